Background: an optimization exercise with open tools, aiming at small area. Do not read the settings as production practice. Where RTL was checked, it was by simulation tests only, not by an equivalence proof against the original. Runs are listed by start time; runs that overlapped did not see each other's results, and the first one shown may already differ from the original design. The series may have gaps, and a smaller design here may also do less where the tests do not look. No functional check of the RTL was part of runs 7, 10, 11 and 13. No activity file was given, so power comes from the tool's default toggle rates.

==> design/flow/design.v <==
module ALU_top (
    input  wire        clk,
    input  wire [31:0] operand1,
    input  wire [31:0] operand2,
    input  wire [2:0]  opcode,
    input  wire        is_signed,
    output reg  [31:0] alu_res
);
    reg [31:0] op1_q, op2_q;
    reg [2:0]  opc_q;
    reg        sgn_q;
    wire [31:0] res;
    always @(posedge clk) begin
        op1_q   <= operand1;
        op2_q   <= operand2;
        opc_q   <= opcode;
        sgn_q   <= is_signed;
        alu_res <= res;
    end
    ALU u_alu (
        .operand1(op1_q),
        .operand2(op2_q),
        .alu_res(res),
        .opcode(opc_q),
        .is_signed(sgn_q)
    );
endmodule

`timescale 1ns / 1ps
module ALU (
    input wire [31:0] operand1,
    input wire [31:0] operand2,
    output reg [31:0] alu_res,
    input wire [2:0] opcode,
    input wire is_signed
);
always@(*) begin
    case(opcode)
        3'b000: begin 
            if(is_signed==1)  alu_res = operand1 + operand2;  
            else alu_res = operand1 - operand2;  
            end
        3'b010: alu_res = $signed(operand1) < $signed(operand2) ? 1:0;  
        3'b011: alu_res = operand1 < operand2 ? 1:0;  
        3'b100: alu_res = operand1 ^ operand2;  
        3'b110: alu_res = operand1 | operand2;  
        3'b111: alu_res = operand1 & operand2;  
        3'b001: alu_res = operand1 << operand2;  
        3'b101: begin  
            if (is_signed == 1) begin
                alu_res = $signed(operand1) >> operand2;  
            end
            else alu_res = operand1 >> operand2;
            end
    endcase
end
endmodule
==> design/flow/run.sh <==
#!/bin/bash
# synth_recipe.tcl (not shown) runs the flow's synth.tcl, then flattens the netlist and writes it again
# the make line also repeats each setting of config.mk as NAME=value (left out here)
make -C /OpenROAD-flow-scripts/flow DESIGN_CONFIG=/design/flow/config.mk WORK_HOME=/design/flow/orfs CLKGATE_MAP_FILE= SYNTH_SCRIPT=/design/flow/synth_recipe.tcl finish
==> design/flow/config.mk <==
export PLATFORM = sky130hd
export DESIGN_NAME = ALU_top
export DESIGN_NICKNAME = ALU_top
export VERILOG_FILES = /design/flow/design.v
export SDC_FILE = /design/flow/constraint.sdc
export NUM_CORES = 4
export LEC_CHECK = 0
export CAP_MARGIN = 20
export CORE_MARGIN = 2
export CORE_UTILIZATION = 45
export SLEW_MARGIN = 20
==> design/flow/constraint.sdc <==
create_clock -name core_clock -period 4.5 [get_ports {clk}]
set_input_delay 0.9000 -clock core_clock [delete_from_list [all_inputs] [get_ports {clk}]]
set_output_delay 0.9000 -clock core_clock [all_outputs]
set_load 0.01 [all_outputs]
==> results.toml, run 1 <==
[synthesis]
yosys-top-cells-area = "dfxtp_1 19%, ha_1 12%, o21ai_0 7.2%"
synth_top_area_share_pct = 19.2
syn-instance-count = 1424
avgSynthCellArea_um2 = 7.33
synth_top_area_cell = "dfxtp_1"
synth_area_um2 = 10400
synth_warnings = 2
ys_ff_latch = 100
synth_nets = 1591
synth_edf_count = 0
synth_ff_type = "dfxtp_1"
synth_cell_types = 73
ys_seq_area_share_pct = 19.2
synth_async_sr_flop_share_pct = 0

[die]
die_h_um = 156
die_x_um = 156
core_um2 = 22700
die_area_um2 = 24400
placementRows = 55
io-pin-count = 101
start_util_pct = 45.9

[timing]
skew_ns = 0.0117
maxSlewHeadroom_pct = 38.2
tightest_slew_ns = 0.924
grt_setup_unrepaired = "no"
fin_crit_sh_pct = 77.9
layout_setup_ws_ns = 0.994
final.setup.tns_ns = 0
hold_viol = 0
finalCriticalPeriod_ns = 3.51
slew_viol_final = 0
fmax_mhz = 285
setup_viol = 0

[clock_tree]
clk_latency_ns = 0.36
cts_hold_buf = 0
ctsLongestPathBuffers = 2
cts_setup_buffers = 0
cts-root-buf = "clkbuf_16"
cts_sinks = 100
cts_inserted_buffers = 9
clk_pin_slew_ns = 0.08
postCtsResizedCells = 0
h-tree-depth = 3
tritoncts = "built"

[worst_setup_path]
end_kind = "register"
crit_type = "reg -> reg"
r2r_slack_ns = 0.99
r2r_cells = 10
r2r-end = "alu_res[16]"
r2r_start = "op2_q[14]"
start_kind = "register"
critPathRequiredTime_ns = 4.81
crit_arrival_ns = 3.81
crit_fanout = 23

[detailed_routing]
drt_pass1_iterations = 6
vias = 11039
routed_wl_um = 41600
drtIter0Drc = 1365
avgViaCountPerCell = 6.28
ant_nets = 0
wire_per_inst_um = 23.7
post-route-drc-count = 0

[layout]
final_cell_mix = "150 x nor2_1, 150 x o21ai_0, 140 x nand2_1"
finish.instance_area_um2 = 12000
post_route_cells_drive_above_1_share_pct = 8.01
nets = 1636
syn_to_final_growth_pct = 14.6
stdcell_count = 1759
diodes = 0

[placed_design]
place.gp.congestion = 0.973
dpl.hpwl_um = 32200
post-place-ws_ns = 1.06
io_buffer_count = 100
dpl_cell_area_um2 = 11700
dp_cells = 1743

[worst_hold_path]
hold_end = "alu_res[28]"
min-delay-start = "op2_q[5]"
hold_class = "reg -> reg"
whs_path_depth = 3

[global_routing]
grt_overflow_total = 0
busiest_layer = "met2"
grt_max_degree = 83
grt_pass1_vias = 10283
use_met3_pct = 5.87
gr-usage-met1_pct = 45.1
grt_pass1_wl_um = 63000
met2_usage_pct = 53.1
antenna_found_initial = 2
grtUsageTotal_pct = 34.0

[outcome]
status = "complete, no violations"

[power_and_ir_drop]
peakVddDrop_mv = 0.198
p_leak_nw = 4.94
p_per_area_nw_per_um2 = 243

[run]
maxCapViolations = 0
[sequential cells by signal (all words and copies together), names as in the netlist]
name     flops
op2_q       32
sgn_q        1
opc_q        3
alu_res     32
op1_q       32
[through the flow]
stage / hold WS (ns) / util (%) / power, mW
after floorplan: 0.722 / - / 1.70
after global placement: 0.696 / 51.3 / 2.08
after detailed placement: 0.711 / 51.3 / 2.08
after CTS: 0.730 / 52.6 / 2.91
after global routing: 0.775 / 52.6 / 3.07
final: 0.751 / 52.6 / 2.91
[where the power goes]
group          switching, mW  total [mW]  internal, mW
registers             0.0730        1.02         0.950
clock network          0.394       0.819         0.425
logic                  0.626        1.06         0.439
total                   1.09        2.91          1.81
[routing by layer]
layer	up-vias	share of wire [%]
met5	-	0
met4	0	5.5
met3	97	7.8
met2	536	44
met1	5183	43
li1	5223	-
[synthesized netlist by cell type (13+ instances only)]
cell type,count
a211oi_1,27
a21o_1,14
a21oi_1,114
a221o_1,14
a221oi_1,24
a31oi_1,15
buf_1,14
buf_2,21
clkbuf_1,66
dfxtp_1,100
ha_1,96
inv_1,89
mux2_2,18
mux2i_1,50
mux4_2,20
nand2_1,140
nand2b_1,13
nand3_1,32
nor2_1,150
nor3_1,43
nor4_1,15
o21ai_0,150
xnor2_1,20
[worst max path at each step]
stage	startpoint	to	cells past startpoint
5_1_grt	op2_q[5]	alu_res[22]	11
3_5_place_dp	op1_q[0]	alu_res[0]	12
2_1_floorplan	op2_q[2]	alu_res[22]	15
6_report	op2_q[14]	alu_res[16]	10
4_1_cts	op1_q[0]	alu_res[0]	12
3_3_place_gp	op1_q[9]	alu_res[26]	11
[worst max-delay path: stages (launching register included)]
cell and delay [ns]:
dfxtp_1 0.36, nor4_1 0.62, nand3_1 0.17, buf_4 0.21
or2_1 0.31, buf_4 0.26, a211oi_1 0.41, mux2i_1 0.16
nand2b_1 0.20, a221oi_1 0.54, a221o_1 0.19
[layout make-up]
type	instances	area, um^2
fill	2244	10800
multi-input combinational	1120	7590
sequential	100	2010
timing repair buffer	145	1350
tap	285	357
inverter	93	349
clock buffer	12	267
clock inverter	4	31.3
[cells by family after synthesis]
group	count (synthesis)	share of synthesized area, %
fa+ha+maj	98	11.9
flops	100	19.2
xor+xnor	26	2.18
compound gates	465	28.6
mux	88	11.1
buf+inv	204	8.13
simple gates	443	19.0
==> inputs of run 2 (changes only) <==
==> design/flow/design.v (replaced) <==
module ALU_top (
    input  wire        clk,
    input  wire [31:0] operand1,
    input  wire [31:0] operand2,
    input  wire [2:0]  opcode,
    input  wire        is_signed,
    output reg  [31:0] alu_res
);
    reg [31:0] op1_q, op2_q;
    reg [2:0]  opc_q;
    reg        sgn_q;
    wire [31:0] res;
    always @(posedge clk) begin
        op1_q   <= operand1;
        op2_q   <= operand2;
        opc_q   <= opcode;
        sgn_q   <= is_signed;
        alu_res <= res;
    end
    ALU u_alu (
        .operand1(op1_q),
        .operand2(op2_q),
        .alu_res(res),
        .opcode(opc_q),
        .is_signed(sgn_q)
    );
endmodule

module ALU (
    input wire [31:0] operand1,
    input wire [31:0] operand2,
    output reg [31:0] alu_res,
    input wire [2:0] opcode,
    input wire is_signed
);
    wire [31:0] a = operand1;
    wire [31:0] b = operand2;
    wire        sub = ~opcode[2] & (opcode[1] | ~is_signed);
    wire [31:0] bx  = b ^ {32{sub}};
    wire [31:0] p   = a ^ bx;
    wire [31:0] g   = a & bx;
    reg  [31:0] G1, P1;
    reg  [32:0] c;
    integer i, l, s;
    reg [31:0] Gt, Pt;
    always @(*) begin
        Gt = g; Pt = p;
        Gt[0] = g[0] | (p[0] & sub);
        for (l = 1; l < 32; l = l * 2)
            for (i = 2*l - 1; i < 32; i = i + 2*l) begin
                Gt[i] = Gt[i] | (Pt[i] & Gt[i-l]);
                Pt[i] = Pt[i] & Pt[i-l];
            end
        for (l = 8; l >= 1; l = l / 2)
            for (i = 3*l - 1; i < 32; i = i + 2*l) begin
                Gt[i] = Gt[i] | (Pt[i] & Gt[i-l]);
                Pt[i] = Pt[i] & Pt[i-l];
            end
        c[0] = sub;
        for (i = 0; i < 32; i = i + 1) c[i+1] = Gt[i];
    end
    wire [31:0] sum = p ^ c[31:0];
    wire        ltu = ~c[32];
    wire        lt  = ltu ^ (~opcode[0] & (a[31] ^ b[31]));
    wire        big = |b[31:5];
    reg  [31:0] r0, r1, r2, r3, r4, r5;
    always @(*) begin
        for (i = 0; i < 32; i = i + 1) r0[i] = opcode[2] ? a[i] : a[31-i];
        r1 = b[0] ? {1'b0,  r0[31:1]}  : r0;
        r2 = b[1] ? {2'b0,  r1[31:2]}  : r1;
        r3 = b[2] ? {4'b0,  r2[31:4]}  : r2;
        r4 = b[3] ? {8'b0,  r3[31:8]}  : r3;
        r5 = b[4] ? {16'b0, r4[31:16]} : r4;
    end
    always @(*) begin
        for (i = 0; i < 32; i = i + 1) begin
            case (opcode)
                3'b000: alu_res[i] = sum[i];
                3'b001: alu_res[i] = ~big & r5[31-i];
                3'b010, 3'b011: alu_res[i] = (i == 0) ? lt : 1'b0;
                3'b100: alu_res[i] = p[i];
                3'b101: alu_res[i] = ~big & r5[i];
                3'b110: alu_res[i] = p[i] | g[i];
                default: alu_res[i] = g[i];
            endcase
        end
    end
endmodule
--- a/design/flow/config.mk
+++ b/design/flow/config.mk
@@ -6,4 +6,5 @@
 export NUM_CORES = 4
 export LEC_CHECK = 0
+export ABC_AREA = 1
 export CAP_MARGIN = 20
 export CORE_MARGIN = 2
==> run 2 against run 1 <==
Compared with the run above:
- count of clock-buffer cells in the layout down 3
- combinational power down 16%
- highest routed layer is now met5
- die area down 23%
- via count down 26%
- largest power group is now registers
- non-clock buffer count down 29
==> results.toml, run 2 <==
[clock_tree]
ctsLongestPathBuffers = 2
cts_inserted_buffers = 9
cts_sinks = 100
cts-root-buf = "clkbuf_16"
tritoncts = "built"
cts_setup_buffers = 0
h-tree-depth = 3
cts_hold_buf = 0
clk_latency_ns = 0.36
postCtsResizedCells = 0
clk_pin_slew_ns = 0.07

[synthesis]
synth_edf_count = 0
synth_async_sr_flop_share_pct = 0
synth_common_cells = "278 x nand2_1, 233 x nand3_1, 119 x inv_1"
synth_area_um2 = 8020
avgSynthCellArea_um2 = 6.78
yosysMostFrequentCell = "nand2_1"
synth_nets = 1331
synth_top_area_share_pct = 25.0
synth_top_area_cell = "dfxtp_1"
syn-instance-count = 1182
ys_ff_latch = 100
synth_ff_type = "dfxtp_1"
synth_warnings = 2
synth_cell_types = 49
ys_seq_area_share_pct = 25.0
yosys-top-cells-area = "dfxtp_1 25%, nand3_1 15%, nand2_1 13%"

[layout]
reg_top3 = "alu_res (32), op1_q (32), op2_q (32)"
nets = 1400
final_common_cell = "nand2_1"
post_route_cells_drive_above_1_share_pct = 7.17
final_cell_mix = "278 x nand2_1, 233 x nand3_1, 119 x inv_1"
diodes = 0
stdcell_count = 1480
final_util_pct = 54.0
fillers = 1744
finish.instance_area_um2 = 9370
syn_to_final_growth_pct = 16.9

[worst_setup_path]
crit_slowest_cell = "fa_1"
crit_type = "reg -> reg"
start_kind = "register"
cp_top_family = "simple AND/OR/NAND/NOR gates"
cp.buffers_inverters = 4
end_kind = "register"
crit_arrival_ns = 4.23
crit_chain = "inv_1 > a21oi_4 > buf_12 > xor2_1 > inv_1 > ha_1 > nand2_1 > nor2_1 > nand3_1 > nand3_1 > nand2_1 > nand2_1 > nand2_1 > nand3_1 > inv_1 > o21bai_1 > a21oi_1 > fa_1 > nor2_1 > a21oi_1 > o21ai_0 > o211ai_1 > a31oi_1 > a22oi_2"
critPathRequiredTime_ns = 4.74
max_stage_delay_ns = 0.36
cp_common_cell = "nand2_1"
crit_fanout = 24

[die]
start_util_pct = 46.2
die_x_um = 137
placementRows = 48
core_um2 = 17400
die_area_um2 = 18900
io-pin-count = 101
die_h_um = 137

[run]
maxCapViolations = 0

[timing]
hold_viol = 0
final.setup.tns_ns = 0
skew_ns = 0.00738
slew_viol_final = 0
fmax_mhz = 250
maxSlewHeadroom_pct = 32.8
fin_crit_sh_pct = 88.8
setup_viol = 0
finalCriticalPeriod_ns = 4.00
tightest_slew_ns = 1.01
grt_setup_unrepaired = "no"

[detailed_routing]
avgViaCountPerCell = 5.50
post-route-drc-count = 0
wire_per_inst_um = 18.5
vias = 8145
drtIter0Drc = 833
drt_pass1_iterations = 6
routed_wl_um = 27300
ant_nets = 0

[global_routing]
grt_pass1_vias = 7505
grt_overflow_total = 0
antenna_found_initial = 2
grtUsageTotal_pct = 29.9
grt_max_degree = 50
grt_pass1_wl_um = 41800

[power_and_ir_drop]
combPwrFrac_pct = 32.8
p_sw_share_pct = 35.2
power_frac_clock_pct = 29.9
p_seq_share_pct = 37.3
p_sw_mw = 0.962
power.internal_mw = 1.77
p_leak_nw = 4.54
peakVddDrop_mv = 0.192
p_per_area_nw_per_um2 = 291
p_total_mw = 2.73

[placed_design]
dpl.hpwl_um = 20800
place.gp.congestion = 1.00
io_buffer_count = 100
dpl_cell_area_um2 = 9060
dp_cells = 1465

[outcome]
status = "complete, no violations"

[worst_hold_path]
hold_class = "reg -> reg"
-- run 2: cell types whose count changed after synthesis, moves of 20 or more --
| cell | before | now |
|---|---|---|
| a21oi_1 | 114 | 46 |
| mux4_2 | 20 | 0 |
| clkbuf_1 | 66 | 9 |
| ha_1 | 96 | 64 |
| xor2_1 | 6 | 31 |
| mux2i_1 | 50 | 0 |
| inv_1 | 89 | 119 |
| nor3_1 | 43 | 9 |
| nor2_1 | 150 | 91 |
| a211oi_1 | 27 | 5 |
| nand2_1 | 140 | 278 |
| o21ai_0 | 150 | 17 |
| a221oi_1 | 24 | 0 |
| nand3_1 | 32 | 233 |
-- run 2: final cells by class --
type	instances	area [um^2]	area share, %
clock buffer	9	225	2.40
clock inverter	6	83.8	0.895
inverter	127	487	5.19
multi-input combinational	897	5160	55.0
sequential	100	2000	21.4
tap	225	282	3.00
timing repair buffer	116	1130	12.1
-- run 2: metrics by stage --
step	hold WS [ns]	setup WS, ns
floorplan	0.648	0.783
CTS	0.765	0.537
global route	0.781	0.174
global placement	0.760	0.640
finish	0.775	0.503
detailed placement	0.746	0.556
-- run 2: worst min-delay path: cells and delay by family (launching register included) --
family / cells / cell delay (ns)
flops: 1 / 0.35
simple gates: 2 / 0.16
fa+ha+maj: 1 / 0.23
-- run 2: cells by family after synthesis --
logic type | after synthesis | synth area share (%)
buf+inv | 185 | 10.8
fa+ha+maj | 80 | 14.0
simple gates | 672 | 38.1
xor+xnor | 32 | 3.50
flops | 100 | 25.0
compound gates | 113 | 8.62
-- run 2: final timing paths --
path	startpoint	end	slack (ns)	cells after the start
max reg2reg	opc_q[1]	alu_res[31]	0.50	24
min reg2reg	op1_q[13]	alu_res[13]	0.78	3
max	opc_q[1]	alu_res[31]	0.50	24
min	op1_q[13]	alu_res[13]	0.78	3
-- run 2: power groups by stage --
| stage | Sequential (mW) | Combinational (mW) | Clock, mW |
|---|---|---|---|
| floorplan | 1.04 | 0.569 | 0 |
| global placement | 1.04 | 0.874 | 0 |
| detailed placement | 1.04 | 0.878 | 0 |
| CTS | 1.02 | 0.883 | 0.830 |
| global route | 1.03 | 1.01 | 0.871 |
| finish | 1.02 | 0.894 | 0.816 |
-- run 2: metal layers --
layer / up-vias / share of wire (%) / track usage [%]
li1: 3989 / - / -
met5: - / 0.099 / 0
met1: 3692 / 43 / 40.0
met3: 88 / 8.0 / 5.59
met4: 4 / 5.2 / 15.5
met2: 372 / 43 / 45.9
==> inputs of run 3 (changes only) <==
==> design/flow/design.v (replaced) <==
module ALU_top (
    input  wire        clk,
    input  wire [31:0] operand1,
    input  wire [31:0] operand2,
    input  wire [2:0]  opcode,
    input  wire        is_signed,
    output reg  [31:0] alu_res
);
    reg [31:0] op1_q, op2_q;
    reg [2:0]  opc_q;
    reg        sgn_q;
    wire [31:0] res;
    always @(posedge clk) begin
        op1_q   <= operand1;
        op2_q   <= operand2;
        opc_q   <= opcode;
        sgn_q   <= is_signed;
        alu_res <= res;
    end
    ALU u_alu (
        .operand1(op1_q),
        .operand2(op2_q),
        .alu_res(res),
        .opcode(opc_q),
        .is_signed(sgn_q)
    );
endmodule

module ALU (
    input wire [31:0] operand1,
    input wire [31:0] operand2,
    output wire [31:0] alu_res,
    input wire [2:0] opcode,
    input wire is_signed
);
    wire n0;
    wire n1;
    wire n2;
    wire n3;
    wire n4;
    wire n5;
    wire n6;
    wire n7;
    wire n8;
    wire n9;
    wire n10;
    wire n11;
    wire n12;
    wire n13;
    wire n14;
    wire n15;
    wire n16;
    wire n17;
    wire n18;
    wire n19;
    wire n20;
    wire n21;
    wire n22;
    wire n23;
    wire n24;
    wire n25;
    wire n26;
    wire n27;
    wire n28;
    wire n29;
    wire n30;
    wire n31;
    wire n32;
    wire n33;
    wire n34;
    wire n35;
    wire n36;
    wire n37;
    wire n38;
    wire n39;
    wire n40;
    wire n41;
    wire n42;
    wire n43;
    wire n44;
    wire n45;
    wire n46;
    wire n47;
    wire n48;
    wire n49;
    wire n50;
    wire n51;
    wire n52;
    wire n53;
    wire n54;
    wire n55;
    wire n56;
    wire n57;
    wire n58;
    wire n59;
    wire n60;
    wire n61;
    wire n62;
    wire n63;
    wire n64;
    wire n65;
    wire n66;
    wire n67;
    wire n68;
    wire n69;
    wire n70;
    wire n71;
    wire n72;
    wire n73;
    wire n74;
    wire n75;
    wire n76;
    wire n77;
    wire n78;
    wire n79;
    wire n80;
    wire n81;
    wire n82;
    wire n83;
    wire n84;
    wire n85;
    wire n86;
    wire n87;
    wire n88;
    wire n89;
    wire n90;
    wire n91;
    wire n92;
    wire n93;
    wire n94;
    wire n95;
    wire n96;
    wire n97;
    wire n98;
    wire n99;
    wire n100;
    wire n101;
    wire n102;
    wire n103;
    wire n104;
    wire n105;
    wire n106;
    wire n107;
    wire n108;
    wire n109;
    wire n110;
    wire n111;
    wire n112;
    wire n113;
    wire n114;
    wire n115;
    wire n116;
    wire n117;
    wire n118;
    wire n119;
    wire n120;
    wire n121;
    wire n122;
    wire n123;
    wire n124;
    wire n125;
    wire n126;
    wire n127;
    wire n128;
    wire n129;
    wire n130;
    wire n131;
    wire n132;
    wire n133;
    wire n134;
    wire n135;
    wire n136;
    wire n137;
    wire n138;
    wire n139;
    wire n140;
    wire n141;
    wire n142;
    wire n143;
    wire n144;
    wire n145;
    wire n146;
    wire n147;
    wire n148;
    wire n149;
    wire n150;
    wire n151;
    wire n152;
    wire n153;
    wire n154;
    wire n155;
    wire n156;
    wire n157;
    wire n158;
    wire n159;
    wire n160;
    wire n161;
    wire n162;
    wire n163;
    wire n164;
    wire n165;
    wire n166;
    wire n167;
    wire n168;
    wire n169;
    wire n170;
    wire n171;
    wire n172;
    wire n173;
    wire n174;
    wire n175;
    wire n176;
    wire n177;
    wire n178;
    wire n179;
    wire n180;
    wire n181;
    wire n182;
    wire n183;
    wire n184;
    wire n185;
    wire n186;
    wire n187;
    wire n188;
    wire n189;
    wire n190;
    wire n191;
    wire n192;
    wire n193;
    wire n194;
    wire n195;
    wire n196;
    wire n197;
    wire n198;
    wire n199;
    wire n200;
    wire n201;
    wire n202;
    wire n203;
    wire n204;
    wire n205;
    wire n206;
    wire n207;
    wire n208;
    wire n209;
    wire n210;
    wire n211;
    wire n212;
    wire n213;
    wire n214;
    wire n215;
    wire n216;
    wire n217;
    wire n218;
    wire n219;
    wire n220;
    wire n221;
    wire n222;
    wire n223;
    wire n224;
    wire n225;
    wire n226;
    wire n227;
    wire n228;
    wire n229;
    wire n230;
    wire n231;
    wire n232;
    wire n233;
    wire n234;
    wire n235;
    wire n236;
    wire n237;
    wire n238;
    wire n239;
    wire n240;
    wire n241;
    wire n242;
    wire n243;
    wire n244;
    wire n245;
    wire n246;
    wire n247;
    wire n248;
    wire n249;
    wire n250;
    wire n251;
    wire n252;
    wire n253;
    wire n254;
    wire n255;
    wire n256;
    wire n257;
    wire n258;
    wire n259;
    wire n260;
    wire n261;
    wire n262;
    wire n263;
    wire n264;
    wire n265;
    wire n266;
    wire n267;
    wire n268;
    wire n269;
    wire n270;
    wire n271;
    wire n272;
    wire n273;
    wire n274;
    wire n275;
    wire n276;
    wire n277;
    wire n278;
    wire n279;
    wire n280;
    wire n281;
    wire n282;
    wire n283;
    wire n284;
    wire n285;
    wire n286;
    wire n287;
    wire n288;
    wire n289;
    wire n290;
    wire n291;
    wire n292;
    wire n293;
    wire n294;
    wire n295;
    wire n296;
    wire n297;
    wire n298;
    wire n299;
    wire n300;
    wire n301;
    wire n302;
    wire n303;
    wire n304;
    wire n305;
    wire n306;
    wire n307;
    wire n308;
    wire n309;
    wire n310;
    wire n311;
    wire n312;
    wire n313;
    wire n314;
    wire n315;
    wire n316;
    wire n317;
    wire n318;
    wire n319;
    wire n320;
    wire n321;
    wire n322;
    wire n323;
    wire n324;
    wire n325;
    wire n326;
    wire n327;
    wire n328;
    wire n329;
    wire n330;
    wire n331;
    wire n332;
    wire n333;
    wire n334;
    wire n335;
    wire n336;
    wire n337;
    wire n338;
    wire n339;
    wire n340;
    wire n341;
    wire n342;
    wire n343;
    wire n344;
    wire n345;
    wire n346;
    wire n347;
    wire n348;
    wire n349;
    wire n350;
    wire n351;
    wire n352;
    wire n353;
    wire n354;
    wire n355;
    wire n356;
    wire n357;
    wire n358;
    wire n359;
    wire n360;
    wire n361;
    wire n362;
    wire n363;
    wire n364;
    wire n365;
    wire n366;
    wire n367;
    wire n368;
    wire n369;
    wire n370;
    wire n371;
    wire n372;
    wire n373;
    wire n374;
    wire n375;
    wire n376;
    wire n377;
    wire n378;
    wire n379;
    wire n380;
    wire n381;
    wire n382;
    wire n383;
    wire n384;
    wire n385;
    wire n386;
    wire n387;
    wire n388;
    wire n389;
    wire n390;
    wire n391;
    wire n392;
    wire n393;
    wire n394;
    wire n395;
    wire n396;
    wire n397;
    wire n398;
    wire n399;
    wire n400;
    wire n401;
    wire n402;
    wire n403;
    wire n404;
    wire n405;
    wire n406;
    wire n407;
    wire n408;
    wire n409;
    wire n410;
    wire n411;
    wire n412;
    wire n413;
    wire n414;
    wire n415;
    wire n416;
    wire n417;
    wire n418;
    wire n419;
    wire n420;
    wire n421;
    wire n422;
    wire n423;
    wire n424;
    wire n425;
    wire n426;
    wire n427;
    wire n428;
    wire n429;
    wire n430;
    wire n431;
    wire n432;
    wire n433;
    wire n434;
    wire n435;
    wire n436;
    wire n437;
    wire n438;
    wire n439;
    wire n440;
    wire n441;
    wire n442;
    wire n443;
    wire n444;
    wire n445;
    wire n446;
    wire n447;
    wire n448;
    wire n449;
    wire n450;
    wire n451;
    wire n452;
    wire n453;
    wire n454;
    wire n455;
    wire n456;
    wire n457;
    wire n458;
    wire n459;
    wire n460;
    wire n461;
    wire n462;
    wire n463;
    wire n464;
    wire n465;
    wire n466;
    wire n467;
    wire n468;
    wire n469;
    wire n470;
    wire n471;
    wire n472;
    wire n473;
    wire n474;
    wire n475;
    wire n476;
    wire n477;
    wire n478;
    wire n479;
    wire n480;
    wire n481;
    wire n482;
    wire n483;
    wire n484;
    wire n485;
    wire n486;
    wire n487;
    wire n488;
    wire n489;
    wire n490;
    wire n491;
    wire n492;
    wire n493;
    wire n494;
    wire n495;
    wire n496;
    wire n497;
    wire n498;
    wire n499;
    wire n500;
    wire n501;
    wire n502;
    wire n503;
    wire n504;
    wire n505;
    wire n506;
    wire n507;
    wire n508;
    wire n509;
    wire n510;
    wire n511;
    wire n512;
    wire n513;
    wire n514;
    wire n515;
    wire n516;
    wire n517;
    wire n518;
    wire n519;
    wire n520;
    wire n521;
    wire n522;
    wire n523;
    wire n524;
    wire n525;
    wire n526;
    wire n527;
    wire n528;
    wire n529;
    wire n530;
    wire n531;
    wire n532;
    wire n533;
    wire n534;
    wire n535;
    wire n536;
    wire n537;
    ALU_inv c0 (.A(opcode[0]), .Y(n0));
    ALU_nor2b c1 (.A(opcode[1]), .B_N(is_signed), .Y(n1));
    ALU_nor2 c2 (.A(opcode[2]), .B(n1), .Y(n2));
    ALU_nor3 c3 (.A(opcode[2]), .B(opcode[1]), .C(opcode[0]), .Y(n3));
    ALU_nor2b c4 (.A(opcode[0]), .B_N(opcode[2]), .Y(n4));
    ALU_and2 c5 (.A(opcode[2]), .B(opcode[1]), .X(n5));
    ALU_nor2b c6 (.A(opcode[2]), .B_N(opcode[1]), .Y(n6));
    ALU_nor4 c7 (.A(operand2[5]), .B(operand2[6]), .C(operand2[7]), .D(operand2[8]), .Y(n7));
    ALU_nor4 c8 (.A(operand2[9]), .B(operand2[10]), .C(operand2[11]), .D(operand2[12]), .Y(n8));
    ALU_nor4 c9 (.A(operand2[13]), .B(operand2[14]), .C(operand2[15]), .D(operand2[16]), .Y(n9));
    ALU_nor4 c10 (.A(operand2[17]), .B(operand2[18]), .C(operand2[19]), .D(operand2[20]), .Y(n10));
    ALU_nor4 c11 (.A(operand2[21]), .B(operand2[22]), .C(operand2[23]), .D(operand2[24]), .Y(n11));
    ALU_nor4 c12 (.A(operand2[25]), .B(operand2[26]), .C(operand2[27]), .D(operand2[28]), .Y(n12));
    ALU_nor3 c13 (.A(operand2[29]), .B(operand2[30]), .C(operand2[31]), .Y(n13));
    ALU_nand4 c14 (.A(n7), .B(n8), .C(n9), .D(n10), .Y(n14));
    ALU_nand3 c15 (.A(n11), .B(n12), .C(n13), .Y(n15));
    ALU_nor4 c16 (.A(n0), .B(opcode[1]), .C(n14), .D(n15), .Y(n16));
    ALU_and2 c17 (.A(n16), .B(opcode[2]), .X(n17));
    ALU_nor2b c18 (.A(opcode[2]), .B_N(n16), .Y(n18));
    ALU_xor2 c19 (.A(operand2[0]), .B(n2), .X(n19));
    ALU_ha c20 (.A(operand1[0]), .B(n19), .COUT(n20), .SUM(n21));
    ALU_xor2 c21 (.A(operand2[1]), .B(n2), .X(n22));
    ALU_ha c22 (.A(operand1[1]), .B(n22), .COUT(n23), .SUM(n24));
    ALU_xor2 c23 (.A(operand2[2]), .B(n2), .X(n25));
    ALU_ha c24 (.A(operand1[2]), .B(n25), .COUT(n26), .SUM(n27));
    ALU_xor2 c25 (.A(operand2[3]), .B(n2), .X(n28));
    ALU_ha c26 (.A(operand1[3]), .B(n28), .COUT(n29), .SUM(n30));
    ALU_xor2 c27 (.A(operand2[4]), .B(n2), .X(n31));
    ALU_ha c28 (.A(operand1[4]), .B(n31), .COUT(n32), .SUM(n33));
    ALU_xor2 c29 (.A(operand2[5]), .B(n2), .X(n34));
    ALU_ha c30 (.A(operand1[5]), .B(n34), .COUT(n35), .SUM(n36));
    ALU_xor2 c31 (.A(operand2[6]), .B(n2), .X(n37));
    ALU_ha c32 (.A(operand1[6]), .B(n37), .COUT(n38), .SUM(n39));
    ALU_xor2 c33 (.A(operand2[7]), .B(n2), .X(n40));
    ALU_ha c34 (.A(operand1[7]), .B(n40), .COUT(n41), .SUM(n42));
    ALU_xor2 c35 (.A(operand2[8]), .B(n2), .X(n43));
    ALU_ha c36 (.A(operand1[8]), .B(n43), .COUT(n44), .SUM(n45));
    ALU_xor2 c37 (.A(operand2[9]), .B(n2), .X(n46));
    ALU_ha c38 (.A(operand1[9]), .B(n46), .COUT(n47), .SUM(n48));
    ALU_xor2 c39 (.A(operand2[10]), .B(n2), .X(n49));
    ALU_ha c40 (.A(operand1[10]), .B(n49), .COUT(n50), .SUM(n51));
    ALU_xor2 c41 (.A(operand2[11]), .B(n2), .X(n52));
    ALU_ha c42 (.A(operand1[11]), .B(n52), .COUT(n53), .SUM(n54));
    ALU_xor2 c43 (.A(operand2[12]), .B(n2), .X(n55));
    ALU_ha c44 (.A(operand1[12]), .B(n55), .COUT(n56), .SUM(n57));
    ALU_xor2 c45 (.A(operand2[13]), .B(n2), .X(n58));
    ALU_ha c46 (.A(operand1[13]), .B(n58), .COUT(n59), .SUM(n60));
    ALU_xor2 c47 (.A(operand2[14]), .B(n2), .X(n61));
    ALU_ha c48 (.A(operand1[14]), .B(n61), .COUT(n62), .SUM(n63));
    ALU_xor2 c49 (.A(operand2[15]), .B(n2), .X(n64));
    ALU_ha c50 (.A(operand1[15]), .B(n64), .COUT(n65), .SUM(n66));
    ALU_xor2 c51 (.A(operand2[16]), .B(n2), .X(n67));
    ALU_ha c52 (.A(operand1[16]), .B(n67), .COUT(n68), .SUM(n69));
    ALU_xor2 c53 (.A(operand2[17]), .B(n2), .X(n70));
    ALU_ha c54 (.A(operand1[17]), .B(n70), .COUT(n71), .SUM(n72));
    ALU_xor2 c55 (.A(operand2[18]), .B(n2), .X(n73));
    ALU_ha c56 (.A(operand1[18]), .B(n73), .COUT(n74), .SUM(n75));
    ALU_xor2 c57 (.A(operand2[19]), .B(n2), .X(n76));
    ALU_ha c58 (.A(operand1[19]), .B(n76), .COUT(n77), .SUM(n78));
    ALU_xor2 c59 (.A(operand2[20]), .B(n2), .X(n79));
    ALU_ha c60 (.A(operand1[20]), .B(n79), .COUT(n80), .SUM(n81));
    ALU_xor2 c61 (.A(operand2[21]), .B(n2), .X(n82));
    ALU_ha c62 (.A(operand1[21]), .B(n82), .COUT(n83), .SUM(n84));
    ALU_xor2 c63 (.A(operand2[22]), .B(n2), .X(n85));
    ALU_ha c64 (.A(operand1[22]), .B(n85), .COUT(n86), .SUM(n87));
    ALU_xor2 c65 (.A(operand2[23]), .B(n2), .X(n88));
    ALU_ha c66 (.A(operand1[23]), .B(n88), .COUT(n89), .SUM(n90));
    ALU_xor2 c67 (.A(operand2[24]), .B(n2), .X(n91));
    ALU_ha c68 (.A(operand1[24]), .B(n91), .COUT(n92), .SUM(n93));
    ALU_xor2 c69 (.A(operand2[25]), .B(n2), .X(n94));
    ALU_ha c70 (.A(operand1[25]), .B(n94), .COUT(n95), .SUM(n96));
    ALU_xor2 c71 (.A(operand2[26]), .B(n2), .X(n97));
    ALU_ha c72 (.A(operand1[26]), .B(n97), .COUT(n98), .SUM(n99));
    ALU_xor2 c73 (.A(operand2[27]), .B(n2), .X(n100));
    ALU_ha c74 (.A(operand1[27]), .B(n100), .COUT(n101), .SUM(n102));
    ALU_xor2 c75 (.A(operand2[28]), .B(n2), .X(n103));
    ALU_ha c76 (.A(operand1[28]), .B(n103), .COUT(n104), .SUM(n105));
    ALU_xor2 c77 (.A(operand2[29]), .B(n2), .X(n106));
    ALU_ha c78 (.A(operand1[29]), .B(n106), .COUT(n107), .SUM(n108));
    ALU_xor2 c79 (.A(operand2[30]), .B(n2), .X(n109));
    ALU_ha c80 (.A(operand1[30]), .B(n109), .COUT(n110), .SUM(n111));
    ALU_xor2 c81 (.A(operand2[31]), .B(n2), .X(n112));
    ALU_ha c82 (.A(operand1[31]), .B(n112), .COUT(n113), .SUM(n114));
    ALU_a21oi c83 (.A1(n21), .A2(n2), .B1(n20), .Y(n115));
    ALU_inv c84 (.A(n115), .Y(n116));
    ALU_a21oi c85 (.A1(n24), .A2(n116), .B1(n23), .Y(n117));
    ALU_a21oi c86 (.A1(n30), .A2(n26), .B1(n29), .Y(n118));
    ALU_nand2 c87 (.A(n30), .B(n27), .Y(n119));
    ALU_a21oi c88 (.A1(n36), .A2(n32), .B1(n35), .Y(n120));
    ALU_nand2 c89 (.A(n36), .B(n33), .Y(n121));
    ALU_a21oi c90 (.A1(n42), .A2(n38), .B1(n41), .Y(n122));
    ALU_nand2 c91 (.A(n42), .B(n39), .Y(n123));
    ALU_a21oi c92 (.A1(n48), .A2(n44), .B1(n47), .Y(n124));
    ALU_nand2 c93 (.A(n48), .B(n45), .Y(n125));
    ALU_a21oi c94 (.A1(n54), .A2(n50), .B1(n53), .Y(n126));
    ALU_nand2 c95 (.A(n54), .B(n51), .Y(n127));
    ALU_a21oi c96 (.A1(n60), .A2(n56), .B1(n59), .Y(n128));
    ALU_nand2 c97 (.A(n60), .B(n57), .Y(n129));
    ALU_a21oi c98 (.A1(n66), .A2(n62), .B1(n65), .Y(n130));
    ALU_nand2 c99 (.A(n66), .B(n63), .Y(n131));
    ALU_a21oi c100 (.A1(n72), .A2(n68), .B1(n71), .Y(n132));
    ALU_nand2 c101 (.A(n72), .B(n69), .Y(n133));
    ALU_a21oi c102 (.A1(n78), .A2(n74), .B1(n77), .Y(n134));
    ALU_nand2 c103 (.A(n78), .B(n75), .Y(n135));
    ALU_a21oi c104 (.A1(n84), .A2(n80), .B1(n83), .Y(n136));
    ALU_nand2 c105 (.A(n84), .B(n81), .Y(n137));
    ALU_a21oi c106 (.A1(n90), .A2(n86), .B1(n89), .Y(n138));
    ALU_nand2 c107 (.A(n90), .B(n87), .Y(n139));
    ALU_a21oi c108 (.A1(n96), .A2(n92), .B1(n95), .Y(n140));
    ALU_nand2 c109 (.A(n96), .B(n93), .Y(n141));
    ALU_a21oi c110 (.A1(n102), .A2(n98), .B1(n101), .Y(n142));
    ALU_nand2 c111 (.A(n102), .B(n99), .Y(n143));
    ALU_a21oi c112 (.A1(n108), .A2(n104), .B1(n107), .Y(n144));
    ALU_nand2 c113 (.A(n108), .B(n105), .Y(n145));
    ALU_a21oi c114 (.A1(n114), .A2(n110), .B1(n113), .Y(n146));
    ALU_nand2 c115 (.A(n114), .B(n111), .Y(n147));
    ALU_o21ai c116 (.A1(n119), .A2(n117), .B1(n118), .Y(n148));
    ALU_o21ai c117 (.A1(n123), .A2(n120), .B1(n122), .Y(n149));
    ALU_nor2 c118 (.A(n123), .B(n121), .Y(n150));
    ALU_o21ai c119 (.A1(n127), .A2(n124), .B1(n126), .Y(n151));
    ALU_nor2 c120 (.A(n127), .B(n125), .Y(n152));
    ALU_o21ai c121 (.A1(n131), .A2(n128), .B1(n130), .Y(n153));
    ALU_nor2 c122 (.A(n131), .B(n129), .Y(n154));
    ALU_o21ai c123 (.A1(n135), .A2(n132), .B1(n134), .Y(n155));
    ALU_nor2 c124 (.A(n135), .B(n133), .Y(n156));
    ALU_o21ai c125 (.A1(n139), .A2(n136), .B1(n138), .Y(n157));
    ALU_nor2 c126 (.A(n139), .B(n137), .Y(n158));
    ALU_o21ai c127 (.A1(n143), .A2(n140), .B1(n142), .Y(n159));
    ALU_nor2 c128 (.A(n143), .B(n141), .Y(n160));
    ALU_o21ai c129 (.A1(n147), .A2(n144), .B1(n146), .Y(n161));
    ALU_nor2 c130 (.A(n147), .B(n145), .Y(n162));
    ALU_a21oi c131 (.A1(n150), .A2(n148), .B1(n149), .Y(n163));
    ALU_a21oi c132 (.A1(n154), .A2(n151), .B1(n153), .Y(n164));
    ALU_nand2 c133 (.A(n154), .B(n152), .Y(n165));
    ALU_a21oi c134 (.A1(n158), .A2(n155), .B1(n157), .Y(n166));
    ALU_nand2 c135 (.A(n158), .B(n156), .Y(n167));
    ALU_a21oi c136 (.A1(n162), .A2(n159), .B1(n161), .Y(n168));
    ALU_nand2 c137 (.A(n162), .B(n160), .Y(n169));
    ALU_o21ai c138 (.A1(n165), .A2(n163), .B1(n164), .Y(n170));
    ALU_o21ai c139 (.A1(n169), .A2(n166), .B1(n168), .Y(n171));
    ALU_nor2 c140 (.A(n169), .B(n167), .Y(n172));
    ALU_a21oi c141 (.A1(n172), .A2(n170), .B1(n171), .Y(n173));
    ALU_inv c142 (.A(n170), .Y(n174));
    ALU_o21ai c143 (.A1(n167), .A2(n174), .B1(n166), .Y(n175));
    ALU_inv c144 (.A(n163), .Y(n176));
    ALU_a21oi c145 (.A1(n152), .A2(n176), .B1(n151), .Y(n177));
    ALU_a21oi c146 (.A1(n156), .A2(n170), .B1(n155), .Y(n178));
    ALU_a21oi c147 (.A1(n160), .A2(n175), .B1(n159), .Y(n179));
    ALU_inv c148 (.A(n148), .Y(n180));
    ALU_o21ai c149 (.A1(n121), .A2(n180), .B1(n120), .Y(n181));
    ALU_o21ai c150 (.A1(n125), .A2(n163), .B1(n124), .Y(n182));
    ALU_o21ai c151 (.A1(n129), .A2(n177), .B1(n128), .Y(n183));
    ALU_inv c152 (.A(n170), .Y(n184));
    ALU_o21ai c153 (.A1(n133), .A2(n184), .B1(n132), .Y(n185));
    ALU_o21ai c154 (.A1(n137), .A2(n178), .B1(n136), .Y(n186));
    ALU_inv c155 (.A(n175), .Y(n187));
    ALU_o21ai c156 (.A1(n141), .A2(n187), .B1(n140), .Y(n188));
    ALU_o21ai c157 (.A1(n145), .A2(n179), .B1(n144), .Y(n189));
    ALU_inv c158 (.A(n117), .Y(n190));
    ALU_a21oi c159 (.A1(n27), .A2(n190), .B1(n26), .Y(n191));
    ALU_a21oi c160 (.A1(n33), .A2(n148), .B1(n32), .Y(n192));
    ALU_a21oi c161 (.A1(n39), .A2(n181), .B1(n38), .Y(n193));
    ALU_inv c162 (.A(n163), .Y(n194));
    ALU_a21oi c163 (.A1(n45), .A2(n194), .B1(n44), .Y(n195));
    ALU_a21oi c164 (.A1(n51), .A2(n182), .B1(n50), .Y(n196));
    ALU_inv c165 (.A(n177), .Y(n197));
    ALU_a21oi c166 (.A1(n57), .A2(n197), .B1(n56), .Y(n198));
    ALU_a21oi c167 (.A1(n63), .A2(n183), .B1(n62), .Y(n199));
    ALU_a21oi c168 (.A1(n69), .A2(n170), .B1(n68), .Y(n200));
    ALU_a21oi c169 (.A1(n75), .A2(n185), .B1(n74), .Y(n201));
    ALU_inv c170 (.A(n178), .Y(n202));
    ALU_a21oi c171 (.A1(n81), .A2(n202), .B1(n80), .Y(n203));
    ALU_a21oi c172 (.A1(n87), .A2(n186), .B1(n86), .Y(n204));
    ALU_a21oi c173 (.A1(n93), .A2(n175), .B1(n92), .Y(n205));
    ALU_a21oi c174 (.A1(n99), .A2(n188), .B1(n98), .Y(n206));
    ALU_inv c175 (.A(n179), .Y(n207));
    ALU_a21oi c176 (.A1(n105), .A2(n207), .B1(n104), .Y(n208));
    ALU_a21oi c177 (.A1(n111), .A2(n189), .B1(n110), .Y(n209));
    ALU_xor2 c178 (.A(n21), .B(n2), .X(n210));
    ALU_xnor2 c179 (.A(n24), .B(n115), .Y(n211));
    ALU_xnor2 c180 (.A(n27), .B(n117), .Y(n212));
    ALU_xnor2 c181 (.A(n30), .B(n191), .Y(n213));
    ALU_xor2 c182 (.A(n33), .B(n148), .X(n214));
    ALU_xnor2 c183 (.A(n36), .B(n192), .Y(n215));
    ALU_xor2 c184 (.A(n39), .B(n181), .X(n216));
    ALU_xnor2 c185 (.A(n42), .B(n193), .Y(n217));
    ALU_xnor2 c186 (.A(n45), .B(n163), .Y(n218));
    ALU_xnor2 c187 (.A(n48), .B(n195), .Y(n219));
    ALU_xor2 c188 (.A(n51), .B(n182), .X(n220));
    ALU_xnor2 c189 (.A(n54), .B(n196), .Y(n221));
    ALU_xnor2 c190 (.A(n57), .B(n177), .Y(n222));
    ALU_xnor2 c191 (.A(n60), .B(n198), .Y(n223));
    ALU_xor2 c192 (.A(n63), .B(n183), .X(n224));
    ALU_xnor2 c193 (.A(n66), .B(n199), .Y(n225));
    ALU_xor2 c194 (.A(n69), .B(n170), .X(n226));
    ALU_xnor2 c195 (.A(n72), .B(n200), .Y(n227));
    ALU_xor2 c196 (.A(n75), .B(n185), .X(n228));
    ALU_xnor2 c197 (.A(n78), .B(n201), .Y(n229));
    ALU_xnor2 c198 (.A(n81), .B(n178), .Y(n230));
    ALU_xnor2 c199 (.A(n84), .B(n203), .Y(n231));
    ALU_xor2 c200 (.A(n87), .B(n186), .X(n232));
    ALU_xnor2 c201 (.A(n90), .B(n204), .Y(n233));
    ALU_xor2 c202 (.A(n93), .B(n175), .X(n234));
    ALU_xnor2 c203 (.A(n96), .B(n205), .Y(n235));
    ALU_xor2 c204 (.A(n99), .B(n188), .X(n236));
    ALU_xnor2 c205 (.A(n102), .B(n206), .Y(n237));
    ALU_xnor2 c206 (.A(n105), .B(n179), .Y(n238));
    ALU_xnor2 c207 (.A(n108), .B(n208), .Y(n239));
    ALU_xor2 c208 (.A(n111), .B(n189), .X(n240));
    ALU_xnor2 c209 (.A(n114), .B(n209), .Y(n241));
    ALU_nor2 c210 (.A(opcode[0]), .B(n114), .Y(n242));
    ALU_xor2 c211 (.A(n173), .B(n242), .X(n243));
    ALU_inv c212 (.A(opcode[2]), .Y(n244));
    ALU_o22ai c213 (.A1(operand1[0]), .A2(n244), .B1(operand1[31]), .B2(opcode[2]), .Y(n245));
    ALU_o22ai c214 (.A1(operand1[1]), .A2(n244), .B1(operand1[30]), .B2(opcode[2]), .Y(n246));
    ALU_o22ai c215 (.A1(operand1[2]), .A2(n244), .B1(operand1[29]), .B2(opcode[2]), .Y(n247));
    ALU_o22ai c216 (.A1(operand1[3]), .A2(n244), .B1(operand1[28]), .B2(opcode[2]), .Y(n248));
    ALU_o22ai c217 (.A1(operand1[4]), .A2(n244), .B1(operand1[27]), .B2(opcode[2]), .Y(n249));
    ALU_o22ai c218 (.A1(operand1[5]), .A2(n244), .B1(operand1[26]), .B2(opcode[2]), .Y(n250));
    ALU_o22ai c219 (.A1(operand1[6]), .A2(n244), .B1(operand1[25]), .B2(opcode[2]), .Y(n251));
    ALU_o22ai c220 (.A1(operand1[7]), .A2(n244), .B1(operand1[24]), .B2(opcode[2]), .Y(n252));
    ALU_o22ai c221 (.A1(operand1[8]), .A2(n244), .B1(operand1[23]), .B2(opcode[2]), .Y(n253));
    ALU_o22ai c222 (.A1(operand1[9]), .A2(n244), .B1(operand1[22]), .B2(opcode[2]), .Y(n254));
    ALU_o22ai c223 (.A1(operand1[10]), .A2(n244), .B1(operand1[21]), .B2(opcode[2]), .Y(n255));
    ALU_o22ai c224 (.A1(operand1[11]), .A2(n244), .B1(operand1[20]), .B2(opcode[2]), .Y(n256));
    ALU_o22ai c225 (.A1(operand1[12]), .A2(n244), .B1(operand1[19]), .B2(opcode[2]), .Y(n257));
    ALU_o22ai c226 (.A1(operand1[13]), .A2(n244), .B1(operand1[18]), .B2(opcode[2]), .Y(n258));
    ALU_o22ai c227 (.A1(operand1[14]), .A2(n244), .B1(operand1[17]), .B2(opcode[2]), .Y(n259));
    ALU_o22ai c228 (.A1(operand1[15]), .A2(n244), .B1(operand1[16]), .B2(opcode[2]), .Y(n260));
    ALU_o22ai c229 (.A1(operand1[16]), .A2(n244), .B1(operand1[15]), .B2(opcode[2]), .Y(n261));
    ALU_o22ai c230 (.A1(operand1[17]), .A2(n244), .B1(operand1[14]), .B2(opcode[2]), .Y(n262));
    ALU_o22ai c231 (.A1(operand1[18]), .A2(n244), .B1(operand1[13]), .B2(opcode[2]), .Y(n263));
    ALU_o22ai c232 (.A1(operand1[19]), .A2(n244), .B1(operand1[12]), .B2(opcode[2]), .Y(n264));
    ALU_o22ai c233 (.A1(operand1[20]), .A2(n244), .B1(operand1[11]), .B2(opcode[2]), .Y(n265));
    ALU_o22ai c234 (.A1(operand1[21]), .A2(n244), .B1(operand1[10]), .B2(opcode[2]), .Y(n266));
    ALU_o22ai c235 (.A1(operand1[22]), .A2(n244), .B1(operand1[9]), .B2(opcode[2]), .Y(n267));
    ALU_o22ai c236 (.A1(operand1[23]), .A2(n244), .B1(operand1[8]), .B2(opcode[2]), .Y(n268));
    ALU_o22ai c237 (.A1(operand1[24]), .A2(n244), .B1(operand1[7]), .B2(opcode[2]), .Y(n269));
    ALU_o22ai c238 (.A1(operand1[25]), .A2(n244), .B1(operand1[6]), .B2(opcode[2]), .Y(n270));
    ALU_o22ai c239 (.A1(operand1[26]), .A2(n244), .B1(operand1[5]), .B2(opcode[2]), .Y(n271));
    ALU_o22ai c240 (.A1(operand1[27]), .A2(n244), .B1(operand1[4]), .B2(opcode[2]), .Y(n272));
    ALU_o22ai c241 (.A1(operand1[28]), .A2(n244), .B1(operand1[3]), .B2(opcode[2]), .Y(n273));
    ALU_o22ai c242 (.A1(operand1[29]), .A2(n244), .B1(operand1[2]), .B2(opcode[2]), .Y(n274));
    ALU_o22ai c243 (.A1(operand1[30]), .A2(n244), .B1(operand1[1]), .B2(opcode[2]), .Y(n275));
    ALU_o22ai c244 (.A1(operand1[31]), .A2(n244), .B1(operand1[0]), .B2(opcode[2]), .Y(n276));
    ALU_inv c245 (.A(operand2[0]), .Y(n277));
    ALU_o22ai c246 (.A1(n246), .A2(n277), .B1(n245), .B2(operand2[0]), .Y(n278));
    ALU_o22ai c247 (.A1(n247), .A2(n277), .B1(n246), .B2(operand2[0]), .Y(n279));
    ALU_o22ai c248 (.A1(n248), .A2(n277), .B1(n247), .B2(operand2[0]), .Y(n280));
    ALU_o22ai c249 (.A1(n249), .A2(n277), .B1(n248), .B2(operand2[0]), .Y(n281));
    ALU_o22ai c250 (.A1(n250), .A2(n277), .B1(n249), .B2(operand2[0]), .Y(n282));
    ALU_o22ai c251 (.A1(n251), .A2(n277), .B1(n250), .B2(operand2[0]), .Y(n283));
    ALU_o22ai c252 (.A1(n252), .A2(n277), .B1(n251), .B2(operand2[0]), .Y(n284));
    ALU_o22ai c253 (.A1(n253), .A2(n277), .B1(n252), .B2(operand2[0]), .Y(n285));
    ALU_o22ai c254 (.A1(n254), .A2(n277), .B1(n253), .B2(operand2[0]), .Y(n286));
    ALU_o22ai c255 (.A1(n255), .A2(n277), .B1(n254), .B2(operand2[0]), .Y(n287));
    ALU_o22ai c256 (.A1(n256), .A2(n277), .B1(n255), .B2(operand2[0]), .Y(n288));
    ALU_o22ai c257 (.A1(n257), .A2(n277), .B1(n256), .B2(operand2[0]), .Y(n289));
    ALU_o22ai c258 (.A1(n258), .A2(n277), .B1(n257), .B2(operand2[0]), .Y(n290));
    ALU_o22ai c259 (.A1(n259), .A2(n277), .B1(n258), .B2(operand2[0]), .Y(n291));
    ALU_o22ai c260 (.A1(n260), .A2(n277), .B1(n259), .B2(operand2[0]), .Y(n292));
    ALU_o22ai c261 (.A1(n261), .A2(n277), .B1(n260), .B2(operand2[0]), .Y(n293));
    ALU_o22ai c262 (.A1(n262), .A2(n277), .B1(n261), .B2(operand2[0]), .Y(n294));
    ALU_o22ai c263 (.A1(n263), .A2(n277), .B1(n262), .B2(operand2[0]), .Y(n295));
    ALU_o22ai c264 (.A1(n264), .A2(n277), .B1(n263), .B2(operand2[0]), .Y(n296));
    ALU_o22ai c265 (.A1(n265), .A2(n277), .B1(n264), .B2(operand2[0]), .Y(n297));
    ALU_o22ai c266 (.A1(n266), .A2(n277), .B1(n265), .B2(operand2[0]), .Y(n298));
    ALU_o22ai c267 (.A1(n267), .A2(n277), .B1(n266), .B2(operand2[0]), .Y(n299));
    ALU_o22ai c268 (.A1(n268), .A2(n277), .B1(n267), .B2(operand2[0]), .Y(n300));
    ALU_o22ai c269 (.A1(n269), .A2(n277), .B1(n268), .B2(operand2[0]), .Y(n301));
    ALU_o22ai c270 (.A1(n270), .A2(n277), .B1(n269), .B2(operand2[0]), .Y(n302));
    ALU_o22ai c271 (.A1(n271), .A2(n277), .B1(n270), .B2(operand2[0]), .Y(n303));
    ALU_o22ai c272 (.A1(n272), .A2(n277), .B1(n271), .B2(operand2[0]), .Y(n304));
    ALU_o22ai c273 (.A1(n273), .A2(n277), .B1(n272), .B2(operand2[0]), .Y(n305));
    ALU_o22ai c274 (.A1(n274), .A2(n277), .B1(n273), .B2(operand2[0]), .Y(n306));
    ALU_o22ai c275 (.A1(n275), .A2(n277), .B1(n274), .B2(operand2[0]), .Y(n307));
    ALU_o22ai c276 (.A1(n276), .A2(n277), .B1(n275), .B2(operand2[0]), .Y(n308));
    ALU_nor2 c277 (.A(operand2[0]), .B(n276), .Y(n309));
    ALU_inv c278 (.A(operand2[1]), .Y(n310));
    ALU_o22ai c279 (.A1(n280), .A2(n310), .B1(n278), .B2(operand2[1]), .Y(n311));
    ALU_o22ai c280 (.A1(n281), .A2(n310), .B1(n279), .B2(operand2[1]), .Y(n312));
    ALU_o22ai c281 (.A1(n282), .A2(n310), .B1(n280), .B2(operand2[1]), .Y(n313));
    ALU_o22ai c282 (.A1(n283), .A2(n310), .B1(n281), .B2(operand2[1]), .Y(n314));
    ALU_o22ai c283 (.A1(n284), .A2(n310), .B1(n282), .B2(operand2[1]), .Y(n315));
    ALU_o22ai c284 (.A1(n285), .A2(n310), .B1(n283), .B2(operand2[1]), .Y(n316));
    ALU_o22ai c285 (.A1(n286), .A2(n310), .B1(n284), .B2(operand2[1]), .Y(n317));
    ALU_o22ai c286 (.A1(n287), .A2(n310), .B1(n285), .B2(operand2[1]), .Y(n318));
    ALU_o22ai c287 (.A1(n288), .A2(n310), .B1(n286), .B2(operand2[1]), .Y(n319));
    ALU_o22ai c288 (.A1(n289), .A2(n310), .B1(n287), .B2(operand2[1]), .Y(n320));
    ALU_o22ai c289 (.A1(n290), .A2(n310), .B1(n288), .B2(operand2[1]), .Y(n321));
    ALU_o22ai c290 (.A1(n291), .A2(n310), .B1(n289), .B2(operand2[1]), .Y(n322));
    ALU_o22ai c291 (.A1(n292), .A2(n310), .B1(n290), .B2(operand2[1]), .Y(n323));
    ALU_o22ai c292 (.A1(n293), .A2(n310), .B1(n291), .B2(operand2[1]), .Y(n324));
    ALU_o22ai c293 (.A1(n294), .A2(n310), .B1(n292), .B2(operand2[1]), .Y(n325));
    ALU_o22ai c294 (.A1(n295), .A2(n310), .B1(n293), .B2(operand2[1]), .Y(n326));
    ALU_o22ai c295 (.A1(n296), .A2(n310), .B1(n294), .B2(operand2[1]), .Y(n327));
    ALU_o22ai c296 (.A1(n297), .A2(n310), .B1(n295), .B2(operand2[1]), .Y(n328));
    ALU_o22ai c297 (.A1(n298), .A2(n310), .B1(n296), .B2(operand2[1]), .Y(n329));
    ALU_o22ai c298 (.A1(n299), .A2(n310), .B1(n297), .B2(operand2[1]), .Y(n330));
    ALU_o22ai c299 (.A1(n300), .A2(n310), .B1(n298), .B2(operand2[1]), .Y(n331));
    ALU_o22ai c300 (.A1(n301), .A2(n310), .B1(n299), .B2(operand2[1]), .Y(n332));
    ALU_o22ai c301 (.A1(n302), .A2(n310), .B1(n300), .B2(operand2[1]), .Y(n333));
    ALU_o22ai c302 (.A1(n303), .A2(n310), .B1(n301), .B2(operand2[1]), .Y(n334));
    ALU_o22ai c303 (.A1(n304), .A2(n310), .B1(n302), .B2(operand2[1]), .Y(n335));
    ALU_o22ai c304 (.A1(n305), .A2(n310), .B1(n303), .B2(operand2[1]), .Y(n336));
    ALU_o22ai c305 (.A1(n306), .A2(n310), .B1(n304), .B2(operand2[1]), .Y(n337));
    ALU_o22ai c306 (.A1(n307), .A2(n310), .B1(n305), .B2(operand2[1]), .Y(n338));
    ALU_o22ai c307 (.A1(n308), .A2(n310), .B1(n306), .B2(operand2[1]), .Y(n339));
    ALU_o22ai c308 (.A1(n309), .A2(n310), .B1(n307), .B2(operand2[1]), .Y(n340));
    ALU_nand2 c309 (.A(n310), .B(n308), .Y(n341));
    ALU_nand2 c310 (.A(n310), .B(n309), .Y(n342));
    ALU_inv c311 (.A(operand2[2]), .Y(n343));
    ALU_o22ai c312 (.A1(n315), .A2(n343), .B1(n311), .B2(operand2[2]), .Y(n344));
    ALU_o22ai c313 (.A1(n316), .A2(n343), .B1(n312), .B2(operand2[2]), .Y(n345));
    ALU_o22ai c314 (.A1(n317), .A2(n343), .B1(n313), .B2(operand2[2]), .Y(n346));
    ALU_o22ai c315 (.A1(n318), .A2(n343), .B1(n314), .B2(operand2[2]), .Y(n347));
    ALU_o22ai c316 (.A1(n319), .A2(n343), .B1(n315), .B2(operand2[2]), .Y(n348));
    ALU_o22ai c317 (.A1(n320), .A2(n343), .B1(n316), .B2(operand2[2]), .Y(n349));
    ALU_o22ai c318 (.A1(n321), .A2(n343), .B1(n317), .B2(operand2[2]), .Y(n350));
    ALU_o22ai c319 (.A1(n322), .A2(n343), .B1(n318), .B2(operand2[2]), .Y(n351));
    ALU_o22ai c320 (.A1(n323), .A2(n343), .B1(n319), .B2(operand2[2]), .Y(n352));
    ALU_o22ai c321 (.A1(n324), .A2(n343), .B1(n320), .B2(operand2[2]), .Y(n353));
    ALU_o22ai c322 (.A1(n325), .A2(n343), .B1(n321), .B2(operand2[2]), .Y(n354));
    ALU_o22ai c323 (.A1(n326), .A2(n343), .B1(n322), .B2(operand2[2]), .Y(n355));
    ALU_o22ai c324 (.A1(n327), .A2(n343), .B1(n323), .B2(operand2[2]), .Y(n356));
    ALU_o22ai c325 (.A1(n328), .A2(n343), .B1(n324), .B2(operand2[2]), .Y(n357));
    ALU_o22ai c326 (.A1(n329), .A2(n343), .B1(n325), .B2(operand2[2]), .Y(n358));
    ALU_o22ai c327 (.A1(n330), .A2(n343), .B1(n326), .B2(operand2[2]), .Y(n359));
    ALU_o22ai c328 (.A1(n331), .A2(n343), .B1(n327), .B2(operand2[2]), .Y(n360));
    ALU_o22ai c329 (.A1(n332), .A2(n343), .B1(n328), .B2(operand2[2]), .Y(n361));
    ALU_o22ai c330 (.A1(n333), .A2(n343), .B1(n329), .B2(operand2[2]), .Y(n362));
    ALU_o22ai c331 (.A1(n334), .A2(n343), .B1(n330), .B2(operand2[2]), .Y(n363));
    ALU_o22ai c332 (.A1(n335), .A2(n343), .B1(n331), .B2(operand2[2]), .Y(n364));
    ALU_o22ai c333 (.A1(n336), .A2(n343), .B1(n332), .B2(operand2[2]), .Y(n365));
    ALU_o22ai c334 (.A1(n337), .A2(n343), .B1(n333), .B2(operand2[2]), .Y(n366));
    ALU_o22ai c335 (.A1(n338), .A2(n343), .B1(n334), .B2(operand2[2]), .Y(n367));
    ALU_o22ai c336 (.A1(n339), .A2(n343), .B1(n335), .B2(operand2[2]), .Y(n368));
    ALU_o22ai c337 (.A1(n340), .A2(n343), .B1(n336), .B2(operand2[2]), .Y(n369));
    ALU_o22ai c338 (.A1(n341), .A2(n343), .B1(n337), .B2(operand2[2]), .Y(n370));
    ALU_o22ai c339 (.A1(n342), .A2(n343), .B1(n338), .B2(operand2[2]), .Y(n371));
    ALU_nor2 c340 (.A(operand2[2]), .B(n339), .Y(n372));
    ALU_nor2 c341 (.A(operand2[2]), .B(n340), .Y(n373));
    ALU_nor2 c342 (.A(operand2[2]), .B(n341), .Y(n374));
    ALU_nor2 c343 (.A(operand2[2]), .B(n342), .Y(n375));
    ALU_inv c344 (.A(operand2[3]), .Y(n376));
    ALU_o22ai c345 (.A1(n352), .A2(n376), .B1(n344), .B2(operand2[3]), .Y(n377));
    ALU_o22ai c346 (.A1(n353), .A2(n376), .B1(n345), .B2(operand2[3]), .Y(n378));
    ALU_o22ai c347 (.A1(n354), .A2(n376), .B1(n346), .B2(operand2[3]), .Y(n379));
    ALU_o22ai c348 (.A1(n355), .A2(n376), .B1(n347), .B2(operand2[3]), .Y(n380));
    ALU_o22ai c349 (.A1(n356), .A2(n376), .B1(n348), .B2(operand2[3]), .Y(n381));
    ALU_o22ai c350 (.A1(n357), .A2(n376), .B1(n349), .B2(operand2[3]), .Y(n382));
    ALU_o22ai c351 (.A1(n358), .A2(n376), .B1(n350), .B2(operand2[3]), .Y(n383));
    ALU_o22ai c352 (.A1(n359), .A2(n376), .B1(n351), .B2(operand2[3]), .Y(n384));
    ALU_o22ai c353 (.A1(n360), .A2(n376), .B1(n352), .B2(operand2[3]), .Y(n385));
    ALU_o22ai c354 (.A1(n361), .A2(n376), .B1(n353), .B2(operand2[3]), .Y(n386));
    ALU_o22ai c355 (.A1(n362), .A2(n376), .B1(n354), .B2(operand2[3]), .Y(n387));
    ALU_o22ai c356 (.A1(n363), .A2(n376), .B1(n355), .B2(operand2[3]), .Y(n388));
    ALU_o22ai c357 (.A1(n364), .A2(n376), .B1(n356), .B2(operand2[3]), .Y(n389));
    ALU_o22ai c358 (.A1(n365), .A2(n376), .B1(n357), .B2(operand2[3]), .Y(n390));
    ALU_o22ai c359 (.A1(n366), .A2(n376), .B1(n358), .B2(operand2[3]), .Y(n391));
    ALU_o22ai c360 (.A1(n367), .A2(n376), .B1(n359), .B2(operand2[3]), .Y(n392));
    ALU_o22ai c361 (.A1(n368), .A2(n376), .B1(n360), .B2(operand2[3]), .Y(n393));
    ALU_o22ai c362 (.A1(n369), .A2(n376), .B1(n361), .B2(operand2[3]), .Y(n394));
    ALU_o22ai c363 (.A1(n370), .A2(n376), .B1(n362), .B2(operand2[3]), .Y(n395));
    ALU_o22ai c364 (.A1(n371), .A2(n376), .B1(n363), .B2(operand2[3]), .Y(n396));
    ALU_o22ai c365 (.A1(n372), .A2(n376), .B1(n364), .B2(operand2[3]), .Y(n397));
    ALU_o22ai c366 (.A1(n373), .A2(n376), .B1(n365), .B2(operand2[3]), .Y(n398));
    ALU_o22ai c367 (.A1(n374), .A2(n376), .B1(n366), .B2(operand2[3]), .Y(n399));
    ALU_o22ai c368 (.A1(n375), .A2(n376), .B1(n367), .B2(operand2[3]), .Y(n400));
    ALU_nand2 c369 (.A(n376), .B(n368), .Y(n401));
    ALU_nand2 c370 (.A(n376), .B(n369), .Y(n402));
    ALU_nand2 c371 (.A(n376), .B(n370), .Y(n403));
    ALU_nand2 c372 (.A(n376), .B(n371), .Y(n404));
    ALU_nand2 c373 (.A(n376), .B(n372), .Y(n405));
    ALU_nand2 c374 (.A(n376), .B(n373), .Y(n406));
    ALU_nand2 c375 (.A(n376), .B(n374), .Y(n407));
    ALU_nand2 c376 (.A(n376), .B(n375), .Y(n408));
    ALU_inv c377 (.A(operand2[4]), .Y(n409));
    ALU_o22ai c378 (.A1(n393), .A2(n409), .B1(n377), .B2(operand2[4]), .Y(n410));
    ALU_o22ai c379 (.A1(n394), .A2(n409), .B1(n378), .B2(operand2[4]), .Y(n411));
    ALU_o22ai c380 (.A1(n395), .A2(n409), .B1(n379), .B2(operand2[4]), .Y(n412));
    ALU_o22ai c381 (.A1(n396), .A2(n409), .B1(n380), .B2(operand2[4]), .Y(n413));
    ALU_o22ai c382 (.A1(n397), .A2(n409), .B1(n381), .B2(operand2[4]), .Y(n414));
    ALU_o22ai c383 (.A1(n398), .A2(n409), .B1(n382), .B2(operand2[4]), .Y(n415));
    ALU_o22ai c384 (.A1(n399), .A2(n409), .B1(n383), .B2(operand2[4]), .Y(n416));
    ALU_o22ai c385 (.A1(n400), .A2(n409), .B1(n384), .B2(operand2[4]), .Y(n417));
    ALU_o22ai c386 (.A1(n401), .A2(n409), .B1(n385), .B2(operand2[4]), .Y(n418));
    ALU_o22ai c387 (.A1(n402), .A2(n409), .B1(n386), .B2(operand2[4]), .Y(n419));
    ALU_o22ai c388 (.A1(n403), .A2(n409), .B1(n387), .B2(operand2[4]), .Y(n420));
    ALU_o22ai c389 (.A1(n404), .A2(n409), .B1(n388), .B2(operand2[4]), .Y(n421));
    ALU_o22ai c390 (.A1(n405), .A2(n409), .B1(n389), .B2(operand2[4]), .Y(n422));
    ALU_o22ai c391 (.A1(n406), .A2(n409), .B1(n390), .B2(operand2[4]), .Y(n423));
    ALU_o22ai c392 (.A1(n407), .A2(n409), .B1(n391), .B2(operand2[4]), .Y(n424));
    ALU_o22ai c393 (.A1(n408), .A2(n409), .B1(n392), .B2(operand2[4]), .Y(n425));
    ALU_nor2 c394 (.A(operand2[4]), .B(n393), .Y(n426));
    ALU_nor2 c395 (.A(operand2[4]), .B(n394), .Y(n427));
    ALU_nor2 c396 (.A(operand2[4]), .B(n395), .Y(n428));
    ALU_nor2 c397 (.A(operand2[4]), .B(n396), .Y(n429));
    ALU_nor2 c398 (.A(operand2[4]), .B(n397), .Y(n430));
    ALU_nor2 c399 (.A(operand2[4]), .B(n398), .Y(n431));
    ALU_nor2 c400 (.A(operand2[4]), .B(n399), .Y(n432));
    ALU_nor2 c401 (.A(operand2[4]), .B(n400), .Y(n433));
    ALU_nor2 c402 (.A(operand2[4]), .B(n401), .Y(n434));
    ALU_nor2 c403 (.A(operand2[4]), .B(n402), .Y(n435));
    ALU_nor2 c404 (.A(operand2[4]), .B(n403), .Y(n436));
    ALU_nor2 c405 (.A(operand2[4]), .B(n404), .Y(n437));
    ALU_nor2 c406 (.A(operand2[4]), .B(n405), .Y(n438));
    ALU_nor2 c407 (.A(operand2[4]), .B(n406), .Y(n439));
    ALU_nor2 c408 (.A(operand2[4]), .B(n407), .Y(n440));
    ALU_nor2 c409 (.A(operand2[4]), .B(n408), .Y(n441));
    ALU_a222oi c410 (.A1(n210), .A2(n3), .B1(n21), .B2(n4), .C1(n20), .C2(n5), .Y(n442));
    ALU_a222oi c411 (.A1(n410), .A2(n17), .B1(n441), .B2(n18), .C1(n243), .C2(n6), .Y(n443));
    ALU_nand2 c412 (.A(n442), .B(n443), .Y(n444));
    ALU_a222oi c413 (.A1(n211), .A2(n3), .B1(n24), .B2(n4), .C1(n23), .C2(n5), .Y(n445));
    ALU_a22oi c414 (.A1(n411), .A2(n17), .B1(n440), .B2(n18), .Y(n446));
    ALU_nand2 c415 (.A(n445), .B(n446), .Y(n447));
    ALU_a222oi c416 (.A1(n212), .A2(n3), .B1(n27), .B2(n4), .C1(n26), .C2(n5), .Y(n448));
    ALU_a22oi c417 (.A1(n412), .A2(n17), .B1(n439), .B2(n18), .Y(n449));
    ALU_nand2 c418 (.A(n448), .B(n449), .Y(n450));
    ALU_a222oi c419 (.A1(n213), .A2(n3), .B1(n30), .B2(n4), .C1(n29), .C2(n5), .Y(n451));
    ALU_a22oi c420 (.A1(n413), .A2(n17), .B1(n438), .B2(n18), .Y(n452));
    ALU_nand2 c421 (.A(n451), .B(n452), .Y(n453));
    ALU_a222oi c422 (.A1(n214), .A2(n3), .B1(n33), .B2(n4), .C1(n32), .C2(n5), .Y(n454));
    ALU_a22oi c423 (.A1(n414), .A2(n17), .B1(n437), .B2(n18), .Y(n455));
    ALU_nand2 c424 (.A(n454), .B(n455), .Y(n456));
    ALU_a222oi c425 (.A1(n215), .A2(n3), .B1(n36), .B2(n4), .C1(n35), .C2(n5), .Y(n457));
    ALU_a22oi c426 (.A1(n415), .A2(n17), .B1(n436), .B2(n18), .Y(n458));
    ALU_nand2 c427 (.A(n457), .B(n458), .Y(n459));
    ALU_a222oi c428 (.A1(n216), .A2(n3), .B1(n39), .B2(n4), .C1(n38), .C2(n5), .Y(n460));
    ALU_a22oi c429 (.A1(n416), .A2(n17), .B1(n435), .B2(n18), .Y(n461));
    ALU_nand2 c430 (.A(n460), .B(n461), .Y(n462));
    ALU_a222oi c431 (.A1(n217), .A2(n3), .B1(n42), .B2(n4), .C1(n41), .C2(n5), .Y(n463));
    ALU_a22oi c432 (.A1(n417), .A2(n17), .B1(n434), .B2(n18), .Y(n464));
    ALU_nand2 c433 (.A(n463), .B(n464), .Y(n465));
    ALU_a222oi c434 (.A1(n218), .A2(n3), .B1(n45), .B2(n4), .C1(n44), .C2(n5), .Y(n466));
    ALU_a22oi c435 (.A1(n418), .A2(n17), .B1(n433), .B2(n18), .Y(n467));
    ALU_nand2 c436 (.A(n466), .B(n467), .Y(n468));
    ALU_a222oi c437 (.A1(n219), .A2(n3), .B1(n48), .B2(n4), .C1(n47), .C2(n5), .Y(n469));
    ALU_a22oi c438 (.A1(n419), .A2(n17), .B1(n432), .B2(n18), .Y(n470));
    ALU_nand2 c439 (.A(n469), .B(n470), .Y(n471));
    ALU_a222oi c440 (.A1(n220), .A2(n3), .B1(n51), .B2(n4), .C1(n50), .C2(n5), .Y(n472));
    ALU_a22oi c441 (.A1(n420), .A2(n17), .B1(n431), .B2(n18), .Y(n473));
    ALU_nand2 c442 (.A(n472), .B(n473), .Y(n474));
    ALU_a222oi c443 (.A1(n221), .A2(n3), .B1(n54), .B2(n4), .C1(n53), .C2(n5), .Y(n475));
    ALU_a22oi c444 (.A1(n421), .A2(n17), .B1(n430), .B2(n18), .Y(n476));
    ALU_nand2 c445 (.A(n475), .B(n476), .Y(n477));
    ALU_a222oi c446 (.A1(n222), .A2(n3), .B1(n57), .B2(n4), .C1(n56), .C2(n5), .Y(n478));
    ALU_a22oi c447 (.A1(n422), .A2(n17), .B1(n429), .B2(n18), .Y(n479));
    ALU_nand2 c448 (.A(n478), .B(n479), .Y(n480));
    ALU_a222oi c449 (.A1(n223), .A2(n3), .B1(n60), .B2(n4), .C1(n59), .C2(n5), .Y(n481));
    ALU_a22oi c450 (.A1(n423), .A2(n17), .B1(n428), .B2(n18), .Y(n482));
    ALU_nand2 c451 (.A(n481), .B(n482), .Y(n483));
    ALU_a222oi c452 (.A1(n224), .A2(n3), .B1(n63), .B2(n4), .C1(n62), .C2(n5), .Y(n484));
    ALU_a22oi c453 (.A1(n424), .A2(n17), .B1(n427), .B2(n18), .Y(n485));
    ALU_nand2 c454 (.A(n484), .B(n485), .Y(n486));
    ALU_a222oi c455 (.A1(n225), .A2(n3), .B1(n66), .B2(n4), .C1(n65), .C2(n5), .Y(n487));
    ALU_a22oi c456 (.A1(n425), .A2(n17), .B1(n426), .B2(n18), .Y(n488));
    ALU_nand2 c457 (.A(n487), .B(n488), .Y(n489));
    ALU_a222oi c458 (.A1(n226), .A2(n3), .B1(n69), .B2(n4), .C1(n68), .C2(n5), .Y(n490));
    ALU_a22oi c459 (.A1(n426), .A2(n17), .B1(n425), .B2(n18), .Y(n491));
    ALU_nand2 c460 (.A(n490), .B(n491), .Y(n492));
    ALU_a222oi c461 (.A1(n227), .A2(n3), .B1(n72), .B2(n4), .C1(n71), .C2(n5), .Y(n493));
    ALU_a22oi c462 (.A1(n427), .A2(n17), .B1(n424), .B2(n18), .Y(n494));
    ALU_nand2 c463 (.A(n493), .B(n494), .Y(n495));
    ALU_a222oi c464 (.A1(n228), .A2(n3), .B1(n75), .B2(n4), .C1(n74), .C2(n5), .Y(n496));
    ALU_a22oi c465 (.A1(n428), .A2(n17), .B1(n423), .B2(n18), .Y(n497));
    ALU_nand2 c466 (.A(n496), .B(n497), .Y(n498));
    ALU_a222oi c467 (.A1(n229), .A2(n3), .B1(n78), .B2(n4), .C1(n77), .C2(n5), .Y(n499));
    ALU_a22oi c468 (.A1(n429), .A2(n17), .B1(n422), .B2(n18), .Y(n500));
    ALU_nand2 c469 (.A(n499), .B(n500), .Y(n501));
    ALU_a222oi c470 (.A1(n230), .A2(n3), .B1(n81), .B2(n4), .C1(n80), .C2(n5), .Y(n502));
    ALU_a22oi c471 (.A1(n430), .A2(n17), .B1(n421), .B2(n18), .Y(n503));
    ALU_nand2 c472 (.A(n502), .B(n503), .Y(n504));
    ALU_a222oi c473 (.A1(n231), .A2(n3), .B1(n84), .B2(n4), .C1(n83), .C2(n5), .Y(n505));
    ALU_a22oi c474 (.A1(n431), .A2(n17), .B1(n420), .B2(n18), .Y(n506));
    ALU_nand2 c475 (.A(n505), .B(n506), .Y(n507));
    ALU_a222oi c476 (.A1(n232), .A2(n3), .B1(n87), .B2(n4), .C1(n86), .C2(n5), .Y(n508));
    ALU_a22oi c477 (.A1(n432), .A2(n17), .B1(n419), .B2(n18), .Y(n509));
    ALU_nand2 c478 (.A(n508), .B(n509), .Y(n510));
    ALU_a222oi c479 (.A1(n233), .A2(n3), .B1(n90), .B2(n4), .C1(n89), .C2(n5), .Y(n511));
    ALU_a22oi c480 (.A1(n433), .A2(n17), .B1(n418), .B2(n18), .Y(n512));
    ALU_nand2 c481 (.A(n511), .B(n512), .Y(n513));
    ALU_a222oi c482 (.A1(n234), .A2(n3), .B1(n93), .B2(n4), .C1(n92), .C2(n5), .Y(n514));
    ALU_a22oi c483 (.A1(n434), .A2(n17), .B1(n417), .B2(n18), .Y(n515));
    ALU_nand2 c484 (.A(n514), .B(n515), .Y(n516));
    ALU_a222oi c485 (.A1(n235), .A2(n3), .B1(n96), .B2(n4), .C1(n95), .C2(n5), .Y(n517));
    ALU_a22oi c486 (.A1(n435), .A2(n17), .B1(n416), .B2(n18), .Y(n518));
    ALU_nand2 c487 (.A(n517), .B(n518), .Y(n519));
    ALU_a222oi c488 (.A1(n236), .A2(n3), .B1(n99), .B2(n4), .C1(n98), .C2(n5), .Y(n520));
    ALU_a22oi c489 (.A1(n436), .A2(n17), .B1(n415), .B2(n18), .Y(n521));
    ALU_nand2 c490 (.A(n520), .B(n521), .Y(n522));
    ALU_a222oi c491 (.A1(n237), .A2(n3), .B1(n102), .B2(n4), .C1(n101), .C2(n5), .Y(n523));
    ALU_a22oi c492 (.A1(n437), .A2(n17), .B1(n414), .B2(n18), .Y(n524));
    ALU_nand2 c493 (.A(n523), .B(n524), .Y(n525));
    ALU_a222oi c494 (.A1(n238), .A2(n3), .B1(n105), .B2(n4), .C1(n104), .C2(n5), .Y(n526));
    ALU_a22oi c495 (.A1(n438), .A2(n17), .B1(n413), .B2(n18), .Y(n527));
    ALU_nand2 c496 (.A(n526), .B(n527), .Y(n528));
    ALU_a222oi c497 (.A1(n239), .A2(n3), .B1(n108), .B2(n4), .C1(n107), .C2(n5), .Y(n529));
    ALU_a22oi c498 (.A1(n439), .A2(n17), .B1(n412), .B2(n18), .Y(n530));
    ALU_nand2 c499 (.A(n529), .B(n530), .Y(n531));
    ALU_a222oi c500 (.A1(n240), .A2(n3), .B1(n111), .B2(n4), .C1(n110), .C2(n5), .Y(n532));
    ALU_a22oi c501 (.A1(n440), .A2(n17), .B1(n411), .B2(n18), .Y(n533));
    ALU_nand2 c502 (.A(n532), .B(n533), .Y(n534));
    ALU_a222oi c503 (.A1(n241), .A2(n3), .B1(n114), .B2(n4), .C1(n113), .C2(n5), .Y(n535));
    ALU_a22oi c504 (.A1(n441), .A2(n17), .B1(n410), .B2(n18), .Y(n536));
    ALU_nand2 c505 (.A(n535), .B(n536), .Y(n537));
    assign alu_res[0] = n444;
    assign alu_res[1] = n447;
    assign alu_res[2] = n450;
    assign alu_res[3] = n453;
    assign alu_res[4] = n456;
    assign alu_res[5] = n459;
    assign alu_res[6] = n462;
    assign alu_res[7] = n465;
    assign alu_res[8] = n468;
    assign alu_res[9] = n471;
    assign alu_res[10] = n474;
    assign alu_res[11] = n477;
    assign alu_res[12] = n480;
    assign alu_res[13] = n483;
    assign alu_res[14] = n486;
    assign alu_res[15] = n489;
    assign alu_res[16] = n492;
    assign alu_res[17] = n495;
    assign alu_res[18] = n498;
    assign alu_res[19] = n501;
    assign alu_res[20] = n504;
    assign alu_res[21] = n507;
    assign alu_res[22] = n510;
    assign alu_res[23] = n513;
    assign alu_res[24] = n516;
    assign alu_res[25] = n519;
    assign alu_res[26] = n522;
    assign alu_res[27] = n525;
    assign alu_res[28] = n528;
    assign alu_res[29] = n531;
    assign alu_res[30] = n534;
    assign alu_res[31] = n537;
endmodule
module ALU_a21oi (input wire A1, input wire A2, input wire B1, output wire Y);
    assign Y = ~((A1 & A2) | B1);
endmodule
module ALU_a222oi (input wire A1, input wire A2, input wire B1, input wire B2, input wire C1, input wire C2, output wire Y);
    assign Y = ~((A1 & A2) | (B1 & B2) | (C1 & C2));
endmodule
module ALU_a22oi (input wire A1, input wire A2, input wire B1, input wire B2, output wire Y);
    assign Y = ~((A1 & A2) | (B1 & B2));
endmodule
module ALU_and2 (input wire A, input wire B, output wire X);
    assign X = A & B;
endmodule
module ALU_ha (input wire A, input wire B, output wire COUT, output wire SUM);
    assign COUT = A & B;
    assign SUM = A ^ B;
endmodule
module ALU_inv (input wire A, output wire Y);
    assign Y = ~A;
endmodule
module ALU_nand2 (input wire A, input wire B, output wire Y);
    assign Y = ~(A & B);
endmodule
module ALU_nand3 (input wire A, input wire B, input wire C, output wire Y);
    assign Y = ~(A & B & C);
endmodule
module ALU_nand4 (input wire A, input wire B, input wire C, input wire D, output wire Y);
    assign Y = ~(A & B & C & D);
endmodule
module ALU_nor2 (input wire A, input wire B, output wire Y);
    assign Y = ~(A | B);
endmodule
module ALU_nor2b (input wire A, input wire B_N, output wire Y);
    assign Y = ~A & B_N;
endmodule
module ALU_nor3 (input wire A, input wire B, input wire C, output wire Y);
    assign Y = ~(A | B | C);
endmodule
module ALU_nor4 (input wire A, input wire B, input wire C, input wire D, output wire Y);
    assign Y = ~(A | B | C | D);
endmodule
module ALU_o21ai (input wire A1, input wire A2, input wire B1, output wire Y);
    assign Y = ~((A1 | A2) & B1);
endmodule
module ALU_o22ai (input wire A1, input wire A2, input wire B1, input wire B2, output wire Y);
    assign Y = ~((A1 | A2) & (B1 | B2));
endmodule
module ALU_xnor2 (input wire A, input wire B, output wire Y);
    assign Y = ~(A ^ B);
endmodule
module ALU_xor2 (input wire A, input wire B, output wire X);
    assign X = A ^ B;
endmodule
==> design/flow/flow/run.sh (new file) <==
#!/bin/bash
# Own flow: the ALU is written as a netlist of cell models (ALU_<cell>, see gen/).
# Swap each model for the sky130 cell of the same function and pins, then run the
# standard ORFS flow on that design. Everything else is the standard layout.
set -euo pipefail
cd "$(dirname "$0")/.."
DESIGN=${FLOW_DESIGN:-$PWD/design.v}
sed -e '/CELL MODELS BEGIN/,/CELL MODELS END/d' \
    -e 's/^\(\s*\)ALU_\([a-z0-9]*\) /\1sky130_fd_sc_hd__\2_1 /' "$DESIGN" > "$PWD/mapped.v"
grep -c 'sky130_fd_sc_hd__' "$PWD/mapped.v" > map.log
bash standard.sh VERILOG_FILES="$PWD/mapped.v" finish > standard.log 2>&1
==> design/flow/standard.sh (new file) <==
#!/bin/bash
# synth_recipe.tcl (not shown) runs the flow's synth.tcl, then flattens the netlist and writes it again
# the make line also repeats each setting of config.mk as NAME=value (left out here)
make -C /OpenROAD-flow-scripts/flow DESIGN_CONFIG=/design/flow/config.mk WORK_HOME=/design/flow/orfs CLKGATE_MAP_FILE= SYNTH_SCRIPT=/design/flow/synth_recipe.tcl "${@:-finish}"
--- a/design/flow/config.mk
+++ b/design/flow/config.mk
@@ -6,5 +6,4 @@
 export NUM_CORES = 4
 export LEC_CHECK = 0
-export ABC_AREA = 1
 export CAP_MARGIN = 20
 export CORE_MARGIN = 2
removed: design/flow/run.sh
==> run 3 against run 2 <==
Compared with the run above:
- synthesized cell count shrank 49%
- setup slack lost 0.12 ns
- maximum frequency shrank 2.9%
- register-to-register slack lost 0.12 ns
- die area shrank 32%
- global-route usage grew 0.24 points
- critical path type unchanged
==> results.toml, run 3 <==
[detailed_routing]
routed_wl_um = 19600
post-route-drc-count = 0
avgViaCountPerCell = 6.60
drtIter0Drc = 643
ant_nets = 0
vias = 5819
drt_pass1_iterations = 18
wire_per_inst_um = 22.2

[worst_setup_path]
cp_common_cell = "a21oi_1"
critPathRequiredTime_ns = 4.73
crit_start = "opc_q[1]"
max_stage_delay_ns = 0.49
start_kind = "register"
crit_arrival_ns = 4.35
crit_type = "reg -> reg"
cp_top_family = "compound AO/OA/AOI/OAI gates"
crit_fanout = 7
crit_slowest_cell = "a21oi_1"
cp.buffers_inverters = 3
crit_chain = "nor2b_1 > nor2_4 > xor2_1 > ha_1 > a21oi_1 > inv_1 > a21oi_1 > o21ai_1 > a21oi_1 > buf_4 > o21ai_1 > inv_1 > o21ai_1 > a21oi_1 > o21ai_1 > a21oi_1 > xnor2_1 > a222oi_1 > nand2_1"
end_kind = "register"
r2r_start = "opc_q[1]"

[clock_tree]
postCtsResizedCells = 0
h-tree-depth = 3
cts-root-buf = "clkbuf_16"
cts_sinks = 100
cts_inserted_buffers = 9
cts_hold_buf = 0
clk_latency_ns = 0.35
ctsLongestPathBuffers = 2
clk_pin_slew_ns = 0.07
tritoncts = "built"
cts_setup_buffers = 0

[timing]
grt_setup_unrepaired = "no"
whs_ns = 0.704
layout_setup_ws_ns = 0.385
finalCriticalPeriod_ns = 4.12
final.setup.tns_ns = 0
tightest_slew_ns = 1.02
maxSlewHeadroom_pct = 31.6
fin_crit_sh_pct = 91.5
skew_ns = 0.00596
hold_viol = 0
setup_viol = 0
fmax_mhz = 243
slew_viol_final = 0

[layout]
stdcell_count = 881
syn_to_final_growth_pct = 30.4
final_cell_mix = "161 x o22ai_1, 100 x dfxtp_1, 100 x clkdlybuf4s50_1"
nets = 834
post_route_cells_drive_above_1_share_pct = 4.74
final_common_cell = "o22ai_1"
fillers = 1032
diodes = 0
reg_top3 = "alu_res (32), op1_q (32), op2_q (32)"

[power_and_ir_drop]
p_leak_nw = 2.71
peakVddDrop_mv = 0.240
p_per_area_nw_per_um2 = 377

[synthesis]
synth_top_area_share_pct = 37.5
synth_area_um2 = 5340
synth_edf_count = 0
yosys-top-cells-area = "dfxtp_1 37%, o22ai_1 19%, ha_1 7.5%"
synth_nets = 707
synth_top_area_cell = "dfxtp_1"
synth_cell_types = 18
synth_ff_type = "dfxtp_1"
synth_common_cells = "161 x o22ai_1, 100 x dfxtp_1, 60 x nand2_1"
ys_ff_latch = 100
yosysMostFrequentCell = "o22ai_1"
synth_async_sr_flop_share_pct = 0
synth_warnings = 1
ys_seq_area_share_pct = 37.5
syn-instance-count = 606
avgSynthCellArea_um2 = 8.82

[die]
io-pin-count = 101
die_x_um = 113
placementRows = 39
start_util_pct = 46.4
core_um2 = 11500
die_h_um = 113
die_area_um2 = 12800

[global_routing]
grt_pass1_vias = 5454
grtUsageTotal_pct = 30.2
grt_max_degree = 40
antenna_found_initial = 0
grt_pass1_wl_um = 29500
grt_overflow_total = 0

[worst_hold_path]
hold_class = "reg -> reg"
min-delay-start = "op1_q[11]"

[run]
maxCapViolations = 0

[placed_design]
post-place-ws_ns = 0.492
dp_cells = 865
io_buffer_count = 100
dpl.hpwl_um = 14800
place.gp.congestion = 1.01

[outcome]
status = "complete, no violations"
-- run 3: cell count changes after synthesis, moves of 18 or more --
cell / before / now
inv_1: 119 / 18
o22ai_1: 4 / 161
buf_2: 30 / 0
nor2_1: 91 / 31
xnor2_1: 1 / 21
a22oi_1: 0 / 31
nand2_1: 278 / 60
a222oi_1: 0 / 33
ha_1: 64 / 32
nand2_2: 18 / 0
nand3_1: 233 / 1
-- run 3: final cells by class --
class	count	area, um^2	area share [%]
multi-input combinational	488	3290	47.3
timing repair buffer	116	1130	16.3
clock buffer	10	229	3.29
inverter	18	67.6	0.970
tap	143	179	2.57
clock inverter	6	63.8	0.916
sequential	100	2000	28.7
-- run 3: metal layers --
| metal | share of wire (%) | vias up | track usage [%] |
|---|---|---|---|
| li1 | - | 2715 | - |
| met1 | 44 | 2774 | 41.4 |
| met2 | 46 | 295 | 47.8 |
| met3 | 7.8 | 35 | 5.62 |
| met4 | 2.2 | 0 | 10.6 |
| met5 | 0 | - | 0 |
-- run 3: kinds of logic (layout without fill, tap and decap cells) --
logic type	Yosys count	count (layout)	share of synthesized area [%]
AND/OR/NAND/NOR	108	108	8.31
XOR/XNOR	65	65	10.7
buffers and inverters	18	150	1.26
adder cells (fa/ha/maj)	32	32	7.49
flip-flops	100	100	37.5
AO/OA/AOI/OAI	283	283	34.8
-- run 3: final timing paths --
kind | to | slack (ns) | cells past startpoint
setup / recovery | alu_res[31] | 0.38 | 19
hold / removal | alu_res[11] | 0.70 | 3
setup reg to reg | alu_res[31] | 0.38 | 19
hold reg to reg | alu_res[11] | 0.70 | 3
-- run 3: worst reg2reg max path, cell delays in order (launching register included) --
cell	delay, ns
dfxtp_1	0.41
nor2b_1	0.10
nor2_4	0.24
xor2_1	0.21
ha_1	0.29
a21oi_1	0.21
inv_1	0.06
a21oi_1	0.29
o21ai_1	0.21
a21oi_1	0.19
buf_4	0.16
o21ai_1	0.08
inv_1	0.07
o21ai_1	0.11
a21oi_1	0.49
o21ai_1	0.18
a21oi_1	0.20
xnor2_1	0.08
a222oi_1	0.33
nand2_1	0.08
-- run 3: where the power goes --
group / internal [mW] / leakage [nW] / switching, mW
registers: 0.960 / 0.840 / 0.0444
clock network: 0.431 / 0.139 / 0.333
logic: 0.388 / 1.73 / 0.473
total: 1.78 / 2.71 / 0.850
-- run 3: through the flow --
stage               area [um^2]  utilization, %  power [mW]
CTS                        6970            60.5        2.63
global placement           6670            58.0        1.83
finish                     6970            60.5        2.63
floorplan                  5350               -        1.54
global route               6970            60.5        2.75
detailed placement         6670            58.0        1.85
==> inputs of run 4 (changes only) <==
==> design/flow/flow/run.sh (replaced) <==
#!/bin/bash
# Own flow: the ALU is written as a netlist of cell models (ALU_<cell>, see gen/).
# Swap each model for the sky130 cell of the same function and pins, then run the
# standard ORFS flow on that design, with plain buf_1 cells as the port buffers.
set -euo pipefail
cd "$(dirname "$0")/.."
DESIGN=${FLOW_DESIGN:-$PWD/design.v}
sed -e '/CELL MODELS BEGIN/,/CELL MODELS END/d' \
    -e 's/^\(\s*\)ALU_\([a-z0-9]*\) /\1sky130_fd_sc_hd__\2_1 /' "$DESIGN" > "$PWD/mapped.v"
grep -c 'sky130_fd_sc_hd__' "$PWD/mapped.v" > map.log
bash standard.sh VERILOG_FILES="$PWD/mapped.v" \
    BUFFER_PORTS_ARGS="-buffer_cell sky130_fd_sc_hd__buf_1" \
    finish > standard.log 2>&1
--- a/design/flow/config.mk
+++ b/design/flow/config.mk
@@ -9,3 +9,4 @@
 export CORE_MARGIN = 2
 export CORE_UTILIZATION = 45
+export CTS_BUF_LIST = sky130_fd_sc_hd__clkbuf_8
 export SLEW_MARGIN = 20
==> run 4 against run 3 <==
Compared with the run above:
- die area unchanged
- final cell count unchanged
- synthesized cell count unchanged
- core utilization is 6.2 points lower
- total power is 10% lower
- largest cell class unchanged
- critical path depth unchanged
- synthesized area unchanged
- highest routed layer unchanged
==> results.toml, run 4 <==
[synthesis]
synth_edf_count = 0
synth_nets = 707
synth_async_sr_flop_share_pct = 0
synth_top_area_cell = "dfxtp_1"
ys_ff_latch = 100
yosysMostFrequentCell = "o22ai_1"
syn-instance-count = 606
synth_ff_type = "dfxtp_1"
ys_seq_area_share_pct = 37.5
yosys-top-cells-area = "dfxtp_1 37%, o22ai_1 19%, ha_1 7.5%"
synth_area_um2 = 5340
synth_common_cells = "161 x o22ai_1, 100 x dfxtp_1, 60 x nand2_1"
avgSynthCellArea_um2 = 8.82
synth_top_area_share_pct = 37.5
synth_cell_types = 18
synth_warnings = 1

[clock_tree]
clk_pin_slew_ns = 0.09
clk_latency_ns = 0.38
cts_hold_buf = 0
tritoncts = "built"
cts-root-buf = "clkbuf_8"
cts_inserted_buffers = 9
cts_sinks = 100
h-tree-depth = 3
ctsLongestPathBuffers = 2
postCtsResizedCells = 0
cts_setup_buffers = 0

[layout]
final_common_cell = "o22ai_1"
final_util_pct = 54.3
finish.instance_area_um2 = 6250
final_cell_mix = "161 x o22ai_1, 100 x dfxtp_1, 100 x buf_1"
diodes = 0
multi_input_area_um2 = 3300
seq_area_um2 = 2000
fillers = 1089
nets = 835
reg_top3 = "alu_res (32), op1_q (32), op2_q (32)"
syn_to_final_growth_pct = 17.0
post_route_cells_drive_above_1_share_pct = 4.74

[die]
start_util_pct = 46.4
die_area_um2 = 12800
io-pin-count = 101
placementRows = 39
core_um2 = 11500
die_h_um = 113
die_x_um = 113

[power_and_ir_drop]
p_leak_nw = 2.41
combPwrFrac_pct = 32.2
p_sw_share_pct = 33.9
p_per_area_nw_per_um2 = 378
p_seq_share_pct = 42.4
power_frac_clock_pct = 25.4
power.internal_mw = 1.56
p_total_mw = 2.36
peakVddDrop_mv = 0.286
p_sw_mw = 0.800

[worst_setup_path]
crit_start = "opc_q[1]"
end_kind = "register"
crit_type = "reg -> reg"
crit_arrival_ns = 4.51
crit_fanout = 8
start_kind = "register"
critPathRequiredTime_ns = 4.77
r2r_start = "opc_q[1]"

[placed_design]
dpl_cell_area_um2 = 6050
dpl.hpwl_um = 14300
post-place-ws_ns = 0.426
place.gp.congestion = 0.994
io_buffer_count = 100

[detailed_routing]
avgViaCountPerCell = 6.49
vias = 5718
post-route-drc-count = 0
drt_pass1_iterations = 25
ant_nets = 0
routed_wl_um = 18600
drtIter0Drc = 778
wire_per_inst_um = 21.2

[global_routing]
grtUsageTotal_pct = 28.3
grt_pass1_wl_um = 27600
grt_pass1_vias = 5014
grt_max_degree = 40
antenna_found_initial = 0
grt_overflow_total = 0

[timing]
tightest_slew_ns = 0.965
grt_setup_unrepaired = "no"
fin_crit_sh_pct = 94.3
setup_viol = 0
maxSlewHeadroom_pct = 35.6
finalCriticalPeriod_ns = 4.24
fmax_mhz = 236
skew_ns = 0.00711
final.setup.tns_ns = 0
layout_setup_ws_ns = 0.258
hold_viol = 0
slew_viol_final = 0

[worst_hold_path]
min-delay-start = "operand1[31]"
hold_class = "in -> reg"

[outcome]
status = "complete, no violations"

[run]
maxCapViolations = 0
==> run 4: cell counts after synthesis <==
No cell type changed its count.
==> run 4: worst paths after layout <==
| check | endpoint | slack (ns) | cells past startpoint |
|---|---|---|---|
| setup / recovery | alu_res[31] | 0.26 | 19 |
| hold / removal | op1_q[31] | 0.60 | 1 |
| setup reg to reg | alu_res[31] | 0.26 | 19 |
| hold reg to reg | alu_res[0] | 0.72 | 3 |
==> run 4: power by group through the flow <==
| stage | clock network (mW) | registers, mW | logic, mW |
|---|---|---|---|
| after global placement | 0 | 1.02 | 0.725 |
| after floorplan | 0 | 1.05 | 0.490 |
| after detailed placement | 0 | 1.02 | 0.735 |
| after global routing | 0.650 | 1.01 | 0.820 |
| final | 0.601 | 1.00 | 0.760 |
| after CTS | 0.618 | 1.00 | 0.741 |
==> run 4: per-layer routing <==
metal / global-route usage, % / part of all wire, % / vias up
li1: - / - / 2703
met1: 39.4 / 45 / 2711
met2: 43.9 / 45 / 267
met3: 5.62 / 7.1 / 37
met4: 10.0 / 2.6 / 0
met5: 0 / 0 / -
==> run 4: final cells by class <==
cell class | instances | share of cell area [%]
timing repair buffer | 117 | 8.04
sequential | 100 | 32.0
clock buffer | 9 | 1.98
clock inverter | 6 | 1.30
multi-input combinational | 488 | 52.7
inverter | 18 | 1.08
tap | 143 | 2.86
==> run 4: kinds of logic after synthesis <==
group	after synthesis	synth area share [%]
buffers and inverters	18	1.26
flip-flops	100	37.5
XOR/XNOR	65	10.7
AND/OR/NAND/NOR	108	8.31
adder cells (fa/ha/maj)	32	7.49
AO/OA/AOI/OAI	283	34.8
==> run 4: worst max-delay path: stages (launching register included) <==
cell and delay (ns):
dfxtp_1 0.44, nor2b_1 0.11, nor2_4 0.24, xor2_1 0.19, ha_1 0.29, a21oi_1 0.24
inv_1 0.06, a21oi_1 0.28, o21ai_1 0.25, a21oi_1 0.20, buf_4 0.16, o21ai_1 0.08
inv_1 0.07, o21ai_1 0.12, a21oi_1 0.50, o21ai_1 0.19, a21oi_1 0.20, xnor2_1 0.08
a222oi_1 0.33, nand2_1 0.08
==> run 4: stage by stage <==
stage                     instances  hold slack [ns]
after floorplan                 606            0.625
final                           881            0.601
after detailed placement        866            0.679
after global routing            881            0.581
after global placement          866            0.692
after CTS                       881            0.582
==> inputs of run 5 (changes only) <==
--- a/design/flow/flow/run.sh
+++ b/design/flow/flow/run.sh
@@ -2,5 +2,6 @@
 # Own flow: the ALU is written as a netlist of cell models (ALU_<cell>, see gen/).
 # Swap each model for the sky130 cell of the same function and pins, then run the
-# standard ORFS flow on that design, with plain buf_1 cells as the port buffers.
+# standard ORFS flow on that design, with plain buf_1 cells as the port buffers and
+# a clock tree of clkbuf_8 without dummy loads.
 set -euo pipefail
 cd "$(dirname "$0")/.."
@@ -11,3 +12,4 @@
 bash standard.sh VERILOG_FILES="$PWD/mapped.v" \
     BUFFER_PORTS_ARGS="-buffer_cell sky130_fd_sc_hd__buf_1" \
+    CTS_ARGS="-sink_clustering_enable -repair_clock_nets -dont_use_dummy_load -buf_list sky130_fd_sc_hd__clkbuf_8" \
     finish > standard.log 2>&1
--- a/design/flow/config.mk
+++ b/design/flow/config.mk
@@ -9,4 +9,3 @@
 export CORE_MARGIN = 2
 export CORE_UTILIZATION = 45
-export CTS_BUF_LIST = sky130_fd_sc_hd__clkbuf_8
 export SLEW_MARGIN = 20
==> run 5 against run 4 <==
Compared with the run above:
- still clean on timing, DRC and antenna
- final area is 1.3% lower
- register-to-register slack hardly changed
- final cell count is 0.68% lower
- critical path type unchanged
- largest power group unchanged
==> results.toml, run 5 <==
[layout]
post_route_cells_drive_above_1_share_pct = 4.10
syn_to_final_growth_pct = 15.5
final_common_cell = "o22ai_1"
diodes = 0
nets = 835
reg_top3 = "alu_res (32), op1_q (32), op2_q (32)"
stdcell_count = 875
final_util_pct = 53.6
final_cell_mix = "161 x o22ai_1, 100 x dfxtp_1, 100 x buf_1"

[placed_design]
post-place-ws_ns = 0.426
dpl.hpwl_um = 14300
io_buffer_count = 100
dp_cells = 866
place.gp.congestion = 0.994

[worst_setup_path]
cp_common_cell = "a21oi_1"
start_kind = "register"
r2r_cells = 19
crit_chain = "nor2b_1 > nor2_4 > xor2_1 > ha_1 > a21oi_1 > inv_1 > a21oi_1 > o21ai_1 > a21oi_1 > buf_4 > o21ai_1 > inv_1 > o21ai_1 > a21oi_1 > o21ai_1 > a21oi_1 > xnor2_1 > a222oi_1 > nand2_1"
cp.buffers_inverters = 3
critPathRequiredTime_ns = 4.76
crit_type = "reg -> reg"
end_kind = "register"
r2r_slack_ns = 0.25
r2r-end = "alu_res[31]"
cp_top_family = "compound AO/OA/AOI/OAI gates"
max_stage_delay_ns = 0.51
crit_arrival_ns = 4.51
cp_num_cells = 19
crit_fanout = 8
crit_slowest_cell = "a21oi_1"
r2r_start = "opc_q[1]"

[detailed_routing]
drtIter0Drc = 794
wire_per_inst_um = 21.1
ant_nets = 0
drt_pass1_iterations = 26
avgViaCountPerCell = 6.52
vias = 5702
routed_wl_um = 18500
post-route-drc-count = 0

[global_routing]
grt_pass1_vias = 4987
grt_overflow_total = 0
grt_pass1_wl_um = 27400
grtUsageTotal_pct = 28.1
grt_max_degree = 40
antenna_found_initial = 0

[synthesis]
synth_edf_count = 0
avgSynthCellArea_um2 = 8.82
synth_area_um2 = 5340
ys_seq_area_share_pct = 37.5
synth_async_sr_flop_share_pct = 0
synth_cell_types = 18
synth_top_area_share_pct = 37.5
yosysMostFrequentCell = "o22ai_1"
synth_common_cells = "161 x o22ai_1, 100 x dfxtp_1, 60 x nand2_1"
synth_nets = 707
synth_ff_type = "dfxtp_1"
syn-instance-count = 606
yosys-top-cells-area = "dfxtp_1 37%, o22ai_1 19%, ha_1 7.5%"
ys_ff_latch = 100
synth_warnings = 1
synth_top_area_cell = "dfxtp_1"

[timing]
maxSlewHeadroom_pct = 36.0
layout_setup_ws_ns = 0.245
hold_viol = 0
slew_viol_final = 0
setup_viol = 0
fin_crit_sh_pct = 94.6
grt_setup_unrepaired = "no"
final.setup.tns_ns = 0
finalCriticalPeriod_ns = 4.25
fmax_mhz = 235
skew_ns = 0.0135
tightest_slew_ns = 0.959

[die]
die_x_um = 113
die_h_um = 113
start_util_pct = 46.4
placementRows = 39
core_um2 = 11500
io-pin-count = 101
die_area_um2 = 12800

[clock_tree]
cts_hold_buf = 0
cts_setup_buffers = 0
cts_inserted_buffers = 9
ctsLongestPathBuffers = 2
cts-root-buf = "clkbuf_8"
clk_latency_ns = 0.37
clk_pin_slew_ns = 0.08
h-tree-depth = 3
cts_sinks = 100
tritoncts = "built"
postCtsResizedCells = 0

[run]
maxCapViolations = 0

[worst_hold_path]
hold_class = "in -> reg"
whs_path_depth = 1
hold_end = "op2_q[22]"
min-delay-start = "operand2[22]"

[power_and_ir_drop]
p_leak_nw = 2.37
p_per_area_nw_per_um2 = 357
p_total_mw = 2.20
peakVddDrop_mv = 0.281

[outcome]
status = "complete, no violations"
## run 5: worst max-delay path by stage
stage / from / to
floorplan: opc_q[2] / alu_res[31]
global placement: opc_q[1] / alu_res[31]
detailed placement: opc_q[1] / alu_res[31]
CTS: opc_q[1] / alu_res[31]
global route: opc_q[1] / alu_res[31]
finish: opc_q[1] / alu_res[31]
## run 5: metal layers
layer  track usage [%]  vias up  part of all wire, %
met4              9.35        0                  2.7
met5                 0        -                    0
met2              43.4      285                   45
met3              5.73       32                  7.6
met1              39.3     2678                   45
li1                  -     2707                    -
## run 5: area by class of cell
| class | instances | area (um^2) |
|---|---|---|
| timing repair buffer | 117 | 503 |
| multi-input combinational | 488 | 3300 |
| sequential | 100 | 2000 |
| clock buffer | 9 | 124 |
| inverter | 18 | 67.6 |
| tap | 143 | 179 |
| fill | 1092 | 5340 |
## run 5: metrics by stage
step | cell area, um^2 | hold WS [ns]
final | 6170 | 0.612
after global routing | 6170 | 0.587
after CTS | 6170 | 0.586
after detailed placement | 6050 | 0.679
after global placement | 6040 | 0.692
after floorplan | 5350 | 0.625
## run 5: worst register-to-register path, cell delays in order (launching register included)
cell	delay (ns)
dfxtp_1	0.44
nor2b_1	0.11
nor2_4	0.24
xor2_1	0.19
ha_1	0.29
a21oi_1	0.24
inv_1	0.06
a21oi_1	0.28
o21ai_1	0.26
a21oi_1	0.21
buf_4	0.16
o21ai_1	0.08
inv_1	0.07
o21ai_1	0.12
a21oi_1	0.51
o21ai_1	0.18
a21oi_1	0.21
xnor2_1	0.08
a222oi_1	0.34
nand2_1	0.08
## run 5: cell families after synthesis
group           synth area share [%]
simple gates                    8.31
flops                           37.5
buf+inv                         1.26
fa+ha+maj                       7.49
xor+xnor                        10.7
compound gates                  34.8
## run 5: power breakdown
part / leakage (nW) / switching [mW] / total (mW) / internal (mW)
registers: 0.840 / 0.0417 / 1.00 / 0.960
clock network: 0.0647 / 0.263 / 0.442 / 0.179
logic: 1.47 / 0.461 / 0.759 / 0.297
==> inputs of run 6 (changes only) <==
--- a/design/flow/config.mk
+++ b/design/flow/config.mk
@@ -8,4 +8,5 @@
 export CAP_MARGIN = 20
 export CORE_MARGIN = 2
-export CORE_UTILIZATION = 45
+export CORE_UTILIZATION = 65
+export GPL_TIMING_DRIVEN = 0
 export SLEW_MARGIN = 20
==> run 6 against run 5 <==
Compared with the run above:
- highest routed layer unchanged
- critical endpoint unchanged
- sequential share of layout area is 0.39 points higher
- sequential power hardly changed
- via count is 5.2% higher
- final cell count is 5.4% lower
==> results.toml, run 6 <==
[layout]
finish.instance_area_um2 = 6130
final_cell_mix = "161 x o22ai_1, 100 x buf_1, 95 x dfxtp_1"
diodes = 0
fillers = 587
post_route_cells_drive_above_1_share_pct = 4.56
syn_to_final_growth_pct = 14.6
reg_top3 = "alu_res (32), op1_q (32), op2_q (32)"
nets = 826
final_common_cell = "o22ai_1"

[worst_setup_path]
r2r_cells = 17
crit_chain = "nor2b_2 > nor2_4 > buf_4 > xor2_1 > ha_1 > a21oi_1 > o21ai_1 > a21oi_4 > o21ai_2 > inv_1 > o21ai_1 > a21oi_2 > o21ai_1 > a21oi_1 > xnor2_1 > a222oi_1 > nand2_1"
start_kind = "register"
end_kind = "register"
max_stage_delay_ns = 0.42
crit_fanout = 9
r2r_slack_ns = 0.15
critPathRequiredTime_ns = 4.72
crit_arrival_ns = 4.57
cp_common_cell = "o21ai_1"
crit_type = "reg -> reg"
crit_slowest_cell = "o21ai_1"

[timing]
tightest_slew_ns = 1.06
final.setup.tns_ns = 0
grt_setup_unrepaired = "no"
skew_ns = 0.0380
finalCriticalPeriod_ns = 4.35
layout_setup_ws_ns = 0.147
fmax_mhz = 230
slew_viol_final = 0
maxSlewHeadroom_pct = 29.4
setup_viol = 0
hold_viol = 0
fin_crit_sh_pct = 96.7

[clock_tree]
clk_latency_ns = 0.37
ctsLongestPathBuffers = 2
h-tree-depth = 3
cts-root-buf = "clkbuf_8"
clk_pin_slew_ns = 0.11
cts_sinks = 100
tritoncts = "built"
cts_hold_buf = 0
cts_inserted_buffers = 9

[die]
core_um2 = 8090
io-pin-count = 101
placementRows = 33
start_util_pct = 66.0
die_h_um = 94.7
die_area_um2 = 8960
die_x_um = 94.7

[placed_design]
post-place-ws_ns = -1.10
place.gp.congestion = 0.976
dpl_cell_area_um2 = 5910
io_buffer_count = 100
dpl.hpwl_um = 12900

[synthesis]
ys_seq_area_share_pct = 37.5
synth_warnings = 1
synth_ff_type = "dfxtp_1"
synth_area_um2 = 5340
yosysMostFrequentCell = "o22ai_1"
yosys-top-cells-area = "dfxtp_1 37%, o22ai_1 19%, ha_1 7.5%"
synth_async_sr_flop_share_pct = 0
syn-instance-count = 606
ys_ff_latch = 100
synth_nets = 707
synth_top_area_cell = "dfxtp_1"
synth_cell_types = 18
synth_common_cells = "161 x o22ai_1, 100 x dfxtp_1, 60 x nand2_1"
synth_top_area_share_pct = 37.5
avgSynthCellArea_um2 = 8.82
synth_edf_count = 0

[global_routing]
antenna_found_initial = 0
grt_max_degree = 42
grt_overflow_total = 0
grt_pass1_wl_um = 27400
grtUsageTotal_pct = 39.9
grt_pass1_vias = 5460

[worst_hold_path]
hold_class = "in -> reg"
whs_path_depth = 1

[power_and_ir_drop]
power.internal_mw = 1.44
combPwrFrac_pct = 33.8
p_seq_share_pct = 45.9
p_total_mw = 2.23
peakVddDrop_mv = 0.214
p_sw_share_pct = 35.8
power_frac_clock_pct = 20.3
p_leak_nw = 2.34
p_sw_mw = 0.800
p_per_area_nw_per_um2 = 365

[detailed_routing]
avgViaCountPerCell = 7.24
post-route-drc-count = 0
drtIter0Drc = 968
ant_nets = 0
vias = 5996
wire_per_inst_um = 22.1
drt_pass1_iterations = 8
routed_wl_um = 18300

[run]
maxCapViolations = 0

[outcome]
status = "complete, no violations"
## run 6: area by class of cell
type	instances	area, um^2	share of cell area (%)
well taps	105	131	2.14
multi-input cells	489	3350	54.6
clock buffers	9	124	2.02
repair buffers	107	447	7.29
flip-flops and latches	100	2010	32.8
inverters	18	67.6	1.10
## run 6: path summary, 6_finish.rpt
| path | start | to |
|---|---|---|
| worst max-delay path | opc_q[1] | alu_res[31] |
| worst min-delay path | operand2[5] | op2_q[5] |
| worst max register to register | opc_q[1] | alu_res[31] |
| worst min register to register | op1_q[21] | alu_res[21] |
## run 6: kinds of logic after synthesis
group,after synthesis,synth area share [%]
buffers and inverters,18,1.26
and+or+nand+nor,108,8.31
AOI/OAI and AO/OA,283,34.8
adders and majority gates,32,7.49
xor gates and xnor gates,65,10.7
DFF,100,37.5
## run 6: timing repair
item	4_1_cts	5_1_grt
resized for setup	5	6
buffers inserted	3	0
gates cloned	1	0
endpoints found under the setup margin	24	8
pin swaps	1	0
hold endpoints to repair	0	0
## run 6: stage by stage
stage                     util (%)  std cells  hold WS (ns)
after floorplan                  -        606         0.625
after global placement        72.4        811         0.667
after detailed placement      73.0        814         0.678
after CTS                     75.1        827         0.603
after global routing          75.7        828         0.596
final                         75.7        828         0.606
## run 6: routing by layer
metal / part of all wire (%) / global-route usage (%)
met1: 38 / 50.6
met2: 46 / 62.7
met3: 12 / 9.98
met4: 4.7 / 20.9
met5: 0 / 0
## run 6: worst max-delay path, delay by kind of cell, from the launching register on
kind / cells / cell delay (ns)
adders and majority gates: 1 / 0.39
DFF: 1 / 0.40
xor gates and xnor gates: 2 / 0.32
AOI/OAI and AO/OA: 9 / 2.23
and+or+nand+nor: 3 / 0.56
buffers and inverters: 2 / 0.30
## run 6: power groups by stage
stage          sequential [mW]  clock, mW  combinational [mW]
2_1_floorplan             1.05          0               0.490
3_3_place_gp              1.04          0               0.660
3_5_place_dp              1.04          0               0.700
4_1_cts                   1.02      0.457               0.714
5_1_grt                   1.03      0.489               0.804
6_report                  1.03      0.455               0.754
## Run 7: large edit since run 6, in outline
design/flow/design.v: 1164 -> 1180 lines; modules unchanged: 1
  ALU: edited, 1084 -> 1100 lines, shown in part
  ALU_a21oi_1: new, 3 lines
  ALU_a222oi_1: new, 3 lines
  ALU_a22oi_1: new, 3 lines
  ALU_and2_1: new, 3 lines
  ALU_ha_1: new, 4 lines
  ALU_inv_2: new, 3 lines
  ALU_nand2_1: new, 3 lines
  ALU_nand3_1: new, 3 lines
  ALU_nand4_1: new, 3 lines
  ALU_nor2_1: new, 3 lines
  ALU_nor2b_1: new, 3 lines
  ALU_nor3_1: new, 3 lines
  ALU_nor4_1: new, 3 lines
  ALU_o21ai_1: new, 3 lines
  ALU_o22ai_1: new, 3 lines
  ALU_xnor2_1: new, 3 lines
  ALU_xor2_1: new, 3 lines
  removed: ALU_a21oi, ALU_a222oi, ALU_a22oi, ALU_and2, ALU_ha, ALU_inv, ALU_nand2, ALU_nand3, ALU_nand4, ALU_nor2, ALU_nor2b, ALU_nor3, ALU_nor4, ALU_o21ai, ALU_o22ai, ALU_xnor2, ALU_xor2
==> module ALU as of run 7, first 123 of 1100 lines <==
module ALU (
    input wire [31:0] operand1,
    input wire [31:0] operand2,
    output wire [31:0] alu_res,
    input wire [2:0] opcode,
    input wire is_signed
);
    wire n0;
    wire n1;
    wire n2;
    wire n3;
    wire n4;
    wire n5;
    wire n6;
    wire n7;
    wire n8;
    wire n9;
    wire n10;
    wire n11;
    wire n12;
    wire n13;
    wire n14;
    wire n15;
    wire n16;
    wire n17;
    wire n18;
    wire n19;
    wire n20;
    wire n21;
    wire n22;
    wire n23;
    wire n24;
    wire n25;
    wire n26;
    wire n27;
    wire n28;
    wire n29;
    wire n30;
    wire n31;
    wire n32;
    wire n33;
    wire n34;
    wire n35;
    wire n36;
    wire n37;
    wire n38;
    wire n39;
    wire n40;
    wire n41;
    wire n42;
    wire n43;
    wire n44;
    wire n45;
    wire n46;
    wire n47;
    wire n48;
    wire n49;
    wire n50;
    wire n51;
    wire n52;
    wire n53;
    wire n54;
    wire n55;
    wire n56;
    wire n57;
    wire n58;
    wire n59;
    wire n60;
    wire n61;
    wire n62;
    wire n63;
    wire n64;
    wire n65;
    wire n66;
    wire n67;
    wire n68;
    wire n69;
    wire n70;
    wire n71;
    wire n72;
    wire n73;
    wire n74;
    wire n75;
    wire n76;
    wire n77;
    wire n78;
    wire n79;
    wire n80;
    wire n81;
    wire n82;
    wire n83;
    wire n84;
    wire n85;
    wire n86;
    wire n87;
    wire n88;
    wire n89;
    wire n90;
    wire n91;
    wire n92;
    wire n93;
    wire n94;
    wire n95;
    wire n96;
    wire n97;
    wire n98;
    wire n99;
    wire n100;
    wire n101;
    wire n102;
    wire n103;
    wire n104;
    wire n105;
    wire n106;
    wire n107;
    wire n108;
    wire n109;
    wire n110;
    wire n111;
    wire n112;
    wire n113;
    wire n114;
    wire n115;
==> module ALU_a21oi_1 as of run 7 <==
module ALU_a21oi_1 (input wire A1, input wire A2, input wire B1, output wire Y);
    assign Y = ~((A1 & A2) | B1);
endmodule
==> module ALU_a222oi_1 as of run 7 <==
module ALU_a222oi_1 (input wire A1, input wire A2, input wire B1, input wire B2, input wire C1, input wire C2, output wire Y);
    assign Y = ~((A1 & A2) | (B1 & B2) | (C1 & C2));
endmodule
==> module ALU_a22oi_1 as of run 7 <==
module ALU_a22oi_1 (input wire A1, input wire A2, input wire B1, input wire B2, output wire Y);
    assign Y = ~((A1 & A2) | (B1 & B2));
endmodule
==> module ALU_and2_1 as of run 7 <==
module ALU_and2_1 (input wire A, input wire B, output wire X);
    assign X = A & B;
endmodule
==> module ALU_ha_1 as of run 7 <==
module ALU_ha_1 (input wire A, input wire B, output wire COUT, output wire SUM);
    assign COUT = A & B;
    assign SUM = A ^ B;
endmodule
==> module ALU_inv_2 as of run 7 <==
module ALU_inv_2 (input wire A, output wire Y);
    assign Y = ~A;
endmodule
==> module ALU_nand2_1 as of run 7 <==
module ALU_nand2_1 (input wire A, input wire B, output wire Y);
    assign Y = ~(A & B);
endmodule
==> module ALU_nand3_1 as of run 7 <==
module ALU_nand3_1 (input wire A, input wire B, input wire C, output wire Y);
    assign Y = ~(A & B & C);
endmodule
==> module ALU_nand4_1 as of run 7 <==
module ALU_nand4_1 (input wire A, input wire B, input wire C, input wire D, output wire Y);
    assign Y = ~(A & B & C & D);
endmodule
==> module ALU_nor2_1 as of run 7 <==
module ALU_nor2_1 (input wire A, input wire B, output wire Y);
    assign Y = ~(A | B);
endmodule
==> module ALU_nor2b_1 as of run 7 <==
module ALU_nor2b_1 (input wire A, input wire B_N, output wire Y);
    assign Y = ~A & B_N;
endmodule
==> module ALU_nor3_1 as of run 7 <==
module ALU_nor3_1 (input wire A, input wire B, input wire C, output wire Y);
    assign Y = ~(A | B | C);
endmodule
==> module ALU_nor4_1 as of run 7 <==
module ALU_nor4_1 (input wire A, input wire B, input wire C, input wire D, output wire Y);
    assign Y = ~(A | B | C | D);
endmodule
==> module ALU_o21ai_1 as of run 7 <==
module ALU_o21ai_1 (input wire A1, input wire A2, input wire B1, output wire Y);
    assign Y = ~((A1 | A2) & B1);
endmodule
==> module ALU_o22ai_1 as of run 7 <==
module ALU_o22ai_1 (input wire A1, input wire A2, input wire B1, input wire B2, output wire Y);
    assign Y = ~((A1 | A2) & (B1 | B2));
endmodule
==> module ALU_xnor2_1 as of run 7 <==
module ALU_xnor2_1 (input wire A, input wire B, output wire Y);
    assign Y = ~(A ^ B);
endmodule
==> module ALU_xor2_1 as of run 7 <==
module ALU_xor2_1 (input wire A, input wire B, output wire X);
    assign X = A ^ B;
endmodule
--- a/design/flow/flow/run.sh
+++ b/design/flow/flow/run.sh
@@ -8,5 +8,5 @@
 DESIGN=${FLOW_DESIGN:-$PWD/design.v}
 sed -e '/CELL MODELS BEGIN/,/CELL MODELS END/d' \
-    -e 's/^\(\s*\)ALU_\([a-z0-9]*\) /\1sky130_fd_sc_hd__\2_1 /' "$DESIGN" > "$PWD/mapped.v"
+    -e 's/^\(\s*\)ALU_\([a-z0-9_]*\) /\1sky130_fd_sc_hd__\2 /' "$DESIGN" > "$PWD/mapped.v"
 grep -c 'sky130_fd_sc_hd__' "$PWD/mapped.v" > map.log
 bash standard.sh VERILOG_FILES="$PWD/mapped.v" \
--- a/design/flow/config.mk
+++ b/design/flow/config.mk
@@ -8,5 +8,4 @@
 export CAP_MARGIN = 20
 export CORE_MARGIN = 2
-export CORE_UTILIZATION = 65
-export GPL_TIMING_DRIVEN = 0
+export CORE_UTILIZATION = 45
 export SLEW_MARGIN = 20
==> run 7 against run 6 <==
Compared with the run above:
- still clean
- sequential share of layout area fell by 0.45 points
- sequential power barely moved
- non-clock buffer count increased by 9
- via count shrank 5.9%
- synthesized cell count rose by 1.2%
- die area grew 43%
- global-route usage fell by 12 points
- setup slack gained 0.24 ns
- synthesized area is 0.49% higher
- critical path depth did not move
- routed wire length decreased by 1.2%
- sequential cell count stayed put
- critical endpoint unchanged
- largest power group unchanged
- highest routed layer unchanged
==> results.toml, run 7 <==
[global_routing]
grt_overflow_total = 0
grt_pass1_vias = 5222
grt_max_degree = 43
grt_pass1_wl_um = 27800
grtUsageTotal_pct = 28.3
antenna_found_initial = 0

[worst_hold_path]
hold_class = "in -> reg"
min-delay-start = "operand2[17]"
hold_end = "op2_q[17]"
whs_path_depth = 1

[synthesis]
synth_area_um2 = 5370
synth_ff_type = "dfxtp_1"
syn-instance-count = 613
ys_ff_latch = 100
synth_async_sr_flop_share_pct = 0
synth_top_area_share_pct = 37.3
avgSynthCellArea_um2 = 8.76
synth_edf_count = 0
synth_nets = 714
synth_top_area_cell = "dfxtp_1"
yosys-top-cells-area = "dfxtp_1 37%, o22ai_1 19%, ha_1 7.5%"
synth_cell_types = 18
synth_warnings = 1
ys_seq_area_share_pct = 37.3
yosysMostFrequentCell = "o22ai_1"
synth_common_cells = "161 x o22ai_1, 100 x dfxtp_1, 60 x nand2_1"

[layout]
post_route_cells_drive_above_1_share_pct = 7.05
stdcell_count = 881
diodes = 0
final_util_pct = 53.7
nets = 841
reg_top3 = "alu_res (32), op1_q (32), op2_q (32)"
syn_to_final_growth_pct = 15.2
final_cell_mix = "161 x o22ai_1, 100 x buf_1, 99 x dfxtp_1"
final_common_cell = "o22ai_1"
finish.instance_area_um2 = 6190
fillers = 1129

[placed_design]
io_buffer_count = 100
dpl.hpwl_um = 14300
dp_cells = 872
dpl_cell_area_um2 = 6060
place.gp.congestion = 0.926
post-place-ws_ns = 0.469

[worst_setup_path]
crit_chain = "nor2b_1 > nor2_1 > buf_4 > xor2_1 > ha_1 > a21oi_1 > o21ai_1 > a21oi_1 > o21ai_1 > inv_2 > o21ai_1 > a21oi_1 > o21ai_1 > a21oi_1 > xnor2_1 > a222oi_1 > nand2_1"
critPathRequiredTime_ns = 4.76
crit_arrival_ns = 4.37
r2r-end = "alu_res[31]"
r2r_slack_ns = 0.39
r2r_start = "opc_q[1]"
end_kind = "register"
cp_top_family = "compound AO/OA/AOI/OAI gates"
cp.buffers_inverters = 2
crit_type = "reg -> reg"
max_stage_delay_ns = 0.53
crit_slowest_cell = "o21ai_1"
r2r_cells = 17
start_kind = "register"
crit_fanout = 9

[timing]
slew_viol_final = 0
hold_viol = 0
maxSlewHeadroom_pct = 49.3
fin_crit_sh_pct = 91.4
skew_ns = 0.0270
layout_setup_ws_ns = 0.385
whs_ns = 0.599
setup_viol = 0
finalCriticalPeriod_ns = 4.11
grt_setup_unrepaired = "no"
tightest_slew_ns = 0.758
fmax_mhz = 243
final.setup.tns_ns = 0

[run]
maxCapViolations = 0

[die]
die_h_um = 113
io-pin-count = 101
core_um2 = 11500
start_util_pct = 46.6
die_x_um = 113
placementRows = 39
die_area_um2 = 12800

[clock_tree]
clk_pin_slew_ns = 0.10
cts_sinks = 100
h-tree-depth = 3
clk_latency_ns = 0.38
postCtsResizedCells = 0
tritoncts = "built"
cts-root-buf = "clkbuf_8"
cts_hold_buf = 0
ctsLongestPathBuffers = 2
cts_inserted_buffers = 9
cts_setup_buffers = 0

[power_and_ir_drop]
p_leak_nw = 2.37
p_total_mw = 2.22
p_per_area_nw_per_um2 = 359
peakVddDrop_mv = 0.332

[detailed_routing]
avgViaCountPerCell = 6.40
vias = 5641
routed_wl_um = 18100
ant_nets = 0
post-route-drc-count = 0
wire_per_inst_um = 20.5
drtIter0Drc = 738
drt_pass1_iterations = 18

[outcome]
status = "complete, no violations"
[run 7: worst register-to-register path, delay by kind of cell, from the launching register on]
family	cells	cell delay, ns
compound gates	9	2.35
flops	1	0.43
simple gates	3	0.38
fa+ha+maj	1	0.33
buf+inv	2	0.30
xor+xnor	2	0.22
[run 7: layer usage]
| layer | vias up | share of wire, % | global-route usage, % | wire [um] |
|---|---|---|---|---|
| met2 | 292 | 45 | 43.8 | 8070 |
| met4 | 0 | 2.7 | 11.3 | 488 |
| met1 | 2606 | 43 | 38.6 | 7770 |
| met3 | 25 | 9.7 | 6.27 | 1750 |
| met5 | - | 0 | 0 | 0 |
| li1 | 2718 | - | - | - |
[run 7: how the worst max path moves through the flow]
stage / start / to / cells after the start
final: opc_q[1] / alu_res[31] / 17
after floorplan: opc_q[2] / alu_res[31] / 17
after global routing: opc_q[1] / alu_res[27] / 17
after detailed placement: opc_q[1] / alu_res[27] / 17
after CTS: opc_q[1] / alu_res[31] / 17
after global placement: opc_q[1] / alu_res[27] / 17
[run 7: logic make-up after synthesis]
kind of cell / after synthesis / share of synthesized area [%]
compound gates: 283 / 34.6
xor+xnor: 65 / 10.6
fa+ha+maj: 32 / 7.46
buf+inv: 22 / 1.54
flops: 100 / 37.3
simple gates: 111 / 8.48
[run 7: layout make-up]
class | count | area, um^2 | area share, %
multi-input cells | 491 | 3300 | 53.4
flip-flops and latches | 100 | 2000 | 32.4
repair buffers | 116 | 495 | 8.01
well taps | 143 | 179 | 2.89
clock buffers | 9 | 124 | 2.00
inverters | 22 | 82.6 | 1.33
[run 7: where the power goes]
part           internal, mW  switching, mW  total (mW)  leakage (nW)
clock                 0.180          0.280       0.460        0.0647
sequential            0.960         0.0487        1.01         0.840
combinational         0.298          0.455       0.753          1.46
total                  1.44          0.783        2.22          2.37
==> inputs of run 8 (changes only) <==
==> design/flow/design.v: back to that of run 3 <==
--- a/design/flow/flow/run.sh
+++ b/design/flow/flow/run.sh
@@ -8,5 +8,5 @@
 DESIGN=${FLOW_DESIGN:-$PWD/design.v}
 sed -e '/CELL MODELS BEGIN/,/CELL MODELS END/d' \
-    -e 's/^\(\s*\)ALU_\([a-z0-9_]*\) /\1sky130_fd_sc_hd__\2 /' "$DESIGN" > "$PWD/mapped.v"
+    -e 's/^\(\s*\)ALU_\([a-z0-9]*\) /\1sky130_fd_sc_hd__\2_1 /' "$DESIGN" > "$PWD/mapped.v"
 grep -c 'sky130_fd_sc_hd__' "$PWD/mapped.v" > map.log
 bash standard.sh VERILOG_FILES="$PWD/mapped.v" \
--- a/design/flow/config.mk
+++ b/design/flow/config.mk
@@ -6,6 +6,7 @@
 export NUM_CORES = 4
 export LEC_CHECK = 0
-export CAP_MARGIN = 20
+export CAP_MARGIN = 0
 export CORE_MARGIN = 2
 export CORE_UTILIZATION = 45
-export SLEW_MARGIN = 20
+export GPL_TIMING_DRIVEN = 0
+export SLEW_MARGIN = 0
==> run 8 against run 7 <==
Compared with the run above:
- still clean
- critical endpoint unchanged
- global-route usage up 0.58 points
- core utilization decreased by 0.29 points
- worst hold slack lost 0.00057 ns
- sequential cell count did not move
- largest power group unchanged
- sequential power barely moved
- synthesized area down 0.49%
- die area shrank 0.47%
- critical path depth decreased by 3
==> results.toml, run 8 <==
[layout]
final_common_cell = "o22ai_1"
diodes = 0
post_route_cells_drive_above_1_share_pct = 4.29
final_cell_mix = "161 x o22ai_1, 100 x buf_1, 95 x dfxtp_1"
syn_to_final_growth_pct = 15.1
reg_top3 = "alu_res (32), op1_q (32), op2_q (32)"
final_util_pct = 53.4
fillers = 1131
nets = 825

[synthesis]
avgSynthCellArea_um2 = 8.82
synth_area_um2 = 5340
yosys-top-cells-area = "dfxtp_1 37%, o22ai_1 19%, ha_1 7.5%"
synth_top_area_cell = "dfxtp_1"
ys_seq_area_share_pct = 37.5
synth_cell_types = 18
yosysMostFrequentCell = "o22ai_1"
synth_ff_type = "dfxtp_1"
synth_common_cells = "161 x o22ai_1, 100 x dfxtp_1, 60 x nand2_1"
synth_top_area_share_pct = 37.5
ys_ff_latch = 100
synth_nets = 707
syn-instance-count = 606
synth_async_sr_flop_share_pct = 0
synth_warnings = 1
synth_edf_count = 0

[detailed_routing]
drtIter0Drc = 853
avgViaCountPerCell = 6.51
post-route-drc-count = 0
routed_wl_um = 18700
vias = 5634
wire_per_inst_um = 21.6
drt_pass1_iterations = 17
ant_nets = 0

[worst_setup_path]
crit_fanout = 26
end_kind = "register"
crit_type = "reg -> reg"
critPathRequiredTime_ns = 4.75
r2r-end = "alu_res[31]"
r2r_slack_ns = 0.25
r2r_cells = 14
start_kind = "register"
crit_arrival_ns = 4.50
r2r_start = "op2_q[3]"

[timing]
skew_ns = 0.0230
layout_setup_ws_ns = 0.247
fmax_mhz = 235
hold_viol = 0
setup_viol = 0
tightest_slew_ns = 1.14
maxSlewHeadroom_pct = 23.8
grt_setup_unrepaired = "no"
slew_viol_final = 0
finalCriticalPeriod_ns = 4.25
whs_ns = 0.599
fin_crit_sh_pct = 94.5

[clock_tree]
tritoncts = "built"
clk_pin_slew_ns = 0.10
cts_hold_buf = 0
clk_latency_ns = 0.38
cts-root-buf = "clkbuf_8"
cts_inserted_buffers = 9
ctsLongestPathBuffers = 2
h-tree-depth = 3
cts_sinks = 100

[placed_design]
post-place-ws_ns = -1.56
io_buffer_count = 100
place.gp.congestion = 0.917
dpl.hpwl_um = 13700

[worst_hold_path]
whs_path_depth = 1
min-delay-start = "operand2[12]"
hold_class = "in -> reg"
hold_end = "op2_q[12]"

[global_routing]
grt_max_degree = 42
grtUsageTotal_pct = 28.9
grt_pass1_wl_um = 28100
antenna_found_initial = 0
grt_pass1_vias = 5073
grt_overflow_total = 0

[run]
maxCapViolations = 0

[die]
die_area_um2 = 12800
placementRows = 39
die_x_um = 113
core_um2 = 11500
die_h_um = 113
start_util_pct = 46.4
io-pin-count = 101

[power_and_ir_drop]
p_leak_nw = 2.33
peakVddDrop_mv = 0.292
p_per_area_nw_per_um2 = 359
p_total_mw = 2.21

[outcome]
status = "complete, no violations"
-- run 8: cells by family (layout without fill, tap and decap cells) --
| group | count (synthesis) | after routing | synth area share [%] |
|---|---|---|---|
| flip-flops | 100 | 100 | 37.5 |
| XOR/XNOR | 65 | 65 | 10.7 |
| AND/OR/NAND/NOR | 108 | 109 | 8.31 |
| buffers and inverters | 18 | 133 | 1.26 |
| adder cells (fa/ha/maj) | 32 | 32 | 7.49 |
| AO/OA/AOI/OAI | 283 | 283 | 34.8 |
-- run 8: timing repair --
item                                    CTS  global route
hold endpoints to repair                  0             0
gates resized for setup                   9             4
gates cloned                              1             0
pin swaps                                 1             0
endpoints found under the setup margin   26             5
setup buffers                             2             0
-- run 8: final cells by class --
class                           count  area [um^2]  area share, %
Clock buffer                        9          124           2.01
Inverter                           18         67.6           1.10
Multi-Input combinational cell    489         3330           54.1
Sequential cell                   100         2010           32.7
Tap cell                          143          179           2.91
Timing Repair Buffer              106          443           7.20
-- run 8: through the flow --
stage | TNS (ns) | cells | instance area (um^2)
2_1_floorplan | 0 | 606 | 5350
4_1_cts | 0 | 865 | 6140
3_5_place_dp | -24.31 | 853 | 5970
3_3_place_gp | -22.30 | 849 | 5910
5_1_grt | 0 | 865 | 6150
6_report | 0 | 865 | 6150
-- run 8: how the worst max path moves through the flow --
stage                     startpoint           to
after global placement      opc_q[2]  alu_res[31]
final                       op2_q[3]  alu_res[31]
after global routing        opc_q[2]  alu_res[31]
after CTS                   opc_q[1]  alu_res[31]
after detailed placement    opc_q[2]  alu_res[31]
after floorplan             opc_q[2]  alu_res[31]
-- run 8: power by group --
part / internal, mW / switching, mW
Sequential: 0.960 / 0.0662
Combinational: 0.292 / 0.442
Clock: 0.180 / 0.269
-- run 8: per-layer routing --
metal,vias to the layer above,routed length [um],global-route usage [%]
met5,-,0,0
met4,0,382,9.27
met3,21,1370,4.98
met2,302,8630,45.7
met1,2631,8320,40.5
li1,2680,-,-
-- run 8: worst max-delay path: stages, from the launching register on --
cell and delay, ns:
dfxtp_1 0.99, xor2_1 0.15, ha_1 0.39, nand2_1 0.08
o21ai_2 0.39, a21oi_4 0.18, o21ai_2 0.39, inv_1 0.08
o21ai_1 0.43, a21oi_2 0.18, o21ai_1 0.22, a21oi_1 0.11
xnor2_1 0.13, a222oi_1 0.32, nand2_1 0.08
==> inputs of run 9 (changes only) <==
--- a/design/flow/config.mk
+++ b/design/flow/config.mk
@@ -6,7 +6,7 @@
 export NUM_CORES = 4
 export LEC_CHECK = 0
-export CAP_MARGIN = 0
+export CAP_MARGIN = 20
 export CORE_MARGIN = 2
 export CORE_UTILIZATION = 45
 export GPL_TIMING_DRIVEN = 0
-export SLEW_MARGIN = 0
+export SLEW_MARGIN = 20
==> run 9 against run 8 <==
Compared with the run above:
- still clean on timing, DRC and antenna
- core utilization increased by 0.14 points
- clock skew decreased by 0.0028 ns
- clock power about the same
- die area unchanged
==> results.toml, run 9 <==
[synthesis]
ys_ff_latch = 100
synth.mux.area_fraction_pct = 0
synth_nets = 707
synth_area_um2 = 5340
synth_edf_count = 0
yosys-top-cells-area = "dfxtp_1 37%, o22ai_1 19%, ha_1 7.5%"
synth-compound-area-share_pct = 34.8
synth_top_family_by_area = "compound AO/OA/AOI/OAI gates"
synth_warnings = 1
synth_xor_area_share_pct = 10.7
synth_ff_type = "dfxtp_1"
synth_top_area_cell = "dfxtp_1"
synth_adder_area_share_pct = 7.49
synth_cell_types = 18
synth_async_sr_flop_share_pct = 0
syn-instance-count = 606
synth_common_cells = "161 x o22ai_1, 100 x dfxtp_1, 60 x nand2_1"
synth_top_area_share_pct = 37.5
ys_seq_area_share_pct = 37.5
yosysMostFrequentCell = "o22ai_1"
avgSynthCellArea_um2 = 8.82
synth-simple-area-share_pct = 8.31

[die]
io-pin-count = 101
die_x_um = 113
die_area_um2 = 12800
placementRows = 39
start_util_pct = 46.4
core_um2 = 11500
die_h_um = 113

[global_routing]
grtUsageTotal_pct = 28.7
grt_pass1_vias = 5186
grt_pass1_wl_um = 28100
grt_overflow_total = 0
antenna_found_initial = 0
grt_max_degree = 41

[worst_setup_path]
crit_fanout = 20
start_kind = "register"
crit_start = "opc_q[1]"
cp_top_family = "compound AO/OA/AOI/OAI gates"
crit_type = "reg -> reg"
crit_chain = "nor2b_1 > nor2_4 > buf_12 > xor2_1 > ha_1 > a21oi_1 > inv_1 > a21oi_1 > o21ai_2 > a21oi_4 > o21ai_2 > inv_1 > o21ai_2 > a21oi_2 > o21ai_1 > a21oi_1 > xnor2_1 > a222oi_1 > nand2_1"
cp.buffers_inverters = 3
crit_arrival_ns = 4.38
max_stage_delay_ns = 0.36
r2r_start = "opc_q[1]"
critPathRequiredTime_ns = 4.76
r2r_slack_ns = 0.37
crit_slowest_cell = "dfxtp_1"
end_kind = "register"

[detailed_routing]
avgViaCountPerCell = 6.51
routed_wl_um = 18700
drt_pass1_iterations = 17
drtIter0Drc = 810
vias = 5624
wire_per_inst_um = 21.6
post-route-drc-count = 0
ant_nets = 0

[timing]
whs_ns = 0.601
skew_ns = 0.0203
grt_setup_unrepaired = "no"
fmax_mhz = 242
finalCriticalPeriod_ns = 4.13
tightest_slew_ns = 0.995
final.setup.tns_ns = 0
setup_viol = 0
slew_viol_final = 0
fin_crit_sh_pct = 91.7
hold_viol = 0
maxSlewHeadroom_pct = 33.6

[placed_design]
io_buffer_count = 100
dpl.hpwl_um = 13800
place.gp.congestion = 0.917

[clock_tree]
cts_inserted_buffers = 9
cts-root-buf = "clkbuf_8"
h-tree-depth = 3
cts_sinks = 100
ctsLongestPathBuffers = 2
clk_pin_slew_ns = 0.09
clk_latency_ns = 0.38
tritoncts = "built"
cts_hold_buf = 0

[layout]
syn_to_final_growth_pct = 15.5
final_common_cell = "o22ai_1"
nets = 824
reg_top3 = "alu_res (32), op1_q (32), op2_q (32)"
diodes = 0
final_cell_mix = "161 x o22ai_1, 100 x buf_1, 95 x dfxtp_1"
post_route_cells_drive_above_1_share_pct = 4.30

[run]
maxCapViolations = 0

[power_and_ir_drop]
p_per_area_nw_per_um2 = 358
p_leak_nw = 2.34
peakVddDrop_mv = 0.239

[outcome]
status = "complete, no violations"

[worst_hold_path]
min-delay-start = "operand2[12]"
hold_class = "in -> reg"
==> run 9: per-stage QoR <==
step	total power, mW	util [%]	cell area [um^2]	setup WS, ns	std cells
2_1_floorplan	1.54	-	5350	0.144	606
3_3_place_gp	1.72	51.3	5910	-1.49	849
3_5_place_dp	1.75	51.9	5980	-0.937	853
4_1_cts	2.20	53.2	6130	0.0220	863
5_1_grt	2.33	53.6	6170	0.0886	864
6_report	2.21	53.6	6170	0.373	864
==> run 9: where the power goes <==
part	switching, mW	internal (mW)	leakage (nW)
Combinational	0.445	0.296	1.44
Clock	0.267	0.179	0.0647
Sequential	0.0637	0.960	0.841
Total	0.775	1.44	2.34
==> run 9: final timing paths <==
path / endpoint / depth (start not counted)
setup / recovery: alu_res[31] / 19
hold reg to reg: alu_res[31] / 3
setup reg to reg: alu_res[31] / 19
hold / removal: op2_q[12] / 1
==> run 9: worst register-to-register path: stages (launching register included) <==
cell and delay, ns:
dfxtp_1 0.36, nor2b_1 0.21, nor2_4 0.07, buf_12 0.18
xor2_1 0.15, ha_1 0.35, a21oi_1 0.23, inv_1 0.06
a21oi_1 0.33, o21ai_2 0.21, a21oi_4 0.34, o21ai_2 0.20
inv_1 0.11, o21ai_2 0.12, a21oi_2 0.29, o21ai_1 0.13
a21oi_1 0.19, xnor2_1 0.08, a222oi_1 0.31, nand2_1 0.08
==> run 9: layer usage <==
layer	up-vias	wire length [um]	GRT usage (%)
met4	0	395	10.0
li1	2685	-	-
met2	303	8590	45.5
met5	-	0	0
met1	2613	8300	39.9
met3	23	1400	4.71
==> run 9: cell type report <==
class                      instances  area, um^2
sequential                       100        2010
fill                            1098        5350
tap                              143         179
timing repair buffer             106         458
clock buffer                       9         124
inverter                          18        67.6
multi-input combinational        488        3330
==> run 9: cell families (layout without fill, tap and decap cells) <==
group           count (synthesis)  in the layout
buf+inv                        18            133
flops                         100            100
compound gates                283            283
fa+ha+maj                      32             32
simple gates                  108            108
xor+xnor                       65             65
==> run 9: timing repair <==
action,CTS,global route
pin swaps,1,0
endpoints found under the hold margin,0,0
resized for setup,5,3
buffers inserted,1,1
cloned,0,0
endpoints found under the setup margin,20,6
==> inputs of run 10 (changes only) <==
==> design/flow/design.v (replaced) <==
module ALU_top (
    input  wire        clk,
    input  wire [31:0] operand1,
    input  wire [31:0] operand2,
    input  wire [2:0]  opcode,
    input  wire        is_signed,
    output reg  [31:0] alu_res
);
    reg [31:0] op1_q, op2_q;
    reg [2:0]  opc_q;
    reg        sgn_q;
    wire [31:0] res;
    always @(posedge clk) begin
        op1_q   <= operand1;
        op2_q   <= operand2;
        opc_q   <= opcode;
        sgn_q   <= is_signed;
        alu_res <= res;
    end
    ALU u_alu (
        .operand1(op1_q),
        .operand2(op2_q),
        .alu_res(res),
        .opcode(opc_q),
        .is_signed(sgn_q)
    );
endmodule

module ALU (
    input wire [31:0] operand1,
    input wire [31:0] operand2,
    output wire [31:0] alu_res,
    input wire [2:0] opcode,
    input wire is_signed
);
    wire n0;
    wire n1;
    wire n2;
    wire n3;
    wire n4;
    wire n5;
    wire n6;
    wire n7;
    wire n8;
    wire n9;
    wire n10;
    wire n11;
    wire n12;
    wire n13;
    wire n14;
    wire n15;
    wire n16;
    wire n17;
    wire n18;
    wire n19;
    wire n20;
    wire n21;
    wire n22;
    wire n23;
    wire n24;
    wire n25;
    wire n26;
    wire n27;
    wire n28;
    wire n29;
    wire n30;
    wire n31;
    wire n32;
    wire n33;
    wire n34;
    wire n35;
    wire n36;
    wire n37;
    wire n38;
    wire n39;
    wire n40;
    wire n41;
    wire n42;
    wire n43;
    wire n44;
    wire n45;
    wire n46;
    wire n47;
    wire n48;
    wire n49;
    wire n50;
    wire n51;
    wire n52;
    wire n53;
    wire n54;
    wire n55;
    wire n56;
    wire n57;
    wire n58;
    wire n59;
    wire n60;
    wire n61;
    wire n62;
    wire n63;
    wire n64;
    wire n65;
    wire n66;
    wire n67;
    wire n68;
    wire n69;
    wire n70;
    wire n71;
    wire n72;
    wire n73;
    wire n74;
    wire n75;
    wire n76;
    wire n77;
    wire n78;
    wire n79;
    wire n80;
    wire n81;
    wire n82;
    wire n83;
    wire n84;
    wire n85;
    wire n86;
    wire n87;
    wire n88;
    wire n89;
    wire n90;
    wire n91;
    wire n92;
    wire n93;
    wire n94;
    wire n95;
    wire n96;
    wire n97;
    wire n98;
    wire n99;
    wire n100;
    wire n101;
    wire n102;
    wire n103;
    wire n104;
    wire n105;
    wire n106;
    wire n107;
    wire n108;
    wire n109;
    wire n110;
    wire n111;
    wire n112;
    wire n113;
    wire n114;
    wire n115;
    wire n116;
    wire n117;
    wire n118;
    wire n119;
    wire n120;
    wire n121;
    wire n122;
    wire n123;
    wire n124;
    wire n125;
    wire n126;
    wire n127;
    wire n128;
    wire n129;
    wire n130;
    wire n131;
    wire n132;
    wire n133;
    wire n134;
    wire n135;
    wire n136;
    wire n137;
    wire n138;
    wire n139;
    wire n140;
    wire n141;
    wire n142;
    wire n143;
    wire n144;
    wire n145;
    wire n146;
    wire n147;
    wire n148;
    wire n149;
    wire n150;
    wire n151;
    wire n152;
    wire n153;
    wire n154;
    wire n155;
    wire n156;
    wire n157;
    wire n158;
    wire n159;
    wire n160;
    wire n161;
    wire n162;
    wire n163;
    wire n164;
    wire n165;
    wire n166;
    wire n167;
    wire n168;
    wire n169;
    wire n170;
    wire n171;
    wire n172;
    wire n173;
    wire n174;
    wire n175;
    wire n176;
    wire n177;
    wire n178;
    wire n179;
    wire n180;
    wire n181;
    wire n182;
    wire n183;
    wire n184;
    wire n185;
    wire n186;
    wire n187;
    wire n188;
    wire n189;
    wire n190;
    wire n191;
    wire n192;
    wire n193;
    wire n194;
    wire n195;
    wire n196;
    wire n197;
    wire n198;
    wire n199;
    wire n200;
    wire n201;
    wire n202;
    wire n203;
    wire n204;
    wire n205;
    wire n206;
    wire n207;
    wire n208;
    wire n209;
    wire n210;
    wire n211;
    wire n212;
    wire n213;
    wire n214;
    wire n215;
    wire n216;
    wire n217;
    wire n218;
    wire n219;
    wire n220;
    wire n221;
    wire n222;
    wire n223;
    wire n224;
    wire n225;
    wire n226;
    wire n227;
    wire n228;
    wire n229;
    wire n230;
    wire n231;
    wire n232;
    wire n233;
    wire n234;
    wire n235;
    wire n236;
    wire n237;
    wire n238;
    wire n239;
    wire n240;
    wire n241;
    wire n242;
    wire n243;
    wire n244;
    wire n245;
    wire n246;
    wire n247;
    wire n248;
    wire n249;
    wire n250;
    wire n251;
    wire n252;
    wire n253;
    wire n254;
    wire n255;
    wire n256;
    wire n257;
    wire n258;
    wire n259;
    wire n260;
    wire n261;
    wire n262;
    wire n263;
    wire n264;
    wire n265;
    wire n266;
    wire n267;
    wire n268;
    wire n269;
    wire n270;
    wire n271;
    wire n272;
    wire n273;
    wire n274;
    wire n275;
    wire n276;
    wire n277;
    wire n278;
    wire n279;
    wire n280;
    wire n281;
    wire n282;
    wire n283;
    wire n284;
    wire n285;
    wire n286;
    wire n287;
    wire n288;
    wire n289;
    wire n290;
    wire n291;
    wire n292;
    wire n293;
    wire n294;
    wire n295;
    wire n296;
    wire n297;
    wire n298;
    wire n299;
    wire n300;
    wire n301;
    wire n302;
    wire n303;
    wire n304;
    wire n305;
    wire n306;
    wire n307;
    wire n308;
    wire n309;
    wire n310;
    wire n311;
    wire n312;
    wire n313;
    wire n314;
    wire n315;
    wire n316;
    wire n317;
    wire n318;
    wire n319;
    wire n320;
    wire n321;
    wire n322;
    wire n323;
    wire n324;
    wire n325;
    wire n326;
    wire n327;
    wire n328;
    wire n329;
    wire n330;
    wire n331;
    wire n332;
    wire n333;
    wire n334;
    wire n335;
    wire n336;
    wire n337;
    wire n338;
    wire n339;
    wire n340;
    wire n341;
    wire n342;
    wire n343;
    wire n344;
    wire n345;
    wire n346;
    wire n347;
    wire n348;
    wire n349;
    wire n350;
    wire n351;
    wire n352;
    wire n353;
    wire n354;
    wire n355;
    wire n356;
    wire n357;
    wire n358;
    wire n359;
    wire n360;
    wire n361;
    wire n362;
    wire n363;
    wire n364;
    wire n365;
    wire n366;
    wire n367;
    wire n368;
    wire n369;
    wire n370;
    wire n371;
    wire n372;
    wire n373;
    wire n374;
    wire n375;
    wire n376;
    wire n377;
    wire n378;
    wire n379;
    wire n380;
    wire n381;
    wire n382;
    wire n383;
    wire n384;
    wire n385;
    wire n386;
    wire n387;
    wire n388;
    wire n389;
    wire n390;
    wire n391;
    wire n392;
    wire n393;
    wire n394;
    wire n395;
    wire n396;
    wire n397;
    wire n398;
    wire n399;
    wire n400;
    wire n401;
    wire n402;
    wire n403;
    wire n404;
    wire n405;
    wire n406;
    wire n407;
    wire n408;
    wire n409;
    wire n410;
    wire n411;
    wire n412;
    wire n413;
    wire n414;
    wire n415;
    wire n416;
    wire n417;
    wire n418;
    wire n419;
    wire n420;
    wire n421;
    wire n422;
    wire n423;
    wire n424;
    wire n425;
    wire n426;
    wire n427;
    wire n428;
    wire n429;
    wire n430;
    wire n431;
    wire n432;
    wire n433;
    wire n434;
    wire n435;
    wire n436;
    wire n437;
    wire n438;
    wire n439;
    wire n440;
    wire n441;
    wire n442;
    wire n443;
    wire n444;
    wire n445;
    wire n446;
    wire n447;
    wire n448;
    wire n449;
    wire n450;
    wire n451;
    wire n452;
    wire n453;
    wire n454;
    wire n455;
    wire n456;
    wire n457;
    wire n458;
    wire n459;
    wire n460;
    wire n461;
    wire n462;
    wire n463;
    wire n464;
    wire n465;
    wire n466;
    wire n467;
    wire n468;
    wire n469;
    wire n470;
    wire n471;
    wire n472;
    wire n473;
    wire n474;
    wire n475;
    wire n476;
    wire n477;
    wire n478;
    wire n479;
    wire n480;
    wire n481;
    wire n482;
    wire n483;
    wire n484;
    wire n485;
    wire n486;
    wire n487;
    wire n488;
    wire n489;
    wire n490;
    wire n491;
    wire n492;
    wire n493;
    wire n494;
    wire n495;
    wire n496;
    wire n497;
    wire n498;
    wire n499;
    wire n500;
    wire n501;
    wire n502;
    wire n503;
    wire n504;
    wire n505;
    wire n506;
    wire n507;
    wire n508;
    wire n509;
    wire n510;
    wire n511;
    wire n512;
    wire n513;
    wire n514;
    wire n515;
    wire n516;
    wire n517;
    wire n518;
    wire n519;
    wire n520;
    wire n521;
    wire n522;
    wire n523;
    wire n524;
    wire n525;
    wire n526;
    wire n527;
    wire n528;
    wire n529;
    wire n530;
    wire n531;
    wire n532;
    wire n533;
    wire n534;
    wire n535;
    wire n536;
    wire n537;
    wire n538;
    wire n539;
    wire n540;
    wire n541;
    wire n542;
    wire n543;
    wire n544;
    wire n545;
    wire n546;
    wire n547;
    wire n548;
    wire n549;
    wire n550;
    wire n551;
    wire n552;
    wire n553;
    wire n554;
    wire n555;
    wire n556;
    wire n557;
    wire n558;
    wire n559;
    wire n560;
    wire n561;
    wire n562;
    wire n563;
    wire n564;
    wire n565;
    wire n566;
    wire n567;
    wire n568;
    wire n569;
    wire n570;
    ALU_inv c0 (.A(opcode[0]), .Y(n0));
    ALU_inv c1 (.A(opcode[1]), .Y(n1));
    ALU_a21oi c2 (.A1(n1), .A2(is_signed), .B1(opcode[2]), .Y(n2));
    ALU_nor3 c3 (.A(opcode[2]), .B(opcode[1]), .C(opcode[0]), .Y(n3));
    ALU_nand2b c4 (.A_N(opcode[0]), .B(opcode[2]), .Y(n4));
    ALU_nand2 c5 (.A(opcode[2]), .B(opcode[1]), .Y(n5));
    ALU_nor2b c6 (.A(opcode[2]), .B_N(opcode[1]), .Y(n6));
    ALU_nor4 c7 (.A(operand2[5]), .B(operand2[6]), .C(operand2[7]), .D(operand2[8]), .Y(n7));
    ALU_nor4 c8 (.A(operand2[9]), .B(operand2[10]), .C(operand2[11]), .D(operand2[12]), .Y(n8));
    ALU_nor4 c9 (.A(operand2[13]), .B(operand2[14]), .C(operand2[15]), .D(operand2[16]), .Y(n9));
    ALU_nor4 c10 (.A(operand2[17]), .B(operand2[18]), .C(operand2[19]), .D(operand2[20]), .Y(n10));
    ALU_nor4 c11 (.A(operand2[21]), .B(operand2[22]), .C(operand2[23]), .D(operand2[24]), .Y(n11));
    ALU_nor4 c12 (.A(operand2[25]), .B(operand2[26]), .C(operand2[27]), .D(operand2[28]), .Y(n12));
    ALU_nor3 c13 (.A(operand2[29]), .B(operand2[30]), .C(operand2[31]), .Y(n13));
    ALU_nand4 c14 (.A(n7), .B(n8), .C(n9), .D(n10), .Y(n14));
    ALU_nand3 c15 (.A(n11), .B(n12), .C(n13), .Y(n15));
    ALU_nor4 c16 (.A(n0), .B(opcode[1]), .C(n14), .D(n15), .Y(n16));
    ALU_and2 c17 (.A(n16), .B(opcode[2]), .X(n17));
    ALU_nor2b c18 (.A(opcode[2]), .B_N(n16), .Y(n18));
    ALU_xor2 c19 (.A(operand1[0]), .B(operand2[0]), .X(n19));
    ALU_xnor2 c20 (.A(n19), .B(n2), .Y(n20));
    ALU_nand2 c21 (.A(operand1[0]), .B(n20), .Y(n21));
    ALU_xor2 c22 (.A(operand1[1]), .B(operand2[1]), .X(n22));
    ALU_xnor2 c23 (.A(n22), .B(n2), .Y(n23));
    ALU_nand2 c24 (.A(operand1[1]), .B(n23), .Y(n24));
    ALU_xor2 c25 (.A(operand1[2]), .B(operand2[2]), .X(n25));
    ALU_xnor2 c26 (.A(n25), .B(n2), .Y(n26));
    ALU_nand2 c27 (.A(operand1[2]), .B(n26), .Y(n27));
    ALU_xor2 c28 (.A(operand1[3]), .B(operand2[3]), .X(n28));
    ALU_xnor2 c29 (.A(n28), .B(n2), .Y(n29));
    ALU_nand2 c30 (.A(operand1[3]), .B(n29), .Y(n30));
    ALU_xor2 c31 (.A(operand1[4]), .B(operand2[4]), .X(n31));
    ALU_xnor2 c32 (.A(n31), .B(n2), .Y(n32));
    ALU_nand2 c33 (.A(operand1[4]), .B(n32), .Y(n33));
    ALU_xor2 c34 (.A(operand1[5]), .B(operand2[5]), .X(n34));
    ALU_xnor2 c35 (.A(n34), .B(n2), .Y(n35));
    ALU_nand2 c36 (.A(operand1[5]), .B(n35), .Y(n36));
    ALU_xor2 c37 (.A(operand1[6]), .B(operand2[6]), .X(n37));
    ALU_xnor2 c38 (.A(n37), .B(n2), .Y(n38));
    ALU_nand2 c39 (.A(operand1[6]), .B(n38), .Y(n39));
    ALU_xor2 c40 (.A(operand1[7]), .B(operand2[7]), .X(n40));
    ALU_xnor2 c41 (.A(n40), .B(n2), .Y(n41));
    ALU_nand2 c42 (.A(operand1[7]), .B(n41), .Y(n42));
    ALU_xor2 c43 (.A(operand1[8]), .B(operand2[8]), .X(n43));
    ALU_xnor2 c44 (.A(n43), .B(n2), .Y(n44));
    ALU_nand2 c45 (.A(operand1[8]), .B(n44), .Y(n45));
    ALU_xor2 c46 (.A(operand1[9]), .B(operand2[9]), .X(n46));
    ALU_xnor2 c47 (.A(n46), .B(n2), .Y(n47));
    ALU_nand2 c48 (.A(operand1[9]), .B(n47), .Y(n48));
    ALU_xor2 c49 (.A(operand1[10]), .B(operand2[10]), .X(n49));
    ALU_xnor2 c50 (.A(n49), .B(n2), .Y(n50));
    ALU_nand2 c51 (.A(operand1[10]), .B(n50), .Y(n51));
    ALU_xor2 c52 (.A(operand1[11]), .B(operand2[11]), .X(n52));
    ALU_xnor2 c53 (.A(n52), .B(n2), .Y(n53));
    ALU_nand2 c54 (.A(operand1[11]), .B(n53), .Y(n54));
    ALU_xor2 c55 (.A(operand1[12]), .B(operand2[12]), .X(n55));
    ALU_xnor2 c56 (.A(n55), .B(n2), .Y(n56));
    ALU_nand2 c57 (.A(operand1[12]), .B(n56), .Y(n57));
    ALU_xor2 c58 (.A(operand1[13]), .B(operand2[13]), .X(n58));
    ALU_xnor2 c59 (.A(n58), .B(n2), .Y(n59));
    ALU_nand2 c60 (.A(operand1[13]), .B(n59), .Y(n60));
    ALU_xor2 c61 (.A(operand1[14]), .B(operand2[14]), .X(n61));
    ALU_xnor2 c62 (.A(n61), .B(n2), .Y(n62));
    ALU_nand2 c63 (.A(operand1[14]), .B(n62), .Y(n63));
    ALU_xor2 c64 (.A(operand1[15]), .B(operand2[15]), .X(n64));
    ALU_xnor2 c65 (.A(n64), .B(n2), .Y(n65));
    ALU_nand2 c66 (.A(operand1[15]), .B(n65), .Y(n66));
    ALU_xor2 c67 (.A(operand1[16]), .B(operand2[16]), .X(n67));
    ALU_xnor2 c68 (.A(n67), .B(n2), .Y(n68));
    ALU_nand2 c69 (.A(operand1[16]), .B(n68), .Y(n69));
    ALU_xor2 c70 (.A(operand1[17]), .B(operand2[17]), .X(n70));
    ALU_xnor2 c71 (.A(n70), .B(n2), .Y(n71));
    ALU_nand2 c72 (.A(operand1[17]), .B(n71), .Y(n72));
    ALU_xor2 c73 (.A(operand1[18]), .B(operand2[18]), .X(n73));
    ALU_xnor2 c74 (.A(n73), .B(n2), .Y(n74));
    ALU_nand2 c75 (.A(operand1[18]), .B(n74), .Y(n75));
    ALU_xor2 c76 (.A(operand1[19]), .B(operand2[19]), .X(n76));
    ALU_xnor2 c77 (.A(n76), .B(n2), .Y(n77));
    ALU_nand2 c78 (.A(operand1[19]), .B(n77), .Y(n78));
    ALU_xor2 c79 (.A(operand1[20]), .B(operand2[20]), .X(n79));
    ALU_xnor2 c80 (.A(n79), .B(n2), .Y(n80));
    ALU_nand2 c81 (.A(operand1[20]), .B(n80), .Y(n81));
    ALU_xor2 c82 (.A(operand1[21]), .B(operand2[21]), .X(n82));
    ALU_xnor2 c83 (.A(n82), .B(n2), .Y(n83));
    ALU_nand2 c84 (.A(operand1[21]), .B(n83), .Y(n84));
    ALU_xor2 c85 (.A(operand1[22]), .B(operand2[22]), .X(n85));
    ALU_xnor2 c86 (.A(n85), .B(n2), .Y(n86));
    ALU_nand2 c87 (.A(operand1[22]), .B(n86), .Y(n87));
    ALU_xor2 c88 (.A(operand1[23]), .B(operand2[23]), .X(n88));
    ALU_xnor2 c89 (.A(n88), .B(n2), .Y(n89));
    ALU_nand2 c90 (.A(operand1[23]), .B(n89), .Y(n90));
    ALU_xor2 c91 (.A(operand1[24]), .B(operand2[24]), .X(n91));
    ALU_xnor2 c92 (.A(n91), .B(n2), .Y(n92));
    ALU_nand2 c93 (.A(operand1[24]), .B(n92), .Y(n93));
    ALU_xor2 c94 (.A(operand1[25]), .B(operand2[25]), .X(n94));
    ALU_xnor2 c95 (.A(n94), .B(n2), .Y(n95));
    ALU_nand2 c96 (.A(operand1[25]), .B(n95), .Y(n96));
    ALU_xor2 c97 (.A(operand1[26]), .B(operand2[26]), .X(n97));
    ALU_xnor2 c98 (.A(n97), .B(n2), .Y(n98));
    ALU_nand2 c99 (.A(operand1[26]), .B(n98), .Y(n99));
    ALU_xor2 c100 (.A(operand1[27]), .B(operand2[27]), .X(n100));
    ALU_xnor2 c101 (.A(n100), .B(n2), .Y(n101));
    ALU_nand2 c102 (.A(operand1[27]), .B(n101), .Y(n102));
    ALU_xor2 c103 (.A(operand1[28]), .B(operand2[28]), .X(n103));
    ALU_xnor2 c104 (.A(n103), .B(n2), .Y(n104));
    ALU_nand2 c105 (.A(operand1[28]), .B(n104), .Y(n105));
    ALU_xor2 c106 (.A(operand1[29]), .B(operand2[29]), .X(n106));
    ALU_xnor2 c107 (.A(n106), .B(n2), .Y(n107));
    ALU_nand2 c108 (.A(operand1[29]), .B(n107), .Y(n108));
    ALU_xor2 c109 (.A(operand1[30]), .B(operand2[30]), .X(n109));
    ALU_xnor2 c110 (.A(n109), .B(n2), .Y(n110));
    ALU_nand2 c111 (.A(operand1[30]), .B(n110), .Y(n111));
    ALU_xor2 c112 (.A(operand1[31]), .B(operand2[31]), .X(n112));
    ALU_xnor2 c113 (.A(n112), .B(n2), .Y(n113));
    ALU_nand2 c114 (.A(operand1[31]), .B(n113), .Y(n114));
    ALU_inv c115 (.A(n2), .Y(n115));
    ALU_o21ai c116 (.A1(n20), .A2(n115), .B1(n21), .Y(n116));
    ALU_inv c117 (.A(n116), .Y(n117));
    ALU_o21ai c118 (.A1(n23), .A2(n117), .B1(n24), .Y(n118));
    ALU_o21ai c119 (.A1(n29), .A2(n27), .B1(n30), .Y(n119));
    ALU_nor2 c120 (.A(n29), .B(n26), .Y(n120));
    ALU_o21ai c121 (.A1(n35), .A2(n33), .B1(n36), .Y(n121));
    ALU_nor2 c122 (.A(n35), .B(n32), .Y(n122));
    ALU_o21ai c123 (.A1(n41), .A2(n39), .B1(n42), .Y(n123));
    ALU_nor2 c124 (.A(n41), .B(n38), .Y(n124));
    ALU_o21ai c125 (.A1(n47), .A2(n45), .B1(n48), .Y(n125));
    ALU_nor2 c126 (.A(n47), .B(n44), .Y(n126));
    ALU_o21ai c127 (.A1(n53), .A2(n51), .B1(n54), .Y(n127));
    ALU_nor2 c128 (.A(n53), .B(n50), .Y(n128));
    ALU_o21ai c129 (.A1(n59), .A2(n57), .B1(n60), .Y(n129));
    ALU_nor2 c130 (.A(n59), .B(n56), .Y(n130));
    ALU_o21ai c131 (.A1(n65), .A2(n63), .B1(n66), .Y(n131));
    ALU_nor2 c132 (.A(n65), .B(n62), .Y(n132));
    ALU_o21ai c133 (.A1(n71), .A2(n69), .B1(n72), .Y(n133));
    ALU_nor2 c134 (.A(n71), .B(n68), .Y(n134));
    ALU_o21ai c135 (.A1(n77), .A2(n75), .B1(n78), .Y(n135));
    ALU_nor2 c136 (.A(n77), .B(n74), .Y(n136));
    ALU_o21ai c137 (.A1(n83), .A2(n81), .B1(n84), .Y(n137));
    ALU_nor2 c138 (.A(n83), .B(n80), .Y(n138));
    ALU_o21ai c139 (.A1(n89), .A2(n87), .B1(n90), .Y(n139));
    ALU_nor2 c140 (.A(n89), .B(n86), .Y(n140));
    ALU_o21ai c141 (.A1(n95), .A2(n93), .B1(n96), .Y(n141));
    ALU_nor2 c142 (.A(n95), .B(n92), .Y(n142));
    ALU_o21ai c143 (.A1(n101), .A2(n99), .B1(n102), .Y(n143));
    ALU_nor2 c144 (.A(n101), .B(n98), .Y(n144));
    ALU_o21ai c145 (.A1(n107), .A2(n105), .B1(n108), .Y(n145));
    ALU_nor2 c146 (.A(n107), .B(n104), .Y(n146));
    ALU_o21ai c147 (.A1(n113), .A2(n111), .B1(n114), .Y(n147));
    ALU_nor2 c148 (.A(n113), .B(n110), .Y(n148));
    ALU_a21oi c149 (.A1(n120), .A2(n118), .B1(n119), .Y(n149));
    ALU_a21oi c150 (.A1(n124), .A2(n121), .B1(n123), .Y(n150));
    ALU_nand2 c151 (.A(n124), .B(n122), .Y(n151));
    ALU_a21oi c152 (.A1(n128), .A2(n125), .B1(n127), .Y(n152));
    ALU_nand2 c153 (.A(n128), .B(n126), .Y(n153));
    ALU_a21oi c154 (.A1(n132), .A2(n129), .B1(n131), .Y(n154));
    ALU_nand2 c155 (.A(n132), .B(n130), .Y(n155));
    ALU_a21oi c156 (.A1(n136), .A2(n133), .B1(n135), .Y(n156));
    ALU_nand2 c157 (.A(n136), .B(n134), .Y(n157));
    ALU_a21oi c158 (.A1(n140), .A2(n137), .B1(n139), .Y(n158));
    ALU_nand2 c159 (.A(n140), .B(n138), .Y(n159));
    ALU_a21oi c160 (.A1(n144), .A2(n141), .B1(n143), .Y(n160));
    ALU_nand2 c161 (.A(n144), .B(n142), .Y(n161));
    ALU_a21oi c162 (.A1(n148), .A2(n145), .B1(n147), .Y(n162));
    ALU_nand2 c163 (.A(n148), .B(n146), .Y(n163));
    ALU_o21ai c164 (.A1(n151), .A2(n149), .B1(n150), .Y(n164));
    ALU_o21ai c165 (.A1(n155), .A2(n152), .B1(n154), .Y(n165));
    ALU_nor2 c166 (.A(n155), .B(n153), .Y(n166));
    ALU_o21ai c167 (.A1(n159), .A2(n156), .B1(n158), .Y(n167));
    ALU_nor2 c168 (.A(n159), .B(n157), .Y(n168));
    ALU_o21ai c169 (.A1(n163), .A2(n160), .B1(n162), .Y(n169));
    ALU_nor2 c170 (.A(n163), .B(n161), .Y(n170));
    ALU_a21oi c171 (.A1(n166), .A2(n164), .B1(n165), .Y(n171));
    ALU_a21oi c172 (.A1(n170), .A2(n167), .B1(n169), .Y(n172));
    ALU_nand2 c173 (.A(n170), .B(n168), .Y(n173));
    ALU_o21ai c174 (.A1(n173), .A2(n171), .B1(n172), .Y(n174));
    ALU_inv c175 (.A(n171), .Y(n175));
    ALU_a21oi c176 (.A1(n168), .A2(n175), .B1(n167), .Y(n176));
    ALU_inv c177 (.A(n164), .Y(n177));
    ALU_o21ai c178 (.A1(n153), .A2(n177), .B1(n152), .Y(n178));
    ALU_o21ai c179 (.A1(n157), .A2(n171), .B1(n156), .Y(n179));
    ALU_o21ai c180 (.A1(n161), .A2(n176), .B1(n160), .Y(n180));
    ALU_inv c181 (.A(n149), .Y(n181));
    ALU_a21oi c182 (.A1(n122), .A2(n181), .B1(n121), .Y(n182));
    ALU_a21oi c183 (.A1(n126), .A2(n164), .B1(n125), .Y(n183));
    ALU_a21oi c184 (.A1(n130), .A2(n178), .B1(n129), .Y(n184));
    ALU_inv c185 (.A(n171), .Y(n185));
    ALU_a21oi c186 (.A1(n134), .A2(n185), .B1(n133), .Y(n186));
    ALU_a21oi c187 (.A1(n138), .A2(n179), .B1(n137), .Y(n187));
    ALU_inv c188 (.A(n176), .Y(n188));
    ALU_a21oi c189 (.A1(n142), .A2(n188), .B1(n141), .Y(n189));
    ALU_a21oi c190 (.A1(n146), .A2(n180), .B1(n145), .Y(n190));
    ALU_inv c191 (.A(n118), .Y(n191));
    ALU_o21ai c192 (.A1(n26), .A2(n191), .B1(n27), .Y(n192));
    ALU_o21ai c193 (.A1(n32), .A2(n149), .B1(n33), .Y(n193));
    ALU_o21ai c194 (.A1(n38), .A2(n182), .B1(n39), .Y(n194));
    ALU_inv c195 (.A(n164), .Y(n195));
    ALU_o21ai c196 (.A1(n44), .A2(n195), .B1(n45), .Y(n196));
    ALU_o21ai c197 (.A1(n50), .A2(n183), .B1(n51), .Y(n197));
    ALU_inv c198 (.A(n178), .Y(n198));
    ALU_o21ai c199 (.A1(n56), .A2(n198), .B1(n57), .Y(n199));
    ALU_o21ai c200 (.A1(n62), .A2(n184), .B1(n63), .Y(n200));
    ALU_o21ai c201 (.A1(n68), .A2(n171), .B1(n69), .Y(n201));
    ALU_o21ai c202 (.A1(n74), .A2(n186), .B1(n75), .Y(n202));
    ALU_inv c203 (.A(n179), .Y(n203));
    ALU_o21ai c204 (.A1(n80), .A2(n203), .B1(n81), .Y(n204));
    ALU_o21ai c205 (.A1(n86), .A2(n187), .B1(n87), .Y(n205));
    ALU_o21ai c206 (.A1(n92), .A2(n176), .B1(n93), .Y(n206));
    ALU_o21ai c207 (.A1(n98), .A2(n189), .B1(n99), .Y(n207));
    ALU_inv c208 (.A(n180), .Y(n208));
    ALU_o21ai c209 (.A1(n104), .A2(n208), .B1(n105), .Y(n209));
    ALU_o21ai c210 (.A1(n110), .A2(n190), .B1(n111), .Y(n210));
    ALU_xnor2 c211 (.A(n20), .B(n2), .Y(n211));
    ALU_xnor2 c212 (.A(n23), .B(n116), .Y(n212));
    ALU_xnor2 c213 (.A(n26), .B(n118), .Y(n213));
    ALU_xnor2 c214 (.A(n29), .B(n192), .Y(n214));
    ALU_xor2 c215 (.A(n32), .B(n149), .X(n215));
    ALU_xnor2 c216 (.A(n35), .B(n193), .Y(n216));
    ALU_xor2 c217 (.A(n38), .B(n182), .X(n217));
    ALU_xnor2 c218 (.A(n41), .B(n194), .Y(n218));
    ALU_xnor2 c219 (.A(n44), .B(n164), .Y(n219));
    ALU_xnor2 c220 (.A(n47), .B(n196), .Y(n220));
    ALU_xor2 c221 (.A(n50), .B(n183), .X(n221));
    ALU_xnor2 c222 (.A(n53), .B(n197), .Y(n222));
    ALU_xnor2 c223 (.A(n56), .B(n178), .Y(n223));
    ALU_xnor2 c224 (.A(n59), .B(n199), .Y(n224));
    ALU_xor2 c225 (.A(n62), .B(n184), .X(n225));
    ALU_xnor2 c226 (.A(n65), .B(n200), .Y(n226));
    ALU_xor2 c227 (.A(n68), .B(n171), .X(n227));
    ALU_xnor2 c228 (.A(n71), .B(n201), .Y(n228));
    ALU_xor2 c229 (.A(n74), .B(n186), .X(n229));
    ALU_xnor2 c230 (.A(n77), .B(n202), .Y(n230));
    ALU_xnor2 c231 (.A(n80), .B(n179), .Y(n231));
    ALU_xnor2 c232 (.A(n83), .B(n204), .Y(n232));
    ALU_xor2 c233 (.A(n86), .B(n187), .X(n233));
    ALU_xnor2 c234 (.A(n89), .B(n205), .Y(n234));
    ALU_xor2 c235 (.A(n92), .B(n176), .X(n235));
    ALU_xnor2 c236 (.A(n95), .B(n206), .Y(n236));
    ALU_xor2 c237 (.A(n98), .B(n189), .X(n237));
    ALU_xnor2 c238 (.A(n101), .B(n207), .Y(n238));
    ALU_xnor2 c239 (.A(n104), .B(n180), .Y(n239));
    ALU_xnor2 c240 (.A(n107), .B(n209), .Y(n240));
    ALU_xor2 c241 (.A(n110), .B(n190), .X(n241));
    ALU_xnor2 c242 (.A(n113), .B(n210), .Y(n242));
    ALU_nor2b c243 (.A(opcode[0]), .B_N(n112), .Y(n243));
    ALU_xnor2 c244 (.A(n174), .B(n243), .Y(n244));
    ALU_inv c245 (.A(opcode[2]), .Y(n245));
    ALU_o22ai c246 (.A1(operand1[0]), .A2(n245), .B1(operand1[31]), .B2(opcode[2]), .Y(n246));
    ALU_o22ai c247 (.A1(operand1[1]), .A2(n245), .B1(operand1[30]), .B2(opcode[2]), .Y(n247));
    ALU_o22ai c248 (.A1(operand1[2]), .A2(n245), .B1(operand1[29]), .B2(opcode[2]), .Y(n248));
    ALU_o22ai c249 (.A1(operand1[3]), .A2(n245), .B1(operand1[28]), .B2(opcode[2]), .Y(n249));
    ALU_o22ai c250 (.A1(operand1[4]), .A2(n245), .B1(operand1[27]), .B2(opcode[2]), .Y(n250));
    ALU_o22ai c251 (.A1(operand1[5]), .A2(n245), .B1(operand1[26]), .B2(opcode[2]), .Y(n251));
    ALU_o22ai c252 (.A1(operand1[6]), .A2(n245), .B1(operand1[25]), .B2(opcode[2]), .Y(n252));
    ALU_o22ai c253 (.A1(operand1[7]), .A2(n245), .B1(operand1[24]), .B2(opcode[2]), .Y(n253));
    ALU_o22ai c254 (.A1(operand1[8]), .A2(n245), .B1(operand1[23]), .B2(opcode[2]), .Y(n254));
    ALU_o22ai c255 (.A1(operand1[9]), .A2(n245), .B1(operand1[22]), .B2(opcode[2]), .Y(n255));
    ALU_o22ai c256 (.A1(operand1[10]), .A2(n245), .B1(operand1[21]), .B2(opcode[2]), .Y(n256));
    ALU_o22ai c257 (.A1(operand1[11]), .A2(n245), .B1(operand1[20]), .B2(opcode[2]), .Y(n257));
    ALU_o22ai c258 (.A1(operand1[12]), .A2(n245), .B1(operand1[19]), .B2(opcode[2]), .Y(n258));
    ALU_o22ai c259 (.A1(operand1[13]), .A2(n245), .B1(operand1[18]), .B2(opcode[2]), .Y(n259));
    ALU_o22ai c260 (.A1(operand1[14]), .A2(n245), .B1(operand1[17]), .B2(opcode[2]), .Y(n260));
    ALU_o22ai c261 (.A1(operand1[15]), .A2(n245), .B1(operand1[16]), .B2(opcode[2]), .Y(n261));
    ALU_o22ai c262 (.A1(operand1[16]), .A2(n245), .B1(operand1[15]), .B2(opcode[2]), .Y(n262));
    ALU_o22ai c263 (.A1(operand1[17]), .A2(n245), .B1(operand1[14]), .B2(opcode[2]), .Y(n263));
    ALU_o22ai c264 (.A1(operand1[18]), .A2(n245), .B1(operand1[13]), .B2(opcode[2]), .Y(n264));
    ALU_o22ai c265 (.A1(operand1[19]), .A2(n245), .B1(operand1[12]), .B2(opcode[2]), .Y(n265));
    ALU_o22ai c266 (.A1(operand1[20]), .A2(n245), .B1(operand1[11]), .B2(opcode[2]), .Y(n266));
    ALU_o22ai c267 (.A1(operand1[21]), .A2(n245), .B1(operand1[10]), .B2(opcode[2]), .Y(n267));
    ALU_o22ai c268 (.A1(operand1[22]), .A2(n245), .B1(operand1[9]), .B2(opcode[2]), .Y(n268));
    ALU_o22ai c269 (.A1(operand1[23]), .A2(n245), .B1(operand1[8]), .B2(opcode[2]), .Y(n269));
    ALU_o22ai c270 (.A1(operand1[24]), .A2(n245), .B1(operand1[7]), .B2(opcode[2]), .Y(n270));
    ALU_o22ai c271 (.A1(operand1[25]), .A2(n245), .B1(operand1[6]), .B2(opcode[2]), .Y(n271));
    ALU_o22ai c272 (.A1(operand1[26]), .A2(n245), .B1(operand1[5]), .B2(opcode[2]), .Y(n272));
    ALU_o22ai c273 (.A1(operand1[27]), .A2(n245), .B1(operand1[4]), .B2(opcode[2]), .Y(n273));
    ALU_o22ai c274 (.A1(operand1[28]), .A2(n245), .B1(operand1[3]), .B2(opcode[2]), .Y(n274));
    ALU_o22ai c275 (.A1(operand1[29]), .A2(n245), .B1(operand1[2]), .B2(opcode[2]), .Y(n275));
    ALU_o22ai c276 (.A1(operand1[30]), .A2(n245), .B1(operand1[1]), .B2(opcode[2]), .Y(n276));
    ALU_o22ai c277 (.A1(operand1[31]), .A2(n245), .B1(operand1[0]), .B2(opcode[2]), .Y(n277));
    ALU_inv c278 (.A(operand2[0]), .Y(n278));
    ALU_o22ai c279 (.A1(n247), .A2(n278), .B1(n246), .B2(operand2[0]), .Y(n279));
    ALU_o22ai c280 (.A1(n248), .A2(n278), .B1(n247), .B2(operand2[0]), .Y(n280));
    ALU_o22ai c281 (.A1(n249), .A2(n278), .B1(n248), .B2(operand2[0]), .Y(n281));
    ALU_o22ai c282 (.A1(n250), .A2(n278), .B1(n249), .B2(operand2[0]), .Y(n282));
    ALU_o22ai c283 (.A1(n251), .A2(n278), .B1(n250), .B2(operand2[0]), .Y(n283));
    ALU_o22ai c284 (.A1(n252), .A2(n278), .B1(n251), .B2(operand2[0]), .Y(n284));
    ALU_o22ai c285 (.A1(n253), .A2(n278), .B1(n252), .B2(operand2[0]), .Y(n285));
    ALU_o22ai c286 (.A1(n254), .A2(n278), .B1(n253), .B2(operand2[0]), .Y(n286));
    ALU_o22ai c287 (.A1(n255), .A2(n278), .B1(n254), .B2(operand2[0]), .Y(n287));
    ALU_o22ai c288 (.A1(n256), .A2(n278), .B1(n255), .B2(operand2[0]), .Y(n288));
    ALU_o22ai c289 (.A1(n257), .A2(n278), .B1(n256), .B2(operand2[0]), .Y(n289));
    ALU_o22ai c290 (.A1(n258), .A2(n278), .B1(n257), .B2(operand2[0]), .Y(n290));
    ALU_o22ai c291 (.A1(n259), .A2(n278), .B1(n258), .B2(operand2[0]), .Y(n291));
    ALU_o22ai c292 (.A1(n260), .A2(n278), .B1(n259), .B2(operand2[0]), .Y(n292));
    ALU_o22ai c293 (.A1(n261), .A2(n278), .B1(n260), .B2(operand2[0]), .Y(n293));
    ALU_o22ai c294 (.A1(n262), .A2(n278), .B1(n261), .B2(operand2[0]), .Y(n294));
    ALU_o22ai c295 (.A1(n263), .A2(n278), .B1(n262), .B2(operand2[0]), .Y(n295));
    ALU_o22ai c296 (.A1(n264), .A2(n278), .B1(n263), .B2(operand2[0]), .Y(n296));
    ALU_o22ai c297 (.A1(n265), .A2(n278), .B1(n264), .B2(operand2[0]), .Y(n297));
    ALU_o22ai c298 (.A1(n266), .A2(n278), .B1(n265), .B2(operand2[0]), .Y(n298));
    ALU_o22ai c299 (.A1(n267), .A2(n278), .B1(n266), .B2(operand2[0]), .Y(n299));
    ALU_o22ai c300 (.A1(n268), .A2(n278), .B1(n267), .B2(operand2[0]), .Y(n300));
    ALU_o22ai c301 (.A1(n269), .A2(n278), .B1(n268), .B2(operand2[0]), .Y(n301));
    ALU_o22ai c302 (.A1(n270), .A2(n278), .B1(n269), .B2(operand2[0]), .Y(n302));
    ALU_o22ai c303 (.A1(n271), .A2(n278), .B1(n270), .B2(operand2[0]), .Y(n303));
    ALU_o22ai c304 (.A1(n272), .A2(n278), .B1(n271), .B2(operand2[0]), .Y(n304));
    ALU_o22ai c305 (.A1(n273), .A2(n278), .B1(n272), .B2(operand2[0]), .Y(n305));
    ALU_o22ai c306 (.A1(n274), .A2(n278), .B1(n273), .B2(operand2[0]), .Y(n306));
    ALU_o22ai c307 (.A1(n275), .A2(n278), .B1(n274), .B2(operand2[0]), .Y(n307));
    ALU_o22ai c308 (.A1(n276), .A2(n278), .B1(n275), .B2(operand2[0]), .Y(n308));
    ALU_o22ai c309 (.A1(n277), .A2(n278), .B1(n276), .B2(operand2[0]), .Y(n309));
    ALU_nor2 c310 (.A(operand2[0]), .B(n277), .Y(n310));
    ALU_inv c311 (.A(operand2[1]), .Y(n311));
    ALU_o22ai c312 (.A1(n281), .A2(n311), .B1(n279), .B2(operand2[1]), .Y(n312));
    ALU_o22ai c313 (.A1(n282), .A2(n311), .B1(n280), .B2(operand2[1]), .Y(n313));
    ALU_o22ai c314 (.A1(n283), .A2(n311), .B1(n281), .B2(operand2[1]), .Y(n314));
    ALU_o22ai c315 (.A1(n284), .A2(n311), .B1(n282), .B2(operand2[1]), .Y(n315));
    ALU_o22ai c316 (.A1(n285), .A2(n311), .B1(n283), .B2(operand2[1]), .Y(n316));
    ALU_o22ai c317 (.A1(n286), .A2(n311), .B1(n284), .B2(operand2[1]), .Y(n317));
    ALU_o22ai c318 (.A1(n287), .A2(n311), .B1(n285), .B2(operand2[1]), .Y(n318));
    ALU_o22ai c319 (.A1(n288), .A2(n311), .B1(n286), .B2(operand2[1]), .Y(n319));
    ALU_o22ai c320 (.A1(n289), .A2(n311), .B1(n287), .B2(operand2[1]), .Y(n320));
    ALU_o22ai c321 (.A1(n290), .A2(n311), .B1(n288), .B2(operand2[1]), .Y(n321));
    ALU_o22ai c322 (.A1(n291), .A2(n311), .B1(n289), .B2(operand2[1]), .Y(n322));
    ALU_o22ai c323 (.A1(n292), .A2(n311), .B1(n290), .B2(operand2[1]), .Y(n323));
    ALU_o22ai c324 (.A1(n293), .A2(n311), .B1(n291), .B2(operand2[1]), .Y(n324));
    ALU_o22ai c325 (.A1(n294), .A2(n311), .B1(n292), .B2(operand2[1]), .Y(n325));
    ALU_o22ai c326 (.A1(n295), .A2(n311), .B1(n293), .B2(operand2[1]), .Y(n326));
    ALU_o22ai c327 (.A1(n296), .A2(n311), .B1(n294), .B2(operand2[1]), .Y(n327));
    ALU_o22ai c328 (.A1(n297), .A2(n311), .B1(n295), .B2(operand2[1]), .Y(n328));
    ALU_o22ai c329 (.A1(n298), .A2(n311), .B1(n296), .B2(operand2[1]), .Y(n329));
    ALU_o22ai c330 (.A1(n299), .A2(n311), .B1(n297), .B2(operand2[1]), .Y(n330));
    ALU_o22ai c331 (.A1(n300), .A2(n311), .B1(n298), .B2(operand2[1]), .Y(n331));
    ALU_o22ai c332 (.A1(n301), .A2(n311), .B1(n299), .B2(operand2[1]), .Y(n332));
    ALU_o22ai c333 (.A1(n302), .A2(n311), .B1(n300), .B2(operand2[1]), .Y(n333));
    ALU_o22ai c334 (.A1(n303), .A2(n311), .B1(n301), .B2(operand2[1]), .Y(n334));
    ALU_o22ai c335 (.A1(n304), .A2(n311), .B1(n302), .B2(operand2[1]), .Y(n335));
    ALU_o22ai c336 (.A1(n305), .A2(n311), .B1(n303), .B2(operand2[1]), .Y(n336));
    ALU_o22ai c337 (.A1(n306), .A2(n311), .B1(n304), .B2(operand2[1]), .Y(n337));
    ALU_o22ai c338 (.A1(n307), .A2(n311), .B1(n305), .B2(operand2[1]), .Y(n338));
    ALU_o22ai c339 (.A1(n308), .A2(n311), .B1(n306), .B2(operand2[1]), .Y(n339));
    ALU_o22ai c340 (.A1(n309), .A2(n311), .B1(n307), .B2(operand2[1]), .Y(n340));
    ALU_o22ai c341 (.A1(n310), .A2(n311), .B1(n308), .B2(operand2[1]), .Y(n341));
    ALU_nand2 c342 (.A(n311), .B(n309), .Y(n342));
    ALU_nand2 c343 (.A(n311), .B(n310), .Y(n343));
    ALU_inv c344 (.A(operand2[2]), .Y(n344));
    ALU_o22ai c345 (.A1(n316), .A2(n344), .B1(n312), .B2(operand2[2]), .Y(n345));
    ALU_o22ai c346 (.A1(n317), .A2(n344), .B1(n313), .B2(operand2[2]), .Y(n346));
    ALU_o22ai c347 (.A1(n318), .A2(n344), .B1(n314), .B2(operand2[2]), .Y(n347));
    ALU_o22ai c348 (.A1(n319), .A2(n344), .B1(n315), .B2(operand2[2]), .Y(n348));
    ALU_o22ai c349 (.A1(n320), .A2(n344), .B1(n316), .B2(operand2[2]), .Y(n349));
    ALU_o22ai c350 (.A1(n321), .A2(n344), .B1(n317), .B2(operand2[2]), .Y(n350));
    ALU_o22ai c351 (.A1(n322), .A2(n344), .B1(n318), .B2(operand2[2]), .Y(n351));
    ALU_o22ai c352 (.A1(n323), .A2(n344), .B1(n319), .B2(operand2[2]), .Y(n352));
    ALU_o22ai c353 (.A1(n324), .A2(n344), .B1(n320), .B2(operand2[2]), .Y(n353));
    ALU_o22ai c354 (.A1(n325), .A2(n344), .B1(n321), .B2(operand2[2]), .Y(n354));
    ALU_o22ai c355 (.A1(n326), .A2(n344), .B1(n322), .B2(operand2[2]), .Y(n355));
    ALU_o22ai c356 (.A1(n327), .A2(n344), .B1(n323), .B2(operand2[2]), .Y(n356));
    ALU_o22ai c357 (.A1(n328), .A2(n344), .B1(n324), .B2(operand2[2]), .Y(n357));
    ALU_o22ai c358 (.A1(n329), .A2(n344), .B1(n325), .B2(operand2[2]), .Y(n358));
    ALU_o22ai c359 (.A1(n330), .A2(n344), .B1(n326), .B2(operand2[2]), .Y(n359));
    ALU_o22ai c360 (.A1(n331), .A2(n344), .B1(n327), .B2(operand2[2]), .Y(n360));
    ALU_o22ai c361 (.A1(n332), .A2(n344), .B1(n328), .B2(operand2[2]), .Y(n361));
    ALU_o22ai c362 (.A1(n333), .A2(n344), .B1(n329), .B2(operand2[2]), .Y(n362));
    ALU_o22ai c363 (.A1(n334), .A2(n344), .B1(n330), .B2(operand2[2]), .Y(n363));
    ALU_o22ai c364 (.A1(n335), .A2(n344), .B1(n331), .B2(operand2[2]), .Y(n364));
    ALU_o22ai c365 (.A1(n336), .A2(n344), .B1(n332), .B2(operand2[2]), .Y(n365));
    ALU_o22ai c366 (.A1(n337), .A2(n344), .B1(n333), .B2(operand2[2]), .Y(n366));
    ALU_o22ai c367 (.A1(n338), .A2(n344), .B1(n334), .B2(operand2[2]), .Y(n367));
    ALU_o22ai c368 (.A1(n339), .A2(n344), .B1(n335), .B2(operand2[2]), .Y(n368));
    ALU_o22ai c369 (.A1(n340), .A2(n344), .B1(n336), .B2(operand2[2]), .Y(n369));
    ALU_o22ai c370 (.A1(n341), .A2(n344), .B1(n337), .B2(operand2[2]), .Y(n370));
    ALU_o22ai c371 (.A1(n342), .A2(n344), .B1(n338), .B2(operand2[2]), .Y(n371));
    ALU_o22ai c372 (.A1(n343), .A2(n344), .B1(n339), .B2(operand2[2]), .Y(n372));
    ALU_nor2 c373 (.A(operand2[2]), .B(n340), .Y(n373));
    ALU_nor2 c374 (.A(operand2[2]), .B(n341), .Y(n374));
    ALU_nor2 c375 (.A(operand2[2]), .B(n342), .Y(n375));
    ALU_nor2 c376 (.A(operand2[2]), .B(n343), .Y(n376));
    ALU_inv c377 (.A(operand2[3]), .Y(n377));
    ALU_o22ai c378 (.A1(n353), .A2(n377), .B1(n345), .B2(operand2[3]), .Y(n378));
    ALU_o22ai c379 (.A1(n354), .A2(n377), .B1(n346), .B2(operand2[3]), .Y(n379));
    ALU_o22ai c380 (.A1(n355), .A2(n377), .B1(n347), .B2(operand2[3]), .Y(n380));
    ALU_o22ai c381 (.A1(n356), .A2(n377), .B1(n348), .B2(operand2[3]), .Y(n381));
    ALU_o22ai c382 (.A1(n357), .A2(n377), .B1(n349), .B2(operand2[3]), .Y(n382));
    ALU_o22ai c383 (.A1(n358), .A2(n377), .B1(n350), .B2(operand2[3]), .Y(n383));
    ALU_o22ai c384 (.A1(n359), .A2(n377), .B1(n351), .B2(operand2[3]), .Y(n384));
    ALU_o22ai c385 (.A1(n360), .A2(n377), .B1(n352), .B2(operand2[3]), .Y(n385));
    ALU_o22ai c386 (.A1(n361), .A2(n377), .B1(n353), .B2(operand2[3]), .Y(n386));
    ALU_o22ai c387 (.A1(n362), .A2(n377), .B1(n354), .B2(operand2[3]), .Y(n387));
    ALU_o22ai c388 (.A1(n363), .A2(n377), .B1(n355), .B2(operand2[3]), .Y(n388));
    ALU_o22ai c389 (.A1(n364), .A2(n377), .B1(n356), .B2(operand2[3]), .Y(n389));
    ALU_o22ai c390 (.A1(n365), .A2(n377), .B1(n357), .B2(operand2[3]), .Y(n390));
    ALU_o22ai c391 (.A1(n366), .A2(n377), .B1(n358), .B2(operand2[3]), .Y(n391));
    ALU_o22ai c392 (.A1(n367), .A2(n377), .B1(n359), .B2(operand2[3]), .Y(n392));
    ALU_o22ai c393 (.A1(n368), .A2(n377), .B1(n360), .B2(operand2[3]), .Y(n393));
    ALU_o22ai c394 (.A1(n369), .A2(n377), .B1(n361), .B2(operand2[3]), .Y(n394));
    ALU_o22ai c395 (.A1(n370), .A2(n377), .B1(n362), .B2(operand2[3]), .Y(n395));
    ALU_o22ai c396 (.A1(n371), .A2(n377), .B1(n363), .B2(operand2[3]), .Y(n396));
    ALU_o22ai c397 (.A1(n372), .A2(n377), .B1(n364), .B2(operand2[3]), .Y(n397));
    ALU_o22ai c398 (.A1(n373), .A2(n377), .B1(n365), .B2(operand2[3]), .Y(n398));
    ALU_o22ai c399 (.A1(n374), .A2(n377), .B1(n366), .B2(operand2[3]), .Y(n399));
    ALU_o22ai c400 (.A1(n375), .A2(n377), .B1(n367), .B2(operand2[3]), .Y(n400));
    ALU_o22ai c401 (.A1(n376), .A2(n377), .B1(n368), .B2(operand2[3]), .Y(n401));
    ALU_nand2 c402 (.A(n377), .B(n369), .Y(n402));
    ALU_nand2 c403 (.A(n377), .B(n370), .Y(n403));
    ALU_nand2 c404 (.A(n377), .B(n371), .Y(n404));
    ALU_nand2 c405 (.A(n377), .B(n372), .Y(n405));
    ALU_nand2 c406 (.A(n377), .B(n373), .Y(n406));
    ALU_nand2 c407 (.A(n377), .B(n374), .Y(n407));
    ALU_nand2 c408 (.A(n377), .B(n375), .Y(n408));
    ALU_nand2 c409 (.A(n377), .B(n376), .Y(n409));
    ALU_inv c410 (.A(operand2[4]), .Y(n410));
    ALU_o22ai c411 (.A1(n394), .A2(n410), .B1(n378), .B2(operand2[4]), .Y(n411));
    ALU_o22ai c412 (.A1(n395), .A2(n410), .B1(n379), .B2(operand2[4]), .Y(n412));
    ALU_o22ai c413 (.A1(n396), .A2(n410), .B1(n380), .B2(operand2[4]), .Y(n413));
    ALU_o22ai c414 (.A1(n397), .A2(n410), .B1(n381), .B2(operand2[4]), .Y(n414));
    ALU_o22ai c415 (.A1(n398), .A2(n410), .B1(n382), .B2(operand2[4]), .Y(n415));
    ALU_o22ai c416 (.A1(n399), .A2(n410), .B1(n383), .B2(operand2[4]), .Y(n416));
    ALU_o22ai c417 (.A1(n400), .A2(n410), .B1(n384), .B2(operand2[4]), .Y(n417));
    ALU_o22ai c418 (.A1(n401), .A2(n410), .B1(n385), .B2(operand2[4]), .Y(n418));
    ALU_o22ai c419 (.A1(n402), .A2(n410), .B1(n386), .B2(operand2[4]), .Y(n419));
    ALU_o22ai c420 (.A1(n403), .A2(n410), .B1(n387), .B2(operand2[4]), .Y(n420));
    ALU_o22ai c421 (.A1(n404), .A2(n410), .B1(n388), .B2(operand2[4]), .Y(n421));
    ALU_o22ai c422 (.A1(n405), .A2(n410), .B1(n389), .B2(operand2[4]), .Y(n422));
    ALU_o22ai c423 (.A1(n406), .A2(n410), .B1(n390), .B2(operand2[4]), .Y(n423));
    ALU_o22ai c424 (.A1(n407), .A2(n410), .B1(n391), .B2(operand2[4]), .Y(n424));
    ALU_o22ai c425 (.A1(n408), .A2(n410), .B1(n392), .B2(operand2[4]), .Y(n425));
    ALU_o22ai c426 (.A1(n409), .A2(n410), .B1(n393), .B2(operand2[4]), .Y(n426));
    ALU_nor2 c427 (.A(operand2[4]), .B(n394), .Y(n427));
    ALU_nor2 c428 (.A(operand2[4]), .B(n395), .Y(n428));
    ALU_nor2 c429 (.A(operand2[4]), .B(n396), .Y(n429));
    ALU_nor2 c430 (.A(operand2[4]), .B(n397), .Y(n430));
    ALU_nor2 c431 (.A(operand2[4]), .B(n398), .Y(n431));
    ALU_nor2 c432 (.A(operand2[4]), .B(n399), .Y(n432));
    ALU_nor2 c433 (.A(operand2[4]), .B(n400), .Y(n433));
    ALU_nor2 c434 (.A(operand2[4]), .B(n401), .Y(n434));
    ALU_nor2 c435 (.A(operand2[4]), .B(n402), .Y(n435));
    ALU_nor2 c436 (.A(operand2[4]), .B(n403), .Y(n436));
    ALU_nor2 c437 (.A(operand2[4]), .B(n404), .Y(n437));
    ALU_nor2 c438 (.A(operand2[4]), .B(n405), .Y(n438));
    ALU_nor2 c439 (.A(operand2[4]), .B(n406), .Y(n439));
    ALU_nor2 c440 (.A(operand2[4]), .B(n407), .Y(n440));
    ALU_nor2 c441 (.A(operand2[4]), .B(n408), .Y(n441));
    ALU_nor2 c442 (.A(operand2[4]), .B(n409), .Y(n442));
    ALU_o22ai c443 (.A1(n20), .A2(n4), .B1(n21), .B2(n5), .Y(n443));
    ALU_a21oi c444 (.A1(n211), .A2(n3), .B1(n443), .Y(n444));
    ALU_a222oi c445 (.A1(n411), .A2(n17), .B1(n442), .B2(n18), .C1(n244), .C2(n6), .Y(n445));
    ALU_nand2 c446 (.A(n444), .B(n445), .Y(n446));
    ALU_o22ai c447 (.A1(n23), .A2(n4), .B1(n24), .B2(n5), .Y(n447));
    ALU_a21oi c448 (.A1(n212), .A2(n3), .B1(n447), .Y(n448));
    ALU_a22oi c449 (.A1(n412), .A2(n17), .B1(n441), .B2(n18), .Y(n449));
    ALU_nand2 c450 (.A(n448), .B(n449), .Y(n450));
    ALU_o22ai c451 (.A1(n26), .A2(n4), .B1(n27), .B2(n5), .Y(n451));
    ALU_a21oi c452 (.A1(n213), .A2(n3), .B1(n451), .Y(n452));
    ALU_a22oi c453 (.A1(n413), .A2(n17), .B1(n440), .B2(n18), .Y(n453));
    ALU_nand2 c454 (.A(n452), .B(n453), .Y(n454));
    ALU_o22ai c455 (.A1(n29), .A2(n4), .B1(n30), .B2(n5), .Y(n455));
    ALU_a21oi c456 (.A1(n214), .A2(n3), .B1(n455), .Y(n456));
    ALU_a22oi c457 (.A1(n414), .A2(n17), .B1(n439), .B2(n18), .Y(n457));
    ALU_nand2 c458 (.A(n456), .B(n457), .Y(n458));
    ALU_o22ai c459 (.A1(n32), .A2(n4), .B1(n33), .B2(n5), .Y(n459));
    ALU_a21oi c460 (.A1(n215), .A2(n3), .B1(n459), .Y(n460));
    ALU_a22oi c461 (.A1(n415), .A2(n17), .B1(n438), .B2(n18), .Y(n461));
    ALU_nand2 c462 (.A(n460), .B(n461), .Y(n462));
    ALU_o22ai c463 (.A1(n35), .A2(n4), .B1(n36), .B2(n5), .Y(n463));
    ALU_a21oi c464 (.A1(n216), .A2(n3), .B1(n463), .Y(n464));
    ALU_a22oi c465 (.A1(n416), .A2(n17), .B1(n437), .B2(n18), .Y(n465));
    ALU_nand2 c466 (.A(n464), .B(n465), .Y(n466));
    ALU_o22ai c467 (.A1(n38), .A2(n4), .B1(n39), .B2(n5), .Y(n467));
    ALU_a21oi c468 (.A1(n217), .A2(n3), .B1(n467), .Y(n468));
    ALU_a22oi c469 (.A1(n417), .A2(n17), .B1(n436), .B2(n18), .Y(n469));
    ALU_nand2 c470 (.A(n468), .B(n469), .Y(n470));
    ALU_o22ai c471 (.A1(n41), .A2(n4), .B1(n42), .B2(n5), .Y(n471));
    ALU_a21oi c472 (.A1(n218), .A2(n3), .B1(n471), .Y(n472));
    ALU_a22oi c473 (.A1(n418), .A2(n17), .B1(n435), .B2(n18), .Y(n473));
    ALU_nand2 c474 (.A(n472), .B(n473), .Y(n474));
    ALU_o22ai c475 (.A1(n44), .A2(n4), .B1(n45), .B2(n5), .Y(n475));
    ALU_a21oi c476 (.A1(n219), .A2(n3), .B1(n475), .Y(n476));
    ALU_a22oi c477 (.A1(n419), .A2(n17), .B1(n434), .B2(n18), .Y(n477));
    ALU_nand2 c478 (.A(n476), .B(n477), .Y(n478));
    ALU_o22ai c479 (.A1(n47), .A2(n4), .B1(n48), .B2(n5), .Y(n479));
    ALU_a21oi c480 (.A1(n220), .A2(n3), .B1(n479), .Y(n480));
    ALU_a22oi c481 (.A1(n420), .A2(n17), .B1(n433), .B2(n18), .Y(n481));
    ALU_nand2 c482 (.A(n480), .B(n481), .Y(n482));
    ALU_o22ai c483 (.A1(n50), .A2(n4), .B1(n51), .B2(n5), .Y(n483));
    ALU_a21oi c484 (.A1(n221), .A2(n3), .B1(n483), .Y(n484));
    ALU_a22oi c485 (.A1(n421), .A2(n17), .B1(n432), .B2(n18), .Y(n485));
    ALU_nand2 c486 (.A(n484), .B(n485), .Y(n486));
    ALU_o22ai c487 (.A1(n53), .A2(n4), .B1(n54), .B2(n5), .Y(n487));
    ALU_a21oi c488 (.A1(n222), .A2(n3), .B1(n487), .Y(n488));
    ALU_a22oi c489 (.A1(n422), .A2(n17), .B1(n431), .B2(n18), .Y(n489));
    ALU_nand2 c490 (.A(n488), .B(n489), .Y(n490));
    ALU_o22ai c491 (.A1(n56), .A2(n4), .B1(n57), .B2(n5), .Y(n491));
    ALU_a21oi c492 (.A1(n223), .A2(n3), .B1(n491), .Y(n492));
    ALU_a22oi c493 (.A1(n423), .A2(n17), .B1(n430), .B2(n18), .Y(n493));
    ALU_nand2 c494 (.A(n492), .B(n493), .Y(n494));
    ALU_o22ai c495 (.A1(n59), .A2(n4), .B1(n60), .B2(n5), .Y(n495));
    ALU_a21oi c496 (.A1(n224), .A2(n3), .B1(n495), .Y(n496));
    ALU_a22oi c497 (.A1(n424), .A2(n17), .B1(n429), .B2(n18), .Y(n497));
    ALU_nand2 c498 (.A(n496), .B(n497), .Y(n498));
    ALU_o22ai c499 (.A1(n62), .A2(n4), .B1(n63), .B2(n5), .Y(n499));
    ALU_a21oi c500 (.A1(n225), .A2(n3), .B1(n499), .Y(n500));
    ALU_a22oi c501 (.A1(n425), .A2(n17), .B1(n428), .B2(n18), .Y(n501));
    ALU_nand2 c502 (.A(n500), .B(n501), .Y(n502));
    ALU_o22ai c503 (.A1(n65), .A2(n4), .B1(n66), .B2(n5), .Y(n503));
    ALU_a21oi c504 (.A1(n226), .A2(n3), .B1(n503), .Y(n504));
    ALU_a22oi c505 (.A1(n426), .A2(n17), .B1(n427), .B2(n18), .Y(n505));
    ALU_nand2 c506 (.A(n504), .B(n505), .Y(n506));
    ALU_o22ai c507 (.A1(n68), .A2(n4), .B1(n69), .B2(n5), .Y(n507));
    ALU_a21oi c508 (.A1(n227), .A2(n3), .B1(n507), .Y(n508));
    ALU_a22oi c509 (.A1(n427), .A2(n17), .B1(n426), .B2(n18), .Y(n509));
    ALU_nand2 c510 (.A(n508), .B(n509), .Y(n510));
    ALU_o22ai c511 (.A1(n71), .A2(n4), .B1(n72), .B2(n5), .Y(n511));
    ALU_a21oi c512 (.A1(n228), .A2(n3), .B1(n511), .Y(n512));
    ALU_a22oi c513 (.A1(n428), .A2(n17), .B1(n425), .B2(n18), .Y(n513));
    ALU_nand2 c514 (.A(n512), .B(n513), .Y(n514));
    ALU_o22ai c515 (.A1(n74), .A2(n4), .B1(n75), .B2(n5), .Y(n515));
    ALU_a21oi c516 (.A1(n229), .A2(n3), .B1(n515), .Y(n516));
    ALU_a22oi c517 (.A1(n429), .A2(n17), .B1(n424), .B2(n18), .Y(n517));
    ALU_nand2 c518 (.A(n516), .B(n517), .Y(n518));
    ALU_o22ai c519 (.A1(n77), .A2(n4), .B1(n78), .B2(n5), .Y(n519));
    ALU_a21oi c520 (.A1(n230), .A2(n3), .B1(n519), .Y(n520));
    ALU_a22oi c521 (.A1(n430), .A2(n17), .B1(n423), .B2(n18), .Y(n521));
    ALU_nand2 c522 (.A(n520), .B(n521), .Y(n522));
    ALU_o22ai c523 (.A1(n80), .A2(n4), .B1(n81), .B2(n5), .Y(n523));
    ALU_a21oi c524 (.A1(n231), .A2(n3), .B1(n523), .Y(n524));
    ALU_a22oi c525 (.A1(n431), .A2(n17), .B1(n422), .B2(n18), .Y(n525));
    ALU_nand2 c526 (.A(n524), .B(n525), .Y(n526));
    ALU_o22ai c527 (.A1(n83), .A2(n4), .B1(n84), .B2(n5), .Y(n527));
    ALU_a21oi c528 (.A1(n232), .A2(n3), .B1(n527), .Y(n528));
    ALU_a22oi c529 (.A1(n432), .A2(n17), .B1(n421), .B2(n18), .Y(n529));
    ALU_nand2 c530 (.A(n528), .B(n529), .Y(n530));
    ALU_o22ai c531 (.A1(n86), .A2(n4), .B1(n87), .B2(n5), .Y(n531));
    ALU_a21oi c532 (.A1(n233), .A2(n3), .B1(n531), .Y(n532));
    ALU_a22oi c533 (.A1(n433), .A2(n17), .B1(n420), .B2(n18), .Y(n533));
    ALU_nand2 c534 (.A(n532), .B(n533), .Y(n534));
    ALU_o22ai c535 (.A1(n89), .A2(n4), .B1(n90), .B2(n5), .Y(n535));
    ALU_a21oi c536 (.A1(n234), .A2(n3), .B1(n535), .Y(n536));
    ALU_a22oi c537 (.A1(n434), .A2(n17), .B1(n419), .B2(n18), .Y(n537));
    ALU_nand2 c538 (.A(n536), .B(n537), .Y(n538));
    ALU_o22ai c539 (.A1(n92), .A2(n4), .B1(n93), .B2(n5), .Y(n539));
    ALU_a21oi c540 (.A1(n235), .A2(n3), .B1(n539), .Y(n540));
    ALU_a22oi c541 (.A1(n435), .A2(n17), .B1(n418), .B2(n18), .Y(n541));
    ALU_nand2 c542 (.A(n540), .B(n541), .Y(n542));
    ALU_o22ai c543 (.A1(n95), .A2(n4), .B1(n96), .B2(n5), .Y(n543));
    ALU_a21oi c544 (.A1(n236), .A2(n3), .B1(n543), .Y(n544));
    ALU_a22oi c545 (.A1(n436), .A2(n17), .B1(n417), .B2(n18), .Y(n545));
    ALU_nand2 c546 (.A(n544), .B(n545), .Y(n546));
    ALU_o22ai c547 (.A1(n98), .A2(n4), .B1(n99), .B2(n5), .Y(n547));
    ALU_a21oi c548 (.A1(n237), .A2(n3), .B1(n547), .Y(n548));
    ALU_a22oi c549 (.A1(n437), .A2(n17), .B1(n416), .B2(n18), .Y(n549));
    ALU_nand2 c550 (.A(n548), .B(n549), .Y(n550));
    ALU_o22ai c551 (.A1(n101), .A2(n4), .B1(n102), .B2(n5), .Y(n551));
    ALU_a21oi c552 (.A1(n238), .A2(n3), .B1(n551), .Y(n552));
    ALU_a22oi c553 (.A1(n438), .A2(n17), .B1(n415), .B2(n18), .Y(n553));
    ALU_nand2 c554 (.A(n552), .B(n553), .Y(n554));
    ALU_o22ai c555 (.A1(n104), .A2(n4), .B1(n105), .B2(n5), .Y(n555));
    ALU_a21oi c556 (.A1(n239), .A2(n3), .B1(n555), .Y(n556));
    ALU_a22oi c557 (.A1(n439), .A2(n17), .B1(n414), .B2(n18), .Y(n557));
    ALU_nand2 c558 (.A(n556), .B(n557), .Y(n558));
    ALU_o22ai c559 (.A1(n107), .A2(n4), .B1(n108), .B2(n5), .Y(n559));
    ALU_a21oi c560 (.A1(n240), .A2(n3), .B1(n559), .Y(n560));
    ALU_a22oi c561 (.A1(n440), .A2(n17), .B1(n413), .B2(n18), .Y(n561));
    ALU_nand2 c562 (.A(n560), .B(n561), .Y(n562));
    ALU_o22ai c563 (.A1(n110), .A2(n4), .B1(n111), .B2(n5), .Y(n563));
    ALU_a21oi c564 (.A1(n241), .A2(n3), .B1(n563), .Y(n564));
    ALU_a22oi c565 (.A1(n441), .A2(n17), .B1(n412), .B2(n18), .Y(n565));
    ALU_nand2 c566 (.A(n564), .B(n565), .Y(n566));
    ALU_o22ai c567 (.A1(n113), .A2(n4), .B1(n114), .B2(n5), .Y(n567));
    ALU_a21oi c568 (.A1(n242), .A2(n3), .B1(n567), .Y(n568));
    ALU_a22oi c569 (.A1(n442), .A2(n17), .B1(n411), .B2(n18), .Y(n569));
    ALU_nand2 c570 (.A(n568), .B(n569), .Y(n570));
    assign alu_res[0] = n446;
    assign alu_res[1] = n450;
    assign alu_res[2] = n454;
    assign alu_res[3] = n458;
    assign alu_res[4] = n462;
    assign alu_res[5] = n466;
    assign alu_res[6] = n470;
    assign alu_res[7] = n474;
    assign alu_res[8] = n478;
    assign alu_res[9] = n482;
    assign alu_res[10] = n486;
    assign alu_res[11] = n490;
    assign alu_res[12] = n494;
    assign alu_res[13] = n498;
    assign alu_res[14] = n502;
    assign alu_res[15] = n506;
    assign alu_res[16] = n510;
    assign alu_res[17] = n514;
    assign alu_res[18] = n518;
    assign alu_res[19] = n522;
    assign alu_res[20] = n526;
    assign alu_res[21] = n530;
    assign alu_res[22] = n534;
    assign alu_res[23] = n538;
    assign alu_res[24] = n542;
    assign alu_res[25] = n546;
    assign alu_res[26] = n550;
    assign alu_res[27] = n554;
    assign alu_res[28] = n558;
    assign alu_res[29] = n562;
    assign alu_res[30] = n566;
    assign alu_res[31] = n570;
endmodule
module ALU_a21oi (input wire A1, input wire A2, input wire B1, output wire Y);
    assign Y = ~((A1 & A2) | B1);
endmodule
module ALU_a222oi (input wire A1, input wire A2, input wire B1, input wire B2, input wire C1, input wire C2, output wire Y);
    assign Y = ~((A1 & A2) | (B1 & B2) | (C1 & C2));
endmodule
module ALU_a22oi (input wire A1, input wire A2, input wire B1, input wire B2, output wire Y);
    assign Y = ~((A1 & A2) | (B1 & B2));
endmodule
module ALU_and2 (input wire A, input wire B, output wire X);
    assign X = A & B;
endmodule
module ALU_inv (input wire A, output wire Y);
    assign Y = ~A;
endmodule
module ALU_nand2 (input wire A, input wire B, output wire Y);
    assign Y = ~(A & B);
endmodule
module ALU_nand2b (input wire A_N, input wire B, output wire Y);
    assign Y = ~(~A_N & B);
endmodule
module ALU_nand3 (input wire A, input wire B, input wire C, output wire Y);
    assign Y = ~(A & B & C);
endmodule
module ALU_nand4 (input wire A, input wire B, input wire C, input wire D, output wire Y);
    assign Y = ~(A & B & C & D);
endmodule
module ALU_nor2 (input wire A, input wire B, output wire Y);
    assign Y = ~(A | B);
endmodule
module ALU_nor2b (input wire A, input wire B_N, output wire Y);
    assign Y = ~A & B_N;
endmodule
module ALU_nor3 (input wire A, input wire B, input wire C, output wire Y);
    assign Y = ~(A | B | C);
endmodule
module ALU_nor4 (input wire A, input wire B, input wire C, input wire D, output wire Y);
    assign Y = ~(A | B | C | D);
endmodule
module ALU_o21ai (input wire A1, input wire A2, input wire B1, output wire Y);
    assign Y = ~((A1 | A2) & B1);
endmodule
module ALU_o22ai (input wire A1, input wire A2, input wire B1, input wire B2, output wire Y);
    assign Y = ~((A1 | A2) & (B1 | B2));
endmodule
module ALU_xnor2 (input wire A, input wire B, output wire Y);
    assign Y = ~(A ^ B);
endmodule
module ALU_xor2 (input wire A, input wire B, output wire X);
    assign X = A ^ B;
endmodule
==> run 10 against run 9 <==
Compared with the run above:
- register-to-register slack better by 0.05 ns
- highest routed layer unchanged
- final area up 0.10%
- critical endpoint is now alu_res[27]
- maximum frequency up 1.3%
- sequential share of layout area about the same
- synthesized cell count up 11%
- via count up 4.0%
- setup slack better by 0.053 ns
- largest cell class unchanged
==> results.toml, run 10 <==
[power_and_ir_drop]
peakVddDrop_mv = 0.301
p_per_area_nw_per_um2 = 363
p_leak_nw = 2.19

[worst_setup_path]
start_kind = "register"
end_kind = "register"
max_stage_delay_ns = 0.65
crit_chain = "a21oi_4 > buf_4 > buf_16 > xnor2_1 > o21ai_1 > a21oi_1 > o21ai_1 > a21oi_2 > inv_1 > a21oi_1 > inv_1 > a21oi_1 > o21ai_1 > xnor2_1 > a21oi_1 > nand2_1"
cp_common_cell = "a21oi_1"
cp_top_family = "compound AO/OA/AOI/OAI gates"
crit_slowest_cell = "dfxtp_4"
crit_fanout = 40
cp.buffers_inverters = 4
crit_type = "reg -> reg"
critPathRequiredTime_ns = 4.73
crit_arrival_ns = 4.31

[synthesis]
syn-instance-count = 671
synth_async_sr_flop_share_pct = 0
synth_common_cells = "193 x o22ai_1, 100 x dfxtp_1, 83 x nand2_1"
yosysMostFrequentCell = "o22ai_1"
avgSynthCellArea_um2 = 8.03
ys_ff_latch = 100
synth_edf_count = 0
synth_ff_type = "dfxtp_1"
synth_warnings = 1
synth_cell_types = 18
synth_top_area_share_pct = 37.2
synth_nets = 740
yosys-top-cells-area = "dfxtp_1 37%, o22ai_1 22%, xnor2_1 8.9%"
synth_area_um2 = 5390
ys_seq_area_share_pct = 37.2
synth_top_area_cell = "dfxtp_1"

[placed_design]
dp_cells = 917
io_buffer_count = 100
dpl_cell_area_um2 = 6020
dpl.hpwl_um = 13000
place.gp.congestion = 0.888

[clock_tree]
clk_pin_slew_ns = 0.10
cts_inserted_buffers = 9
cts-root-buf = "clkbuf_8"
cts_sinks = 100
cts_hold_buf = 0
tritoncts = "built"
clk_latency_ns = 0.38
h-tree-depth = 3
ctsLongestPathBuffers = 2

[detailed_routing]
wl_met2_um = 7410
drt_pass1_iterations = 6
ant_nets = 0
vias = 5848
maxUsedRoutingLayer = "met4"
wire_per_inst_um = 18.6
wl_met3_um = 1710
avgViaCountPerCell = 6.30
routed_wl_um = 17200
drtIter0Drc = 651
post-route-drc-count = 0
wl_met1_um = 7750

[layout]
reg_top3 = "alu_res (32), op1_q (32), op2_q (32)"
syn_to_final_growth_pct = 14.7
final_common_cell = "o22ai_1"
nets = 856
finish.instance_area_um2 = 6180
diodes = 0
stdcell_count = 928
post_route_cells_drive_above_1_share_pct = 3.57
final_cell_mix = "193 x o22ai_1, 100 x buf_1, 94 x dfxtp_1"
final_util_pct = 53.4

[outcome]
status = "complete, no violations"

[global_routing]
grt_overflow_total = 0
grt_max_degree = 41
antenna_found_initial = 0
grtUsageTotal_pct = 26.5
grt_pass1_wl_um = 26700
grt_pass1_vias = 5151

[timing]
finalCriticalPeriod_ns = 4.07
skew_ns = 0.0287
setup_viol = 0
tightest_slew_ns = 0.956
fmax_mhz = 245
grt_setup_unrepaired = "no"
hold_viol = 0
maxSlewHeadroom_pct = 36.2
slew_viol_final = 0
whs_ns = 0.596
fin_crit_sh_pct = 90.5

[die]
die_h_um = 113
die_x_um = 113
start_util_pct = 46.6
io-pin-count = 101
die_area_um2 = 12900
placementRows = 39
core_um2 = 11600

[worst_hold_path]
hold_class = "in -> reg"

[run]
maxCapViolations = 0
-- run 10: final cells by class --
type                       instances  area, um^2
sequential                       100        2010
tap                              143         179
clock buffer                       9         124
inverter                          20        75.1
timing repair buffer             105         437
fill                            1172        5390
multi-input combinational        551        3350
-- run 10: worst paths after layout --
kind	from	endpoint	slack, ns	cells past startpoint
worst min-delay path	operand2[26]	op2_q[26]	0.60	1
worst max register to register	opc_q[2]	alu_res[27]	0.43	16
worst min register to register	op1_q[15]	alu_res[15]	0.72	4
worst max-delay path	opc_q[2]	alu_res[27]	0.43	16
-- run 10: metrics by stage --
stage | worst slack [ns] | setup TNS (ns) | total power, mW
CTS | 0.162 | 0 | 2.25
detailed placement | -0.432 | -2.02 | 1.80
global route | 0.0668 | 0 | 2.38
global placement | -1.14 | -13.60 | 1.78
finish | 0.426 | 0 | 2.24
floorplan | 0.246 | 0 | 1.59
-- run 10: report_power, final --
part	switching, mW	leakage (nW)	internal [mW]	total (mW)
clock	0.264	0.0647	0.179	0.443
combinational	0.470	1.29	0.297	0.766
sequential	0.0722	0.841	0.962	1.03
total	0.806	2.19	1.44	2.24
-- run 10: logic make-up after synthesis --
kind of cell	synth area share (%)
compound gates	35.4
simple gates	10.3
flops	37.2
xor+xnor	15.8
buf+inv	1.39
-- run 10: layer usage --
layer / up-vias / global-route usage [%]
met5: - / 0
met4: 0 / 8.70
met3: 27 / 5.37
met2: 296 / 40.2
met1: 2710 / 37.9
li1: 2815 / -
-- run 10: repair_timing --
action | in CTS | in global routing
gates resized for setup | 6 | 2
endpoints found under the setup margin | 10 | 6
endpoints found under the hold margin | 0 | 0
setup buffers | 2 | 0
==> inputs of run 11 (changes only) <==
==> design/flow/design.v: back to that of run 7 <==
--- a/design/flow/flow/run.sh
+++ b/design/flow/flow/run.sh
@@ -8,5 +8,5 @@
 DESIGN=${FLOW_DESIGN:-$PWD/design.v}
 sed -e '/CELL MODELS BEGIN/,/CELL MODELS END/d' \
-    -e 's/^\(\s*\)ALU_\([a-z0-9]*\) /\1sky130_fd_sc_hd__\2_1 /' "$DESIGN" > "$PWD/mapped.v"
+    -e 's/^\(\s*\)ALU_\([a-z0-9_]*\) /\1sky130_fd_sc_hd__\2 /' "$DESIGN" > "$PWD/mapped.v"
 grep -c 'sky130_fd_sc_hd__' "$PWD/mapped.v" > map.log
 bash standard.sh VERILOG_FILES="$PWD/mapped.v" \
==> run 11 against run 10 <==
Compared with the run above:
- worst hold slack worse by 0.0026 ns
- count of clock-buffer cells in the layout stayed put
- non-clock buffer count is 1 higher
- sequential power hardly changed
- final area hardly changed
- clock skew is 0.0083 ns lower
- maximum frequency is 3.9% lower
- largest cell class unchanged
==> results.toml, run 11 <==
[power_and_ir_drop]
p_seq_share_pct = 46.0
p_leak_nw = 2.33
power_frac_clock_pct = 20.5
p_total_mw = 2.23
peakVddDrop_mv = 0.297
power.internal_mw = 1.44
p_per_area_nw_per_um2 = 360
p_sw_share_pct = 35.5
p_sw_mw = 0.791
combPwrFrac_pct = 33.5

[synthesis]
syn-instance-count = 613
synth-simple-area-share_pct = 8.48
synth_common_cells = "161 x o22ai_1, 100 x dfxtp_1, 60 x nand2_1"
synth.mux.area_fraction_pct = 0
yosysMostFrequentCell = "o22ai_1"
avgSynthCellArea_um2 = 8.76
yosys-top-cells-area = "dfxtp_1 37%, o22ai_1 19%, ha_1 7.5%"
synth_top_area_cell = "dfxtp_1"
synth_xor_area_share_pct = 10.6
synth_cell_types = 18
synth_area_um2 = 5370
synth_ff_type = "dfxtp_1"
synth_top_family_by_area = "compound AO/OA/AOI/OAI gates"
ys_ff_latch = 100
synth_warnings = 1
synth-compound-area-share_pct = 34.6
synth_nets = 714
ys_seq_area_share_pct = 37.3
synth_edf_count = 0
synth_adder_area_share_pct = 7.46
synth_top_area_share_pct = 37.3
synth_async_sr_flop_share_pct = 0

[clock_tree]
clk_pin_slew_ns = 0.10
cts_sinks = 100
cts-root-buf = "clkbuf_8"
tritoncts = "built"
ctsLongestPathBuffers = 2
cts_hold_buf = 0
h-tree-depth = 3
clk_latency_ns = 0.39
cts_inserted_buffers = 9

[timing]
tightest_slew_ns = 0.863
fin_crit_sh_pct = 94.1
setup_viol = 0
finalCriticalPeriod_ns = 4.24
skew_ns = 0.0204
fmax_mhz = 236
grt_setup_unrepaired = "no"
final.setup.tns_ns = 0
slew_viol_final = 0
whs_ns = 0.593
maxSlewHeadroom_pct = 42.3
hold_viol = 0
layout_setup_ws_ns = 0.263

[layout]
reg_top3 = "alu_res (32), op1_q (32), op2_q (32)"
final_util_pct = 53.7
final_cell_mix = "161 x o22ai_1, 100 x buf_1, 94 x dfxtp_1"
nets = 831
diodes = 0
finish.instance_area_um2 = 6180
stdcell_count = 871
final_common_cell = "o22ai_1"
syn_to_final_growth_pct = 15.1
post_route_cells_drive_above_1_share_pct = 7.83

[worst_setup_path]
end_kind = "register"
start_kind = "register"
crit_type = "reg -> reg"
crit_arrival_ns = 4.47
r2r_cells = 17
r2r_slack_ns = 0.26
critPathRequiredTime_ns = 4.73
r2r-end = "alu_res[27]"
r2r_start = "opc_q[1]"
crit_fanout = 7

[detailed_routing]
vias = 5697
drt_pass1_iterations = 19
wire_per_inst_um = 20.6
post-route-drc-count = 0
routed_wl_um = 17900
ant_nets = 0
drtIter0Drc = 675
avgViaCountPerCell = 6.54

[placed_design]
dpl_cell_area_um2 = 5970
dpl.hpwl_um = 13600
dp_cells = 859
post-place-ws_ns = -1.08
io_buffer_count = 100
place.gp.congestion = 0.955

[global_routing]
grtUsageTotal_pct = 27.6
grt_max_degree = 44
grt_pass1_vias = 5119
antenna_found_initial = 1
grt_overflow_total = 0
grt_pass1_wl_um = 27000

[die]
die_area_um2 = 12800
io-pin-count = 101
die_x_um = 113
placementRows = 39
core_um2 = 11500
die_h_um = 113
start_util_pct = 46.6

[worst_hold_path]
hold_end = "op1_q[25]"
whs_path_depth = 1
hold_class = "in -> reg"
min-delay-start = "operand1[25]"

[outcome]
status = "complete, no violations"

[run]
maxCapViolations = 0
## run 11: changes by cell type in the layout (fill, tap and decap cells not counted), sizes merged, moves of 11 or more
cell    previous run  this run
o22ai            193       161
a222oi             1        33
nand2             83        60
ha                 0        32
a21oi             51        40
xnor2             55        21
o21ai             40        18
## run 11: kinds of logic after synthesis
group | count (synthesis)
and+or+nand+nor | 111
xor gates and xnor gates | 65
buffers and inverters | 22
adders and majority gates | 32
DFF | 100
AOI/OAI and AO/OA | 283
## run 11: final cells by class
cell class | instances | area [um^2]
Clock buffer | 9 | 124
Sequential cell | 100 | 2010
Timing Repair Buffer | 106 | 428
Tap cell | 143 | 179
Fill cell | 1149 | 5340
Inverter | 22 | 82.6
Multi-Input combinational cell | 491 | 3350
## run 11: worst max path at each step
stage                        start          end  slack [ns]  depth (start not counted)
after floorplan           opc_q[2]  alu_res[31]        0.25                         17
after global placement    opc_q[2]  alu_res[29]       -0.90                         17
after detailed placement  opc_q[2]  alu_res[29]       -1.08                         17
after CTS                 opc_q[1]  alu_res[30]         0.1                         17
after global routing      opc_q[1]  alu_res[30]        0.01                         16
final                     opc_q[1]  alu_res[27]        0.26                         17
## run 11: critical path, stage by stage, from the launching register on
cell and delay (ns):
dfxtp_1 0.36, nor2b_2 0.29, nor2_4 0.08, buf_4 0.19, xor2_1 0.15, ha_1 0.38, nand2_1 0.09, o21ai_2 0.35
a21oi_4 0.16, o21ai_2 0.38, inv_2 0.04, o21ai_1 0.38, inv_2 0.06, o21ai_1 0.20, a21oi_1 0.11, xnor2_1 0.14
a222oi_1 0.57, nand2_1 0.14
## run 11: layer usage
layer / share of wire (%) / up-vias / track usage (%)
met3: 10 / 20 / 5.52
li1: - / 2704 / -
met1: 43 / 2650 / 37.9
met4: 2.1 / 0 / 9.67
met5: 0 / - / 0
met2: 45 / 323 / 43.3
## run 11: power by group through the flow
stage / Combinational [mW] / Clock [mW] / Sequential (mW)
6_report: 0.746 / 0.456 / 1.02
5_1_grt: 0.810 / 0.512 / 1.03
4_1_cts: 0.719 / 0.474 / 1.03
3_5_place_dp: 0.709 / 0 / 1.05
3_3_place_gp: 0.692 / 0 / 1.04
2_1_floorplan: 0.495 / 0 / 1.05
## run 11: repair_timing
item | 4_1_cts | 5_1_grt
endpoints found under the setup margin | 24 | 10
buffers inserted | 0 | 3
pin swaps | 2 | 2
gates resized for setup | 10 | 6
==> inputs of run 12 (changes only) <==
==> design/flow/design.v (replaced) <==
module ALU_top (
    input  wire        clk,
    input  wire [31:0] operand1,
    input  wire [31:0] operand2,
    input  wire [2:0]  opcode,
    input  wire        is_signed,
    output reg  [31:0] alu_res
);
    reg [31:0] op1_q, op2_q;
    reg [2:0]  opc_q;
    reg        sgn_q;
    wire [31:0] res;
    always @(posedge clk) begin
        op1_q   <= operand1;
        op2_q   <= operand2;
        opc_q   <= opcode;
        sgn_q   <= is_signed;
        alu_res <= res;
    end
    ALU u_alu (
        .operand1(op1_q),
        .operand2(op2_q),
        .alu_res(res),
        .opcode(opc_q),
        .is_signed(sgn_q)
    );
endmodule

module ALU (
    input wire [31:0] operand1,
    input wire [31:0] operand2,
    output wire [31:0] alu_res,
    input wire [2:0] opcode,
    input wire is_signed
);
    wire n0;
    wire n1;
    wire n2;
    wire n3;
    wire n4;
    wire n5;
    wire n6;
    wire n7;
    wire n8;
    wire n9;
    wire n10;
    wire n11;
    wire n12;
    wire n13;
    wire n14;
    wire n15;
    wire n16;
    wire n17;
    wire n18;
    wire n19;
    wire n20;
    wire n21;
    wire n22;
    wire n23;
    wire n24;
    wire n25;
    wire n26;
    wire n27;
    wire n28;
    wire n29;
    wire n30;
    wire n31;
    wire n32;
    wire n33;
    wire n34;
    wire n35;
    wire n36;
    wire n37;
    wire n38;
    wire n39;
    wire n40;
    wire n41;
    wire n42;
    wire n43;
    wire n44;
    wire n45;
    wire n46;
    wire n47;
    wire n48;
    wire n49;
    wire n50;
    wire n51;
    wire n52;
    wire n53;
    wire n54;
    wire n55;
    wire n56;
    wire n57;
    wire n58;
    wire n59;
    wire n60;
    wire n61;
    wire n62;
    wire n63;
    wire n64;
    wire n65;
    wire n66;
    wire n67;
    wire n68;
    wire n69;
    wire n70;
    wire n71;
    wire n72;
    wire n73;
    wire n74;
    wire n75;
    wire n76;
    wire n77;
    wire n78;
    wire n79;
    wire n80;
    wire n81;
    wire n82;
    wire n83;
    wire n84;
    wire n85;
    wire n86;
    wire n87;
    wire n88;
    wire n89;
    wire n90;
    wire n91;
    wire n92;
    wire n93;
    wire n94;
    wire n95;
    wire n96;
    wire n97;
    wire n98;
    wire n99;
    wire n100;
    wire n101;
    wire n102;
    wire n103;
    wire n104;
    wire n105;
    wire n106;
    wire n107;
    wire n108;
    wire n109;
    wire n110;
    wire n111;
    wire n112;
    wire n113;
    wire n114;
    wire n115;
    wire n116;
    wire n117;
    wire n118;
    wire n119;
    wire n120;
    wire n121;
    wire n122;
    wire n123;
    wire n124;
    wire n125;
    wire n126;
    wire n127;
    wire n128;
    wire n129;
    wire n130;
    wire n131;
    wire n132;
    wire n133;
    wire n134;
    wire n135;
    wire n136;
    wire n137;
    wire n138;
    wire n139;
    wire n140;
    wire n141;
    wire n142;
    wire n143;
    wire n144;
    wire n145;
    wire n146;
    wire n147;
    wire n148;
    wire n149;
    wire n150;
    wire n151;
    wire n152;
    wire n153;
    wire n154;
    wire n155;
    wire n156;
    wire n157;
    wire n158;
    wire n159;
    wire n160;
    wire n161;
    wire n162;
    wire n163;
    wire n164;
    wire n165;
    wire n166;
    wire n167;
    wire n168;
    wire n169;
    wire n170;
    wire n171;
    wire n172;
    wire n173;
    wire n174;
    wire n175;
    wire n176;
    wire n177;
    wire n178;
    wire n179;
    wire n180;
    wire n181;
    wire n182;
    wire n183;
    wire n184;
    wire n185;
    wire n186;
    wire n187;
    wire n188;
    wire n189;
    wire n190;
    wire n191;
    wire n192;
    wire n193;
    wire n194;
    wire n195;
    wire n196;
    wire n197;
    wire n198;
    wire n199;
    wire n200;
    wire n201;
    wire n202;
    wire n203;
    wire n204;
    wire n205;
    wire n206;
    wire n207;
    wire n208;
    wire n209;
    wire n210;
    wire n211;
    wire n212;
    wire n213;
    wire n214;
    wire n215;
    wire n216;
    wire n217;
    wire n218;
    wire n219;
    wire n220;
    wire n221;
    wire n222;
    wire n223;
    wire n224;
    wire n225;
    wire n226;
    wire n227;
    wire n228;
    wire n229;
    wire n230;
    wire n231;
    wire n232;
    wire n233;
    wire n234;
    wire n235;
    wire n236;
    wire n237;
    wire n238;
    wire n239;
    wire n240;
    wire n241;
    wire n242;
    wire n243;
    wire n244;
    wire n245;
    wire n246;
    wire n247;
    wire n248;
    wire n249;
    wire n250;
    wire n251;
    wire n252;
    wire n253;
    wire n254;
    wire n255;
    wire n256;
    wire n257;
    wire n258;
    wire n259;
    wire n260;
    wire n261;
    wire n262;
    wire n263;
    wire n264;
    wire n265;
    wire n266;
    wire n267;
    wire n268;
    wire n269;
    wire n270;
    wire n271;
    wire n272;
    wire n273;
    wire n274;
    wire n275;
    wire n276;
    wire n277;
    wire n278;
    wire n279;
    wire n280;
    wire n281;
    wire n282;
    wire n283;
    wire n284;
    wire n285;
    wire n286;
    wire n287;
    wire n288;
    wire n289;
    wire n290;
    wire n291;
    wire n292;
    wire n293;
    wire n294;
    wire n295;
    wire n296;
    wire n297;
    wire n298;
    wire n299;
    wire n300;
    wire n301;
    wire n302;
    wire n303;
    wire n304;
    wire n305;
    wire n306;
    wire n307;
    wire n308;
    wire n309;
    wire n310;
    wire n311;
    wire n312;
    wire n313;
    wire n314;
    wire n315;
    wire n316;
    wire n317;
    wire n318;
    wire n319;
    wire n320;
    wire n321;
    wire n322;
    wire n323;
    wire n324;
    wire n325;
    wire n326;
    wire n327;
    wire n328;
    wire n329;
    wire n330;
    wire n331;
    wire n332;
    wire n333;
    wire n334;
    wire n335;
    wire n336;
    wire n337;
    wire n338;
    wire n339;
    wire n340;
    wire n341;
    wire n342;
    wire n343;
    wire n344;
    wire n345;
    wire n346;
    wire n347;
    wire n348;
    wire n349;
    wire n350;
    wire n351;
    wire n352;
    wire n353;
    wire n354;
    wire n355;
    wire n356;
    wire n357;
    wire n358;
    wire n359;
    wire n360;
    wire n361;
    wire n362;
    wire n363;
    wire n364;
    wire n365;
    wire n366;
    wire n367;
    wire n368;
    wire n369;
    wire n370;
    wire n371;
    wire n372;
    wire n373;
    wire n374;
    wire n375;
    wire n376;
    wire n377;
    wire n378;
    wire n379;
    wire n380;
    wire n381;
    wire n382;
    wire n383;
    wire n384;
    wire n385;
    wire n386;
    wire n387;
    wire n388;
    wire n389;
    wire n390;
    wire n391;
    wire n392;
    wire n393;
    wire n394;
    wire n395;
    wire n396;
    wire n397;
    wire n398;
    wire n399;
    wire n400;
    wire n401;
    wire n402;
    wire n403;
    wire n404;
    wire n405;
    wire n406;
    wire n407;
    wire n408;
    wire n409;
    wire n410;
    wire n411;
    wire n412;
    wire n413;
    wire n414;
    wire n415;
    wire n416;
    wire n417;
    wire n418;
    wire n419;
    wire n420;
    wire n421;
    wire n422;
    wire n423;
    wire n424;
    wire n425;
    wire n426;
    wire n427;
    wire n428;
    wire n429;
    wire n430;
    wire n431;
    wire n432;
    wire n433;
    wire n434;
    wire n435;
    wire n436;
    wire n437;
    wire n438;
    wire n439;
    wire n440;
    wire n441;
    wire n442;
    wire n443;
    wire n444;
    wire n445;
    wire n446;
    wire n447;
    wire n448;
    wire n449;
    wire n450;
    wire n451;
    wire n452;
    wire n453;
    wire n454;
    wire n455;
    wire n456;
    wire n457;
    wire n458;
    wire n459;
    wire n460;
    wire n461;
    wire n462;
    wire n463;
    wire n464;
    wire n465;
    wire n466;
    wire n467;
    wire n468;
    wire n469;
    wire n470;
    wire n471;
    wire n472;
    wire n473;
    wire n474;
    wire n475;
    wire n476;
    wire n477;
    wire n478;
    wire n479;
    wire n480;
    wire n481;
    wire n482;
    wire n483;
    wire n484;
    wire n485;
    wire n486;
    wire n487;
    wire n488;
    wire n489;
    wire n490;
    wire n491;
    wire n492;
    wire n493;
    wire n494;
    wire n495;
    wire n496;
    wire n497;
    wire n498;
    wire n499;
    wire n500;
    wire n501;
    wire n502;
    wire n503;
    wire n504;
    wire n505;
    wire n506;
    wire n507;
    wire n508;
    wire n509;
    wire n510;
    wire n511;
    wire n512;
    wire n513;
    wire n514;
    wire n515;
    wire n516;
    wire n517;
    wire n518;
    wire n519;
    wire n520;
    wire n521;
    wire n522;
    wire n523;
    wire n524;
    wire n525;
    wire n526;
    wire n527;
    wire n528;
    wire n529;
    wire n530;
    wire n531;
    wire n532;
    wire n533;
    wire n534;
    wire n535;
    ALU_inv c0 (.A(opcode[0]), .Y(n0));
    ALU_nor2b c1 (.A(opcode[1]), .B_N(is_signed), .Y(n1));
    ALU_nor2 c2 (.A(opcode[2]), .B(n1), .Y(n2));
    ALU_nor3 c3 (.A(opcode[2]), .B(opcode[1]), .C(opcode[0]), .Y(n3));
    ALU_nor2b c4 (.A(opcode[0]), .B_N(opcode[2]), .Y(n4));
    ALU_and2 c5 (.A(opcode[2]), .B(opcode[1]), .X(n5));
    ALU_nor2b c6 (.A(opcode[2]), .B_N(opcode[1]), .Y(n6));
    ALU_nor4 c7 (.A(operand2[5]), .B(operand2[6]), .C(operand2[7]), .D(operand2[8]), .Y(n7));
    ALU_nor4 c8 (.A(operand2[9]), .B(operand2[10]), .C(operand2[11]), .D(operand2[12]), .Y(n8));
    ALU_nor4 c9 (.A(operand2[13]), .B(operand2[14]), .C(operand2[15]), .D(operand2[16]), .Y(n9));
    ALU_nor4 c10 (.A(operand2[17]), .B(operand2[18]), .C(operand2[19]), .D(operand2[20]), .Y(n10));
    ALU_nor4 c11 (.A(operand2[21]), .B(operand2[22]), .C(operand2[23]), .D(operand2[24]), .Y(n11));
    ALU_nor4 c12 (.A(operand2[25]), .B(operand2[26]), .C(operand2[27]), .D(operand2[28]), .Y(n12));
    ALU_nor3 c13 (.A(operand2[29]), .B(operand2[30]), .C(operand2[31]), .Y(n13));
    ALU_nand4 c14 (.A(n7), .B(n8), .C(n9), .D(n10), .Y(n14));
    ALU_nand3 c15 (.A(n11), .B(n12), .C(n13), .Y(n15));
    ALU_nor4 c16 (.A(n0), .B(opcode[1]), .C(n14), .D(n15), .Y(n16));
    ALU_and2 c17 (.A(n16), .B(opcode[2]), .X(n17));
    ALU_nor2b c18 (.A(opcode[2]), .B_N(n16), .Y(n18));
    ALU_xor2 c19 (.A(operand2[0]), .B(n2), .X(n19));
    ALU_ha c20 (.A(operand1[0]), .B(n19), .COUT(n20), .SUM(n21));
    ALU_xor2 c21 (.A(operand2[1]), .B(n2), .X(n22));
    ALU_ha c22 (.A(operand1[1]), .B(n22), .COUT(n23), .SUM(n24));
    ALU_xor2 c23 (.A(operand2[2]), .B(n2), .X(n25));
    ALU_ha c24 (.A(operand1[2]), .B(n25), .COUT(n26), .SUM(n27));
    ALU_xor2 c25 (.A(operand2[3]), .B(n2), .X(n28));
    ALU_ha c26 (.A(operand1[3]), .B(n28), .COUT(n29), .SUM(n30));
    ALU_xor2 c27 (.A(operand2[4]), .B(n2), .X(n31));
    ALU_ha c28 (.A(operand1[4]), .B(n31), .COUT(n32), .SUM(n33));
    ALU_xor2 c29 (.A(operand2[5]), .B(n2), .X(n34));
    ALU_ha c30 (.A(operand1[5]), .B(n34), .COUT(n35), .SUM(n36));
    ALU_xor2 c31 (.A(operand2[6]), .B(n2), .X(n37));
    ALU_ha c32 (.A(operand1[6]), .B(n37), .COUT(n38), .SUM(n39));
    ALU_xor2 c33 (.A(operand2[7]), .B(n2), .X(n40));
    ALU_ha c34 (.A(operand1[7]), .B(n40), .COUT(n41), .SUM(n42));
    ALU_xor2 c35 (.A(operand2[8]), .B(n2), .X(n43));
    ALU_ha c36 (.A(operand1[8]), .B(n43), .COUT(n44), .SUM(n45));
    ALU_xor2 c37 (.A(operand2[9]), .B(n2), .X(n46));
    ALU_ha c38 (.A(operand1[9]), .B(n46), .COUT(n47), .SUM(n48));
    ALU_xor2 c39 (.A(operand2[10]), .B(n2), .X(n49));
    ALU_ha c40 (.A(operand1[10]), .B(n49), .COUT(n50), .SUM(n51));
    ALU_xor2 c41 (.A(operand2[11]), .B(n2), .X(n52));
    ALU_ha c42 (.A(operand1[11]), .B(n52), .COUT(n53), .SUM(n54));
    ALU_xor2 c43 (.A(operand2[12]), .B(n2), .X(n55));
    ALU_ha c44 (.A(operand1[12]), .B(n55), .COUT(n56), .SUM(n57));
    ALU_xor2 c45 (.A(operand2[13]), .B(n2), .X(n58));
    ALU_ha c46 (.A(operand1[13]), .B(n58), .COUT(n59), .SUM(n60));
    ALU_xor2 c47 (.A(operand2[14]), .B(n2), .X(n61));
    ALU_ha c48 (.A(operand1[14]), .B(n61), .COUT(n62), .SUM(n63));
    ALU_xor2 c49 (.A(operand2[15]), .B(n2), .X(n64));
    ALU_ha c50 (.A(operand1[15]), .B(n64), .COUT(n65), .SUM(n66));
    ALU_xor2 c51 (.A(operand2[16]), .B(n2), .X(n67));
    ALU_ha c52 (.A(operand1[16]), .B(n67), .COUT(n68), .SUM(n69));
    ALU_xor2 c53 (.A(operand2[17]), .B(n2), .X(n70));
    ALU_ha c54 (.A(operand1[17]), .B(n70), .COUT(n71), .SUM(n72));
    ALU_xor2 c55 (.A(operand2[18]), .B(n2), .X(n73));
    ALU_ha c56 (.A(operand1[18]), .B(n73), .COUT(n74), .SUM(n75));
    ALU_xor2 c57 (.A(operand2[19]), .B(n2), .X(n76));
    ALU_ha c58 (.A(operand1[19]), .B(n76), .COUT(n77), .SUM(n78));
    ALU_xor2 c59 (.A(operand2[20]), .B(n2), .X(n79));
    ALU_ha c60 (.A(operand1[20]), .B(n79), .COUT(n80), .SUM(n81));
    ALU_xor2 c61 (.A(operand2[21]), .B(n2), .X(n82));
    ALU_ha c62 (.A(operand1[21]), .B(n82), .COUT(n83), .SUM(n84));
    ALU_xor2 c63 (.A(operand2[22]), .B(n2), .X(n85));
    ALU_ha c64 (.A(operand1[22]), .B(n85), .COUT(n86), .SUM(n87));
    ALU_xor2 c65 (.A(operand2[23]), .B(n2), .X(n88));
    ALU_ha c66 (.A(operand1[23]), .B(n88), .COUT(n89), .SUM(n90));
    ALU_xor2 c67 (.A(operand2[24]), .B(n2), .X(n91));
    ALU_ha c68 (.A(operand1[24]), .B(n91), .COUT(n92), .SUM(n93));
    ALU_xor2 c69 (.A(operand2[25]), .B(n2), .X(n94));
    ALU_ha c70 (.A(operand1[25]), .B(n94), .COUT(n95), .SUM(n96));
    ALU_xor2 c71 (.A(operand2[26]), .B(n2), .X(n97));
    ALU_ha c72 (.A(operand1[26]), .B(n97), .COUT(n98), .SUM(n99));
    ALU_xor2 c73 (.A(operand2[27]), .B(n2), .X(n100));
    ALU_ha c74 (.A(operand1[27]), .B(n100), .COUT(n101), .SUM(n102));
    ALU_xor2 c75 (.A(operand2[28]), .B(n2), .X(n103));
    ALU_ha c76 (.A(operand1[28]), .B(n103), .COUT(n104), .SUM(n105));
    ALU_xor2 c77 (.A(operand2[29]), .B(n2), .X(n106));
    ALU_ha c78 (.A(operand1[29]), .B(n106), .COUT(n107), .SUM(n108));
    ALU_xor2 c79 (.A(operand2[30]), .B(n2), .X(n109));
    ALU_ha c80 (.A(operand1[30]), .B(n109), .COUT(n110), .SUM(n111));
    ALU_xor2 c81 (.A(operand2[31]), .B(n2), .X(n112));
    ALU_ha c82 (.A(operand1[31]), .B(n112), .COUT(n113), .SUM(n114));
    ALU_a21oi c83 (.A1(n21), .A2(n2), .B1(n20), .Y(n115));
    ALU_inv c84 (.A(n115), .Y(n116));
    ALU_a21oi c85 (.A1(n24), .A2(n116), .B1(n23), .Y(n117));
    ALU_a21oi c86 (.A1(n30), .A2(n26), .B1(n29), .Y(n118));
    ALU_nand2 c87 (.A(n30), .B(n27), .Y(n119));
    ALU_a21oi c88 (.A1(n36), .A2(n32), .B1(n35), .Y(n120));
    ALU_nand2 c89 (.A(n36), .B(n33), .Y(n121));
    ALU_a21oi c90 (.A1(n42), .A2(n38), .B1(n41), .Y(n122));
    ALU_nand2 c91 (.A(n42), .B(n39), .Y(n123));
    ALU_a21oi c92 (.A1(n48), .A2(n44), .B1(n47), .Y(n124));
    ALU_nand2 c93 (.A(n48), .B(n45), .Y(n125));
    ALU_a21oi c94 (.A1(n54), .A2(n50), .B1(n53), .Y(n126));
    ALU_nand2 c95 (.A(n54), .B(n51), .Y(n127));
    ALU_a21oi c96 (.A1(n60), .A2(n56), .B1(n59), .Y(n128));
    ALU_nand2 c97 (.A(n60), .B(n57), .Y(n129));
    ALU_a21oi c98 (.A1(n66), .A2(n62), .B1(n65), .Y(n130));
    ALU_nand2 c99 (.A(n66), .B(n63), .Y(n131));
    ALU_a21oi c100 (.A1(n72), .A2(n68), .B1(n71), .Y(n132));
    ALU_nand2 c101 (.A(n72), .B(n69), .Y(n133));
    ALU_a21oi c102 (.A1(n78), .A2(n74), .B1(n77), .Y(n134));
    ALU_nand2 c103 (.A(n78), .B(n75), .Y(n135));
    ALU_a21oi c104 (.A1(n84), .A2(n80), .B1(n83), .Y(n136));
    ALU_nand2 c105 (.A(n84), .B(n81), .Y(n137));
    ALU_a21oi c106 (.A1(n90), .A2(n86), .B1(n89), .Y(n138));
    ALU_nand2 c107 (.A(n90), .B(n87), .Y(n139));
    ALU_a21oi c108 (.A1(n96), .A2(n92), .B1(n95), .Y(n140));
    ALU_nand2 c109 (.A(n96), .B(n93), .Y(n141));
    ALU_a21oi c110 (.A1(n102), .A2(n98), .B1(n101), .Y(n142));
    ALU_nand2 c111 (.A(n102), .B(n99), .Y(n143));
    ALU_a21oi c112 (.A1(n108), .A2(n104), .B1(n107), .Y(n144));
    ALU_nand2 c113 (.A(n108), .B(n105), .Y(n145));
    ALU_a21oi c114 (.A1(n114), .A2(n110), .B1(n113), .Y(n146));
    ALU_nand2 c115 (.A(n114), .B(n111), .Y(n147));
    ALU_o21ai c116 (.A1(n119), .A2(n117), .B1(n118), .Y(n148));
    ALU_o21ai c117 (.A1(n123), .A2(n120), .B1(n122), .Y(n149));
    ALU_nor2 c118 (.A(n123), .B(n121), .Y(n150));
    ALU_o21ai c119 (.A1(n127), .A2(n124), .B1(n126), .Y(n151));
    ALU_nor2 c120 (.A(n127), .B(n125), .Y(n152));
    ALU_o21ai c121 (.A1(n131), .A2(n128), .B1(n130), .Y(n153));
    ALU_nor2 c122 (.A(n131), .B(n129), .Y(n154));
    ALU_o21ai c123 (.A1(n135), .A2(n132), .B1(n134), .Y(n155));
    ALU_nor2 c124 (.A(n135), .B(n133), .Y(n156));
    ALU_o21ai c125 (.A1(n139), .A2(n136), .B1(n138), .Y(n157));
    ALU_nor2 c126 (.A(n139), .B(n137), .Y(n158));
    ALU_o21ai c127 (.A1(n143), .A2(n140), .B1(n142), .Y(n159));
    ALU_nor2 c128 (.A(n143), .B(n141), .Y(n160));
    ALU_o21ai c129 (.A1(n147), .A2(n144), .B1(n146), .Y(n161));
    ALU_nor2 c130 (.A(n147), .B(n145), .Y(n162));
    ALU_a21oi c131 (.A1(n150), .A2(n148), .B1(n149), .Y(n163));
    ALU_a21oi c132 (.A1(n154), .A2(n151), .B1(n153), .Y(n164));
    ALU_nand2 c133 (.A(n154), .B(n152), .Y(n165));
    ALU_a21oi c134 (.A1(n158), .A2(n155), .B1(n157), .Y(n166));
    ALU_nand2 c135 (.A(n158), .B(n156), .Y(n167));
    ALU_a21oi c136 (.A1(n162), .A2(n159), .B1(n161), .Y(n168));
    ALU_nand2 c137 (.A(n162), .B(n160), .Y(n169));
    ALU_o21ai c138 (.A1(n165), .A2(n163), .B1(n164), .Y(n170));
    ALU_o21ai c139 (.A1(n169), .A2(n166), .B1(n168), .Y(n171));
    ALU_nor2 c140 (.A(n169), .B(n167), .Y(n172));
    ALU_a21oi c141 (.A1(n172), .A2(n170), .B1(n171), .Y(n173));
    ALU_inv c142 (.A(n170), .Y(n174));
    ALU_o21ai c143 (.A1(n167), .A2(n174), .B1(n166), .Y(n175));
    ALU_inv c144 (.A(n163), .Y(n176));
    ALU_a21oi c145 (.A1(n152), .A2(n176), .B1(n151), .Y(n177));
    ALU_a21oi c146 (.A1(n156), .A2(n170), .B1(n155), .Y(n178));
    ALU_a21oi c147 (.A1(n160), .A2(n175), .B1(n159), .Y(n179));
    ALU_inv c148 (.A(n148), .Y(n180));
    ALU_o21ai c149 (.A1(n121), .A2(n180), .B1(n120), .Y(n181));
    ALU_o21ai c150 (.A1(n125), .A2(n163), .B1(n124), .Y(n182));
    ALU_o21ai c151 (.A1(n129), .A2(n177), .B1(n128), .Y(n183));
    ALU_o21ai c152 (.A1(n133), .A2(n174), .B1(n132), .Y(n184));
    ALU_o21ai c153 (.A1(n137), .A2(n178), .B1(n136), .Y(n185));
    ALU_inv c154 (.A(n175), .Y(n186));
    ALU_o21ai c155 (.A1(n141), .A2(n186), .B1(n140), .Y(n187));
    ALU_o21ai c156 (.A1(n145), .A2(n179), .B1(n144), .Y(n188));
    ALU_inv c157 (.A(n117), .Y(n189));
    ALU_a21oi c158 (.A1(n27), .A2(n189), .B1(n26), .Y(n190));
    ALU_a21oi c159 (.A1(n33), .A2(n148), .B1(n32), .Y(n191));
    ALU_a21oi c160 (.A1(n39), .A2(n181), .B1(n38), .Y(n192));
    ALU_a21oi c161 (.A1(n45), .A2(n176), .B1(n44), .Y(n193));
    ALU_a21oi c162 (.A1(n51), .A2(n182), .B1(n50), .Y(n194));
    ALU_inv c163 (.A(n177), .Y(n195));
    ALU_a21oi c164 (.A1(n57), .A2(n195), .B1(n56), .Y(n196));
    ALU_a21oi c165 (.A1(n63), .A2(n183), .B1(n62), .Y(n197));
    ALU_a21oi c166 (.A1(n69), .A2(n170), .B1(n68), .Y(n198));
    ALU_a21oi c167 (.A1(n75), .A2(n184), .B1(n74), .Y(n199));
    ALU_inv c168 (.A(n178), .Y(n200));
    ALU_a21oi c169 (.A1(n81), .A2(n200), .B1(n80), .Y(n201));
    ALU_a21oi c170 (.A1(n87), .A2(n185), .B1(n86), .Y(n202));
    ALU_a21oi c171 (.A1(n93), .A2(n175), .B1(n92), .Y(n203));
    ALU_a21oi c172 (.A1(n99), .A2(n187), .B1(n98), .Y(n204));
    ALU_inv c173 (.A(n179), .Y(n205));
    ALU_a21oi c174 (.A1(n105), .A2(n205), .B1(n104), .Y(n206));
    ALU_a21oi c175 (.A1(n111), .A2(n188), .B1(n110), .Y(n207));
    ALU_xor2 c176 (.A(n21), .B(n2), .X(n208));
    ALU_xnor2 c177 (.A(n24), .B(n115), .Y(n209));
    ALU_xnor2 c178 (.A(n27), .B(n117), .Y(n210));
    ALU_xnor2 c179 (.A(n30), .B(n190), .Y(n211));
    ALU_xor2 c180 (.A(n33), .B(n148), .X(n212));
    ALU_xnor2 c181 (.A(n36), .B(n191), .Y(n213));
    ALU_xor2 c182 (.A(n39), .B(n181), .X(n214));
    ALU_xnor2 c183 (.A(n42), .B(n192), .Y(n215));
    ALU_xnor2 c184 (.A(n45), .B(n163), .Y(n216));
    ALU_xnor2 c185 (.A(n48), .B(n193), .Y(n217));
    ALU_xor2 c186 (.A(n51), .B(n182), .X(n218));
    ALU_xnor2 c187 (.A(n54), .B(n194), .Y(n219));
    ALU_xnor2 c188 (.A(n57), .B(n177), .Y(n220));
    ALU_xnor2 c189 (.A(n60), .B(n196), .Y(n221));
    ALU_xor2 c190 (.A(n63), .B(n183), .X(n222));
    ALU_xnor2 c191 (.A(n66), .B(n197), .Y(n223));
    ALU_xor2 c192 (.A(n69), .B(n170), .X(n224));
    ALU_xnor2 c193 (.A(n72), .B(n198), .Y(n225));
    ALU_xor2 c194 (.A(n75), .B(n184), .X(n226));
    ALU_xnor2 c195 (.A(n78), .B(n199), .Y(n227));
    ALU_xnor2 c196 (.A(n81), .B(n178), .Y(n228));
    ALU_xnor2 c197 (.A(n84), .B(n201), .Y(n229));
    ALU_xor2 c198 (.A(n87), .B(n185), .X(n230));
    ALU_xnor2 c199 (.A(n90), .B(n202), .Y(n231));
    ALU_xor2 c200 (.A(n93), .B(n175), .X(n232));
    ALU_xnor2 c201 (.A(n96), .B(n203), .Y(n233));
    ALU_xor2 c202 (.A(n99), .B(n187), .X(n234));
    ALU_xnor2 c203 (.A(n102), .B(n204), .Y(n235));
    ALU_xnor2 c204 (.A(n105), .B(n179), .Y(n236));
    ALU_xnor2 c205 (.A(n108), .B(n206), .Y(n237));
    ALU_xor2 c206 (.A(n111), .B(n188), .X(n238));
    ALU_xnor2 c207 (.A(n114), .B(n207), .Y(n239));
    ALU_nor2 c208 (.A(opcode[0]), .B(n114), .Y(n240));
    ALU_xor2 c209 (.A(n173), .B(n240), .X(n241));
    ALU_inv c210 (.A(opcode[2]), .Y(n242));
    ALU_o22ai c211 (.A1(operand1[0]), .A2(n242), .B1(operand1[31]), .B2(opcode[2]), .Y(n243));
    ALU_o22ai c212 (.A1(operand1[1]), .A2(n242), .B1(operand1[30]), .B2(opcode[2]), .Y(n244));
    ALU_o22ai c213 (.A1(operand1[2]), .A2(n242), .B1(operand1[29]), .B2(opcode[2]), .Y(n245));
    ALU_o22ai c214 (.A1(operand1[3]), .A2(n242), .B1(operand1[28]), .B2(opcode[2]), .Y(n246));
    ALU_o22ai c215 (.A1(operand1[4]), .A2(n242), .B1(operand1[27]), .B2(opcode[2]), .Y(n247));
    ALU_o22ai c216 (.A1(operand1[5]), .A2(n242), .B1(operand1[26]), .B2(opcode[2]), .Y(n248));
    ALU_o22ai c217 (.A1(operand1[6]), .A2(n242), .B1(operand1[25]), .B2(opcode[2]), .Y(n249));
    ALU_o22ai c218 (.A1(operand1[7]), .A2(n242), .B1(operand1[24]), .B2(opcode[2]), .Y(n250));
    ALU_o22ai c219 (.A1(operand1[8]), .A2(n242), .B1(operand1[23]), .B2(opcode[2]), .Y(n251));
    ALU_o22ai c220 (.A1(operand1[9]), .A2(n242), .B1(operand1[22]), .B2(opcode[2]), .Y(n252));
    ALU_o22ai c221 (.A1(operand1[10]), .A2(n242), .B1(operand1[21]), .B2(opcode[2]), .Y(n253));
    ALU_o22ai c222 (.A1(operand1[11]), .A2(n242), .B1(operand1[20]), .B2(opcode[2]), .Y(n254));
    ALU_o22ai c223 (.A1(operand1[12]), .A2(n242), .B1(operand1[19]), .B2(opcode[2]), .Y(n255));
    ALU_o22ai c224 (.A1(operand1[13]), .A2(n242), .B1(operand1[18]), .B2(opcode[2]), .Y(n256));
    ALU_o22ai c225 (.A1(operand1[14]), .A2(n242), .B1(operand1[17]), .B2(opcode[2]), .Y(n257));
    ALU_o22ai c226 (.A1(operand1[15]), .A2(n242), .B1(operand1[16]), .B2(opcode[2]), .Y(n258));
    ALU_o22ai c227 (.A1(operand1[16]), .A2(n242), .B1(operand1[15]), .B2(opcode[2]), .Y(n259));
    ALU_o22ai c228 (.A1(operand1[17]), .A2(n242), .B1(operand1[14]), .B2(opcode[2]), .Y(n260));
    ALU_o22ai c229 (.A1(operand1[18]), .A2(n242), .B1(operand1[13]), .B2(opcode[2]), .Y(n261));
    ALU_o22ai c230 (.A1(operand1[19]), .A2(n242), .B1(operand1[12]), .B2(opcode[2]), .Y(n262));
    ALU_o22ai c231 (.A1(operand1[20]), .A2(n242), .B1(operand1[11]), .B2(opcode[2]), .Y(n263));
    ALU_o22ai c232 (.A1(operand1[21]), .A2(n242), .B1(operand1[10]), .B2(opcode[2]), .Y(n264));
    ALU_o22ai c233 (.A1(operand1[22]), .A2(n242), .B1(operand1[9]), .B2(opcode[2]), .Y(n265));
    ALU_o22ai c234 (.A1(operand1[23]), .A2(n242), .B1(operand1[8]), .B2(opcode[2]), .Y(n266));
    ALU_o22ai c235 (.A1(operand1[24]), .A2(n242), .B1(operand1[7]), .B2(opcode[2]), .Y(n267));
    ALU_o22ai c236 (.A1(operand1[25]), .A2(n242), .B1(operand1[6]), .B2(opcode[2]), .Y(n268));
    ALU_o22ai c237 (.A1(operand1[26]), .A2(n242), .B1(operand1[5]), .B2(opcode[2]), .Y(n269));
    ALU_o22ai c238 (.A1(operand1[27]), .A2(n242), .B1(operand1[4]), .B2(opcode[2]), .Y(n270));
    ALU_o22ai c239 (.A1(operand1[28]), .A2(n242), .B1(operand1[3]), .B2(opcode[2]), .Y(n271));
    ALU_o22ai c240 (.A1(operand1[29]), .A2(n242), .B1(operand1[2]), .B2(opcode[2]), .Y(n272));
    ALU_o22ai c241 (.A1(operand1[30]), .A2(n242), .B1(operand1[1]), .B2(opcode[2]), .Y(n273));
    ALU_o22ai c242 (.A1(operand1[31]), .A2(n242), .B1(operand1[0]), .B2(opcode[2]), .Y(n274));
    ALU_inv c243 (.A(operand2[0]), .Y(n275));
    ALU_o22ai c244 (.A1(n244), .A2(n275), .B1(n243), .B2(operand2[0]), .Y(n276));
    ALU_o22ai c245 (.A1(n245), .A2(n275), .B1(n244), .B2(operand2[0]), .Y(n277));
    ALU_o22ai c246 (.A1(n246), .A2(n275), .B1(n245), .B2(operand2[0]), .Y(n278));
    ALU_o22ai c247 (.A1(n247), .A2(n275), .B1(n246), .B2(operand2[0]), .Y(n279));
    ALU_o22ai c248 (.A1(n248), .A2(n275), .B1(n247), .B2(operand2[0]), .Y(n280));
    ALU_o22ai c249 (.A1(n249), .A2(n275), .B1(n248), .B2(operand2[0]), .Y(n281));
    ALU_o22ai c250 (.A1(n250), .A2(n275), .B1(n249), .B2(operand2[0]), .Y(n282));
    ALU_o22ai c251 (.A1(n251), .A2(n275), .B1(n250), .B2(operand2[0]), .Y(n283));
    ALU_o22ai c252 (.A1(n252), .A2(n275), .B1(n251), .B2(operand2[0]), .Y(n284));
    ALU_o22ai c253 (.A1(n253), .A2(n275), .B1(n252), .B2(operand2[0]), .Y(n285));
    ALU_o22ai c254 (.A1(n254), .A2(n275), .B1(n253), .B2(operand2[0]), .Y(n286));
    ALU_o22ai c255 (.A1(n255), .A2(n275), .B1(n254), .B2(operand2[0]), .Y(n287));
    ALU_o22ai c256 (.A1(n256), .A2(n275), .B1(n255), .B2(operand2[0]), .Y(n288));
    ALU_o22ai c257 (.A1(n257), .A2(n275), .B1(n256), .B2(operand2[0]), .Y(n289));
    ALU_o22ai c258 (.A1(n258), .A2(n275), .B1(n257), .B2(operand2[0]), .Y(n290));
    ALU_o22ai c259 (.A1(n259), .A2(n275), .B1(n258), .B2(operand2[0]), .Y(n291));
    ALU_o22ai c260 (.A1(n260), .A2(n275), .B1(n259), .B2(operand2[0]), .Y(n292));
    ALU_o22ai c261 (.A1(n261), .A2(n275), .B1(n260), .B2(operand2[0]), .Y(n293));
    ALU_o22ai c262 (.A1(n262), .A2(n275), .B1(n261), .B2(operand2[0]), .Y(n294));
    ALU_o22ai c263 (.A1(n263), .A2(n275), .B1(n262), .B2(operand2[0]), .Y(n295));
    ALU_o22ai c264 (.A1(n264), .A2(n275), .B1(n263), .B2(operand2[0]), .Y(n296));
    ALU_o22ai c265 (.A1(n265), .A2(n275), .B1(n264), .B2(operand2[0]), .Y(n297));
    ALU_o22ai c266 (.A1(n266), .A2(n275), .B1(n265), .B2(operand2[0]), .Y(n298));
    ALU_o22ai c267 (.A1(n267), .A2(n275), .B1(n266), .B2(operand2[0]), .Y(n299));
    ALU_o22ai c268 (.A1(n268), .A2(n275), .B1(n267), .B2(operand2[0]), .Y(n300));
    ALU_o22ai c269 (.A1(n269), .A2(n275), .B1(n268), .B2(operand2[0]), .Y(n301));
    ALU_o22ai c270 (.A1(n270), .A2(n275), .B1(n269), .B2(operand2[0]), .Y(n302));
    ALU_o22ai c271 (.A1(n271), .A2(n275), .B1(n270), .B2(operand2[0]), .Y(n303));
    ALU_o22ai c272 (.A1(n272), .A2(n275), .B1(n271), .B2(operand2[0]), .Y(n304));
    ALU_o22ai c273 (.A1(n273), .A2(n275), .B1(n272), .B2(operand2[0]), .Y(n305));
    ALU_o22ai c274 (.A1(n274), .A2(n275), .B1(n273), .B2(operand2[0]), .Y(n306));
    ALU_nor2 c275 (.A(operand2[0]), .B(n274), .Y(n307));
    ALU_inv c276 (.A(operand2[1]), .Y(n308));
    ALU_o22ai c277 (.A1(n278), .A2(n308), .B1(n276), .B2(operand2[1]), .Y(n309));
    ALU_o22ai c278 (.A1(n279), .A2(n308), .B1(n277), .B2(operand2[1]), .Y(n310));
    ALU_o22ai c279 (.A1(n280), .A2(n308), .B1(n278), .B2(operand2[1]), .Y(n311));
    ALU_o22ai c280 (.A1(n281), .A2(n308), .B1(n279), .B2(operand2[1]), .Y(n312));
    ALU_o22ai c281 (.A1(n282), .A2(n308), .B1(n280), .B2(operand2[1]), .Y(n313));
    ALU_o22ai c282 (.A1(n283), .A2(n308), .B1(n281), .B2(operand2[1]), .Y(n314));
    ALU_o22ai c283 (.A1(n284), .A2(n308), .B1(n282), .B2(operand2[1]), .Y(n315));
    ALU_o22ai c284 (.A1(n285), .A2(n308), .B1(n283), .B2(operand2[1]), .Y(n316));
    ALU_o22ai c285 (.A1(n286), .A2(n308), .B1(n284), .B2(operand2[1]), .Y(n317));
    ALU_o22ai c286 (.A1(n287), .A2(n308), .B1(n285), .B2(operand2[1]), .Y(n318));
    ALU_o22ai c287 (.A1(n288), .A2(n308), .B1(n286), .B2(operand2[1]), .Y(n319));
    ALU_o22ai c288 (.A1(n289), .A2(n308), .B1(n287), .B2(operand2[1]), .Y(n320));
    ALU_o22ai c289 (.A1(n290), .A2(n308), .B1(n288), .B2(operand2[1]), .Y(n321));
    ALU_o22ai c290 (.A1(n291), .A2(n308), .B1(n289), .B2(operand2[1]), .Y(n322));
    ALU_o22ai c291 (.A1(n292), .A2(n308), .B1(n290), .B2(operand2[1]), .Y(n323));
    ALU_o22ai c292 (.A1(n293), .A2(n308), .B1(n291), .B2(operand2[1]), .Y(n324));
    ALU_o22ai c293 (.A1(n294), .A2(n308), .B1(n292), .B2(operand2[1]), .Y(n325));
    ALU_o22ai c294 (.A1(n295), .A2(n308), .B1(n293), .B2(operand2[1]), .Y(n326));
    ALU_o22ai c295 (.A1(n296), .A2(n308), .B1(n294), .B2(operand2[1]), .Y(n327));
    ALU_o22ai c296 (.A1(n297), .A2(n308), .B1(n295), .B2(operand2[1]), .Y(n328));
    ALU_o22ai c297 (.A1(n298), .A2(n308), .B1(n296), .B2(operand2[1]), .Y(n329));
    ALU_o22ai c298 (.A1(n299), .A2(n308), .B1(n297), .B2(operand2[1]), .Y(n330));
    ALU_o22ai c299 (.A1(n300), .A2(n308), .B1(n298), .B2(operand2[1]), .Y(n331));
    ALU_o22ai c300 (.A1(n301), .A2(n308), .B1(n299), .B2(operand2[1]), .Y(n332));
    ALU_o22ai c301 (.A1(n302), .A2(n308), .B1(n300), .B2(operand2[1]), .Y(n333));
    ALU_o22ai c302 (.A1(n303), .A2(n308), .B1(n301), .B2(operand2[1]), .Y(n334));
    ALU_o22ai c303 (.A1(n304), .A2(n308), .B1(n302), .B2(operand2[1]), .Y(n335));
    ALU_o22ai c304 (.A1(n305), .A2(n308), .B1(n303), .B2(operand2[1]), .Y(n336));
    ALU_o22ai c305 (.A1(n306), .A2(n308), .B1(n304), .B2(operand2[1]), .Y(n337));
    ALU_o22ai c306 (.A1(n307), .A2(n308), .B1(n305), .B2(operand2[1]), .Y(n338));
    ALU_nand2 c307 (.A(n308), .B(n306), .Y(n339));
    ALU_nand2 c308 (.A(n308), .B(n307), .Y(n340));
    ALU_inv c309 (.A(operand2[2]), .Y(n341));
    ALU_o22ai c310 (.A1(n313), .A2(n341), .B1(n309), .B2(operand2[2]), .Y(n342));
    ALU_o22ai c311 (.A1(n314), .A2(n341), .B1(n310), .B2(operand2[2]), .Y(n343));
    ALU_o22ai c312 (.A1(n315), .A2(n341), .B1(n311), .B2(operand2[2]), .Y(n344));
    ALU_o22ai c313 (.A1(n316), .A2(n341), .B1(n312), .B2(operand2[2]), .Y(n345));
    ALU_o22ai c314 (.A1(n317), .A2(n341), .B1(n313), .B2(operand2[2]), .Y(n346));
    ALU_o22ai c315 (.A1(n318), .A2(n341), .B1(n314), .B2(operand2[2]), .Y(n347));
    ALU_o22ai c316 (.A1(n319), .A2(n341), .B1(n315), .B2(operand2[2]), .Y(n348));
    ALU_o22ai c317 (.A1(n320), .A2(n341), .B1(n316), .B2(operand2[2]), .Y(n349));
    ALU_o22ai c318 (.A1(n321), .A2(n341), .B1(n317), .B2(operand2[2]), .Y(n350));
    ALU_o22ai c319 (.A1(n322), .A2(n341), .B1(n318), .B2(operand2[2]), .Y(n351));
    ALU_o22ai c320 (.A1(n323), .A2(n341), .B1(n319), .B2(operand2[2]), .Y(n352));
    ALU_o22ai c321 (.A1(n324), .A2(n341), .B1(n320), .B2(operand2[2]), .Y(n353));
    ALU_o22ai c322 (.A1(n325), .A2(n341), .B1(n321), .B2(operand2[2]), .Y(n354));
    ALU_o22ai c323 (.A1(n326), .A2(n341), .B1(n322), .B2(operand2[2]), .Y(n355));
    ALU_o22ai c324 (.A1(n327), .A2(n341), .B1(n323), .B2(operand2[2]), .Y(n356));
    ALU_o22ai c325 (.A1(n328), .A2(n341), .B1(n324), .B2(operand2[2]), .Y(n357));
    ALU_o22ai c326 (.A1(n329), .A2(n341), .B1(n325), .B2(operand2[2]), .Y(n358));
    ALU_o22ai c327 (.A1(n330), .A2(n341), .B1(n326), .B2(operand2[2]), .Y(n359));
    ALU_o22ai c328 (.A1(n331), .A2(n341), .B1(n327), .B2(operand2[2]), .Y(n360));
    ALU_o22ai c329 (.A1(n332), .A2(n341), .B1(n328), .B2(operand2[2]), .Y(n361));
    ALU_o22ai c330 (.A1(n333), .A2(n341), .B1(n329), .B2(operand2[2]), .Y(n362));
    ALU_o22ai c331 (.A1(n334), .A2(n341), .B1(n330), .B2(operand2[2]), .Y(n363));
    ALU_o22ai c332 (.A1(n335), .A2(n341), .B1(n331), .B2(operand2[2]), .Y(n364));
    ALU_o22ai c333 (.A1(n336), .A2(n341), .B1(n332), .B2(operand2[2]), .Y(n365));
    ALU_o22ai c334 (.A1(n337), .A2(n341), .B1(n333), .B2(operand2[2]), .Y(n366));
    ALU_o22ai c335 (.A1(n338), .A2(n341), .B1(n334), .B2(operand2[2]), .Y(n367));
    ALU_o22ai c336 (.A1(n339), .A2(n341), .B1(n335), .B2(operand2[2]), .Y(n368));
    ALU_o22ai c337 (.A1(n340), .A2(n341), .B1(n336), .B2(operand2[2]), .Y(n369));
    ALU_nor2 c338 (.A(operand2[2]), .B(n337), .Y(n370));
    ALU_nor2 c339 (.A(operand2[2]), .B(n338), .Y(n371));
    ALU_nor2 c340 (.A(operand2[2]), .B(n339), .Y(n372));
    ALU_nor2 c341 (.A(operand2[2]), .B(n340), .Y(n373));
    ALU_inv c342 (.A(operand2[3]), .Y(n374));
    ALU_o22ai c343 (.A1(n350), .A2(n374), .B1(n342), .B2(operand2[3]), .Y(n375));
    ALU_o22ai c344 (.A1(n351), .A2(n374), .B1(n343), .B2(operand2[3]), .Y(n376));
    ALU_o22ai c345 (.A1(n352), .A2(n374), .B1(n344), .B2(operand2[3]), .Y(n377));
    ALU_o22ai c346 (.A1(n353), .A2(n374), .B1(n345), .B2(operand2[3]), .Y(n378));
    ALU_o22ai c347 (.A1(n354), .A2(n374), .B1(n346), .B2(operand2[3]), .Y(n379));
    ALU_o22ai c348 (.A1(n355), .A2(n374), .B1(n347), .B2(operand2[3]), .Y(n380));
    ALU_o22ai c349 (.A1(n356), .A2(n374), .B1(n348), .B2(operand2[3]), .Y(n381));
    ALU_o22ai c350 (.A1(n357), .A2(n374), .B1(n349), .B2(operand2[3]), .Y(n382));
    ALU_o22ai c351 (.A1(n358), .A2(n374), .B1(n350), .B2(operand2[3]), .Y(n383));
    ALU_o22ai c352 (.A1(n359), .A2(n374), .B1(n351), .B2(operand2[3]), .Y(n384));
    ALU_o22ai c353 (.A1(n360), .A2(n374), .B1(n352), .B2(operand2[3]), .Y(n385));
    ALU_o22ai c354 (.A1(n361), .A2(n374), .B1(n353), .B2(operand2[3]), .Y(n386));
    ALU_o22ai c355 (.A1(n362), .A2(n374), .B1(n354), .B2(operand2[3]), .Y(n387));
    ALU_o22ai c356 (.A1(n363), .A2(n374), .B1(n355), .B2(operand2[3]), .Y(n388));
    ALU_o22ai c357 (.A1(n364), .A2(n374), .B1(n356), .B2(operand2[3]), .Y(n389));
    ALU_o22ai c358 (.A1(n365), .A2(n374), .B1(n357), .B2(operand2[3]), .Y(n390));
    ALU_o22ai c359 (.A1(n366), .A2(n374), .B1(n358), .B2(operand2[3]), .Y(n391));
    ALU_o22ai c360 (.A1(n367), .A2(n374), .B1(n359), .B2(operand2[3]), .Y(n392));
    ALU_o22ai c361 (.A1(n368), .A2(n374), .B1(n360), .B2(operand2[3]), .Y(n393));
    ALU_o22ai c362 (.A1(n369), .A2(n374), .B1(n361), .B2(operand2[3]), .Y(n394));
    ALU_o22ai c363 (.A1(n370), .A2(n374), .B1(n362), .B2(operand2[3]), .Y(n395));
    ALU_o22ai c364 (.A1(n371), .A2(n374), .B1(n363), .B2(operand2[3]), .Y(n396));
    ALU_o22ai c365 (.A1(n372), .A2(n374), .B1(n364), .B2(operand2[3]), .Y(n397));
    ALU_o22ai c366 (.A1(n373), .A2(n374), .B1(n365), .B2(operand2[3]), .Y(n398));
    ALU_nand2 c367 (.A(n374), .B(n366), .Y(n399));
    ALU_nand2 c368 (.A(n374), .B(n367), .Y(n400));
    ALU_nand2 c369 (.A(n374), .B(n368), .Y(n401));
    ALU_nand2 c370 (.A(n374), .B(n369), .Y(n402));
    ALU_nand2 c371 (.A(n374), .B(n370), .Y(n403));
    ALU_nand2 c372 (.A(n374), .B(n371), .Y(n404));
    ALU_nand2 c373 (.A(n374), .B(n372), .Y(n405));
    ALU_nand2 c374 (.A(n374), .B(n373), .Y(n406));
    ALU_inv c375 (.A(operand2[4]), .Y(n407));
    ALU_o22ai c376 (.A1(n391), .A2(n407), .B1(n375), .B2(operand2[4]), .Y(n408));
    ALU_o22ai c377 (.A1(n392), .A2(n407), .B1(n376), .B2(operand2[4]), .Y(n409));
    ALU_o22ai c378 (.A1(n393), .A2(n407), .B1(n377), .B2(operand2[4]), .Y(n410));
    ALU_o22ai c379 (.A1(n394), .A2(n407), .B1(n378), .B2(operand2[4]), .Y(n411));
    ALU_o22ai c380 (.A1(n395), .A2(n407), .B1(n379), .B2(operand2[4]), .Y(n412));
    ALU_o22ai c381 (.A1(n396), .A2(n407), .B1(n380), .B2(operand2[4]), .Y(n413));
    ALU_o22ai c382 (.A1(n397), .A2(n407), .B1(n381), .B2(operand2[4]), .Y(n414));
    ALU_o22ai c383 (.A1(n398), .A2(n407), .B1(n382), .B2(operand2[4]), .Y(n415));
    ALU_o22ai c384 (.A1(n399), .A2(n407), .B1(n383), .B2(operand2[4]), .Y(n416));
    ALU_o22ai c385 (.A1(n400), .A2(n407), .B1(n384), .B2(operand2[4]), .Y(n417));
    ALU_o22ai c386 (.A1(n401), .A2(n407), .B1(n385), .B2(operand2[4]), .Y(n418));
    ALU_o22ai c387 (.A1(n402), .A2(n407), .B1(n386), .B2(operand2[4]), .Y(n419));
    ALU_o22ai c388 (.A1(n403), .A2(n407), .B1(n387), .B2(operand2[4]), .Y(n420));
    ALU_o22ai c389 (.A1(n404), .A2(n407), .B1(n388), .B2(operand2[4]), .Y(n421));
    ALU_o22ai c390 (.A1(n405), .A2(n407), .B1(n389), .B2(operand2[4]), .Y(n422));
    ALU_o22ai c391 (.A1(n406), .A2(n407), .B1(n390), .B2(operand2[4]), .Y(n423));
    ALU_nor2 c392 (.A(operand2[4]), .B(n391), .Y(n424));
    ALU_nor2 c393 (.A(operand2[4]), .B(n392), .Y(n425));
    ALU_nor2 c394 (.A(operand2[4]), .B(n393), .Y(n426));
    ALU_nor2 c395 (.A(operand2[4]), .B(n394), .Y(n427));
    ALU_nor2 c396 (.A(operand2[4]), .B(n395), .Y(n428));
    ALU_nor2 c397 (.A(operand2[4]), .B(n396), .Y(n429));
    ALU_nor2 c398 (.A(operand2[4]), .B(n397), .Y(n430));
    ALU_nor2 c399 (.A(operand2[4]), .B(n398), .Y(n431));
    ALU_nor2 c400 (.A(operand2[4]), .B(n399), .Y(n432));
    ALU_nor2 c401 (.A(operand2[4]), .B(n400), .Y(n433));
    ALU_nor2 c402 (.A(operand2[4]), .B(n401), .Y(n434));
    ALU_nor2 c403 (.A(operand2[4]), .B(n402), .Y(n435));
    ALU_nor2 c404 (.A(operand2[4]), .B(n403), .Y(n436));
    ALU_nor2 c405 (.A(operand2[4]), .B(n404), .Y(n437));
    ALU_nor2 c406 (.A(operand2[4]), .B(n405), .Y(n438));
    ALU_nor2 c407 (.A(operand2[4]), .B(n406), .Y(n439));
    ALU_a222oi c408 (.A1(n208), .A2(n3), .B1(n21), .B2(n4), .C1(n20), .C2(n5), .Y(n440));
    ALU_a222oi c409 (.A1(n408), .A2(n17), .B1(n439), .B2(n18), .C1(n241), .C2(n6), .Y(n441));
    ALU_nand2 c410 (.A(n440), .B(n441), .Y(n442));
    ALU_a222oi c411 (.A1(n209), .A2(n3), .B1(n24), .B2(n4), .C1(n23), .C2(n5), .Y(n443));
    ALU_a22oi c412 (.A1(n409), .A2(n17), .B1(n438), .B2(n18), .Y(n444));
    ALU_nand2 c413 (.A(n443), .B(n444), .Y(n445));
    ALU_a222oi c414 (.A1(n210), .A2(n3), .B1(n27), .B2(n4), .C1(n26), .C2(n5), .Y(n446));
    ALU_a22oi c415 (.A1(n410), .A2(n17), .B1(n437), .B2(n18), .Y(n447));
    ALU_nand2 c416 (.A(n446), .B(n447), .Y(n448));
    ALU_a222oi c417 (.A1(n211), .A2(n3), .B1(n30), .B2(n4), .C1(n29), .C2(n5), .Y(n449));
    ALU_a22oi c418 (.A1(n411), .A2(n17), .B1(n436), .B2(n18), .Y(n450));
    ALU_nand2 c419 (.A(n449), .B(n450), .Y(n451));
    ALU_a222oi c420 (.A1(n212), .A2(n3), .B1(n33), .B2(n4), .C1(n32), .C2(n5), .Y(n452));
    ALU_a22oi c421 (.A1(n412), .A2(n17), .B1(n435), .B2(n18), .Y(n453));
    ALU_nand2 c422 (.A(n452), .B(n453), .Y(n454));
    ALU_a222oi c423 (.A1(n213), .A2(n3), .B1(n36), .B2(n4), .C1(n35), .C2(n5), .Y(n455));
    ALU_a22oi c424 (.A1(n413), .A2(n17), .B1(n434), .B2(n18), .Y(n456));
    ALU_nand2 c425 (.A(n455), .B(n456), .Y(n457));
    ALU_a222oi c426 (.A1(n214), .A2(n3), .B1(n39), .B2(n4), .C1(n38), .C2(n5), .Y(n458));
    ALU_a22oi c427 (.A1(n414), .A2(n17), .B1(n433), .B2(n18), .Y(n459));
    ALU_nand2 c428 (.A(n458), .B(n459), .Y(n460));
    ALU_a222oi c429 (.A1(n215), .A2(n3), .B1(n42), .B2(n4), .C1(n41), .C2(n5), .Y(n461));
    ALU_a22oi c430 (.A1(n415), .A2(n17), .B1(n432), .B2(n18), .Y(n462));
    ALU_nand2 c431 (.A(n461), .B(n462), .Y(n463));
    ALU_a222oi c432 (.A1(n216), .A2(n3), .B1(n45), .B2(n4), .C1(n44), .C2(n5), .Y(n464));
    ALU_a22oi c433 (.A1(n416), .A2(n17), .B1(n431), .B2(n18), .Y(n465));
    ALU_nand2 c434 (.A(n464), .B(n465), .Y(n466));
    ALU_a222oi c435 (.A1(n217), .A2(n3), .B1(n48), .B2(n4), .C1(n47), .C2(n5), .Y(n467));
    ALU_a22oi c436 (.A1(n417), .A2(n17), .B1(n430), .B2(n18), .Y(n468));
    ALU_nand2 c437 (.A(n467), .B(n468), .Y(n469));
    ALU_a222oi c438 (.A1(n218), .A2(n3), .B1(n51), .B2(n4), .C1(n50), .C2(n5), .Y(n470));
    ALU_a22oi c439 (.A1(n418), .A2(n17), .B1(n429), .B2(n18), .Y(n471));
    ALU_nand2 c440 (.A(n470), .B(n471), .Y(n472));
    ALU_a222oi c441 (.A1(n219), .A2(n3), .B1(n54), .B2(n4), .C1(n53), .C2(n5), .Y(n473));
    ALU_a22oi c442 (.A1(n419), .A2(n17), .B1(n428), .B2(n18), .Y(n474));
    ALU_nand2 c443 (.A(n473), .B(n474), .Y(n475));
    ALU_a222oi c444 (.A1(n220), .A2(n3), .B1(n57), .B2(n4), .C1(n56), .C2(n5), .Y(n476));
    ALU_a22oi c445 (.A1(n420), .A2(n17), .B1(n427), .B2(n18), .Y(n477));
    ALU_nand2 c446 (.A(n476), .B(n477), .Y(n478));
    ALU_a222oi c447 (.A1(n221), .A2(n3), .B1(n60), .B2(n4), .C1(n59), .C2(n5), .Y(n479));
    ALU_a22oi c448 (.A1(n421), .A2(n17), .B1(n426), .B2(n18), .Y(n480));
    ALU_nand2 c449 (.A(n479), .B(n480), .Y(n481));
    ALU_a222oi c450 (.A1(n222), .A2(n3), .B1(n63), .B2(n4), .C1(n62), .C2(n5), .Y(n482));
    ALU_a22oi c451 (.A1(n422), .A2(n17), .B1(n425), .B2(n18), .Y(n483));
    ALU_nand2 c452 (.A(n482), .B(n483), .Y(n484));
    ALU_a222oi c453 (.A1(n223), .A2(n3), .B1(n66), .B2(n4), .C1(n65), .C2(n5), .Y(n485));
    ALU_a22oi c454 (.A1(n423), .A2(n17), .B1(n424), .B2(n18), .Y(n486));
    ALU_nand2 c455 (.A(n485), .B(n486), .Y(n487));
    ALU_a222oi c456 (.A1(n224), .A2(n3), .B1(n69), .B2(n4), .C1(n68), .C2(n5), .Y(n488));
    ALU_a22oi c457 (.A1(n424), .A2(n17), .B1(n423), .B2(n18), .Y(n489));
    ALU_nand2 c458 (.A(n488), .B(n489), .Y(n490));
    ALU_a222oi c459 (.A1(n225), .A2(n3), .B1(n72), .B2(n4), .C1(n71), .C2(n5), .Y(n491));
    ALU_a22oi c460 (.A1(n425), .A2(n17), .B1(n422), .B2(n18), .Y(n492));
    ALU_nand2 c461 (.A(n491), .B(n492), .Y(n493));
    ALU_a222oi c462 (.A1(n226), .A2(n3), .B1(n75), .B2(n4), .C1(n74), .C2(n5), .Y(n494));
    ALU_a22oi c463 (.A1(n426), .A2(n17), .B1(n421), .B2(n18), .Y(n495));
    ALU_nand2 c464 (.A(n494), .B(n495), .Y(n496));
    ALU_a222oi c465 (.A1(n227), .A2(n3), .B1(n78), .B2(n4), .C1(n77), .C2(n5), .Y(n497));
    ALU_a22oi c466 (.A1(n427), .A2(n17), .B1(n420), .B2(n18), .Y(n498));
    ALU_nand2 c467 (.A(n497), .B(n498), .Y(n499));
    ALU_a222oi c468 (.A1(n228), .A2(n3), .B1(n81), .B2(n4), .C1(n80), .C2(n5), .Y(n500));
    ALU_a22oi c469 (.A1(n428), .A2(n17), .B1(n419), .B2(n18), .Y(n501));
    ALU_nand2 c470 (.A(n500), .B(n501), .Y(n502));
    ALU_a222oi c471 (.A1(n229), .A2(n3), .B1(n84), .B2(n4), .C1(n83), .C2(n5), .Y(n503));
    ALU_a22oi c472 (.A1(n429), .A2(n17), .B1(n418), .B2(n18), .Y(n504));
    ALU_nand2 c473 (.A(n503), .B(n504), .Y(n505));
    ALU_a222oi c474 (.A1(n230), .A2(n3), .B1(n87), .B2(n4), .C1(n86), .C2(n5), .Y(n506));
    ALU_a22oi c475 (.A1(n430), .A2(n17), .B1(n417), .B2(n18), .Y(n507));
    ALU_nand2 c476 (.A(n506), .B(n507), .Y(n508));
    ALU_a222oi c477 (.A1(n231), .A2(n3), .B1(n90), .B2(n4), .C1(n89), .C2(n5), .Y(n509));
    ALU_a22oi c478 (.A1(n431), .A2(n17), .B1(n416), .B2(n18), .Y(n510));
    ALU_nand2 c479 (.A(n509), .B(n510), .Y(n511));
    ALU_a222oi c480 (.A1(n232), .A2(n3), .B1(n93), .B2(n4), .C1(n92), .C2(n5), .Y(n512));
    ALU_a22oi c481 (.A1(n432), .A2(n17), .B1(n415), .B2(n18), .Y(n513));
    ALU_nand2 c482 (.A(n512), .B(n513), .Y(n514));
    ALU_a222oi c483 (.A1(n233), .A2(n3), .B1(n96), .B2(n4), .C1(n95), .C2(n5), .Y(n515));
    ALU_a22oi c484 (.A1(n433), .A2(n17), .B1(n414), .B2(n18), .Y(n516));
    ALU_nand2 c485 (.A(n515), .B(n516), .Y(n517));
    ALU_a222oi c486 (.A1(n234), .A2(n3), .B1(n99), .B2(n4), .C1(n98), .C2(n5), .Y(n518));
    ALU_a22oi c487 (.A1(n434), .A2(n17), .B1(n413), .B2(n18), .Y(n519));
    ALU_nand2 c488 (.A(n518), .B(n519), .Y(n520));
    ALU_a222oi c489 (.A1(n235), .A2(n3), .B1(n102), .B2(n4), .C1(n101), .C2(n5), .Y(n521));
    ALU_a22oi c490 (.A1(n435), .A2(n17), .B1(n412), .B2(n18), .Y(n522));
    ALU_nand2 c491 (.A(n521), .B(n522), .Y(n523));
    ALU_a222oi c492 (.A1(n236), .A2(n3), .B1(n105), .B2(n4), .C1(n104), .C2(n5), .Y(n524));
    ALU_a22oi c493 (.A1(n436), .A2(n17), .B1(n411), .B2(n18), .Y(n525));
    ALU_nand2 c494 (.A(n524), .B(n525), .Y(n526));
    ALU_a222oi c495 (.A1(n237), .A2(n3), .B1(n108), .B2(n4), .C1(n107), .C2(n5), .Y(n527));
    ALU_a22oi c496 (.A1(n437), .A2(n17), .B1(n410), .B2(n18), .Y(n528));
    ALU_nand2 c497 (.A(n527), .B(n528), .Y(n529));
    ALU_a222oi c498 (.A1(n238), .A2(n3), .B1(n111), .B2(n4), .C1(n110), .C2(n5), .Y(n530));
    ALU_a22oi c499 (.A1(n438), .A2(n17), .B1(n409), .B2(n18), .Y(n531));
    ALU_nand2 c500 (.A(n530), .B(n531), .Y(n532));
    ALU_a222oi c501 (.A1(n239), .A2(n3), .B1(n114), .B2(n4), .C1(n113), .C2(n5), .Y(n533));
    ALU_a22oi c502 (.A1(n439), .A2(n17), .B1(n408), .B2(n18), .Y(n534));
    ALU_nand2 c503 (.A(n533), .B(n534), .Y(n535));
    assign alu_res[0] = n442;
    assign alu_res[1] = n445;
    assign alu_res[2] = n448;
    assign alu_res[3] = n451;
    assign alu_res[4] = n454;
    assign alu_res[5] = n457;
    assign alu_res[6] = n460;
    assign alu_res[7] = n463;
    assign alu_res[8] = n466;
    assign alu_res[9] = n469;
    assign alu_res[10] = n472;
    assign alu_res[11] = n475;
    assign alu_res[12] = n478;
    assign alu_res[13] = n481;
    assign alu_res[14] = n484;
    assign alu_res[15] = n487;
    assign alu_res[16] = n490;
    assign alu_res[17] = n493;
    assign alu_res[18] = n496;
    assign alu_res[19] = n499;
    assign alu_res[20] = n502;
    assign alu_res[21] = n505;
    assign alu_res[22] = n508;
    assign alu_res[23] = n511;
    assign alu_res[24] = n514;
    assign alu_res[25] = n517;
    assign alu_res[26] = n520;
    assign alu_res[27] = n523;
    assign alu_res[28] = n526;
    assign alu_res[29] = n529;
    assign alu_res[30] = n532;
    assign alu_res[31] = n535;
endmodule
module ALU_a21oi (input wire A1, input wire A2, input wire B1, output wire Y);
    assign Y = ~((A1 & A2) | B1);
endmodule
module ALU_a222oi (input wire A1, input wire A2, input wire B1, input wire B2, input wire C1, input wire C2, output wire Y);
    assign Y = ~((A1 & A2) | (B1 & B2) | (C1 & C2));
endmodule
module ALU_a22oi (input wire A1, input wire A2, input wire B1, input wire B2, output wire Y);
    assign Y = ~((A1 & A2) | (B1 & B2));
endmodule
module ALU_and2 (input wire A, input wire B, output wire X);
    assign X = A & B;
endmodule
module ALU_ha (input wire A, input wire B, output wire COUT, output wire SUM);
    assign COUT = A & B;
    assign SUM = A ^ B;
endmodule
module ALU_inv (input wire A, output wire Y);
    assign Y = ~A;
endmodule
module ALU_nand2 (input wire A, input wire B, output wire Y);
    assign Y = ~(A & B);
endmodule
module ALU_nand3 (input wire A, input wire B, input wire C, output wire Y);
    assign Y = ~(A & B & C);
endmodule
module ALU_nand4 (input wire A, input wire B, input wire C, input wire D, output wire Y);
    assign Y = ~(A & B & C & D);
endmodule
module ALU_nor2 (input wire A, input wire B, output wire Y);
    assign Y = ~(A | B);
endmodule
module ALU_nor2b (input wire A, input wire B_N, output wire Y);
    assign Y = ~A & B_N;
endmodule
module ALU_nor3 (input wire A, input wire B, input wire C, output wire Y);
    assign Y = ~(A | B | C);
endmodule
module ALU_nor4 (input wire A, input wire B, input wire C, input wire D, output wire Y);
    assign Y = ~(A | B | C | D);
endmodule
module ALU_o21ai (input wire A1, input wire A2, input wire B1, output wire Y);
    assign Y = ~((A1 | A2) & B1);
endmodule
module ALU_o22ai (input wire A1, input wire A2, input wire B1, input wire B2, output wire Y);
    assign Y = ~((A1 | A2) & (B1 | B2));
endmodule
module ALU_xnor2 (input wire A, input wire B, output wire Y);
    assign Y = ~(A ^ B);
endmodule
module ALU_xor2 (input wire A, input wire B, output wire X);
    assign X = A ^ B;
endmodule
--- a/design/flow/flow/run.sh
+++ b/design/flow/flow/run.sh
@@ -8,5 +8,5 @@
 DESIGN=${FLOW_DESIGN:-$PWD/design.v}
 sed -e '/CELL MODELS BEGIN/,/CELL MODELS END/d' \
-    -e 's/^\(\s*\)ALU_\([a-z0-9_]*\) /\1sky130_fd_sc_hd__\2 /' "$DESIGN" > "$PWD/mapped.v"
+    -e 's/^\(\s*\)ALU_\([a-z0-9]*\) /\1sky130_fd_sc_hd__\2_1 /' "$DESIGN" > "$PWD/mapped.v"
 grep -c 'sky130_fd_sc_hd__' "$PWD/mapped.v" > map.log
 bash standard.sh VERILOG_FILES="$PWD/mapped.v" \
==> run 12 against run 11 <==
Compared with the run above:
- largest cell class unchanged
- count of clock-buffer cells in the layout did not move
- still clean on timing, DRC and antenna
- sequential share of layout area grew 0.15 points
- via count fell by 1.4%
- core utilization fell by 0.24 points
==> results.toml, run 12 <==
[outcome]
status = "complete, no violations"

[die]
io-pin-count = 101
core_um2 = 11500
die_area_um2 = 12700
die_x_um = 113
start_util_pct = 46.3
placementRows = 39
die_h_um = 113

[timing]
tightest_slew_ns = 0.985
setup_viol = 0
fmax_mhz = 237
finalCriticalPeriod_ns = 4.23
slew_viol_final = 0
fin_crit_sh_pct = 93.9
maxSlewHeadroom_pct = 34.3
hold_viol = 0
grt_setup_unrepaired = "no"
skew_ns = 0.0222

[detailed_routing]
ant_nets = 0
vias = 5617
drt_pass1_iterations = 18
post-route-drc-count = 0
routed_wl_um = 18300
avgViaCountPerCell = 6.51
wire_per_inst_um = 21.2
drtIter0Drc = 735

[layout]
nets = 823
fillers = 1117
stdcell_count = 863
syn_to_final_growth_pct = 15.3
reg_top3 = "alu_res (32), op1_q (32), op2_q (32)"
multi_input_area_um2 = 3320
final_common_cell = "o22ai_1"
seq_area_um2 = 2010
final_cell_mix = "161 x o22ai_1, 100 x buf_1, 94 x dfxtp_1"
diodes = 0
finish.instance_area_um2 = 6150
post_route_cells_drive_above_1_share_pct = 4.58

[worst_setup_path]
crit_type = "reg -> reg"
start_kind = "register"
r2r_start = "opc_q[2]"
crit_fanout = 40
end_kind = "register"
crit_chain = "nor2_4 > xor2_1 > ha_1 > a21oi_1 > inv_1 > a21oi_1 > o21ai_2 > a21oi_2 > o21ai_2 > inv_1 > o21ai_2 > a21oi_2 > o21ai_1 > a21oi_1 > xnor2_1 > a222oi_1 > nand2_1"
crit_arrival_ns = 4.47
r2r-end = "alu_res[31]"
max_stage_delay_ns = 0.64
critPathRequiredTime_ns = 4.75
crit_slowest_cell = "dfxtp_4"
r2r_cells = 17
r2r_slack_ns = 0.27

[clock_tree]
cts-root-buf = "clkbuf_8"
clk_latency_ns = 0.38
cts_sinks = 100
clk_pin_slew_ns = 0.09
cts_hold_buf = 0
h-tree-depth = 3
tritoncts = "built"
ctsLongestPathBuffers = 2
cts_inserted_buffers = 9

[placed_design]
io_buffer_count = 100
place.gp.congestion = 0.929
dpl_cell_area_um2 = 5980
dpl.hpwl_um = 14000
dp_cells = 852

[worst_hold_path]
hold_class = "in -> reg"
min-delay-start = "opcode[2]"
hold_end = "opc_q[2]"
whs_path_depth = 1

[synthesis]
synth_warnings = 1
synth_edf_count = 0
synth_top_area_cell = "dfxtp_1"
synth_async_sr_flop_share_pct = 0
avgSynthCellArea_um2 = 8.84
synth_cell_types = 18
synth_top_area_share_pct = 37.5
yosys-top-cells-area = "dfxtp_1 38%, o22ai_1 19%, ha_1 7.5%"
ys_ff_latch = 100
synth_nets = 705
synth_common_cells = "161 x o22ai_1, 100 x dfxtp_1, 60 x nand2_1"
syn-instance-count = 604
yosysMostFrequentCell = "o22ai_1"
synth_ff_type = "dfxtp_1"
synth_area_um2 = 5340
ys_seq_area_share_pct = 37.5

[global_routing]
antenna_found_initial = 0
grt_max_degree = 41
grt_overflow_total = 0
grt_pass1_wl_um = 27700
grtUsageTotal_pct = 28.4
grt_pass1_vias = 5009

[run]
maxCapViolations = 0

[power_and_ir_drop]
p_leak_nw = 2.33
peakVddDrop_mv = 0.266
p_per_area_nw_per_um2 = 358
[run 12: changes by cell type in the layout (fill, tap and decap cells not counted), sizes merged]
cell	change
inv	-6
buf	+1
nor2	-3
[run 12: repair_timing]
item / CTS / global route
endpoints found under the hold margin: 0 / 0
pin swaps: 1 / 0
resized for setup: 8 / 2
endpoints found under the setup margin: 17 / 4
buffers inserted: 2 / 0
[run 12: routing by layer]
| layer | track usage, % | wire [um] |
|---|---|---|
| met5 | 0 | 0 |
| met4 | 7.15 | 244 |
| met3 | 5.84 | 1320 |
| met2 | 46.1 | 8530 |
| met1 | 38.9 | 8230 |
[run 12: how the worst max path moves through the flow]
stage	startpoint	to	cells after the start
2_1_floorplan	opc_q[2]	alu_res[31]	17
3_3_place_gp	opc_q[2]	alu_res[31]	17
3_5_place_dp	opc_q[2]	alu_res[31]	17
4_1_cts	opc_q[2]	alu_res[31]	16
5_1_grt	opc_q[2]	alu_res[31]	17
6_report	opc_q[2]	alu_res[31]	17
[run 12: layout make-up]
cell class | instances | share of cell area [%]
well taps | 143 | 2.91
flip-flops and latches | 100 | 32.8
multi-input cells | 488 | 53.9
repair buffers | 107 | 7.40
clock buffers | 9 | 2.01
inverters | 16 | 0.976
[run 12: per-stage QoR]
stage | power (mW) | TNS (ns) | utilization (%) | hold WS (ns) | worst slack [ns]
finish | 2.20 | 0 | 53.4 | 0.598 | 0.274
global route | 2.33 | 0 | 53.4 | 0.577 | 0.00550
CTS | 2.20 | 0 | 53.3 | 0.575 | 0.0708
detailed placement | 1.75 | -6.32 | 51.9 | 0.682 | -0.932
global placement | 1.72 | -20.18 | 51.2 | 0.680 | -1.55
floorplan | 1.54 | 0 | - | 0.625 | 0.183
[run 12: power by group]
group	switching, mW	leakage, nW	total (mW)	internal [mW]
Sequential	0.0654	0.841	1.03	0.960
Clock	0.264	0.0647	0.443	0.179
Combinational	0.438	1.42	0.731	0.293
Total	0.767	2.33	2.20	1.43
[run 12: worst max-delay path: cells and delay by family (launching register included)]
family                     cells  cell delay, ns
xor gates and xnor gates       2            0.24
buffers and inverters          2            0.22
DFF                            1            0.64
and+or+nand+nor                2            0.16
adders and majority gates      1            0.33
AOI/OAI and AO/OA             10            2.49
[run 12: cells by family (layout without fill, tap and decap cells)]
kind of cell / count (synthesis) / in the layout / share of synthesized area (%)
simple gates: 108 / 108 / 8.32
fa+ha+maj: 32 / 32 / 7.50
xor+xnor: 65 / 65 / 10.7
flops: 100 / 100 / 37.5
compound gates: 283 / 283 / 34.9
buf+inv: 16 / 132 / 1.13
==> inputs of run 13 (changes only) <==
==> design/flow/design.v (replaced) <==
module ALU_top (
    input  wire        clk,
    input  wire [31:0] operand1,
    input  wire [31:0] operand2,
    input  wire [2:0]  opcode,
    input  wire        is_signed,
    output reg  [31:0] alu_res
);
    reg [31:0] op1_q, op2_q;
    reg [2:0]  opc_q;
    reg        sgn_q;
    wire [31:0] res;
    always @(posedge clk) begin
        op1_q   <= operand1;
        op2_q   <= operand2;
        opc_q   <= opcode;
        sgn_q   <= is_signed;
        alu_res <= res;
    end
    ALU u_alu (
        .operand1(op1_q),
        .operand2(op2_q),
        .alu_res(res),
        .opcode(opc_q),
        .is_signed(sgn_q)
    );
endmodule

module ALU (
    input wire [31:0] operand1,
    input wire [31:0] operand2,
    output wire [31:0] alu_res,
    input wire [2:0] opcode,
    input wire is_signed
);
    wire n0;
    wire n1;
    wire n2;
    wire n3;
    wire n4;
    wire n5;
    wire n6;
    wire n7;
    wire n8;
    wire n9;
    wire n10;
    wire n11;
    wire n12;
    wire n13;
    wire n14;
    wire n15;
    wire n16;
    wire n17;
    wire n18;
    wire n19;
    wire n20;
    wire n21;
    wire n22;
    wire n23;
    wire n24;
    wire n25;
    wire n26;
    wire n27;
    wire n28;
    wire n29;
    wire n30;
    wire n31;
    wire n32;
    wire n33;
    wire n34;
    wire n35;
    wire n36;
    wire n37;
    wire n38;
    wire n39;
    wire n40;
    wire n41;
    wire n42;
    wire n43;
    wire n44;
    wire n45;
    wire n46;
    wire n47;
    wire n48;
    wire n49;
    wire n50;
    wire n51;
    wire n52;
    wire n53;
    wire n54;
    wire n55;
    wire n56;
    wire n57;
    wire n58;
    wire n59;
    wire n60;
    wire n61;
    wire n62;
    wire n63;
    wire n64;
    wire n65;
    wire n66;
    wire n67;
    wire n68;
    wire n69;
    wire n70;
    wire n71;
    wire n72;
    wire n73;
    wire n74;
    wire n75;
    wire n76;
    wire n77;
    wire n78;
    wire n79;
    wire n80;
    wire n81;
    wire n82;
    wire n83;
    wire n84;
    wire n85;
    wire n86;
    wire n87;
    wire n88;
    wire n89;
    wire n90;
    wire n91;
    wire n92;
    wire n93;
    wire n94;
    wire n95;
    wire n96;
    wire n97;
    wire n98;
    wire n99;
    wire n100;
    wire n101;
    wire n102;
    wire n103;
    wire n104;
    wire n105;
    wire n106;
    wire n107;
    wire n108;
    wire n109;
    wire n110;
    wire n111;
    wire n112;
    wire n113;
    wire n114;
    wire n115;
    wire n116;
    wire n117;
    wire n118;
    wire n119;
    wire n120;
    wire n121;
    wire n122;
    wire n123;
    wire n124;
    wire n125;
    wire n126;
    wire n127;
    wire n128;
    wire n129;
    wire n130;
    wire n131;
    wire n132;
    wire n133;
    wire n134;
    wire n135;
    wire n136;
    wire n137;
    wire n138;
    wire n139;
    wire n140;
    wire n141;
    wire n142;
    wire n143;
    wire n144;
    wire n145;
    wire n146;
    wire n147;
    wire n148;
    wire n149;
    wire n150;
    wire n151;
    wire n152;
    wire n153;
    wire n154;
    wire n155;
    wire n156;
    wire n157;
    wire n158;
    wire n159;
    wire n160;
    wire n161;
    wire n162;
    wire n163;
    wire n164;
    wire n165;
    wire n166;
    wire n167;
    wire n168;
    wire n169;
    wire n170;
    wire n171;
    wire n172;
    wire n173;
    wire n174;
    wire n175;
    wire n176;
    wire n177;
    wire n178;
    wire n179;
    wire n180;
    wire n181;
    wire n182;
    wire n183;
    wire n184;
    wire n185;
    wire n186;
    wire n187;
    wire n188;
    wire n189;
    wire n190;
    wire n191;
    wire n192;
    wire n193;
    wire n194;
    wire n195;
    wire n196;
    wire n197;
    wire n198;
    wire n199;
    wire n200;
    wire n201;
    wire n202;
    wire n203;
    wire n204;
    wire n205;
    wire n206;
    wire n207;
    wire n208;
    wire n209;
    wire n210;
    wire n211;
    wire n212;
    wire n213;
    wire n214;
    wire n215;
    wire n216;
    wire n217;
    wire n218;
    wire n219;
    wire n220;
    wire n221;
    wire n222;
    wire n223;
    wire n224;
    wire n225;
    wire n226;
    wire n227;
    wire n228;
    wire n229;
    wire n230;
    wire n231;
    wire n232;
    wire n233;
    wire n234;
    wire n235;
    wire n236;
    wire n237;
    wire n238;
    wire n239;
    wire n240;
    wire n241;
    wire n242;
    wire n243;
    wire n244;
    wire n245;
    wire n246;
    wire n247;
    wire n248;
    wire n249;
    wire n250;
    wire n251;
    wire n252;
    wire n253;
    wire n254;
    wire n255;
    wire n256;
    wire n257;
    wire n258;
    wire n259;
    wire n260;
    wire n261;
    wire n262;
    wire n263;
    wire n264;
    wire n265;
    wire n266;
    wire n267;
    wire n268;
    wire n269;
    wire n270;
    wire n271;
    wire n272;
    wire n273;
    wire n274;
    wire n275;
    wire n276;
    wire n277;
    wire n278;
    wire n279;
    wire n280;
    wire n281;
    wire n282;
    wire n283;
    wire n284;
    wire n285;
    wire n286;
    wire n287;
    wire n288;
    wire n289;
    wire n290;
    wire n291;
    wire n292;
    wire n293;
    wire n294;
    wire n295;
    wire n296;
    wire n297;
    wire n298;
    wire n299;
    wire n300;
    wire n301;
    wire n302;
    wire n303;
    wire n304;
    wire n305;
    wire n306;
    wire n307;
    wire n308;
    wire n309;
    wire n310;
    wire n311;
    wire n312;
    wire n313;
    wire n314;
    wire n315;
    wire n316;
    wire n317;
    wire n318;
    wire n319;
    wire n320;
    wire n321;
    wire n322;
    wire n323;
    wire n324;
    wire n325;
    wire n326;
    wire n327;
    wire n328;
    wire n329;
    wire n330;
    wire n331;
    wire n332;
    wire n333;
    wire n334;
    wire n335;
    wire n336;
    wire n337;
    wire n338;
    wire n339;
    wire n340;
    wire n341;
    wire n342;
    wire n343;
    wire n344;
    wire n345;
    wire n346;
    wire n347;
    wire n348;
    wire n349;
    wire n350;
    wire n351;
    wire n352;
    wire n353;
    wire n354;
    wire n355;
    wire n356;
    wire n357;
    wire n358;
    wire n359;
    wire n360;
    wire n361;
    wire n362;
    wire n363;
    wire n364;
    wire n365;
    wire n366;
    wire n367;
    wire n368;
    wire n369;
    wire n370;
    wire n371;
    wire n372;
    wire n373;
    wire n374;
    wire n375;
    wire n376;
    wire n377;
    wire n378;
    wire n379;
    wire n380;
    wire n381;
    wire n382;
    wire n383;
    wire n384;
    wire n385;
    wire n386;
    wire n387;
    wire n388;
    wire n389;
    wire n390;
    wire n391;
    wire n392;
    wire n393;
    wire n394;
    wire n395;
    wire n396;
    wire n397;
    wire n398;
    wire n399;
    wire n400;
    wire n401;
    wire n402;
    wire n403;
    wire n404;
    wire n405;
    wire n406;
    wire n407;
    wire n408;
    wire n409;
    wire n410;
    wire n411;
    wire n412;
    wire n413;
    wire n414;
    wire n415;
    wire n416;
    wire n417;
    wire n418;
    wire n419;
    wire n420;
    wire n421;
    wire n422;
    wire n423;
    wire n424;
    wire n425;
    wire n426;
    wire n427;
    wire n428;
    wire n429;
    wire n430;
    wire n431;
    wire n432;
    wire n433;
    wire n434;
    wire n435;
    wire n436;
    wire n437;
    wire n438;
    wire n439;
    wire n440;
    wire n441;
    wire n442;
    wire n443;
    wire n444;
    wire n445;
    wire n446;
    wire n447;
    wire n448;
    wire n449;
    wire n450;
    wire n451;
    wire n452;
    wire n453;
    wire n454;
    wire n455;
    wire n456;
    wire n457;
    wire n458;
    wire n459;
    wire n460;
    wire n461;
    wire n462;
    wire n463;
    wire n464;
    wire n465;
    wire n466;
    wire n467;
    wire n468;
    wire n469;
    wire n470;
    wire n471;
    wire n472;
    wire n473;
    wire n474;
    wire n475;
    wire n476;
    wire n477;
    wire n478;
    wire n479;
    wire n480;
    wire n481;
    wire n482;
    wire n483;
    wire n484;
    wire n485;
    wire n486;
    wire n487;
    wire n488;
    wire n489;
    wire n490;
    wire n491;
    wire n492;
    wire n493;
    wire n494;
    wire n495;
    wire n496;
    wire n497;
    wire n498;
    wire n499;
    wire n500;
    wire n501;
    wire n502;
    wire n503;
    wire n504;
    wire n505;
    wire n506;
    wire n507;
    wire n508;
    wire n509;
    wire n510;
    wire n511;
    wire n512;
    wire n513;
    wire n514;
    wire n515;
    wire n516;
    wire n517;
    wire n518;
    wire n519;
    wire n520;
    wire n521;
    wire n522;
    wire n523;
    wire n524;
    wire n525;
    wire n526;
    wire n527;
    wire n528;
    wire n529;
    wire n530;
    wire n531;
    wire n532;
    wire n533;
    wire n534;
    wire n535;
    wire n536;
    wire n537;
    wire n538;
    wire n539;
    wire n540;
    wire n541;
    wire n542;
    wire n543;
    wire n544;
    wire n545;
    wire n546;
    wire n547;
    wire n548;
    ALU_inv c0 (.A(opcode[0]), .Y(n0));
    ALU_nor2b c1 (.A(opcode[1]), .B_N(is_signed), .Y(n1));
    ALU_nor2 c2 (.A(opcode[2]), .B(n1), .Y(n2));
    ALU_nor2 c3 (.A(opcode[2]), .B(n1), .Y(n3));
    ALU_nor2 c4 (.A(opcode[2]), .B(n1), .Y(n4));
    ALU_nor2 c5 (.A(opcode[2]), .B(n1), .Y(n5));
    ALU_nor3 c6 (.A(opcode[2]), .B(opcode[1]), .C(opcode[0]), .Y(n6));
    ALU_nor3 c7 (.A(opcode[2]), .B(opcode[1]), .C(opcode[0]), .Y(n7));
    ALU_nor2b c8 (.A(opcode[0]), .B_N(opcode[2]), .Y(n8));
    ALU_nor2b c9 (.A(opcode[0]), .B_N(opcode[2]), .Y(n9));
    ALU_and2 c10 (.A(opcode[2]), .B(opcode[1]), .X(n10));
    ALU_and2 c11 (.A(opcode[2]), .B(opcode[1]), .X(n11));
    ALU_nor2b c12 (.A(opcode[2]), .B_N(opcode[1]), .Y(n12));
    ALU_nor4 c13 (.A(operand2[5]), .B(operand2[6]), .C(operand2[7]), .D(operand2[8]), .Y(n13));
    ALU_nor4 c14 (.A(operand2[9]), .B(operand2[10]), .C(operand2[11]), .D(operand2[12]), .Y(n14));
    ALU_nor4 c15 (.A(operand2[13]), .B(operand2[14]), .C(operand2[15]), .D(operand2[16]), .Y(n15));
    ALU_nor4 c16 (.A(operand2[17]), .B(operand2[18]), .C(operand2[19]), .D(operand2[20]), .Y(n16));
    ALU_nor4 c17 (.A(operand2[21]), .B(operand2[22]), .C(operand2[23]), .D(operand2[24]), .Y(n17));
    ALU_nor4 c18 (.A(operand2[25]), .B(operand2[26]), .C(operand2[27]), .D(operand2[28]), .Y(n18));
    ALU_nor3 c19 (.A(operand2[29]), .B(operand2[30]), .C(operand2[31]), .Y(n19));
    ALU_nand4 c20 (.A(n13), .B(n14), .C(n15), .D(n16), .Y(n20));
    ALU_nand3 c21 (.A(n17), .B(n18), .C(n19), .Y(n21));
    ALU_nor4 c22 (.A(n0), .B(opcode[1]), .C(n20), .D(n21), .Y(n22));
    ALU_and2 c23 (.A(n22), .B(opcode[2]), .X(n23));
    ALU_and2 c24 (.A(n22), .B(opcode[2]), .X(n24));
    ALU_nor2b c25 (.A(opcode[2]), .B_N(n22), .Y(n25));
    ALU_nor2b c26 (.A(opcode[2]), .B_N(n22), .Y(n26));
    ALU_xor2 c27 (.A(operand2[0]), .B(n2), .X(n27));
    ALU_ha c28 (.A(operand1[0]), .B(n27), .COUT(n28), .SUM(n29));
    ALU_xor2 c29 (.A(operand2[1]), .B(n2), .X(n30));
    ALU_ha c30 (.A(operand1[1]), .B(n30), .COUT(n31), .SUM(n32));
    ALU_xor2 c31 (.A(operand2[2]), .B(n2), .X(n33));
    ALU_ha c32 (.A(operand1[2]), .B(n33), .COUT(n34), .SUM(n35));
    ALU_xor2 c33 (.A(operand2[3]), .B(n2), .X(n36));
    ALU_ha c34 (.A(operand1[3]), .B(n36), .COUT(n37), .SUM(n38));
    ALU_xor2 c35 (.A(operand2[4]), .B(n2), .X(n39));
    ALU_ha c36 (.A(operand1[4]), .B(n39), .COUT(n40), .SUM(n41));
    ALU_xor2 c37 (.A(operand2[5]), .B(n2), .X(n42));
    ALU_ha c38 (.A(operand1[5]), .B(n42), .COUT(n43), .SUM(n44));
    ALU_xor2 c39 (.A(operand2[6]), .B(n2), .X(n45));
    ALU_ha c40 (.A(operand1[6]), .B(n45), .COUT(n46), .SUM(n47));
    ALU_xor2 c41 (.A(operand2[7]), .B(n2), .X(n48));
    ALU_ha c42 (.A(operand1[7]), .B(n48), .COUT(n49), .SUM(n50));
    ALU_xor2 c43 (.A(operand2[8]), .B(n3), .X(n51));
    ALU_ha c44 (.A(operand1[8]), .B(n51), .COUT(n52), .SUM(n53));
    ALU_xor2 c45 (.A(operand2[9]), .B(n3), .X(n54));
    ALU_ha c46 (.A(operand1[9]), .B(n54), .COUT(n55), .SUM(n56));
    ALU_xor2 c47 (.A(operand2[10]), .B(n3), .X(n57));
    ALU_ha c48 (.A(operand1[10]), .B(n57), .COUT(n58), .SUM(n59));
    ALU_xor2 c49 (.A(operand2[11]), .B(n3), .X(n60));
    ALU_ha c50 (.A(operand1[11]), .B(n60), .COUT(n61), .SUM(n62));
    ALU_xor2 c51 (.A(operand2[12]), .B(n3), .X(n63));
    ALU_ha c52 (.A(operand1[12]), .B(n63), .COUT(n64), .SUM(n65));
    ALU_xor2 c53 (.A(operand2[13]), .B(n3), .X(n66));
    ALU_ha c54 (.A(operand1[13]), .B(n66), .COUT(n67), .SUM(n68));
    ALU_xor2 c55 (.A(operand2[14]), .B(n3), .X(n69));
    ALU_ha c56 (.A(operand1[14]), .B(n69), .COUT(n70), .SUM(n71));
    ALU_xor2 c57 (.A(operand2[15]), .B(n3), .X(n72));
    ALU_ha c58 (.A(operand1[15]), .B(n72), .COUT(n73), .SUM(n74));
    ALU_xor2 c59 (.A(operand2[16]), .B(n4), .X(n75));
    ALU_ha c60 (.A(operand1[16]), .B(n75), .COUT(n76), .SUM(n77));
    ALU_xor2 c61 (.A(operand2[17]), .B(n4), .X(n78));
    ALU_ha c62 (.A(operand1[17]), .B(n78), .COUT(n79), .SUM(n80));
    ALU_xor2 c63 (.A(operand2[18]), .B(n4), .X(n81));
    ALU_ha c64 (.A(operand1[18]), .B(n81), .COUT(n82), .SUM(n83));
    ALU_xor2 c65 (.A(operand2[19]), .B(n4), .X(n84));
    ALU_ha c66 (.A(operand1[19]), .B(n84), .COUT(n85), .SUM(n86));
    ALU_xor2 c67 (.A(operand2[20]), .B(n4), .X(n87));
    ALU_ha c68 (.A(operand1[20]), .B(n87), .COUT(n88), .SUM(n89));
    ALU_xor2 c69 (.A(operand2[21]), .B(n4), .X(n90));
    ALU_ha c70 (.A(operand1[21]), .B(n90), .COUT(n91), .SUM(n92));
    ALU_xor2 c71 (.A(operand2[22]), .B(n4), .X(n93));
    ALU_ha c72 (.A(operand1[22]), .B(n93), .COUT(n94), .SUM(n95));
    ALU_xor2 c73 (.A(operand2[23]), .B(n4), .X(n96));
    ALU_ha c74 (.A(operand1[23]), .B(n96), .COUT(n97), .SUM(n98));
    ALU_xor2 c75 (.A(operand2[24]), .B(n5), .X(n99));
    ALU_ha c76 (.A(operand1[24]), .B(n99), .COUT(n100), .SUM(n101));
    ALU_xor2 c77 (.A(operand2[25]), .B(n5), .X(n102));
    ALU_ha c78 (.A(operand1[25]), .B(n102), .COUT(n103), .SUM(n104));
    ALU_xor2 c79 (.A(operand2[26]), .B(n5), .X(n105));
    ALU_ha c80 (.A(operand1[26]), .B(n105), .COUT(n106), .SUM(n107));
    ALU_xor2 c81 (.A(operand2[27]), .B(n5), .X(n108));
    ALU_ha c82 (.A(operand1[27]), .B(n108), .COUT(n109), .SUM(n110));
    ALU_xor2 c83 (.A(operand2[28]), .B(n5), .X(n111));
    ALU_ha c84 (.A(operand1[28]), .B(n111), .COUT(n112), .SUM(n113));
    ALU_xor2 c85 (.A(operand2[29]), .B(n5), .X(n114));
    ALU_ha c86 (.A(operand1[29]), .B(n114), .COUT(n115), .SUM(n116));
    ALU_xor2 c87 (.A(operand2[30]), .B(n5), .X(n117));
    ALU_ha c88 (.A(operand1[30]), .B(n117), .COUT(n118), .SUM(n119));
    ALU_xor2 c89 (.A(operand2[31]), .B(n5), .X(n120));
    ALU_ha c90 (.A(operand1[31]), .B(n120), .COUT(n121), .SUM(n122));
    ALU_a21oi c91 (.A1(n29), .A2(n2), .B1(n28), .Y(n123));
    ALU_inv c92 (.A(n123), .Y(n124));
    ALU_a21oi c93 (.A1(n32), .A2(n124), .B1(n31), .Y(n125));
    ALU_a21oi c94 (.A1(n38), .A2(n34), .B1(n37), .Y(n126));
    ALU_nand2 c95 (.A(n38), .B(n35), .Y(n127));
    ALU_a21oi c96 (.A1(n44), .A2(n40), .B1(n43), .Y(n128));
    ALU_nand2 c97 (.A(n44), .B(n41), .Y(n129));
    ALU_a21oi c98 (.A1(n50), .A2(n46), .B1(n49), .Y(n130));
    ALU_nand2 c99 (.A(n50), .B(n47), .Y(n131));
    ALU_a21oi c100 (.A1(n56), .A2(n52), .B1(n55), .Y(n132));
    ALU_nand2 c101 (.A(n56), .B(n53), .Y(n133));
    ALU_a21oi c102 (.A1(n62), .A2(n58), .B1(n61), .Y(n134));
    ALU_nand2 c103 (.A(n62), .B(n59), .Y(n135));
    ALU_a21oi c104 (.A1(n68), .A2(n64), .B1(n67), .Y(n136));
    ALU_nand2 c105 (.A(n68), .B(n65), .Y(n137));
    ALU_a21oi c106 (.A1(n74), .A2(n70), .B1(n73), .Y(n138));
    ALU_nand2 c107 (.A(n74), .B(n71), .Y(n139));
    ALU_a21oi c108 (.A1(n80), .A2(n76), .B1(n79), .Y(n140));
    ALU_nand2 c109 (.A(n80), .B(n77), .Y(n141));
    ALU_a21oi c110 (.A1(n86), .A2(n82), .B1(n85), .Y(n142));
    ALU_nand2 c111 (.A(n86), .B(n83), .Y(n143));
    ALU_a21oi c112 (.A1(n92), .A2(n88), .B1(n91), .Y(n144));
    ALU_nand2 c113 (.A(n92), .B(n89), .Y(n145));
    ALU_a21oi c114 (.A1(n98), .A2(n94), .B1(n97), .Y(n146));
    ALU_nand2 c115 (.A(n98), .B(n95), .Y(n147));
    ALU_a21oi c116 (.A1(n104), .A2(n100), .B1(n103), .Y(n148));
    ALU_nand2 c117 (.A(n104), .B(n101), .Y(n149));
    ALU_a21oi c118 (.A1(n110), .A2(n106), .B1(n109), .Y(n150));
    ALU_nand2 c119 (.A(n110), .B(n107), .Y(n151));
    ALU_a21oi c120 (.A1(n116), .A2(n112), .B1(n115), .Y(n152));
    ALU_nand2 c121 (.A(n116), .B(n113), .Y(n153));
    ALU_a21oi c122 (.A1(n122), .A2(n118), .B1(n121), .Y(n154));
    ALU_nand2 c123 (.A(n122), .B(n119), .Y(n155));
    ALU_o21ai c124 (.A1(n127), .A2(n125), .B1(n126), .Y(n156));
    ALU_o21ai c125 (.A1(n131), .A2(n128), .B1(n130), .Y(n157));
    ALU_nor2 c126 (.A(n131), .B(n129), .Y(n158));
    ALU_o21ai c127 (.A1(n135), .A2(n132), .B1(n134), .Y(n159));
    ALU_nor2 c128 (.A(n135), .B(n133), .Y(n160));
    ALU_o21ai c129 (.A1(n139), .A2(n136), .B1(n138), .Y(n161));
    ALU_nor2 c130 (.A(n139), .B(n137), .Y(n162));
    ALU_o21ai c131 (.A1(n143), .A2(n140), .B1(n142), .Y(n163));
    ALU_nor2 c132 (.A(n143), .B(n141), .Y(n164));
    ALU_o21ai c133 (.A1(n147), .A2(n144), .B1(n146), .Y(n165));
    ALU_nor2 c134 (.A(n147), .B(n145), .Y(n166));
    ALU_o21ai c135 (.A1(n151), .A2(n148), .B1(n150), .Y(n167));
    ALU_nor2 c136 (.A(n151), .B(n149), .Y(n168));
    ALU_o21ai c137 (.A1(n155), .A2(n152), .B1(n154), .Y(n169));
    ALU_nor2 c138 (.A(n155), .B(n153), .Y(n170));
    ALU_a21oi c139 (.A1(n158), .A2(n156), .B1(n157), .Y(n171));
    ALU_a21oi c140 (.A1(n162), .A2(n159), .B1(n161), .Y(n172));
    ALU_nand2 c141 (.A(n162), .B(n160), .Y(n173));
    ALU_a21oi c142 (.A1(n166), .A2(n163), .B1(n165), .Y(n174));
    ALU_nand2 c143 (.A(n166), .B(n164), .Y(n175));
    ALU_a21oi c144 (.A1(n170), .A2(n167), .B1(n169), .Y(n176));
    ALU_nand2 c145 (.A(n170), .B(n168), .Y(n177));
    ALU_o21ai c146 (.A1(n173), .A2(n171), .B1(n172), .Y(n178));
    ALU_o21ai c147 (.A1(n177), .A2(n174), .B1(n176), .Y(n179));
    ALU_nor2 c148 (.A(n177), .B(n175), .Y(n180));
    ALU_a21oi c149 (.A1(n180), .A2(n178), .B1(n179), .Y(n181));
    ALU_inv c150 (.A(n178), .Y(n182));
    ALU_o21ai c151 (.A1(n175), .A2(n182), .B1(n174), .Y(n183));
    ALU_inv c152 (.A(n171), .Y(n184));
    ALU_a21oi c153 (.A1(n160), .A2(n184), .B1(n159), .Y(n185));
    ALU_a21oi c154 (.A1(n164), .A2(n178), .B1(n163), .Y(n186));
    ALU_a21oi c155 (.A1(n168), .A2(n183), .B1(n167), .Y(n187));
    ALU_inv c156 (.A(n156), .Y(n188));
    ALU_o21ai c157 (.A1(n129), .A2(n188), .B1(n128), .Y(n189));
    ALU_o21ai c158 (.A1(n133), .A2(n171), .B1(n132), .Y(n190));
    ALU_o21ai c159 (.A1(n137), .A2(n185), .B1(n136), .Y(n191));
    ALU_o21ai c160 (.A1(n141), .A2(n182), .B1(n140), .Y(n192));
    ALU_o21ai c161 (.A1(n145), .A2(n186), .B1(n144), .Y(n193));
    ALU_inv c162 (.A(n183), .Y(n194));
    ALU_o21ai c163 (.A1(n149), .A2(n194), .B1(n148), .Y(n195));
    ALU_o21ai c164 (.A1(n153), .A2(n187), .B1(n152), .Y(n196));
    ALU_inv c165 (.A(n125), .Y(n197));
    ALU_a21oi c166 (.A1(n35), .A2(n197), .B1(n34), .Y(n198));
    ALU_a21oi c167 (.A1(n41), .A2(n156), .B1(n40), .Y(n199));
    ALU_a21oi c168 (.A1(n47), .A2(n189), .B1(n46), .Y(n200));
    ALU_a21oi c169 (.A1(n53), .A2(n184), .B1(n52), .Y(n201));
    ALU_a21oi c170 (.A1(n59), .A2(n190), .B1(n58), .Y(n202));
    ALU_inv c171 (.A(n185), .Y(n203));
    ALU_a21oi c172 (.A1(n65), .A2(n203), .B1(n64), .Y(n204));
    ALU_a21oi c173 (.A1(n71), .A2(n191), .B1(n70), .Y(n205));
    ALU_a21oi c174 (.A1(n77), .A2(n178), .B1(n76), .Y(n206));
    ALU_a21oi c175 (.A1(n83), .A2(n192), .B1(n82), .Y(n207));
    ALU_inv c176 (.A(n186), .Y(n208));
    ALU_a21oi c177 (.A1(n89), .A2(n208), .B1(n88), .Y(n209));
    ALU_a21oi c178 (.A1(n95), .A2(n193), .B1(n94), .Y(n210));
    ALU_a21oi c179 (.A1(n101), .A2(n183), .B1(n100), .Y(n211));
    ALU_a21oi c180 (.A1(n107), .A2(n195), .B1(n106), .Y(n212));
    ALU_inv c181 (.A(n187), .Y(n213));
    ALU_a21oi c182 (.A1(n113), .A2(n213), .B1(n112), .Y(n214));
    ALU_a21oi c183 (.A1(n119), .A2(n196), .B1(n118), .Y(n215));
    ALU_xor2 c184 (.A(n29), .B(n2), .X(n216));
    ALU_xnor2 c185 (.A(n32), .B(n123), .Y(n217));
    ALU_xnor2 c186 (.A(n35), .B(n125), .Y(n218));
    ALU_xnor2 c187 (.A(n38), .B(n198), .Y(n219));
    ALU_xor2 c188 (.A(n41), .B(n156), .X(n220));
    ALU_xnor2 c189 (.A(n44), .B(n199), .Y(n221));
    ALU_xor2 c190 (.A(n47), .B(n189), .X(n222));
    ALU_xnor2 c191 (.A(n50), .B(n200), .Y(n223));
    ALU_xnor2 c192 (.A(n53), .B(n171), .Y(n224));
    ALU_xnor2 c193 (.A(n56), .B(n201), .Y(n225));
    ALU_xor2 c194 (.A(n59), .B(n190), .X(n226));
    ALU_xnor2 c195 (.A(n62), .B(n202), .Y(n227));
    ALU_xnor2 c196 (.A(n65), .B(n185), .Y(n228));
    ALU_xnor2 c197 (.A(n68), .B(n204), .Y(n229));
    ALU_xor2 c198 (.A(n71), .B(n191), .X(n230));
    ALU_xnor2 c199 (.A(n74), .B(n205), .Y(n231));
    ALU_xor2 c200 (.A(n77), .B(n178), .X(n232));
    ALU_xnor2 c201 (.A(n80), .B(n206), .Y(n233));
    ALU_xor2 c202 (.A(n83), .B(n192), .X(n234));
    ALU_xnor2 c203 (.A(n86), .B(n207), .Y(n235));
    ALU_xnor2 c204 (.A(n89), .B(n186), .Y(n236));
    ALU_xnor2 c205 (.A(n92), .B(n209), .Y(n237));
    ALU_xor2 c206 (.A(n95), .B(n193), .X(n238));
    ALU_xnor2 c207 (.A(n98), .B(n210), .Y(n239));
    ALU_xor2 c208 (.A(n101), .B(n183), .X(n240));
    ALU_xnor2 c209 (.A(n104), .B(n211), .Y(n241));
    ALU_xor2 c210 (.A(n107), .B(n195), .X(n242));
    ALU_xnor2 c211 (.A(n110), .B(n212), .Y(n243));
    ALU_xnor2 c212 (.A(n113), .B(n187), .Y(n244));
    ALU_xnor2 c213 (.A(n116), .B(n214), .Y(n245));
    ALU_xor2 c214 (.A(n119), .B(n196), .X(n246));
    ALU_xnor2 c215 (.A(n122), .B(n215), .Y(n247));
    ALU_nor2 c216 (.A(opcode[0]), .B(n122), .Y(n248));
    ALU_xor2 c217 (.A(n181), .B(n248), .X(n249));
    ALU_inv c218 (.A(opcode[2]), .Y(n250));
    ALU_o22ai c219 (.A1(operand1[0]), .A2(n250), .B1(operand1[31]), .B2(opcode[2]), .Y(n251));
    ALU_o22ai c220 (.A1(operand1[1]), .A2(n250), .B1(operand1[30]), .B2(opcode[2]), .Y(n252));
    ALU_o22ai c221 (.A1(operand1[2]), .A2(n250), .B1(operand1[29]), .B2(opcode[2]), .Y(n253));
    ALU_o22ai c222 (.A1(operand1[3]), .A2(n250), .B1(operand1[28]), .B2(opcode[2]), .Y(n254));
    ALU_o22ai c223 (.A1(operand1[4]), .A2(n250), .B1(operand1[27]), .B2(opcode[2]), .Y(n255));
    ALU_o22ai c224 (.A1(operand1[5]), .A2(n250), .B1(operand1[26]), .B2(opcode[2]), .Y(n256));
    ALU_o22ai c225 (.A1(operand1[6]), .A2(n250), .B1(operand1[25]), .B2(opcode[2]), .Y(n257));
    ALU_o22ai c226 (.A1(operand1[7]), .A2(n250), .B1(operand1[24]), .B2(opcode[2]), .Y(n258));
    ALU_o22ai c227 (.A1(operand1[8]), .A2(n250), .B1(operand1[23]), .B2(opcode[2]), .Y(n259));
    ALU_o22ai c228 (.A1(operand1[9]), .A2(n250), .B1(operand1[22]), .B2(opcode[2]), .Y(n260));
    ALU_o22ai c229 (.A1(operand1[10]), .A2(n250), .B1(operand1[21]), .B2(opcode[2]), .Y(n261));
    ALU_o22ai c230 (.A1(operand1[11]), .A2(n250), .B1(operand1[20]), .B2(opcode[2]), .Y(n262));
    ALU_o22ai c231 (.A1(operand1[12]), .A2(n250), .B1(operand1[19]), .B2(opcode[2]), .Y(n263));
    ALU_o22ai c232 (.A1(operand1[13]), .A2(n250), .B1(operand1[18]), .B2(opcode[2]), .Y(n264));
    ALU_o22ai c233 (.A1(operand1[14]), .A2(n250), .B1(operand1[17]), .B2(opcode[2]), .Y(n265));
    ALU_o22ai c234 (.A1(operand1[15]), .A2(n250), .B1(operand1[16]), .B2(opcode[2]), .Y(n266));
    ALU_o22ai c235 (.A1(operand1[16]), .A2(n250), .B1(operand1[15]), .B2(opcode[2]), .Y(n267));
    ALU_o22ai c236 (.A1(operand1[17]), .A2(n250), .B1(operand1[14]), .B2(opcode[2]), .Y(n268));
    ALU_o22ai c237 (.A1(operand1[18]), .A2(n250), .B1(operand1[13]), .B2(opcode[2]), .Y(n269));
    ALU_o22ai c238 (.A1(operand1[19]), .A2(n250), .B1(operand1[12]), .B2(opcode[2]), .Y(n270));
    ALU_o22ai c239 (.A1(operand1[20]), .A2(n250), .B1(operand1[11]), .B2(opcode[2]), .Y(n271));
    ALU_o22ai c240 (.A1(operand1[21]), .A2(n250), .B1(operand1[10]), .B2(opcode[2]), .Y(n272));
    ALU_o22ai c241 (.A1(operand1[22]), .A2(n250), .B1(operand1[9]), .B2(opcode[2]), .Y(n273));
    ALU_o22ai c242 (.A1(operand1[23]), .A2(n250), .B1(operand1[8]), .B2(opcode[2]), .Y(n274));
    ALU_o22ai c243 (.A1(operand1[24]), .A2(n250), .B1(operand1[7]), .B2(opcode[2]), .Y(n275));
    ALU_o22ai c244 (.A1(operand1[25]), .A2(n250), .B1(operand1[6]), .B2(opcode[2]), .Y(n276));
    ALU_o22ai c245 (.A1(operand1[26]), .A2(n250), .B1(operand1[5]), .B2(opcode[2]), .Y(n277));
    ALU_o22ai c246 (.A1(operand1[27]), .A2(n250), .B1(operand1[4]), .B2(opcode[2]), .Y(n278));
    ALU_o22ai c247 (.A1(operand1[28]), .A2(n250), .B1(operand1[3]), .B2(opcode[2]), .Y(n279));
    ALU_o22ai c248 (.A1(operand1[29]), .A2(n250), .B1(operand1[2]), .B2(opcode[2]), .Y(n280));
    ALU_o22ai c249 (.A1(operand1[30]), .A2(n250), .B1(operand1[1]), .B2(opcode[2]), .Y(n281));
    ALU_o22ai c250 (.A1(operand1[31]), .A2(n250), .B1(operand1[0]), .B2(opcode[2]), .Y(n282));
    ALU_inv c251 (.A(operand2[0]), .Y(n283));
    ALU_inv c252 (.A(operand2[0]), .Y(n284));
    ALU_o22ai c253 (.A1(n252), .A2(n283), .B1(n251), .B2(operand2[0]), .Y(n285));
    ALU_o22ai c254 (.A1(n253), .A2(n283), .B1(n252), .B2(operand2[0]), .Y(n286));
    ALU_o22ai c255 (.A1(n254), .A2(n283), .B1(n253), .B2(operand2[0]), .Y(n287));
    ALU_o22ai c256 (.A1(n255), .A2(n283), .B1(n254), .B2(operand2[0]), .Y(n288));
    ALU_o22ai c257 (.A1(n256), .A2(n283), .B1(n255), .B2(operand2[0]), .Y(n289));
    ALU_o22ai c258 (.A1(n257), .A2(n283), .B1(n256), .B2(operand2[0]), .Y(n290));
    ALU_o22ai c259 (.A1(n258), .A2(n283), .B1(n257), .B2(operand2[0]), .Y(n291));
    ALU_o22ai c260 (.A1(n259), .A2(n283), .B1(n258), .B2(operand2[0]), .Y(n292));
    ALU_o22ai c261 (.A1(n260), .A2(n283), .B1(n259), .B2(operand2[0]), .Y(n293));
    ALU_o22ai c262 (.A1(n261), .A2(n283), .B1(n260), .B2(operand2[0]), .Y(n294));
    ALU_o22ai c263 (.A1(n262), .A2(n283), .B1(n261), .B2(operand2[0]), .Y(n295));
    ALU_o22ai c264 (.A1(n263), .A2(n283), .B1(n262), .B2(operand2[0]), .Y(n296));
    ALU_o22ai c265 (.A1(n264), .A2(n283), .B1(n263), .B2(operand2[0]), .Y(n297));
    ALU_o22ai c266 (.A1(n265), .A2(n283), .B1(n264), .B2(operand2[0]), .Y(n298));
    ALU_o22ai c267 (.A1(n266), .A2(n283), .B1(n265), .B2(operand2[0]), .Y(n299));
    ALU_o22ai c268 (.A1(n267), .A2(n283), .B1(n266), .B2(operand2[0]), .Y(n300));
    ALU_o22ai c269 (.A1(n268), .A2(n284), .B1(n267), .B2(operand2[0]), .Y(n301));
    ALU_o22ai c270 (.A1(n269), .A2(n284), .B1(n268), .B2(operand2[0]), .Y(n302));
    ALU_o22ai c271 (.A1(n270), .A2(n284), .B1(n269), .B2(operand2[0]), .Y(n303));
    ALU_o22ai c272 (.A1(n271), .A2(n284), .B1(n270), .B2(operand2[0]), .Y(n304));
    ALU_o22ai c273 (.A1(n272), .A2(n284), .B1(n271), .B2(operand2[0]), .Y(n305));
    ALU_o22ai c274 (.A1(n273), .A2(n284), .B1(n272), .B2(operand2[0]), .Y(n306));
    ALU_o22ai c275 (.A1(n274), .A2(n284), .B1(n273), .B2(operand2[0]), .Y(n307));
    ALU_o22ai c276 (.A1(n275), .A2(n284), .B1(n274), .B2(operand2[0]), .Y(n308));
    ALU_o22ai c277 (.A1(n276), .A2(n284), .B1(n275), .B2(operand2[0]), .Y(n309));
    ALU_o22ai c278 (.A1(n277), .A2(n284), .B1(n276), .B2(operand2[0]), .Y(n310));
    ALU_o22ai c279 (.A1(n278), .A2(n284), .B1(n277), .B2(operand2[0]), .Y(n311));
    ALU_o22ai c280 (.A1(n279), .A2(n284), .B1(n278), .B2(operand2[0]), .Y(n312));
    ALU_o22ai c281 (.A1(n280), .A2(n284), .B1(n279), .B2(operand2[0]), .Y(n313));
    ALU_o22ai c282 (.A1(n281), .A2(n284), .B1(n280), .B2(operand2[0]), .Y(n314));
    ALU_o22ai c283 (.A1(n282), .A2(n284), .B1(n281), .B2(operand2[0]), .Y(n315));
    ALU_nor2 c284 (.A(operand2[0]), .B(n282), .Y(n316));
    ALU_inv c285 (.A(operand2[1]), .Y(n317));
    ALU_inv c286 (.A(operand2[1]), .Y(n318));
    ALU_o22ai c287 (.A1(n287), .A2(n317), .B1(n285), .B2(operand2[1]), .Y(n319));
    ALU_o22ai c288 (.A1(n288), .A2(n317), .B1(n286), .B2(operand2[1]), .Y(n320));
    ALU_o22ai c289 (.A1(n289), .A2(n317), .B1(n287), .B2(operand2[1]), .Y(n321));
    ALU_o22ai c290 (.A1(n290), .A2(n317), .B1(n288), .B2(operand2[1]), .Y(n322));
    ALU_o22ai c291 (.A1(n291), .A2(n317), .B1(n289), .B2(operand2[1]), .Y(n323));
    ALU_o22ai c292 (.A1(n292), .A2(n317), .B1(n290), .B2(operand2[1]), .Y(n324));
    ALU_o22ai c293 (.A1(n293), .A2(n317), .B1(n291), .B2(operand2[1]), .Y(n325));
    ALU_o22ai c294 (.A1(n294), .A2(n317), .B1(n292), .B2(operand2[1]), .Y(n326));
    ALU_o22ai c295 (.A1(n295), .A2(n317), .B1(n293), .B2(operand2[1]), .Y(n327));
    ALU_o22ai c296 (.A1(n296), .A2(n317), .B1(n294), .B2(operand2[1]), .Y(n328));
    ALU_o22ai c297 (.A1(n297), .A2(n317), .B1(n295), .B2(operand2[1]), .Y(n329));
    ALU_o22ai c298 (.A1(n298), .A2(n317), .B1(n296), .B2(operand2[1]), .Y(n330));
    ALU_o22ai c299 (.A1(n299), .A2(n317), .B1(n297), .B2(operand2[1]), .Y(n331));
    ALU_o22ai c300 (.A1(n300), .A2(n317), .B1(n298), .B2(operand2[1]), .Y(n332));
    ALU_o22ai c301 (.A1(n301), .A2(n317), .B1(n299), .B2(operand2[1]), .Y(n333));
    ALU_o22ai c302 (.A1(n302), .A2(n317), .B1(n300), .B2(operand2[1]), .Y(n334));
    ALU_o22ai c303 (.A1(n303), .A2(n318), .B1(n301), .B2(operand2[1]), .Y(n335));
    ALU_o22ai c304 (.A1(n304), .A2(n318), .B1(n302), .B2(operand2[1]), .Y(n336));
    ALU_o22ai c305 (.A1(n305), .A2(n318), .B1(n303), .B2(operand2[1]), .Y(n337));
    ALU_o22ai c306 (.A1(n306), .A2(n318), .B1(n304), .B2(operand2[1]), .Y(n338));
    ALU_o22ai c307 (.A1(n307), .A2(n318), .B1(n305), .B2(operand2[1]), .Y(n339));
    ALU_o22ai c308 (.A1(n308), .A2(n318), .B1(n306), .B2(operand2[1]), .Y(n340));
    ALU_o22ai c309 (.A1(n309), .A2(n318), .B1(n307), .B2(operand2[1]), .Y(n341));
    ALU_o22ai c310 (.A1(n310), .A2(n318), .B1(n308), .B2(operand2[1]), .Y(n342));
    ALU_o22ai c311 (.A1(n311), .A2(n318), .B1(n309), .B2(operand2[1]), .Y(n343));
    ALU_o22ai c312 (.A1(n312), .A2(n318), .B1(n310), .B2(operand2[1]), .Y(n344));
    ALU_o22ai c313 (.A1(n313), .A2(n318), .B1(n311), .B2(operand2[1]), .Y(n345));
    ALU_o22ai c314 (.A1(n314), .A2(n318), .B1(n312), .B2(operand2[1]), .Y(n346));
    ALU_o22ai c315 (.A1(n315), .A2(n318), .B1(n313), .B2(operand2[1]), .Y(n347));
    ALU_o22ai c316 (.A1(n316), .A2(n318), .B1(n314), .B2(operand2[1]), .Y(n348));
    ALU_nand2 c317 (.A(n318), .B(n315), .Y(n349));
    ALU_nand2 c318 (.A(n318), .B(n316), .Y(n350));
    ALU_inv c319 (.A(operand2[2]), .Y(n351));
    ALU_inv c320 (.A(operand2[2]), .Y(n352));
    ALU_o22ai c321 (.A1(n323), .A2(n351), .B1(n319), .B2(operand2[2]), .Y(n353));
    ALU_o22ai c322 (.A1(n324), .A2(n351), .B1(n320), .B2(operand2[2]), .Y(n354));
    ALU_o22ai c323 (.A1(n325), .A2(n351), .B1(n321), .B2(operand2[2]), .Y(n355));
    ALU_o22ai c324 (.A1(n326), .A2(n351), .B1(n322), .B2(operand2[2]), .Y(n356));
    ALU_o22ai c325 (.A1(n327), .A2(n351), .B1(n323), .B2(operand2[2]), .Y(n357));
    ALU_o22ai c326 (.A1(n328), .A2(n351), .B1(n324), .B2(operand2[2]), .Y(n358));
    ALU_o22ai c327 (.A1(n329), .A2(n351), .B1(n325), .B2(operand2[2]), .Y(n359));
    ALU_o22ai c328 (.A1(n330), .A2(n351), .B1(n326), .B2(operand2[2]), .Y(n360));
    ALU_o22ai c329 (.A1(n331), .A2(n351), .B1(n327), .B2(operand2[2]), .Y(n361));
    ALU_o22ai c330 (.A1(n332), .A2(n351), .B1(n328), .B2(operand2[2]), .Y(n362));
    ALU_o22ai c331 (.A1(n333), .A2(n351), .B1(n329), .B2(operand2[2]), .Y(n363));
    ALU_o22ai c332 (.A1(n334), .A2(n351), .B1(n330), .B2(operand2[2]), .Y(n364));
    ALU_o22ai c333 (.A1(n335), .A2(n351), .B1(n331), .B2(operand2[2]), .Y(n365));
    ALU_o22ai c334 (.A1(n336), .A2(n351), .B1(n332), .B2(operand2[2]), .Y(n366));
    ALU_o22ai c335 (.A1(n337), .A2(n351), .B1(n333), .B2(operand2[2]), .Y(n367));
    ALU_o22ai c336 (.A1(n338), .A2(n351), .B1(n334), .B2(operand2[2]), .Y(n368));
    ALU_o22ai c337 (.A1(n339), .A2(n352), .B1(n335), .B2(operand2[2]), .Y(n369));
    ALU_o22ai c338 (.A1(n340), .A2(n352), .B1(n336), .B2(operand2[2]), .Y(n370));
    ALU_o22ai c339 (.A1(n341), .A2(n352), .B1(n337), .B2(operand2[2]), .Y(n371));
    ALU_o22ai c340 (.A1(n342), .A2(n352), .B1(n338), .B2(operand2[2]), .Y(n372));
    ALU_o22ai c341 (.A1(n343), .A2(n352), .B1(n339), .B2(operand2[2]), .Y(n373));
    ALU_o22ai c342 (.A1(n344), .A2(n352), .B1(n340), .B2(operand2[2]), .Y(n374));
    ALU_o22ai c343 (.A1(n345), .A2(n352), .B1(n341), .B2(operand2[2]), .Y(n375));
    ALU_o22ai c344 (.A1(n346), .A2(n352), .B1(n342), .B2(operand2[2]), .Y(n376));
    ALU_o22ai c345 (.A1(n347), .A2(n352), .B1(n343), .B2(operand2[2]), .Y(n377));
    ALU_o22ai c346 (.A1(n348), .A2(n352), .B1(n344), .B2(operand2[2]), .Y(n378));
    ALU_o22ai c347 (.A1(n349), .A2(n352), .B1(n345), .B2(operand2[2]), .Y(n379));
    ALU_o22ai c348 (.A1(n350), .A2(n352), .B1(n346), .B2(operand2[2]), .Y(n380));
    ALU_nor2 c349 (.A(operand2[2]), .B(n347), .Y(n381));
    ALU_nor2 c350 (.A(operand2[2]), .B(n348), .Y(n382));
    ALU_nor2 c351 (.A(operand2[2]), .B(n349), .Y(n383));
    ALU_nor2 c352 (.A(operand2[2]), .B(n350), .Y(n384));
    ALU_inv c353 (.A(operand2[3]), .Y(n385));
    ALU_inv c354 (.A(operand2[3]), .Y(n386));
    ALU_o22ai c355 (.A1(n361), .A2(n385), .B1(n353), .B2(operand2[3]), .Y(n387));
    ALU_o22ai c356 (.A1(n362), .A2(n385), .B1(n354), .B2(operand2[3]), .Y(n388));
    ALU_o22ai c357 (.A1(n363), .A2(n385), .B1(n355), .B2(operand2[3]), .Y(n389));
    ALU_o22ai c358 (.A1(n364), .A2(n385), .B1(n356), .B2(operand2[3]), .Y(n390));
    ALU_o22ai c359 (.A1(n365), .A2(n385), .B1(n357), .B2(operand2[3]), .Y(n391));
    ALU_o22ai c360 (.A1(n366), .A2(n385), .B1(n358), .B2(operand2[3]), .Y(n392));
    ALU_o22ai c361 (.A1(n367), .A2(n385), .B1(n359), .B2(operand2[3]), .Y(n393));
    ALU_o22ai c362 (.A1(n368), .A2(n385), .B1(n360), .B2(operand2[3]), .Y(n394));
    ALU_o22ai c363 (.A1(n369), .A2(n385), .B1(n361), .B2(operand2[3]), .Y(n395));
    ALU_o22ai c364 (.A1(n370), .A2(n385), .B1(n362), .B2(operand2[3]), .Y(n396));
    ALU_o22ai c365 (.A1(n371), .A2(n385), .B1(n363), .B2(operand2[3]), .Y(n397));
    ALU_o22ai c366 (.A1(n372), .A2(n385), .B1(n364), .B2(operand2[3]), .Y(n398));
    ALU_o22ai c367 (.A1(n373), .A2(n385), .B1(n365), .B2(operand2[3]), .Y(n399));
    ALU_o22ai c368 (.A1(n374), .A2(n385), .B1(n366), .B2(operand2[3]), .Y(n400));
    ALU_o22ai c369 (.A1(n375), .A2(n385), .B1(n367), .B2(operand2[3]), .Y(n401));
    ALU_o22ai c370 (.A1(n376), .A2(n385), .B1(n368), .B2(operand2[3]), .Y(n402));
    ALU_o22ai c371 (.A1(n377), .A2(n386), .B1(n369), .B2(operand2[3]), .Y(n403));
    ALU_o22ai c372 (.A1(n378), .A2(n386), .B1(n370), .B2(operand2[3]), .Y(n404));
    ALU_o22ai c373 (.A1(n379), .A2(n386), .B1(n371), .B2(operand2[3]), .Y(n405));
    ALU_o22ai c374 (.A1(n380), .A2(n386), .B1(n372), .B2(operand2[3]), .Y(n406));
    ALU_o22ai c375 (.A1(n381), .A2(n386), .B1(n373), .B2(operand2[3]), .Y(n407));
    ALU_o22ai c376 (.A1(n382), .A2(n386), .B1(n374), .B2(operand2[3]), .Y(n408));
    ALU_o22ai c377 (.A1(n383), .A2(n386), .B1(n375), .B2(operand2[3]), .Y(n409));
    ALU_o22ai c378 (.A1(n384), .A2(n386), .B1(n376), .B2(operand2[3]), .Y(n410));
    ALU_nand2 c379 (.A(n386), .B(n377), .Y(n411));
    ALU_nand2 c380 (.A(n386), .B(n378), .Y(n412));
    ALU_nand2 c381 (.A(n386), .B(n379), .Y(n413));
    ALU_nand2 c382 (.A(n386), .B(n380), .Y(n414));
    ALU_nand2 c383 (.A(n386), .B(n381), .Y(n415));
    ALU_nand2 c384 (.A(n386), .B(n382), .Y(n416));
    ALU_nand2 c385 (.A(n386), .B(n383), .Y(n417));
    ALU_nand2 c386 (.A(n386), .B(n384), .Y(n418));
    ALU_inv c387 (.A(operand2[4]), .Y(n419));
    ALU_inv c388 (.A(operand2[4]), .Y(n420));
    ALU_o22ai c389 (.A1(n403), .A2(n419), .B1(n387), .B2(operand2[4]), .Y(n421));
    ALU_o22ai c390 (.A1(n404), .A2(n419), .B1(n388), .B2(operand2[4]), .Y(n422));
    ALU_o22ai c391 (.A1(n405), .A2(n419), .B1(n389), .B2(operand2[4]), .Y(n423));
    ALU_o22ai c392 (.A1(n406), .A2(n419), .B1(n390), .B2(operand2[4]), .Y(n424));
    ALU_o22ai c393 (.A1(n407), .A2(n419), .B1(n391), .B2(operand2[4]), .Y(n425));
    ALU_o22ai c394 (.A1(n408), .A2(n419), .B1(n392), .B2(operand2[4]), .Y(n426));
    ALU_o22ai c395 (.A1(n409), .A2(n419), .B1(n393), .B2(operand2[4]), .Y(n427));
    ALU_o22ai c396 (.A1(n410), .A2(n419), .B1(n394), .B2(operand2[4]), .Y(n428));
    ALU_o22ai c397 (.A1(n411), .A2(n419), .B1(n395), .B2(operand2[4]), .Y(n429));
    ALU_o22ai c398 (.A1(n412), .A2(n419), .B1(n396), .B2(operand2[4]), .Y(n430));
    ALU_o22ai c399 (.A1(n413), .A2(n419), .B1(n397), .B2(operand2[4]), .Y(n431));
    ALU_o22ai c400 (.A1(n414), .A2(n419), .B1(n398), .B2(operand2[4]), .Y(n432));
    ALU_o22ai c401 (.A1(n415), .A2(n419), .B1(n399), .B2(operand2[4]), .Y(n433));
    ALU_o22ai c402 (.A1(n416), .A2(n419), .B1(n400), .B2(operand2[4]), .Y(n434));
    ALU_o22ai c403 (.A1(n417), .A2(n419), .B1(n401), .B2(operand2[4]), .Y(n435));
    ALU_o22ai c404 (.A1(n418), .A2(n419), .B1(n402), .B2(operand2[4]), .Y(n436));
    ALU_nor2 c405 (.A(operand2[4]), .B(n403), .Y(n437));
    ALU_nor2 c406 (.A(operand2[4]), .B(n404), .Y(n438));
    ALU_nor2 c407 (.A(operand2[4]), .B(n405), .Y(n439));
    ALU_nor2 c408 (.A(operand2[4]), .B(n406), .Y(n440));
    ALU_nor2 c409 (.A(operand2[4]), .B(n407), .Y(n441));
    ALU_nor2 c410 (.A(operand2[4]), .B(n408), .Y(n442));
    ALU_nor2 c411 (.A(operand2[4]), .B(n409), .Y(n443));
    ALU_nor2 c412 (.A(operand2[4]), .B(n410), .Y(n444));
    ALU_nor2 c413 (.A(operand2[4]), .B(n411), .Y(n445));
    ALU_nor2 c414 (.A(operand2[4]), .B(n412), .Y(n446));
    ALU_nor2 c415 (.A(operand2[4]), .B(n413), .Y(n447));
    ALU_nor2 c416 (.A(operand2[4]), .B(n414), .Y(n448));
    ALU_nor2 c417 (.A(operand2[4]), .B(n415), .Y(n449));
    ALU_nor2 c418 (.A(operand2[4]), .B(n416), .Y(n450));
    ALU_nor2 c419 (.A(operand2[4]), .B(n417), .Y(n451));
    ALU_nor2 c420 (.A(operand2[4]), .B(n418), .Y(n452));
    ALU_a222oi c421 (.A1(n216), .A2(n6), .B1(n29), .B2(n8), .C1(n28), .C2(n10), .Y(n453));
    ALU_a222oi c422 (.A1(n421), .A2(n23), .B1(n452), .B2(n25), .C1(n249), .C2(n12), .Y(n454));
    ALU_nand2 c423 (.A(n453), .B(n454), .Y(n455));
    ALU_a222oi c424 (.A1(n217), .A2(n6), .B1(n32), .B2(n8), .C1(n31), .C2(n10), .Y(n456));
    ALU_a22oi c425 (.A1(n422), .A2(n23), .B1(n451), .B2(n25), .Y(n457));
    ALU_nand2 c426 (.A(n456), .B(n457), .Y(n458));
    ALU_a222oi c427 (.A1(n218), .A2(n6), .B1(n35), .B2(n8), .C1(n34), .C2(n10), .Y(n459));
    ALU_a22oi c428 (.A1(n423), .A2(n23), .B1(n450), .B2(n25), .Y(n460));
    ALU_nand2 c429 (.A(n459), .B(n460), .Y(n461));
    ALU_a222oi c430 (.A1(n219), .A2(n6), .B1(n38), .B2(n8), .C1(n37), .C2(n10), .Y(n462));
    ALU_a22oi c431 (.A1(n424), .A2(n23), .B1(n449), .B2(n25), .Y(n463));
    ALU_nand2 c432 (.A(n462), .B(n463), .Y(n464));
    ALU_a222oi c433 (.A1(n220), .A2(n6), .B1(n41), .B2(n8), .C1(n40), .C2(n10), .Y(n465));
    ALU_a22oi c434 (.A1(n425), .A2(n23), .B1(n448), .B2(n25), .Y(n466));
    ALU_nand2 c435 (.A(n465), .B(n466), .Y(n467));
    ALU_a222oi c436 (.A1(n221), .A2(n6), .B1(n44), .B2(n8), .C1(n43), .C2(n10), .Y(n468));
    ALU_a22oi c437 (.A1(n426), .A2(n23), .B1(n447), .B2(n25), .Y(n469));
    ALU_nand2 c438 (.A(n468), .B(n469), .Y(n470));
    ALU_a222oi c439 (.A1(n222), .A2(n6), .B1(n47), .B2(n8), .C1(n46), .C2(n10), .Y(n471));
    ALU_a22oi c440 (.A1(n427), .A2(n23), .B1(n446), .B2(n25), .Y(n472));
    ALU_nand2 c441 (.A(n471), .B(n472), .Y(n473));
    ALU_a222oi c442 (.A1(n223), .A2(n6), .B1(n50), .B2(n8), .C1(n49), .C2(n10), .Y(n474));
    ALU_a22oi c443 (.A1(n428), .A2(n23), .B1(n445), .B2(n25), .Y(n475));
    ALU_nand2 c444 (.A(n474), .B(n475), .Y(n476));
    ALU_a222oi c445 (.A1(n224), .A2(n6), .B1(n53), .B2(n8), .C1(n52), .C2(n10), .Y(n477));
    ALU_a22oi c446 (.A1(n429), .A2(n23), .B1(n444), .B2(n25), .Y(n478));
    ALU_nand2 c447 (.A(n477), .B(n478), .Y(n479));
    ALU_a222oi c448 (.A1(n225), .A2(n6), .B1(n56), .B2(n8), .C1(n55), .C2(n10), .Y(n480));
    ALU_a22oi c449 (.A1(n430), .A2(n23), .B1(n443), .B2(n25), .Y(n481));
    ALU_nand2 c450 (.A(n480), .B(n481), .Y(n482));
    ALU_a222oi c451 (.A1(n226), .A2(n6), .B1(n59), .B2(n8), .C1(n58), .C2(n10), .Y(n483));
    ALU_a22oi c452 (.A1(n431), .A2(n23), .B1(n442), .B2(n25), .Y(n484));
    ALU_nand2 c453 (.A(n483), .B(n484), .Y(n485));
    ALU_a222oi c454 (.A1(n227), .A2(n6), .B1(n62), .B2(n8), .C1(n61), .C2(n10), .Y(n486));
    ALU_a22oi c455 (.A1(n432), .A2(n23), .B1(n441), .B2(n25), .Y(n487));
    ALU_nand2 c456 (.A(n486), .B(n487), .Y(n488));
    ALU_a222oi c457 (.A1(n228), .A2(n6), .B1(n65), .B2(n8), .C1(n64), .C2(n10), .Y(n489));
    ALU_a22oi c458 (.A1(n433), .A2(n23), .B1(n440), .B2(n25), .Y(n490));
    ALU_nand2 c459 (.A(n489), .B(n490), .Y(n491));
    ALU_a222oi c460 (.A1(n229), .A2(n6), .B1(n68), .B2(n8), .C1(n67), .C2(n10), .Y(n492));
    ALU_a22oi c461 (.A1(n434), .A2(n23), .B1(n439), .B2(n25), .Y(n493));
    ALU_nand2 c462 (.A(n492), .B(n493), .Y(n494));
    ALU_a222oi c463 (.A1(n230), .A2(n6), .B1(n71), .B2(n8), .C1(n70), .C2(n10), .Y(n495));
    ALU_a22oi c464 (.A1(n435), .A2(n23), .B1(n438), .B2(n25), .Y(n496));
    ALU_nand2 c465 (.A(n495), .B(n496), .Y(n497));
    ALU_a222oi c466 (.A1(n231), .A2(n6), .B1(n74), .B2(n8), .C1(n73), .C2(n10), .Y(n498));
    ALU_a22oi c467 (.A1(n436), .A2(n23), .B1(n437), .B2(n25), .Y(n499));
    ALU_nand2 c468 (.A(n498), .B(n499), .Y(n500));
    ALU_a222oi c469 (.A1(n232), .A2(n7), .B1(n77), .B2(n9), .C1(n76), .C2(n11), .Y(n501));
    ALU_a22oi c470 (.A1(n437), .A2(n24), .B1(n436), .B2(n26), .Y(n502));
    ALU_nand2 c471 (.A(n501), .B(n502), .Y(n503));
    ALU_a222oi c472 (.A1(n233), .A2(n7), .B1(n80), .B2(n9), .C1(n79), .C2(n11), .Y(n504));
    ALU_a22oi c473 (.A1(n438), .A2(n24), .B1(n435), .B2(n26), .Y(n505));
    ALU_nand2 c474 (.A(n504), .B(n505), .Y(n506));
    ALU_a222oi c475 (.A1(n234), .A2(n7), .B1(n83), .B2(n9), .C1(n82), .C2(n11), .Y(n507));
    ALU_a22oi c476 (.A1(n439), .A2(n24), .B1(n434), .B2(n26), .Y(n508));
    ALU_nand2 c477 (.A(n507), .B(n508), .Y(n509));
    ALU_a222oi c478 (.A1(n235), .A2(n7), .B1(n86), .B2(n9), .C1(n85), .C2(n11), .Y(n510));
    ALU_a22oi c479 (.A1(n440), .A2(n24), .B1(n433), .B2(n26), .Y(n511));
    ALU_nand2 c480 (.A(n510), .B(n511), .Y(n512));
    ALU_a222oi c481 (.A1(n236), .A2(n7), .B1(n89), .B2(n9), .C1(n88), .C2(n11), .Y(n513));
    ALU_a22oi c482 (.A1(n441), .A2(n24), .B1(n432), .B2(n26), .Y(n514));
    ALU_nand2 c483 (.A(n513), .B(n514), .Y(n515));
    ALU_a222oi c484 (.A1(n237), .A2(n7), .B1(n92), .B2(n9), .C1(n91), .C2(n11), .Y(n516));
    ALU_a22oi c485 (.A1(n442), .A2(n24), .B1(n431), .B2(n26), .Y(n517));
    ALU_nand2 c486 (.A(n516), .B(n517), .Y(n518));
    ALU_a222oi c487 (.A1(n238), .A2(n7), .B1(n95), .B2(n9), .C1(n94), .C2(n11), .Y(n519));
    ALU_a22oi c488 (.A1(n443), .A2(n24), .B1(n430), .B2(n26), .Y(n520));
    ALU_nand2 c489 (.A(n519), .B(n520), .Y(n521));
    ALU_a222oi c490 (.A1(n239), .A2(n7), .B1(n98), .B2(n9), .C1(n97), .C2(n11), .Y(n522));
    ALU_a22oi c491 (.A1(n444), .A2(n24), .B1(n429), .B2(n26), .Y(n523));
    ALU_nand2 c492 (.A(n522), .B(n523), .Y(n524));
    ALU_a222oi c493 (.A1(n240), .A2(n7), .B1(n101), .B2(n9), .C1(n100), .C2(n11), .Y(n525));
    ALU_a22oi c494 (.A1(n445), .A2(n24), .B1(n428), .B2(n26), .Y(n526));
    ALU_nand2 c495 (.A(n525), .B(n526), .Y(n527));
    ALU_a222oi c496 (.A1(n241), .A2(n7), .B1(n104), .B2(n9), .C1(n103), .C2(n11), .Y(n528));
    ALU_a22oi c497 (.A1(n446), .A2(n24), .B1(n427), .B2(n26), .Y(n529));
    ALU_nand2 c498 (.A(n528), .B(n529), .Y(n530));
    ALU_a222oi c499 (.A1(n242), .A2(n7), .B1(n107), .B2(n9), .C1(n106), .C2(n11), .Y(n531));
    ALU_a22oi c500 (.A1(n447), .A2(n24), .B1(n426), .B2(n26), .Y(n532));
    ALU_nand2 c501 (.A(n531), .B(n532), .Y(n533));
    ALU_a222oi c502 (.A1(n243), .A2(n7), .B1(n110), .B2(n9), .C1(n109), .C2(n11), .Y(n534));
    ALU_a22oi c503 (.A1(n448), .A2(n24), .B1(n425), .B2(n26), .Y(n535));
    ALU_nand2 c504 (.A(n534), .B(n535), .Y(n536));
    ALU_a222oi c505 (.A1(n244), .A2(n7), .B1(n113), .B2(n9), .C1(n112), .C2(n11), .Y(n537));
    ALU_a22oi c506 (.A1(n449), .A2(n24), .B1(n424), .B2(n26), .Y(n538));
    ALU_nand2 c507 (.A(n537), .B(n538), .Y(n539));
    ALU_a222oi c508 (.A1(n245), .A2(n7), .B1(n116), .B2(n9), .C1(n115), .C2(n11), .Y(n540));
    ALU_a22oi c509 (.A1(n450), .A2(n24), .B1(n423), .B2(n26), .Y(n541));
    ALU_nand2 c510 (.A(n540), .B(n541), .Y(n542));
    ALU_a222oi c511 (.A1(n246), .A2(n7), .B1(n119), .B2(n9), .C1(n118), .C2(n11), .Y(n543));
    ALU_a22oi c512 (.A1(n451), .A2(n24), .B1(n422), .B2(n26), .Y(n544));
    ALU_nand2 c513 (.A(n543), .B(n544), .Y(n545));
    ALU_a222oi c514 (.A1(n247), .A2(n7), .B1(n122), .B2(n9), .C1(n121), .C2(n11), .Y(n546));
    ALU_a22oi c515 (.A1(n452), .A2(n24), .B1(n421), .B2(n26), .Y(n547));
    ALU_nand2 c516 (.A(n546), .B(n547), .Y(n548));
    assign alu_res[0] = n455;
    assign alu_res[1] = n458;
    assign alu_res[2] = n461;
    assign alu_res[3] = n464;
    assign alu_res[4] = n467;
    assign alu_res[5] = n470;
    assign alu_res[6] = n473;
    assign alu_res[7] = n476;
    assign alu_res[8] = n479;
    assign alu_res[9] = n482;
    assign alu_res[10] = n485;
    assign alu_res[11] = n488;
    assign alu_res[12] = n491;
    assign alu_res[13] = n494;
    assign alu_res[14] = n497;
    assign alu_res[15] = n500;
    assign alu_res[16] = n503;
    assign alu_res[17] = n506;
    assign alu_res[18] = n509;
    assign alu_res[19] = n512;
    assign alu_res[20] = n515;
    assign alu_res[21] = n518;
    assign alu_res[22] = n521;
    assign alu_res[23] = n524;
    assign alu_res[24] = n527;
    assign alu_res[25] = n530;
    assign alu_res[26] = n533;
    assign alu_res[27] = n536;
    assign alu_res[28] = n539;
    assign alu_res[29] = n542;
    assign alu_res[30] = n545;
    assign alu_res[31] = n548;
endmodule
module ALU_a21oi (input wire A1, input wire A2, input wire B1, output wire Y);
    assign Y = ~((A1 & A2) | B1);
endmodule
module ALU_a222oi (input wire A1, input wire A2, input wire B1, input wire B2, input wire C1, input wire C2, output wire Y);
    assign Y = ~((A1 & A2) | (B1 & B2) | (C1 & C2));
endmodule
module ALU_a22oi (input wire A1, input wire A2, input wire B1, input wire B2, output wire Y);
    assign Y = ~((A1 & A2) | (B1 & B2));
endmodule
module ALU_and2 (input wire A, input wire B, output wire X);
    assign X = A & B;
endmodule
module ALU_ha (input wire A, input wire B, output wire COUT, output wire SUM);
    assign COUT = A & B;
    assign SUM = A ^ B;
endmodule
module ALU_inv (input wire A, output wire Y);
    assign Y = ~A;
endmodule
module ALU_nand2 (input wire A, input wire B, output wire Y);
    assign Y = ~(A & B);
endmodule
module ALU_nand3 (input wire A, input wire B, input wire C, output wire Y);
    assign Y = ~(A & B & C);
endmodule
module ALU_nand4 (input wire A, input wire B, input wire C, input wire D, output wire Y);
    assign Y = ~(A & B & C & D);
endmodule
module ALU_nor2 (input wire A, input wire B, output wire Y);
    assign Y = ~(A | B);
endmodule
module ALU_nor2b (input wire A, input wire B_N, output wire Y);
    assign Y = ~A & B_N;
endmodule
module ALU_nor3 (input wire A, input wire B, input wire C, output wire Y);
    assign Y = ~(A | B | C);
endmodule
module ALU_nor4 (input wire A, input wire B, input wire C, input wire D, output wire Y);
    assign Y = ~(A | B | C | D);
endmodule
module ALU_o21ai (input wire A1, input wire A2, input wire B1, output wire Y);
    assign Y = ~((A1 | A2) & B1);
endmodule
module ALU_o22ai (input wire A1, input wire A2, input wire B1, input wire B2, output wire Y);
    assign Y = ~((A1 | A2) & (B1 | B2));
endmodule
module ALU_xnor2 (input wire A, input wire B, output wire Y);
    assign Y = ~(A ^ B);
endmodule
module ALU_xor2 (input wire A, input wire B, output wire X);
    assign X = A ^ B;
endmodule
==> run 13 against run 12 <==
Compared with the run above:
- count of clock-buffer cells in the layout unchanged
- routed wire length decreased by 1.4%
- final area increased by 0.61%
- critical path type unchanged
- sequential share of layout area decreased by 0.18 points
- die area increased by 1.0%
- global-route usage decreased by 1.1 points
- non-clock buffer count decreased by 2
==> results.toml, run 13 <==
[global_routing]
grt_pass1_wl_um = 26900
grt_pass1_vias = 5151
grtUsageTotal_pct = 27.4
grt_overflow_total = 0
antenna_found_initial = 0
grt_max_degree = 49

[clock_tree]
cts-root-buf = "clkbuf_8"
clk_pin_slew_ns = 0.09
tritoncts = "built"
h-tree-depth = 3
cts_hold_buf = 0
cts_inserted_buffers = 9
cts_sinks = 100
ctsLongestPathBuffers = 2
clk_latency_ns = 0.38

[timing]
maxSlewHeadroom_pct = 41.3
setup_viol = 0
finalCriticalPeriod_ns = 4.21
fin_crit_sh_pct = 93.6
slew_viol_final = 0
fmax_mhz = 238
tightest_slew_ns = 0.879
layout_setup_ws_ns = 0.290
skew_ns = 0.0271
hold_viol = 0

[placed_design]
place.gp.congestion = 0.935
dpl_cell_area_um2 = 5980
post-place-ws_ns = -0.791
dpl.hpwl_um = 13800
dp_cells = 861
io_buffer_count = 100

[synthesis]
synth_top_area_share_pct = 37.1
synth_area_um2 = 5390
synth_top_area_cell = "dfxtp_1"
yosys-top-cells-area = "dfxtp_1 37%, o22ai_1 19%, ha_1 7.4%"
avgSynthCellArea_um2 = 8.75
ys_seq_area_share_pct = 37.1
yosysMostFrequentCell = "o22ai_1"
synth_async_sr_flop_share_pct = 0
synth_warnings = 1
synth_cell_types = 18
synth_nets = 717
synth_edf_count = 0
synth_ff_type = "dfxtp_1"
syn-instance-count = 616
ys_ff_latch = 100
synth_common_cells = "161 x o22ai_1, 100 x dfxtp_1, 60 x nand2_1"

[layout]
final_common_cell = "o22ai_1"
nets = 833
finish.instance_area_um2 = 6190
final_cell_mix = "161 x o22ai_1, 100 x buf_1, 93 x dfxtp_1"
reg_top3 = "alu_res (32), op1_q (32), op2_q (32)"
final_util_pct = 53.5
stdcell_count = 873
post_route_cells_drive_above_1_share_pct = 4.52
diodes = 0
syn_to_final_growth_pct = 14.8
fillers = 1076

[detailed_routing]
drtIter0Drc = 827
vias = 5670
wire_per_inst_um = 20.7
ant_nets = 0
routed_wl_um = 18100
drt_pass1_iterations = 6
avgViaCountPerCell = 6.49
post-route-drc-count = 0

[die]
die_area_um2 = 12900
placementRows = 39
start_util_pct = 46.6
core_um2 = 11600
io-pin-count = 101
die_x_um = 113
die_h_um = 113

[worst_setup_path]
crit_arrival_ns = 4.43
end_kind = "register"
max_stage_delay_ns = 0.60
crit_chain = "nor2b_4 > nor2_4 > xor2_1 > ha_1 > a21oi_1 > inv_1 > a21oi_1 > o21ai_1 > a21oi_2 > o21ai_2 > inv_1 > o21ai_1 > a21oi_2 > inv_1 > a21oi_1 > xnor2_1 > a222oi_1 > nand2_1"
r2r_start = "opc_q[1]"
crit_slowest_cell = "a222oi_1"
start_kind = "register"
critPathRequiredTime_ns = 4.72
crit_start = "opc_q[1]"
crit_fanout = 7
crit_type = "reg -> reg"

[outcome]
status = "complete, no violations"

[worst_hold_path]
min-delay-start = "operand1[28]"
hold_class = "in -> reg"

[power_and_ir_drop]
p_per_area_nw_per_um2 = 353
peakVddDrop_mv = 0.312
p_leak_nw = 2.35

[run]
maxCapViolations = 0
-- run 13: final timing paths --
path                      end  slack [ns]  depth (start not counted)
hold reg to reg   alu_res[23]        0.72                          3
setup reg to reg  alu_res[29]        0.29                         18
setup / recovery  alu_res[29]        0.29                         18
hold / removal      op1_q[28]        0.60                          1
-- run 13: worst max-delay path, delay by kind of cell, from the launching register on --
family	cells	cell delay (ns)
AO/OA/AOI/OAI	9	2.42
XOR/XNOR	2	0.23
adder cells (fa/ha/maj)	1	0.33
buffers and inverters	3	0.23
flip-flops	1	0.38
AND/OR/NAND/NOR	3	0.44
-- run 13: power breakdown --
| part | switching (mW) | leakage, nW | internal [mW] | total [mW] |
|---|---|---|---|---|
| clock network | 0.264 | 0.0647 | 0.179 | 0.443 |
| registers | 0.0677 | 0.841 | 0.960 | 1.03 |
| logic | 0.424 | 1.45 | 0.292 | 0.716 |
| total | 0.756 | 2.35 | 1.43 | 2.19 |
-- run 13: through the flow --
step,TNS [ns],hold WS (ns),power (mW)
finish,0,0.597,2.19
floorplan,0,0.625,1.54
detailed placement,-5.20,0.688,1.73
CTS,0,0.573,2.18
global route,-0.000977,0.570,2.32
global placement,-14.15,0.673,1.71
-- run 13: repair_timing --
action                     CTS  global route
setup endpoints to repair   19             6
gates resized for setup      8             6
pin swaps                    2             2
setup buffers                2             1
-- run 13: routing by layer --
layer | global-route usage [%] | vias up | wire length (um)
met5 | 0 | - | 0
met4 | 8.86 | 0 | 442
met3 | 6.32 | 28 | 1510
met2 | 43.7 | 291 | 8210
met1 | 36.8 | 2636 | 7910
li1 | - | 2715 | -
-- run 13: logic make-up (layout without fill, tap and decap cells) --
kind of cell / Yosys count / count (layout) / synth area share, %
DFF: 100 / 100 / 37.1
xor gates and xnor gates: 65 / 65 / 10.6
AOI/OAI and AO/OA: 283 / 283 / 34.5
adders and majority gates: 32 / 32 / 7.42
and+or+nand+nor: 116 / 116 / 9.00
buffers and inverters: 20 / 134 / 1.39
-- run 13: final cells by class --
type / count / area [um^2] / share of cell area, %
multi-input cells: 496 / 3360 / 54.4
inverters: 20 / 75.1 / 1.21
clock buffers: 9 / 124 / 2.00
well taps: 143 / 179 / 2.89
repair buffers: 105 / 430 / 6.96
flip-flops and latches: 100 / 2020 / 32.6

## separate check: timing with driven ports
In the flow no input, the clock included, has a driving cell. The finished layouts below were timed again as built, in two steps.
Step 1: set_driving_cell puts a clkbuf_16 on clk and a buf_2 on each other input, an assumption about the parent block.
Step 2 adds t to the input delays and takes it off the output delays; t is the mean of the earliest and latest rising clock arrival at the registers after step 1. Input paths then give back, and output paths get back, about the clock's delay inside the block.
Slacks: ideal / step 1 / step 2; pairs: ideal / step 1.
run	shift t [ns]	setup WS [ns]	clock arrival spread, ns
run 1	0.401	0.994 / 0.994 / 0.994	0.012 / 0.012
run 2	0.405	0.503 / 0.503 / 0.503	0.007 / 0.008
run 3	0.392	0.385 / 0.385 / 0.385	0.007 / 0.006
run 4	0.414	0.258 / 0.258 / 0.258	0.008 / 0.007
run 5	0.401	0.245 / 0.245 / 0.245	0.014 / 0.013
run 6	0.388	0.147 / 0.147 / 0.147	0.038 / 0.038
run 7	0.405	0.385 / 0.385 / 0.385	0.027 / 0.027
run 8	0.408	0.247 / 0.247 / 0.247	0.023 / 0.023
run 9	0.407	0.373 / 0.373 / 0.373	0.020 / 0.021
run 10	0.407	0.426 / 0.426 / 0.426	0.029 / 0.029
run 11	0.415	0.263 / 0.263 / 0.263	0.020 / 0.020
run 12	0.410	0.274 / 0.274 / 0.274	0.022 / 0.022
run 13	0.405	0.290 / 0.290 / 0.290	0.027 / 0.027
After both steps every run listed still meets setup and hold.
